Context: an optimization exercise on an open-source flow, tuned for small area and a short achievable clock period. The choices shown serve that exercise and are no tape-out recipe. At most, simulation tests tie the RTL to the original design; equivalence was not proved. The runs stand in the order in which they began. Some may have run side by side, so a run need not build on the results above it, and the first need not be the original design. The series may have gaps, and a smaller design here may also do less where the tests do not look. The RTL of runs 8 to 17, 20 to 28, 30, 33 to 36, 41, 42, 44 to 46, 48, 49 and 54 was laid out without a check of its function. Power figures rest on the tool's default switching activity, not on a simulated workload.

==> flow/design.v <==
module ROM_shift
(
	input [4:0] addr,
	output reg [23:0] q
);
	reg [23:0] rom[31:0];
	initial 
	begin
		$readmemb("ROM_shift_init.mem", rom);
	end
	always @ (addr)
	begin
		q <= rom[addr];
	end
endmodule
module IEEE754_AdderSubtract
(
	input clock,
	input resetn,
	input [31:0] a,
	input [31:0] b,
	output reg [31:0] y
);
	wire mode, sign;
	wire [7:0]  exp_g;
	wire [23:0] mnts_g;
	wire [47:0] mnts_shift; 
	ControlLogic _ControlLogic (a, b, mode, sign, exp_g, mnts_g, mnts_shift);
	wire [30:0] adder_result;
	Adder _Adder (exp_g, mnts_g, mnts_shift[47:23], adder_result);
	wire [30:0] subtract_result;
	Subtract _Subtract (exp_g, mnts_g, mnts_shift[47:23], subtract_result);
	wire [30:0] result;
	assign result = mode ? adder_result : subtract_result;
	reg [31:0] y1;
	always @(posedge clock) 
	begin
		if (!resetn) begin
			y1 <= 32'h00000000;
			y  <= 32'h00000000;
		end else begin
			y1 <= {sign, result};
			y  <= y1;
		end
	end
endmodule
module ControlLogic
(
	input  [31:0] a,
	input  [31:0] b,
	output mode,
	output sign,
	output [7:0]  exp_g,
	output [23:0] mnts_g,
	output [47:0] mnts_shift
);
	wire sign_a, sign_b;
	wire [7:0]  exp_a, exp_b;
	wire [7:0]  exp_l;
	wire [22:0] mnts_a, mnts_b;
	wire [23:0] mnts_l;
	assign sign_a = a[31];
	assign sign_b = b[31];
	assign exp_a = a[30:23];
	assign exp_b = b[30:23];
	assign mnts_a = a[22:0];
	assign mnts_b = b[22:0];
	wire greater_exp;
	assign greater_exp  = (exp_b >= exp_a) ? 1'b1 : 1'b0;
	assign exp_g = greater_exp ? exp_b : exp_a;
	assign exp_l = greater_exp ? exp_a : exp_b;
	assign mnts_g = greater_exp ? {1'b1, mnts_b} : {1'b1, mnts_a};
	assign mnts_l = greater_exp ? {1'b1, mnts_a} : {1'b1, mnts_b};
	wire [7:0] shift;
	assign shift = exp_g - exp_l;
	wire [23:0] shift_mult_, shift_mult;
	ROM_shift ROM_shift_(shift[4:0], shift_mult_);
	assign shift_mult = shift < 32 ? shift_mult_ : 24'b000000000000000000000001;
	assign mnts_shift = mnts_l * shift_mult;
	assign mode = (sign_a == sign_b) ? 1'b1 : 1'b0;
	wire greater;
	assign greater = (a[30:0] >= b[30:0]) ? sign_a : sign_b;
	assign sign = mode ? sign_a : greater;
endmodule
module Adder
(
	input  [7:0]  exp_g,
	input  [23:0] mnts_g, 
	input  [24:0] mnts_shift,
	output [30:0] result
);
	wire signed [24:0] mnts;
	assign mnts = mnts_shift + mnts_g;
	wire nrm_bit = mnts[24];
	wire [7:0] exp;
	assign exp = exp_g + nrm_bit;
	wire [22:0] mnts_res;
	assign mnts_res = nrm_bit ? mnts[23:1] : mnts[22:0];
	assign result = {exp, mnts_res};
endmodule
module Subtract
(
	input  [7:0]  exp_g,
	input  [23:0] mnts_g, 
	input  [24:0] mnts_shift,
	output [30:0] result
);
	wire [23:0] mnts;
	assign mnts = (mnts_g >= mnts_shift) ? mnts_g - mnts_shift : mnts_shift - mnts_g;
	wire [4:0] shift_left;
	CLZ_24bits _CLZ_24bits(mnts, shift_left);
	wire [23:0] mnts_norm;
	assign mnts_norm = mnts << shift_left;
	wire [7:0] exp_norm;
	assign exp_norm = exp_g - shift_left;
	assign result = {exp_norm, mnts_norm[22:0]};
endmodule
module CLZ_24bits
(
	input [23:0] X,
	output unsigned [4:0] Y
);
	wire unsigned [11:0] p;
	wire unsigned [5:0]  v_clz4b;
	wire unsigned [2:0]  y_bne;
	wire unsigned [1:0]  y_mux;
	wire unsigned Q;
	priority_encoder_4b pe8(X[3:0],   p[11:10], v_clz4b[5]);  
	priority_encoder_4b pe7(X[7:4],   p[9:8],   v_clz4b[4]);  
	priority_encoder_4b pe6(X[11:8],  p[7:6],   v_clz4b[3]);  
	priority_encoder_4b pe5(X[15:12], p[5:4],   v_clz4b[2]);  
	priority_encoder_4b pe4(X[19:16], p[3:2],   v_clz4b[1]);  
	priority_encoder_4b pe3(X[23:20], p[1:0],   v_clz4b[0]);  
	BNE BNE_(v_clz4b, y_bne, Q);
	mux_282 mux_282_(y_bne, p, y_mux);
	assign Y = {y_bne, y_mux};
endmodule
module priority_encoder_4b
(
	input [3:0] X,
	output[1:0] Y,
	output v
);
	wire unsigned [1:0]Out_;
	wire unsigned v_;
	reg unsigned [1:0] Out;
	reg unsigned v_reg;
	assign Out_[0] = X[3] || (~X[2] && X[1]);
	assign Out_[1] = X[3] || X[2];
	assign v_ = X[3] || X[2] || X[0] || X[1];
	assign Y = ~Out_;
	assign v = ~v_;
endmodule
module BNE
(
	input unsigned [5:0] a,
	output unsigned[2:0] y,
	output unsigned Q
);
	assign Q = a[0] && a[1] && a[2] && a[3] &&
				  a[4] && a[5]; 
	assign y[0] = (a[0] && (~a[1] || (a[2] && ~a[3]))) || 
					  (a[0] && a[2] && a[4]);
	assign y[1] = a[0] && a[1] && (~a[2] || ~a[3] || (a[4] && a[5]));
	assign y[2] = a[0] && a[1] && a[2] && a[3];
endmodule
module mux_282
(
	input  unsigned [2:0]  S,
	input  unsigned [11:0] X,
	output reg unsigned [1:0]  Y	
);
	wire unsigned[1:0] Y_;
	always @(*) begin
		case(S)
			3'b000:  Y <= X[1:0];
			3'b001:  Y <= X[3:2];
			3'b010:  Y <= X[5:4];
			3'b011:  Y <= X[7:6];
			3'b100:  Y <= X[9:8];
			3'b101:  Y <= X[11:10];
			default: Y <= 2'b00;
		endcase
	end
endmodule
==> flow/ROM_shift_init.mem <==
100000000000000000000000
010000000000000000000000
001000000000000000000000
000100000000000000000000
000010000000000000000000
000001000000000000000000
000000100000000000000000
000000010000000000000000
000000001000000000000000
000000000100000000000000
000000000010000000000000
000000000001000000000000
000000000000100000000000
000000000000010000000000
000000000000001000000000
000000000000000100000000
000000000000000010000000
000000000000000001000000
000000000000000000100000
000000000000000000010000
000000000000000000001000
000000000000000000000100
000000000000000000000010
000000000000000000000001
000000000000000000000000
000000000000000000000000
000000000000000000000000
000000000000000000000000
000000000000000000000000
000000000000000000000000
000000000000000000000000
000000000000000000000000
==> flow/run.sh <==
#!/bin/bash
# synth_recipe.tcl (not shown) runs the flow's synth.tcl, then flattens the netlist and writes it again
# the make line also repeats each setting of config.mk as NAME=value (left out here)
make -C /OpenROAD-flow-scripts/flow DESIGN_CONFIG=/design/flow/config.mk WORK_HOME=/design/flow/orfs CLKGATE_MAP_FILE= SYNTH_SCRIPT=/design/flow/synth_recipe.tcl finish
==> flow/config.mk <==
export PLATFORM = sky130hd
export DESIGN_NAME = IEEE754_AdderSubtract
export DESIGN_NICKNAME = IEEE754_AdderSubtract
export VERILOG_FILES = /design/flow/design.v
export SDC_FILE = /design/flow/constraint.sdc
export NUM_CORES = 4
export LEC_CHECK = 0
export CAP_MARGIN = 20
export CORE_MARGIN = 2
export CORE_UTILIZATION = 40
export SLEW_MARGIN = 20
==> flow/constraint.sdc <==
create_clock -name core_clock -period 22.0 [get_ports {clock}]
set_input_delay 4.4000 -clock core_clock [delete_from_list [all_inputs] [get_ports {clock}]]
set_output_delay 4.4000 -clock core_clock [all_outputs]
set_load 0.01 [all_outputs]
==> impl_metrics.csv, run 1 <==
group,metric,value,unit
cells_and_area,nets,4348,
floorplan,io_pins,98,
route,vias_per_cell,5.46,
clocking,cts_tree,"built",
synthesis,syn_nets,4275,
global_route,track_usage,25.8,%
timing,period_needed,21.03,ns
floorplan,num_rows,96,
min_path,min_to,"y[13]$_SDFF_PN0_",
pwr,power.density,37.1,mW/mm2
route,wl_per_cell,20.9,um
route,postRouteAntennaNets,0,
timing,tightestPinTransition,0.967,ns
clocking,cts-root-buf,"clkbuf_16",
floorplan,fp.coreArea,0.0685,mm2
clocking,cts_buffer_depth,2,
synthesis,yosys_warnings,3,
synthesis,ys_ff_latch,64,
route,drt_iter0_drc,2137,
worst_setup_path,critPathArrivalTime,21.24,ns
clocking,numCtsBuffers,9,
pwr,pwr-share-comb,76.5,%
synthesis,ys_seq_area_share,4.63,%
job,maxCapViolations,0,
timing,post-route-period-util,95.6,%
pwr,power.switching,0.000597,W
worst_setup_path,rrSetupSlack,21.45,ns
worst_setup_path,worst_setup_path_start_kind,"primary input",
route,drc,0,
status,status,"complete, no violations",
worst_setup_path,path_max_fanout,22,
timing,final-setup-viol-count,0,
timing,max_freq,47.5,MHz
placement,dp_hpwl,76.9,mm
timing,timing.final.hold_violations,0,
placement,dp_slack,0.0970,ns
pwr,clkPwrFrac,10.4,%
placement,routabilityCongestion,0.979,
cells_and_area,area.growth.synth_to_final,10.2,%
global_route,grt_first_pass_wirelength,140,mm
clocking,cts.clk_slew.worst_paths,0.05,ns
route,vias,24000,
timing,relSlewSlack,35.5,%
synthesis,synth-edff-count,0,
cells_and_area,nFillCells,6914,
pwr,seqPwrFrac,13.1,%
clocking,clock_sinks,64,
floorplan,initial_core_util,40.4,%
pwr,peakVddDrop,0.0467,mV
cells_and_area,drive_gt1_share,6.98,%
synthesis,avgSynthCellArea,8.05,um2
synthesis,synthFlopType,"dfxtp_1",
placement,port_buffers,97,
clocking,htreeDepth,3,
worst_setup_path,path_class,"primary input to flop",
floorplan,die_w,267,um
synthesis,synthTopCellsByArea,"fa_1 (35%), ha_1 (13%), inv_1 (9.1%)",
min_path,hold_start,"y1[13]$_SDFF_PN0_",
worst_setup_path,r2r_cells,1,
synthesis,synth_cell_types,95,
worst_setup_path,critPathSlowestCell,"fa_1",
floorplan,fp.dieH,267,um
synthesis,synth_top_area_share,35.1,%
worst_setup_path,timing.rr.start,"y1[25]$_SDFF_PN0_",
synthesis,async_flop_share,0,%
global_route,globalRoute.totalOverflow,0,
floorplan,die-area,0.0713,mm2
cells_and_area,final_util,44.5,%
worst_setup_path,crit_required,22.21,ns
worst_setup_path,reg2reg_to,"y[25]$_SDFF_PN0_",
synthesis,syn_inst,3437,
global_route,antenna_found_initial,3,
pwr,p_int,0.000533,W
clocking,clk_latency,0.31,ns
pwr,p_leak,15.5,nW
route,drt_wl_total,92.1,mm
timing,worst_slack,0.969,ns
worst_setup_path,critPathCaptureType,"flop",
route,drtPass1Iterations,5,
timing,drv_slew,0,
min_path,hp-class,"flop to flop",
global_route,grt_pass1_vias,23600,
clocking,cts_hold_buf,0,
global_route,grt_max_degree,85,
synthesis,yosys.area.top_type,"fa_1",
pwr,swShare,52.9,%
timing,fin_skew,0.00220,ns
synthesis,syn_area,0.0277,mm2
min_path,worstHoldPathCells,1,
worst_setup_path,cpPeakStageDelay,0.58,ns
## metal layers
| layer | GRT usage, % | vias to the layer above | routed length (um) |
|---|---|---|---|
| met5 | 0 | - | 33 |
| met3 | 4.30 | 154 | 8250 |
| met1 | 36.5 | 11800 | 40500 |
| li1 | - | 11000 | - |
| met4 | 6.10 | 6 | 2390 |
| met2 | 41.2 | 1059 | 40900 |
## power groups by stage
stage / combinational (W) / sequential, W / clock [W]
after detailed placement: 0.000837 / 0.000151 / 0
after floorplan: 0.000546 / 0.000155 / 0
after global placement: 0.000838 / 0.000150 / 0
after CTS: 0.000842 / 0.000148 / 0.000120
after global routing: 0.000936 / 0.000150 / 0.000125
final: 0.000865 / 0.000148 / 0.000117
## layout by cell type (no fill, tap or decap), types with 24 or more instances in the layout
| cell | instances |
|---|---|
| a211oi_1 | 25 |
| a21o_1 | 64 |
| a21oi_1 | 153 |
| and2_1 | 72 |
| buf_4 | 114 |
| clkdlybuf4s50_1 | 97 |
| dfxtp_1 | 64 |
| fa_1 | 485 |
| ha_1 | 284 |
| inv_1 | 668 |
| mux2_2 | 35 |
| mux2i_1 | 36 |
| nand2_1 | 399 |
| nand2b_1 | 24 |
| nand3_1 | 41 |
| nor2_1 | 372 |
| nor2b_1 | 29 |
| nor3_1 | 35 |
| o211ai_1 | 31 |
| o21ai_0 | 78 |
| xnor2_1 | 51 |
## worst max path at each step
stage	startpoint	end	slack (ns)	cells past startpoint
floorplan	a[24]	y1[30]$_SDFF_PN0_	0.96	81
global placement	a[24]	y1[30]$_SDFF_PN0_	0.35	79
detailed placement	a[24]	y1[30]$_SDFF_PN0_	0.1	80
CTS	a[24]	y1[30]$_SDFF_PN0_	0.34	80
global route	a[24]	y1[30]$_SDFF_PN0_	-0.001	81
finish	a[24]	y1[30]$_SDFF_PN0_	0.97	81
## Yosys cell counts (18+ instances only)
| cell type | count |
|---|---|
| nor2b_1 | 29 |
| nand4_1 | 19 |
| fa_1 | 485 |
| nor2_1 | 378 |
| o21a_1 | 21 |
| o22ai_1 | 22 |
| clkbuf_1 | 118 |
| nor3_1 | 36 |
| o21ai_0 | 80 |
| buf_2 | 18 |
| dfxtp_1 | 64 |
| nand2b_1 | 24 |
| and2_1 | 73 |
| mux2_2 | 35 |
| ha_1 | 287 |
| inv_1 | 671 |
| a21oi_1 | 156 |
| o21bai_1 | 21 |
| mux2i_1 | 36 |
| nand2_1 | 403 |
| xnor2_1 | 54 |
| a21o_1 | 64 |
| a211oi_1 | 26 |
| o211ai_1 | 31 |
| nand3_1 | 41 |
## layout make-up
cell class	instances	area, um2	share of cell area [%]
repair buffers	217	1900	6.24
diodes	1	2.50	0.00821
clock inverters	4	25.0	0.0821
clock buffers	9	225	0.739
inverters	674	2540	8.34
multi-input cells	2544	23400	76.8
well taps	882	1100	3.62
flip-flops and latches	64	1280	4.20
## timing repair
item                                    4_1_cts  5_1_grt
gates resized for setup                       0       44
buffers inserted                              0        4
endpoints found under the setup margin        0       10
## worst max-delay path, delay by kind of cell
| family | cells | cell delay [ns] |
|---|---|---|
| compound gates | 33 | 5.99 |
| fa+ha+maj | 13 | 5.24 |
| simple gates | 18 | 3.05 |
| buf+inv | 14 | 1.99 |
| xor+xnor | 3 | 0.51 |
## cells by family (layout without fill, tap and decap cells)
family          count (synthesis)  after routing  share of synthesized area, %
compound gates                551            551                          13.5
xor+xnor                       68             68                          2.21
fa+ha+maj                     773            773                          48.1
buf+inv                       829            904                          11.5
flops                          64             64                          4.63
mux                            71             71                          2.73
other cells                     0              1                             0
simple gates                 1081           1081                          17.4
## metrics by stage
step / total power (W) / setup TNS (ns) / hold WS [ns] / cells / area, um2
final: 0.00113 / 0 / 0.427 / 4395 / 30500
after global routing: 0.00121 / -0.00127 / 0.434 / 4394 / 30500
after CTS: 0.00111 / 0 / 0.428 / 4390 / 30300
after detailed placement: 0.000988 / 0 / 0.417 / 4377 / 30000
after global placement: 0.000988 / 0 / 0.415 / 4377 / 30000
after floorplan: 0.000700 / 0 / 0.406 / 3437 / 27700
## state kept, by name, summed over array words and instances, names as in the netlist
name and count:
y 32, y1 32
==> run 2, diff against run 1 <==
==> flow/design.v (replaced) <==
module IEEE754_AdderSubtract
(
	input clock,
	input resetn,
	input [31:0] a,
	input [31:0] b,
	output reg [31:0] y
);
	reg [31:0] a_r, b_r;
	reg        v_r;
	wire [31:0] f;
	fp_addsub_core core (a_r, b_r, f);
	always @(posedge clock) begin
		a_r <= a;
		b_r <= b;
		v_r <= resetn;
		if (!resetn || !v_r)
			y <= 32'h00000000;
		else
			y <= f;
	end
endmodule
module fp_addsub_core
(
	input  [31:0] a,
	input  [31:0] b,
	output [31:0] y
);
	wire        agb = a[30:0] >= b[30:0];
	wire [30:0] x   = agb ? a[30:0] : b[30:0];
	wire [30:0] w   = agb ? b[30:0] : a[30:0];
	wire        s   = agb ? a[31] : b[31];
	wire        sub = a[31] ^ b[31];
	wire [7:0]  sh  = x[30:23] - w[30:23];
	wire [23:0] mw  = {1'b1, w[22:0]};
	wire [23:0] sm  = (|sh[7:5]) ? 24'd1 : (mw >> sh[4:0]);
	wire [23:0] mx  = {1'b1, x[22:0]};
	wire [24:0] r   = sub ? ({1'b0, mx} - {1'b0, sm}) : ({1'b0, mx} + {1'b0, sm});
	wire        z4  = ~|r[24:9];
	wire [24:0] n1  = z4 ? {r[8:0], 16'b0} : r;
	wire        z3  = ~|n1[24:17];
	wire [24:0] n2  = z3 ? {n1[16:0], 8'b0} : n1;
	wire        z2  = ~|n2[24:21];
	wire [24:0] n3  = z2 ? {n2[20:0], 4'b0} : n2;
	wire        z1  = ~|n3[24:23];
	wire [24:0] n4  = z1 ? {n3[22:0], 2'b0} : n3;
	wire        z0  = ~n4[24];
	wire [24:0] n5  = z0 ? {n4[23:0], 1'b0} : n4;
	wire [4:0]  lz  = {z4, z3, z2, z1 & n5[24], z0};
	wire [7:0]  e   = x[30:23] + 8'd1 - {3'b0, lz};
	assign y = {s, e, n5[23:1]};
endmodule
--- a/flow/config.mk
+++ b/flow/config.mk
@@ -6,4 +6,5 @@
 export NUM_CORES = 4
 export LEC_CHECK = 0
+export ABC_AREA = 1
 export CAP_MARGIN = 20
 export CORE_MARGIN = 2
removed: flow/ROM_shift_init.mem
==> run 2 against run 1 <==
Effect of this change:
- register-to-register slack got worse by 12 ns
- power fell by 7.8%
- wire length is 74% lower
- setup slack gained 8.4 ns
- sequential share of layout area rose by 15 points
- area after synthesis is 68% lower
- final area down 67%
- clock skew grew 0.0093 ns
- sequential power grew 41%
- worst hold slack improved by 0.063 ns
- die area is 67% lower
- combinational power fell by 23%
- critical path type is now flop to flop
- largest cell class unchanged
- highest routed layer is now met4
==> impl_metrics.csv, run 2 <==
group,metric,value,unit
clocking,clk_latency,0.36,ns
synthesis,synth_cell_types,40,
placement,placedInstanceArea,0.00980,mm2
clocking,cts-root-buf,"clkbuf_16",
synthesis,yosys_warnings,1,
cells_and_area,final_common_cell,"nand2_1",
synthesis,syn_area,0.00880,mm2
synthesis,synth_xor_area_share,4.28,%
status,status,"complete, no violations",
cells_and_area,nets,1656,
global_route,grt_pass1_vias,8117,
clocking,cts.clk_slew.worst_paths,0.07,ns
worst_setup_path,crit_start,"b_r[23]$_DFF_P_",
cells_and_area,nFillCells,2340,
timing,timing.final.hold_violations,0,
synthesis,synth_compound_area_share,8.80,%
worst_setup_path,reg2reg_to,"y[30]$_SDFF_PP0_",
global_route,track_usage,20.4,%
route,wl_per_cell,13.1,um
timing,tightestPinTransition,0.875,ns
timing,period_needed,12.58,ns
synthesis,synthMuxAreaShare,0,%
worst_setup_path,r2r_cells,74,
pwr,power,0.00104,W
route,vias,8931,
clocking,cts_resized,0,
synthesis,ys_top_cells_by_count,"nand2_1 (510), nand3_1 (159), nor2_1 (144)",
cells_and_area,final_util,46.6,%
worst_setup_path,critPathArrivalTime,12.83,ns
synthesis,synth-simple-area-share,44.5,%
min_path,worstHoldPathCells,2,
route,vias_per_cell,4.95,
worst_setup_path,path_max_fanout,86,
synthesis,synthFlopType,"dfxtp_1",
cells_and_area,drive_gt1_share,5.18,%
timing,fin_skew,0.0115,ns
synthesis,syn_inst,1465,
floorplan,initial_core_util,40.6,%
route,drc,0,
worst_setup_path,crit_family,"simple AND/OR/NAND/NOR gates",
timing,drv_slew,0,
timing,post-route-period-util,57.2,%
synthesis,ys_ff_latch,97,
timing,fin_hold_ws,0.490,ns
cells_and_area,final_cell_mix,"nand2_1 (510), nand3_1 (159), nor2_1 (144), inv_1 (140)",
cells_and_area,final_cells,1806,
synthesis,yosysMostFrequentCell,"nand2_1",
worst_setup_path,cp.depth,74,
floorplan,die-area,0.0232,mm2
floorplan,fp.coreArea,0.0217,mm2
min_path,hp-class,"flop to flop",
synthesis,synth-edff-count,0,
synthesis,synth_top_area_share,22.1,%
timing,relSlewSlack,41.7,%
worst_setup_path,crit_required,22.25,ns
timing,fin_tns_setup,0,ns
global_route,grt_max_degree,87,
global_route,antenna_found_initial,0,
clocking,htreeDepth,3,
worst_setup_path,timing.rr.start,"b_r[23]$_DFF_P_",
route,drt_wl_total,23.6,mm
worst_setup_path,cp.buffers_inverters,12,
timing,final-setup-viol-count,0,
cells_and_area,antenna_cells,0,
placement,dp_slack,9.47,ns
route,postRouteAntennaNets,0,
global_route,grt_first_pass_wirelength,39.3,mm
clocking,cts_tree,"built",
cells_and_area,area.growth.synth_to_final,14.9,%
placement,post-place-cells,1790,
job,maxCapViolations,0,
floorplan,die_w,152,um
worst_setup_path,worst_setup_path_start_kind,"flop",
synthesis,syn_nets,1600,
synthesis,ys_seq_area_share,22.1,%
floorplan,num_rows,54,
clocking,clock_sinks,97,
placement,port_buffers,97,
worst_setup_path,critPathCaptureType,"flop",
synthesis,synth_top_family_by_area,"simple AND/OR/NAND/NOR gates",
clocking,post_cts_buffers,0,
clocking,cts_buffer_depth,2,
synthesis,avgSynthCellArea,6.01,um2
worst_setup_path,critPathSlowestCell,"ha_1",
clocking,cts_hold_buf,0,
global_route,globalRoute.totalOverflow,0,
worst_setup_path,cpPeakStageDelay,0.84,ns
floorplan,io_pins,98,
timing,max_freq,79.5,MHz
pwr,peakVddDrop,0.0470,mV
cells_and_area,largestRegisters,"a_r (32), b_r (32), y (32)",
worst_setup_path,rrSetupSlack,9.42,ns
synthesis,yosys.area.top_type,"dfxtp_1",
timing,worst_slack,9.42,ns
synthesis,async_flop_share,0,%
clocking,numCtsBuffers,9,
placement,dp_hpwl,19.3,mm
placement,routabilityCongestion,0.916,
route,drt_iter0_drc,585,
synthesis,synthTopCellsByArea,"dfxtp_1 (22%), nand2_1 (22%), ha_1 (9.5%)",
cells_and_area,fin_area,0.0101,mm2
pwr,p_leak,5.30,nW
==> run 2: cell types whose count changed in the layout (fill, tap and decap cells not counted), moves of 71 or more <==
cell	before	now
nand3_1	41	159
ha_1	284	67
nor2_1	372	144
nand2_1	399	510
inv_1	668	140
fa_1	485	2
a21oi_1	153	45
buf_4	114	0
and2_1	72	1
==> run 2: worst reg2reg max path, delay by kind of cell, from the launching register on <==
kind	cells	cell delay [ns]
buffers and inverters	12	1.44
AO/OA/AOI/OAI	11	2.10
adder cells (fa/ha/maj)	7	2.76
flip-flops	1	0.35
AND/OR/NAND/NOR	42	5.51
XOR/XNOR	2	0.35
==> run 2: per-layer routing <==
metal / vias up / wire (um) / track usage [%]
met3: 29 / 844 / 2.42
met1: 3921 / 11400 / 27.0
met4: 0 / 361 / 5.47
met2: 203 / 11100 / 35.1
li1: 4778 / - / -
met5: - / 0 / 0
==> run 2: cell families after synthesis <==
kind of cell / count (synthesis)
DFF: 97
buffers and inverters: 208
and+or+nand+nor: 904
xor gates and xnor gates: 43
adders and majority gates: 69
AOI/OAI and AO/OA: 144
==> run 2: worst min path at each step <==
stage | startpoint | end | slack (ns)
floorplan | b_r[31]$_DFF_P_ | y[31]$_SDFF_PP0_ | 0.44
global placement | b_r[31]$_DFF_P_ | y[31]$_SDFF_PP0_ | 0.47
detailed placement | b_r[31]$_DFF_P_ | y[31]$_SDFF_PP0_ | 0.48
CTS | b_r[31]$_DFF_P_ | y[31]$_SDFF_PP0_ | 0.49
global route | b_r[31]$_DFF_P_ | y[31]$_SDFF_PP0_ | 0.55
finish | b_r[31]$_DFF_P_ | y[31]$_SDFF_PP0_ | 0.49
==> run 2: layout make-up <==
| type | instances | area (um2) | area share [%] |
|---|---|---|---|
| Multi-Input combinational cell | 1160 | 5950 | 58.8 |
| Sequential cell | 97 | 1940 | 19.2 |
| Timing Repair Buffer | 97 | 971 | 9.60 |
| Inverter | 156 | 588 | 5.82 |
| Tap cell | 280 | 350 | 3.46 |
| Clock buffer | 9 | 225 | 2.23 |
| Clock inverter | 7 | 87.6 | 0.866 |
==> run 2: where the power goes <==
| group | switching (W) | total, W | internal (W) |
|---|---|---|---|
| Sequential | 0.00000845 | 0.000209 | 0.000201 |
| Combinational | 0.000429 | 0.000666 | 0.000237 |
| Clock | 0.0000763 | 0.000167 | 0.0000906 |
| Total | 0.000513 | 0.00104 | 0.000528 |
==> run 3, diff against run 2 <==
==> flow/design.v (replaced) <==
module IEEE754_AdderSubtract
(
	input clock,
	input resetn,
	input [31:0] a,
	input [31:0] b,
	output reg [31:0] y
);
	wire [7:0]  ea = a[30:23];
	wire [7:0]  eb = b[30:23];
	wire [7:0]  dba, dab;
	wire        ge;                              
	bk_add #(8) u_dba (eb, ~ea, 1'b1, dba, ge);
	bk_add #(8) u_dab (ea, ~eb, 1'b1, dab, );
	wire [7:0]  sh = ge ? dba : dab;
	reg         v1, sg1, sub1, big1;
	reg  [7:0]  eg1;
	reg  [4:0]  sh1;
	reg  [22:0] mg1, mw1;
	always @(posedge clock) begin
		v1   <= resetn;
		sg1  <= ge ? b[31] : a[31];
		sub1 <= a[31] ^ b[31];
		eg1  <= ge ? eb : ea;
		big1 <= |sh[7:5];
		sh1  <= sh[4:0];
		mg1  <= ge ? b[22:0] : a[22:0];
		mw1  <= ge ? a[22:0] : b[22:0];
	end
	wire [23:0] sm = big1 ? 24'd1 : ({1'b1, mw1} >> sh1);
	wire [24:0] A = {2'b01, mg1};
	wire [24:0] B = {1'b0, sm} ^ {25{sub1}};
	wire [24:0] p = A ^ B;
	wire [24:0] gc;                              
	wire [24:0] pc;                              
	wire        co;
	bk_prefix #(25, 16) u_pre (A & B, p, gc, pc, co);
	wire        neg = sub1 & ~co;
	wire [24:0] r = p ^ (gc | (pc & {25{co}})) ^ {25{neg}};
	wire        s = sg1 ^ neg;
	wire        z4 = ~|r[24:9];
	wire [24:0] n1 = z4 ? {r[8:0], 16'b0} : r;
	wire        z3 = ~|n1[24:17];
	wire [24:0] n2 = z3 ? {n1[16:0], 8'b0} : n1;
	wire        z2 = ~|n2[24:21];
	wire [24:0] n3 = z2 ? {n2[20:0], 4'b0} : n2;
	wire        z1 = ~|n3[24:23];
	wire [24:0] n4 = z1 ? {n3[22:0], 2'b0} : n3;
	wire        z0 = ~n4[24];
	wire [24:0] n5 = z0 ? {n4[23:0], 1'b0} : n4;
	wire [4:0]  lz = {z4, z3, z2, z1 & n5[24], z0};
	wire [7:0]  egp, e;
	bk_add #(8) u_inc (eg1, 8'd0, 1'b1, egp, );
	bk_add #(8) u_exp (egp, {3'b111, ~lz}, 1'b1, e, );
	always @(posedge clock) begin
		if (!resetn || !v1)
			y <= 32'h00000000;
		else
			y <= {s, e, n5[23:1]};
	end
endmodule
module bk_prefix #(parameter N = 8, parameter TOPD = 4)
(
	input  [N-1:0] g,
	input  [N-1:0] p,
	output [N-1:0] gc,
	output [N-1:0] pc,
	output         co
);
	reg [N-1:0] G, P, Gn, Pn;
	integer i, d;
	always @(*) begin
		G = g;
		P = p;
		for (d = 1; d < N; d = d * 2) begin
			Gn = G; Pn = P;
			for (i = 2*d-1; i < N; i = i + 2*d) begin
				Gn[i] = G[i] | (P[i] & G[i-d]);
				Pn[i] = P[i] & P[i-d];
			end
			G = Gn; P = Pn;
		end
		for (d = TOPD; d >= 1; d = d / 2) begin
			Gn = G; Pn = P;
			for (i = 3*d-1; i < N; i = i + 2*d) begin
				Gn[i] = G[i] | (P[i] & G[i-d]);
				Pn[i] = P[i] & P[i-d];
			end
			G = Gn; P = Pn;
		end
	end
	assign gc = {G[N-2:0], 1'b0};
	assign pc = {P[N-2:0], 1'b1};
	assign co = G[N-1];
endmodule
module bk_add #(parameter N = 8, parameter TOPD = 4)
(
	input  [N-1:0] x,
	input  [N-1:0] y,
	input          ci,
	output [N-1:0] s,
	output         co
);
	wire [N-1:0] p = x ^ y;
	wire [N-1:0] gc, pc;
	wire         c;
	bk_prefix #(N, TOPD) u_pre (x & y, p, gc, pc, c);
	assign s  = p ^ (gc | (pc & {N{ci}}));
	assign co = c | (&p & ci);
endmodule
==> run 3 against run 2 <==
Effect of this change:
- power down 4.1%
- die area decreased by 7.8%
- worst hold slack gained 0.067 ns
- still clean on timing, DRC and antenna
- maximum frequency increased by 34%
- largest power group unchanged
- sequential power rose by 9.6%
- setup slack improved by 3.2 ns
- clock-buffer cell count up 3
- first-iteration DRC count down 16%
==> impl_metrics.csv, run 3 <==
group,metric,value,unit
status,status,"complete, no violations",
route,postRouteAntennaNets,0,
global_route,track_usage,20.6,%
global_route,grt_first_pass_wirelength,36.0,mm
pwr,power.density,106,mW/mm2
worst_setup_path,rrSetupSlack,12.64,ns
cells_and_area,drive_gt1_share,5.54,%
worst_setup_path,endpoint,"y[30]$_SDFF_PP0_",
cells_and_area,nets,1519,
cells_and_area,top_register,"y",
worst_setup_path,timing.rr.start,"sh1[0]$_DFF_P_",
worst_setup_path,worst_setup_path_start_kind,"flop",
floorplan,fp.coreArea,0.0200,mm2
worst_setup_path,critPathSlowestCell,"dfxtp_1",
synthesis,syn_nets,1465,
route,drt_iter0_drc,489,
pwr,clkPwrFrac,15.7,%
timing,rsz0062_at_grt,"false",
clocking,cts_resized,0,
timing,tightestPinTransition,1.02,ns
clocking,cts.clk_slew.worst_paths,0.07,ns
clocking,clk_latency,0.36,ns
worst_setup_path,path_max_fanout,25,
synthesis,yosys_warnings,3,
cells_and_area,final_cell_mix,"nand2_1 (474), inv_1 (139), nor2_1 (125), o21ai_0 (116), clkdlybuf4s50_1 (97)",
route,drt_wl_total,21.9,mm
global_route,globalRoute.totalOverflow,0,
synthesis,syn_area,0.00810,mm2
floorplan,io_pins,98,
worst_setup_path,path_class,"flop to flop",
job,maxCapViolations,0,
clocking,cts_buffer_depth,2,
synthesis,ys_top_cells_by_count,"nand2_1 (474), inv_1 (139), nor2_1 (126)",
timing,post-route-period-util,42.5,%
cells_and_area,largest_reg_flops,32,
cells_and_area,antenna_cells,0,
route,vias_per_cell,4.82,
global_route,grt_pass1_vias,7377,
floorplan,die-area,0.0214,mm2
worst_setup_path,crit_start,"sh1[0]$_DFF_P_",
cells_and_area,area.growth.synth_to_final,16.4,%
synthesis,synth_top_area_share,23.5,%
pwr,p_leak,4.77,nW
synthesis,syn_inst,1350,
timing,fin_tns_setup,0,ns
worst_setup_path,crit_required,22.24,ns
synthesis,yosysMostFrequentCell,"nand2_1",
floorplan,num_rows,52,
worst_setup_path,cp.buffers_inverters,8,
clocking,clock_sinks,95,
floorplan,die_w,146,um
route,drtPass1Iterations,7,
clocking,htreeDepth,3,
cells_and_area,final_common_cell,"nand2_1",
worst_setup_path,cpPeakStageDelay,0.89,ns
route,vias,8098,
worst_setup_path,critPathCaptureType,"flop",
placement,port_buffers,97,
timing,relSlewSlack,31.6,%
pwr,pwr-share-comb,61.5,%
min_path,worstHoldPathCells,2,
worst_setup_path,crit_family,"simple AND/OR/NAND/NOR gates",
cells_and_area,largestRegisters,"y (32), mg1 (23), mw1 (23)",
timing,max_freq,107,MHz
synthesis,yosys.area.top_type,"dfxtp_1",
timing,drv_slew,0,
synthesis,synth-edff-count,0,
synthesis,synthTopCellsByArea,"dfxtp_1 (23%), nand2_1 (22%), ha_1 (7.3%)",
pwr,seqPwrFrac,22.9,%
placement,routabilityCongestion,0.945,
worst_setup_path,reg2reg_to,"y[30]$_SDFF_PP0_",
timing,fin_skew,0.0165,ns
placement,dp_hpwl,17.8,mm
pwr,p_int,0.000505,W
timing,final-setup-viol-count,0,
worst_setup_path,cpMostUsedCell,"nand2_1",
route,wl_per_cell,13.0,um
synthesis,avgSynthCellArea,6.00,um2
clocking,cts-root-buf,"clkbuf_16",
global_route,grt_max_degree,70,
clocking,numCtsBuffers,9,
synthesis,synth_cell_types,47,
worst_setup_path,cp.depth,56,
placement,dp_slack,12.67,ns
clocking,post_cts_buffers,0,
timing,worst_slack,12.64,ns
synthesis,async_flop_share,0,%
pwr,swShare,49.4,%
min_path,hp-class,"flop to flop",
floorplan,fp.dieH,146,um
synthesis,synthFlopType,"dfxtp_1",
floorplan,initial_core_util,40.4,%
timing,period_needed,9.36,ns
pwr,power,0.00100,W
timing,timing.final.hold_violations,0,
global_route,antenna_found_initial,0,
worst_setup_path,r2r_cells,56,
synthesis,ys_ff_latch,95,
synthesis,ys_seq_area_share,23.5,%
clocking,cts_hold_buf,0,
worst_setup_path,critPathArrivalTime,9.60,ns
pwr,power.switching,0.000494,W
route,drc,0,
clocking,cts_tree,"built",
pwr,peakVddDrop,0.0445,mV
==> run 3: stage by stage <==
| stage | hold slack (ns) | utilization [%] | cells | cell area (um2) |
|---|---|---|---|---|
| after floorplan | 0.458 | - | 1350 | 8100 |
| after global placement | 0.541 | 45.6 | 1663 | 9130 |
| after detailed placement | 0.545 | 45.6 | 1663 | 9130 |
| after CTS | 0.564 | 47.0 | 1679 | 9420 |
| after global routing | 0.604 | 47.0 | 1679 | 9420 |
| final | 0.557 | 47.0 | 1679 | 9420 |
==> run 3: worst min path at each step <==
stage,slack [ns],start,to
floorplan,0.46,sg1$_DFF_P_,y[31]$_SDFF_PP0_
global placement,0.54,eg1[7]$_DFF_P_,y[30]$_SDFF_PP0_
detailed placement,0.54,eg1[7]$_DFF_P_,y[30]$_SDFF_PP0_
CTS,0.56,eg1[7]$_DFF_P_,y[30]$_SDFF_PP0_
global route,0.60,v1$_DFF_P_,y[29]$_SDFF_PP0_
finish,0.56,eg1[7]$_DFF_P_,y[30]$_SDFF_PP0_
==> run 3: cells by family (layout without fill, tap and decap cells) <==
group           count (synthesis)  in the layout  share of synthesized area, %
xor+xnor                       52             52                          5.72
fa+ha+maj                      49             49                          7.76
flops                          95             95                          23.5
compound gates                197            197                          13.0
simple gates                  735            735                          38.3
mux                             4              4                         0.495
buf+inv                       218            277                          11.3
==> run 3: per-layer routing <==
metal | routed length (um) | GRT usage, % | vias up | share of wire (%)
li1 | - | - | 4343 | -
met1 | 10600 | 27.2 | 3531 | 48
met2 | 9980 | 34.8 | 188 | 46
met3 | 839 | 3.19 | 36 | 3.8
met4 | 494 | 6.17 | 0 | 2.3
met5 | 0 | 0 | - | 0
==> run 3: power by group through the flow <==
stage	clock (W)	combinational (W)	sequential, W
global route	0.000166	0.000702	0.000233
finish	0.000157	0.000615	0.000229
CTS	0.000160	0.000614	0.000229
floorplan	0	0.000464	0.000228
global placement	0	0.000618	0.000233
detailed placement	0	0.000611	0.000233
==> run 3: layout make-up <==
type | count | area (um2)
Timing Repair Buffer | 100 | 993
Multi-Input combinational cell | 1037 | 5290
Inverter | 161 | 608
Clock buffer | 12 | 256
Fill cell | 2232 | 10600
Sequential cell | 95 | 1900
Clock inverter | 4 | 35.0
Tap cell | 270 | 338
==> run 3: tightest hold or removal path, stage by stage, from the launching register on <==
cell and delay (ns):
dfxtp_1 0.32, xnor2_1 0.07, a21oi_1 0.13
==> run 4, diff against run 3 <==
==> flow/flow/run.sh (new file) <==
#!/bin/bash
# The standard layout, with the smallest plain buffer (buf_1) as the port
# buffer on every input and output instead of the default choice.
set -euo pipefail
bash standard.sh finish "BUFFER_PORTS_ARGS=-buffer_cell sky130_fd_sc_hd__buf_1" > standard_flow.log 2>&1
==> flow/standard.sh (new file) <==
#!/bin/bash
# synth_recipe.tcl (not shown) runs the flow's synth.tcl, then flattens the netlist and writes it again
# the make line also repeats each setting of config.mk as NAME=value (left out here)
make -C /OpenROAD-flow-scripts/flow DESIGN_CONFIG=/design/flow/config.mk WORK_HOME=/design/flow/orfs CLKGATE_MAP_FILE= SYNTH_SCRIPT=/design/flow/synth_recipe.tcl "${@:-finish}"
--- a/flow/config.mk
+++ b/flow/config.mk
@@ -10,3 +10,4 @@
 export CORE_MARGIN = 2
 export CORE_UTILIZATION = 40
+export GPL_TIMING_DRIVEN = 0
 export SLEW_MARGIN = 20
removed: flow/run.sh
==> run 4 against run 3 <==
Effect of this change:
- still clean
- final cell count grew 3.2%
- clock skew fell by 0.0094 ns
- power rose by 0.14%
- wire length rose by 4.5%
- combinational power increased by 1%
- sequential cell count did not move
- maximum frequency increased by 13%
- area after synthesis stayed put
- clock power about the same
- largest power group unchanged
==> impl_metrics.csv, run 4 <==
group,metric,value,unit
job,maxCapViolations,0,
synthesis,yosys_warnings,3,
synthesis,synth_xor_area_share,5.72,%
global_route,grt_max_degree,20,
timing,timing.final.hold_violations,0,
route,postRouteAntennaNets,0,
cells_and_area,final_common_cell,"nand2_1",
synthesis,syn_inst,1350,
synthesis,syn_nets,1465,
cells_and_area,largestRegisters,"y (32), mg1 (23), mw1 (23)",
synthesis,syn_area,0.00810,mm2
floorplan,fp.coreArea,0.0200,mm2
clocking,cts_buffer_depth,2,
clocking,htreeDepth,3,
global_route,globalRoute.totalOverflow,0,
placement,port_buffers,97,
worst_setup_path,cpMostUsedCell,"nand2_1",
timing,rsz0062_at_grt,"false",
timing,fin_tns_setup,0,ns
pwr,peakVddDrop,0.0525,mV
synthesis,synth-edff-count,0,
global_route,antenna_found_initial,0,
route,drc,0,
floorplan,initial_core_util,40.4,%
synthesis,synth-simple-area-share,38.3,%
timing,final-setup-viol-count,0,
timing,drv_slew,0,
synthesis,synthTopCellsByArea,"dfxtp_1 (23%), nand2_1 (22%), ha_1 (7.3%)",
worst_setup_path,timing.rr.start,"sh1[0]$_DFF_P_",
worst_setup_path,crit_family,"simple AND/OR/NAND/NOR gates",
worst_setup_path,crit_start,"sh1[0]$_DFF_P_",
synthesis,synthMuxAreaShare,0.495,%
cells_and_area,area.growth.synth_to_final,12.3,%
route,drt_iter0_drc,487,
pwr,p_int,0.000493,W
synthesis,async_flop_share,0,%
clocking,cts-root-buf,"clkbuf_16",
cells_and_area,nets,1573,
route,vias_per_cell,4.79,
placement,dp_hpwl,19.0,mm
worst_setup_path,endpoint,"y[30]$_SDFF_PP0_",
clocking,cts.clk_slew.worst_paths,0.07,ns
synthesis,synth_fa_ha_area_share,7.76,%
placement,routabilityCongestion,0.959,
pwr,seqPwrFrac,21.8,%
worst_setup_path,crit_required,22.25,ns
worst_setup_path,critPathArrivalTime,8.51,ns
timing,tightestPinTransition,0.698,ns
pwr,swShare,50.8,%
cells_and_area,final_cell_mix,"nand2_1 (474), inv_1 (139), nor2_1 (126), o21ai_0 (116), buf_1 (100)",
synthesis,ys_seq_area_share,23.5,%
clocking,clock_sinks,95,
clocking,numCtsBuffers,9,
floorplan,die_w,146,um
timing,fin_hold_ws,0.525,ns
timing,period_needed,8.27,ns
clocking,clk_latency,0.36,ns
pwr,p_leak,4.65,nW
synthesis,ys_ff_latch,95,
worst_setup_path,reg2reg_to,"y[30]$_SDFF_PP0_",
route,vias,8308,
synthesis,synthFlopType,"dfxtp_1",
worst_setup_path,r2r_cells,57,
timing,fin_skew,0.00708,ns
floorplan,num_rows,52,
pwr,power.density,110,mW/mm2
clocking,post_cts_buffers,0,
floorplan,die-area,0.0214,mm2
worst_setup_path,critPathCaptureType,"flop",
worst_setup_path,cp.depth,57,
synthesis,ys_top_cells_by_count,"nand2_1 (474), inv_1 (139), nor2_1 (126)",
cells_and_area,antenna_cells,0,
pwr,clkPwrFrac,15.9,%
synthesis,synth_compound_area_share,13.0,%
route,wl_per_cell,13.2,um
clocking,cts_tree,"built",
synthesis,yosys.area.top_type,"dfxtp_1",
synthesis,avgSynthCellArea,6.00,um2
cells_and_area,top_register,"y",
worst_setup_path,rrSetupSlack,13.73,ns
synthesis,synth_top_area_share,23.5,%
route,drt_wl_total,22.8,mm
route,drtPass1Iterations,5,
global_route,grt_first_pass_wirelength,38.2,mm
global_route,track_usage,21.8,%
synthesis,synth_top_family_by_area,"simple AND/OR/NAND/NOR gates",
worst_setup_path,path_class,"flop to flop",
cells_and_area,final_util,45.4,%
pwr,pwr-share-comb,62.3,%
cells_and_area,largest_reg_flops,32,
synthesis,synth_cell_types,47,
worst_setup_path,worst_setup_path_start_kind,"flop",
floorplan,io_pins,98,
min_path,hp-class,"flop to flop",
clocking,cts_hold_buf,0,
clocking,cts_resized,0,
timing,post-route-period-util,37.6,%
worst_setup_path,critPathSlowestCell,"xor2_1",
pwr,power.switching,0.000508,W
floorplan,fp.dieH,146,um
worst_setup_path,cpPeakStageDelay,0.38,ns
timing,max_freq,121,MHz
synthesis,yosysMostFrequentCell,"nand2_1",
status,status,"complete, no violations",
worst_setup_path,path_max_fanout,10,
timing,relSlewSlack,53.4,%
worst_setup_path,cp.buffers_inverters,12,
global_route,grt_pass1_vias,7842,
cells_and_area,drive_gt1_share,6.77,%
[run 4: kinds of logic (layout without fill, tap and decap cells)]
family,count (synthesis),count (layout)
compound gates,197,197
xor+xnor,52,52
fa+ha+maj,49,49
buf+inv,218,331
flops,95,95
mux,4,4
simple gates,735,735
[run 4: worst min-delay path by stage]
stage	from	to	slack [ns]	depth (start not counted)
final	sg1$_DFF_P_	y[31]$_SDFF_PP0_	0.53	2
after global routing	v1$_DFF_P_	y[23]$_SDFF_PP0_	0.58	2
after CTS	sg1$_DFF_P_	y[31]$_SDFF_PP0_	0.53	2
after detailed placement	sg1$_DFF_P_	y[31]$_SDFF_PP0_	0.52	2
after global placement	sg1$_DFF_P_	y[31]$_SDFF_PP0_	0.50	2
after floorplan	sg1$_DFF_P_	y[31]$_SDFF_PP0_	0.46	2
[run 4: layout make-up]
cell class	count	area [um2]
buffer	57	304
clock buffer	9	225
clock inverter	7	72.6
fill	2244	10900
inverter	161	608
multi-input combinational	1037	5280
sequential	95	1900
tap	270	338
timing repair buffer	97	364
[run 4: power groups by stage]
| stage | Sequential [W] | Combinational, W | Clock [W] |
|---|---|---|---|
| after floorplan | 0.000228 | 0.000464 | 0 |
| after global placement | 0.000223 | 0.000618 | 0 |
| after detailed placement | 0.000223 | 0.000619 | 0 |
| after CTS | 0.000219 | 0.000622 | 0.000164 |
| after global routing | 0.000222 | 0.000711 | 0.000170 |
| final | 0.000219 | 0.000624 | 0.000159 |
[run 4: worst min-delay path, cell delays in order (launching register included)]
cell	delay [ns]
dfxtp_1	0.33
xor2_1	0.08
nor2_1	0.07
[run 4: layer usage]
metal,wire length [um],part of all wire [%],up-vias,GRT usage (%)
met3,786,3.4,30,2.94
met5,0,0,-,0
met1,10600,47,3643,27.7
li1,-,-,4452,-
met2,10900,48,183,38.4
met4,534,2.3,0,6.99
[run 4: through the flow]
step                      power [W]  cell area, um2  cells  setup WS (ns)
after floorplan            0.000691            8100   1350          15.18
after global placement     0.000841            8800   1717          13.79
after detailed placement   0.000842            8800   1717          13.73
after CTS                   0.00100            9090   1733          13.69
after global routing        0.00110            9090   1733          12.80
final                       0.00100            9090   1733          13.73
==> run 5, diff against run 4 <==
==> flow/run.sh (new file) <==
#!/bin/bash
# synth_recipe.tcl (not shown) runs the flow's synth.tcl, then flattens the netlist and writes it again
# the make line also repeats each setting of config.mk as NAME=value (left out here)
make -C /OpenROAD-flow-scripts/flow DESIGN_CONFIG=/design/flow/config.mk WORK_HOME=/design/flow/orfs CLKGATE_MAP_FILE= SYNTH_SCRIPT=/design/flow/synth_recipe.tcl finish
removed: flow/flow/run.sh
removed: flow/standard.sh
==> run 5 against run 4 <==
Effect of this change:
- die area stayed put
- via count is 1.3% higher
- area after synthesis stayed put
- synthesized cell count stayed put
- first-iteration DRC count is 9.0% higher
- utilization is 3.0 points higher
- sequential power hardly changed
- non-clock buffer count stayed put
- critical endpoint unchanged
- largest cell class unchanged
==> impl_metrics.csv, run 5 <==
group,metric,value,unit
floorplan,die_w,146,um
worst_setup_path,path_class,"flop to flop",
clocking,post_cts_buffers,0,
worst_setup_path,critPathCaptureType,"flop",
worst_setup_path,cpMostUsedCell,"nand2_1",
timing,post-route-period-util,37.8,%
cells_and_area,top_register,"y",
global_route,grt_pass1_vias,7937,
cells_and_area,nets,1573,
clocking,cts_hold_buf,0,
placement,dp_hpwl,19.4,mm
floorplan,fp.dieH,146,um
worst_setup_path,path_max_fanout,10,
synthesis,synthFlopType,"dfxtp_1",
cells_and_area,fin_area,0.00970,mm2
clocking,cts-root-buf,"clkbuf_16",
floorplan,initial_core_util,40.4,%
cells_and_area,antenna_cells,0,
status,status,"complete, no violations",
clocking,clk_latency,0.36,ns
route,wl_per_cell,13.5,um
synthesis,synth_xor_area_share,5.72,%
cells_and_area,largestRegisters,"y (32), mg1 (23), mw1 (23)",
pwr,p_leak,4.91,nW
global_route,track_usage,22.1,%
synthesis,ys_top_cells_by_count,"nand2_1 (474), inv_1 (139), nor2_1 (126)",
clocking,numCtsBuffers,9,
placement,port_buffers,97,
route,vias_per_cell,4.85,
synthesis,syn_area,0.00810,mm2
worst_setup_path,worst_setup_path_start_kind,"flop",
synthesis,yosys.area.top_type,"dfxtp_1",
floorplan,io_pins,98,
timing,relSlewSlack,53.7,%
synthesis,synth_compound_area_share,13.0,%
synthesis,synthTopCellsByArea,"dfxtp_1 (23%), nand2_1 (22%), ha_1 (7.3%)",
job,maxCapViolations,0,
route,drc,0,
clocking,clock_sinks,95,
timing,timing.final.hold_violations,0,
synthesis,synth-edff-count,0,
timing,tightestPinTransition,0.694,ns
worst_setup_path,crit_required,22.25,ns
synthesis,async_flop_share,0,%
global_route,antenna_found_initial,0,
synthesis,synth_fa_ha_area_share,7.76,%
worst_setup_path,cpPeakStageDelay,0.36,ns
synthesis,syn_nets,1465,
cells_and_area,seq_area,0.00190,mm2
floorplan,fp.coreArea,0.0200,mm2
placement,post-place-cells,1717,
worst_setup_path,critPathArrivalTime,8.57,ns
global_route,grt_max_degree,21,
clocking,cts_buffer_depth,2,
clocking,cts_tree,"built",
cells_and_area,final_cell_mix,"nand2_1 (474), inv_1 (139), nor2_1 (126), o21ai_0 (116), clkdlybuf4s50_1 (97)",
placement,routabilityCongestion,0.935,
timing,fin_skew,0.00712,ns
synthesis,synth_top_area_share,23.5,%
floorplan,num_rows,52,
pwr,power.density,107,mW/mm2
synthesis,yosysMostFrequentCell,"nand2_1",
pwr,peakVddDrop,0.0444,mV
synthesis,synth_top_family_by_area,"simple AND/OR/NAND/NOR gates",
clocking,htreeDepth,3,
synthesis,ys_ff_latch,95,
route,postRouteAntennaNets,0,
cells_and_area,largest_reg_flops,32,
global_route,globalRoute.totalOverflow,0,
timing,fin_tns_setup,0,ns
synthesis,synth_cell_types,47,
timing,period_needed,8.32,ns
synthesis,yosys_warnings,3,
cells_and_area,drive_gt1_share,6.77,%
clocking,cts_resized,0,
route,drt_wl_total,23.4,mm
synthesis,synth-simple-area-share,38.3,%
min_path,hp-class,"flop to flop",
worst_setup_path,critPathSlowestCell,"ha_1",
timing,rsz0062_at_grt,"false",
timing,drv_slew,0,
clocking,cts.clk_slew.worst_paths,0.08,ns
timing,max_freq,120,MHz
global_route,grt_first_pass_wirelength,38.5,mm
route,drtPass1Iterations,7,
floorplan,die-area,0.0214,mm2
cells_and_area,area.growth.synth_to_final,19.9,%
synthesis,ys_seq_area_share,23.5,%
cells_and_area,final_cells,1733,
timing,final-setup-viol-count,0,
synthesis,syn_inst,1350,
route,drt_iter0_drc,531,
cells_and_area,final_common_cell,"nand2_1",
placement,placedInstanceArea,0.00940,mm2
cells_and_area,multiInputGateArea,0.00528,mm2
synthesis,avgSynthCellArea,6.00,um2
route,vias,8413,
synthesis,synthMuxAreaShare,0.495,%
cells_and_area,nFillCells,2161,
## run 5: final timing paths
check | startpoint | endpoint | slack (ns) | cells after the start
worst max-delay path | sh1[0]$_DFF_P_ | y[30]$_SDFF_PP0_ | 13.68 | 58
worst min register to register | sg1$_DFF_P_ | y[31]$_SDFF_PP0_ | 0.53 | 2
worst max register to register | sh1[0]$_DFF_P_ | y[30]$_SDFF_PP0_ | 13.68 | 58
worst min-delay path | sg1$_DFF_P_ | y[31]$_SDFF_PP0_ | 0.53 | 2
## run 5: final cells by class
class	count	share of cell area (%)
Multi-Input combinational cell	1037	54.4
Sequential cell	95	19.6
Timing Repair Buffer	97	10.0
Inverter	161	6.27
Tap cell	270	3.48
Buffer	57	3.13
Clock buffer	9	2.32
Clock inverter	7	0.761
## run 5: power breakdown
part           internal, W  switching [W]  total [W]
combinational     0.000235       0.000419   0.000654
clock            0.0000816      0.0000793   0.000161
sequential        0.000204      0.0000147   0.000219
total             0.000521       0.000513    0.00103
## run 5: logic make-up (layout without fill, tap and decap cells)
kind of cell             count (synthesis)  count (layout)
AND/OR/NAND/NOR                        735             735
buffers and inverters                  218             331
multiplexers                             4               4
XOR/XNOR                                52              52
adder cells (fa/ha/maj)                 49              49
flip-flops                              95              95
AO/OA/AOI/OAI                          197             197
## run 5: through the flow
stage	power (W)	hold WS (ns)	worst slack (ns)	utilization, %
2_1_floorplan	0.000691	0.458	15.18	-
3_3_place_gp	0.000871	0.510	13.73	46.9
3_5_place_dp	0.000872	0.520	13.75	46.9
4_1_cts	0.00104	0.539	13.71	48.4
5_1_grt	0.00114	0.566	12.70	48.4
6_report	0.00103	0.526	13.68	48.4
## run 5: critical path, delay by kind of cell, from the launching register on
kind | cells | cell delay, ns
buf+inv | 13 | 1.48
simple gates | 33 | 4.05
xor+xnor | 1 | 0.16
flops | 1 | 0.30
compound gates | 9 | 1.53
fa+ha+maj | 2 | 0.64
## run 5: layer usage
layer	global-route usage (%)	share of wire, %	vias to the layer above
met5	0	0	-
met4	6.65	1.9	0
met3	2.75	3.4	27
met2	39.3	48	182
met1	27.9	47	3749
li1	-	-	4455
==> run 6, diff against run 5 <==
==> flow/flow/run.sh (new file) <==
#!/bin/bash
# The standard layout, with two changes to how it is made:
#  - the smallest plain buffer (buf_1) as the port buffer on every input and output;
#  - repair_timing aims for 14 ns of setup slack (the clock and constraints are unchanged).
set -euo pipefail
bash standard.sh finish "BUFFER_PORTS_ARGS=-buffer_cell sky130_fd_sc_hd__buf_1" SETUP_SLACK_MARGIN=14 > standard_flow.log 2>&1
==> flow/standard.sh (new file) <==
#!/bin/bash
# synth_recipe.tcl (not shown) runs the flow's synth.tcl, then flattens the netlist and writes it again
# the make line also repeats each setting of config.mk as NAME=value (left out here)
make -C /OpenROAD-flow-scripts/flow DESIGN_CONFIG=/design/flow/config.mk WORK_HOME=/design/flow/orfs CLKGATE_MAP_FILE= SYNTH_SCRIPT=/design/flow/synth_recipe.tcl "${@:-finish}"
removed: flow/run.sh
==> run 6 against run 5 <==
Effect of this change:
- sequential cell count did not move
- still clean
- largest cell class unchanged
- clock skew barely moved
- synthesized cell count did not move
- combinational power rose by 5.7%
- register-to-register slack improved by 0.94 ns
- first-iteration DRC count fell by 8.5%
- global-route usage fell by 0.21 points
- critical endpoint unchanged
- critical path depth rose by 2
- utilization rose by 0.062 points
- sequential share of layout area barely moved
- clock power barely moved
- critical path type unchanged
- largest power group unchanged
- clock-buffer cell count did not move
==> impl_metrics.csv, run 6 <==
group,metric,value,unit
global_route,grt_pass1_vias,7833,
pwr,swShare,50.5,%
timing,final-setup-viol-count,0,
synthesis,yosys.area.top_type,"dfxtp_1",
placement,routabilityCongestion,0.959,
cells_and_area,antenna_cells,0,
min_path,hp-class,"flop to flop",
synthesis,synth_xor_area_share,5.72,%
clocking,cts_buffer_depth,2,
worst_setup_path,crit_required,22.25,ns
route,vias_per_cell,4.82,
timing,worst_slack,14.62,ns
cells_and_area,area.growth.synth_to_final,20.0,%
floorplan,die_w,146,um
timing,fin_tns_setup,0,ns
synthesis,yosysMostFrequentCell,"nand2_1",
timing,drv_slew,0,
synthesis,syn_inst,1350,
global_route,grt_max_degree,20,
synthesis,syn_nets,1465,
synthesis,ys_top_cells_by_count,"nand2_1 (474), inv_1 (139), nor2_1 (126)",
timing,period_needed,7.38,ns
placement,dp_slack,13.73,ns
synthesis,synth_fa_ha_area_share,7.76,%
worst_setup_path,cpPeakStageDelay,0.37,ns
global_route,track_usage,21.9,%
pwr,power_leader,"combinational cells",
status,status,"complete, no violations",
pwr,seqPwrFrac,20.5,%
worst_setup_path,critPathCaptureType,"flop",
pwr,power.density,110,mW/mm2
synthesis,ys_ff_latch,95,
global_route,grt_first_pass_wirelength,38.2,mm
floorplan,initial_core_util,40.4,%
timing,tightestPinTransition,0.699,ns
placement,port_buffers,97,
cells_and_area,final_common_cell,"nand2_1",
route,postRouteAntennaNets,0,
synthesis,synth-edff-count,0,
worst_setup_path,critPathSlowestCell,"ha_1",
synthesis,synthFlopType,"dfxtp_1",
synthesis,synth_cell_types,47,
floorplan,io_pins,98,
pwr,pwr.group.clock,0.000159,W
floorplan,fp.dieH,146,um
route,wl_per_cell,13.3,um
cells_and_area,top_register,"y",
timing,fin_skew,0.00705,ns
floorplan,die-area,0.0214,mm2
route,drt_iter0_drc,486,
clocking,cts-root-buf,"clkbuf_16",
timing,rsz0062_at_grt,"false",
pwr,p_int,0.000529,W
synthesis,async_flop_share,0,%
route,vias,8509,
synthesis,syn_area,0.00810,mm2
cells_and_area,largest_reg_flops,32,
timing,post-route-period-util,33.6,%
floorplan,num_rows,52,
pwr,clkPwrFrac,14.9,%
cells_and_area,largestRegisters,"y (32), mg1 (23), mw1 (23)",
placement,placedInstanceArea,0.00880,mm2
synthesis,avgSynthCellArea,6.00,um2
clocking,htreeDepth,3,
route,drt_wl_total,23.5,mm
synthesis,synth_top_area_share,23.5,%
synthesis,yosys_warnings,3,
timing,max_freq,135,MHz
synthesis,synthMuxAreaShare,0.495,%
timing,timing.final.hold_violations,0,
worst_setup_path,cpMostUsedCell,"nand2_1",
route,drc,0,
worst_setup_path,path_class,"flop to flop",
synthesis,ys_seq_area_share,23.5,%
pwr,p_seq,0.000219,W
pwr,pg_comb,0.000691,W
global_route,antenna_found_initial,0,
floorplan,fp.coreArea,0.0200,mm2
worst_setup_path,worst_setup_path_start_kind,"flop",
worst_setup_path,critPathArrivalTime,7.63,ns
synthesis,synth_compound_area_share,13.0,%
clocking,numCtsBuffers,9,
job,maxCapViolations,0,
route,drtPass1Iterations,5,
pwr,power.switching,0.000540,W
global_route,globalRoute.totalOverflow,0,
pwr,p_leak,4.90,nW
synthesis,synthTopCellsByArea,"dfxtp_1 (23%), nand2_1 (22%), ha_1 (7.3%)",
placement,dp_hpwl,19.0,mm
cells_and_area,fin_area,0.00972,mm2
clocking,clk_latency,0.36,ns
clocking,clock_sinks,95,
worst_setup_path,path_max_fanout,10,
pwr,pwr-share-comb,64.6,%
synthesis,synth_top_family_by_area,"simple AND/OR/NAND/NOR gates",
timing,relSlewSlack,53.4,%
clocking,cts.clk_slew.worst_paths,0.07,ns
cells_and_area,drive_gt1_share,14.4,%
cells_and_area,final_cell_mix,"nand2_1 (453), inv_1 (137), nor2_1 (112), buf_1 (98), dfxtp_1 (93)",
pwr,peakVddDrop,0.0527,mV
synthesis,synth-simple-area-share,38.3,%
clocking,cts_tree,"built",
cells_and_area,nets,1606,
[run 6: cell counts after synthesis]
Identical to the previous run, type by type.
[run 6: cell type report]
cell class / instances / area, um2
Multi-Input combinational cell: 1039 / 5580
Tap cell: 270 / 338
Fill cell: 2192 / 10300
Timing Repair Buffer: 128 / 618
Inverter: 161 / 613
Sequential cell: 95 / 1900
Clock buffer: 9 / 225
Buffer: 57 / 367
Clock inverter: 7 / 72.6
[run 6: timing repair]
action                                  in CTS  in global routing
hold buffers                                 0                  0
buffers inserted                             0                 30
endpoints found under the setup margin       2                  4
cloned                                       0                  3
pin swaps                                    0                 48
gates resized for setup                     13                141
[run 6: metrics by stage]
step	total power, W	hold WS [ns]	utilization [%]	instances
after floorplan	0.000691	0.458	-	1350
after global placement	0.000841	0.503	43.9	1717
after detailed placement	0.000842	0.515	43.9	1717
after CTS	0.00101	0.534	45.5	1733
after global routing	0.00117	0.576	48.5	1766
final	0.00107	0.526	48.5	1766
[run 6: logic make-up (layout without fill, tap and decap cells)]
| group | after synthesis | count (layout) |
|---|---|---|
| DFF | 95 | 95 |
| adders and majority gates | 49 | 49 |
| xor gates and xnor gates | 52 | 52 |
| buffers and inverters | 218 | 362 |
| AOI/OAI and AO/OA | 197 | 197 |
| muxes | 4 | 4 |
| and+or+nand+nor | 735 | 737 |
[run 6: worst max-delay path, delay by kind of cell (launching register included)]
family / cells / cell delay [ns]
AND/OR/NAND/NOR: 38 / 4.19
AO/OA/AOI/OAI: 7 / 0.94
adder cells (fa/ha/maj): 2 / 0.66
XOR/XNOR: 1 / 0.10
buffers and inverters: 12 / 1.01
flip-flops: 1 / 0.33
[run 6: worst paths after layout]
kind                  startpoint                to  slack (ns)  depth (start not counted)
hold / removal       sg1$_DFF_P_  y[31]$_SDFF_PP0_        0.53                          2
hold reg to reg      sg1$_DFF_P_  y[31]$_SDFF_PP0_        0.53                          2
setup reg to reg  sh1[0]$_DFF_P_  y[30]$_SDFF_PP0_       14.62                         60
setup / recovery  sh1[0]$_DFF_P_  y[30]$_SDFF_PP0_       14.62                         60
[run 6: routing by layer]
| layer | routed length, um | global-route usage, % |
|---|---|---|
| met5 | 0 | 0 |
| met4 | 557 | 6.99 |
| met3 | 860 | 2.94 |
| met2 | 11400 | 38.4 |
| met1 | 10700 | 27.8 |
==> run 7, diff against run 6 <==
==> flow/flow/run.sh (replaced) <==
#!/bin/bash
# The standard layout, with two changes to how it is made:
#  - the smallest plain buffer (buf_1) as the port buffer on every input and output;
#  - repair_timing aims for 16 ns of setup slack (the clock and constraints are unchanged).
set -euo pipefail
bash standard.sh finish "BUFFER_PORTS_ARGS=-buffer_cell sky130_fd_sc_hd__buf_1" SETUP_SLACK_MARGIN=16 > standard_flow.log 2>&1
==> run 7 against run 6 <==
Effect of this change:
- final area rose by 30%
- worst hold slack better by 0.0061 ns
- still clean
- critical path type unchanged
- clock-buffer cell count increased by 1
- highest routed layer unchanged
- first-iteration DRC count rose by 9.5%
==> impl_metrics.csv, run 7 <==
group,metric,value,unit
status,status,"complete, no violations",
synthesis,ys_seq_area_share,23.5,%
worst_setup_path,r2r_cells,64,
worst_setup_path,crit_start,"sh1[0]$_DFF_P_",
route,postRouteAntennaNets,0,
worst_setup_path,endpoint,"y[30]$_SDFF_PP0_",
pwr,power.density,107,mW/mm2
timing,max_freq,139,MHz
route,vias,9559,
clocking,cts.clk_slew.worst_paths,0.08,ns
timing,drv_slew,0,
synthesis,synthFlopType,"dfxtp_1",
timing,post-route-period-util,32.6,%
pwr,seqPwrFrac,16.4,%
pwr,pwr-share-comb,72.1,%
placement,port_buffers,97,
pwr,clkPwrFrac,11.5,%
floorplan,die-area,0.0214,mm2
worst_setup_path,path_class,"flop to flop",
cells_and_area,drive_gt1_share,36.1,%
route,drt_wl_total,29.0,mm
route,drt_iter0_drc,532,
cells_and_area,antenna_cells,0,
worst_setup_path,timing.rr.start,"sh1[0]$_DFF_P_",
route,wl_per_cell,15.2,um
cells_and_area,largestRegisters,"y (32), mg1 (23), mw1 (23)",
worst_setup_path,reg2reg_to,"y[30]$_SDFF_PP0_",
worst_setup_path,critPathSlowestCell,"ha_1",
placement,routabilityCongestion,0.963,
synthesis,synthTopCellsByArea,"dfxtp_1 (23%), nand2_1 (22%), ha_1 (7.3%)",
worst_setup_path,critPathCaptureType,"flop",
clocking,cts_buffer_depth,2,
timing,worst_slack,14.82,ns
timing,tightestPinTransition,0.688,ns
cells_and_area,area.growth.synth_to_final,56.5,%
synthesis,yosys.area.top_type,"dfxtp_1",
clocking,htreeDepth,3,
timing,fin_hold_ws,0.532,ns
floorplan,io_pins,98,
synthesis,syn_nets,1465,
worst_setup_path,crit_required,22.25,ns
placement,dp_hpwl,19.0,mm
synthesis,synth_cell_types,47,
worst_setup_path,path_max_fanout,7,
pwr,p_leak,6.20,nW
min_path,hp-class,"flop to flop",
global_route,antenna_found_initial,0,
pwr,power.switching,0.000647,W
global_route,track_usage,25.6,%
global_route,globalRoute.totalOverflow,0,
pwr,p_int,0.000704,W
route,vias_per_cell,5.03,
cells_and_area,final_cell_mix,"nand2_1 (356), buf_4 (125), inv_1 (123), nor2_1 (93), dfxtp_1 (92)",
timing,fin_skew,0.0115,ns
synthesis,async_flop_share,0,%
floorplan,num_rows,52,
worst_setup_path,cpPeakStageDelay,0.38,ns
clocking,numCtsBuffers,9,
synthesis,syn_area,0.00810,mm2
floorplan,initial_core_util,40.4,%
worst_setup_path,critPathArrivalTime,7.42,ns
cells_and_area,nFillCells,1781,
clocking,clk_latency,0.36,ns
cells_and_area,largest_reg_flops,32,
synthesis,ys_top_cells_by_count,"nand2_1 (474), inv_1 (139), nor2_1 (126)",
worst_setup_path,worst_setup_path_start_kind,"flop",
floorplan,fp.coreArea,0.0200,mm2
clocking,cts-root-buf,"clkbuf_16",
synthesis,yosysMostFrequentCell,"nand2_1",
floorplan,die_w,146,um
route,drc,0,
min_path,hold_start,"sg1$_DFF_P_",
floorplan,fp.dieH,146,um
synthesis,avgSynthCellArea,6.00,um2
cells_and_area,top_register,"y",
min_path,worstHoldPathCells,2,
cells_and_area,nets,1743,
clocking,cts_hold_buf,0,
timing,final-setup-viol-count,0,
pwr,swShare,47.9,%
global_route,grt_first_pass_wirelength,44.2,mm
synthesis,synth_top_area_share,23.5,%
global_route,grt_pass1_vias,8982,
cells_and_area,final_common_cell,"nand2_1",
min_path,min_to,"y[31]$_SDFF_PP0_",
synthesis,yosys_warnings,3,
timing,relSlewSlack,54.1,%
route,drtPass1Iterations,5,
timing,fin_tns_setup,0,ns
synthesis,synth-edff-count,0,
clocking,cts_tree,"built",
timing,period_needed,7.18,ns
placement,dp_slack,14.06,ns
pwr,power,0.00135,W
worst_setup_path,rrSetupSlack,14.82,ns
pwr,peakVddDrop,0.0488,mV
global_route,grt_max_degree,17,
timing,timing.final.hold_violations,0,
clocking,clock_sinks,95,
synthesis,ys_ff_latch,95,
job,maxCapViolations,0,
timing,rsz0062_at_grt,"true",
synthesis,syn_inst,1350,
==> run 7: timing repair <==
item | CTS | global route
endpoints found under the setup margin | 91 | 91
resized for setup | 344 | 164
endpoints found under the hold margin | 0 | 0
pin swaps | 141 | 70
cloned | 19 | 2
setup buffers | 116 | 33
==> run 7: cell families (layout without fill, tap and decap cells) <==
logic type | count (synthesis) | after routing | synth area share, %
and+or+nand+nor | 735 | 737 | 38.3
buffers and inverters | 218 | 498 | 11.3
AOI/OAI and AO/OA | 197 | 197 | 13.0
DFF | 95 | 95 | 23.5
xor gates and xnor gates | 52 | 52 | 5.72
adders and majority gates | 49 | 49 | 7.76
muxes | 4 | 4 | 0.495
==> run 7: metal layers <==
| metal | share of wire, % | global-route usage (%) |
|---|---|---|
| met4 | 3.8 | 10.0 |
| met5 | 0 | 0 |
| met2 | 51 | 46.9 |
| met3 | 4.1 | 3.41 |
| met1 | 41 | 30.1 |
==> run 7: cell type report <==
type / count / area (um2) / share of cell area, %
clock inverters: 5 / 46.3 / 0.365
repair inverters: 1 / 30.0 / 0.237
well taps: 270 / 338 / 2.67
repair buffers: 264 / 2040 / 16.1
clock buffers: 10 / 239 / 1.89
multi-input cells: 1039 / 6770 / 53.4
inverters: 161 / 653 / 5.16
flip-flops and latches: 95 / 1910 / 15.1
plain buffers: 57 / 646 / 5.10
==> run 7: power by group through the flow <==
stage | sequential, W | combinational [W] | clock, W
final | 0.000222 | 0.000973 | 0.000155
after global routing | 0.000225 | 0.00106 | 0.000163
after CTS | 0.000220 | 0.000861 | 0.000155
after detailed placement | 0.000223 | 0.000635 | 0
after global placement | 0.000223 | 0.000634 | 0
after floorplan | 0.000228 | 0.000480 | 0
==> run 7: through the flow <==
step	cells	area, um2	util, %
global route	1902	12700	63.2
floorplan	1350	8330	-
CTS	1867	11800	58.8
global placement	1717	9030	45.1
detailed placement	1717	9030	45.1
finish	1902	12700	63.2
==> run 7: critical path: cells and delay by family, from the launching register on <==
family                     cells  cell delay [ns]
adders and majority gates      2             0.60
DFF                            1             0.34
AOI/OAI and AO/OA              8             0.85
and+or+nand+nor               39             3.87
xor gates and xnor gates       1             0.18
buffers and inverters         14             1.23
==> run 8, diff against run 7 <==
--- a/flow/design.v
+++ b/flow/design.v
@@ -5,5 +5,5 @@
 	input [31:0] a,
 	input [31:0] b,
-	output reg [31:0] y
+	output [31:0] y
 );
 	wire [7:0]  ea = a[30:23];
@@ -39,24 +39,34 @@
 	wire [24:0] r = p ^ (gc | (pc & {25{co}})) ^ {25{neg}};
 	wire        s = sg1 ^ neg;
-	wire        z4 = ~|r[24:9];
-	wire [24:0] n1 = z4 ? {r[8:0], 16'b0} : r;
-	wire        z3 = ~|n1[24:17];
-	wire [24:0] n2 = z3 ? {n1[16:0], 8'b0} : n1;
-	wire        z2 = ~|n2[24:21];
-	wire [24:0] n3 = z2 ? {n2[20:0], 4'b0} : n2;
-	wire        z1 = ~|n3[24:23];
-	wire [24:0] n4 = z1 ? {n3[22:0], 2'b0} : n3;
-	wire        z0 = ~n4[24];
-	wire [24:0] n5 = z0 ? {n4[23:0], 1'b0} : n4;
-	wire [4:0]  lz = {z4, z3, z2, z1 & n5[24], z0};
+	wire [4:0]  c;                               
+	wire        nz;                              
+	lzc32 u_lzc ({r, 7'b0}, c, nz);
+	wire [24:0] n1 = c[4] ? {r[8:0], 16'b0} : r;
+	wire [24:0] n2 = c[3] ? {n1[16:0], 8'b0} : n1;
+	wire [24:0] n3 = c[2] ? {n2[20:0], 4'b0} : n2;
+	wire [4:0]  lz = {c[4:2], c[1] & nz, c[0]};
 	wire [7:0]  egp, e;
 	bk_add #(8) u_inc (eg1, 8'd0, 1'b1, egp, );
 	bk_add #(8) u_exp (egp, {3'b111, ~lz}, 1'b1, e, );
+	reg         s2;
+	reg  [7:0]  e2;
+	reg  [1:0]  k2;
+	reg  [23:0] n32;
 	always @(posedge clock) begin
-		if (!resetn || !v1)
-			y <= 32'h00000000;
-		else
-			y <= {s, e, n5[23:1]};
+		if (!resetn || !v1) begin
+			s2  <= 1'b0;
+			e2  <= 8'd0;
+			k2  <= 2'd0;
+			n32 <= 24'd0;
+		end else begin
+			s2  <= s;
+			e2  <= e;
+			k2  <= c[1:0];
+			n32 <= n3[23:0];
+		end
 	end
+	wire [23:0] n4 = k2[1] ? {n32[21:0], 2'b0} : n32;
+	wire [23:0] n5 = k2[0] ? {n4[22:0], 1'b0} : n4;
+	assign y = {s2, e2, n5[23:1]};
 endmodule
 module bk_prefix #(parameter N = 8, parameter TOPD = 4)
@@ -109,2 +119,51 @@
 	assign co = c | (&p & ci);
 endmodule
+module lzc32
+(
+	input  [31:0] x,
+	output [4:0]  c,
+	output        v
+);
+	wire [3:0] ch, cl;
+	wire       vh, vl;
+	lzc16 u_h (x[31:16], ch, vh);
+	lzc16 u_l (x[15:0],  cl, vl);
+	assign v = vh | vl;
+	assign c = vh ? {1'b0, ch} : {1'b1, cl};
+endmodule
+module lzc16
+(
+	input  [15:0] x,
+	output [3:0]  c,
+	output        v
+);
+	wire [2:0] ch, cl;
+	wire       vh, vl;
+	lzc8 u_h (x[15:8], ch, vh);
+	lzc8 u_l (x[7:0],  cl, vl);
+	assign v = vh | vl;
+	assign c = vh ? {1'b0, ch} : {1'b1, cl};
+endmodule
+module lzc8
+(
+	input  [7:0] x,
+	output [2:0] c,
+	output       v
+);
+	wire [1:0] ch, cl;
+	wire       vh, vl;
+	lzc4 u_h (x[7:4], ch, vh);
+	lzc4 u_l (x[3:0], cl, vl);
+	assign v = vh | vl;
+	assign c = vh ? {1'b0, ch} : {1'b1, cl};
+endmodule
+module lzc4
+(
+	input  [3:0] x,
+	output [1:0] c,
+	output       v
+);
+	assign v = |x;
+	assign c[1] = ~(x[3] | x[2]);
+	assign c[0] = ~(x[3] | (~x[2] & x[1]));
+endmodule
==> flow/flow/run.sh (replaced) <==
#!/bin/bash
# The standard layout, with two changes to how it is made:
#  - the smallest plain buffer (buf_1) as the port buffer on every input and output;
#  - repair_timing aims for 15 ns of setup slack (the clock and constraints are unchanged).
set -euo pipefail
bash standard.sh finish "BUFFER_PORTS_ARGS=-buffer_cell sky130_fd_sc_hd__buf_1" SETUP_SLACK_MARGIN=15 > standard_flow.log 2>&1
==> run 8 against run 7 <==
Effect of this change:
- via count fell by 9.8%
- critical path depth fell by 59
- still clean
- sequential cell count rose by 3
- area after synthesis rose by 2.6%
==> impl_metrics.csv, run 8 <==
group,metric,value,unit
synthesis,avgSynthCellArea,6.21,um2
cells_and_area,final_common_cell,"nand2_1",
route,drt_wl_total,24.7,mm
pwr,p_seq,0.000227,W
synthesis,syn_inst,1338,
clocking,cts_buffer_depth,2,
pwr,peakVddDrop,0.0486,mV
floorplan,num_rows,52,
worst_setup_path,r2r_cells,49,
placement,routabilityCongestion,0.945,
timing,tightestPinTransition,0.679,ns
worst_setup_path,timing.rr.start,"sh1[0]$_DFF_P_",
synthesis,ys_ff_latch,98,
worst_setup_path,critPathSlowestCell,"clkbuf_1",
clocking,clk_latency,0.36,ns
route,drt_iter0_drc,490,
worst_setup_path,cp.buffers_inverters,3,
timing,relSlewSlack,54.7,%
placement,dp_slack,14.39,ns
route,vias,8625,
global_route,antenna_found_initial,0,
clocking,htreeDepth,3,
pwr,power_leader,"combinational cells",
cells_and_area,nets,1577,
global_route,globalRoute.totalOverflow,0,
floorplan,fp.dieH,148,um
pwr,power.density,97.3,mW/mm2
timing,rsz0062_at_grt,"true",
pwr,clkPwrFrac,16.9,%
timing,drv_slew,0,
min_path,hold_start,"sg1$_DFF_P_",
min_path,worstHoldPathCells,2,
cells_and_area,final_cell_mix,"nand2_1 (433), inv_1 (144), buf_1 (100), o21ai_0 (96), dfxtp_1 (96)",
timing,period_needed,6.72,ns
timing,max_freq,149,MHz
global_route,track_usage,22.3,%
route,drc,0,
cells_and_area,drive_gt1_share,12.8,%
synthesis,ys_top_cells_by_count,"nand2_1 (448), inv_1 (146), o21ai_0 (120)",
synthesis,async_flop_share,0,%
cells_and_area,largest_reg_flops,24,
synthesis,yosysMostFrequentCell,"nand2_1",
worst_setup_path,crit_required,17.60,ns
clocking,cts.clk_slew.worst_paths,0.07,ns
timing,timing.final.hold_violations,0,
placement,placedInstanceArea,0.00901,mm2
timing,fin_skew,0.0104,ns
route,drtPass1Iterations,5,
clocking,cts_hold_buf,0,
placement,dp_hpwl,20.4,mm
worst_setup_path,critPathCaptureType,"primary output",
clocking,cts-root-buf,"clkbuf_16",
worst_setup_path,critPathArrivalTime,2.32,ns
synthesis,synth_cell_types,47,
worst_setup_path,path_max_fanout,10,
pwr,power.switching,0.000463,W
synthesis,synthFlopType,"dfxtp_1",
route,vias_per_cell,4.97,
worst_setup_path,reg2reg_to,"e2[7]$_SDFF_PP0_",
clocking,cts_tree,"built",
cells_and_area,fin_area,0.00976,mm2
pwr,pwr-share-comb,59.1,%
global_route,grt_first_pass_wirelength,39.5,mm
cells_and_area,largestRegisters,"n32 (24), mg1 (23), mw1 (23)",
timing,worst_slack,15.28,ns
clocking,numCtsBuffers,9,
synthesis,syn_nets,1453,
floorplan,die-area,0.0219,mm2
pwr,pg_comb,0.000561,W
timing,fin_tns_setup,0,ns
floorplan,initial_core_util,40.9,%
route,postRouteAntennaNets,0,
cells_and_area,area.growth.synth_to_final,17.5,%
global_route,grt_pass1_vias,7875,
worst_setup_path,rrSetupSlack,15.41,ns
worst_setup_path,crit_family,"buffers and inverters",
timing,final-setup-viol-count,0,
clocking,clock_sinks,98,
status,status,"complete, no violations",
pwr,pwr.group.clock,0.000161,W
pwr,swShare,48.8,%
job,maxCapViolations,0,
synthesis,yosys.area.top_type,"dfxtp_1",
pwr,p_leak,4.76,nW
cells_and_area,antenna_cells,0,
floorplan,fp.coreArea,0.0203,mm2
synthesis,ys_seq_area_share,23.6,%
pwr,seqPwrFrac,24.0,%
cells_and_area,top_register,"n32",
worst_setup_path,path_cells,"clkbuf_1 -> clkbuf_1 -> mux2i_1 -> mux2i_1 -> buf_1",
pwr,p_int,0.000486,W
worst_setup_path,cpPeakStageDelay,0.58,ns
min_path,min_to,"s2$_SDFF_PP0_",
worst_setup_path,worst_setup_path_start_kind,"flop",
synthesis,yosys_warnings,3,
synthesis,synth_top_area_share,23.6,%
floorplan,die_w,148,um
route,wl_per_cell,14.2,um
synthesis,syn_area,0.00830,mm2
placement,port_buffers,97,
synthesis,synthTopCellsByArea,"dfxtp_1 (24%), nand2_1 (20%), o21ai_0 (7.2%)",
global_route,grt_max_degree,18,
worst_setup_path,path_class,"flop to primary output",
synthesis,synth-edff-count,0,
timing,post-route-period-util,30.6,%
min_path,hp-class,"flop to flop",
floorplan,io_pins,98,
run 8: changes by cell type after synthesis, sizes merged, moves of 4 or more:
cell,change
a21oi,+13
buf,-4
mux2i,+30
nand2,-26
nand3,-12
nand4,+5
nor2,-23
nor3,+5
o211ai,+7
o21ai,-5
o21bai,-5
run 8: timing repair:
action,in CTS,in global routing
buffers inserted,0,15
setup endpoints to repair,61,63
cloned,0,1
gates resized for setup,26,135
pin swaps,0,21
run 8: per-stage QoR:
| stage | cells | hold WS, ns | total power (W) | utilization (%) |
|---|---|---|---|---|
| finish | 1736 | 0.528 | 0.000949 | 48.1 |
| floorplan | 1338 | 0.458 | 0.000603 | - |
| CTS | 1720 | 0.541 | 0.000907 | 46.1 |
| global placement | 1705 | 0.511 | 0.000739 | 44.4 |
| detailed placement | 1705 | 0.532 | 0.000742 | 44.4 |
| global route | 1736 | 0.555 | 0.00103 | 48.1 |
run 8: cell families after synthesis:
family | share of synthesized area, %
compound gates | 13.9
xor+xnor | 5.14
fa+ha+maj | 7.56
buf+inv | 10.4
flops | 23.6
mux | 4.10
simple gates | 35.3
run 8: cell type report:
class                           instances  area, um2
Clock inverter                          6       73.8
Buffer                                 54        353
Inverter                              160        603
Clock buffer                            9        225
Sequential cell                        98       1970
Multi-Input combinational cell       1026       5710
Timing Repair Buffer                  113        482
Fill cell                            2250      10500
Tap cell                              270        338
run 8: metal layers:
metal  up-vias  routed length (um)  track usage [%]
met5         -                   0                0
met3        40                 999             3.44
met1      3845               11300             28.9
met4         0                 670             6.24
met2       216               11700             38.4
li1       4524                   -                -
run 8: how the worst max path moves through the flow:
stage	start	endpoint	slack (ns)	cells after the start
final	k2[1]$_SDFF_PP0_	y[20]	15.28	5
after detailed placement	a[24]	mg1[15]$_DFF_P_	14.39	17
after global placement	a[24]	mg1[12]$_DFF_P_	14.45	17
after CTS	sh1[0]$_DFF_P_	e2[7]$_SDFF_PP0_	15.00	47
after floorplan	a[24]	big1$_DFF_P_	15.40	19
after global routing	sh1[0]$_DFF_P_	e2[7]$_SDFF_PP0_	14.87	48
run 8: worst register-to-register path, delay by kind of cell (launching register included):
family          cells  cell delay [ns]
compound gates      8             1.19
flops               1             0.40
buf+inv             8             0.80
fa+ha+maj           2             0.71
xor+xnor            1             0.18
simple gates       30             3.24
==> run 9, diff against run 8 <==
--- a/flow/design.v
+++ b/flow/design.v
@@ -5,5 +5,5 @@
 	input [31:0] a,
 	input [31:0] b,
-	output [31:0] y
+	output reg [31:0] y
 );
 	wire [7:0]  ea = a[30:23];
@@ -49,24 +49,12 @@
 	bk_add #(8) u_inc (eg1, 8'd0, 1'b1, egp, );
 	bk_add #(8) u_exp (egp, {3'b111, ~lz}, 1'b1, e, );
-	reg         s2;
-	reg  [7:0]  e2;
-	reg  [1:0]  k2;
-	reg  [23:0] n32;
+	wire [24:0] n4 = c[1] ? {n3[22:0], 2'b0} : n3;
+	wire [24:0] n5 = c[0] ? {n4[23:0], 1'b0} : n4;
 	always @(posedge clock) begin
-		if (!resetn || !v1) begin
-			s2  <= 1'b0;
-			e2  <= 8'd0;
-			k2  <= 2'd0;
-			n32 <= 24'd0;
-		end else begin
-			s2  <= s;
-			e2  <= e;
-			k2  <= c[1:0];
-			n32 <= n3[23:0];
-		end
+		if (!resetn || !v1)
+			y <= 32'h00000000;
+		else
+			y <= {s, e, n5[23:1]};
 	end
-	wire [23:0] n4 = k2[1] ? {n32[21:0], 2'b0} : n32;
-	wire [23:0] n5 = k2[0] ? {n4[22:0], 1'b0} : n4;
-	assign y = {s2, e2, n5[23:1]};
 endmodule
 module bk_prefix #(parameter N = 8, parameter TOPD = 4)
==> run 9 against run 8 <==
Effect of this change:
- setup slack gained 0.042 ns
- area after synthesis is 3.0% higher
- worst hold slack worse by 0.019 ns
- clock skew about the same
- die area rose by 3.0%
- synthesized cell count increased by 6.6%
- power is 11% higher
- utilization is 0.42 points higher
- via count rose by 8.5%
- clock power down 3%
==> impl_metrics.csv, run 9 <==
group,metric,value,unit
route,postRouteAntennaNets,0,
floorplan,die_w,150,um
floorplan,fp.coreArea,0.0210,mm2
pwr,p_leak,5.13,nW
route,dr_wl_met3,1.08,mm
timing,fin_tns_setup,0,ns
clocking,numCtsBuffers,9,
synthesis,synth_top_area_share,22.2,%
timing,post-route-period-util,30.4,%
cells_and_area,nFillCells,2248,
cells_and_area,largestRegisters,"y (32), mg1 (23), mw1 (23)",
cells_and_area,final_common_cell,"nand2_1",
worst_setup_path,path_max_fanout,10,
synthesis,avgSynthCellArea,6.00,um2
synthesis,syn_area,0.00856,mm2
global_route,grt_max_degree,19,
clocking,cts-root-buf,"clkbuf_16",
status,status,"complete, no violations",
timing,rsz0062_at_grt,"true",
synthesis,synthFlopType,"dfxtp_1",
synthesis,yosys_warnings,3,
route,wl_per_cell,14.4,um
synthesis,synth-edff-count,0,
route,vias,9354,
cells_and_area,nets,1685,
floorplan,num_rows,53,
synthesis,yosys.area.top_type,"dfxtp_1",
timing,tightestPinTransition,0.692,ns
cells_and_area,largest_reg_flops,32,
floorplan,initial_core_util,40.7,%
job,maxCapViolations,0,
global_route,grt_pass1_vias,8514,
timing,fin_skew,0.0106,ns
cells_and_area,drive_gt1_share,15.7,%
worst_setup_path,cpMostUsedCell,"nand2_1",
clocking,clk_latency,0.36,ns
pwr,peakVddDrop,0.0420,mV
synthesis,async_flop_share,0,%
route,drc,0,
clocking,cts_buffer_depth,2,
clocking,cts.clk_slew.worst_paths,0.07,ns
placement,dp_hpwl,21.3,mm
global_route,track_usage,23.2,%
cells_and_area,antenna_cells,0,
synthesis,synthTopCellsByArea,"dfxtp_1 (22%), nand2_1 (21%), nand3_1 (10%)",
timing,period_needed,6.68,ns
timing,final-setup-viol-count,0,
route,dr_wl_met2,12.4,mm
floorplan,fp.dieH,150,um
timing,fin_hold_ws,0.509,ns
floorplan,die-area,0.0226,mm2
synthesis,ys_seq_area_share,22.2,%
synthesis,syn_nets,1541,
worst_setup_path,cpPeakStageDelay,0.36,ns
cells_and_area,final_cell_mix,"nand2_1 (452), nand3_1 (175), inv_1 (154), buf_1 (99), dfxtp_1 (94)",
global_route,grt_first_pass_wirelength,41.4,mm
cells_and_area,final_util,48.5,%
route,wirelength_met1,12.3,mm
global_route,antenna_found_initial,0,
worst_setup_path,critPathSlowestCell,"ha_1",
synthesis,yosysMostFrequentCell,"nand2_1",
clocking,cts_hold_buf,0,
min_path,hp-class,"flop to flop",
synthesis,synth_cell_types,47,
cells_and_area,area.growth.synth_to_final,19.1,%
timing,max_freq,150,MHz
floorplan,io_pins,98,
placement,routabilityCongestion,0.899,
clocking,cts_tree,"built",
worst_setup_path,worst_setup_path_start_kind,"flop",
route,highest_layer,"met4",
timing,relSlewSlack,53.9,%
global_route,globalRoute.totalOverflow,0,
synthesis,ys_top_cells_by_count,"nand2_1 (476), nand3_1 (178), inv_1 (156)",
route,drt_iter0_drc,624,
worst_setup_path,crit_required,22.25,ns
clocking,clock_sinks,95,
timing,drv_slew,0,
worst_setup_path,critPathArrivalTime,6.93,ns
placement,port_buffers,97,
synthesis,syn_inst,1426,
worst_setup_path,critPathCaptureType,"flop",
route,drtPass1Iterations,6,
placement,dp_slack,14.43,ns
route,vias_per_cell,5.06,
route,drt_wl_total,26.6,mm
timing,timing.final.hold_violations,0,
timing,worst_slack,15.32,ns
pwr,power.density,103,mW/mm2
clocking,htreeDepth,3,
synthesis,ys_ff_latch,95,
worst_setup_path,path_class,"flop to flop",
cells_and_area,top_register,"y",
[run 9: final cells by class]
type	count	area (um2)	area share (%)
plain buffers	63	452	4.43
flip-flops and latches	95	1900	18.7
inverters	172	656	6.43
clock inverters	6	63.8	0.626
well taps	275	344	3.38
clock buffers	10	229	2.25
repair buffers	133	649	6.37
multi-input cells	1096	5890	57.8
[run 9: metrics by stage]
stage	cells	area (um2)	power [W]
floorplan	1426	8560	0.000666
global placement	1798	9270	0.000820
detailed placement	1798	9270	0.000821
CTS	1815	9620	0.000986
global route	1850	10200	0.00114
finish	1850	10200	0.00105
[run 9: per-layer routing]
layer | up-vias | GRT usage [%]
met3 | 52 | 3.03
met4 | 0 | 8.96
met2 | 234 | 38.8
li1 | 4840 | -
met1 | 4228 | 30.2
met5 | - | 0
[run 9: final timing paths]
| path | start | endpoint | slack (ns) | depth (start not counted) |
|---|---|---|---|---|
| worst max-delay path | sh1[0]$_DFF_P_ | y[30]$_SDFF_PP0_ | 15.32 | 56 |
| worst min-delay path | sg1$_DFF_P_ | y[31]$_SDFF_PP0_ | 0.51 | 2 |
| worst max register to register | sh1[0]$_DFF_P_ | y[30]$_SDFF_PP0_ | 15.32 | 56 |
| worst min register to register | sg1$_DFF_P_ | y[31]$_SDFF_PP0_ | 0.51 | 2 |
[run 9: critical path: cells and delay by family, from the launching register on]
family                   cells  cell delay (ns)
AO/OA/AOI/OAI               10             1.27
XOR/XNOR                     1             0.17
adder cells (fa/ha/maj)      2             0.68
buffers and inverters       15             1.28
flip-flops                   1             0.31
AND/OR/NAND/NOR             28             2.83
[run 9: repair_timing]
item,CTS,global route
setup buffers,1,33
endpoints found under the setup margin,59,62
gates resized for setup,24,149
cloned,0,2
pin swaps,2,40
[run 9: cells by family (layout without fill, tap and decap cells)]
family                     after synthesis  count (layout)  synth area share [%]
buffers and inverters                  235             384                  11.8
and+or+nand+nor                        818             818                  42.3
muxes                                    4               4                 0.468
DFF                                     95              95                  22.2
AOI/OAI and AO/OA                      188             188                  12.0
adders and majority gates               49              49                  7.34
xor gates and xnor gates                37              37                  3.87
[run 9: where the power goes]
part	internal, W	switching, W	leakage, nW	total (W)
logic	0.000230	0.000444	4.20	0.000674
clock network	0.0000799	0.0000761	0.140	0.000156
registers	0.000206	0.0000155	0.794	0.000222
total	0.000516	0.000536	5.13	0.00105
==> run 10, diff against run 9 <==
--- a/flow/design.v
+++ b/flow/design.v
@@ -5,5 +5,5 @@
 	input [31:0] a,
 	input [31:0] b,
-	output reg [31:0] y
+	output [31:0] y
 );
 	wire [7:0]  ea = a[30:23];
@@ -49,12 +49,24 @@
 	bk_add #(8) u_inc (eg1, 8'd0, 1'b1, egp, );
 	bk_add #(8) u_exp (egp, {3'b111, ~lz}, 1'b1, e, );
-	wire [24:0] n4 = c[1] ? {n3[22:0], 2'b0} : n3;
-	wire [24:0] n5 = c[0] ? {n4[23:0], 1'b0} : n4;
+	reg         s2;
+	reg  [7:0]  e2;
+	reg  [1:0]  k2;
+	reg  [23:0] n32;
 	always @(posedge clock) begin
-		if (!resetn || !v1)
-			y <= 32'h00000000;
-		else
-			y <= {s, e, n5[23:1]};
+		if (!resetn || !v1) begin
+			s2  <= 1'b0;
+			e2  <= 8'd0;
+			k2  <= 2'd0;
+			n32 <= 24'd0;
+		end else begin
+			s2  <= s;
+			e2  <= e;
+			k2  <= c[1:0];
+			n32 <= n3[23:0];
+		end
 	end
+	wire [23:0] n4 = k2[1] ? {n32[21:0], 2'b0} : n32;
+	wire [23:0] n5 = k2[0] ? {n4[22:0], 1'b0} : n4;
+	assign y = {s2, e2, n5[23:1]};
 endmodule
 module bk_prefix #(parameter N = 8, parameter TOPD = 4)
==> flow/flow/run.sh (replaced) <==
#!/bin/bash
# The standard layout, with three changes to how it is made:
#  - synthesis maps the logic with flow/abc_area.script (registers are mapped as
#    before, the ABC step only maps the logic between them);
#  - the smallest plain buffer (buf_1) as the port buffer on every input and output;
#  - repair_timing aims for 15 ns of setup slack (the clock and constraints are unchanged).
set -euo pipefail
mkdir -p scripts
for f in "$FLOW_HOME"/scripts/*; do ln -sfn "$f" scripts/; done
rm -f scripts/abc_area.script
cp flow/abc_area.script scripts/abc_area.script
bash standard.sh finish SCRIPTS_DIR="$PWD/scripts" "BUFFER_PORTS_ARGS=-buffer_cell sky130_fd_sc_hd__buf_1" SETUP_SLACK_MARGIN=15 > standard_flow.log 2>&1
==> flow/flow/abc_area.script (new file) <==
strash
dch
amap
topo
stime -c
buffer -c
upsize -c
dnsize -c
--- a/flow/config.mk
+++ b/flow/config.mk
@@ -9,5 +9,5 @@
 export CAP_MARGIN = 20
 export CORE_MARGIN = 2
-export CORE_UTILIZATION = 40
+export CORE_UTILIZATION = 60
 export GPL_TIMING_DRIVEN = 0
 export SLEW_MARGIN = 20
==> run 10 against run 9 <==
Effect of this change:
- worst hold slack got worse by 0.076 ns
- power decreased by 17%
- die area decreased by 46%
- combinational power decreased by 25%
- non-clock buffer count increased by 42
- clock power decreased by 8%
- critical path depth decreased by 13
- final cell count decreased by 31%
- sequential cell count increased by 3
==> impl_metrics.csv, run 10 <==
group,metric,value,unit
placement,placedInstanceArea,0.00749,mm2
clocking,numCtsBuffers,9,
synthesis,ys_seq_area_share,28.6,%
global_route,grt_pass1_vias,6923,
job,maxCapViolations,0,
route,postRouteAntennaNets,0,
cells_and_area,final_common_cell,"o22ai_1",
worst_setup_path,r2r_cells,43,
floorplan,die_w,111,um
timing,period_needed,8.02,ns
worst_setup_path,critPathArrivalTime,8.31,ns
global_route,grt_first_pass_wirelength,32.2,mm
clocking,clk_latency,0.35,ns
pwr,p_leak,3.80,nW
clocking,cts-root-buf,"clkbuf_16",
synthesis,ys_ff_latch,98,
clocking,cts_buffer_depth,2,
min_path,worstHoldPathCells,1,
placement,dp_hpwl,14.6,mm
route,vias,7808,
cells_and_area,largestRegisters,"n32 (24), mg1 (23), mw1 (23)",
synthesis,yosys.area.top_type,"dfxtp_1",
placement,port_buffers,97,
pwr,power.density,97.1,mW/mm2
timing,timing.final.hold_violations,0,
clocking,clock_sinks,98,
synthesis,avgSynthCellArea,7.37,um2
clocking,cts_tree,"built",
floorplan,num_rows,39,
worst_setup_path,crit_family,"compound AO/OA/AOI/OAI gates",
timing,tightestPinTransition,0.635,ns
clocking,htreeDepth,3,
floorplan,fp.dieH,111,um
route,drc,0,
synthesis,syn_inst,929,
worst_setup_path,rrSetupSlack,13.98,ns
timing,fin_tns_setup,0,ns
floorplan,die-area,0.0123,mm2
worst_setup_path,cpMostUsedCell,"nor4_4",
synthesis,synthTopCellsByArea,"dfxtp_1 (29%), o22ai_1 (16%), ha_1 (8.6%)",
worst_setup_path,cpPeakStageDelay,0.41,ns
synthesis,async_flop_share,0,%
clocking,cts.clk_slew.worst_paths,0.07,ns
min_path,hold_start,"sg1$_DFF_P_",
cells_and_area,nets,1235,
floorplan,fp.coreArea,0.0113,mm2
route,wl_per_cell,16.9,um
cells_and_area,top_register,"n32",
synthesis,syn_nets,1044,
worst_setup_path,cp.buffers_inverters,7,
clocking,cts_hold_buf,0,
synthesis,synth_top_area_share,28.6,%
synthesis,yosys_warnings,3,
cells_and_area,drive_gt1_share,22.8,%
route,drtPass1Iterations,7,
synthesis,syn_area,0.00685,mm2
placement,routabilityCongestion,0.992,
floorplan,io_pins,98,
timing,max_freq,125,MHz
synthesis,synth_cell_types,65,
cells_and_area,final_cell_mix,"o22ai_1 (152), inv_1 (106), buf_1 (99), dfxtp_1 (97), nor2_1 (90)",
status,status,"complete, no violations",
min_path,hp-class,"flop to flop",
worst_setup_path,timing.rr.start,"sh1[0]$_DFF_P_",
floorplan,initial_core_util,60.8,%
worst_setup_path,reg2reg_to,"e2[7]$_SDFF_PP0_",
cells_and_area,largest_reg_flops,24,
synthesis,synthFlopType,"dfxtp_1",
timing,drv_slew,0,
cells_and_area,fin_area,0.00898,mm2
cells_and_area,area.growth.synth_to_final,31.2,%
synthesis,synth-edff-count,0,
worst_setup_path,path_max_fanout,6,
timing,fin_skew,0.00723,ns
min_path,min_to,"s2$_SDFF_PP0_",
global_route,grt_max_degree,16,
worst_setup_path,path_class,"flop to flop",
worst_setup_path,worst_setup_path_start_kind,"flop",
route,drt_wl_total,21.5,mm
global_route,antenna_found_initial,0,
route,drt_iter0_drc,834,
synthesis,yosysMostFrequentCell,"o22ai_1",
timing,post-route-period-util,36.5,%
worst_setup_path,critPathSlowestCell,"a2111oi_4",
global_route,track_usage,31.9,%
timing,relSlewSlack,57.2,%
timing,final-setup-viol-count,0,
route,vias_per_cell,6.16,
pwr,peakVddDrop,0.0544,mV
worst_setup_path,crit_required,22.29,ns
cells_and_area,antenna_cells,0,
global_route,globalRoute.totalOverflow,0,
worst_setup_path,critPathCaptureType,"flop",
timing,rsz0062_at_grt,"true",
synthesis,ys_top_cells_by_count,"o22ai_1 (172), inv_1 (112), dfxtp_1 (98)",
==> run 10: what timing repair did <==
item | CTS | global route
gates resized for setup | 71 | 104
pin swaps | 46 | 54
gates cloned | 2 | 1
endpoints found under the setup margin | 82 | 70
hold endpoints to repair | 0 | 0
setup buffers | 52 | 28
==> run 10: cells by family (layout without fill, tap and decap cells) <==
logic type      after synthesis  in the layout  share of synthesized area [%]
simple gates                219            219                           14.9
fa+ha+maj                    49             49                           9.17
xor+xnor                     11             11                           1.52
flops                        98             98                           28.6
buf+inv                     179            375                           10.2
compound gates              373            373                           35.6
==> run 10: where the power goes <==
group	switching, W	leakage (nW)	internal [W]
registers	0.0000163	0.818	0.000205
logic	0.000293	2.86	0.000215
clock network	0.0000669	0.127	0.0000768
==> run 10: worst max path at each step <==
| stage | from | end | slack [ns] | cells past startpoint |
|---|---|---|---|---|
| after floorplan | sh1[0]$_DFF_P_ | e2[7]$_SDFF_PP0_ | 14.74 | 45 |
| after global placement | sh1[1]$_DFF_P_ | e2[7]$_SDFF_PP0_ | 13.46 | 41 |
| after detailed placement | sh1[1]$_DFF_P_ | e2[7]$_SDFF_PP0_ | 13.39 | 41 |
| after CTS | sh1[0]$_DFF_P_ | e2[7]$_SDFF_PP0_ | 14.36 | 48 |
| after global routing | sh1[0]$_DFF_P_ | e2[7]$_SDFF_PP0_ | 13.71 | 44 |
| final | sh1[0]$_DFF_P_ | e2[7]$_SDFF_PP0_ | 13.98 | 43 |
==> run 10: through the flow <==
step	utilization, %	hold WS, ns	total power (W)	std cells	setup slack, ns
after floorplan	-	0.414	0.000502	929	14.74
after global placement	66.4	0.418	0.000587	1169	13.46
after detailed placement	66.4	0.425	0.000589	1169	13.39
after CTS	74.6	0.434	0.000793	1239	14.36
after global routing	79.7	0.453	0.000920	1268	13.71
final	79.7	0.433	0.000872	1268	13.98
==> run 10: layout make-up <==
type	instances	area [um2]
buffer	59	375
clock buffer	12	236
clock inverter	4	26.3
fill	798	2290
inverter	120	459
multi-input combinational	652	4690
sequential	98	1960
tap	143	179
timing repair buffer	179	1040
timing repair inverter	1	7.51
==> run 10: routing by layer <==
metal | up-vias | wire length (um) | GRT usage, %
met5 | - | 0 | 0
met4 | 0 | 747 | 10.8
met3 | 74 | 1730 | 5.69
met2 | 418 | 9900 | 52.3
met1 | 3517 | 9110 | 42.6
li1 | 3799 | - | -
==> run 11, diff against run 10 <==
==> flow/flow/run.sh (replaced) <==
#!/bin/bash
# The standard layout, with two changes to how it is made:
#  - the smallest plain buffer (buf_1) as the port buffer on every input and output;
#  - repair_timing aims for 15 ns of setup slack (the clock and constraints are unchanged).
set -euo pipefail
bash standard.sh finish "BUFFER_PORTS_ARGS=-buffer_cell sky130_fd_sc_hd__buf_1" SETUP_SLACK_MARGIN=15 > standard_flow.log 2>&1
--- a/flow/config.mk
+++ b/flow/config.mk
@@ -10,4 +10,5 @@
 export CORE_MARGIN = 2
 export CORE_UTILIZATION = 60
+export CTS_BUF_LIST = sky130_fd_sc_hd__clkbuf_8
 export GPL_TIMING_DRIVEN = 0
 export SLEW_MARGIN = 20
removed: flow/flow/abc_area.script
==> run 11 against run 10 <==
Effect of this change:
- final area rose by 5.9%
- sequential cell count did not move
- power rose by 4.5%
- maximum frequency rose by 19%
- critical path depth fell by 38
- via count rose by 14%
- clock power fell by 13%
- largest power group unchanged
- die area rose by 20%
- combinational power rose by about 10%
- utilization fell by 8.7 points
- clock-buffer cell count did not move
==> impl_metrics.csv, run 11 <==
group,metric,value,unit
cells_and_area,antenna_cells,0,
timing,post-route-period-util,30.6,%
route,vias,8865,
timing,drv_slew,0,
synthesis,ys_seq_area_share,23.6,%
route,dr_wl_met2,10.7,mm
clocking,cts_tree,"built",
placement,post-place-cells,1611,
global_route,globalRoute.totalOverflow,0,
pwr,power.density,95.9,mW/mm2
timing,rsz0062_at_grt,"true",
synthesis,syn_inst,1338,
cells_and_area,drive_gt1_share,12.1,%
synthesis,yosysMostFrequentCell,"nand2_1",
placement,port_buffers,97,
pwr,power,0.000912,W
timing,period_needed,6.72,ns
synthesis,synth-edff-count,0,
worst_setup_path,rrSetupSlack,15.28,ns
timing,tightestPinTransition,0.716,ns
timing,fin_skew,0.0105,ns
cells_and_area,nets,1573,
route,vias_per_cell,5.41,
cells_and_area,final_util,71.0,%
synthesis,ys_ff_latch,98,
global_route,grt_max_degree,17,
synthesis,async_flop_share,0,%
synthesis,yosys.area.top_type,"dfxtp_1",
worst_setup_path,path_class,"flop to primary output",
clocking,clock_sinks,98,
clocking,cts-root-buf,"clkbuf_8",
worst_setup_path,cp.depth,5,
cells_and_area,largestRegisters,"n32 (24), mg1 (23), mw1 (23)",
synthesis,ys_top_cells_by_count,"nand2_1 (448), inv_1 (146), o21ai_0 (120)",
pwr,peakVddDrop,0.0638,mV
floorplan,initial_core_util,62.0,%
synthesis,syn_nets,1453,
cells_and_area,nFillCells,1265,
placement,routabilityCongestion,0.976,
min_path,worstHoldPathCells,2,
cells_and_area,top_register,"n32",
route,wirelength_met1,10.5,mm
clocking,cts_hold_buf,0,
synthesis,yosys_warnings,3,
timing,final-setup-viol-count,0,
worst_setup_path,path_max_fanout,10,
route,dr_wl_met3,1.34,mm
route,wl_per_cell,14.2,um
worst_setup_path,crit_family,"buffers and inverters",
synthesis,synth_top_area_share,23.6,%
cells_and_area,largest_reg_flops,24,
synthesis,syn_area,0.00830,mm2
global_route,track_usage,31.5,%
synthesis,synthTopCellsByArea,"dfxtp_1 (24%), nand2_1 (20%), o21ai_0 (7.2%)",
timing,fin_tns_setup,0,ns
timing,relSlewSlack,52.3,%
clocking,clk_latency,0.38,ns
route,drc,0,
synthesis,synth_cell_types,47,
clocking,cts_buffer_depth,2,
floorplan,num_rows,42,
route,drt_iter0_drc,660,
status,status,"complete, no violations",
worst_setup_path,path_cells,"clkbuf_1 -> clkbuf_1 -> mux2i_1 -> mux2i_1 -> buf_1",
cells_and_area,final_common_cell,"nand2_1",
floorplan,fp.dieH,122,um
min_path,hp-class,"flop to flop",
route,postRouteAntennaNets,0,
route,highest_layer,"met4",
worst_setup_path,critPathSlowestCell,"clkbuf_1",
synthesis,synthFlopType,"dfxtp_1",
global_route,grt_pass1_vias,7741,
worst_setup_path,worst_setup_path_start_kind,"flop",
timing,max_freq,149,MHz
worst_setup_path,cpPeakStageDelay,0.58,ns
global_route,grt_first_pass_wirelength,36.9,mm
pwr,p_leak,4.70,nW
clocking,cts.clk_slew.worst_paths,0.09,ns
clocking,numCtsBuffers,9,
floorplan,io_pins,98,
worst_setup_path,crit_required,17.60,ns
timing,timing.final.hold_violations,0,
floorplan,die_w,122,um
floorplan,fp.coreArea,0.0134,mm2
worst_setup_path,r2r_cells,48,
cells_and_area,final_cell_mix,"nand2_1 (436), inv_1 (144), buf_1 (99), o21ai_0 (97), dfxtp_1 (96)",
worst_setup_path,critPathCaptureType,"primary output",
route,drt_wl_total,23.3,mm
cells_and_area,final_cells,1639,
placement,dp_hpwl,19.0,mm
floorplan,die-area,0.0148,mm2
clocking,htreeDepth,3,
cells_and_area,area.growth.synth_to_final,14.5,%
synthesis,avgSynthCellArea,6.21,um2
worst_setup_path,critPathArrivalTime,2.32,ns
worst_setup_path,cp.buffers_inverters,3,
global_route,antenna_found_initial,0,
route,drtPass1Iterations,5,
job,maxCapViolations,0,
## run 11: cell types whose count changed in the layout (fill, tap and decap cells not counted), sizes merged, moves of 10 or more
cell    before  now
nand2       63  463
o22ai      172    1
nand3        2   75
o21ai       57  124
buf        196  132
inv        120  158
mux2i        0   34
xor2         9   41
nor2        99  117
a211oi      17    0
o22a        16    0
clkbuf      54   43
o211ai       1   12
or3         10    0
## run 11: routing by layer
metal | up-vias | track usage (%)
li1 | 4518 | -
met1 | 3986 | 41.3
met2 | 300 | 52.0
met3 | 61 | 5.10
met4 | 0 | 11.9
met5 | - | 0
## run 11: cell families after synthesis
logic type                 count (synthesis)  synth area share (%)
and+or+nand+nor                          686                  35.3
xor gates and xnor gates                  47                  5.14
buffers and inverters                    214                  10.4
AOI/OAI and AO/OA                        210                  13.9
muxes                                     34                  4.10
DFF                                       98                  23.6
adders and majority gates                 49                  7.56
## run 11: area by class of cell
type                    count  area, um2  share of cell area [%]
plain buffers              54        335                    3.53
clock buffers              12        165                    1.74
clock inverters             4       56.3                   0.592
inverters                 160        607                    6.38
multi-input cells        1026       5710                    60.0
flip-flops and latches     98       1970                    20.7
well taps                 176        220                    2.32
repair buffers            109        452                    4.75
## run 11: final timing paths
kind / start / endpoint
setup / recovery: k2[1]$_SDFF_PP0_ / y[16]
hold / removal: sg1$_DFF_P_ / s2$_SDFF_PP0_
setup reg to reg: sh1[0]$_DFF_P_ / e2[7]$_SDFF_PP0_
hold reg to reg: sg1$_DFF_P_ / s2$_SDFF_PP0_
## run 11: tightest hold or removal path: cells and delay by family, from the launching register on
family                    cells  cell delay (ns)
DFF                           1             0.33
xor gates and xnor gates      1             0.06
and+or+nand+nor               1             0.07
## run 11: where the power goes
part           total (W)  internal [W]  switching [W]
logic           0.000559      0.000187       0.000372
clock network   0.000126     0.0000626      0.0000632
registers       0.000227      0.000208      0.0000194
total           0.000912      0.000457       0.000454
## run 11: per-stage QoR
stage	hold slack [ns]	area [um2]	setup slack, ns
after floorplan	0.458	8300	15.40
after global placement	0.474	8890	14.56
after detailed placement	0.480	8890	14.52
after CTS	0.502	9140	14.95
after global routing	0.579	9510	14.91
final	0.493	9510	15.28
## run 11: timing repair
item                                    4_1_cts  5_1_grt
gates cloned                                  0        1
pin swaps                                     0       16
buffers inserted                              0       11
endpoints found under the hold margin         0        0
endpoints found under the setup margin        8       63
gates resized for setup                      16      135
==> run 12, diff against run 11 <==
==> flow/flow/run.sh (replaced) <==
#!/bin/bash
# The standard layout, with three changes to how it is made:
#  - synthesis maps the logic with flow/abc_area.script (registers are mapped as
#    before, the ABC step only maps the logic between them);
#  - the smallest plain buffer (buf_1) as the port buffer on every input and output;
#  - repair_timing aims for 15 ns of setup slack (the clock and constraints are unchanged).
set -euo pipefail
mkdir -p scripts
for f in "$FLOW_HOME"/scripts/*; do ln -sfn "$f" scripts/; done
rm -f scripts/abc_area.script
cp flow/abc_area.script scripts/abc_area.script
bash standard.sh finish SCRIPTS_DIR="$PWD/scripts" "BUFFER_PORTS_ARGS=-buffer_cell sky130_fd_sc_hd__buf_1" SETUP_SLACK_MARGIN=15 > standard_flow.log 2>&1
==> flow/flow/abc_area.script (new file) <==
strash
dch
map -a
topo
stime -c
buffer -c
upsize -c
dnsize -c
==> run 12 against run 11 <==
Effect of this change:
- area after synthesis shrank 11%
- clock-buffer cell count shrank 3
- critical path depth grew 45
==> impl_metrics.csv, run 12 <==
group,metric,value,unit
status,status,"complete, no violations",
clocking,cts_buffer_depth,2,
synthesis,ys_top_cells_by_count,"nand2_1 (156), inv_1 (120), nor2_1 (116)",
route,wl_per_cell,15.9,um
worst_setup_path,crit_required,22.28,ns
global_route,grt_pass1_vias,6639,
floorplan,num_rows,40,
timing,final-setup-viol-count,0,
pwr,clkPwrFrac,13.6,%
cells_and_area,final_cells,1355,
pwr,p_int,0.000529,W
worst_setup_path,critPathSlowestCell,"xor2_1",
timing,fin_tns_setup,0,ns
cells_and_area,largestRegisters,"n32 (24), mg1 (23), mw1 (23)",
global_route,track_usage,31.2,%
placement,port_buffers,97,
timing,fin_hold_ws,0.489,ns
placement,post-place-cells,1293,
placement,dp_slack,13.75,ns
synthesis,syn_inst,1049,
floorplan,die_w,115,um
pwr,peakVddDrop,0.0467,mV
clocking,numCtsBuffers,9,
route,drtPass1Iterations,7,
placement,placedInstanceArea,0.00795,mm2
route,vias_per_cell,5.62,
cells_and_area,area.growth.synth_to_final,24.2,%
worst_setup_path,path_class,"flop to flop",
synthesis,avgSynthCellArea,7.05,um2
global_route,grt_first_pass_wirelength,32.3,mm
global_route,globalRoute.totalOverflow,0,
pwr,power.density,110,mW/mm2
timing,timing.final.hold_violations,0,
worst_setup_path,critPathCaptureType,"flop",
pwr,pwr-share-comb,63.5,%
timing,period_needed,7.10,ns
clocking,cts.clk_slew.worst_paths,0.09,ns
synthesis,synth_cell_types,51,
cells_and_area,fin_area,0.00919,mm2
cells_and_area,nFillCells,940,
clocking,htreeDepth,3,
synthesis,synthFlopType,"dfxtp_1",
floorplan,fp.dieH,115,um
synthesis,synth-edff-count,0,
floorplan,initial_core_util,61.6,%
worst_setup_path,critPathArrivalTime,7.38,ns
clocking,clock_sinks,98,
cells_and_area,drive_gt1_share,18.4,%
pwr,p_seq,0.000232,W
timing,post-route-period-util,32.3,%
pwr,power_leader,"combinational cells",
pwr,pg_comb,0.000643,W
route,drt_wl_total,21.5,mm
route,drc,0,
synthesis,yosysMostFrequentCell,"nand2_1",
cells_and_area,largest_reg_flops,24,
cells_and_area,final_cell_mix,"nand2_1 (150), inv_1 (110), nor2_1 (107), buf_1 (98), dfxtp_1 (97)",
global_route,antenna_found_initial,0,
route,vias,7609,
cells_and_area,final_util,76.5,%
timing,fin_skew,0.0126,ns
worst_setup_path,cpMostUsedCell,"nand2_1",
timing,drv_slew,0,
timing,max_freq,141,MHz
min_path,hp-class,"flop to flop",
pwr,seqPwrFrac,22.9,%
timing,tightestPinTransition,0.765,ns
synthesis,yosys.area.top_type,"dfxtp_1",
route,drt_iter0_drc,731,
cells_and_area,antenna_cells,0,
clocking,clk_latency,0.39,ns
global_route,grt_max_degree,17,
synthesis,async_flop_share,0,%
clocking,cts-root-buf,"clkbuf_8",
job,maxCapViolations,0,
synthesis,yosys_warnings,3,
timing,relSlewSlack,48.6,%
pwr,power.switching,0.000484,W
route,postRouteAntennaNets,0,
synthesis,synth_top_area_share,26.5,%
synthesis,syn_nets,1164,
placement,routabilityCongestion,0.972,
placement,dp_hpwl,15.9,mm
synthesis,synthTopCellsByArea,"dfxtp_1 (27%), xor2_1 (8.2%), ha_1 (7.9%)",
cells_and_area,nets,1318,
pwr,pwr.group.clock,0.000138,W
pwr,swShare,47.8,%
cells_and_area,final_common_cell,"nand2_1",
floorplan,io_pins,98,
worst_setup_path,cpPeakStageDelay,0.50,ns
worst_setup_path,path_max_fanout,6,
synthesis,syn_area,0.00740,mm2
pwr,power,0.00101,W
cells_and_area,top_register,"n32",
floorplan,fp.coreArea,0.0120,mm2
timing,worst_slack,14.90,ns
clocking,cts_tree,"built",
timing,rsz0062_at_grt,"true",
pwr,p_leak,4.17,nW
synthesis,ys_ff_latch,98,
synthesis,ys_seq_area_share,26.5,%
floorplan,die-area,0.0132,mm2
worst_setup_path,worst_setup_path_start_kind,"flop",
[run 12: cell count changes after synthesis, sizes merged, moves of 14 or more]
| cell | previous run | this run |
|---|---|---|
| a21oi | 57 | 82 |
| xor2 | 41 | 70 |
| o22ai | 1 | 20 |
| nand2 | 463 | 164 |
| nand3 | 75 | 24 |
| o21ai | 124 | 110 |
| inv | 157 | 136 |
[run 12: layout make-up]
type                       instances  area [um2]  area share (%)
multi-input combinational        762        5160            56.2
sequential                        98        1970            21.4
timing repair buffer             143         751            8.17
inverter                         140         539            5.87
buffer                            49         348            3.79
tap                              147         184            2.00
clock buffer                       9         124            1.35
clock inverter                     7         116            1.27
[run 12: routing by layer]
| layer | up-vias | routed length (um) | track usage, % |
|---|---|---|---|
| met1 | 3453 | 9650 | 41.6 |
| met5 | - | 0 | 0 |
| met2 | 324 | 9960 | 51.3 |
| li1 | 3789 | - | - |
| met4 | 0 | 412 | 9.32 |
| met3 | 43 | 1500 | 5.96 |
[run 12: cell families (layout without fill, tap and decap cells)]
group / after synthesis / after routing / share of synthesized area (%)
flip-flops: 98 / 98 / 26.5
AO/OA/AOI/OAI: 264 / 264 / 21.0
multiplexers: 47 / 47 / 6.36
adder cells (fa/ha/maj): 49 / 49 / 8.49
XOR/XNOR: 71 / 71 / 8.66
AND/OR/NAND/NOR: 331 / 331 / 18.6
buffers and inverters: 189 / 348 / 10.3
[run 12: final timing paths]
| path | from | end | slack, ns | depth (start not counted) |
|---|---|---|---|---|
| setup / recovery | sh1[0]$_DFF_P_ | e2[7]$_SDFF_PP0_ | 14.90 | 50 |
| hold / removal | sg1$_DFF_P_ | s2$_SDFF_PP0_ | 0.49 | 1 |
| setup reg to reg | sh1[0]$_DFF_P_ | e2[7]$_SDFF_PP0_ | 14.90 | 50 |
| hold reg to reg | sg1$_DFF_P_ | s2$_SDFF_PP0_ | 0.49 | 1 |
[run 12: critical path: cells and delay by family (launching register included)]
family / cells / cell delay, ns
muxes: 1 / 0.21
and+or+nand+nor: 19 / 2.08
xor gates and xnor gates: 4 / 0.98
DFF: 1 / 0.39
buffers and inverters: 14 / 1.13
AOI/OAI and AO/OA: 10 / 1.53
adders and majority gates: 2 / 0.66
[run 12: timing repair]
action                     CTS  global route
resized for setup           83           124
hold buffers                 0             0
buffers inserted            12            31
setup endpoints to repair   65            64
pin swaps                   19            55
cloned                       2             1
==> run 13, diff against run 12 <==
==> flow/flow/abc_area.script (replaced) <==
&get -n
&st
&dch
&nf -R 1000
&put
buffer -c
topo
stime -c
upsize -c
dnsize -c
==> run 13 against run 12 <==
Effect of this change:
- highest routed layer unchanged
- maximum frequency decreased by 4.5%
- combinational power grew 2%
- power decreased by 1.5%
- still clean on timing, DRC and antenna
==> impl_metrics.csv, run 13 <==
group,metric,value,unit
worst_setup_path,cpPeakStageDelay,0.42,ns
placement,dp_hpwl,14.8,mm
min_path,min_to,"s2$_SDFF_PP0_",
cells_and_area,final_cell_mix,"nand2_1 (214), buf_1 (100), dfxtp_1 (97), nor2_1 (68), a21oi_1 (66)",
cells_and_area,top_register,"n32",
route,drt_wl_total,20.4,mm
worst_setup_path,cp.buffers_inverters,6,
cells_and_area,nets,1214,
synthesis,synth-edff-count,0,
placement,routabilityCongestion,0.979,
clocking,cts_resized,92,
status,status,"complete, no violations",
global_route,met1_usage,44.3,%
cells_and_area,drive_gt1_share,21.6,%
cells_and_area,final_cells,1249,
route,drtPass1Iterations,6,
cells_and_area,area.growth.synth_to_final,23.6,%
timing,fin_tns_setup,0,ns
pwr,clkPwrFrac,10.7,%
global_route,antenna_found_initial,0,
global_route,grtUsageMet2,47.3,%
synthesis,yosys.area.top_type,"dfxtp_1",
synthesis,ys_seq_area_share,26.9,%
worst_setup_path,r2r_cells,42,
floorplan,fp.coreArea,0.0119,mm2
worst_setup_path,critPathSlowestCell,"or3_4",
floorplan,initial_core_util,61.1,%
timing,fin_hold_ws,0.503,ns
timing,period_needed,7.43,ns
route,dr_wl_met2,9.27,mm
clocking,cts_tree,"built",
synthesis,yosysMostFrequentCell,"nand2_1",
global_route,globalRoute.totalOverflow,0,
synthesis,synth_top_area_share,26.9,%
global_route,grt_pass1_vias,6274,
clocking,cts.clk_slew.worst_paths,0.08,ns
synthesis,synthFlopType,"dfxtp_1",
clocking,htreeDepth,3,
synthesis,synth_cell_types,65,
synthesis,ys_top_cells_by_count,"nand2_1 (217), dfxtp_1 (98), a21oi_1 (80)",
synthesis,synthTopCellsByArea,"dfxtp_1 (27%), nand2_1 (11%), ha_1 (8.1%)",
route,postRouteAntennaNets,0,
clocking,numCtsBuffers,9,
global_route,track_usage,30.3,%
clocking,clk_latency,0.39,ns
timing,relSlewSlack,45.4,%
route,vias_per_cell,5.78,
pwr,p_int,0.000545,W
cells_and_area,antenna_cells,0,
worst_setup_path,reg2reg_to,"e2[7]$_SDFF_PP0_",
cells_and_area,largest_reg_flops,24,
worst_setup_path,critPathArrivalTime,7.69,ns
pwr,power.switching,0.000452,W
job,maxCapViolations,0,
route,drt_iter0_drc,660,
timing,fin_skew,0.0163,ns
timing,timing.final.hold_violations,0,
synthesis,syn_inst,935,
placement,port_buffers,97,
floorplan,num_rows,40,
route,dr_wl_met3,1.31,mm
cells_and_area,largestRegisters,"n32 (24), mg1 (23), mw1 (23)",
min_path,hold_start,"sg1$_DFF_P_",
cells_and_area,final_common_cell,"nand2_1",
floorplan,die-area,0.0130,mm2
timing,final-setup-viol-count,0,
worst_setup_path,crit_required,22.26,ns
worst_setup_path,path_class,"flop to flop",
synthesis,yosys_warnings,3,
pwr,swShare,45.4,%
route,highest_layer,"met4",
timing,post-route-period-util,33.8,%
floorplan,fp.dieH,114,um
floorplan,die_w,114,um
min_path,hp-class,"flop to flop",
worst_setup_path,rrSetupSlack,14.57,ns
pwr,seqPwrFrac,23.5,%
global_route,met3_usage,3.92,%
min_path,worstHoldPathCells,2,
pwr,peakVddDrop,0.0561,mV
clocking,cts_buffer_depth,2,
timing,drv_slew,0,
synthesis,avgSynthCellArea,7.79,um2
global_route,grt_first_pass_wirelength,31.4,mm
clocking,post_cts_buffers,42,
placement,post-place-cells,1179,
clocking,cts_hold_buf,0,
worst_setup_path,cpMostUsedCell,"nor2_1",
route,vias,7221,
timing,tightestPinTransition,0.816,ns
worst_setup_path,path_max_fanout,7,
global_route,busiest_layer,"met2",
floorplan,io_pins,98,
timing,rsz0062_at_grt,"true",
pwr,p_leak,3.94,nW
timing,max_freq,135,MHz
synthesis,syn_nets,1050,
worst_setup_path,critPathCaptureType,"flop",
route,wl_per_cell,16.3,um
synthesis,ys_ff_latch,98,
pwr,power.density,111,mW/mm2
global_route,grt_max_degree,15,
clocking,clock_sinks,98,
synthesis,syn_area,0.00728,mm2
synthesis,async_flop_share,0,%
worst_setup_path,timing.rr.start,"sh1[0]$_DFF_P_",
route,drc,0,
worst_setup_path,crit_family,"simple AND/OR/NAND/NOR gates",
clocking,cts-root-buf,"clkbuf_8",
route,wirelength_met1,9.36,mm
pwr,pwr-share-comb,65.8,%
worst_setup_path,worst_setup_path_start_kind,"flop",
[run 13: power by group through the flow]
stage	Combinational, W	Sequential [W]	Clock [W]
finish	0.000656	0.000235	0.000106
global route	0.000703	0.000238	0.000115
global placement	0.000489	0.000236	0
detailed placement	0.000489	0.000237	0
floorplan	0.000379	0.000229	0
CTS	0.000599	0.000234	0.000108
[run 13: worst reg2reg max path, delay by kind of cell, from the launching register on]
kind | cells | cell delay [ns]
mux | 1 | 0.39
simple gates | 17 | 2.43
compound gates | 13 | 1.94
buf+inv | 6 | 0.86
fa+ha+maj | 2 | 0.72
flops | 1 | 0.38
xor+xnor | 3 | 0.61
[run 13: final cells by class]
type | instances | area (um2)
Timing Repair Buffer | 152 | 797
Tap cell | 147 | 184
Sequential cell | 98 | 1960
Clock buffer | 11 | 151
Fill cell | 947 | 2910
Clock inverter | 3 | 17.5
Inverter | 29 | 110
Buffer | 55 | 323
Multi-Input combinational cell | 754 | 5450
[run 13: worst max-delay path by stage]
stage	from	to	slack, ns	cells past startpoint
floorplan	sh1[0]$_DFF_P_	e2[7]$_SDFF_PP0_	15.03	44
global placement	sh1[0]$_DFF_P_	e2[7]$_SDFF_PP0_	13.75	42
finish	sh1[0]$_DFF_P_	e2[7]$_SDFF_PP0_	14.57	42
CTS	sh1[0]$_DFF_P_	e2[7]$_SDFF_PP0_	14.81	45
global route	sh1[0]$_DFF_P_	e2[7]$_SDFF_PP0_	14.28	43
detailed placement	sh1[0]$_DFF_P_	e2[7]$_SDFF_PP0_	13.76	43
[run 13: through the flow]
stage               area, um2  util [%]  worst slack (ns)  power (W)
finish                   9000      75.6             14.57   0.000997
global route             9000      75.6             14.28    0.00106
CTS                      8740      73.4             14.81   0.000941
detailed placement       7840      65.9             13.76   0.000726
global placement         7840      65.9             13.75   0.000726
floorplan                7300         -             15.03   0.000608
[run 13: kinds of logic after synthesis]
kind of cell | count (synthesis) | share of synthesized area (%)
adder cells (fa/ha/maj) | 49 | 8.62
XOR/XNOR | 84 | 10.3
AO/OA/AOI/OAI | 210 | 17.0
flip-flops | 98 | 26.9
AND/OR/NAND/NOR | 355 | 21.2
buffers and inverters | 84 | 4.71
multiplexers | 55 | 11.3
==> run 14, diff against run 13 <==
--- a/flow/design.v
+++ b/flow/design.v
@@ -14,5 +14,5 @@
 	bk_add #(8) u_dab (ea, ~eb, 1'b1, dab, );
 	wire [7:0]  sh = ge ? dba : dab;
-	reg         v1, sg1, sub1, big1;
+	reg         v1, sg1, sub1;
 	reg  [7:0]  eg1;
 	reg  [4:0]  sh1;
@@ -23,10 +23,9 @@
 		sub1 <= a[31] ^ b[31];
 		eg1  <= ge ? eb : ea;
-		big1 <= |sh[7:5];
-		sh1  <= sh[4:0];
+		sh1  <= (|sh[7:5]) ? 5'd23 : sh[4:0];
 		mg1  <= ge ? b[22:0] : a[22:0];
 		mw1  <= ge ? a[22:0] : b[22:0];
 	end
-	wire [23:0] sm = big1 ? 24'd1 : ({1'b1, mw1} >> sh1);
+	wire [23:0] sm = {1'b1, mw1} >> sh1;
 	wire [24:0] A = {2'b01, mg1};
 	wire [24:0] B = {1'b0, sm} ^ {25{sub1}};
@@ -53,14 +52,14 @@
 	reg  [1:0]  k2;
 	reg  [23:0] n32;
+	always @(posedge clock)
+		k2 <= c[1:0];                            
 	always @(posedge clock) begin
 		if (!resetn || !v1) begin
 			s2  <= 1'b0;
 			e2  <= 8'd0;
-			k2  <= 2'd0;
 			n32 <= 24'd0;
 		end else begin
 			s2  <= s;
 			e2  <= e;
-			k2  <= c[1:0];
 			n32 <= n3[23:0];
 		end
==> flow/flow/run.sh (replaced) <==
#!/bin/bash
# The standard layout, with two changes to how it is made:
#  - the smallest plain buffer (buf_1) as the port buffer on every input and output;
#  - repair_timing aims for 15 ns of setup slack (the clock and constraints are unchanged).
set -euo pipefail
bash standard.sh finish "BUFFER_PORTS_ARGS=-buffer_cell sky130_fd_sc_hd__buf_1" SETUP_SLACK_MARGIN=15 > standard_flow.log 2>&1
removed: flow/flow/abc_area.script
==> run 14 against run 13 <==
Effect of this change:
- still clean
- worst hold slack lost 0.010 ns
- via count grew 24%
- sequential power shrank 5%
- critical path depth shrank 37
- clock power is essentially flat
- final cell count grew 31%
- synthesized cell count grew 42%
- global-route usage grew 0.97 points
- setup slack gained 0.68 ns
- maximum frequency grew 10%
- die area grew 12%
- area after synthesis grew 13%
- critical endpoint is now y[16]
- largest cell class unchanged
- highest routed layer unchanged
==> impl_metrics.csv, run 14 <==
group,metric,value,unit
clocking,clock_sinks,97,
global_route,globalRoute.totalOverflow,0,
job,maxCapViolations,0,
timing,fin_skew,0.0149,ns
placement,routabilityCongestion,0.991,
synthesis,synth_cell_types,46,
synthesis,synthFlopType,"dfxtp_1",
timing,max_freq,148,MHz
synthesis,yosys_warnings,3,
route,vias_per_cell,5.48,
timing,worst_slack,15.25,ns
placement,post-place-cells,1597,
min_path,min_to,"s2$_SDFF_PP0_",
route,drc,0,
timing,timing.final.hold_violations,0,
timing,period_needed,6.75,ns
clocking,htreeDepth,3,
global_route,track_usage,31.3,%
clocking,clk_latency,0.39,ns
cells_and_area,fin_area,0.00943,mm2
synthesis,syn_inst,1324,
worst_setup_path,timing.rr.start,"sh1[0]$_SDFF_PP1_",
pwr,peakVddDrop,0.0596,mV
placement,dp_slack,14.30,ns
placement,dp_hpwl,18.2,mm
worst_setup_path,r2r_cells,47,
global_route,antenna_found_initial,0,
timing,drv_slew,0,
synthesis,ys_ff_latch,97,
synthesis,syn_area,0.00822,mm2
clocking,cts-root-buf,"clkbuf_8",
synthesis,async_flop_share,0,%
worst_setup_path,path_class,"flop to primary output",
timing,fin_tns_setup,0,ns
synthesis,yosysMostFrequentCell,"nand2_1",
worst_setup_path,endpoint,"y[16]",
worst_setup_path,crit_required,17.60,ns
status,status,"complete, no violations",
floorplan,die-area,0.0147,mm2
floorplan,die_w,121,um
worst_setup_path,rrSetupSlack,15.42,ns
clocking,numCtsBuffers,9,
placement,placedInstanceArea,0.00880,mm2
timing,relSlewSlack,53.9,%
worst_setup_path,worst_setup_path_start_kind,"flop",
floorplan,initial_core_util,61.8,%
floorplan,fp.dieH,121,um
cells_and_area,nFillCells,1212,
synthesis,ys_seq_area_share,23.6,%
synthesis,synth-edff-count,0,
synthesis,synthTopCellsByArea,"dfxtp_1 (24%), nand2_1 (20%), o21ai_0 (8.1%)",
floorplan,io_pins,98,
cells_and_area,antenna_cells,0,
synthesis,synth_top_area_share,23.6,%
global_route,grt_max_degree,17,
route,vias,8961,
cells_and_area,largestRegisters,"n32 (24), mg1 (23), mw1 (23)",
placement,port_buffers,97,
route,drt_wl_total,23.1,mm
synthesis,yosys.area.top_type,"dfxtp_1",
clocking,cts.clk_slew.worst_paths,0.10,ns
synthesis,avgSynthCellArea,6.21,um2
cells_and_area,nets,1569,
route,drt_iter0_drc,786,
cells_and_area,seq_area,0.00194,mm2
clocking,cts_tree,"built",
cells_and_area,drive_gt1_share,12.1,%
worst_setup_path,path_max_fanout,10,
synthesis,syn_nets,1439,
cells_and_area,final_cell_mix,"nand2_1 (433), inv_1 (149), buf_1 (101), o21ai_0 (97), dfxtp_1 (96)",
cells_and_area,top_register,"n32",
timing,rsz0062_at_grt,"true",
min_path,hp-class,"flop to flop",
cells_and_area,area.growth.synth_to_final,14.8,%
global_route,grt_pass1_vias,7795,
cells_and_area,largest_reg_flops,24,
min_path,worstHoldPathCells,2,
route,wl_per_cell,14.1,um
cells_and_area,final_cells,1635,
floorplan,num_rows,42,
cells_and_area,multiInputGateArea,0.00557,mm2
pwr,power.density,97.1,mW/mm2
worst_setup_path,crit_start,"k2[1]$_DFF_P_",
route,drtPass1Iterations,7,
floorplan,fp.coreArea,0.0133,mm2
timing,final-setup-viol-count,0,
worst_setup_path,reg2reg_to,"e2[7]$_SDFF_PP0_",
pwr,p_leak,4.87,nW
synthesis,ys_top_cells_by_count,"nand2_1 (442), inv_1 (150), o21ai_0 (133)",
timing,post-route-period-util,30.7,%
global_route,grt_first_pass_wirelength,36.8,mm
timing,tightestPinTransition,0.692,ns
clocking,cts_buffer_depth,2,
worst_setup_path,critPathCaptureType,"primary output",
min_path,hold_start,"sg1$_DFF_P_",
worst_setup_path,critPathArrivalTime,2.35,ns
cells_and_area,final_common_cell,"nand2_1",
route,postRouteAntennaNets,0,
[run 14: routing by layer]
| metal | global-route usage (%) | up-vias | wire [um] | share of wire [%] |
|---|---|---|---|---|
| li1 | - | 4513 | - | - |
| met1 | 43.4 | 4019 | 10500 | 46 |
| met2 | 49.4 | 381 | 10300 | 44 |
| met3 | 5.55 | 48 | 1710 | 7.4 |
| met4 | 9.67 | 0 | 582 | 2.5 |
| met5 | 0 | - | 0 | 0 |
[run 14: where the power goes]
| group | internal, W | switching [W] | total [W] |
|---|---|---|---|
| combinational | 0.000200 | 0.000386 | 0.000586 |
| sequential | 0.000206 | 0.0000166 | 0.000223 |
| clock | 0.0000411 | 0.0000656 | 0.000107 |
| total | 0.000447 | 0.000469 | 0.000916 |
[run 14: cell families after synthesis]
group / after synthesis / synth area share (%)
flip-flops: 97 / 23.6
buffers and inverters: 220 / 11.0
AND/OR/NAND/NOR: 671 / 35.3
AO/OA/AOI/OAI: 216 / 14.1
adder cells (fa/ha/maj): 49 / 7.64
multiplexers: 33 / 4.02
XOR/XNOR: 38 / 4.23
[run 14: worst max-delay path: stages (launching register included)]
cell,delay (ns)
dfxtp_1,0.33
clkbuf_1,0.40
clkbuf_1,0.59
mux2i_1,0.34
mux2i_1,0.14
buf_1,0.16
[run 14: repair_timing]
item	4_1_cts	5_1_grt
pin swaps	1	17
setup endpoints to repair	61	63
setup buffers	0	22
resized for setup	25	140
hold buffers	0	0
endpoints found under the hold margin	0	0
[run 14: cell type report]
type,instances,area share [%]
multi-input cells,1007,59.0
repair buffers,119,5.61
plain buffers,58,4.07
clock buffers,9,1.31
clock inverters,7,0.491
inverters,162,6.57
flip-flops and latches,97,20.6
well taps,176,2.33
[run 14: stage by stage]
step	hold slack (ns)	utilization, %	power [W]
2_1_floorplan	0.458	-	0.000623
3_3_place_gp	0.471	66.2	0.000752
3_5_place_dp	0.478	66.2	0.000759
4_1_cts	0.500	67.7	0.000867
5_1_grt	0.562	70.9	0.000993
6_report	0.492	70.9	0.000916
==> run 15, diff against run 14 <==
--- a/flow/design.v
+++ b/flow/design.v
@@ -34,5 +34,5 @@
 	wire [24:0] pc;                              
 	wire        co;
-	bk_prefix #(25, 16) u_pre (A & B, p, gc, pc, co);
+	sk_prefix #(25) u_pre (A & B, p, gc, pc, co);
 	wire        neg = sub1 & ~co;
 	wire [24:0] r = p ^ (gc | (pc & {25{co}})) ^ {25{neg}};
@@ -45,7 +45,12 @@
 	wire [24:0] n3 = c[2] ? {n2[20:0], 4'b0} : n2;
 	wire [4:0]  lz = {c[4:2], c[1] & nz, c[0]};
-	wire [7:0]  egp, e;
+	wire [7:0]  egp;
+	wire [2:0]  ehd;
+	wire [4:0]  elo;
+	wire        nb;                              
 	bk_add #(8) u_inc (eg1, 8'd0, 1'b1, egp, );
-	bk_add #(8) u_exp (egp, {3'b111, ~lz}, 1'b1, e, );
+	bk_add #(3, 2) u_dec (egp[7:5], 3'b111, 1'b0, ehd, );
+	bk_add #(5) u_exp (egp[4:0], ~lz, 1'b1, elo, nb);
+	wire [7:0]  e = {nb ? egp[7:5] : ehd, elo};
 	reg         s2;
 	reg  [7:0]  e2;
@@ -103,4 +108,33 @@
 	assign co = G[N-1];
 endmodule
+module sk_prefix #(parameter N = 8)
+(
+	input  [N-1:0] g,
+	input  [N-1:0] p,
+	output [N-1:0] gc,
+	output [N-1:0] pc,
+	output         co
+);
+	reg [N-1:0] G, P, Gn, Pn;
+	integer i, l, j;
+	always @(*) begin
+		G = g;
+		P = p;
+		for (l = 1; l < N; l = l * 2) begin
+			Gn = G; Pn = P;
+			for (i = 0; i < N; i = i + 1) begin
+				if ((i / l) % 2 == 1) begin
+					j = (i / l) * l - 1;
+					Gn[i] = G[i] | (P[i] & G[j]);
+					Pn[i] = P[i] & P[j];
+				end
+			end
+			G = Gn; P = Pn;
+		end
+	end
+	assign gc = {G[N-2:0], 1'b0};
+	assign pc = {P[N-2:0], 1'b1};
+	assign co = G[N-1];
+endmodule
 module bk_add #(parameter N = 8, parameter TOPD = 4)
 (
==> run 15 against run 14 <==
Effect of this change:
- still clean on timing, DRC and antenna
- clock-buffer cell count unchanged
- area after synthesis decreased by 0.65%
- worst hold slack improved by 0.0042 ns
- combinational power decreased by 2%
- synthesized cell count increased by 0.38%
- setup slack got worse by 0.043 ns
- critical endpoint is now mg1[18]$_DFF_P_
- largest cell class unchanged
==> impl_metrics.csv, run 15 <==
group,metric,value,unit
status,status,"complete, no violations",
pwr,p_leak,4.69,nW
pwr,p_int,0.000454,W
cells_and_area,antenna_cells,0,
timing,rsz0062_at_grt,"true",
synthesis,synthFlopType,"dfxtp_1",
timing,tightestPinTransition,0.676,ns
pwr,pwr-share-comb,62.4,%
worst_setup_path,r2r_cells,46,
route,drt_wl_total,22.0,mm
pwr,clkPwrFrac,13.4,%
timing,period_needed,6.79,ns
worst_setup_path,crit_required,22.27,ns
cells_and_area,nets,1566,
synthesis,ys_seq_area_share,23.8,%
synthesis,avgSynthCellArea,6.14,um2
clocking,numCtsBuffers,9,
floorplan,num_rows,42,
timing,fin_skew,0.00821,ns
min_path,hp-class,"flop to flop",
synthesis,ys_ff_latch,97,
cells_and_area,largest_reg_flops,24,
cells_and_area,top_register,"n32",
timing,relSlewSlack,54.9,%
clocking,cts_buffer_depth,2,
synthesis,ys_top_cells_by_count,"nand2_1 (434), inv_1 (148), o21ai_0 (134)",
route,drtPass1Iterations,5,
route,drt_iter0_drc,637,
route,vias_per_cell,5.30,
clocking,cts-root-buf,"clkbuf_8",
synthesis,yosys_warnings,5,
worst_setup_path,reg2reg_to,"e2[7]$_SDFF_PP0_",
pwr,pwr.group.clock,0.000123,W
cells_and_area,drive_gt1_share,8.87,%
placement,routabilityCongestion,0.946,
synthesis,async_flop_share,0,%
clocking,clk_latency,0.40,ns
pwr,pg_comb,0.000572,W
pwr,seqPwrFrac,24.2,%
clocking,post_cts_buffers,0,
min_path,hold_start,"sg1$_DFF_P_",
worst_setup_path,worst_setup_path_start_kind,"primary input",
floorplan,io_pins,98,
clocking,cts_tree,"built",
synthesis,yosys.area.top_type,"dfxtp_1",
timing,timing.final.hold_violations,0,
clocking,cts.clk_slew.worst_paths,0.10,ns
timing,fin_tns_setup,0,ns
placement,dp_hpwl,17.6,mm
synthesis,yosysMostFrequentCell,"nand2_1",
placement,port_buffers,97,
pwr,power.switching,0.000462,W
timing,final-setup-viol-count,0,
route,drc,0,
worst_setup_path,path_max_fanout,10,
pwr,power.density,98.9,mW/mm2
synthesis,synthTopCellsByArea,"dfxtp_1 (24%), nand2_1 (20%), o21ai_0 (8.2%)",
synthesis,syn_nets,1445,
cells_and_area,largestRegisters,"n32 (24), mg1 (23), mw1 (23)",
cells_and_area,area.growth.synth_to_final,13.4,%
cells_and_area,final_common_cell,"nand2_1",
global_route,grt_max_degree,19,
clocking,cts_resized,17,
cells_and_area,final_cell_mix,"nand2_1 (429), inv_1 (148), o21ai_0 (114), buf_1 (103), dfxtp_1 (97)",
floorplan,fp.dieH,121,um
timing,drv_slew,0,
global_route,grt_first_pass_wirelength,36.0,mm
pwr,peakVddDrop,0.0463,mV
clocking,cts_hold_buf,0,
pwr,p_seq,0.000222,W
synthesis,syn_inst,1329,
worst_setup_path,timing.rr.start,"sh1[1]$_SDFF_PP1_",
global_route,globalRoute.totalOverflow,0,
worst_setup_path,path_class,"primary input to flop",
clocking,htreeDepth,3,
global_route,grt_pass1_vias,7787,
route,postRouteAntennaNets,0,
timing,max_freq,147,MHz
min_path,min_to,"s2$_SDFF_PP0_",
synthesis,synth_cell_types,49,
pwr,power_leader,"combinational cells",
global_route,track_usage,30.6,%
timing,post-route-period-util,30.9,%
floorplan,die_w,121,um
synthesis,synth_top_area_share,23.8,%
floorplan,die-area,0.0146,mm2
route,vias,8638,
global_route,antenna_found_initial,0,
synthesis,synth-edff-count,0,
floorplan,fp.coreArea,0.0132,mm2
worst_setup_path,rrSetupSlack,15.44,ns
clocking,clock_sinks,97,
job,maxCapViolations,0,
floorplan,initial_core_util,61.7,%
pwr,power,0.000916,W
route,wl_per_cell,13.5,um
min_path,worstHoldPathCells,2,
pwr,swShare,50.4,%
worst_setup_path,critPathArrivalTime,7.06,ns
worst_setup_path,critPathCaptureType,"flop",
synthesis,syn_area,0.00817,mm2
## run 15: cell count changes after synthesis, moves of 4 or more
cell      delta
nand2_4      +4
xnor2_1      +6
o21bai_1     -4
nor2_1      +24
xor2_1       +9
buf_2        -7
inv_2        +8
nand3_2      -7
clkbuf_1     +9
nand4_1     -23
nor2_2       -4
nand2_1      -8
## run 15: metal layers
layer  up-vias  routed length, um  global-route usage (%)
met5         -                  0                       0
met4         0                470                    9.45
met2       272              10100                    50.3
met3        40               1130                    5.00
met1      3846              10300                    41.2
li1       4480                  -                       -
## run 15: critical path, cell delays in order
cell	delay, ns
buf_1	0.13
inv_1	0.06
ha_1	0.35
a21oi_1	0.15
o21ai_0	0.09
nor2_1	0.15
inv_1	0.06
a21oi_1	0.21
inv_1	0.08
a21oi_2	0.16
o21bai_1	0.12
a21oi_2	0.26
inv_2	0.16
clkbuf_1	0.27
o21ai_0	0.41
## run 15: cell families after synthesis
logic type	after synthesis	share of synthesized area, %
muxes	30	3.68
adders and majority gates	50	7.85
xor gates and xnor gates	51	5.47
and+or+nand+nor	651	33.2
buffers and inverters	225	11.0
DFF	97	23.8
AOI/OAI and AO/OA	225	15.0
## run 15: worst max-delay path by stage
| stage | startpoint | to | cells past startpoint |
|---|---|---|---|
| after global placement | a[24] | mg1[22]$_DFF_P_ | 15 |
| after floorplan | a[26] | mg1[22]$_DFF_P_ | 14 |
| after CTS | sh1[0]$_SDFF_PP1_ | e2[7]$_SDFF_PP0_ | 51 |
| after global routing | sh1[0]$_SDFF_PP1_ | e2[7]$_SDFF_PP0_ | 52 |
| after detailed placement | a[26] | mg1[22]$_DFF_P_ | 15 |
| final | a[26] | mg1[18]$_DFF_P_ | 15 |
## run 15: metrics by stage
stage,instance area (um2),utilization [%],setup WS [ns],instances,hold slack (ns)
final,9260,69.9,15.21,1631,0.497
after floorplan,8170,-,15.19,1329,0.458
after CTS,8990,67.9,14.98,1618,0.496
after detailed placement,8750,66.1,14.13,1602,0.483
after global placement,8750,66.1,14.11,1602,0.487
after global routing,9260,69.9,14.90,1631,0.518
## run 15: layout make-up
class / instances / area [um2]
Buffer: 56 / 318
Clock buffer: 9 / 124
Clock inverter: 7 / 85.1
Fill cell: 1274 / 3980
Inverter: 169 / 649
Multi-Input combinational cell: 1007 / 5460
Sequential cell: 97 / 1940
Tap cell: 176 / 220
Timing Repair Buffer: 110 / 462
==> run 16, diff against run 15 <==
--- a/flow/design.v
+++ b/flow/design.v
@@ -14,19 +14,22 @@
 	bk_add #(8) u_dab (ea, ~eb, 1'b1, dab, );
 	wire [7:0]  sh = ge ? dba : dab;
-	reg         v1, sg1, sub1;
+	reg         v1, sg1, sub1, ge1;
 	reg  [7:0]  eg1;
 	reg  [4:0]  sh1;
-	reg  [22:0] mg1, mw1;
+	reg  [22:0] ma1, mb1;
 	always @(posedge clock) begin
 		v1   <= resetn;
 		sg1  <= ge ? b[31] : a[31];
 		sub1 <= a[31] ^ b[31];
+		ge1  <= ge;
 		eg1  <= ge ? eb : ea;
 		sh1  <= (|sh[7:5]) ? 5'd23 : sh[4:0];
-		mg1  <= ge ? b[22:0] : a[22:0];
-		mw1  <= ge ? a[22:0] : b[22:0];
+		ma1  <= a[22:0];
+		mb1  <= b[22:0];
 	end
-	wire [23:0] sm = {1'b1, mw1} >> sh1;
-	wire [24:0] A = {2'b01, mg1};
+	wire [22:0] mg = ge1 ? mb1 : ma1;
+	wire [22:0] mw = ge1 ? ma1 : mb1;
+	wire [23:0] sm = {1'b1, mw} >> sh1;
+	wire [24:0] A = {2'b01, mg};
 	wire [24:0] B = {1'b0, sm} ^ {25{sub1}};
 	wire [24:0] p = A ^ B;
@@ -34,5 +37,5 @@
 	wire [24:0] pc;                              
 	wire        co;
-	sk_prefix #(25) u_pre (A & B, p, gc, pc, co);
+	bk_prefix #(25, 16) u_pre (A & B, p, gc, pc, co);
 	wire        neg = sub1 & ~co;
 	wire [24:0] r = p ^ (gc | (pc & {25{co}})) ^ {25{neg}};
@@ -108,33 +111,4 @@
 	assign co = G[N-1];
 endmodule
-module sk_prefix #(parameter N = 8)
-(
-	input  [N-1:0] g,
-	input  [N-1:0] p,
-	output [N-1:0] gc,
-	output [N-1:0] pc,
-	output         co
-);
-	reg [N-1:0] G, P, Gn, Pn;
-	integer i, l, j;
-	always @(*) begin
-		G = g;
-		P = p;
-		for (l = 1; l < N; l = l * 2) begin
-			Gn = G; Pn = P;
-			for (i = 0; i < N; i = i + 1) begin
-				if ((i / l) % 2 == 1) begin
-					j = (i / l) * l - 1;
-					Gn[i] = G[i] | (P[i] & G[j]);
-					Pn[i] = P[i] & P[j];
-				end
-			end
-			G = Gn; P = Pn;
-		end
-	end
-	assign gc = {G[N-2:0], 1'b0};
-	assign pc = {P[N-2:0], 1'b1};
-	assign co = G[N-1];
-endmodule
 module bk_add #(parameter N = 8, parameter TOPD = 4)
 (
==> run 16 against run 15 <==
Effect of this change:
- still clean
- clock skew is 0.0080 ns higher
- clock power is 7% lower
- via count is 4.4% higher
- sequential power is 4% lower
- register-to-register slack worse by 0.27 ns
- critical path depth is 35 higher
- global-route usage is 0.20 points lower
- largest cell class unchanged
- largest power group unchanged
- highest routed layer unchanged
==> impl_metrics.csv, run 16 <==
group,metric,value,unit
min_path,hp-class,"flop to flop",
route,highest_layer,"met4",
placement,post-place-cells,1645,
clocking,cts-root-buf,"clkbuf_8",
cells_and_area,final_cell_mix,"nand2_1 (485), inv_1 (143), buf_1 (100), dfxtp_1 (97), nand3_1 (92)",
cells_and_area,fin_area,0.00984,mm2
pwr,power,0.000955,W
cells_and_area,largestRegisters,"n32 (24), ma1 (23), mb1 (23)",
worst_setup_path,cpMostUsedCell,"nand2_1",
timing,fin_skew,0.0162,ns
route,drt_iter0_drc,691,
timing,period_needed,6.83,ns
timing,timing.final.hold_violations,0,
pwr,p_int,0.000470,W
cells_and_area,seq_area,0.00196,mm2
clocking,cts_hold_buf,0,
timing,post-route-period-util,31.0,%
job,maxCapViolations,0,
synthesis,yosys_warnings,5,
floorplan,num_rows,43,
floorplan,die_w,123,um
synthesis,ys_top_cells_by_count,"nand2_1 (498), inv_1 (144), o21ai_0 (103)",
timing,relSlewSlack,50.7,%
worst_setup_path,critPathArrivalTime,7.12,ns
clocking,cts_resized,29,
route,vias_per_cell,5.34,
floorplan,die-area,0.0152,mm2
global_route,busiest_layer,"met2",
placement,port_buffers,97,
worst_setup_path,crit_start,"ge1$_DFF_P_",
synthesis,yosys.area.top_type,"dfxtp_1",
clocking,numCtsBuffers,9,
worst_setup_path,path_max_fanout,10,
global_route,met1_usage,41.6,%
timing,rsz0062_at_grt,"true",
worst_setup_path,crit_required,22.29,ns
pwr,power.density,97.1,mW/mm2
cells_and_area,top_register,"n32",
pwr,seqPwrFrac,22.3,%
global_route,met3_usage,3.92,%
pwr,power.switching,0.000485,W
cells_and_area,nets,1620,
timing,final-setup-viol-count,0,
status,status,"complete, no violations",
worst_setup_path,endpoint,"e2[7]$_SDFF_PP0_",
synthesis,yosysMostFrequentCell,"nand2_1",
clocking,clock_sinks,98,
pwr,pwr-share-comb,65.8,%
pwr,swShare,50.8,%
timing,tightestPinTransition,0.740,ns
cells_and_area,final_cells,1689,
global_route,globalRoute.totalOverflow,0,
clocking,cts.clk_slew.worst_paths,0.09,ns
synthesis,syn_nets,1484,
route,vias,9017,
cells_and_area,drive_gt1_share,14.1,%
synthesis,ys_seq_area_share,23.0,%
pwr,p_leak,5.06,nW
floorplan,initial_core_util,61.5,%
placement,dp_hpwl,18.7,mm
synthesis,synthTopCellsByArea,"dfxtp_1 (23%), nand2_1 (22%), ha_1 (7.0%)",
global_route,grt_pass1_vias,7758,
route,drt_wl_total,23.5,mm
synthesis,async_flop_share,0,%
route,dr_wl_met3,1.46,mm
clocking,clk_latency,0.39,ns
synthesis,synth-edff-count,0,
worst_setup_path,worst_setup_path_start_kind,"flop",
timing,worst_slack,15.17,ns
global_route,track_usage,30.4,%
worst_setup_path,path_class,"flop to flop",
worst_setup_path,rrSetupSlack,15.17,ns
clocking,post_cts_buffers,5,
worst_setup_path,critPathCaptureType,"flop",
global_route,grt_max_degree,17,
synthesis,syn_area,0.00854,mm2
global_route,grtUsageMet2,49.3,%
timing,max_freq,146,MHz
cells_and_area,nFillCells,1291,
floorplan,fp.dieH,123,um
placement,dp_slack,14.18,ns
synthesis,synth_top_area_share,23.0,%
worst_setup_path,timing.rr.start,"ge1$_DFF_P_",
cells_and_area,multiInputGateArea,0.00588,mm2
worst_setup_path,reg2reg_to,"e2[7]$_SDFF_PP0_",
timing,fin_tns_setup,0,ns
synthesis,ys_ff_latch,98,
route,drc,0,
cells_and_area,antenna_cells,0,
synthesis,synth_cell_types,50,
synthesis,syn_inst,1368,
global_route,grt_first_pass_wirelength,36.6,mm
worst_setup_path,r2r_cells,50,
floorplan,io_pins,98,
placement,placedInstanceArea,0.00913,mm2
pwr,clkPwrFrac,11.9,%
synthesis,synthFlopType,"dfxtp_1",
route,wl_per_cell,13.9,um
route,dr_wl_met2,10.7,mm
worst_setup_path,cpPeakStageDelay,0.43,ns
route,drtPass1Iterations,5,
pwr,peakVddDrop,0.0489,mV
cells_and_area,largest_reg_flops,24,
placement,routabilityCongestion,0.954,
clocking,htreeDepth,3,
cells_and_area,area.growth.synth_to_final,15.2,%
synthesis,avgSynthCellArea,6.24,um2
clocking,cts_tree,"built",
clocking,cts_buffer_depth,2,
floorplan,fp.coreArea,0.0139,mm2
timing,drv_slew,0,
worst_setup_path,critPathSlowestCell,"o21ai_0",
cells_and_area,final_common_cell,"nand2_1",
route,wirelength_met1,10.7,mm
global_route,antenna_found_initial,0,
route,postRouteAntennaNets,0,
run 16: cell count changes after synthesis, sizes merged, moves of 5 or more:
cell    delta
inv       -11
clkbuf     -9
nand4     +11
buf       +13
xor2      -11
nor2      -15
nand2     +72
nor3       -5
o21ai     -31
nand3     +31
run 16: final cells by class:
class,instances,share of cell area [%]
plain buffers,60,4.10
clock buffers,12,1.68
clock inverters,4,0.331
inverters,157,6.04
multi-input cells,1053,59.8
flip-flops and latches,98,20.0
well taps,180,2.29
repair buffers,125,5.84
run 16: worst max-delay path: cells and delay by family (launching register included):
family,cells,cell delay [ns]
XOR/XNOR,1,0.18
adder cells (fa/ha/maj),2,0.64
AO/OA/AOI/OAI,6,1.21
AND/OR/NAND/NOR,30,3.30
flip-flops,1,0.32
buffers and inverters,11,1.03
run 16: cell families after synthesis:
| group | after synthesis | synth area share [%] |
|---|---|---|
| adder cells (fa/ha/maj) | 50 | 7.50 |
| AO/OA/AOI/OAI | 181 | 11.6 |
| buffers and inverters | 217 | 11.0 |
| AND/OR/NAND/NOR | 751 | 39.0 |
| multiplexers | 34 | 3.99 |
| flip-flops | 98 | 23.0 |
| XOR/XNOR | 37 | 3.88 |
run 16: through the flow:
stage | util (%) | hold WS (ns)
floorplan | - | 0.458
global placement | 65.8 | 0.478
detailed placement | 65.8 | 0.484
CTS | 68.0 | 0.507
global route | 70.9 | 0.527
finish | 70.9 | 0.501
run 16: worst min path at each step:
stage                      startpoint             to  slack, ns  cells past startpoint
after floorplan           sg1$_DFF_P_  s2$_SDFF_PP0_       0.46                      2
after global placement    sg1$_DFF_P_  s2$_SDFF_PP0_       0.48                      2
after detailed placement  sg1$_DFF_P_  s2$_SDFF_PP0_       0.48                      2
after CTS                 sg1$_DFF_P_  s2$_SDFF_PP0_       0.51                      2
after global routing      sg1$_DFF_P_  s2$_SDFF_PP0_       0.53                      2
final                     sg1$_DFF_P_  s2$_SDFF_PP0_       0.50                      2
run 16: power groups by stage:
stage | combinational [W] | clock, W | sequential, W
floorplan | 0.000421 | 0 | 0.000215
global placement | 0.000548 | 0 | 0.000217
detailed placement | 0.000555 | 0 | 0.000217
CTS | 0.000570 | 0.000115 | 0.000213
global route | 0.000700 | 0.000122 | 0.000216
finish | 0.000628 | 0.000114 | 0.000213
==> run 17, diff against run 16 <==
--- a/flow/design.v
+++ b/flow/design.v
@@ -14,5 +14,5 @@
 	bk_add #(8) u_dab (ea, ~eb, 1'b1, dab, );
 	wire [7:0]  sh = ge ? dba : dab;
-	reg         v1, sg1, sub1, ge1;
+	reg         v1, sg1, sub1, ge1, big1;
 	reg  [7:0]  eg1;
 	reg  [4:0]  sh1;
@@ -24,5 +24,6 @@
 		ge1  <= ge;
 		eg1  <= ge ? eb : ea;
-		sh1  <= (|sh[7:5]) ? 5'd23 : sh[4:0];
+		big1 <= |sh[7:5];
+		sh1  <= sh[4:0];
 		ma1  <= a[22:0];
 		mb1  <= b[22:0];
@@ -30,5 +31,6 @@
 	wire [22:0] mg = ge1 ? mb1 : ma1;
 	wire [22:0] mw = ge1 ? ma1 : mb1;
-	wire [23:0] sm = {1'b1, mw} >> sh1;
+	wire [4:0]  she = big1 ? 5'd23 : sh1;
+	wire [23:0] sm = {1'b1, mw} >> she;
 	wire [24:0] A = {2'b01, mg};
 	wire [24:0] B = {1'b0, sm} ^ {25{sub1}};
@@ -47,33 +49,31 @@
 	wire [24:0] n2 = c[3] ? {n1[16:0], 8'b0} : n1;
 	wire [24:0] n3 = c[2] ? {n2[20:0], 4'b0} : n2;
-	wire [4:0]  lz = {c[4:2], c[1] & nz, c[0]};
 	wire [7:0]  egp;
+	bk_add #(8) u_inc (eg1, 8'd0, 1'b1, egp, );
+	reg         s2;
+	reg  [7:0]  egp2;
+	reg  [4:0]  lz2;
+	reg  [23:0] n32;
+	always @(posedge clock) begin
+		if (!resetn || !v1) begin
+			s2   <= 1'b0;
+			egp2 <= 8'd0;
+			lz2  <= 5'd0;
+			n32  <= 24'd0;
+		end else begin
+			s2   <= s;
+			egp2 <= egp;
+			lz2  <= {c[4:2], c[1] & nz, c[0]};   
+			n32  <= n3[23:0];
+		end
+	end
+	wire [23:0] n4 = lz2[1] ? {n32[21:0], 2'b0} : n32;
+	wire [23:0] n5 = lz2[0] ? {n4[22:0], 1'b0} : n4;
 	wire [2:0]  ehd;
 	wire [4:0]  elo;
 	wire        nb;                              
-	bk_add #(8) u_inc (eg1, 8'd0, 1'b1, egp, );
-	bk_add #(3, 2) u_dec (egp[7:5], 3'b111, 1'b0, ehd, );
-	bk_add #(5) u_exp (egp[4:0], ~lz, 1'b1, elo, nb);
-	wire [7:0]  e = {nb ? egp[7:5] : ehd, elo};
-	reg         s2;
-	reg  [7:0]  e2;
-	reg  [1:0]  k2;
-	reg  [23:0] n32;
-	always @(posedge clock)
-		k2 <= c[1:0];                            
-	always @(posedge clock) begin
-		if (!resetn || !v1) begin
-			s2  <= 1'b0;
-			e2  <= 8'd0;
-			n32 <= 24'd0;
-		end else begin
-			s2  <= s;
-			e2  <= e;
-			n32 <= n3[23:0];
-		end
-	end
-	wire [23:0] n4 = k2[1] ? {n32[21:0], 2'b0} : n32;
-	wire [23:0] n5 = k2[0] ? {n4[22:0], 1'b0} : n4;
-	assign y = {s2, e2, n5[23:1]};
+	bk_add #(3, 2) u_dec (egp2[7:5], 3'b111, 1'b0, ehd, );
+	bk_add #(5) u_exp (egp2[4:0], ~lz2, 1'b1, elo, nb);
+	assign y = {s2, nb ? egp2[7:5] : ehd, elo, n5[23:1]};
 endmodule
 module bk_prefix #(parameter N = 8, parameter TOPD = 4)
==> run 17 against run 16 <==
Effect of this change:
- synthesized cell count decreased by 2.3%
- final cell count shrank 3.5%
- largest cell class unchanged
- still clean on timing, DRC and antenna
- via count shrank 4.7%
- power fell by 10%
- clock power rose by 9%
- area after synthesis shrank 2.4%
- combinational power down 18%
- critical path type is now flop to primary output
- wire length decreased by 5.0%
==> impl_metrics.csv, run 17 <==
group,metric,value,unit
status,status,"complete, no violations",
floorplan,die-area,0.0148,mm2
min_path,hp-class,"flop to flop",
floorplan,num_rows,43,
global_route,grt_max_degree,20,
worst_setup_path,cp.buffers_inverters,4,
timing,drv_slew,0,
global_route,grt_pass1_vias,7442,
route,drtPass1Iterations,5,
worst_setup_path,critPathArrivalTime,2.43,ns
pwr,p_int,0.000431,W
timing,fin_skew,0.0152,ns
synthesis,syn_area,0.00833,mm2
worst_setup_path,crit_required,17.60,ns
cells_and_area,final_common_cell,"nand2_1",
synthesis,yosysMostFrequentCell,"nand2_1",
worst_setup_path,worst_setup_path_start_kind,"flop",
pwr,power.density,93.7,mW/mm2
cells_and_area,drive_gt1_share,5.86,%
cells_and_area,largest_reg_flops,24,
route,vias,8594,
synthesis,synth-edff-count,0,
synthesis,synth_xor_area_share,5.92,%
pwr,power_leader,"combinational cells",
pwr,p_leak,4.61,nW
route,postRouteAntennaNets,0,
pwr,pwr.group.clock,0.000124,W
timing,timing.final.hold_violations,0,
clocking,cts.clk_slew.worst_paths,0.10,ns
synthesis,synth_fa_ha_area_share,7.69,%
synthesis,synthMuxAreaShare,4.44,%
synthesis,synth_compound_area_share,11.0,%
pwr,swShare,49.7,%
synthesis,ys_top_cells_by_count,"nand2_1 (507), inv_1 (137), dfxtp_1 (102)",
synthesis,synthFlopType,"dfxtp_1",
cells_and_area,nFillCells,1374,
timing,post-route-period-util,31.0,%
synthesis,yosys_warnings,5,
floorplan,initial_core_util,60.7,%
route,drt_iter0_drc,656,
synthesis,ys_seq_area_share,24.5,%
timing,period_needed,6.83,ns
worst_setup_path,crit_family,"buffers and inverters",
pwr,pg_comb,0.000513,W
clocking,numCtsBuffers,9,
cells_and_area,largestRegisters,"n32 (24), ma1 (23), mb1 (23)",
synthesis,ys_ff_latch,102,
global_route,track_usage,30.4,%
cells_and_area,nets,1561,
worst_setup_path,path_class,"flop to primary output",
cells_and_area,antenna_cells,0,
floorplan,fp.coreArea,0.0137,mm2
global_route,globalRoute.totalOverflow,0,
cells_and_area,top_register,"n32",
timing,max_freq,146,MHz
synthesis,synth_top_area_share,24.5,%
global_route,grt_first_pass_wirelength,35.5,mm
pwr,power.switching,0.000427,W
timing,rsz0062_at_grt,"true",
timing,final-setup-viol-count,0,
route,drc,0,
floorplan,io_pins,98,
floorplan,die_w,122,um
synthesis,syn_nets,1453,
route,drt_wl_total,22.4,mm
clocking,htreeDepth,3,
route,wl_per_cell,13.7,um
synthesis,synth-simple-area-share,36.7,%
pwr,clkPwrFrac,14.5,%
synthesis,yosys.area.top_type,"dfxtp_1",
synthesis,syn_inst,1337,
clocking,cts_tree,"built",
timing,relSlewSlack,54.5,%
placement,port_buffers,97,
worst_setup_path,path_cells,"buf_6 -> buf_6 -> inv_1 -> ha_1 -> a21oi_1 -> nand2_1 -> a21oi_2 -> o21bai_1 -> nand2_1 -> nand2_1 -> o21ai_0 -> buf_1",
worst_setup_path,critPathSlowestCell,"dfxtp_1",
job,maxCapViolations,0,
clocking,cts-root-buf,"clkbuf_8",
pwr,p_seq,0.000221,W
global_route,antenna_found_initial,0,
synthesis,synthTopCellsByArea,"dfxtp_1 (25%), nand2_1 (23%), ha_1 (7.2%)",
route,vias_per_cell,5.27,
timing,tightestPinTransition,0.683,ns
timing,fin_tns_setup,0,ns
placement,routabilityCongestion,0.982,
worst_setup_path,cpMostUsedCell,"nand2_1",
pwr,seqPwrFrac,25.8,%
worst_setup_path,cpPeakStageDelay,0.35,ns
worst_setup_path,path_max_fanout,10,
synthesis,synth_cell_types,44,
synthesis,avgSynthCellArea,6.23,um2
synthesis,synth_top_family_by_area,"simple AND/OR/NAND/NOR gates",
clocking,cts_buffer_depth,2,
placement,dp_hpwl,18.5,mm
clocking,clock_sinks,102,
pwr,peakVddDrop,0.0507,mV
pwr,pwr-share-comb,59.8,%
clocking,post_cts_buffers,0,
timing,fin_hold_ws,0.432,ns
synthesis,async_flop_share,0,%
clocking,clk_latency,0.38,ns
floorplan,fp.dieH,122,um
worst_setup_path,critPathCaptureType,"primary output",
cells_and_area,final_cell_mix,"nand2_1 (507), inv_1 (137), dfxtp_1 (102), o21ai_0 (101), buf_1 (99)",
cells_and_area,area.growth.synth_to_final,9.95,%
==> run 17: cell count changes after synthesis, sizes merged, moves of 5 or more <==
cell	previous run	this run
o21ai	108	102
xor2	32	40
nor3	6	11
or2	6	1
nor2	87	92
buf	31	21
nand3	111	72
xnor2	5	12
nand4	14	23
inv	152	139
==> run 17: repair_timing <==
action / CTS / global route
endpoints found under the hold margin: 0 / 0
hold buffers: 0 / 0
endpoints found under the setup margin: 6 / 12
gates resized for setup: 5 / 8
==> run 17: routing by layer <==
metal  up-vias  part of all wire, %  GRT usage, %
met4         0                  3.3          11.4
li1       4461                    -             -
met2       330                   45          49.2
met5         -                    0             0
met1      3748                   46          41.2
met3        55                  6.3          4.21
==> run 17: area by class of cell <==
type,instances,area (um2),area share [%]
Multi-Input combinational cell,1038,5490,59.9
Sequential cell,102,2040,22.3
Inverter,143,537,5.86
Timing Repair Buffer,97,365,3.99
Buffer,54,292,3.18
Tap cell,180,225,2.46
Clock buffer,9,124,1.35
Clock inverter,7,91.3,0.997
==> run 17: logic make-up (layout without fill, tap and decap cells) <==
family / count (synthesis) / after routing
AOI/OAI and AO/OA: 169 / 169
adders and majority gates: 50 / 50
muxes: 37 / 37
buffers and inverters: 197 / 310
xor gates and xnor gates: 52 / 52
DFF: 102 / 102
and+or+nand+nor: 730 / 730
==> run 17: final timing paths <==
path / startpoint / slack (ns) / endpoint / depth (start not counted)
worst min-delay path: eg1[0]$_DFF_P_ / 0.43 / egp2[0]$_SDFF_PP0_ / 1
worst max-delay path: lz2[1]$_SDFF_PP0_ / 15.17 / y[29] / 12
worst max register to register: ge1$_DFF_P_ / 16.05 / n32[11]$_SDFF_PP0_ / 36
worst min register to register: eg1[0]$_DFF_P_ / 0.43 / egp2[0]$_SDFF_PP0_ / 1
==> run 17: metrics by stage <==
step | utilization (%) | instance area [um2] | setup WS, ns | total power (W) | cells
floorplan | - | 8330 | 15.27 | 0.000598 | 1337
global placement | 65.0 | 8920 | 14.82 | 0.000722 | 1614
detailed placement | 65.0 | 8920 | 14.74 | 0.000727 | 1614
CTS | 66.7 | 9150 | 15.03 | 0.000852 | 1630
global route | 66.8 | 9160 | 14.95 | 0.000933 | 1630
finish | 66.8 | 9160 | 15.17 | 0.000858 | 1630
==> run 18, diff against run 17 <==
--- a/flow/design.v
+++ b/flow/design.v
@@ -14,5 +14,5 @@
 	bk_add #(8) u_dab (ea, ~eb, 1'b1, dab, );
 	wire [7:0]  sh = ge ? dba : dab;
-	reg         v1, sg1, sub1, ge1, big1;
+	reg         v1, sg1, sub1, ge1;
 	reg  [7:0]  eg1;
 	reg  [4:0]  sh1;
@@ -24,6 +24,5 @@
 		ge1  <= ge;
 		eg1  <= ge ? eb : ea;
-		big1 <= |sh[7:5];
-		sh1  <= sh[4:0];
+		sh1  <= (|sh[7:5]) ? 5'd23 : sh[4:0];
 		ma1  <= a[22:0];
 		mb1  <= b[22:0];
@@ -31,6 +30,5 @@
 	wire [22:0] mg = ge1 ? mb1 : ma1;
 	wire [22:0] mw = ge1 ? ma1 : mb1;
-	wire [4:0]  she = big1 ? 5'd23 : sh1;
-	wire [23:0] sm = {1'b1, mw} >> she;
+	wire [23:0] sm = {1'b1, mw} >> sh1;
 	wire [24:0] A = {2'b01, mg};
 	wire [24:0] B = {1'b0, sm} ^ {25{sub1}};
==> flow/flow/run.sh (replaced) <==
#!/bin/bash
# The standard layout, with two changes to how it is made:
#  - the smallest plain buffer (buf_1) as the port buffer on every input and output;
#  - repair_timing aims for 15.3 ns of setup slack (the clock and constraints are unchanged).
set -euo pipefail
bash standard.sh finish "BUFFER_PORTS_ARGS=-buffer_cell sky130_fd_sc_hd__buf_1" SETUP_SLACK_MARGIN=15.3 > standard_flow.log 2>&1
==> run 18 against run 17 <==
Effect of this change:
- maximum frequency is 3.5% higher
- non-clock buffer count is 13 higher
- final area is 0.89% higher
- clock skew up 0.0096 ns
- sequential power decreased by 2%
- area after synthesis shrank 0.20%
- clock power is 12% lower
- setup slack improved by 0.23 ns
- register-to-register slack worse by 0.18 ns
- first-iteration DRC count is 10% higher
- clock-buffer cell count stayed put
==> impl_metrics.csv, run 18 <==
group,metric,value,unit
status,status,"complete, no violations",
floorplan,die-area,0.0148,mm2
timing,rsz0062_at_grt,"true",
pwr,p_leak,4.67,nW
worst_setup_path,crit_start,"lz2[1]$_SDFF_PP0_",
placement,routabilityCongestion,0.954,
synthesis,synth_top_area_share,24.3,%
route,drt_wl_total,23.1,mm
placement,post-place-cells,1614,
cells_and_area,top_register,"n32",
job,maxCapViolations,0,
clocking,htreeDepth,3,
global_route,track_usage,31.2,%
route,wl_per_cell,14.1,um
clocking,clk_latency,0.39,ns
cells_and_area,final_cells,1638,
synthesis,ys_seq_area_share,24.3,%
timing,post-route-period-util,30.0,%
synthesis,syn_area,0.00832,mm2
cells_and_area,largestRegisters,"n32 (24), ma1 (23), mb1 (23)",
synthesis,synth-edff-count,0,
route,vias,8662,
synthesis,async_flop_share,0,%
floorplan,fp.coreArea,0.0137,mm2
worst_setup_path,critPathArrivalTime,2.20,ns
worst_setup_path,worst_setup_path_start_kind,"flop",
synthesis,yosys_warnings,5,
timing,fin_tns_setup,0,ns
timing,fin_skew,0.0248,ns
synthesis,ys_ff_latch,101,
clocking,cts_buffer_depth,2,
pwr,peakVddDrop,0.0785,mV
cells_and_area,final_common_cell,"nand2_1",
pwr,power.density,91.6,mW/mm2
cells_and_area,antenna_cells,0,
synthesis,synth_cell_types,50,
synthesis,syn_inst,1337,
synthesis,yosysMostFrequentCell,"nand2_1",
timing,period_needed,6.60,ns
worst_setup_path,path_class,"flop to primary output",
route,vias_per_cell,5.29,
cells_and_area,final_util,67.4,%
cells_and_area,nets,1569,
placement,placedInstanceArea,0.00891,mm2
worst_setup_path,rrSetupSlack,15.87,ns
route,drc,0,
worst_setup_path,path_max_fanout,4,
cells_and_area,fin_area,0.00925,mm2
worst_setup_path,timing.rr.start,"sh1[0]$_SDFF_PP1_",
synthesis,avgSynthCellArea,6.22,um2
clocking,cts-root-buf,"clkbuf_8",
synthesis,syn_nets,1453,
synthesis,synthTopCellsByArea,"dfxtp_1 (24%), nand2_1 (23%), ha_1 (7.2%)",
global_route,antenna_found_initial,0,
synthesis,yosys.area.top_type,"dfxtp_1",
timing,worst_slack,15.40,ns
min_path,hp-class,"flop to flop",
floorplan,die_w,122,um
global_route,grt_pass1_vias,7606,
timing,drv_slew,0,
clocking,cts_tree,"built",
placement,dp_hpwl,18.9,mm
clocking,cts_hold_buf,0,
placement,port_buffers,97,
clocking,clock_sinks,101,
worst_setup_path,reg2reg_to,"n32[22]$_SDFF_PP0_",
cells_and_area,final_cell_mix,"nand2_1 (502), inv_1 (135), buf_1 (105), dfxtp_1 (99), o21ai_0 (90)",
worst_setup_path,critPathCaptureType,"primary output",
global_route,grt_max_degree,19,
timing,tightestPinTransition,0.719,ns
timing,final-setup-viol-count,0,
clocking,cts.clk_slew.worst_paths,0.11,ns
cells_and_area,area.growth.synth_to_final,11.1,%
route,postRouteAntennaNets,0,
worst_setup_path,r2r_cells,34,
route,drt_iter0_drc,724,
global_route,grt_first_pass_wirelength,36.6,mm
timing,timing.final.hold_violations,0,
cells_and_area,nFillCells,1332,
synthesis,ys_top_cells_by_count,"nand2_1 (504), inv_1 (136), dfxtp_1 (101)",
placement,dp_slack,14.83,ns
floorplan,io_pins,98,
timing,fin_hold_ws,0.460,ns
cells_and_area,drive_gt1_share,7.27,%
floorplan,fp.dieH,122,um
clocking,numCtsBuffers,9,
floorplan,num_rows,43,
worst_setup_path,crit_required,17.60,ns
timing,relSlewSlack,52.1,%
timing,max_freq,152,MHz
synthesis,synthFlopType,"dfxtp_1",
pwr,power,0.000846,W
route,drtPass1Iterations,5,
global_route,globalRoute.totalOverflow,0,
floorplan,initial_core_util,60.6,%
cells_and_area,largest_reg_flops,24,
worst_setup_path,endpoint,"y[30]",
==> run 18: cell count changes after synthesis, sizes merged, moves of 6 or more <==
cell   previous run  this run
inv             139       145
buf              21        29
o21ai           102        96
nand2           524       517
nor2             92        84
==> run 18: cell type report <==
class | instances | area [um2] | share of cell area (%)
Multi-Input combinational cell | 1030 | 5490 | 59.4
Clock inverter | 7 | 55.1 | 0.595
Timing Repair Buffer | 105 | 428 | 4.63
Inverter | 147 | 563 | 6.09
Sequential cell | 101 | 2020 | 21.9
Tap cell | 180 | 225 | 2.44
Buffer | 59 | 333 | 3.60
Clock buffer | 9 | 124 | 1.34
==> run 18: worst min path at each step <==
stage,startpoint,endpoint,slack (ns),cells after the start
floorplan,eg1[0]$_DFF_P_,egp2[0]$_SDFF_PP0_,0.40,1
global placement,eg1[0]$_DFF_P_,egp2[0]$_SDFF_PP0_,0.43,1
detailed placement,eg1[0]$_DFF_P_,egp2[0]$_SDFF_PP0_,0.44,1
CTS,eg1[0]$_DFF_P_,egp2[0]$_SDFF_PP0_,0.45,1
global route,eg1[0]$_DFF_P_,egp2[0]$_SDFF_PP0_,0.48,1
finish,eg1[0]$_DFF_P_,egp2[0]$_SDFF_PP0_,0.46,1
==> run 18: kinds of logic after synthesis <==
logic type	after synthesis	synth area share, %
adder cells (fa/ha/maj)	50	7.70
flip-flops	101	24.3
multiplexers	40	4.81
AO/OA/AOI/OAI	175	11.8
buffers and inverters	206	10.1
AND/OR/NAND/NOR	719	36.4
XOR/XNOR	46	4.93
==> run 18: per-layer routing <==
metal,global-route usage (%),vias up,part of all wire (%)
met2,53.6,282,47
met1,39.0,3827,44
met4,12.6,0,3.3
li1,-,4496,-
met3,5.01,57,5.1
met5,0,-,0
==> run 18: power breakdown <==
part / internal [W] / switching (W)
clock: 0.0000427 / 0.0000660
combinational: 0.000173 / 0.000348
sequential: 0.000204 / 0.0000119
==> run 18: worst max-delay path, cell delays in order, from the launching register on <==
cell and delay (ns):
dfxtp_2 0.35, buf_8 0.12, clkbuf_16 0.15, inv_8 0.05, ha_4 0.20, a21oi_2 0.14, nand2_2 0.08, a21oi_2 0.14
o21bai_1 0.09, nand2_1 0.12, nand3_2 0.09, xnor2_1 0.14, buf_2 0.14
==> run 18: repair_timing <==
item / 4_1_cts / 5_1_grt
setup buffers: 3 / 5
setup endpoints to repair: 19 / 17
gates resized for setup: 17 / 17
pin swaps: 2 / 7
==> run 19, diff against run 18 <==
==> flow/flow/run.sh (replaced) <==
#!/bin/bash
# The standard layout, with two changes to how it is made:
#  - the smallest plain buffer (buf_1) as the port buffer on every input and output;
#  - repair_timing aims for 15 ns of setup slack (the clock and constraints are unchanged).
set -euo pipefail
bash standard.sh finish "BUFFER_PORTS_ARGS=-buffer_cell sky130_fd_sc_hd__buf_1" SETUP_SLACK_MARGIN=15 > standard_flow.log 2>&1
==> run 19 against run 18 <==
Effect of this change:
- non-clock buffer count fell by 8
- clock-buffer cell count rose by 1
- worst hold slack got worse by 0.031 ns
- still clean
- maximum frequency fell by 3.0%
- combinational power fell by 2%
- first-iteration DRC count fell by 2.3%
- sequential share of layout area rose by 0.25 points
==> impl_metrics.csv, run 19 <==
group,metric,value,unit
worst_setup_path,path_cells,"clkbuf_8 -> clkbuf_8 -> inv_2 -> ha_4 -> a21oi_1 -> nand2_1 -> a21oi_2 -> o21bai_1 -> nand2_1 -> nand2_2 -> xor2_1 -> clkbuf_2",
timing,final-setup-viol-count,0,
synthesis,yosys_warnings,5,
pwr,seqPwrFrac,25.7,%
clocking,clk_latency,0.41,ns
global_route,grtUsageMet2,54.0,%
cells_and_area,final_common_cell,"nand2_1",
synthesis,ys_ff_latch,101,
route,drt_wl_total,22.8,mm
floorplan,die-area,0.0148,mm2
timing,timing.final.hold_violations,0,
worst_setup_path,critPathSlowestCell,"dfxtp_2",
synthesis,synth_cell_types,50,
clocking,cts_hold_buf,0,
clocking,htreeDepth,3,
synthesis,synth_top_area_share,24.3,%
global_route,grt_pass1_vias,7799,
cells_and_area,area.growth.synth_to_final,9.84,%
synthesis,syn_nets,1453,
global_route,grt_max_degree,18,
synthesis,ys_seq_area_share,24.3,%
synthesis,synth-edff-count,0,
cells_and_area,final_cells,1630,
timing,drv_slew,0,
route,vias_per_cell,5.30,
cells_and_area,final_cell_mix,"nand2_1 (503), inv_1 (136), buf_1 (105), dfxtp_1 (100), o21ai_0 (90)",
cells_and_area,nets,1561,
worst_setup_path,cpPeakStageDelay,0.36,ns
timing,max_freq,147,MHz
timing,tightestPinTransition,0.692,ns
synthesis,syn_inst,1337,
timing,post-route-period-util,30.9,%
placement,post-place-cells,1614,
placement,port_buffers,97,
global_route,antenna_found_initial,0,
status,status,"complete, no violations",
pwr,swShare,50.3,%
timing,period_needed,6.80,ns
floorplan,fp.coreArea,0.0137,mm2
min_path,hp-class,"flop to flop",
route,postRouteAntennaNets,0,
worst_setup_path,path_max_fanout,10,
synthesis,yosys.area.top_type,"dfxtp_1",
timing,relSlewSlack,53.9,%
worst_setup_path,critPathCaptureType,"primary output",
placement,dp_slack,14.82,ns
timing,fin_skew,0.0360,ns
placement,dp_hpwl,18.8,mm
synthesis,syn_area,0.00832,mm2
worst_setup_path,critPathArrivalTime,2.40,ns
pwr,power.switching,0.000423,W
pwr,p_int,0.000417,W
cells_and_area,antenna_cells,0,
pwr,peakVddDrop,0.0908,mV
synthesis,async_flop_share,0,%
floorplan,die_w,122,um
timing,worst_slack,15.20,ns
timing,fin_hold_ws,0.429,ns
timing,rsz0062_at_grt,"false",
worst_setup_path,path_class,"flop to primary output",
job,maxCapViolations,0,
global_route,met3_usage,5.38,%
global_route,met1_usage,39.2,%
pwr,power.density,92.0,mW/mm2
global_route,busiest_layer,"met2",
clocking,numCtsBuffers,9,
clocking,cts_buffer_depth,2,
clocking,clock_sinks,101,
pwr,power,0.000840,W
synthesis,ys_top_cells_by_count,"nand2_1 (504), inv_1 (136), dfxtp_1 (101)",
route,drtPass1Iterations,5,
floorplan,initial_core_util,60.6,%
route,drt_iter0_drc,707,
global_route,globalRoute.totalOverflow,0,
synthesis,avgSynthCellArea,6.22,um2
synthesis,synthTopCellsByArea,"dfxtp_1 (24%), nand2_1 (23%), ha_1 (7.2%)",
cells_and_area,largestRegisters,"n32 (24), ma1 (23), mb1 (23)",
worst_setup_path,crit_required,17.60,ns
floorplan,fp.dieH,122,um
clocking,post_cts_buffers,0,
timing,fin_tns_setup,0,ns
route,vias,8634,
clocking,cts-root-buf,"clkbuf_8",
clocking,cts.clk_slew.worst_paths,0.12,ns
cells_and_area,largest_reg_flops,24,
global_route,grt_first_pass_wirelength,36.7,mm
cells_and_area,fin_area,0.00914,mm2
clocking,cts_resized,7,
route,drc,0,
route,wl_per_cell,14.0,um
clocking,cts_tree,"built",
synthesis,synthFlopType,"dfxtp_1",
cells_and_area,top_register,"n32",
worst_setup_path,worst_setup_path_start_kind,"flop",
cells_and_area,drive_gt1_share,6.21,%
synthesis,yosysMostFrequentCell,"nand2_1",
cells_and_area,final_util,66.6,%
pwr,p_leak,4.61,nW
placement,placedInstanceArea,0.00891,mm2
floorplan,io_pins,98,
pwr,clkPwrFrac,13.6,%
pwr,pwr-share-comb,60.7,%
placement,routabilityCongestion,0.978,
global_route,track_usage,31.4,%
floorplan,num_rows,43,
run 19: cell count changes in the layout (fill, tap and decap cells not counted), moves of 2 or more:
cell / previous run / this run
clkbuf_8: 9 / 12
buf_4: 16 / 8
clkbuf_2: 0 / 4
buf_2: 9 / 7
a21oi_1: 42 / 45
a21oi_2: 6 / 3
run 19: worst paths after layout:
| path | start | end | slack, ns | depth (start not counted) |
|---|---|---|---|---|
| setup / recovery | lz2[1]$_SDFF_PP0_ | y[28] | 15.20 | 12 |
| hold / removal | eg1[0]$_DFF_P_ | egp2[0]$_SDFF_PP0_ | 0.43 | 1 |
| setup reg to reg | sh1[0]$_SDFF_PP1_ | n32[15]$_SDFF_PP0_ | 15.93 | 33 |
| hold reg to reg | eg1[0]$_DFF_P_ | egp2[0]$_SDFF_PP0_ | 0.43 | 1 |
run 19: area by class of cell:
class	count	area, um2
Fill cell	1378	4580
Timing Repair Buffer	97	368
Clock inverter	6	45.0
Sequential cell	101	2020
Multi-Input combinational cell	1030	5470
Clock buffer	10	138
Tap cell	180	225
Inverter	147	552
Buffer	59	312
run 19: worst max-delay path, delay by kind of cell, from the launching register on:
| kind | cells | cell delay, ns |
|---|---|---|
| compound gates | 3 | 0.34 |
| xor+xnor | 1 | 0.14 |
| fa+ha+maj | 1 | 0.27 |
| buf+inv | 4 | 0.55 |
| flops | 1 | 0.36 |
| simple gates | 3 | 0.31 |
run 19: power by group through the flow:
stage | clock, W | sequential, W | combinational, W
final | 0.000114 | 0.000216 | 0.000510
after detailed placement | 0 | 0.000220 | 0.000499
after floorplan | 0 | 0.000216 | 0.000376
after global routing | 0.000124 | 0.000218 | 0.000576
after CTS | 0.000116 | 0.000216 | 0.000503
after global placement | 0 | 0.000219 | 0.000495
run 19: cells by family (layout without fill, tap and decap cells):
| kind of cell | count (synthesis) | after routing | synth area share (%) |
|---|---|---|---|
| AO/OA/AOI/OAI | 175 | 175 | 11.8 |
| XOR/XNOR | 46 | 46 | 4.93 |
| adder cells (fa/ha/maj) | 50 | 50 | 7.70 |
| buffers and inverters | 206 | 319 | 10.1 |
| flip-flops | 101 | 101 | 24.3 |
| multiplexers | 40 | 40 | 4.81 |
| AND/OR/NAND/NOR | 719 | 719 | 36.4 |
run 19: metal layers:
layer | routed length [um] | share of wire (%)
met1 | 10000 | 44
met3 | 1320 | 5.8
met2 | 10700 | 47
met4 | 763 | 3.3
met5 | 0 | 0
==> run 20, diff against run 19 <==
--- a/flow/design.v
+++ b/flow/design.v
@@ -14,5 +14,5 @@
 	bk_add #(8) u_dab (ea, ~eb, 1'b1, dab, );
 	wire [7:0]  sh = ge ? dba : dab;
-	reg         v1, sg1, sub1, ge1;
+	reg         v1, sg1, sub1, ge1, big1;
 	reg  [7:0]  eg1;
 	reg  [4:0]  sh1;
@@ -24,5 +24,6 @@
 		ge1  <= ge;
 		eg1  <= ge ? eb : ea;
-		sh1  <= (|sh[7:5]) ? 5'd23 : sh[4:0];
+		big1 <= |sh[7:5];
+		sh1  <= sh[4:0];
 		ma1  <= a[22:0];
 		mb1  <= b[22:0];
@@ -30,5 +31,6 @@
 	wire [22:0] mg = ge1 ? mb1 : ma1;
 	wire [22:0] mw = ge1 ? ma1 : mb1;
-	wire [23:0] sm = {1'b1, mw} >> sh1;
+	wire [4:0]  she = big1 ? 5'd23 : sh1;
+	wire [23:0] sm = {1'b1, mw} >> she;
 	wire [24:0] A = {2'b01, mg};
 	wire [24:0] B = {1'b0, sm} ^ {25{sub1}};
@@ -47,4 +49,5 @@
 	wire [24:0] n2 = c[3] ? {n1[16:0], 8'b0} : n1;
 	wire [24:0] n3 = c[2] ? {n2[20:0], 4'b0} : n2;
+	wire [24:0] n4 = c[0] ? {n3[23:0], 1'b0} : n3;
 	wire [7:0]  egp;
 	bk_add #(8) u_inc (eg1, 8'd0, 1'b1, egp, );
@@ -52,5 +55,5 @@
 	reg  [7:0]  egp2;
 	reg  [4:0]  lz2;
-	reg  [23:0] n32;
+	reg  [23:0] n42;
 	always @(posedge clock) begin
 		if (!resetn || !v1) begin
@@ -58,14 +61,13 @@
 			egp2 <= 8'd0;
 			lz2  <= 5'd0;
-			n32  <= 24'd0;
+			n42  <= 24'd0;
 		end else begin
 			s2   <= s;
 			egp2 <= egp;
 			lz2  <= {c[4:2], c[1] & nz, c[0]};   
-			n32  <= n3[23:0];
+			n42  <= n4[23:0];
 		end
 	end
-	wire [23:0] n4 = lz2[1] ? {n32[21:0], 2'b0} : n32;
-	wire [23:0] n5 = lz2[0] ? {n4[22:0], 1'b0} : n4;
+	wire [23:0] n5 = lz2[1] ? {n42[21:0], 2'b0} : n42;
 	wire [2:0]  ehd;
 	wire [4:0]  elo;
==> flow/flow/run.sh (replaced) <==
#!/bin/bash
# The standard layout, with two changes to how it is made:
#  - the smallest plain buffer (buf_1) as the port buffer on every input and output;
#  - repair_timing aims for 15.3 ns of setup slack (the clock and constraints are unchanged).
set -euo pipefail
bash standard.sh finish "BUFFER_PORTS_ARGS=-buffer_cell sky130_fd_sc_hd__buf_1" SETUP_SLACK_MARGIN=15.3 > standard_flow.log 2>&1
==> run 20 against run 19 <==
Effect of this change:
- via count up 4.2%
- setup slack improved by 0.22 ns
- sequential cell count increased by 1
- register-to-register slack worse by 0.07 ns
- final area up 1.1%
- wire length grew 1.4%
- critical path type unchanged
- largest power group unchanged
- utilization up 0.74 points
- synthesized cell count is 3.7% higher
- first-iteration DRC count shrank 2.3%
- still clean on timing, DRC and antenna
==> impl_metrics.csv, run 20 <==
group,metric,value,unit
synthesis,ys_seq_area_share,24.4,%
worst_setup_path,r2r_cells,33,
pwr,p_leak,4.75,nW
status,status,"complete, no violations",
placement,routabilityCongestion,0.978,
worst_setup_path,critPathCaptureType,"primary output",
route,drtPass1Iterations,5,
synthesis,ys_top_cells_by_count,"nand2_1 (545), inv_1 (138), o21ai_0 (113)",
timing,max_freq,152,MHz
cells_and_area,antenna_cells,0,
worst_setup_path,cp.depth,11,
synthesis,synthFlopType,"dfxtp_1",
floorplan,fp.coreArea,0.0137,mm2
timing,fin_hold_ws,0.449,ns
clocking,clock_sinks,102,
floorplan,die_w,122,um
timing,timing.final.hold_violations,0,
worst_setup_path,crit_required,17.60,ns
synthesis,synth-edff-count,0,
route,drt_wl_total,23.1,mm
worst_setup_path,critPathSlowestCell,"dfxtp_4",
cells_and_area,top_register,"n42",
placement,dp_hpwl,18.7,mm
global_route,grt_first_pass_wirelength,37.0,mm
pwr,power.density,96.0,mW/mm2
cells_and_area,fin_area,0.00924,mm2
floorplan,io_pins,98,
synthesis,synth_top_area_share,24.5,%
placement,placedInstanceArea,0.00895,mm2
synthesis,ys_ff_latch,102,
synthesis,synthTopCellsByArea,"nand2_1 (24%), dfxtp_1 (24%), ha_1 (7.2%)",
clocking,cts_buffer_depth,2,
route,drc,0,
worst_setup_path,path_max_fanout,6,
worst_setup_path,cpPeakStageDelay,0.39,ns
placement,port_buffers,97,
worst_setup_path,cp.buffers_inverters,3,
global_route,antenna_found_initial,0,
global_route,track_usage,31.4,%
worst_setup_path,path_cells,"inv_2 -> buf_8 -> ha_4 -> a21oi_2 -> nand2_1 -> a21oi_2 -> o21bai_2 -> nand2_2 -> nand3_1 -> xnor2_1 -> buf_2",
timing,relSlewSlack,52.7,%
timing,fin_skew,0.0214,ns
timing,tightestPinTransition,0.710,ns
job,maxCapViolations,0,
synthesis,synth_cell_types,44,
route,drt_iter0_drc,691,
synthesis,yosys.area.top_type,"nand2_1",
floorplan,die-area,0.0149,mm2
timing,drv_slew,0,
synthesis,syn_area,0.00835,mm2
pwr,peakVddDrop,0.0541,mV
worst_setup_path,critPathArrivalTime,2.18,ns
clocking,cts_tree,"built",
worst_setup_path,cpMostUsedCell,"a21oi_2",
floorplan,initial_core_util,60.9,%
min_path,worstHoldPathCells,1,
cells_and_area,final_cell_mix,"nand2_1 (543), inv_1 (136), o21ai_0 (112), nor2_1 (104), dfxtp_1 (101)",
global_route,grt_pass1_vias,7906,
cells_and_area,largest_reg_flops,24,
timing,final-setup-viol-count,0,
route,wl_per_cell,13.7,um
synthesis,async_flop_share,0,%
worst_setup_path,crit_family,"compound AO/OA/AOI/OAI gates",
clocking,cts.clk_slew.worst_paths,0.10,ns
route,vias,8997,
synthesis,syn_nets,1503,
global_route,grt_max_degree,18,
timing,post-route-period-util,29.9,%
clocking,numCtsBuffers,9,
timing,period_needed,6.58,ns
synthesis,syn_inst,1387,
clocking,htreeDepth,3,
synthesis,yosys_warnings,5,
global_route,globalRoute.totalOverflow,0,
route,postRouteAntennaNets,0,
clocking,cts-root-buf,"clkbuf_8",
cells_and_area,drive_gt1_share,6.98,%
synthesis,avgSynthCellArea,6.02,um2
cells_and_area,nets,1617,
clocking,clk_latency,0.39,ns
timing,fin_tns_setup,0,ns
route,vias_per_cell,5.34,
floorplan,fp.dieH,122,um
synthesis,yosysMostFrequentCell,"nand2_1",
timing,rsz0062_at_grt,"true",
floorplan,num_rows,43,
cells_and_area,area.growth.synth_to_final,10.6,%
min_path,hp-class,"flop to flop",
worst_setup_path,worst_setup_path_start_kind,"flop",
cells_and_area,final_common_cell,"nand2_1",
cells_and_area,largestRegisters,"n42 (24), ma1 (23), mb1 (23)",
worst_setup_path,path_class,"flop to primary output",
[run 20: what timing repair did]
action                                  4_1_cts  5_1_grt
gates resized for setup                      11       24
endpoints found under the setup margin        8       38
setup buffers                                 0        6
hold buffers                                  0        0
pin swaps                                     2        3
gates cloned                                  0        0
[run 20: routing by layer]
metal	wire, um	global-route usage [%]
met5	0	0
met2	10600	51.4
met1	10700	42.4
met3	1250	4.59
met4	610	10.3
[run 20: kinds of logic after synthesis]
logic type / after synthesis / synth area share (%)
xor+xnor: 54 / 5.84
compound gates: 191 / 12.3
fa+ha+maj: 50 / 7.67
flops: 102 / 24.4
mux: 3 / 0.359
buf+inv: 200 / 9.88
simple gates: 787 / 39.5
[run 20: worst paths after layout]
| kind | startpoint | end | slack (ns) |
|---|---|---|---|
| setup reg to reg | big1$_DFF_P_ | lz2[1]$_SDFF_PP0_ | 15.86 |
| hold / removal | eg1[0]$_DFF_P_ | egp2[0]$_SDFF_PP0_ | 0.45 |
| setup / recovery | lz2[1]$_SDFF_PP0_ | y[30] | 15.42 |
| hold reg to reg | eg1[0]$_DFF_P_ | egp2[0]$_SDFF_PP0_ | 0.45 |
[run 20: final cells by class]
| type | count | area, um2 |
|---|---|---|
| inverters | 147 | 554 |
| plain buffers | 53 | 293 |
| flip-flops and latches | 102 | 2050 |
| clock inverters | 5 | 41.3 |
| fillers | 1339 | 4480 |
| clock buffers | 10 | 138 |
| repair buffers | 103 | 414 |
| multi-input cells | 1085 | 5530 |
| well taps | 180 | 225 |
[run 20: through the flow]
stage                     worst slack, ns  util [%]  total power (W)  std cells
final                               15.42      67.3         0.000887       1685
after detailed placement            14.69      65.2         0.000760       1664
after CTS                           15.31      66.8         0.000874       1679
after global placement              14.75      65.2         0.000754       1664
after global routing                15.23      67.3         0.000970       1685
after floorplan                     15.35         -         0.000627       1387
[run 20: power by group]
group          internal (W)  switching [W]  leakage, nW
registers          0.000211      0.0000144        0.852
logic              0.000180       0.000371         3.81
clock network     0.0000450      0.0000660       0.0911
total              0.000436       0.000451         4.75
[run 20: worst register-to-register path: cells and delay by family, from the launching register on]
| family | cells | cell delay (ns) |
|---|---|---|
| AOI/OAI and AO/OA | 5 | 1.37 |
| xor gates and xnor gates | 1 | 0.17 |
| adders and majority gates | 1 | 0.34 |
| buffers and inverters | 4 | 0.73 |
| DFF | 1 | 0.42 |
| and+or+nand+nor | 22 | 2.97 |
==> run 21, diff against run 20 <==
--- a/flow/design.v
+++ b/flow/design.v
@@ -49,5 +49,4 @@
 	wire [24:0] n2 = c[3] ? {n1[16:0], 8'b0} : n1;
 	wire [24:0] n3 = c[2] ? {n2[20:0], 4'b0} : n2;
-	wire [24:0] n4 = c[0] ? {n3[23:0], 1'b0} : n3;
 	wire [7:0]  egp;
 	bk_add #(8) u_inc (eg1, 8'd0, 1'b1, egp, );
@@ -55,5 +54,5 @@
 	reg  [7:0]  egp2;
 	reg  [4:0]  lz2;
-	reg  [23:0] n42;
+	reg  [23:0] n32;
 	always @(posedge clock) begin
 		if (!resetn || !v1) begin
@@ -61,13 +60,14 @@
 			egp2 <= 8'd0;
 			lz2  <= 5'd0;
-			n42  <= 24'd0;
+			n32  <= 24'd0;
 		end else begin
 			s2   <= s;
 			egp2 <= egp;
 			lz2  <= {c[4:2], c[1] & nz, c[0]};   
-			n42  <= n4[23:0];
+			n32  <= n3[23:0];
 		end
 	end
-	wire [23:0] n5 = lz2[1] ? {n42[21:0], 2'b0} : n42;
+	wire [23:0] n4 = lz2[1] ? {n32[21:0], 2'b0} : n32;
+	wire [23:0] n5 = lz2[0] ? {n4[22:0], 1'b0} : n4;
 	wire [2:0]  ehd;
 	wire [4:0]  elo;
==> flow/flow/run.sh (replaced) <==
#!/bin/bash
# The standard layout, with two changes to how it is made:
#  - the smallest plain buffer (buf_1) as the port buffer on every input and output;
#  - repair_timing aims for 15.6 ns of setup slack (the clock and constraints are unchanged).
set -euo pipefail
bash standard.sh finish "BUFFER_PORTS_ARGS=-buffer_cell sky130_fd_sc_hd__buf_1" SETUP_SLACK_MARGIN=15.6 > standard_flow.log 2>&1
==> run 21 against run 20 <==
Effect of this change:
- still clean
- critical path depth up 1
- global-route usage down 0.56 points
- worst hold slack better by 0.012 ns
- clock skew down 0.0028 ns
- sequential power down 2%
- via count down 3.0%
- maximum frequency down 0.65%
- register-to-register slack better by 0.19 ns
- synthesized cell count down 3.6%
==> impl_metrics.csv, run 21 <==
group,metric,value,unit
status,status,"complete, no violations",
cells_and_area,final_cell_mix,"nand2_1 (496), inv_1 (131), dfxtp_1 (101), o21ai_0 (97), buf_1 (89)",
cells_and_area,final_util,69.3,%
placement,port_buffers,97,
floorplan,die_w,122,um
timing,final-setup-viol-count,0,
clocking,cts_tree,"built",
cells_and_area,fin_area,0.00950,mm2
timing,period_needed,6.62,ns
synthesis,synth-edff-count,0,
cells_and_area,top_register,"n32",
floorplan,initial_core_util,60.7,%
synthesis,yosys_warnings,5,
synthesis,syn_area,0.00833,mm2
clocking,clock_sinks,102,
worst_setup_path,path_max_fanout,3,
placement,placedInstanceArea,0.00895,mm2
worst_setup_path,path_class,"flop to primary output",
route,vias,8724,
timing,tightestPinTransition,0.699,ns
timing,fin_tns_setup,0,ns
clocking,htreeDepth,3,
worst_setup_path,critPathArrivalTime,2.22,ns
clocking,cts_buffer_depth,2,
pwr,power.switching,0.000436,W
worst_setup_path,crit_required,17.60,ns
pwr,seqPwrFrac,25.5,%
timing,timing.final.hold_violations,0,
synthesis,avgSynthCellArea,6.23,um2
clocking,clk_latency,0.39,ns
clocking,cts-root-buf,"clkbuf_8",
pwr,p_int,0.000433,W
route,wl_per_cell,14.2,um
worst_setup_path,critPathCaptureType,"primary output",
route,drtPass1Iterations,6,
global_route,grt_pass1_vias,7494,
clocking,numCtsBuffers,9,
synthesis,synthTopCellsByArea,"dfxtp_1 (25%), nand2_1 (23%), ha_1 (7.2%)",
clocking,cts.clk_slew.worst_paths,0.11,ns
synthesis,synthFlopType,"dfxtp_1",
job,maxCapViolations,0,
global_route,globalRoute.totalOverflow,0,
synthesis,syn_inst,1337,
route,postRouteAntennaNets,0,
global_route,grt_first_pass_wirelength,36.1,mm
cells_and_area,drive_gt1_share,10.1,%
worst_setup_path,worst_setup_path_start_kind,"flop",
route,drc,0,
timing,rsz0062_at_grt,"true",
cells_and_area,largestRegisters,"n32 (24), ma1 (23), mb1 (23)",
cells_and_area,largest_reg_flops,24,
synthesis,ys_seq_area_share,24.5,%
synthesis,synth_top_area_share,24.5,%
floorplan,io_pins,98,
timing,drv_slew,0,
pwr,pwr-share-comb,61.9,%
route,vias_per_cell,5.30,
floorplan,fp.coreArea,0.0137,mm2
pwr,peakVddDrop,0.0552,mV
timing,fin_hold_ws,0.462,ns
cells_and_area,area.growth.synth_to_final,14.0,%
floorplan,die-area,0.0148,mm2
synthesis,yosysMostFrequentCell,"nand2_1",
global_route,grt_max_degree,19,
synthesis,yosys.area.top_type,"dfxtp_1",
worst_setup_path,rrSetupSlack,16.05,ns
min_path,hp-class,"flop to flop",
floorplan,fp.dieH,122,um
cells_and_area,final_common_cell,"nand2_1",
placement,dp_hpwl,18.5,mm
timing,relSlewSlack,53.4,%
synthesis,synth_cell_types,44,
pwr,p_leak,4.76,nW
pwr,power,0.000869,W
synthesis,async_flop_share,0,%
global_route,track_usage,30.8,%
pwr,clkPwrFrac,12.6,%
cells_and_area,nets,1578,
synthesis,ys_top_cells_by_count,"nand2_1 (507), inv_1 (137), dfxtp_1 (102)",
pwr,power.density,91.4,mW/mm2
global_route,antenna_found_initial,0,
pwr,swShare,50.2,%
route,drt_iter0_drc,705,
placement,routabilityCongestion,0.972,
synthesis,syn_nets,1453,
floorplan,num_rows,43,
timing,fin_skew,0.0186,ns
route,drt_wl_total,23.5,mm
synthesis,ys_ff_latch,102,
timing,post-route-period-util,30.1,%
timing,max_freq,151,MHz
cells_and_area,antenna_cells,0,
==> run 21: cell type report <==
type	instances	area, um2
Buffer	54	328
Clock buffer	9	124
Clock inverter	7	53.8
Fill cell	1237	4220
Inverter	143	552
Multi-Input combinational cell	1038	5640
Sequential cell	102	2050
Tap cell	180	225
Timing Repair Buffer	114	531
==> run 21: final timing paths <==
check | start | to | cells past startpoint
max | lz2[1]$_SDFF_PP0_ | y[30] | 12
min | eg1[0]$_DFF_P_ | egp2[0]$_SDFF_PP0_ | 1
max reg2reg | ge1$_DFF_P_ | n32[11]$_SDFF_PP0_ | 37
min reg2reg | eg1[0]$_DFF_P_ | egp2[0]$_SDFF_PP0_ | 1
==> run 21: stage by stage <==
| step | instances | setup WS, ns |
|---|---|---|
| floorplan | 1337 | 15.58 |
| global placement | 1614 | 15.09 |
| detailed placement | 1614 | 15.02 |
| CTS | 1642 | 15.33 |
| global route | 1647 | 15.25 |
| finish | 1647 | 15.38 |
==> run 21: kinds of logic (layout without fill, tap and decap cells) <==
group | count (synthesis) | after routing | share of synthesized area, %
fa+ha+maj | 50 | 50 | 7.69
buf+inv | 197 | 327 | 9.74
flops | 102 | 102 | 24.5
xor+xnor | 52 | 52 | 5.92
simple gates | 730 | 730 | 36.7
compound gates | 169 | 169 | 11.0
mux | 37 | 37 | 4.44
==> run 21: repair_timing <==
item	CTS	global route
buffers inserted	12	5
gates resized for setup	24	58
endpoints found under the setup margin	31	36
pin swaps	8	23
cloned	0	0
hold buffers	0	0
==> run 21: power groups by stage <==
stage,Sequential (W),Clock (W),Combinational [W]
6_report,0.000222,0.000109,0.000538
5_1_grt,0.000224,0.000118,0.000599
4_1_cts,0.000222,0.000111,0.000517
3_5_place_dp,0.000226,0,0.000504
3_3_place_gp,0.000225,0,0.000500
2_1_floorplan,0.000221,0,0.000379
==> run 21: critical path: stages (launching register included) <==
cell and delay [ns]:
dfxtp_4 0.38, buf_8 0.12, clkbuf_16 0.14, inv_8 0.05
ha_4 0.20, a21oi_4 0.12, nand2_2 0.08, a21oi_2 0.17
o21bai_2 0.10, nand2_2 0.09, nand3_2 0.08, xnor2_2 0.13
buf_2 0.15
==> run 21: layer usage <==
layer  GRT usage [%]  share of wire, %  vias up
met5               0                 0        -
met4            10.1               2.8        0
met3            4.59               6.1       58
met2            50.6                46      335
met1            41.6                45     3849
li1                -                 -     4482
==> run 22, diff against run 21 <==
--- a/flow/design.v
+++ b/flow/design.v
@@ -9,12 +9,9 @@
 	wire [7:0]  ea = a[30:23];
 	wire [7:0]  eb = b[30:23];
-	wire [7:0]  dba, dab;
+	wire [7:0]  dba;                             
 	wire        ge;                              
 	bk_add #(8) u_dba (eb, ~ea, 1'b1, dba, ge);
-	bk_add #(8) u_dab (ea, ~eb, 1'b1, dab, );
-	wire [7:0]  sh = ge ? dba : dab;
-	reg         v1, sg1, sub1, ge1, big1;
-	reg  [7:0]  eg1;
-	reg  [4:0]  sh1;
+	reg         v1, sg1, sub1, ge1;
+	reg  [7:0]  eg1, d1;
 	reg  [22:0] ma1, mb1;
 	always @(posedge clock) begin
@@ -24,6 +21,5 @@
 		ge1  <= ge;
 		eg1  <= ge ? eb : ea;
-		big1 <= |sh[7:5];
-		sh1  <= sh[4:0];
+		d1   <= dba;
 		ma1  <= a[22:0];
 		mb1  <= b[22:0];
@@ -31,5 +27,7 @@
 	wire [22:0] mg = ge1 ? mb1 : ma1;
 	wire [22:0] mw = ge1 ? ma1 : mb1;
-	wire [4:0]  she = big1 ? 5'd23 : sh1;
+	wire [7:0]  sh;
+	bk_add #(8) u_neg (d1 ^ {8{~ge1}}, 8'd0, ~ge1, sh, );
+	wire [4:0]  she = (|sh[7:5]) ? 5'd23 : sh[4:0];
 	wire [23:0] sm = {1'b1, mw} >> she;
 	wire [24:0] A = {2'b01, mg};
@@ -49,4 +47,5 @@
 	wire [24:0] n2 = c[3] ? {n1[16:0], 8'b0} : n1;
 	wire [24:0] n3 = c[2] ? {n2[20:0], 4'b0} : n2;
+	wire [24:0] n4 = c[0] ? {n3[23:0], 1'b0} : n3;
 	wire [7:0]  egp;
 	bk_add #(8) u_inc (eg1, 8'd0, 1'b1, egp, );
@@ -54,5 +53,5 @@
 	reg  [7:0]  egp2;
 	reg  [4:0]  lz2;
-	reg  [23:0] n32;
+	reg  [23:0] n42;
 	always @(posedge clock) begin
 		if (!resetn || !v1) begin
@@ -60,14 +59,13 @@
 			egp2 <= 8'd0;
 			lz2  <= 5'd0;
-			n32  <= 24'd0;
+			n42  <= 24'd0;
 		end else begin
 			s2   <= s;
 			egp2 <= egp;
 			lz2  <= {c[4:2], c[1] & nz, c[0]};   
-			n32  <= n3[23:0];
+			n42  <= n4[23:0];
 		end
 	end
-	wire [23:0] n4 = lz2[1] ? {n32[21:0], 2'b0} : n32;
-	wire [23:0] n5 = lz2[0] ? {n4[22:0], 1'b0} : n4;
+	wire [23:0] n5 = lz2[1] ? {n42[21:0], 2'b0} : n42;
 	wire [2:0]  ehd;
 	wire [4:0]  elo;
==> flow/flow/run.sh (replaced) <==
#!/bin/bash
# The standard layout, with two changes to how it is made:
#  - the smallest plain buffer (buf_1) as the port buffer on every input and output;
#  - repair_timing aims for 15.3 ns of setup slack (the clock and constraints are unchanged).
set -euo pipefail
bash standard.sh finish "BUFFER_PORTS_ARGS=-buffer_cell sky130_fd_sc_hd__buf_1" SETUP_SLACK_MARGIN=15.3 > standard_flow.log 2>&1
==> run 22 against run 21 <==
Effect of this change:
- sequential power is essentially flat
- non-clock buffer count rose by 61
- wire length is 8.7% higher
- critical path type unchanged
- final area grew 11%
- largest power group unchanged
- synthesized cell count is 6.0% higher
- utilization grew 6.3 points
- clock skew shrank 0.00080 ns
- die area up 3.0%
- final cell count grew 8.6%
- clock-buffer cell count stayed put
- still clean
- first-iteration DRC count up 41%
- global-route usage increased by 2.2 points
==> impl_metrics.csv, run 22 <==
group,metric,value,unit
cells_and_area,antenna_cells,0,
route,drc,0,
clocking,clock_sinks,104,
route,drt_iter0_drc,995,
global_route,grt_first_pass_wirelength,39.9,mm
pwr,p_leak,5.31,nW
route,drt_wl_total,25.5,mm
route,vias_per_cell,5.43,
route,postRouteAntennaNets,0,
synthesis,yosys_warnings,5,
floorplan,fp.coreArea,0.0139,mm2
floorplan,num_rows,43,
clocking,cts_buffer_depth,2,
global_route,antenna_found_initial,0,
pwr,swShare,49.8,%
synthesis,syn_nets,1527,
worst_setup_path,critPathArrivalTime,2.22,ns
floorplan,die-area,0.0153,mm2
worst_setup_path,crit_family,"buffers and inverters",
clocking,htreeDepth,3,
clocking,cts_hold_buf,0,
timing,relSlewSlack,53.1,%
worst_setup_path,path_class,"flop to primary output",
worst_setup_path,path_cells,"inv_2 -> clkbuf_8 -> ha_4 -> a21oi_2 -> nand2_2 -> a21oi_2 -> o21bai_1 -> buf_4 -> buf_4 -> xor2_1 -> clkbuf_2",
floorplan,initial_core_util,61.6,%
timing,drv_slew,0,
min_path,hp-class,"flop to flop",
synthesis,yosys.area.top_type,"dfxtp_1",
placement,port_buffers,97,
cells_and_area,final_common_cell,"nand2_1",
floorplan,fp.dieH,124,um
worst_setup_path,critPathCaptureType,"primary output",
synthesis,synthTopCellsByArea,"dfxtp_1 (24%), nand2_1 (21%), o21ai_0 (8.7%)",
job,maxCapViolations,0,
timing,tightestPinTransition,0.704,ns
synthesis,synthFlopType,"dfxtp_1",
worst_setup_path,cp.buffers_inverters,5,
placement,dp_slack,13.61,ns
synthesis,yosysMostFrequentCell,"nand2_1",
route,vias,9707,
pwr,clkPwrFrac,12.9,%
placement,routabilityCongestion,0.962,
cells_and_area,nets,1713,
synthesis,synth_xor_area_share,4.98,%
synthesis,syn_inst,1417,
timing,post-route-period-util,30.1,%
synthesis,synth_cell_types,45,
clocking,numCtsBuffers,9,
synthesis,ys_top_cells_by_count,"nand2_1 (479), inv_1 (180), o21ai_0 (150)",
global_route,track_usage,33.0,%
worst_setup_path,worst_setup_path_start_kind,"flop",
cells_and_area,final_cell_mix,"nand2_1 (450), inv_1 (175), o21ai_0 (107), dfxtp_1 (102), buf_1 (94)",
floorplan,io_pins,98,
synthesis,syn_area,0.00859,mm2
synthesis,ys_ff_latch,104,
timing,fin_skew,0.0178,ns
clocking,cts.clk_slew.worst_paths,0.11,ns
cells_and_area,area.growth.synth_to_final,22.5,%
clocking,cts_tree,"built",
pwr,peakVddDrop,0.0711,mV
synthesis,synth_top_area_share,24.2,%
pwr,power.density,95.4,mW/mm2
synthesis,synth_fa_ha_area_share,6.41,%
synthesis,synth-simple-area-share,37.4,%
global_route,grt_max_degree,21,
cells_and_area,largestRegisters,"n42 (24), ma1 (23), mb1 (23)",
floorplan,die_w,124,um
timing,max_freq,151,MHz
synthesis,ys_seq_area_share,24.2,%
clocking,clk_latency,0.40,ns
pwr,pwr-share-comb,64.7,%
synthesis,synthMuxAreaShare,0.364,%
worst_setup_path,path_max_fanout,6,
clocking,cts-root-buf,"clkbuf_8",
cells_and_area,drive_gt1_share,17.7,%
status,status,"complete, no violations",
placement,dp_hpwl,18.8,mm
pwr,seqPwrFrac,22.4,%
route,drtPass1Iterations,6,
timing,final-setup-viol-count,0,
global_route,globalRoute.totalOverflow,0,
worst_setup_path,cpPeakStageDelay,0.38,ns
synthesis,synth_top_family_by_area,"simple AND/OR/NAND/NOR gates",
cells_and_area,largest_reg_flops,24,
cells_and_area,top_register,"n42",
timing,period_needed,6.62,ns
synthesis,synth_compound_area_share,14.1,%
worst_setup_path,crit_required,17.60,ns
synthesis,synth-edff-count,0,
synthesis,avgSynthCellArea,6.06,um2
timing,fin_tns_setup,0,ns
timing,timing.final.hold_violations,0,
timing,worst_slack,15.38,ns
synthesis,async_flop_share,0,%
global_route,grt_pass1_vias,8445,
route,wl_per_cell,14.3,um
pwr,power.switching,0.000500,W
worst_setup_path,critPathSlowestCell,"dfxtp_4",
timing,rsz0062_at_grt,"false",
pwr,p_int,0.000505,W
==> run 22: what timing repair did <==
item	4_1_cts	5_1_grt
pin swaps	23	55
gates resized for setup	99	118
setup buffers	36	37
endpoints found under the setup margin	35	44
gates cloned	1	4
==> run 22: path summary, 6_finish.rpt <==
path | start | slack (ns) | depth (start not counted) | to
max reg2reg | ge1$_DFF_P_ | 15.57 | 51 | n42[18]$_SDFF_PP0_
max | lz2[1]$_SDFF_PP0_ | 15.38 | 11 | y[27]
min | eg1[0]$_DFF_P_ | 0.46 | 1 | egp2[0]$_SDFF_PP0_
min reg2reg | eg1[0]$_DFF_P_ | 0.46 | 1 | egp2[0]$_SDFF_PP0_
==> run 22: area by class of cell <==
class                           count  area (um2)
Buffer                             56         405
Clock buffer                        9         124
Clock inverter                      7        96.3
Fill cell                        1187        3410
Inverter                          203         773
Multi-Input combinational cell   1056        5840
Sequential cell                   104        2090
Tap cell                          180         225
Timing Repair Buffer              173         975
==> run 22: cell families after synthesis <==
| logic type | after synthesis |
|---|---|
| compound gates | 222 |
| xor+xnor | 48 |
| fa+ha+maj | 44 |
| buf+inv | 259 |
| flops | 104 |
| mux | 3 |
| simple gates | 737 |
==> run 22: per-layer routing <==
layer | GRT usage (%) | wire [um] | vias up
met5 | 0 | 0 | -
met4 | 11.8 | 748 | 0
met3 | 3.85 | 1620 | 74
met2 | 54.2 | 11800 | 398
met1 | 44.8 | 11300 | 4367
li1 | - | - | 4868
==> run 22: through the flow <==
| step | utilization [%] | power [W] | std cells | area (um2) | hold slack, ns |
|---|---|---|---|---|---|
| CTS | 71.2 | 0.000926 | 1747 | 9920 | 0.459 |
| global placement | 65.9 | 0.000741 | 1694 | 9180 | 0.431 |
| global route | 75.5 | 0.00108 | 1788 | 10500 | 0.472 |
| floorplan | - | 0.000621 | 1417 | 8590 | 0.399 |
| detailed placement | 65.9 | 0.000748 | 1694 | 9180 | 0.433 |
| finish | 75.5 | 0.00100 | 1788 | 10500 | 0.458 |
==> run 22: power by group through the flow <==
stage / sequential (W) / clock (W) / combinational, W
after floorplan: 0.000226 / 0 / 0.000395
after global placement: 0.000228 / 0 / 0.000513
after detailed placement: 0.000229 / 0 / 0.000519
after CTS: 0.000225 / 0.000132 / 0.000570
after global routing: 0.000228 / 0.000138 / 0.000719
final: 0.000225 / 0.000130 / 0.000649
==> run 23, diff against run 22 <==
--- a/flow/design.v
+++ b/flow/design.v
@@ -31,6 +31,6 @@
 	wire [4:0]  she = (|sh[7:5]) ? 5'd23 : sh[4:0];
 	wire [23:0] sm = {1'b1, mw} >> she;
-	wire [24:0] A = {2'b01, mg};
-	wire [24:0] B = {1'b0, sm} ^ {25{sub1}};
+	wire [24:0] A = {2'b01, mg} ^ {25{sub1}};
+	wire [24:0] B = {1'b0, sm};
 	wire [24:0] p = A ^ B;
 	wire [24:0] gc;                              
@@ -38,7 +38,6 @@
 	wire        co;
 	bk_prefix #(25, 16) u_pre (A & B, p, gc, pc, co);
-	wire        neg = sub1 & ~co;
-	wire [24:0] r = p ^ (gc | (pc & {25{co}})) ^ {25{neg}};
-	wire        s = sg1 ^ neg;
+	wire [24:0] r = p ^ (gc | (pc & {25{co}})) ^ {25{sub1 & ~co}};
+	wire        s = sg1 ^ (sub1 & (co | (&p)));
 	wire [4:0]  c;                               
 	wire        nz;                              
==> run 23 against run 22 <==
Effect of this change:
- via count grew 1.4%
- highest routed layer unchanged
- setup slack worse by 0.079 ns
- still clean
- maximum frequency down 1.2%
==> impl_metrics.csv, run 23 <==
group,metric,value,unit
status,status,"complete, no violations",
clocking,cts_tree,"built",
placement,dp_hpwl,18.5,mm
pwr,p_int,0.000496,W
clocking,htreeDepth,3,
global_route,grt_max_degree,20,
floorplan,die_w,121,um
worst_setup_path,cp.buffers_inverters,9,
clocking,cts_buffer_depth,2,
floorplan,fp.coreArea,0.0133,mm2
worst_setup_path,crit_family,"simple AND/OR/NAND/NOR gates",
synthesis,ys_top_cells_by_count,"nand2_1 (420), inv_1 (161), o21ai_0 (145)",
worst_setup_path,path_class,"flop to flop",
global_route,globalRoute.totalOverflow,0,
synthesis,synth_top_area_share,25.4,%
cells_and_area,fin_area,0.0111,mm2
synthesis,synth_cell_types,46,
timing,period_needed,6.70,ns
worst_setup_path,critPathCaptureType,"flop",
worst_setup_path,critPathSlowestCell,"dfxtp_4",
placement,placedInstanceArea,0.00879,mm2
timing,fin_hold_ws,0.440,ns
global_route,track_usage,32.6,%
clocking,cts_resized,102,
pwr,swShare,49.3,%
global_route,antenna_found_initial,0,
clocking,clk_latency,0.40,ns
worst_setup_path,timing.rr.start,"ge1$_DFF_P_",
cells_and_area,largest_reg_flops,24,
cells_and_area,final_cell_mix,"nand2_1 (358), inv_1 (150), dfxtp_1 (102), nand3_1 (98), buf_1 (97)",
job,maxCapViolations,0,
pwr,seqPwrFrac,22.6,%
cells_and_area,final_cells,1727,
timing,fin_skew,0.0138,ns
cells_and_area,nets,1657,
worst_setup_path,path_max_fanout,8,
clocking,numCtsBuffers,9,
clocking,cts-root-buf,"clkbuf_8",
route,drc,0,
global_route,grt_pass1_vias,8219,
synthesis,ys_ff_latch,104,
synthesis,syn_inst,1329,
placement,post-place-cells,1602,
synthesis,syn_nets,1440,
synthesis,yosys.area.top_type,"dfxtp_1",
worst_setup_path,reg2reg_to,"n42[21]$_SDFF_PP0_",
cells_and_area,top_register,"n42",
clocking,clock_sinks,104,
route,vias_per_cell,5.70,
worst_setup_path,cpMostUsedCell,"nor2_4",
route,drtPass1Iterations,8,
worst_setup_path,cpPeakStageDelay,0.39,ns
timing,tightestPinTransition,0.702,ns
route,vias,9843,
cells_and_area,antenna_cells,0,
pwr,p_leak,5.43,nW
timing,post-route-period-util,30.5,%
cells_and_area,final_util,83.3,%
route,drt_iter0_drc,1022,
timing,worst_slack,15.30,ns
clocking,cts_hold_buf,0,
floorplan,fp.dieH,121,um
synthesis,yosysMostFrequentCell,"nand2_1",
route,wl_per_cell,16.3,um
placement,dp_slack,13.56,ns
pwr,clkPwrFrac,12.0,%
floorplan,die-area,0.0146,mm2
clocking,cts.clk_slew.worst_paths,0.11,ns
placement,port_buffers,97,
worst_setup_path,cp.depth,42,
route,drt_wl_total,28.1,mm
floorplan,num_rows,42,
timing,final-setup-viol-count,0,
timing,drv_slew,0,
global_route,grt_first_pass_wirelength,38.2,mm
cells_and_area,drive_gt1_share,25.1,%
worst_setup_path,endpoint,"n42[21]$_SDFF_PP0_",
min_path,hp-class,"flop to flop",
pwr,power.density,88.4,mW/mm2
cells_and_area,final_common_cell,"nand2_1",
pwr,power.switching,0.000482,W
worst_setup_path,r2r_cells,42,
worst_setup_path,critPathArrivalTime,7.04,ns
synthesis,synthFlopType,"dfxtp_1",
route,postRouteAntennaNets,0,
synthesis,async_flop_share,0,%
synthesis,yosys_warnings,5,
worst_setup_path,worst_setup_path_start_kind,"flop",
pwr,power,0.000978,W
synthesis,syn_area,0.00820,mm2
cells_and_area,area.growth.synth_to_final,34.9,%
worst_setup_path,rrSetupSlack,15.30,ns
placement,routabilityCongestion,0.970,
worst_setup_path,crit_required,22.34,ns
timing,timing.final.hold_violations,0,
synthesis,synthTopCellsByArea,"dfxtp_1 (25%), nand2_1 (19%), o21ai_0 (8.8%)",
floorplan,initial_core_util,61.7,%
timing,max_freq,149,MHz
cells_and_area,largestRegisters,"n42 (24), ma1 (23), mb1 (23)",
synthesis,avgSynthCellArea,6.17,um2
worst_setup_path,crit_start,"ge1$_DFF_P_",
pwr,peakVddDrop,0.0618,mV
clocking,post_cts_buffers,16,
floorplan,io_pins,98,
timing,relSlewSlack,53.2,%
synthesis,ys_seq_area_share,25.4,%
timing,rsz0062_at_grt,"true",
timing,fin_tns_setup,0,ns
synthesis,synth-edff-count,0,
pwr,pwr-share-comb,65.4,%
run 23: changes by cell type in the layout (fill, tap and decap cells not counted), moves of 7 or more:
| cell | delta |
|---|---|
| inv_1 | -25 |
| nor2_1 | -26 |
| ha_1 | -7 |
| o21ai_0 | -16 |
| nand2_2 | +16 |
| nand3_2 | +18 |
| nand4_1 | -10 |
| buf_4 | +20 |
| nand3_1 | +7 |
| ha_4 | +7 |
| nand2_1 | -92 |
run 23: routing by layer:
metal / vias to the layer above / GRT usage, % / share of wire, %
met5: - / 0 / 0
met4: 0 / 10.3 / 5.1
met2: 552 / 57.5 / 48
met1: 4440 / 40.5 / 39
met3: 137 / 5.22 / 8.2
li1: 4714 / - / -
run 23: power groups by stage:
stage	Combinational (W)	Clock (W)	Sequential [W]
detailed placement	0.000427	0	0.000224
global route	0.000691	0.000126	0.000223
floorplan	0.000319	0	0.000222
global placement	0.000422	0	0.000224
finish	0.000640	0.000117	0.000221
CTS	0.000466	0.000118	0.000220
run 23: cell type report:
type	count	area, um2
plain buffers	54	439
clock buffers	9	124
clock inverters	7	65.1
fillers	890	2230
inverters	175	682
multi-input cells	996	6120
flip-flops and latches	104	2090
well taps	176	220
repair buffers	205	1330
repair inverters	1	7.51
run 23: cells by family (layout without fill, tap and decap cells):
family / after synthesis / after routing / share of synthesized area, %
AO/OA/AOI/OAI: 214 / 214 / 13.9
XOR/XNOR: 50 / 50 / 5.43
adder cells (fa/ha/maj): 45 / 45 / 6.86
buffers and inverters: 229 / 451 / 11.6
flip-flops: 104 / 104 / 25.4
multiplexers: 7 / 7 / 0.869
AND/OR/NAND/NOR: 680 / 680 / 36.0
run 23: worst min-delay path by stage:
| stage | start | end | slack (ns) | cells after the start |
|---|---|---|---|---|
| 6_report | eg1[0]$_DFF_P_ | egp2[0]$_SDFF_PP0_ | 0.44 | 1 |
| 5_1_grt | eg1[0]$_DFF_P_ | egp2[0]$_SDFF_PP0_ | 0.46 | 1 |
| 4_1_cts | eg1[0]$_DFF_P_ | egp2[0]$_SDFF_PP0_ | 0.44 | 1 |
| 3_5_place_dp | eg1[0]$_DFF_P_ | egp2[0]$_SDFF_PP0_ | 0.42 | 1 |
| 3_3_place_gp | eg1[0]$_DFF_P_ | egp2[0]$_SDFF_PP0_ | 0.42 | 1 |
| 2_1_floorplan | eg1[0]$_DFF_P_ | egp2[0]$_SDFF_PP0_ | 0.40 | 1 |
==> run 24, diff against run 23 <==
--- a/flow/design.v
+++ b/flow/design.v
@@ -9,9 +9,12 @@
 	wire [7:0]  ea = a[30:23];
 	wire [7:0]  eb = b[30:23];
-	wire [7:0]  dba;                             
+	wire [7:0]  dba, dab;
 	wire        ge;                              
 	bk_add #(8) u_dba (eb, ~ea, 1'b1, dba, ge);
-	reg         v1, sg1, sub1, ge1;
-	reg  [7:0]  eg1, d1;
+	bk_add #(8) u_dab (ea, ~eb, 1'b1, dab, );
+	wire [7:0]  sh = ge ? dba : dab;
+	reg         v1, sg1, sub1, ge1, big1;
+	reg  [7:0]  eg1;
+	reg  [4:0]  sh1;
 	reg  [22:0] ma1, mb1;
 	always @(posedge clock) begin
@@ -21,5 +24,6 @@
 		ge1  <= ge;
 		eg1  <= ge ? eb : ea;
-		d1   <= dba;
+		big1 <= |sh[7:5];
+		sh1  <= sh[4:0];
 		ma1  <= a[22:0];
 		mb1  <= b[22:0];
@@ -27,7 +31,5 @@
 	wire [22:0] mg = ge1 ? mb1 : ma1;
 	wire [22:0] mw = ge1 ? ma1 : mb1;
-	wire [7:0]  sh;
-	bk_add #(8) u_neg (d1 ^ {8{~ge1}}, 8'd0, ~ge1, sh, );
-	wire [4:0]  she = (|sh[7:5]) ? 5'd23 : sh[4:0];
+	wire [4:0]  she = big1 ? 5'd23 : sh1;
 	wire [23:0] sm = {1'b1, mw} >> she;
 	wire [24:0] A = {2'b01, mg} ^ {25{sub1}};
==> run 24 against run 23 <==
Effect of this change:
- wire length shrank 17%
- combinational power shrank about 30%
- critical path depth shrank 29
- clock skew grew 0.0059 ns
- global-route usage shrank 1.2 points
==> impl_metrics.csv, run 24 <==
group,metric,value,unit
status,status,"complete, no violations",
clocking,clock_sinks,102,
worst_setup_path,cp.buffers_inverters,4,
timing,final-setup-viol-count,0,
pwr,clkPwrFrac,15.6,%
cells_and_area,final_util,68.2,%
cells_and_area,seq_area,0.00205,mm2
synthesis,synth_cell_types,48,
pwr,swShare,48.1,%
floorplan,io_pins,98,
global_route,grt_pass1_vias,7904,
global_route,antenna_found_initial,0,
clocking,cts-root-buf,"clkbuf_8",
pwr,p_seq,0.000218,W
synthesis,yosys_warnings,5,
cells_and_area,top_register,"n42",
floorplan,fp.coreArea,0.0138,mm2
cells_and_area,area.growth.synth_to_final,11.3,%
timing,post-route-period-util,30.6,%
synthesis,synth_top_area_share,24.1,%
cells_and_area,nFillCells,1291,
worst_setup_path,crit_required,17.60,ns
cells_and_area,fin_area,0.00943,mm2
worst_setup_path,critPathSlowestCell,"dfxtp_4",
synthesis,synth-edff-count,0,
route,drtPass1Iterations,7,
pwr,pwr-share-comb,56.7,%
synthesis,ys_seq_area_share,24.1,%
route,drc,0,
floorplan,die_w,123,um
route,drt_wl_total,23.3,mm
clocking,cts_hold_buf,0,
synthesis,yosysMostFrequentCell,"nand2_1",
cells_and_area,largestRegisters,"n42 (24), ma1 (23), mb1 (23)",
floorplan,num_rows,43,
floorplan,die-area,0.0151,mm2
synthesis,ys_top_cells_by_count,"nand2_1 (481), inv_1 (156), nand3_1 (120)",
pwr,peakVddDrop,0.0547,mV
placement,port_buffers,97,
timing,max_freq,148,MHz
clocking,clk_latency,0.39,ns
pwr,power.switching,0.000379,W
clocking,cts_tree,"built",
synthesis,syn_area,0.00847,mm2
cells_and_area,multiInputGateArea,0.00558,mm2
clocking,cts.clk_slew.worst_paths,0.11,ns
timing,period_needed,6.74,ns
worst_setup_path,path_max_fanout,6,
synthesis,syn_nets,1496,
timing,rsz0062_at_grt,"true",
placement,dp_hpwl,18.9,mm
clocking,numCtsBuffers,9,
timing,drv_slew,0,
global_route,grt_max_degree,18,
timing,timing.final.hold_violations,0,
floorplan,fp.dieH,123,um
cells_and_area,final_common_cell,"nand2_1",
cells_and_area,final_cell_mix,"nand2_1 (478), inv_1 (154), nand3_1 (120), o21ai_0 (117), dfxtp_1 (101)",
pwr,p_int,0.000409,W
global_route,globalRoute.totalOverflow,0,
placement,routabilityCongestion,0.999,
cells_and_area,antenna_cells,0,
pwr,power_leader,"combinational cells",
timing,relSlewSlack,49.5,%
clocking,cts_buffer_depth,2,
cells_and_area,drive_gt1_share,8.88,%
route,wl_per_cell,13.9,um
synthesis,synthTopCellsByArea,"dfxtp_1 (24%), nand2_1 (21%), ha_1 (7.2%)",
worst_setup_path,path_cells,"inv_4 -> buf_8 -> ha_4 -> a21oi_4 -> nand2_2 -> a21oi_4 -> o21bai_4 -> nand2_2 -> inv_2 -> nor2_4 -> nand2_2 -> xnor2_2 -> buf_2",
pwr,seqPwrFrac,27.6,%
clocking,htreeDepth,3,
worst_setup_path,cpPeakStageDelay,0.40,ns
synthesis,async_flop_share,0,%
synthesis,synthFlopType,"dfxtp_1",
job,maxCapViolations,0,
worst_setup_path,crit_family,"simple AND/OR/NAND/NOR gates",
pwr,pg_comb,0.000447,W
worst_setup_path,worst_setup_path_start_kind,"flop",
worst_setup_path,critPathCaptureType,"primary output",
min_path,hp-class,"flop to flop",
cells_and_area,nets,1611,
synthesis,avgSynthCellArea,6.14,um2
worst_setup_path,rrSetupSlack,16.17,ns
timing,tightestPinTransition,0.757,ns
synthesis,ys_ff_latch,102,
route,vias_per_cell,5.35,
pwr,power.density,83.5,mW/mm2
route,vias,8983,
placement,placedInstanceArea,0.00906,mm2
route,drt_iter0_drc,811,
pwr,pwr.group.clock,0.000123,W
worst_setup_path,cpMostUsedCell,"nand2_2",
synthesis,syn_inst,1379,
timing,fin_skew,0.0197,ns
worst_setup_path,critPathArrivalTime,2.34,ns
synthesis,yosys.area.top_type,"dfxtp_1",
timing,fin_tns_setup,0,ns
pwr,p_leak,4.79,nW
worst_setup_path,path_class,"flop to primary output",
global_route,track_usage,31.4,%
global_route,grt_first_pass_wirelength,37.1,mm
route,postRouteAntennaNets,0,
cells_and_area,largest_reg_flops,24,
floorplan,initial_core_util,61.2,%
run 24: changes by cell type in the layout (fill, tap and decap cells not counted), sizes merged, moves of 5 or more:
cell and delta:
buf -107, nand2 +69, o21ai -26, a21oi +13, nand3 +8, clkbuf +7, xor2 -6, nor2 +5
o211ai -5
run 24: what timing repair did:
| item | CTS | global route |
|---|---|---|
| gates resized for setup | 16 | 20 |
| setup buffers | 2 | 5 |
| setup endpoints to repair | 18 | 17 |
| pin swaps | 1 | 7 |
run 24: per-layer routing:
layer	GRT usage, %	share of wire, %
met1	39.4	43
met2	51.8	46
met3	6.97	7.4
met4	13.4	3.4
met5	0	0
run 24: area by class of cell:
class | instances | area share, %
Clock buffer | 10 | 1.46
Clock inverter | 5 | 0.703
Tap cell | 180 | 2.39
Sequential cell | 102 | 21.7
Timing Repair Buffer | 104 | 4.51
Buffer | 54 | 3.17
Multi-Input combinational cell | 1052 | 59.2
Inverter | 171 | 6.89
run 24: cells by family (layout without fill, tap and decap cells):
kind of cell / after synthesis / in the layout / synth area share, %
buffers and inverters: 225 / 344 / 11.0
and+or+nand+nor: 752 / 752 / 39.3
adders and majority gates: 51 / 51 / 7.71
DFF: 102 / 102 / 24.1
muxes: 6 / 6 / 0.709
xor gates and xnor gates: 43 / 43 / 4.45
AOI/OAI and AO/OA: 200 / 200 / 12.7
run 24: path summary, 6_finish.rpt:
path,cells past startpoint,from,end
worst min register to register,1,eg1[0]$_DFF_P_,egp2[0]$_SDFF_PP0_
worst max register to register,36,ge1$_DFF_P_,n42[1]$_SDFF_PP0_
worst min-delay path,1,eg1[0]$_DFF_P_,egp2[0]$_SDFF_PP0_
worst max-delay path,13,lz2[1]$_SDFF_PP0_,y[30]
run 24: stage by stage:
step	setup slack (ns)	power (W)	hold WS, ns	std cells
final	15.26	0.000788	0.426	1678
after global placement	14.81	0.000640	0.419	1656
after detailed placement	14.68	0.000644	0.415	1656
after CTS	15.25	0.000772	0.430	1673
after global routing	15.16	0.000853	0.455	1678
after floorplan	15.42	0.000536	0.399	1379
run 24: worst register-to-register path: cells and delay by family, from the launching register on:
kind / cells / cell delay [ns]
buffers and inverters: 7 / 1.36
adder cells (fa/ha/maj): 1 / 0.43
AO/OA/AOI/OAI: 9 / 1.56
flip-flops: 1 / 0.32
AND/OR/NAND/NOR: 19 / 2.09
==> run 25, diff against run 24 <==
--- a/flow/design.v
+++ b/flow/design.v
@@ -33,6 +33,6 @@
 	wire [4:0]  she = big1 ? 5'd23 : sh1;
 	wire [23:0] sm = {1'b1, mw} >> she;
-	wire [24:0] A = {2'b01, mg} ^ {25{sub1}};
-	wire [24:0] B = {1'b0, sm};
+	wire [24:0] A = {2'b01, mg};
+	wire [24:0] B = {1'b0, sm} ^ {25{sub1}};
 	wire [24:0] p = A ^ B;
 	wire [24:0] gc;                              
@@ -40,6 +40,7 @@
 	wire        co;
 	bk_prefix #(25, 16) u_pre (A & B, p, gc, pc, co);
-	wire [24:0] r = p ^ (gc | (pc & {25{co}})) ^ {25{sub1 & ~co}};
-	wire        s = sg1 ^ (sub1 & (co | (&p)));
+	wire        neg = sub1 & ~co;
+	wire [24:0] r = p ^ (gc | (pc & {25{co}})) ^ {25{neg}};
+	wire        s = sg1 ^ neg;
 	wire [4:0]  c;                               
 	wire        nz;                              
--- a/flow/config.mk
+++ b/flow/config.mk
@@ -9,5 +9,5 @@
 export CAP_MARGIN = 20
 export CORE_MARGIN = 2
-export CORE_UTILIZATION = 60
+export CORE_UTILIZATION = 70
 export CTS_BUF_LIST = sky130_fd_sc_hd__clkbuf_8
 export GPL_TIMING_DRIVEN = 0
==> run 25 against run 24 <==
Effect of this change:
- global-route usage rose by 8.1 points
- die area fell by 15%
- utilization rose by 12 points
- sequential power rose by 4%
- still clean
- critical endpoint is now big1$_DFF_P_
- sequential share of layout area rose by 0.48 points
- clock skew fell by 0.0014 ns
- largest cell class unchanged
- setup slack improved by 0.077 ns
- combinational power rose by 25%
- clock-buffer cell count fell by 1
- clock power barely moved
- synthesized cell count rose by 0.58%
==> impl_metrics.csv, run 25 <==
group,metric,value,unit
status,status,"complete, no violations",
worst_setup_path,path_class,"primary input to flop",
floorplan,fp.dieH,113,um
global_route,met1_usage,49.4,%
route,drt_iter0_drc,1161,
cells_and_area,nets,1616,
worst_setup_path,rrSetupSlack,15.88,ns
global_route,grt_first_pass_wirelength,40.9,mm
worst_setup_path,path_max_fanout,5,
placement,dp_slack,14.59,ns
job,maxCapViolations,0,
route,postRouteAntennaNets,0,
cells_and_area,antenna_cells,0,
placement,routabilityCongestion,0.982,
cells_and_area,top_register,"n42",
clocking,cts_buffer_depth,2,
worst_setup_path,timing.rr.start,"ge1$_DFF_P_",
synthesis,ys_ff_latch,102,
global_route,globalRoute.totalOverflow,0,
timing,timing.final.hold_violations,0,
timing,max_freq,150,MHz
cells_and_area,drive_gt1_share,6.91,%
worst_setup_path,crit_start,"a[23]",
synthesis,syn_inst,1387,
timing,drv_slew,0,
route,vias,9610,
cells_and_area,final_cell_mix,"nand2_1 (542), inv_1 (137), o21ai_0 (111), nor2_1 (103), dfxtp_1 (101)",
placement,dp_hpwl,18.6,mm
floorplan,die_w,113,um
floorplan,fp.coreArea,0.0115,mm2
global_route,grtUsageMet2,64.8,%
global_route,track_usage,39.5,%
min_path,hold_start,"eg1[0]$_DFF_P_",
synthesis,synth-edff-count,0,
cells_and_area,final_common_cell,"nand2_1",
timing,fin_tns_setup,0,ns
synthesis,synthTopCellsByArea,"nand2_1 (24%), dfxtp_1 (24%), ha_1 (7.2%)",
global_route,grt_max_degree,21,
clocking,numCtsBuffers,9,
min_path,hp-class,"flop to flop",
worst_setup_path,worst_setup_path_start_kind,"primary input",
worst_setup_path,reg2reg_to,"n42[3]$_SDFF_PP0_",
timing,fin_hold_ws,0.465,ns
synthesis,synth_top_area_share,24.5,%
synthesis,synthFlopType,"dfxtp_1",
synthesis,async_flop_share,0,%
worst_setup_path,critPathArrivalTime,6.96,ns
synthesis,yosysMostFrequentCell,"nand2_1",
floorplan,initial_core_util,72.5,%
timing,fin_skew,0.0182,ns
route,wl_per_cell,15.3,um
worst_setup_path,r2r_cells,35,
timing,relSlewSlack,54.5,%
clocking,clk_latency,0.41,ns
global_route,met3_usage,7.50,%
cells_and_area,fin_area,0.00921,mm2
pwr,power,0.000906,W
synthesis,syn_nets,1503,
global_route,grt_pass1_vias,8776,
cells_and_area,largestRegisters,"n42 (24), ma1 (23), mb1 (23)",
floorplan,num_rows,39,
placement,placedInstanceArea,0.00890,mm2
cells_and_area,final_cells,1648,
timing,period_needed,6.66,ns
cells_and_area,largest_reg_flops,24,
synthesis,ys_top_cells_by_count,"nand2_1 (545), inv_1 (138), o21ai_0 (113)",
worst_setup_path,crit_required,22.30,ns
route,vias_per_cell,5.83,
timing,rsz0062_at_grt,"true",
timing,post-route-period-util,30.3,%
clocking,cts_tree,"built",
synthesis,avgSynthCellArea,6.02,um2
synthesis,yosys_warnings,5,
floorplan,io_pins,98,
pwr,power.density,98.3,mW/mm2
route,drtPass1Iterations,17,
min_path,min_to,"egp2[0]$_SDFF_PP0_",
synthesis,synth_cell_types,44,
clocking,cts-root-buf,"clkbuf_8",
timing,worst_slack,15.34,ns
placement,port_buffers,97,
cells_and_area,area.growth.synth_to_final,10.3,%
clocking,clock_sinks,102,
clocking,cts.clk_slew.worst_paths,0.11,ns
timing,final-setup-viol-count,0,
floorplan,die-area,0.0128,mm2
cells_and_area,final_util,80.0,%
global_route,busiest_layer,"met2",
clocking,htreeDepth,3,
route,drc,0,
placement,post-place-cells,1627,
synthesis,ys_seq_area_share,24.4,%
synthesis,syn_area,0.00835,mm2
timing,tightestPinTransition,0.683,ns
min_path,worstHoldPathCells,1,
worst_setup_path,critPathCaptureType,"flop",
route,drt_wl_total,25.3,mm
global_route,antenna_found_initial,0,
pwr,peakVddDrop,0.0906,mV
pwr,p_leak,4.74,nW
synthesis,yosys.area.top_type,"nand2_1",
==> run 25: changes by cell type after synthesis, sizes merged, moves of 4 or more <==
cell,delta
o22ai,-4
clkbuf,-4
xor2,+7
nand2,+58
or2,-6
a21oi,-8
inv,-22
nor3,-6
nand3,-44
nor2,+33
xnor2,+4
o211ai,+10
==> run 25: logic make-up (layout without fill, tap and decap cells) <==
group | count (synthesis) | in the layout | share of synthesized area [%]
flops | 102 | 102 | 24.4
mux | 3 | 3 | 0.359
simple gates | 787 | 787 | 39.5
compound gates | 191 | 191 | 12.3
buf+inv | 200 | 318 | 9.88
xor+xnor | 54 | 54 | 5.84
fa+ha+maj | 50 | 50 | 7.67
==> run 25: repair_timing <==
item / CTS / global route
gates resized for setup: 11 / 19
buffers inserted: 4 / 1
pin swaps: 1 / 8
hold buffers: 0 / 0
endpoints found under the setup margin: 13 / 17
==> run 25: where the power goes <==
part	internal (W)	total, W	switching, W
Sequential	0.000211	0.000227	0.0000155
Combinational	0.000180	0.000559	0.000379
Clock	0.0000450	0.000120	0.0000752
==> run 25: per-layer routing <==
layer	vias up	part of all wire, %
met4	0	4.5
met1	4224	39
met5	-	0
li1	4612	-
met2	660	46
met3	114	9.9
==> run 25: worst max-delay path: stages <==
cell     delay, ns
buf_1         0.14
inv_1         0.07
ha_1          0.20
inv_1         0.07
fa_1          0.17
nand2_1       0.09
a21oi_2       0.16
o21ai_1       0.11
a21oi_1       0.17
inv_1         0.08
a21oi_2       0.15
inv_1         0.07
a21oi_2       0.18
nor2_2        0.09
nor2_4        0.17
buf_4         0.17
o21ai_0       0.09
xor2_1        0.15
nor2_1        0.13
nand2_1       0.10
==> run 25: worst max path at each step <==
stage	end	slack [ns]	cells past startpoint
after floorplan	big1$_DFF_P_	15.35	18
after global placement	big1$_DFF_P_	14.79	19
after detailed placement	big1$_DFF_P_	14.59	19
after CTS	y[28]	15.31	11
after global routing	big1$_DFF_P_	15.23	21
final	big1$_DFF_P_	15.34	20
==> run 25: final cells by class <==
cell class / instances / area, um2
fillers: 865 / 2300
plain buffers: 53 / 290
repair buffers: 102 / 405
flip-flops and latches: 102 / 2040
well taps: 143 / 179
clock buffers: 9 / 124
clock inverters: 7 / 75.1
inverters: 147 / 554
multi-input cells: 1085 / 5540
==> run 26, diff against run 25 <==
==> flow/flow/run.sh (replaced) <==
#!/bin/bash
# The standard layout, with two changes to how it is made:
#  - the smallest plain buffer (buf_1) as the port buffer on every input and output;
#  - repair_timing aims for 15.5 ns of setup slack (the clock and constraints are unchanged).
set -euo pipefail
bash standard.sh finish "BUFFER_PORTS_ARGS=-buffer_cell sky130_fd_sc_hd__buf_1" SETUP_SLACK_MARGIN=15.5 > standard_flow.log 2>&1
--- a/flow/config.mk
+++ b/flow/config.mk
@@ -9,5 +9,5 @@
 export CAP_MARGIN = 20
 export CORE_MARGIN = 2
-export CORE_UTILIZATION = 70
+export CORE_UTILIZATION = 60
 export CTS_BUF_LIST = sky130_fd_sc_hd__clkbuf_8
 export GPL_TIMING_DRIVEN = 0
==> run 26 against run 25 <==
Effect of this change:
- maximum frequency up 2.1%
- clock-buffer cell count unchanged
- first-iteration DRC count down 34%
- global-route usage down 7.4 points
- via count down 5.2%
- register-to-register slack better by 0.18 ns
- combinational power up 0.9%
- final cell count up 2.7%
- sequential share of layout area down 0.61 points
- sequential cell count unchanged
- final area up 2.9%
- setup slack better by 0.13 ns
==> impl_metrics.csv, run 26 <==
group,metric,value,unit
cells_and_area,fin_area,0.00948,mm2
cells_and_area,largest_reg_flops,24,
worst_setup_path,critPathSlowestCell,"dfxtp_2",
synthesis,synth_compound_area_share,12.3,%
global_route,antenna_found_initial,0,
worst_setup_path,crit_family,"compound AO/OA/AOI/OAI gates",
synthesis,synthFlopType,"dfxtp_1",
min_path,min_to,"egp2[0]$_SDFF_PP0_",
worst_setup_path,cp.buffers_inverters,3,
timing,tightestPinTransition,0.688,ns
synthesis,async_flop_share,0,%
synthesis,synth_top_area_share,24.5,%
cells_and_area,multiInputGateArea,0.00561,mm2
route,drtPass1Iterations,5,
route,vias,9110,
route,dr_wl_met2,10.9,mm
floorplan,io_pins,98,
route,highest_layer,"met4",
synthesis,syn_nets,1503,
synthesis,synth_cell_types,44,
timing,timing.final.hold_violations,0,
floorplan,num_rows,43,
synthesis,syn_area,0.00835,mm2
route,vias_per_cell,5.38,
placement,dp_slack,14.98,ns
route,drt_iter0_drc,765,
pwr,p_int,0.000478,W
synthesis,synthTopCellsByArea,"nand2_1 (24%), dfxtp_1 (24%), ha_1 (7.2%)",
placement,port_buffers,97,
min_path,worstHoldPathCells,1,
synthesis,ys_ff_latch,102,
global_route,globalRoute.totalOverflow,0,
route,drt_wl_total,23.7,mm
cells_and_area,area.growth.synth_to_final,13.5,%
synthesis,yosys_warnings,5,
timing,rsz0062_at_grt,"true",
timing,worst_slack,15.47,ns
cells_and_area,final_util,69.1,%
clocking,cts_hold_buf,0,
worst_setup_path,path_cells,"inv_2 -> buf_8 -> ha_4 -> a21oi_4 -> nand2_2 -> a21oi_4 -> o21bai_4 -> nand2_2 -> nand3_2 -> xnor2_1 -> buf_2",
job,maxCapViolations,0,
worst_setup_path,crit_required,17.60,ns
min_path,hp-class,"flop to flop",
cells_and_area,drive_gt1_share,8.99,%
timing,period_needed,6.53,ns
synthesis,synth_xor_area_share,5.84,%
worst_setup_path,path_class,"flop to primary output",
worst_setup_path,cpPeakStageDelay,0.36,ns
pwr,power.switching,0.000460,W
cells_and_area,final_common_cell,"nand2_1",
cells_and_area,largestRegisters,"n42 (24), ma1 (23), mb1 (23)",
floorplan,die_w,122,um
synthesis,synthMuxAreaShare,0.359,%
cells_and_area,nets,1623,
min_path,hold_start,"eg1[0]$_DFF_P_",
timing,relSlewSlack,54.1,%
timing,final-setup-viol-count,0,
worst_setup_path,r2r_cells,34,
synthesis,yosys.area.top_type,"nand2_1",
timing,post-route-period-util,29.7,%
worst_setup_path,worst_setup_path_start_kind,"flop",
synthesis,avgSynthCellArea,6.02,um2
status,status,"complete, no violations",
synthesis,synth_fa_ha_area_share,7.67,%
synthesis,synth-edff-count,0,
cells_and_area,final_cells,1692,
placement,dp_hpwl,18.6,mm
synthesis,yosysMostFrequentCell,"nand2_1",
route,dr_wl_met3,1.59,mm
route,wl_per_cell,14.0,um
floorplan,fp.coreArea,0.0137,mm2
worst_setup_path,reg2reg_to,"n42[1]$_SDFF_PP0_",
placement,routabilityCongestion,0.984,
clocking,cts_tree,"built",
pwr,peakVddDrop,0.0570,mV
worst_setup_path,path_max_fanout,3,
timing,max_freq,153,MHz
pwr,swShare,49.1,%
global_route,track_usage,32.1,%
cells_and_area,top_register,"n42",
placement,placedInstanceArea,0.00896,mm2
route,postRouteAntennaNets,0,
cells_and_area,seq_area,0.00204,mm2
synthesis,synth-simple-area-share,39.5,%
clocking,numCtsBuffers,9,
route,wirelength_met1,10.7,mm
timing,drv_slew,0,
cells_and_area,nFillCells,1269,
floorplan,initial_core_util,60.9,%
clocking,cts_buffer_depth,2,
pwr,pwr-share-comb,60.1,%
synthesis,synth_top_family_by_area,"simple AND/OR/NAND/NOR gates",
floorplan,die-area,0.0149,mm2
cells_and_area,antenna_cells,0,
pwr,clkPwrFrac,15.8,%
clocking,htreeDepth,3,
clocking,cts.clk_slew.worst_paths,0.10,ns
pwr,power,0.000938,W
worst_setup_path,critPathCaptureType,"primary output",
clocking,clk_latency,0.39,ns
worst_setup_path,rrSetupSlack,16.06,ns
global_route,grt_first_pass_wirelength,38.1,mm
run 26: cell types whose count changed in the layout (fill, tap and decap cells not counted), moves of 3 or more:
cell       delta
nand2_1       -3
inv_2         +3
buf_1         -5
bufinv_16     +3
buf_4         +6
clkbuf_1      -5
inv_1         -3
o21ai_2       +3
clkbuf_2      +6
run 26: power groups by stage:
| stage | clock network [W] | registers (W) | logic, W |
|---|---|---|---|
| final | 0.000148 | 0.000226 | 0.000564 |
| after floorplan | 0 | 0.000225 | 0.000402 |
| after detailed placement | 0 | 0.000230 | 0.000529 |
| after CTS | 0.000150 | 0.000226 | 0.000542 |
| after global routing | 0.000157 | 0.000229 | 0.000637 |
| after global placement | 0 | 0.000229 | 0.000525 |
run 26: cell families (layout without fill, tap and decap cells):
| group | after synthesis | after routing |
|---|---|---|
| buffers and inverters | 200 | 325 |
| AOI/OAI and AO/OA | 191 | 191 |
| and+or+nand+nor | 787 | 787 |
| DFF | 102 | 102 |
| adders and majority gates | 50 | 50 |
| xor gates and xnor gates | 54 | 54 |
| muxes | 3 | 3 |
run 26: worst reg2reg max path, delay by kind of cell (launching register included):
family	cells	cell delay, ns
xor gates and xnor gates	1	0.16
DFF	1	0.42
buffers and inverters	3	0.74
AOI/OAI and AO/OA	5	1.05
adders and majority gates	1	0.38
and+or+nand+nor	24	3.15
run 26: how the worst max path moves through the flow:
stage / from / endpoint / slack, ns / depth (start not counted)
CTS: lz2[1]$_SDFF_PP0_ / y[30] / 15.50 / 11
floorplan: a[24] / big1$_DFF_P_ / 15.52 / 18
global route: a[23] / sh1[3]$_DFF_P_ / 15.33 / 19
detailed placement: a[24] / sh1[3]$_DFF_P_ / 14.98 / 20
finish: lz2[1]$_SDFF_PP0_ / y[30] / 15.47 / 11
global placement: a[24] / big1$_DFF_P_ / 15.01 / 19
run 26: area by class of cell:
type	count	area share, %
buffer	53	3.19
clock buffer	9	1.31
clock inverter	7	1.45
inverter	147	5.85
multi-input combinational	1085	59.2
sequential	102	21.6
tap	180	2.38
timing repair buffer	109	5.05
run 26: per-layer routing:
layer  global-route usage (%)  up-vias
met4                     9.99        0
li1                         -     4620
met1                     42.6     4079
met3                     4.68       44
met5                        0        -
met2                     53.8      367
run 26: timing repair:
item / CTS / global route
pin swaps: 8 / 21
endpoints found under the setup margin: 13 / 44
resized for setup: 14 / 56
setup buffers: 11 / 1
endpoints found under the hold margin: 0 / 0
==> run 27, diff against run 26 <==
--- a/flow/design.v
+++ b/flow/design.v
@@ -50,30 +50,30 @@
 	wire [24:0] n3 = c[2] ? {n2[20:0], 4'b0} : n2;
 	wire [24:0] n4 = c[0] ? {n3[23:0], 1'b0} : n3;
+	wire [4:0]  lz = {c[4:2], c[1] & nz, c[0]};
 	wire [7:0]  egp;
-	bk_add #(8) u_inc (eg1, 8'd0, 1'b1, egp, );
-	reg         s2;
-	reg  [7:0]  egp2;
-	reg  [4:0]  lz2;
-	reg  [23:0] n42;
-	always @(posedge clock) begin
-		if (!resetn || !v1) begin
-			s2   <= 1'b0;
-			egp2 <= 8'd0;
-			lz2  <= 5'd0;
-			n42  <= 24'd0;
-		end else begin
-			s2   <= s;
-			egp2 <= egp;
-			lz2  <= {c[4:2], c[1] & nz, c[0]};   
-			n42  <= n4[23:0];
-		end
-	end
-	wire [23:0] n5 = lz2[1] ? {n42[21:0], 2'b0} : n42;
 	wire [2:0]  ehd;
 	wire [4:0]  elo;
 	wire        nb;                              
-	bk_add #(3, 2) u_dec (egp2[7:5], 3'b111, 1'b0, ehd, );
-	bk_add #(5) u_exp (egp2[4:0], ~lz2, 1'b1, elo, nb);
-	assign y = {s2, nb ? egp2[7:5] : ehd, elo, n5[23:1]};
+	bk_add #(8) u_inc (eg1, 8'd0, 1'b1, egp, );
+	bk_add #(3, 2) u_dec (egp[7:5], 3'b111, 1'b0, ehd, );
+	bk_add #(5) u_exp (egp[4:0], ~lz, 1'b1, elo, nb);
+	reg         s2, k2;
+	reg  [7:0]  e2;
+	reg  [23:0] n42;
+	always @(posedge clock)
+		k2 <= c[1];                              
+	always @(posedge clock) begin
+		if (!resetn || !v1) begin
+			s2  <= 1'b0;
+			e2  <= 8'd0;
+			n42 <= 24'd0;
+		end else begin
+			s2  <= s;
+			e2  <= {nb ? egp[7:5] : ehd, elo};
+			n42 <= n4[23:0];
+		end
+	end
+	wire [23:0] n5 = k2 ? {n42[21:0], 2'b0} : n42;
+	assign y = {s2, e2, n5[23:1]};
 endmodule
 module bk_prefix #(parameter N = 8, parameter TOPD = 4)
==> flow/flow/run.sh (replaced) <==
#!/bin/bash
# The standard layout, with two changes to how it is made:
#  - the smallest plain buffer (buf_1) as the port buffer on every input and output;
#  - repair_timing aims for 15.3 ns of setup slack (the clock and constraints are unchanged).
set -euo pipefail
bash standard.sh finish "BUFFER_PORTS_ARGS=-buffer_cell sky130_fd_sc_hd__buf_1" SETUP_SLACK_MARGIN=15.3 > standard_flow.log 2>&1
==> run 27 against run 26 <==
Effect of this change:
- sequential power down 2%
- final cell count increased by 4.4%
- highest routed layer unchanged
- area after synthesis is 0.16% higher
- critical path depth up 43
- clock skew up 0.012 ns
- still clean
- synthesized cell count is 0.65% higher
- power up 13%
==> impl_metrics.csv, run 27 <==
group,metric,value,unit
synthesis,ys_top_cells_by_count,"nand2_1 (504), inv_1 (147), o21ai_0 (122)",
worst_setup_path,critPathSlowestCell,"dfxtp_4",
worst_setup_path,worst_setup_path_start_kind,"flop",
timing,tightestPinTransition,0.666,ns
synthesis,yosysMostFrequentCell,"nand2_1",
pwr,peakVddDrop,0.0521,mV
global_route,grt_pass1_vias,8098,
clocking,cts_tree,"built",
clocking,numCtsBuffers,9,
synthesis,synth_cell_types,46,
job,maxCapViolations,0,
cells_and_area,nets,1698,
pwr,power.density,101,mW/mm2
floorplan,num_rows,43,
cells_and_area,final_util,75.8,%
placement,routabilityCongestion,0.973,
clocking,cts_buffer_depth,2,
floorplan,die-area,0.0149,mm2
clocking,htreeDepth,3,
route,drc,0,
worst_setup_path,timing.rr.start,"big1$_DFF_P_",
route,drt_iter0_drc,1007,
global_route,track_usage,31.5,%
min_path,hp-class,"flop to flop",
timing,period_needed,6.70,ns
timing,drv_slew,0,
floorplan,fp.dieH,122,um
worst_setup_path,path_class,"flop to flop",
route,drt_wl_total,25.5,mm
global_route,globalRoute.totalOverflow,0,
synthesis,synth_top_area_share,23.4,%
cells_and_area,drive_gt1_share,19.8,%
floorplan,io_pins,98,
min_path,hold_start,"sg1$_DFF_P_",
synthesis,syn_area,0.00837,mm2
placement,dp_slack,14.14,ns
synthesis,ys_seq_area_share,23.4,%
global_route,grt_max_degree,18,
cells_and_area,area.growth.synth_to_final,24.7,%
synthesis,syn_inst,1396,
timing,worst_slack,15.30,ns
cells_and_area,antenna_cells,0,
timing,relSlewSlack,55.4,%
synthesis,yosys_warnings,5,
cells_and_area,nFillCells,1145,
clocking,clock_sinks,98,
worst_setup_path,critPathArrivalTime,7.02,ns
route,vias_per_cell,5.48,
timing,fin_skew,0.0255,ns
worst_setup_path,cpMostUsedCell,"nand2_1",
pwr,p_leak,5.30,nW
worst_setup_path,crit_required,22.32,ns
synthesis,yosys.area.top_type,"dfxtp_1",
synthesis,ys_ff_latch,98,
synthesis,syn_nets,1512,
worst_setup_path,path_max_fanout,8,
clocking,cts_hold_buf,0,
timing,fin_tns_setup,0,ns
global_route,grt_first_pass_wirelength,37.5,mm
route,wl_per_cell,14.4,um
synthesis,synthTopCellsByArea,"dfxtp_1 (23%), nand2_1 (23%), o21ai_0 (7.3%)",
synthesis,avgSynthCellArea,5.99,um2
floorplan,initial_core_util,60.8,%
route,vias,9678,
timing,timing.final.hold_violations,0,
clocking,cts-root-buf,"clkbuf_8",
route,postRouteAntennaNets,0,
worst_setup_path,crit_start,"big1$_DFF_P_",
timing,post-route-period-util,30.5,%
status,status,"complete, no violations",
cells_and_area,top_register,"n42",
synthesis,synth-edff-count,0,
cells_and_area,largestRegisters,"n42 (24), ma1 (23), mb1 (23)",
floorplan,die_w,122,um
route,drtPass1Iterations,8,
cells_and_area,largest_reg_flops,24,
worst_setup_path,cpPeakStageDelay,0.39,ns
synthesis,synthFlopType,"dfxtp_1",
cells_and_area,final_common_cell,"nand2_1",
timing,max_freq,149,MHz
synthesis,async_flop_share,0,%
global_route,antenna_found_initial,0,
clocking,clk_latency,0.39,ns
placement,port_buffers,97,
timing,rsz0062_at_grt,"false",
floorplan,fp.coreArea,0.0138,mm2
worst_setup_path,critPathCaptureType,"flop",
clocking,cts.clk_slew.worst_paths,0.10,ns
timing,final-setup-viol-count,0,
placement,dp_hpwl,18.6,mm
cells_and_area,final_cell_mix,"nand2_1 (457), inv_1 (140), buf_1 (100), nor2_1 (97), dfxtp_1 (95)",
==> run 27: metal layers <==
layer	track usage, %	routed length [um]	vias to the layer above
met2	51.6	11800	442
met3	6.09	1890	97
li1	-	-	4811
met5	0	0	-
met1	41.5	10800	4328
met4	11.1	1010	0
==> run 27: critical path: cells and delay by family (launching register included) <==
| kind | cells | cell delay [ns] |
|---|---|---|
| compound gates | 5 | 0.58 |
| buf+inv | 12 | 1.26 |
| simple gates | 34 | 3.66 |
| xor+xnor | 1 | 0.16 |
| fa+ha+maj | 2 | 0.60 |
| flops | 1 | 0.39 |
==> run 27: stage by stage <==
step	hold slack (ns)	total power [W]	cells	cell area, um2
global placement	0.468	0.000780	1673	8960
CTS	0.507	0.000919	1704	9420
global route	0.562	0.00115	1766	10400
floorplan	0.458	0.000649	1396	8370
detailed placement	0.482	0.000786	1673	8960
finish	0.524	0.00106	1766	10400
==> run 27: worst paths after layout <==
check / endpoint / slack [ns] / depth (start not counted)
worst min-delay path: s2$_SDFF_PP0_ / 0.52 / 2
worst max register to register: e2[7]$_SDFF_PP0_ / 15.30 / 54
worst max-delay path: e2[7]$_SDFF_PP0_ / 15.30 / 54
worst min register to register: s2$_SDFF_PP0_ / 0.52 / 2
==> run 27: final cells by class <==
| type | instances | area (um2) | area share, % |
|---|---|---|---|
| buffer | 56 | 382 | 3.66 |
| clock buffer | 10 | 138 | 1.32 |
| clock inverter | 5 | 45.0 | 0.431 |
| inverter | 158 | 606 | 5.80 |
| multi-input combinational | 1086 | 6080 | 58.2 |
| sequential | 98 | 1970 | 18.9 |
| tap | 180 | 225 | 2.16 |
| timing repair buffer | 173 | 996 | 9.54 |
==> run 27: what timing repair did <==
item | in CTS | in global routing
endpoints found under the setup margin | 8 | 17
pin swaps | 10 | 74
gates cloned | 2 | 2
buffers inserted | 14 | 60
resized for setup | 70 | 187
==> run 27: where the power goes <==
part | switching (W) | internal (W)
combinational | 0.000458 | 0.000269
sequential | 0.0000147 | 0.000206
clock | 0.0000642 | 0.0000455
==> run 27: logic make-up after synthesis <==
logic type	count (synthesis)	synth area share (%)
buffers and inverters	214	10.5
adder cells (fa/ha/maj)	50	7.66
AND/OR/NAND/NOR	794	40.8
XOR/XNOR	41	4.61
AO/OA/AOI/OAI	192	12.1
multiplexers	7	0.867
flip-flops	98	23.4
==> run 28, diff against run 27 <==
--- a/flow/design.v
+++ b/flow/design.v
@@ -9,12 +9,11 @@
 	wire [7:0]  ea = a[30:23];
 	wire [7:0]  eb = b[30:23];
-	wire [7:0]  dba, dab;
+	wire [7:0]  d;                               
 	wire        ge;                              
-	bk_add #(8) u_dba (eb, ~ea, 1'b1, dba, ge);
-	bk_add #(8) u_dab (ea, ~eb, 1'b1, dab, );
-	wire [7:0]  sh = ge ? dba : dab;
+	bk_add #(8) u_dba (eb, ~ea, 1'b1, d, ge);
+	wire        big = ge ? (|d[7:5]) : (~&d[7:5] | (d == 8'he0));
 	reg         v1, sg1, sub1, ge1, big1;
 	reg  [7:0]  eg1;
-	reg  [4:0]  sh1;
+	reg  [4:0]  d1;
 	reg  [22:0] ma1, mb1;
 	always @(posedge clock) begin
@@ -24,13 +23,13 @@
 		ge1  <= ge;
 		eg1  <= ge ? eb : ea;
-		big1 <= |sh[7:5];
-		sh1  <= sh[4:0];
+		big1 <= big;
+		d1   <= d[4:0];
 		ma1  <= a[22:0];
 		mb1  <= b[22:0];
 	end
 	wire [22:0] mg = ge1 ? mb1 : ma1;
-	wire [22:0] mw = ge1 ? ma1 : mb1;
-	wire [4:0]  she = big1 ? 5'd23 : sh1;
-	wire [23:0] sm = {1'b1, mw} >> she;
+	wire [23:0] mw = ge1 ? {1'b1, ma1} : {2'b01, mb1[22:1]};
+	wire [4:0]  she = big1 ? {4'b1011, ge1} : (d1 ^ {5{~ge1}});
+	wire [23:0] sm = mw >> she;
 	wire [24:0] A = {2'b01, mg};
 	wire [24:0] B = {1'b0, sm} ^ {25{sub1}};
==> run 28 against run 27 <==
Effect of this change:
- still clean on timing, DRC and antenna
- non-clock buffer count rose by 11
- sequential power fell by 3%
- maximum frequency fell by 0.71%
- sequential cell count did not move
- clock power rose by about 10%
- synthesized cell count fell by 3.7%
- final area rose by 2.7%
- clock skew fell by 0.012 ns
==> impl_metrics.csv, run 28 <==
group,metric,value,unit
status,status,"complete, no violations",
timing,fin_skew,0.0139,ns
synthesis,ys_seq_area_share,24.3,%
floorplan,fp.coreArea,0.0132,mm2
floorplan,io_pins,98,
timing,tightestPinTransition,0.672,ns
timing,relSlewSlack,55.2,%
synthesis,synth_cell_types,46,
worst_setup_path,critPathCaptureType,"flop",
timing,period_needed,6.75,ns
global_route,antenna_found_initial,0,
global_route,grt_max_degree,19,
worst_setup_path,critPathSlowestCell,"dfxtp_4",
floorplan,die-area,0.0144,mm2
worst_setup_path,crit_required,22.33,ns
floorplan,fp.dieH,120,um
synthesis,synthTopCellsByArea,"dfxtp_1 (24%), nand2_1 (19%), o21ai_0 (9.1%)",
clocking,cts_hold_buf,0,
cells_and_area,top_register,"n42",
clocking,clock_sinks,98,
timing,worst_slack,15.25,ns
timing,post-route-period-util,30.7,%
cells_and_area,drive_gt1_share,23.8,%
route,drt_wl_total,28.2,mm
synthesis,syn_area,0.00809,mm2
pwr,power.switching,0.000657,W
synthesis,ys_ff_latch,98,
clocking,cts_buffer_depth,2,
synthesis,syn_inst,1345,
min_path,hp-class,"flop to flop",
pwr,pwr-share-comb,73.2,%
placement,routabilityCongestion,0.982,
worst_setup_path,r2r_cells,49,
timing,fin_tns_setup,0,ns
clocking,cts.clk_slew.worst_paths,0.10,ns
route,vias,9988,
clocking,numCtsBuffers,9,
pwr,p_leak,5.21,nW
timing,max_freq,148,MHz
cells_and_area,nFillCells,953,
clocking,cts_tree,"built",
pwr,seqPwrFrac,17.2,%
synthesis,synth_top_area_share,24.3,%
global_route,grt_pass1_vias,8430,
job,maxCapViolations,0,
timing,final-setup-viol-count,0,
route,wl_per_cell,16.4,um
synthesis,synthFlopType,"dfxtp_1",
cells_and_area,largestRegisters,"n42 (24), ma1 (23), mb1 (23)",
floorplan,initial_core_util,61.3,%
route,drc,0,
synthesis,yosys.area.top_type,"dfxtp_1",
synthesis,synth-edff-count,0,
floorplan,num_rows,42,
cells_and_area,multiInputGateArea,0.00613,mm2
floorplan,die_w,120,um
worst_setup_path,path_max_fanout,10,
placement,dp_hpwl,18.3,mm
cells_and_area,seq_area,0.00197,mm2
cells_and_area,largest_reg_flops,24,
timing,timing.final.hold_violations,0,
synthesis,yosys_warnings,5,
global_route,grt_first_pass_wirelength,39.3,mm
cells_and_area,area.growth.synth_to_final,32.6,%
synthesis,ys_top_cells_by_count,"nand2_1 (418), inv_1 (158), o21ai_0 (147)",
pwr,swShare,52.5,%
route,vias_per_cell,5.80,
worst_setup_path,cpPeakStageDelay,0.43,ns
clocking,htreeDepth,3,
route,postRouteAntennaNets,0,
timing,rsz0062_at_grt,"true",
worst_setup_path,path_class,"flop to flop",
pwr,peakVddDrop,0.0562,mV
route,drtPass1Iterations,10,
placement,dp_slack,13.51,ns
pwr,p_int,0.000595,W
pwr,clkPwrFrac,9.7,%
clocking,clk_latency,0.39,ns
cells_and_area,final_common_cell,"nand2_1",
clocking,cts-root-buf,"clkbuf_8",
synthesis,avgSynthCellArea,6.01,um2
pwr,power.density,117,mW/mm2
worst_setup_path,critPathArrivalTime,7.08,ns
synthesis,async_flop_share,0,%
worst_setup_path,worst_setup_path_start_kind,"flop",
placement,port_buffers,97,
cells_and_area,antenna_cells,0,
worst_setup_path,cpMostUsedCell,"nand2_1",
min_path,worstHoldPathCells,2,
clocking,post_cts_buffers,34,
timing,drv_slew,0,
global_route,globalRoute.totalOverflow,0,
cells_and_area,final_cell_mix,"nand2_1 (366), inv_1 (143), nor2_1 (101), buf_1 (100), dfxtp_1 (95)",
global_route,track_usage,33.8,%
route,drt_iter0_drc,1274,
clocking,cts_resized,128,
synthesis,yosysMostFrequentCell,"nand2_1",
cells_and_area,nets,1649,
synthesis,syn_nets,1454,
==> run 28: worst paths after layout <==
kind               start                to  slack (ns)
max          ge1$_DFF_P_  e2[7]$_SDFF_PP0_       15.25
min reg2reg  sg1$_DFF_P_     s2$_SDFF_PP0_        0.51
max reg2reg  ge1$_DFF_P_  e2[7]$_SDFF_PP0_       15.25
min          sg1$_DFF_P_     s2$_SDFF_PP0_        0.51
==> run 28: logic make-up (layout without fill, tap and decap cells) <==
logic type                 Yosys count  in the layout  synth area share [%]
and+or+nand+nor                    699            699                  36.7
AOI/OAI and AO/OA                  234            234                  15.5
buffers and inverters              226            426                  11.5
DFF                                 98             98                  24.3
adders and majority gates           43             43                  6.65
xor gates and xnor gates            43             43                  5.08
muxes                                2              2                 0.263
==> run 28: power by group through the flow <==
stage | Combinational (W) | Clock, W | Sequential (W)
6_report | 0.000916 | 0.000121 | 0.000215
5_1_grt | 0.000990 | 0.000131 | 0.000217
4_1_cts | 0.000707 | 0.000124 | 0.000214
3_5_place_dp | 0.000642 | 0 | 0.000218
3_3_place_gp | 0.000636 | 0 | 0.000217
2_1_floorplan | 0.000488 | 0 | 0.000216
==> run 28: critical path, delay by kind of cell, from the launching register on <==
family | cells | cell delay [ns]
buf+inv | 10 | 1.08
xor+xnor | 2 | 0.44
compound gates | 6 | 0.97
fa+ha+maj | 2 | 0.57
flops | 1 | 0.43
simple gates | 29 | 3.17
==> run 28: layout make-up <==
class	instances	share of cell area (%)
inverters	169	6.02
clock buffers	9	1.16
multi-input cells	1021	57.2
plain buffers	57	3.99
repair inverters	1	0.0584
clock inverters	7	0.794
well taps	176	2.05
flip-flops and latches	98	18.4
repair buffers	183	10.4
==> run 28: through the flow <==
stage / hold slack (ns) / util (%) / instance area (um2) / power (W) / std cells
after floorplan: 0.458 / - / 8090 / 0.000704 / 1345
after global placement: 0.493 / 65.7 / 8670 / 0.000853 / 1618
after detailed placement: 0.493 / 65.7 / 8670 / 0.000860 / 1618
after CTS: 0.521 / 72.0 / 9500 / 0.00105 / 1670
after global routing: 0.569 / 81.3 / 10700 / 0.00134 / 1721
final: 0.513 / 81.3 / 10700 / 0.00125 / 1721
==> run 28: routing by layer <==
metal	share of wire, %	up-vias	track usage (%)	wire (um)
met5	0	-	0	0
met4	5.8	0	13.8	1640
met3	8.5	193	5.09	2390
met2	46	632	56.3	12900
met1	40	4473	43.8	11200
li1	-	4690	-	-
==> run 29, diff against run 28 <==
--- a/flow/design.v
+++ b/flow/design.v
@@ -49,30 +49,30 @@
 	wire [24:0] n3 = c[2] ? {n2[20:0], 4'b0} : n2;
 	wire [24:0] n4 = c[0] ? {n3[23:0], 1'b0} : n3;
-	wire [4:0]  lz = {c[4:2], c[1] & nz, c[0]};
 	wire [7:0]  egp;
+	bk_add #(8) u_inc (eg1, 8'd0, 1'b1, egp, );
+	reg         s2;
+	reg  [7:0]  egp2;
+	reg  [4:0]  lz2;
+	reg  [23:0] n42;
+	always @(posedge clock) begin
+		if (!resetn || !v1) begin
+			s2   <= 1'b0;
+			egp2 <= 8'd0;
+			lz2  <= 5'd0;
+			n42  <= 24'd0;
+		end else begin
+			s2   <= s;
+			egp2 <= egp;
+			lz2  <= {c[4:2], c[1] & nz, c[0]};   
+			n42  <= n4[23:0];
+		end
+	end
+	wire [23:0] n5 = lz2[1] ? {n42[21:0], 2'b0} : n42;
 	wire [2:0]  ehd;
 	wire [4:0]  elo;
 	wire        nb;                              
-	bk_add #(8) u_inc (eg1, 8'd0, 1'b1, egp, );
-	bk_add #(3, 2) u_dec (egp[7:5], 3'b111, 1'b0, ehd, );
-	bk_add #(5) u_exp (egp[4:0], ~lz, 1'b1, elo, nb);
-	reg         s2, k2;
-	reg  [7:0]  e2;
-	reg  [23:0] n42;
-	always @(posedge clock)
-		k2 <= c[1];                              
-	always @(posedge clock) begin
-		if (!resetn || !v1) begin
-			s2  <= 1'b0;
-			e2  <= 8'd0;
-			n42 <= 24'd0;
-		end else begin
-			s2  <= s;
-			e2  <= {nb ? egp[7:5] : ehd, elo};
-			n42 <= n4[23:0];
-		end
-	end
-	wire [23:0] n5 = k2 ? {n42[21:0], 2'b0} : n42;
-	assign y = {s2, e2, n5[23:1]};
+	bk_add #(3, 2) u_dec (egp2[7:5], 3'b111, 1'b0, ehd, );
+	bk_add #(5) u_exp (egp2[4:0], ~lz2, 1'b1, elo, nb);
+	assign y = {s2, nb ? egp2[7:5] : ehd, elo, n5[23:1]};
 endmodule
 module bk_prefix #(parameter N = 8, parameter TOPD = 4)
==> run 29 against run 28 <==
Effect of this change:
- highest routed layer unchanged
- clock power shrank 12%
- worst hold slack got worse by 0.073 ns
- clock-buffer cell count stayed put
- via count shrank 13%
- first-iteration DRC count fell by 46%
- area after synthesis is the same
- sequential cell count rose by 4
- final cell count shrank 5.8%
- wire length decreased by 19%
- setup slack gained 0.18 ns
- critical endpoint is now y[30]
- global-route usage is 2.0 points lower
- utilization down 13 points
==> impl_metrics.csv, run 29 <==
group,metric,value,unit
worst_setup_path,worst_setup_path_start_kind,"flop",
route,drc,0,
floorplan,io_pins,98,
cells_and_area,final_util,67.9,%
pwr,p_leak,4.47,nW
route,vias,8714,
worst_setup_path,timing.rr.start,"ge1$_DFF_P_",
route,wl_per_cell,14.0,um
worst_setup_path,reg2reg_to,"n42[23]$_SDFF_PP0_",
pwr,power,0.000845,W
synthesis,async_flop_share,0,%
cells_and_area,area.growth.synth_to_final,10.8,%
floorplan,initial_core_util,61.3,%
timing,drv_slew,0,
cells_and_area,largestRegisters,"n42 (24), ma1 (23), mb1 (23)",
global_route,grt_first_pass_wirelength,36.6,mm
worst_setup_path,r2r_cells,38,
min_path,hp-class,"flop to flop",
min_path,worstHoldPathCells,1,
worst_setup_path,path_class,"flop to primary output",
synthesis,synth_cell_types,42,
global_route,antenna_found_initial,0,
clocking,cts_hold_buf,0,
cells_and_area,drive_gt1_share,7.27,%
job,maxCapViolations,0,
placement,routabilityCongestion,0.979,
timing,relSlewSlack,55.5,%
global_route,grt_max_degree,18,
status,status,"complete, no violations",
worst_setup_path,critPathArrivalTime,2.17,ns
timing,fin_tns_setup,0,ns
cells_and_area,fin_area,0.00896,mm2
worst_setup_path,crit_required,17.60,ns
timing,post-route-period-util,29.9,%
cells_and_area,top_register,"n42",
synthesis,ys_seq_area_share,25.3,%
synthesis,synthTopCellsByArea,"dfxtp_1 (25%), nand2_1 (20%), o21ai_0 (8.7%)",
cells_and_area,final_cell_mix,"nand2_1 (425), inv_1 (159), o21ai_0 (134), nand3_1 (124), dfxtp_1 (101)",
floorplan,num_rows,42,
synthesis,yosysMostFrequentCell,"nand2_1",
timing,timing.final.hold_violations,0,
pwr,peakVddDrop,0.0573,mV
timing,period_needed,6.57,ns
clocking,cts_buffer_depth,2,
clocking,cts_resized,9,
placement,dp_slack,14.72,ns
synthesis,ys_top_cells_by_count,"nand2_1 (426), inv_1 (158), o21ai_0 (140)",
clocking,cts.clk_slew.worst_paths,0.09,ns
worst_setup_path,path_max_fanout,6,
placement,placedInstanceArea,0.00867,mm2
synthesis,syn_inst,1328,
min_path,hold_start,"eg1[0]$_DFF_P_",
synthesis,syn_nets,1437,
clocking,post_cts_buffers,0,
synthesis,yosys_warnings,5,
floorplan,fp.coreArea,0.0132,mm2
cells_and_area,antenna_cells,0,
floorplan,die-area,0.0144,mm2
cells_and_area,nets,1549,
route,vias_per_cell,5.38,
timing,rsz0062_at_grt,"true",
placement,dp_hpwl,18.4,mm
route,drtPass1Iterations,5,
worst_setup_path,critPathCaptureType,"primary output",
timing,fin_hold_ws,0.440,ns
synthesis,ys_ff_latch,102,
timing,fin_skew,0.0130,ns
timing,worst_slack,15.43,ns
global_route,globalRoute.totalOverflow,0,
clocking,htreeDepth,3,
pwr,power.density,94.4,mW/mm2
cells_and_area,nFillCells,1260,
synthesis,synthFlopType,"dfxtp_1",
clocking,cts-root-buf,"clkbuf_8",
cells_and_area,largest_reg_flops,24,
placement,port_buffers,97,
timing,max_freq,152,MHz
worst_setup_path,rrSetupSlack,15.63,ns
clocking,clock_sinks,102,
timing,tightestPinTransition,0.667,ns
clocking,clk_latency,0.38,ns
route,postRouteAntennaNets,0,
synthesis,synth-edff-count,0,
global_route,grt_pass1_vias,7758,
placement,post-place-cells,1601,
synthesis,synth_top_area_share,25.3,%
synthesis,avgSynthCellArea,6.09,um2
global_route,track_usage,31.9,%
min_path,min_to,"egp2[0]$_SDFF_PP0_",
synthesis,yosys.area.top_type,"dfxtp_1",
route,drt_iter0_drc,686,
floorplan,die_w,120,um
cells_and_area,final_common_cell,"nand2_1",
floorplan,fp.dieH,120,um
clocking,cts_tree,"built",
cells_and_area,final_cells,1621,
clocking,numCtsBuffers,9,
synthesis,syn_area,0.00809,mm2
route,drt_wl_total,22.7,mm
timing,final-setup-viol-count,0,
run 29: cell count changes in the layout (fill, tap and decap cells not counted), sizes merged, moves of 5 or more:
cell,change
nor2,-44
a21oi,-12
nand3,+23
o21ai,-9
xnor2,+5
buf,-84
run 29: layer usage:
metal | global-route usage [%] | wire length, um | up-vias
met5 | 0 | 0 | -
met4 | 10.0 | 509 | 0
met3 | 4.37 | 1290 | 39
met2 | 54.5 | 10800 | 299
met1 | 41.5 | 10100 | 3913
li1 | - | - | 4463
run 29: kinds of logic after synthesis:
| family | count (synthesis) | synth area share (%) |
|---|---|---|
| AND/OR/NAND/NOR | 687 | 35.9 |
| buffers and inverters | 227 | 11.7 |
| AO/OA/AOI/OAI | 216 | 14.5 |
| flip-flops | 102 | 25.3 |
| XOR/XNOR | 51 | 5.80 |
| adder cells (fa/ha/maj) | 43 | 6.65 |
| multiplexers | 2 | 0.263 |
run 29: worst max-delay path, stage by stage, from the launching register on:
cell and delay (ns):
dfxtp_4 0.38, inv_2 0.06, buf_8 0.12, ha_4 0.21, a21oi_1 0.12, nand2_1 0.10
a21oi_2 0.18, o21bai_1 0.13, nand2_1 0.11, nand3_1 0.09, xnor2_1 0.13, buf_2 0.15
run 29: where the power goes:
group / internal [W] / total (W) / switching [W]
combinational: 0.000169 / 0.000517 / 0.000349
clock: 0.0000417 / 0.000107 / 0.0000650
sequential: 0.000210 / 0.000221 / 0.0000112
total: 0.000420 / 0.000845 / 0.000425
run 29: final cells by class:
| class | count | area (um2) | share of cell area, % |
|---|---|---|---|
| buffer | 58 | 332 | 3.70 |
| clock buffer | 9 | 124 | 1.38 |
| clock inverter | 7 | 48.8 | 0.545 |
| inverter | 169 | 636 | 7.10 |
| multi-input combinational | 999 | 5150 | 57.5 |
| sequential | 102 | 2050 | 22.8 |
| tap | 176 | 220 | 2.46 |
| timing repair buffer | 101 | 398 | 4.44 |
run 29: worst max-delay path by stage:
stage,cells after the start,slack (ns),to,from
after floorplan,12,15.45,sg1$_DFF_P_,a[24]
after global placement,34,14.77,lz2[1]$_SDFF_PP0_,ge1$_DFF_P_
after detailed placement,34,14.72,lz2[1]$_SDFF_PP0_,ge1$_DFF_P_
after CTS,11,15.30,y[28],lz2[1]$_SDFF_PP0_
after global routing,38,15.26,n42[21]$_SDFF_PP0_,ge1$_DFF_P_
final,11,15.43,y[30],lz2[1]$_SDFF_PP0_
==> run 30, diff against run 29 <==
--- a/flow/design.v
+++ b/flow/design.v
@@ -32,6 +32,6 @@
 	wire [4:0]  she = big1 ? {4'b1011, ge1} : (d1 ^ {5{~ge1}});
 	wire [23:0] sm = mw >> she;
-	wire [24:0] A = {2'b01, mg};
-	wire [24:0] B = {1'b0, sm} ^ {25{sub1}};
+	wire [24:0] A = {2'b01, mg} ^ {25{sub1}};
+	wire [24:0] B = {1'b0, sm};
 	wire [24:0] p = A ^ B;
 	wire [24:0] gc;                              
@@ -39,7 +39,6 @@
 	wire        co;
 	bk_prefix #(25, 16) u_pre (A & B, p, gc, pc, co);
-	wire        neg = sub1 & ~co;
-	wire [24:0] r = p ^ (gc | (pc & {25{co}})) ^ {25{neg}};
-	wire        s = sg1 ^ neg;
+	wire [24:0] r = p ^ (gc | (pc & {25{co}})) ^ {25{sub1 & ~co}};
+	wire        s = sg1 ^ (sub1 & (co | (&p)));
 	wire [4:0]  c;                               
 	wire        nz;                              
==> run 30 against run 29 <==
Effect of this change:
- area after synthesis rose by 3.2%
- global-route usage decreased by 1.7 points
- final area rose by 2.8%
==> impl_metrics.csv, run 30 <==
group,metric,value,unit
status,status,"complete, no violations",
timing,fin_skew,0.0215,ns
route,drt_iter0_drc,638,
timing,relSlewSlack,33.0,%
synthesis,synth_fa_ha_area_share,6.59,%
route,wl_per_cell,13.0,um
min_path,worstHoldPathCells,1,
floorplan,die_w,122,um
route,postRouteAntennaNets,0,
synthesis,syn_nets,1478,
route,drc,0,
clocking,clock_sinks,102,
clocking,clk_latency,0.40,ns
global_route,track_usage,30.1,%
job,maxCapViolations,0,
floorplan,io_pins,98,
global_route,globalRoute.totalOverflow,0,
timing,period_needed,6.56,ns
worst_setup_path,path_max_fanout,6,
synthesis,synth_xor_area_share,4.81,%
route,drt_wl_total,21.6,mm
synthesis,synth-simple-area-share,36.5,%
timing,tightestPinTransition,0.997,ns
clocking,cts_tree,"built",
timing,final-setup-viol-count,0,
worst_setup_path,path_class,"flop to primary output",
floorplan,fp.dieH,122,um
synthesis,synthFlopType,"dfxtp_1",
worst_setup_path,r2r_cells,36,
worst_setup_path,crit_required,17.60,ns
placement,post-place-cells,1645,
synthesis,yosys.area.top_type,"dfxtp_1",
timing,post-route-period-util,29.8,%
synthesis,ys_ff_latch,102,
cells_and_area,area.growth.synth_to_final,10.3,%
pwr,p_leak,4.77,nW
global_route,antenna_found_initial,0,
synthesis,synthMuxAreaShare,0.734,%
synthesis,synth_cell_types,49,
synthesis,yosysMostFrequentCell,"nand2_1",
cells_and_area,nets,1589,
min_path,hold_start,"eg1[0]$_DFF_P_",
worst_setup_path,critPathCaptureType,"primary output",
cells_and_area,largest_reg_flops,24,
cells_and_area,drive_gt1_share,7.21,%
pwr,peakVddDrop,0.0649,mV
placement,routabilityCongestion,0.973,
pwr,power.density,84.5,mW/mm2
synthesis,yosys_warnings,5,
clocking,htreeDepth,3,
clocking,cts-root-buf,"clkbuf_8",
synthesis,ys_seq_area_share,24.5,%
synthesis,syn_area,0.00835,mm2
worst_setup_path,crit_start,"lz2[1]$_SDFF_PP0_",
min_path,hp-class,"flop to flop",
worst_setup_path,critPathArrivalTime,2.16,ns
route,drtPass1Iterations,7,
clocking,numCtsBuffers,9,
cells_and_area,final_common_cell,"nand2_1",
floorplan,fp.coreArea,0.0137,mm2
placement,port_buffers,97,
synthesis,synth_top_area_share,24.5,%
timing,timing.final.hold_violations,0,
timing,rsz0062_at_grt,"false",
synthesis,ys_top_cells_by_count,"nand2_1 (489), inv_1 (180), o21ai_0 (136)",
timing,drv_slew,0,
cells_and_area,antenna_cells,0,
worst_setup_path,timing.rr.start,"ge1$_DFF_P_",
cells_and_area,multiInputGateArea,0.00530,mm2
clocking,cts_buffer_depth,2,
synthesis,avgSynthCellArea,6.10,um2
clocking,cts.clk_slew.worst_paths,0.09,ns
route,vias,8688,
placement,dp_hpwl,17.8,mm
cells_and_area,top_register,"n42",
synthesis,synth_top_family_by_area,"simple AND/OR/NAND/NOR gates",
synthesis,synth_compound_area_share,14.4,%
timing,max_freq,152,MHz
synthesis,syn_inst,1368,
clocking,cts_hold_buf,0,
cells_and_area,largestRegisters,"n42 (24), ma1 (23), mb1 (23)",
synthesis,synthTopCellsByArea,"dfxtp_1 (24%), nand2_1 (22%), o21ai_0 (8.2%)",
cells_and_area,nFillCells,1334,
synthesis,synth-edff-count,0,
pwr,power,0.000778,W
global_route,grt_max_degree,20,
worst_setup_path,worst_setup_path_start_kind,"flop",
global_route,grt_pass1_vias,7675,
timing,fin_tns_setup,0,ns
floorplan,die-area,0.0149,mm2
route,vias_per_cell,5.22,
cells_and_area,final_cells,1664,
global_route,grt_first_pass_wirelength,35.7,mm
synthesis,async_flop_share,0,%
cells_and_area,seq_area,0.00205,mm2
floorplan,num_rows,43,
cells_and_area,final_cell_mix,"nand2_1 (487), inv_1 (179), o21ai_0 (135), dfxtp_1 (101), buf_1 (97)",
floorplan,initial_core_util,60.8,%
## run 30: cell types whose count changed after synthesis, moves of 5 or more
cell and change:
nand2_1 +63, inv_1 +22, nand3_1 -30, buf_4 -5, nand3_2 +7, nor2_1 -21
## run 30: worst max-delay path: stages (launching register included)
cell	delay [ns]
dfxtp_4	0.38
inv_2	0.06
buf_8	0.12
ha_4	0.22
a21oi_2	0.13
nand2_2	0.09
a21oi_2	0.19
o21bai_1	0.11
nand2_1	0.13
nand3_2	0.08
xnor2_1	0.14
buf_2	0.14
## run 30: cell type report
class	count	share of cell area, %
Inverter	188	7.67
Tap cell	180	2.45
Timing Repair Buffer	100	4.24
Clock buffer	10	1.50
Clock inverter	6	0.625
Buffer	59	3.77
Sequential cell	102	22.2
Multi-Input combinational cell	1019	57.5
## run 30: timing repair
action                     in CTS  in global routing
setup buffers                   1                  2
pin swaps                       1                  5
gates resized for setup         8                 13
cloned                          0                  0
setup endpoints to repair       5                 10
## run 30: final timing paths
kind | slack [ns] | endpoint
worst max register to register | 16.02 | n42[17]$_SDFF_PP0_
worst min-delay path | 0.44 | egp2[0]$_SDFF_PP0_
worst max-delay path | 15.44 | y[30]
worst min register to register | 0.44 | egp2[0]$_SDFF_PP0_
## run 30: cell families (layout without fill, tap and decap cells)
kind of cell	Yosys count	count (layout)
simple gates	705	705
buf+inv	247	363
compound gates	219	219
flops	102	102
xor+xnor	45	45
fa+ha+maj	44	44
mux	6	6
## run 30: power breakdown
group | total [W] | switching (W) | internal [W]
Sequential | 0.000217 | 0.00000958 | 0.000207
Clock | 0.000116 | 0.0000692 | 0.0000472
Combinational | 0.000445 | 0.000300 | 0.000145
Total | 0.000778 | 0.000379 | 0.000399
## run 30: metrics by stage
step	setup WS (ns)	hold WS (ns)	instance area [um2]	utilization, %
2_1_floorplan	15.44	0.399	8350	-
3_3_place_gp	15.04	0.416	8940	65.1
3_5_place_dp	15.02	0.427	8940	65.1
4_1_cts	15.35	0.440	9170	66.8
5_1_grt	15.30	0.473	9210	67.1
6_report	15.44	0.436	9210	67.1
## run 30: layer usage
layer | global-route usage, % | wire, um | vias to the layer above
met2 | 48.8 | 9620 | 313
met3 | 3.89 | 1330 | 47
met4 | 10.5 | 581 | 0
li1 | - | - | 4551
met1 | 41.3 | 10100 | 3777
met5 | 0 | 0 | -
==> run 31, diff against run 30 <==
--- a/flow/design.v
+++ b/flow/design.v
@@ -32,6 +32,6 @@
 	wire [4:0]  she = big1 ? {4'b1011, ge1} : (d1 ^ {5{~ge1}});
 	wire [23:0] sm = mw >> she;
-	wire [24:0] A = {2'b01, mg} ^ {25{sub1}};
-	wire [24:0] B = {1'b0, sm};
+	wire [24:0] A = {2'b01, mg};
+	wire [24:0] B = {1'b0, sm} ^ {25{sub1}};
 	wire [24:0] p = A ^ B;
 	wire [24:0] gc;                              
@@ -39,6 +39,7 @@
 	wire        co;
 	bk_prefix #(25, 16) u_pre (A & B, p, gc, pc, co);
-	wire [24:0] r = p ^ (gc | (pc & {25{co}})) ^ {25{sub1 & ~co}};
-	wire        s = sg1 ^ (sub1 & (co | (&p)));
+	wire        neg = sub1 & ~co;
+	wire [24:0] r = p ^ (gc | (pc & {25{co}})) ^ {25{neg}};
+	wire        s = sg1 ^ neg;
 	wire [4:0]  c;                               
 	wire        nz;                              
==> flow/flow/run.sh (replaced) <==
#!/bin/bash
# The standard layout, with two changes to how it is made:
#  - the smallest plain buffer (buf_1) as the port buffer on every input and output;
#  - repair_timing aims for 15.1 ns of setup slack (the clock and constraints are unchanged).
set -euo pipefail
bash standard.sh finish "BUFFER_PORTS_ARGS=-buffer_cell sky130_fd_sc_hd__buf_1" SETUP_SLACK_MARGIN=15.1 > standard_flow.log 2>&1
==> run 31 against run 30 <==
Effect of this change:
- critical endpoint is now y[28]
- critical path type unchanged
- register-to-register slack lost 0.42 ns
- largest power group unchanged
- clock-buffer cell count shrank 1
- highest routed layer unchanged
- power grew 7.9%
- still clean
==> impl_metrics.csv, run 31 <==
group,metric,value,unit
status,status,"complete, no violations",
cells_and_area,final_common_cell,"nand2_1",
synthesis,ys_ff_latch,102,
pwr,p_leak,4.43,nW
timing,fin_skew,0.0139,ns
cells_and_area,final_cell_mix,"nand2_1 (426), inv_1 (160), o21ai_0 (137), nand3_1 (124), dfxtp_1 (101)",
placement,port_buffers,97,
floorplan,die-area,0.0144,mm2
min_path,hold_start,"eg1[0]$_DFF_P_",
timing,relSlewSlack,46.8,%
job,maxCapViolations,0,
clocking,cts_tree,"built",
synthesis,synth-edff-count,0,
synthesis,async_flop_share,0,%
worst_setup_path,timing.rr.start,"ge1$_DFF_P_",
cells_and_area,top_register,"n42",
timing,post-route-period-util,30.6,%
cells_and_area,area.growth.synth_to_final,10.0,%
synthesis,synth_top_family_by_area,"simple AND/OR/NAND/NOR gates",
timing,fin_tns_setup,0,ns
synthesis,synth_fa_ha_area_share,6.65,%
cells_and_area,final_cells,1617,
cells_and_area,nets,1545,
route,drt_iter0_drc,722,
global_route,grt_first_pass_wirelength,36.6,mm
global_route,grt_pass1_vias,7760,
clocking,htreeDepth,3,
worst_setup_path,crit_start,"lz2[1]$_SDFF_PP0_",
clocking,clk_latency,0.38,ns
worst_setup_path,critPathCaptureType,"primary output",
synthesis,synth_top_area_share,25.3,%
synthesis,syn_nets,1437,
synthesis,syn_inst,1328,
synthesis,yosys_warnings,5,
worst_setup_path,cp.buffers_inverters,3,
global_route,track_usage,31.9,%
route,vias,8709,
worst_setup_path,path_class,"flop to primary output",
floorplan,die_w,120,um
cells_and_area,largest_reg_flops,24,
worst_setup_path,critPathSlowestCell,"dfxtp_4",
clocking,numCtsBuffers,9,
floorplan,num_rows,42,
timing,drv_slew,0,
route,drt_wl_total,22.6,mm
synthesis,synthMuxAreaShare,0.263,%
cells_and_area,seq_area,0.00205,mm2
worst_setup_path,path_max_fanout,10,
timing,timing.final.hold_violations,0,
clocking,cts_buffer_depth,2,
route,wl_per_cell,14.0,um
placement,post-place-cells,1601,
synthesis,syn_area,0.00809,mm2
synthesis,synth-simple-area-share,35.9,%
min_path,hp-class,"flop to flop",
timing,tightestPinTransition,0.791,ns
pwr,power.density,94.4,mW/mm2
global_route,antenna_found_initial,0,
synthesis,synthFlopType,"dfxtp_1",
synthesis,yosys.area.top_type,"dfxtp_1",
worst_setup_path,worst_setup_path_start_kind,"flop",
clocking,cts.clk_slew.worst_paths,0.09,ns
floorplan,io_pins,98,
clocking,clock_sinks,102,
floorplan,fp.dieH,120,um
floorplan,initial_core_util,61.3,%
placement,placedInstanceArea,0.00867,mm2
pwr,peakVddDrop,0.0567,mV
worst_setup_path,crit_required,17.60,ns
timing,rsz0062_at_grt,"false",
worst_setup_path,cpMostUsedCell,"nand2_1",
placement,dp_hpwl,18.4,mm
route,postRouteAntennaNets,0,
cells_and_area,nFillCells,1268,
timing,max_freq,148,MHz
cells_and_area,antenna_cells,0,
cells_and_area,largestRegisters,"n42 (24), ma1 (23), mb1 (23)",
cells_and_area,multiInputGateArea,0.00513,mm2
global_route,grt_max_degree,18,
cells_and_area,drive_gt1_share,6.38,%
timing,period_needed,6.73,ns
global_route,globalRoute.totalOverflow,0,
worst_setup_path,path_cells,"inv_1 -> buf_6 -> ha_1 -> a21oi_1 -> nand2_1 -> a21oi_2 -> o21bai_1 -> nand2_1 -> nand2_1 -> xor2_1 -> clkbuf_2",
synthesis,ys_top_cells_by_count,"nand2_1 (426), inv_1 (158), o21ai_0 (140)",
synthesis,ys_seq_area_share,25.3,%
route,vias_per_cell,5.39,
synthesis,synthTopCellsByArea,"dfxtp_1 (25%), nand2_1 (20%), o21ai_0 (8.7%)",
route,drc,0,
synthesis,yosysMostFrequentCell,"nand2_1",
worst_setup_path,crit_family,"buffers and inverters",
synthesis,synth_xor_area_share,5.80,%
clocking,cts_hold_buf,0,
synthesis,synth_cell_types,42,
worst_setup_path,critPathArrivalTime,2.33,ns
synthesis,avgSynthCellArea,6.09,um2
floorplan,fp.coreArea,0.0132,mm2
route,drtPass1Iterations,5,
clocking,cts-root-buf,"clkbuf_8",
placement,routabilityCongestion,0.979,
cells_and_area,fin_area,0.00889,mm2
synthesis,synth_compound_area_share,14.5,%
timing,final-setup-viol-count,0,
worst_setup_path,cpPeakStageDelay,0.37,ns
run 31: cell types whose count changed after synthesis, sizes merged, moves of 4 or more:
| cell | change |
|---|---|
| nand2 | -70 |
| or2 | +5 |
| a21o | +4 |
| nand3 | +22 |
| o21ai | +6 |
| nor2 | +21 |
| inv | -19 |
| mux2i | -4 |
| a31oi | -4 |
| a21oi | -7 |
| xor2 | +4 |
run 31: logic make-up after synthesis:
family | count (synthesis)
AO/OA/AOI/OAI | 216
XOR/XNOR | 51
flip-flops | 102
adder cells (fa/ha/maj) | 43
buffers and inverters | 227
AND/OR/NAND/NOR | 687
multiplexers | 2
run 31: path summary, 6_finish.rpt:
path | cells after the start | end | slack (ns)
worst max-delay path | 11 | y[28] | 15.27
worst min-delay path | 1 | egp2[0]$_SDFF_PP0_ | 0.44
worst max register to register | 38 | n42[23]$_SDFF_PP0_ | 15.60
worst min register to register | 1 | egp2[0]$_SDFF_PP0_ | 0.44
run 31: stage by stage:
| step | hold slack [ns] | utilization, % | power (W) | setup slack, ns |
|---|---|---|---|---|
| floorplan | 0.399 | - | 0.000598 | 15.45 |
| global placement | 0.413 | 65.7 | 0.000716 | 14.77 |
| detailed placement | 0.422 | 65.7 | 0.000721 | 14.72 |
| CTS | 0.438 | 67.1 | 0.000830 | 15.14 |
| global route | 0.448 | 67.4 | 0.000917 | 15.11 |
| finish | 0.440 | 67.4 | 0.000840 | 15.27 |
run 31: area by class of cell:
type	count	area share [%]
timing repair buffer	97	4.14
buffer	58	3.63
clock inverter	7	0.549
inverter	169	7.13
tap	176	2.48
multi-input combinational	999	57.7
clock buffer	9	1.39
sequential	102	23.0
run 31: layer usage:
layer | global-route usage, % | vias up | routed length, um
li1 | - | 4452 | -
met1 | 41.5 | 3919 | 10100
met2 | 54.5 | 294 | 10700
met3 | 4.37 | 44 | 1320
met4 | 10.0 | 0 | 572
met5 | 0 | - | 0
run 31: where the power goes:
part           internal, W  total, W  switching [W]  leakage [nW]
Combinational     0.000166  0.000513       0.000347          3.49
Clock            0.0000417  0.000106      0.0000644        0.0945
Sequential        0.000210  0.000221      0.0000109         0.852
Total             0.000418  0.000840       0.000422          4.43
run 31: timing repair:
action,in CTS,in global routing
resized for setup,4,26
endpoints found under the setup margin,31,31
pin swaps,0,1
gates cloned,0,0
setup buffers,0,0
==> run 32, diff against run 31 <==
==> flow/flow/run.sh (replaced) <==
#!/bin/bash
# The standard layout, with two changes to how it is made:
#  - the smallest plain buffer (buf_1) as the port buffer on every input and output;
#  - repair_timing aims for 15.5 ns of setup slack (the clock and constraints are unchanged).
set -euo pipefail
bash standard.sh finish "BUFFER_PORTS_ARGS=-buffer_cell sky130_fd_sc_hd__buf_1" SETUP_SLACK_MARGIN=15.5 > standard_flow.log 2>&1
==> run 32 against run 31 <==
Effect of this change:
- still clean
- die area unchanged
- power grew 4.1%
- critical path depth is the same
- via count grew 1.2%
- first-iteration DRC count is 8.3% lower
- sequential share of layout area decreased by 0.56 points
- worst hold slack better by 0.032 ns
- global-route usage grew 0.16 points
- sequential power hardly changed
- final area up 2.4%
==> impl_metrics.csv, run 32 <==
group,metric,value,unit
status,status,"complete, no violations",
synthesis,syn_nets,1437,
floorplan,io_pins,98,
clocking,cts-root-buf,"clkbuf_8",
pwr,pwr-share-comb,60.2,%
global_route,antenna_found_initial,0,
clocking,clock_sinks,102,
synthesis,syn_area,0.00809,mm2
worst_setup_path,path_cells,"inv_2 -> buf_8 -> ha_4 -> a21oi_2 -> nand2_1 -> a21oi_2 -> o21bai_2 -> nand2_2 -> nand2_2 -> xor2_1 -> buf_2",
timing,post-route-period-util,29.7,%
synthesis,yosysMostFrequentCell,"nand2_1",
cells_and_area,top_register,"n42",
min_path,hp-class,"flop to flop",
global_route,grt_pass1_vias,7887,
timing,timing.final.hold_violations,0,
floorplan,die-area,0.0144,mm2
synthesis,ys_ff_latch,102,
route,postRouteAntennaNets,0,
timing,fin_tns_setup,0,ns
synthesis,syn_inst,1328,
placement,port_buffers,97,
synthesis,avgSynthCellArea,6.09,um2
synthesis,synthFlopType,"dfxtp_1",
pwr,power.switching,0.000436,W
pwr,pwr.group.clock,0.000127,W
timing,drv_slew,0,
pwr,power_leader,"combinational cells",
route,vias,8812,
clocking,cts_hold_buf,0,
cells_and_area,final_cell_mix,"nand2_1 (423), inv_1 (157), o21ai_0 (123), nand3_1 (123), dfxtp_1 (101)",
synthesis,synth-edff-count,0,
route,wl_per_cell,14.1,um
clocking,htreeDepth,3,
worst_setup_path,path_max_fanout,3,
synthesis,synthTopCellsByArea,"dfxtp_1 (25%), nand2_1 (20%), o21ai_0 (8.7%)",
cells_and_area,largest_reg_flops,24,
clocking,cts_tree,"built",
cells_and_area,nets,1557,
floorplan,num_rows,42,
cells_and_area,final_common_cell,"nand2_1",
worst_setup_path,cp.buffers_inverters,3,
floorplan,fp.dieH,120,um
clocking,cts.clk_slew.worst_paths,0.11,ns
placement,placedInstanceArea,0.00869,mm2
cells_and_area,antenna_cells,0,
global_route,grt_max_degree,20,
timing,rsz0062_at_grt,"true",
worst_setup_path,worst_setup_path_start_kind,"flop",
cells_and_area,nFillCells,1199,
timing,tightestPinTransition,0.672,ns
global_route,grt_first_pass_wirelength,37.1,mm
worst_setup_path,crit_required,17.60,ns
timing,worst_slack,15.46,ns
timing,final-setup-viol-count,0,
pwr,peakVddDrop,0.0623,mV
pwr,p_seq,0.000221,W
route,drtPass1Iterations,5,
pwr,power.density,96.0,mW/mm2
timing,max_freq,153,MHz
timing,fin_skew,0.0223,ns
synthesis,ys_top_cells_by_count,"nand2_1 (426), inv_1 (158), o21ai_0 (140)",
cells_and_area,largestRegisters,"n42 (24), ma1 (23), mb1 (23)",
timing,fin_hold_ws,0.472,ns
pwr,seqPwrFrac,25.3,%
worst_setup_path,path_class,"flop to primary output",
route,drt_wl_total,22.9,mm
timing,period_needed,6.54,ns
route,drt_iter0_drc,662,
placement,routabilityCongestion,0.966,
global_route,track_usage,32.0,%
synthesis,ys_seq_area_share,25.3,%
floorplan,fp.coreArea,0.0132,mm2
worst_setup_path,cpPeakStageDelay,0.35,ns
synthesis,async_flop_share,0,%
global_route,globalRoute.totalOverflow,0,
synthesis,synth_top_area_share,25.3,%
worst_setup_path,critPathArrivalTime,2.14,ns
route,drc,0,
worst_setup_path,crit_family,"compound AO/OA/AOI/OAI gates",
clocking,cts_buffer_depth,2,
cells_and_area,seq_area,0.00204,mm2
worst_setup_path,critPathCaptureType,"primary output",
clocking,clk_latency,0.39,ns
worst_setup_path,critPathSlowestCell,"dfxtp_2",
pwr,swShare,49.8,%
pwr,p_int,0.000438,W
cells_and_area,multiInputGateArea,0.00518,mm2
pwr,pg_comb,0.000526,W
placement,dp_hpwl,18.4,mm
floorplan,die_w,120,um
pwr,clkPwrFrac,14.5,%
synthesis,synth_cell_types,42,
cells_and_area,area.growth.synth_to_final,12.6,%
synthesis,yosys.area.top_type,"dfxtp_1",
cells_and_area,drive_gt1_share,8.33,%
synthesis,yosys_warnings,5,
timing,relSlewSlack,55.2,%
placement,dp_slack,14.83,ns
pwr,p_leak,4.53,nW
job,maxCapViolations,0,
clocking,numCtsBuffers,9,
cells_and_area,fin_area,0.00911,mm2
route,vias_per_cell,5.41,
floorplan,initial_core_util,61.3,%
==> run 32: cell count changes in the layout (fill, tap and decap cells not counted), moves of 3 or more <==
cell	change
nand2_2	+3
inv_1	-3
buf_4	+11
o21ai_1	+14
o21ai_0	-14
buf_2	+3
clkbuf_1	-4
nand2_1	-3
==> run 32: worst paths after layout <==
kind                startpoint            endpoint  slack, ns  cells past startpoint
max          lz2[1]$_SDFF_PP0_               y[28]      15.46                     11
min reg2reg        sg1$_DFF_P_       s2$_SDFF_PP0_       0.47                      2
min                sg1$_DFF_P_       s2$_SDFF_PP0_       0.47                      2
max reg2reg        ge1$_DFF_P_  n42[11]$_SDFF_PP0_      16.00                     40
==> run 32: per-layer routing <==
metal,global-route usage [%],wire length [um]
met5,0,0
met4,9.93,425
met3,4.61,1190
met2,53.3,10800
met1,42.8,10500
==> run 32: repair_timing <==
item                       in CTS  in global routing
setup endpoints to repair      35                 34
pin swaps                       2                  5
buffers inserted                5                  7
gates resized for setup        17                 43
==> run 32: worst reg2reg max path, delay by kind of cell (launching register included) <==
| family | cells | cell delay (ns) |
|---|---|---|
| XOR/XNOR | 1 | 0.17 |
| AO/OA/AOI/OAI | 4 | 0.69 |
| adder cells (fa/ha/maj) | 1 | 0.40 |
| AND/OR/NAND/NOR | 24 | 2.86 |
| buffers and inverters | 10 | 1.49 |
| flip-flops | 1 | 0.31 |
==> run 32: cells by family after synthesis <==
| kind of cell | synth area share (%) |
|---|---|
| AND/OR/NAND/NOR | 35.9 |
| flip-flops | 25.3 |
| multiplexers | 0.263 |
| adder cells (fa/ha/maj) | 6.65 |
| XOR/XNOR | 5.80 |
| AO/OA/AOI/OAI | 14.5 |
| buffers and inverters | 11.7 |
==> run 32: final cells by class <==
class,count,share of cell area [%]
clock inverters,7,0.989
repair buffers,109,5.17
plain buffers,58,3.70
well taps,176,2.42
multi-input cells,999,56.9
inverters,169,7.01
clock buffers,9,1.36
flip-flops and latches,102,22.4
==> run 32: through the flow <==
stage          total power, W  utilization, %  std cells
2_1_floorplan        0.000598               -       1328
3_3_place_gp         0.000715            65.9       1601
3_5_place_dp         0.000722            65.9       1601
4_1_cts              0.000855            68.2       1622
5_1_grt              0.000949            69.0       1629
6_report             0.000874            69.0       1629
==> run 33, diff against run 32 <==
--- a/flow/design.v
+++ b/flow/design.v
@@ -12,15 +12,18 @@
 	wire        ge;                              
 	bk_add #(8) u_dba (eb, ~ea, 1'b1, d, ge);
-	wire        big = ge ? (|d[7:5]) : (~&d[7:5] | (d == 8'he0));
-	reg         v1, sg1, sub1, ge1, big1;
-	reg  [7:0]  eg1;
+	wire [3:0]  dt  = {1'b0, ea[7:5]} - {1'b0, eb[7:5]};
+	wire        big = (dt == 4'd1)  ? (ea[4:0] >= eb[4:0]) :
+	                  (dt == 4'hf)  ? (eb[4:0] >= ea[4:0]) : (dt != 4'd0);
+	reg         v1, sa1, sb1, ge1, big1;
+	reg  [7:0]  ea1, eb1;
 	reg  [4:0]  d1;
 	reg  [22:0] ma1, mb1;
 	always @(posedge clock) begin
 		v1   <= resetn;
-		sg1  <= ge ? b[31] : a[31];
-		sub1 <= a[31] ^ b[31];
+		sa1  <= a[31];
+		sb1  <= b[31];
 		ge1  <= ge;
-		eg1  <= ge ? eb : ea;
+		ea1  <= ea;
+		eb1  <= eb;
 		big1 <= big;
 		d1   <= d[4:0];
@@ -28,4 +31,7 @@
 		mb1  <= b[22:0];
 	end
+	wire        sg1  = ge1 ? sb1 : sa1;
+	wire        sub1 = sa1 ^ sb1;
+	wire [7:0]  eg1  = ge1 ? eb1 : ea1;
 	wire [22:0] mg = ge1 ? mb1 : ma1;
 	wire [23:0] mw = ge1 ? {1'b1, ma1} : {2'b01, mb1[22:1]};
==> flow/flow/run.sh (replaced) <==
#!/bin/bash
# The standard layout, with two changes to how it is made:
#  - the smallest plain buffer (buf_1) as the port buffer on every input and output;
#  - repair_timing aims for 15.6 ns of setup slack (the clock and constraints are unchanged).
set -euo pipefail
bash standard.sh finish "BUFFER_PORTS_ARGS=-buffer_cell sky130_fd_sc_hd__buf_1" SETUP_SLACK_MARGIN=15.6 > standard_flow.log 2>&1
==> run 33 against run 32 <==
Effect of this change:
- still clean
- maximum frequency down 0.46%
- utilization up 0.080 points
- global-route usage up 0.75 points
- power up 1.9%
- synthesized cell count up 6.1%
- wire length up 6.1%
- final area up 5.4%
- combinational power up 1%
- worst hold slack better by 0.053 ns
- critical path type unchanged
- critical endpoint is now y[26]
- largest cell class unchanged
==> impl_metrics.csv, run 33 <==
group,metric,value,unit
status,status,"complete, no violations",
worst_setup_path,critPathCaptureType,"primary output",
timing,fin_tns_setup,0,ns
timing,post-route-period-util,29.9,%
cells_and_area,drive_gt1_share,8.40,%
worst_setup_path,rrSetupSlack,16.09,ns
timing,relSlewSlack,56.0,%
min_path,worstHoldPathCells,3,
worst_setup_path,timing.rr.start,"ge1$_DFF_P_",
clocking,numCtsBuffers,9,
global_route,grt_max_degree,23,
route,drtPass1Iterations,5,
global_route,track_usage,32.8,%
floorplan,num_rows,43,
pwr,p_leak,4.86,nW
clocking,cts_tree,"built",
clocking,cts_buffer_depth,2,
timing,final-setup-viol-count,0,
cells_and_area,nets,1644,
worst_setup_path,crit_required,17.60,ns
route,wirelength_met1,11.1,mm
min_path,min_to,"egp2[0]$_SDFF_PP0_",
synthesis,syn_nets,1522,
synthesis,ys_seq_area_share,25.8,%
job,maxCapViolations,0,
timing,rsz0062_at_grt,"true",
synthesis,synthFlopType,"dfxtp_1",
placement,dp_slack,15.18,ns
timing,worst_slack,15.43,ns
min_path,hold_start,"eb1[0]$_DFF_P_",
worst_setup_path,endpoint,"y[26]",
synthesis,synth_top_area_share,25.8,%
global_route,antenna_found_initial,0,
clocking,htreeDepth,3,
floorplan,die-area,0.0152,mm2
synthesis,synthTopCellsByArea,"dfxtp_1 (26%), nand2_1 (21%), nand3_1 (8.5%)",
clocking,cts_hold_buf,0,
worst_setup_path,path_class,"flop to primary output",
synthesis,async_flop_share,0,%
timing,timing.final.hold_violations,0,
route,vias,9413,
floorplan,die_w,123,um
worst_setup_path,critPathArrivalTime,2.17,ns
route,vias_per_cell,5.49,
worst_setup_path,worst_setup_path_start_kind,"flop",
route,postRouteAntennaNets,0,
synthesis,ys_top_cells_by_count,"nand2_1 (480), inv_1 (179), nand3_1 (145)",
synthesis,yosys_warnings,5,
synthesis,yosysMostFrequentCell,"nand2_1",
worst_setup_path,r2r_cells,39,
timing,period_needed,6.57,ns
cells_and_area,top_register,"n42",
cells_and_area,final_cells,1716,
timing,tightestPinTransition,0.660,ns
global_route,grt_first_pass_wirelength,39.5,mm
cells_and_area,largest_reg_flops,24,
synthesis,synth-edff-count,0,
timing,fin_hold_ws,0.525,ns
route,drt_iter0_drc,823,
cells_and_area,area.growth.synth_to_final,12.5,%
pwr,power.density,92.8,mW/mm2
global_route,globalRoute.totalOverflow,0,
cells_and_area,antenna_cells,0,
route,drc,0,
timing,max_freq,152,MHz
floorplan,io_pins,98,
pwr,peakVddDrop,0.0571,mV
global_route,grt_pass1_vias,8394,
route,drt_wl_total,24.3,mm
synthesis,synth_cell_types,43,
clocking,cts-root-buf,"clkbuf_8",
route,wl_per_cell,14.2,um
cells_and_area,largestRegisters,"n42 (24), ma1 (23), mb1 (23)",
route,dr_wl_met3,1.59,mm
synthesis,syn_inst,1409,
placement,post-place-cells,1686,
route,highest_layer,"met4",
clocking,cts.clk_slew.worst_paths,0.12,ns
placement,dp_hpwl,19.5,mm
synthesis,avgSynthCellArea,6.05,um2
floorplan,fp.dieH,123,um
worst_setup_path,reg2reg_to,"n42[2]$_SDFF_PP0_",
synthesis,ys_ff_latch,110,
floorplan,initial_core_util,61.4,%
timing,drv_slew,0,
floorplan,fp.coreArea,0.0139,mm2
clocking,clk_latency,0.40,ns
cells_and_area,final_cell_mix,"nand2_1 (476), inv_1 (176), nand3_1 (145), o21ai_0 (121), dfxtp_1 (106)",
placement,placedInstanceArea,0.00912,mm2
cells_and_area,fin_area,0.00959,mm2
synthesis,syn_area,0.00853,mm2
min_path,hp-class,"flop to flop",
placement,routabilityCongestion,1.03,
placement,port_buffers,97,
synthesis,yosys.area.top_type,"dfxtp_1",
cells_and_area,final_common_cell,"nand2_1",
clocking,clock_sinks,110,
route,dr_wl_met2,11.0,mm
timing,fin_skew,0.0185,ns
worst_setup_path,path_max_fanout,3,
worst_setup_path,crit_start,"lz2[1]$_SDFF_PP0_",
-- run 33: changes by cell type after synthesis, moves of 7 or more --
cell,change
inv_2,-8
inv_1,+21
o21ai_0,-7
nand3_1,+21
nand2_1,+54
xor2_1,-8
dfxtp_1,+8
-- run 33: cell families after synthesis --
kind of cell / synth area share, %
compound gates: 13.0
xor+xnor: 3.87
fa+ha+maj: 6.98
buf+inv: 11.7
flops: 25.8
mux: 0.587
simple gates: 38.1
-- run 33: layout make-up --
class | count | area, um2
tap | 180 | 225
multi-input combinational | 1059 | 5440
clock buffer | 9 | 124
buffer | 58 | 337
timing repair buffer | 110 | 479
clock inverter | 7 | 90.1
inverter | 183 | 692
fill | 1325 | 4290
sequential | 110 | 2210
-- run 33: through the flow --
| stage | util (%) | power [W] |
|---|---|---|
| 2_1_floorplan | - | 0.000604 |
| 3_3_place_gp | 65.7 | 0.000723 |
| 3_5_place_dp | 65.7 | 0.000730 |
| 4_1_cts | 68.1 | 0.000864 |
| 5_1_grt | 69.1 | 0.000972 |
| 6_report | 69.1 | 0.000890 |
-- run 33: routing by layer --
layer | vias to the layer above | track usage, %
met1 | 4232 | 44.6
met3 | 56 | 5.07
met4 | 0 | 11.3
met5 | - | 0
met2 | 392 | 52.9
li1 | 4733 | -
-- run 33: report_power, final --
| part | internal [W] | switching [W] | total [W] |
|---|---|---|---|
| logic | 0.000175 | 0.000357 | 0.000532 |
| registers | 0.000224 | 0.0000107 | 0.000234 |
| clock network | 0.0000460 | 0.0000778 | 0.000124 |
-- run 33: worst max-delay path, stage by stage (launching register included) --
cell	delay [ns]
dfxtp_2	0.36
inv_2	0.05
buf_8	0.12
ha_4	0.23
a21oi_4	0.13
nand2_2	0.08
a21oi_2	0.15
buf_4	0.13
buf_6	0.08
buf_6	0.08
buf_6	0.08
xor2_1	0.14
buf_2	0.15
-- run 33: timing repair --
action                                 CTS  global route
gates resized for setup                 24            52
gates cloned                             0             1
setup buffers                            9             4
setup endpoints to repair               30            34
endpoints found under the hold margin    0             0
pin swaps                                4             5
==> run 34, diff against run 33 <==
--- a/flow/design.v
+++ b/flow/design.v
@@ -55,30 +55,34 @@
 	wire [24:0] n3 = c[2] ? {n2[20:0], 4'b0} : n2;
 	wire [24:0] n4 = c[0] ? {n3[23:0], 1'b0} : n3;
+	wire [4:0]  lz = {c[4:2], c[1] & nz, c[0]};
 	wire [7:0]  egp;
+	wire [5:0]  et, etd;                         
 	bk_add #(8) u_inc (eg1, 8'd0, 1'b1, egp, );
+	bk_add #(6) u_et  (egp[7:2], {3'b111, ~lz[4:2]}, 1'b1, et, );
+	bk_add #(6) u_etd (egp[7:2], {3'b111, ~lz[4:2]}, 1'b0, etd, );
 	reg         s2;
-	reg  [7:0]  egp2;
-	reg  [4:0]  lz2;
+	reg  [5:0]  et2, etd2;
+	reg  [1:0]  el2, lz2;
 	reg  [23:0] n42;
 	always @(posedge clock) begin
 		if (!resetn || !v1) begin
 			s2   <= 1'b0;
-			egp2 <= 8'd0;
-			lz2  <= 5'd0;
+			et2  <= 6'd0;
+			etd2 <= 6'd0;
+			el2  <= 2'd0;
+			lz2  <= 2'd0;
 			n42  <= 24'd0;
 		end else begin
 			s2   <= s;
-			egp2 <= egp;
-			lz2  <= {c[4:2], c[1] & nz, c[0]};   
+			et2  <= et;
+			etd2 <= etd;
+			el2  <= egp[1:0];
+			lz2  <= lz[1:0];
 			n42  <= n4[23:0];
 		end
 	end
 	wire [23:0] n5 = lz2[1] ? {n42[21:0], 2'b0} : n42;
-	wire [2:0]  ehd;
-	wire [4:0]  elo;
-	wire        nb;                              
-	bk_add #(3, 2) u_dec (egp2[7:5], 3'b111, 1'b0, ehd, );
-	bk_add #(5) u_exp (egp2[4:0], ~lz2, 1'b1, elo, nb);
-	assign y = {s2, nb ? egp2[7:5] : ehd, elo, n5[23:1]};
+	wire [2:0]  elo = {1'b0, el2} - {1'b0, lz2};   
+	assign y = {s2, elo[2] ? etd2 : et2, elo[1:0], n5[23:1]};
 endmodule
 module bk_prefix #(parameter N = 8, parameter TOPD = 4)
==> run 34 against run 33 <==
Effect of this change:
- final cell count increased by 1.9%
- area after synthesis increased by 5.6%
- setup slack improved by 0.26 ns
- global-route usage decreased by 1.3 points
- sequential share of layout area decreased by 1.7 points
- wire length increased by 4.5%
- highest routed layer unchanged
- first-iteration DRC count decreased by 2.4%
- sequential cell count increased by 3
- critical path depth decreased by 6
- utilization increased by 3.8 points
- power increased by 18%
- synthesized cell count unchanged
==> impl_metrics.csv, run 34 <==
group,metric,value,unit
global_route,track_usage,31.4,%
global_route,globalRoute.totalOverflow,0,
synthesis,synth_compound_area_share,13.1,%
worst_setup_path,crit_required,17.60,ns
synthesis,synth_top_family_by_area,"simple AND/OR/NAND/NOR gates",
route,drc,0,
global_route,grt_pass1_vias,8578,
synthesis,yosys_warnings,4,
worst_setup_path,crit_start,"el2[0]$_SDFF_PP0_",
synthesis,synthFlopType,"dfxtp_1",
synthesis,synth_top_area_share,25.1,%
clocking,clk_latency,0.45,ns
synthesis,synth_xor_area_share,3.57,%
clocking,cts_tree,"built",
cells_and_area,nFillCells,1274,
timing,max_freq,158,MHz
synthesis,async_flop_share,0,%
floorplan,num_rows,44,
timing,rsz0062_at_grt,"false",
cells_and_area,seq_area,0.00227,mm2
synthesis,synthMuxAreaShare,1.33,%
pwr,p_leak,5.30,nW
timing,fin_skew,0.0126,ns
timing,relSlewSlack,58.1,%
cells_and_area,final_common_cell,"nand2_1",
route,drtPass1Iterations,5,
cells_and_area,area.growth.synth_to_final,18.1,%
route,wirelength_met1,11.4,mm
worst_setup_path,critPathArrivalTime,1.91,ns
worst_setup_path,timing.rr.start,"ge1$_DFF_P_",
route,dr_wl_met2,11.8,mm
clocking,cts_hold_buf,0,
synthesis,yosysMostFrequentCell,"nand2_1",
placement,dp_hpwl,20.0,mm
synthesis,synth_fa_ha_area_share,7.14,%
clocking,cts.clk_slew.worst_paths,0.07,ns
synthesis,synthTopCellsByArea,"dfxtp_1 (25%), nand2_1 (19%), inv_1 (6.7%)",
synthesis,synth_cell_types,54,
pwr,peakVddDrop,0.0677,mV
placement,port_buffers,97,
status,status,"complete, no violations",
cells_and_area,multiInputGateArea,0.00604,mm2
synthesis,yosys.area.top_type,"dfxtp_1",
min_path,hold_start,"eb1[0]$_DFF_P_",
global_route,grt_first_pass_wirelength,40.6,mm
floorplan,initial_core_util,61.7,%
route,vias_per_cell,5.47,
synthesis,syn_inst,1409,
floorplan,io_pins,98,
synthesis,ys_ff_latch,113,
cells_and_area,largest_reg_flops,24,
cells_and_area,antenna_cells,0,
global_route,grt_max_degree,17,
synthesis,synth-simple-area-share,38.3,%
synthesis,syn_area,0.00901,mm2
clocking,numCtsBuffers,17,
cells_and_area,drive_gt1_share,16.6,%
timing,tightestPinTransition,0.622,ns
floorplan,die_w,127,um
min_path,hp-class,"flop to flop",
clocking,cts_buffer_depth,2,
timing,post-route-period-util,28.7,%
route,vias,9562,
pwr,power.density,98.5,mW/mm2
synthesis,avgSynthCellArea,6.39,um2
cells_and_area,largestRegisters,"n42 (24), ma1 (23), mb1 (23)",
synthesis,synth-edff-count,0,
route,drt_iter0_drc,803,
cells_and_area,fin_area,0.0106,mm2
clocking,clock_sinks,113,
global_route,antenna_found_initial,0,
worst_setup_path,worst_setup_path_start_kind,"flop",
synthesis,syn_nets,1524,
worst_setup_path,path_max_fanout,6,
timing,period_needed,6.31,ns
clocking,htreeDepth,4,
worst_setup_path,path_class,"flop to primary output",
placement,routabilityCongestion,1.01,
route,wl_per_cell,14.6,um
route,highest_layer,"met4",
clocking,cts-root-buf,"clkbuf_8",
timing,timing.final.hold_violations,0,
timing,drv_slew,0,
synthesis,ys_top_cells_by_count,"nand2_1 (459), inv_1 (160), o21ai_0 (119)",
cells_and_area,nets,1666,
route,dr_wl_met3,1.52,mm
route,postRouteAntennaNets,0,
route,drt_wl_total,25.4,mm
timing,final-setup-viol-count,0,
floorplan,die-area,0.0160,mm2
placement,placedInstanceArea,0.00960,mm2
floorplan,fp.dieH,127,um
worst_setup_path,critPathCaptureType,"primary output",
floorplan,fp.coreArea,0.0146,mm2
cells_and_area,top_register,"n42",
cells_and_area,final_cell_mix,"nand2_1 (446), inv_1 (160), dfxtp_1 (111), nand3_1 (102), buf_1 (100)",
job,maxCapViolations,0,
synthesis,ys_seq_area_share,25.1,%
timing,fin_tns_setup,0,ns
## run 34: report_power, final
group,internal [W],total (W),switching [W]
logic,0.000209,0.000603,0.000394
clock network,0.000113,0.000204,0.0000911
registers,0.000231,0.000242,0.0000104
total,0.000553,0.00105,0.000495
## run 34: what timing repair did
action                     4_1_cts  5_1_grt
gates cloned                     0        1
setup buffers                    2       23
pin swaps                        3       44
setup endpoints to repair       14       32
resized for setup               30      132
## run 34: cells by family after synthesis
group / Yosys count
and+or+nand+nor: 749
buffers and inverters: 237
AOI/OAI and AO/OA: 215
DFF: 113
adders and majority gates: 49
xor gates and xnor gates: 35
muxes: 11
## run 34: final cells by class
cell class / count / share of cell area (%)
Buffer: 60 / 4.12
Clock buffer: 17 / 2.20
Clock inverter: 15 / 1.72
Inverter: 177 / 6.32
Multi-Input combinational cell: 1059 / 56.7
Sequential cell: 113 / 21.3
Tap cell: 184 / 2.16
Timing Repair Buffer: 123 / 5.42
## run 34: critical path, stage by stage, from the launching register on
cell and delay [ns]:
dfxtp_1 0.31, inv_1 0.03, ha_1 0.20, fa_1 0.35
buf_2 0.17, mux2_2 0.28, buf_1 0.13
## run 34: per-stage QoR
stage | hold slack (ns) | power (W) | cells | setup WS [ns] | util, %
2_1_floorplan | 0.474 | 0.000649 | 1409 | 16.17 | -
3_3_place_gp | 0.514 | 0.000767 | 1690 | 14.79 | 65.8
3_5_place_dp | 0.519 | 0.000775 | 1690 | 14.72 | 65.8
4_1_cts | 0.537 | 0.000990 | 1724 | 15.60 | 69.3
5_1_grt | 0.589 | 0.00113 | 1748 | 15.47 | 72.9
6_report | 0.534 | 0.00105 | 1748 | 15.69 | 72.9
## run 34: final timing paths
kind                       endpoint  slack (ns)  depth (start not counted)
setup / recovery              y[26]       15.69                          6
setup reg to reg  et2[3]$_SDFF_PP0_       15.81                         39
hold reg to reg   el2[0]$_SDFF_PP0_        0.53                          3
hold / removal    el2[0]$_SDFF_PP0_        0.53                          3
## run 34: routing by layer
layer	vias up	track usage (%)
met5	-	0
met4	0	11.6
met3	55	5.02
met2	347	52.1
met1	4360	41.3
li1	4800	-
==> run 35, diff against run 34 <==
==> flow/design.v (replaced) <==
module IEEE754_AdderSubtract
(
	input clock,
	input resetn,
	input [31:0] a,
	input [31:0] b,
	output [31:0] y
);
	wire [7:0]  ea = a[30:23];
	wire [7:0]  eb = b[30:23];
	wire [7:0]  d;                               
	wire        ge;                              
	bk_add #(8) u_dba (eb, ~ea, 1'b1, d, ge);
	wire        big = ge ? (|d[7:5]) : (~&d[7:5] | (d == 8'he0));
	reg         v1, sg1, sub1, ge1, big1;
	reg  [7:0]  eg1;
	reg  [4:0]  d1;
	reg  [22:0] ma1, mb1;
	always @(posedge clock) begin
		v1   <= resetn;
		sg1  <= ge ? b[31] : a[31];
		sub1 <= a[31] ^ b[31];
		ge1  <= ge;
		eg1  <= ge ? eb : ea;
		big1 <= big;
		d1   <= d[4:0];
		ma1  <= a[22:0];
		mb1  <= b[22:0];
	end
	wire [22:0] mg = ge1 ? mb1 : ma1;
	wire [23:0] mw = ge1 ? {1'b1, ma1} : {2'b01, mb1[22:1]};
	wire [4:0]  she = big1 ? {4'b1011, ge1} : (d1 ^ {5{~ge1}});
	wire [23:0] sm = mw >> she;
	wire [24:0] A = {2'b01, mg};
	wire [24:0] B = {1'b0, sm} ^ {25{sub1}};
	wire [24:0] p = A ^ B;
	wire [24:0] gc;                              
	wire [24:0] pc;                              
	wire        co;
	bk_prefix #(25, 16) u_pre (A & B, p, gc, pc, co);
	wire        neg = sub1 & ~co;
	wire [24:0] r = p ^ (gc | (pc & {25{co}})) ^ {25{neg}};
	wire        s = sg1 ^ neg;
	wire        z4 = ~|r[24:9];
	wire [24:0] n1 = z4 ? {r[8:0], 16'b0} : r;
	wire        z3 = ~|n1[24:17];
	wire [24:0] n2 = z3 ? {n1[16:0], 8'b0} : n1;
	wire        z2 = ~|n2[24:21];
	wire [24:0] n3 = z2 ? {n2[20:0], 4'b0} : n2;
	wire        z1 = ~|n3[24:23];
	wire [24:0] n4 = z1 ? {n3[22:0], 2'b0} : n3;
	wire        z0 = ~n4[24];
	wire        nz = |n3[24:21];                 
	wire [7:0]  egp;
	bk_add #(8) u_inc (eg1, 8'd0, 1'b1, egp, );
	reg         s2;
	reg  [7:0]  egp2;
	reg  [4:0]  lz2;
	reg  [23:0] n42;
	always @(posedge clock) begin
		if (!resetn || !v1) begin
			s2   <= 1'b0;
			egp2 <= 8'd0;
			lz2  <= 5'd0;
			n42  <= 24'd0;
		end else begin
			s2   <= s;
			egp2 <= egp;
			lz2  <= {z4, z3, z2, z1 & nz, z0};   
			n42  <= n4[23:0];
		end
	end
	wire [23:0] n5 = lz2[0] ? {n42[22:0], 1'b0} : n42;
	wire [2:0]  ehd;
	wire [4:0]  elo;
	wire        nb;                              
	bk_add #(3, 2) u_dec (egp2[7:5], 3'b111, 1'b0, ehd, );
	bk_add #(5) u_exp (egp2[4:0], ~lz2, 1'b1, elo, nb);
	assign y = {s2, nb ? egp2[7:5] : ehd, elo, n5[23:1]};
endmodule
module bk_prefix #(parameter N = 8, parameter TOPD = 4)
(
	input  [N-1:0] g,
	input  [N-1:0] p,
	output [N-1:0] gc,
	output [N-1:0] pc,
	output         co
);
	reg [N-1:0] G, P, Gn, Pn;
	integer i, d;
	always @(*) begin
		G = g;
		P = p;
		for (d = 1; d < N; d = d * 2) begin
			Gn = G; Pn = P;
			for (i = 2*d-1; i < N; i = i + 2*d) begin
				Gn[i] = G[i] | (P[i] & G[i-d]);
				Pn[i] = P[i] & P[i-d];
			end
			G = Gn; P = Pn;
		end
		for (d = TOPD; d >= 1; d = d / 2) begin
			Gn = G; Pn = P;
			for (i = 3*d-1; i < N; i = i + 2*d) begin
				Gn[i] = G[i] | (P[i] & G[i-d]);
				Pn[i] = P[i] & P[i-d];
			end
			G = Gn; P = Pn;
		end
	end
	assign gc = {G[N-2:0], 1'b0};
	assign pc = {P[N-2:0], 1'b1};
	assign co = G[N-1];
endmodule
module bk_add #(parameter N = 8, parameter TOPD = 4)
(
	input  [N-1:0] x,
	input  [N-1:0] y,
	input          ci,
	output [N-1:0] s,
	output         co
);
	wire [N-1:0] p = x ^ y;
	wire [N-1:0] gc, pc;
	wire         c;
	bk_prefix #(N, TOPD) u_pre (x & y, p, gc, pc, c);
	assign s  = p ^ (gc | (pc & {N{ci}}));
	assign co = c | (&p & ci);
endmodule
==> flow/flow/run.sh (replaced) <==
#!/bin/bash
# The standard layout, with two changes to how it is made:
#  - the smallest plain buffer (buf_1) as the port buffer on every input and output;
#  - repair_timing aims for 15.3 ns of setup slack (the clock and constraints are unchanged).
set -euo pipefail
bash standard.sh finish "BUFFER_PORTS_ARGS=-buffer_cell sky130_fd_sc_hd__buf_1" SETUP_SLACK_MARGIN=15.3 > standard_flow.log 2>&1
==> run 35 against run 34 <==
Effect of this change:
- register-to-register slack got worse by 0.12 ns
- global-route usage decreased by 1.3 points
- clock skew about the same
- wire length decreased by 15%
- first-iteration DRC count decreased by 21%
- utilization decreased by 3.4 points
- final cell count decreased by 8.8%
- power decreased by 6.4%
- critical path type unchanged
- largest power group unchanged
==> impl_metrics.csv, run 35 <==
group,metric,value,unit
synthesis,synthFlopType,"dfxtp_1",
timing,relSlewSlack,54.4,%
placement,port_buffers,97,
global_route,met3_usage,3.52,%
route,wl_per_cell,13.5,um
synthesis,yosysMostFrequentCell,"nand2_1",
synthesis,ys_seq_area_share,25.4,%
synthesis,synth_cell_types,44,
min_path,hp-class,"flop to flop",
cells_and_area,final_common_cell,"nand2_1",
synthesis,syn_nets,1396,
timing,fin_skew,0.0121,ns
cells_and_area,drive_gt1_share,9.87,%
job,maxCapViolations,0,
clocking,cts_tree,"built",
worst_setup_path,critPathArrivalTime,2.15,ns
cells_and_area,final_cells,1595,
global_route,grtUsageMet2,48.9,%
worst_setup_path,critPathSlowestCell,"dfxtp_4",
timing,final-setup-viol-count,0,
timing,fin_hold_ws,0.430,ns
cells_and_area,seq_area,0.00205,mm2
worst_setup_path,cpPeakStageDelay,0.36,ns
synthesis,synth_top_area_share,25.4,%
timing,post-route-period-util,29.8,%
route,postRouteAntennaNets,0,
route,vias_per_cell,5.22,
synthesis,yosys.area.top_type,"dfxtp_1",
timing,drv_slew,0,
synthesis,avgSynthCellArea,6.24,um2
timing,tightestPinTransition,0.684,ns
status,status,"complete, no violations",
placement,dp_hpwl,17.2,mm
timing,period_needed,6.55,ns
clocking,numCtsBuffers,9,
floorplan,fp.dieH,120,um
cells_and_area,nFillCells,1230,
global_route,busiest_layer,"met2",
clocking,htreeDepth,3,
pwr,peakVddDrop,0.0700,mV
timing,max_freq,153,MHz
worst_setup_path,crit_start,"lz2[0]$_SDFF_PP0_",
synthesis,syn_area,0.00803,mm2
worst_setup_path,path_class,"flop to primary output",
pwr,power.density,108,mW/mm2
route,drtPass1Iterations,5,
timing,fin_tns_setup,0,ns
route,drt_iter0_drc,636,
worst_setup_path,critPathCaptureType,"primary output",
floorplan,initial_core_util,61.1,%
route,drc,0,
floorplan,die_w,120,um
pwr,p_leak,4.59,nW
timing,rsz0062_at_grt,"false",
cells_and_area,antenna_cells,0,
clocking,cts_hold_buf,0,
route,vias,8323,
clocking,cts.clk_slew.worst_paths,0.10,ns
timing,timing.final.hold_violations,0,
min_path,worstHoldPathCells,1,
worst_setup_path,cpMostUsedCell,"nand2_1",
floorplan,io_pins,98,
synthesis,ys_top_cells_by_count,"nand2_1 (365), inv_1 (172), o21ai_0 (164)",
global_route,grt_first_pass_wirelength,34.9,mm
cells_and_area,multiInputGateArea,0.00512,mm2
global_route,met1_usage,41.7,%
cells_and_area,final_cell_mix,"nand2_1 (362), inv_1 (172), o21ai_0 (138), buf_1 (99), dfxtp_1 (99)",
placement,post-place-cells,1560,
clocking,clk_latency,0.38,ns
min_path,min_to,"egp2[0]$_SDFF_PP0_",
floorplan,num_rows,42,
cells_and_area,top_register,"n42",
worst_setup_path,reg2reg_to,"n42[6]$_SDFF_PP0_",
synthesis,syn_inst,1287,
worst_setup_path,path_cells,"buf_4 -> ha_1 -> nand2_1 -> nand2_2 -> a21oi_2 -> o21bai_1 -> nand2_1 -> inv_1 -> nor2_2 -> xor2_1 -> buf_1",
synthesis,ys_ff_latch,102,
worst_setup_path,crit_required,17.60,ns
cells_and_area,largest_reg_flops,24,
worst_setup_path,path_max_fanout,6,
clocking,cts_buffer_depth,2,
floorplan,fp.coreArea,0.0131,mm2
synthesis,synthTopCellsByArea,"dfxtp_1 (25%), nand2_1 (17%), o21ai_0 (10%)",
worst_setup_path,timing.rr.start,"d1[0]$_DFF_P_",
pwr,power,0.000981,W
worst_setup_path,r2r_cells,45,
min_path,hold_start,"eg1[0]$_DFF_P_",
global_route,antenna_found_initial,0,
synthesis,async_flop_share,0,%
worst_setup_path,rrSetupSlack,15.69,ns
global_route,track_usage,30.2,%
global_route,globalRoute.totalOverflow,0,
synthesis,synth-edff-count,0,
cells_and_area,largestRegisters,"n42 (24), ma1 (23), mb1 (23)",
cells_and_area,area.growth.synth_to_final,13.6,%
synthesis,yosys_warnings,5,
placement,routabilityCongestion,0.995,
clocking,clock_sinks,102,
cells_and_area,nets,1523,
clocking,cts-root-buf,"clkbuf_8",
global_route,grt_pass1_vias,7397,
floorplan,die-area,0.0143,mm2
global_route,grt_max_degree,18,
route,drt_wl_total,21.5,mm
worst_setup_path,worst_setup_path_start_kind,"flop",
## run 35: cell types whose count changed after synthesis, moves of 8 or more
cell / change
nand2_1: -94
o21ai_0: +45
nand3_1: -43
a21oi_1: -18
nand3_2: -16
and2_1: +14
xnor2_1: +14
inv_1: +12
dfxtp_1: -11
xor2_1: +9
clkbuf_1: +8
o21ai_1: +8
## run 35: how the worst max path moves through the flow
stage	to	slack [ns]	cells past startpoint
2_1_floorplan	sg1$_DFF_P_	15.44	12
3_3_place_gp	lz2[1]$_SDFF_PP0_	14.77	46
3_5_place_dp	lz2[1]$_SDFF_PP0_	14.70	43
4_1_cts	y[30]	15.31	13
5_1_grt	n42[21]$_SDFF_PP0_	15.29	49
6_report	y[28]	15.45	11
## run 35: report_power, final
group	total, W	internal [W]	switching, W
logic	0.000642	0.000227	0.000414
registers	0.000221	0.000209	0.0000118
clock network	0.000119	0.0000531	0.0000655
total	0.000981	0.000490	0.000492
## run 35: cell type report
cell class / count / area share [%]
clock inverter: 7 / 0.809
tap: 176 / 2.41
multi-input combinational: 947 / 56.2
sequential: 102 / 22.4
timing repair buffer: 116 / 5.58
inverter: 181 / 7.50
clock buffer: 9 / 1.36
buffer: 57 / 3.74
## run 35: layer usage
layer	routed length, um	share of wire (%)
met5	0	0
met4	479	2.2
met3	1230	5.7
met2	9650	45
met1	10200	47
## run 35: logic make-up (layout without fill, tap and decap cells)
logic type	after synthesis	count (layout)	synth area share [%]
buf+inv	238	370	12.2
flops	102	102	25.4
fa+ha+maj	43	43	6.70
simple gates	590	590	32.0
mux	6	6	0.763
xor+xnor	56	56	6.11
compound gates	252	252	16.9
## run 35: per-stage QoR
step	utilization, %	setup slack, ns	instance area, um2
final	69.5	15.45	9130
after global routing	69.5	15.29	9130
after CTS	67.8	15.31	8910
after detailed placement	65.6	14.70	8620
after global placement	65.6	14.77	8620
after floorplan	-	15.44	8030
## run 35: repair_timing
| action | 4_1_cts | 5_1_grt |
|---|---|---|
| gates resized for setup | 26 | 77 |
| setup buffers | 3 | 16 |
| endpoints found under the setup margin | 31 | 30 |
| pin swaps | 1 | 17 |
## run 35: worst max-delay path, delay by kind of cell, from the launching register on
family	cells	cell delay [ns]
AOI/OAI and AO/OA	2	0.23
xor gates and xnor gates	1	0.16
adders and majority gates	1	0.28
buffers and inverters	3	0.36
DFF	1	0.36
and+or+nand+nor	4	0.36
==> run 36, diff against run 35 <==
==> flow/flow/run.sh (replaced) <==
#!/bin/bash
# The standard layout, with two changes to how it is made:
#  - the smallest plain buffer (buf_1) as the port buffer on every input and output;
#  - repair_timing aims for 15.0 ns of setup slack (the clock and constraints are unchanged).
set -euo pipefail
bash standard.sh finish "BUFFER_PORTS_ARGS=-buffer_cell sky130_fd_sc_hd__buf_1" SETUP_SLACK_MARGIN=15.0 > standard_flow.log 2>&1
==> run 36 against run 35 <==
Effect of this change:
- still clean on timing, DRC and antenna
- final cell count fell by 0.82%
- sequential cell count did not move
- clock-buffer cell count did not move
- non-clock buffer count fell by 13
- setup slack got worse by 0.27 ns
- utilization fell by 1.3 points
- critical path depth rose by 2
- largest cell class unchanged
- highest routed layer unchanged
==> impl_metrics.csv, run 36 <==
group,metric,value,unit
global_route,antenna_found_initial,0,
worst_setup_path,rrSetupSlack,15.45,ns
cells_and_area,drive_gt1_share,7.97,%
route,postRouteAntennaNets,0,
min_path,hold_start,"eg1[0]$_DFF_P_",
global_route,globalRoute.totalOverflow,0,
synthesis,synth-edff-count,0,
placement,dp_hpwl,17.2,mm
clocking,cts-root-buf,"clkbuf_8",
synthesis,synthMuxAreaShare,0.763,%
worst_setup_path,path_class,"flop to primary output",
placement,port_buffers,97,
floorplan,io_pins,98,
route,vias,8242,
timing,rsz0062_at_grt,"false",
cells_and_area,largest_reg_flops,24,
min_path,worstHoldPathCells,1,
cells_and_area,seq_area,0.00205,mm2
floorplan,num_rows,42,
global_route,track_usage,29.9,%
cells_and_area,antenna_cells,0,
route,wl_per_cell,13.3,um
synthesis,synth_top_family_by_area,"simple AND/OR/NAND/NOR gates",
floorplan,fp.dieH,120,um
clocking,numCtsBuffers,9,
clocking,cts.clk_slew.worst_paths,0.10,ns
clocking,cts_hold_buf,0,
synthesis,synth_top_area_share,25.4,%
clocking,htreeDepth,3,
global_route,grt_first_pass_wirelength,34.6,mm
placement,placedInstanceArea,0.00862,mm2
synthesis,synth_cell_types,44,
worst_setup_path,critPathCaptureType,"primary output",
timing,max_freq,147,MHz
synthesis,async_flop_share,0,%
timing,drv_slew,0,
synthesis,ys_seq_area_share,25.4,%
timing,fin_hold_ws,0.426,ns
clocking,clock_sinks,102,
worst_setup_path,path_max_fanout,10,
worst_setup_path,crit_required,17.60,ns
worst_setup_path,r2r_cells,42,
timing,fin_tns_setup,0,ns
timing,fin_skew,0.0118,ns
route,vias_per_cell,5.21,
cells_and_area,top_register,"n42",
cells_and_area,area.growth.synth_to_final,11.5,%
synthesis,syn_area,0.00803,mm2
cells_and_area,nFillCells,1274,
route,drc,0,
synthesis,yosys_warnings,5,
synthesis,synth_xor_area_share,6.11,%
synthesis,synth_fa_ha_area_share,6.70,%
timing,tightestPinTransition,0.681,ns
job,maxCapViolations,0,
min_path,min_to,"egp2[0]$_SDFF_PP0_",
synthesis,syn_inst,1287,
floorplan,die-area,0.0143,mm2
cells_and_area,multiInputGateArea,0.00508,mm2
route,drtPass1Iterations,5,
synthesis,synth-simple-area-share,32.0,%
pwr,power,0.000959,W
synthesis,syn_nets,1396,
synthesis,avgSynthCellArea,6.24,um2
floorplan,fp.coreArea,0.0131,mm2
route,drt_iter0_drc,608,
cells_and_area,final_cells,1582,
placement,routabilityCongestion,0.995,
min_path,hp-class,"flop to flop",
clocking,clk_latency,0.38,ns
pwr,p_leak,4.52,nW
placement,post-place-cells,1560,
cells_and_area,final_util,68.2,%
timing,worst_slack,15.18,ns
cells_and_area,largestRegisters,"n42 (24), ma1 (23), mb1 (23)",
synthesis,yosysMostFrequentCell,"nand2_1",
worst_setup_path,critPathArrivalTime,2.42,ns
worst_setup_path,timing.rr.start,"ge1$_DFF_P_",
synthesis,synth_compound_area_share,16.9,%
timing,period_needed,6.82,ns
timing,post-route-period-util,31.0,%
cells_and_area,final_cell_mix,"nand2_1 (365), inv_1 (174), o21ai_0 (151), buf_1 (101), dfxtp_1 (99)",
worst_setup_path,reg2reg_to,"n42[13]$_SDFF_PP0_",
synthesis,yosys.area.top_type,"dfxtp_1",
floorplan,die_w,120,um
placement,dp_slack,14.70,ns
route,drt_wl_total,21.1,mm
timing,relSlewSlack,54.6,%
cells_and_area,final_common_cell,"nand2_1",
synthesis,ys_top_cells_by_count,"nand2_1 (365), inv_1 (172), o21ai_0 (164)",
global_route,grt_pass1_vias,7323,
worst_setup_path,worst_setup_path_start_kind,"flop",
cells_and_area,nets,1510,
clocking,cts_tree,"built",
cells_and_area,fin_area,0.00896,mm2
pwr,peakVddDrop,0.0652,mV
synthesis,synthTopCellsByArea,"dfxtp_1 (25%), nand2_1 (17%), o21ai_0 (10%)",
pwr,power.density,107,mW/mm2
synthesis,ys_ff_latch,102,
floorplan,initial_core_util,61.1,%
timing,final-setup-viol-count,0,
status,status,"complete, no violations",
clocking,cts_buffer_depth,2,
timing,timing.final.hold_violations,0,
global_route,grt_max_degree,18,
synthesis,synthFlopType,"dfxtp_1",
## run 36: cell count changes in the layout (fill, tap and decap cells not counted), sizes merged
cell	before	now
buf	145	127
clkbuf	37	42
## run 36: worst max-delay path, cell delays in order (launching register included)
cell	delay, ns
dfxtp_4	0.39
inv_1	0.09
clkbuf_4	0.20
ha_1	0.19
a21oi_1	0.14
nand2_1	0.10
a21oi_2	0.16
o21bai_1	0.10
nand2_1	0.06
inv_1	0.05
nor2_1	0.14
inv_1	0.10
o21ai_0	0.15
buf_1	0.16
## run 36: timing repair
item                                    CTS  global route
buffers inserted                          0             6
resized for setup                         6            56
pin swaps                                 0             3
endpoints found under the setup margin   29            31
## run 36: final cells by class
| class | count | area share (%) |
|---|---|---|
| multi-input cells | 947 | 56.7 |
| flip-flops and latches | 102 | 22.9 |
| inverters | 181 | 7.61 |
| repair buffers | 103 | 4.57 |
| plain buffers | 57 | 3.58 |
| well taps | 176 | 2.46 |
| clock buffers | 9 | 1.38 |
| clock inverters | 7 | 0.824 |
## run 36: cell families after synthesis
group,after synthesis
muxes,6
buffers and inverters,238
xor gates and xnor gates,56
DFF,102
AOI/OAI and AO/OA,252
and+or+nand+nor,590
adders and majority gates,43
## run 36: power by group
group / total (W) / leakage (nW) / switching, W / internal, W
clock: 0.000118 / 0.104 / 0.0000649 / 0.0000532
combinational: 0.000620 / 3.56 / 0.000406 / 0.000214
sequential: 0.000221 / 0.852 / 0.0000116 / 0.000209
## run 36: per-layer routing
metal  vias to the layer above  wire length, um  GRT usage (%)  share of wire (%)
met5                         -                0              0                  0
met3                        37             1190           3.52                5.6
li1                       4313                -              -                  -
met4                         0              429           9.93                2.0
met2                       292             9530           48.1                 45
met1                      3600             9970           41.7                 47
## run 36: how the worst max path moves through the flow
stage                       from  depth (start not counted)                end  slack, ns
6_report       lz2[0]$_SDFF_PP0_                         13              y[29]      15.18
5_1_grt              ge1$_DFF_P_                         45  n42[6]$_SDFF_PP0_      14.97
4_1_cts             big1$_DFF_P_                         46  lz2[1]$_SDFF_PP0_      15.02
3_5_place_dp        big1$_DFF_P_                         43  lz2[1]$_SDFF_PP0_      14.70
3_3_place_gp        big1$_DFF_P_                         46  lz2[1]$_SDFF_PP0_      14.77
2_1_floorplan              a[24]                         12        sg1$_DFF_P_      15.44
==> run 37, diff against run 36 <==
--- a/flow/design.v
+++ b/flow/design.v
@@ -42,14 +42,11 @@
 	wire [24:0] r = p ^ (gc | (pc & {25{co}})) ^ {25{neg}};
 	wire        s = sg1 ^ neg;
-	wire        z4 = ~|r[24:9];
-	wire [24:0] n1 = z4 ? {r[8:0], 16'b0} : r;
-	wire        z3 = ~|n1[24:17];
-	wire [24:0] n2 = z3 ? {n1[16:0], 8'b0} : n1;
-	wire        z2 = ~|n2[24:21];
-	wire [24:0] n3 = z2 ? {n2[20:0], 4'b0} : n2;
-	wire        z1 = ~|n3[24:23];
-	wire [24:0] n4 = z1 ? {n3[22:0], 2'b0} : n3;
-	wire        z0 = ~n4[24];
-	wire        nz = |n3[24:21];                 
+	wire [4:0]  c;                               
+	wire        nz;                              
+	lzc32 u_lzc ({r, 7'b0}, c, nz);
+	wire [24:0] n1 = c[4] ? {r[8:0], 16'b0} : r;
+	wire [24:0] n2 = c[3] ? {n1[16:0], 8'b0} : n1;
+	wire [24:0] n3 = c[2] ? {n2[20:0], 4'b0} : n2;
+	wire [24:0] n4 = c[0] ? {n3[23:0], 1'b0} : n3;
 	wire [7:0]  egp;
 	bk_add #(8) u_inc (eg1, 8'd0, 1'b1, egp, );
@@ -67,9 +64,9 @@
 			s2   <= s;
 			egp2 <= egp;
-			lz2  <= {z4, z3, z2, z1 & nz, z0};   
+			lz2  <= {c[4:2], c[1] & nz, c[0]};   
 			n42  <= n4[23:0];
 		end
 	end
-	wire [23:0] n5 = lz2[0] ? {n42[22:0], 1'b0} : n42;
+	wire [23:0] n5 = lz2[1] ? {n42[21:0], 2'b0} : n42;
 	wire [2:0]  ehd;
 	wire [4:0]  elo;
@@ -128,2 +125,51 @@
 	assign co = c | (&p & ci);
 endmodule
+module lzc32
+(
+	input  [31:0] x,
+	output [4:0]  c,
+	output        v
+);
+	wire [3:0] ch, cl;
+	wire       vh, vl;
+	lzc16 u_h (x[31:16], ch, vh);
+	lzc16 u_l (x[15:0],  cl, vl);
+	assign v = vh | vl;
+	assign c = vh ? {1'b0, ch} : {1'b1, cl};
+endmodule
+module lzc16
+(
+	input  [15:0] x,
+	output [3:0]  c,
+	output        v
+);
+	wire [2:0] ch, cl;
+	wire       vh, vl;
+	lzc8 u_h (x[15:8], ch, vh);
+	lzc8 u_l (x[7:0],  cl, vl);
+	assign v = vh | vl;
+	assign c = vh ? {1'b0, ch} : {1'b1, cl};
+endmodule
+module lzc8
+(
+	input  [7:0] x,
+	output [2:0] c,
+	output       v
+);
+	wire [1:0] ch, cl;
+	wire       vh, vl;
+	lzc4 u_h (x[7:4], ch, vh);
+	lzc4 u_l (x[3:0], cl, vl);
+	assign v = vh | vl;
+	assign c = vh ? {1'b0, ch} : {1'b1, cl};
+endmodule
+module lzc4
+(
+	input  [3:0] x,
+	output [1:0] c,
+	output       v
+);
+	assign v = |x;
+	assign c[1] = ~(x[3] | x[2]);
+	assign c[0] = ~(x[3] | (~x[2] & x[1]));
+endmodule
==> flow/flow/run.sh (replaced) <==
#!/bin/bash
# The standard layout, with two changes to how it is made:
#  - the smallest plain buffer (buf_1) as the port buffer on every input and output;
#  - repair_timing aims for 15.3 ns of setup slack (the clock and constraints are unchanged).
set -euo pipefail
bash standard.sh finish "BUFFER_PORTS_ARGS=-buffer_cell sky130_fd_sc_hd__buf_1" SETUP_SLACK_MARGIN=15.3 > standard_flow.log 2>&1
--- a/flow/config.mk
+++ b/flow/config.mk
@@ -11,4 +11,6 @@
 export CORE_UTILIZATION = 60
 export CTS_BUF_LIST = sky130_fd_sc_hd__clkbuf_8
+export CTS_CLUSTER_DIAMETER = 100
+export CTS_CLUSTER_SIZE = 30
 export GPL_TIMING_DRIVEN = 0
 export SLEW_MARGIN = 20
==> run 37 against run 36 <==
Effect of this change:
- worst hold slack improved by 0.014 ns
- critical path depth is 2 lower
- clock power fell by 9%
- sequential cell count unchanged
- combinational power is 17% lower
- still clean on timing, DRC and antenna
- final cell count up 2.5%
- synthesized cell count is 3.2% higher
- global-route usage rose by 2.0 points
- register-to-register slack gained 0.18 ns
- clock skew up 0.0012 ns
- highest routed layer unchanged
==> impl_metrics.csv, run 37 <==
group,metric,value,unit
clocking,cts_hold_buf,0,
route,postRouteAntennaNets,0,
cells_and_area,final_cells,1621,
synthesis,synthTopCellsByArea,"dfxtp_1 (25%), nand2_1 (20%), o21ai_0 (8.7%)",
synthesis,synth-edff-count,0,
global_route,grt_max_degree,18,
worst_setup_path,worst_setup_path_start_kind,"flop",
timing,tightestPinTransition,0.667,ns
synthesis,syn_inst,1328,
route,wl_per_cell,14.0,um
timing,drv_slew,0,
timing,rsz0062_at_grt,"true",
synthesis,ys_seq_area_share,25.3,%
clocking,cts_buffer_depth,2,
floorplan,initial_core_util,61.3,%
worst_setup_path,path_cells,"inv_2 -> buf_8 -> ha_4 -> a21oi_1 -> nand2_1 -> a21oi_2 -> o21bai_1 -> nand2_1 -> nand3_1 -> xnor2_1 -> buf_2",
placement,dp_slack,14.72,ns
clocking,numCtsBuffers,9,
synthesis,yosys.area.top_type,"dfxtp_1",
synthesis,syn_area,0.00809,mm2
route,vias_per_cell,5.38,
clocking,htreeDepth,3,
placement,post-place-cells,1601,
synthesis,synth_cell_types,42,
synthesis,avgSynthCellArea,6.09,um2
floorplan,die_w,120,um
global_route,grt_first_pass_wirelength,36.6,mm
timing,max_freq,152,MHz
cells_and_area,final_cell_mix,"nand2_1 (425), inv_1 (159), o21ai_0 (134), nand3_1 (124), dfxtp_1 (101)",
timing,timing.final.hold_violations,0,
synthesis,synthFlopType,"dfxtp_1",
route,drc,0,
pwr,power.density,94.4,mW/mm2
global_route,antenna_found_initial,0,
worst_setup_path,path_max_fanout,6,
cells_and_area,final_common_cell,"nand2_1",
floorplan,fp.coreArea,0.0132,mm2
placement,routabilityCongestion,0.979,
timing,worst_slack,15.43,ns
timing,fin_tns_setup,0,ns
worst_setup_path,path_class,"flop to primary output",
cells_and_area,largest_reg_flops,24,
pwr,power,0.000845,W
global_route,globalRoute.totalOverflow,0,
synthesis,synth_xor_area_share,5.80,%
synthesis,synth_top_area_share,25.3,%
cells_and_area,antenna_cells,0,
timing,fin_skew,0.0130,ns
route,drt_wl_total,22.7,mm
synthesis,synth_top_family_by_area,"simple AND/OR/NAND/NOR gates",
job,maxCapViolations,0,
timing,post-route-period-util,29.9,%
worst_setup_path,crit_required,17.60,ns
clocking,cts.clk_slew.worst_paths,0.09,ns
worst_setup_path,cp.buffers_inverters,3,
synthesis,ys_ff_latch,102,
worst_setup_path,cpMostUsedCell,"nand2_1",
route,vias,8714,
floorplan,fp.dieH,120,um
worst_setup_path,crit_family,"compound AO/OA/AOI/OAI gates",
pwr,p_leak,4.47,nW
cells_and_area,final_util,67.9,%
global_route,grt_pass1_vias,7758,
clocking,cts-root-buf,"clkbuf_8",
route,drtPass1Iterations,5,
worst_setup_path,critPathCaptureType,"primary output",
floorplan,num_rows,42,
cells_and_area,largestRegisters,"n42 (24), ma1 (23), mb1 (23)",
placement,port_buffers,97,
pwr,peakVddDrop,0.0573,mV
cells_and_area,drive_gt1_share,7.27,%
global_route,track_usage,31.9,%
clocking,clk_latency,0.38,ns
worst_setup_path,critPathArrivalTime,2.17,ns
floorplan,die-area,0.0144,mm2
worst_setup_path,cpPeakStageDelay,0.38,ns
synthesis,syn_nets,1437,
timing,period_needed,6.57,ns
synthesis,synth_compound_area_share,14.5,%
timing,relSlewSlack,55.5,%
clocking,clock_sinks,102,
synthesis,async_flop_share,0,%
cells_and_area,area.growth.synth_to_final,10.8,%
floorplan,io_pins,98,
cells_and_area,nets,1549,
placement,dp_hpwl,18.4,mm
worst_setup_path,critPathSlowestCell,"dfxtp_4",
clocking,cts_tree,"built",
status,status,"complete, no violations",
synthesis,synthMuxAreaShare,0.263,%
synthesis,yosys_warnings,5,
cells_and_area,top_register,"n42",
synthesis,ys_top_cells_by_count,"nand2_1 (426), inv_1 (158), o21ai_0 (140)",
min_path,hp-class,"flop to flop",
synthesis,synth-simple-area-share,35.9,%
synthesis,yosysMostFrequentCell,"nand2_1",
timing,final-setup-viol-count,0,
synthesis,synth_fa_ha_area_share,6.65,%
route,drt_iter0_drc,686,
-- run 37: layer usage --
metal	track usage, %	vias to the layer above	share of wire (%)
met3	4.37	39	5.7
li1	-	4463	-
met1	41.5	3913	45
met4	10.0	0	2.2
met5	0	-	0
met2	54.5	299	47
-- run 37: layout make-up --
cell class	instances	area, um2
Fill cell	1260	4230
Sequential cell	102	2050
Inverter	169	636
Buffer	58	332
Multi-Input combinational cell	999	5150
Clock buffer	9	124
Timing Repair Buffer	101	398
Clock inverter	7	48.8
Tap cell	176	220
-- run 37: worst paths after layout --
kind	startpoint	to	slack [ns]	cells after the start
hold / removal	eg1[0]$_DFF_P_	egp2[0]$_SDFF_PP0_	0.44	1
setup reg to reg	ge1$_DFF_P_	n42[23]$_SDFF_PP0_	15.63	38
setup / recovery	lz2[1]$_SDFF_PP0_	y[30]	15.43	11
hold reg to reg	eg1[0]$_DFF_P_	egp2[0]$_SDFF_PP0_	0.44	1
-- run 37: report_power, final --
group	total, W	switching, W	internal, W
Sequential	0.000221	0.0000112	0.000210
Combinational	0.000517	0.000349	0.000169
Clock	0.000107	0.0000650	0.0000417
-- run 37: metrics by stage --
stage | instance area [um2] | hold WS (ns)
floorplan | 8090 | 0.399
global placement | 8670 | 0.413
detailed placement | 8670 | 0.422
CTS | 8870 | 0.438
global route | 8960 | 0.448
finish | 8960 | 0.440
-- run 37: timing repair --
item,CTS,global route
gates cloned,0,0
buffers inserted,0,4
setup endpoints to repair,34,32
pin swaps,1,5
gates resized for setup,9,38
-- run 37: cells by family after synthesis --
family / count (synthesis)
and+or+nand+nor: 687
buffers and inverters: 227
AOI/OAI and AO/OA: 216
DFF: 102
xor gates and xnor gates: 51
adders and majority gates: 43
muxes: 2
-- run 37: worst register-to-register path, delay by kind of cell (launching register included) --
family | cells | cell delay [ns]
AOI/OAI and AO/OA | 5 | 1.02
adders and majority gates | 1 | 0.40
xor gates and xnor gates | 1 | 0.12
DFF | 1 | 0.33
and+or+nand+nor | 24 | 3.13
buffers and inverters | 7 | 1.29
==> run 38, diff against run 37 <==
--- a/flow/config.mk
+++ b/flow/config.mk
@@ -11,6 +11,4 @@
 export CORE_UTILIZATION = 60
 export CTS_BUF_LIST = sky130_fd_sc_hd__clkbuf_8
-export CTS_CLUSTER_DIAMETER = 100
-export CTS_CLUSTER_SIZE = 30
-export GPL_TIMING_DRIVEN = 0
+export GPL_TIMING_DRIVEN = 1
 export SLEW_MARGIN = 20
==> run 38 against run 37 <==
Effect of this change:
- still clean
- die area unchanged
- non-clock buffer count down 45
- sequential power about the same
- via count down 2.3%
- utilization about the same
- final cell count down 2.3%
- sequential cell count unchanged
- maximum frequency about the same
- area after synthesis unchanged
- clock-buffer cell count unchanged
- largest cell class unchanged
- highest routed layer unchanged
==> impl_metrics.csv, run 38 <==
group,metric,value,unit
status,status,"complete, no violations",
clocking,numCtsBuffers,9,
timing,timing.final.hold_violations,0,
global_route,grt_max_degree,62,
clocking,cts_tree,"built",
synthesis,yosysMostFrequentCell,"nand2_1",
cells_and_area,largestRegisters,"n42 (24), ma1 (23), mb1 (23)",
synthesis,synthMuxAreaShare,0.263,%
worst_setup_path,critPathArrivalTime,2.17,ns
synthesis,synth_compound_area_share,14.5,%
timing,post-route-period-util,29.8,%
placement,port_buffers,97,
synthesis,ys_top_cells_by_count,"nand2_1 (426), inv_1 (158), o21ai_0 (140)",
synthesis,synthTopCellsByArea,"dfxtp_1 (25%), nand2_1 (20%), o21ai_0 (8.7%)",
synthesis,syn_area,0.00809,mm2
global_route,globalRoute.totalOverflow,0,
floorplan,io_pins,98,
timing,relSlewSlack,40.2,%
clocking,cts_resized,11,
worst_setup_path,cpPeakStageDelay,0.38,ns
cells_and_area,final_cell_mix,"nand2_1 (425), inv_1 (156), o21ai_0 (136), nand3_1 (124), dfxtp_1 (101)",
timing,final-setup-viol-count,0,
global_route,grt_first_pass_wirelength,34.9,mm
cells_and_area,area.growth.synth_to_final,10.7,%
clocking,cts_hold_buf,0,
synthesis,synth_top_area_share,25.3,%
clocking,clk_latency,0.40,ns
route,drc,0,
synthesis,syn_inst,1328,
floorplan,fp.dieH,120,um
timing,period_needed,6.57,ns
clocking,post_cts_buffers,3,
synthesis,synth-simple-area-share,35.9,%
pwr,power.density,97.1,mW/mm2
floorplan,fp.coreArea,0.0132,mm2
clocking,cts.clk_slew.worst_paths,0.11,ns
floorplan,die-area,0.0144,mm2
timing,drv_slew,0,
worst_setup_path,crit_family,"compound AO/OA/AOI/OAI gates",
cells_and_area,final_common_cell,"nand2_1",
cells_and_area,antenna_cells,0,
worst_setup_path,cp.buffers_inverters,2,
route,drtPass1Iterations,6,
synthesis,synth-edff-count,0,
worst_setup_path,crit_required,17.60,ns
floorplan,initial_core_util,61.3,%
floorplan,num_rows,42,
worst_setup_path,rrSetupSlack,15.74,ns
timing,fin_tns_setup,0,ns
synthesis,ys_seq_area_share,25.3,%
route,vias,8510,
synthesis,yosys_warnings,5,
cells_and_area,multiInputGateArea,0.00523,mm2
synthesis,synth_xor_area_share,5.80,%
synthesis,ys_ff_latch,102,
worst_setup_path,timing.rr.start,"ge1$_DFF_P_",
clocking,cts_buffer_depth,2,
floorplan,die_w,120,um
min_path,hp-class,"flop to flop",
worst_setup_path,r2r_cells,36,
job,maxCapViolations,0,
cells_and_area,nets,1511,
clocking,htreeDepth,3,
worst_setup_path,critPathCaptureType,"primary output",
worst_setup_path,worst_setup_path_start_kind,"flop",
synthesis,synthFlopType,"dfxtp_1",
worst_setup_path,path_cells,"clkinvlp_4 -> ha_4 -> a21oi_1 -> nand2_1 -> a21oi_2 -> o21bai_2 -> nand2_1 -> nand3_1 -> xnor2_1 -> clkbuf_2",
cells_and_area,largest_reg_flops,24,
worst_setup_path,path_max_fanout,3,
global_route,track_usage,29.9,%
timing,max_freq,152,MHz
min_path,worstHoldPathCells,1,
timing,fin_skew,0.0242,ns
cells_and_area,nFillCells,1272,
synthesis,yosys.area.top_type,"dfxtp_1",
worst_setup_path,reg2reg_to,"n42[3]$_SDFF_PP0_",
pwr,peakVddDrop,0.0565,mV
worst_setup_path,path_class,"flop to primary output",
route,wl_per_cell,13.5,um
clocking,cts-root-buf,"clkbuf_8",
cells_and_area,seq_area,0.00205,mm2
route,drt_iter0_drc,766,
route,drt_wl_total,21.4,mm
worst_setup_path,cpMostUsedCell,"nand2_1",
cells_and_area,drive_gt1_share,7.04,%
cells_and_area,top_register,"n42",
global_route,grt_pass1_vias,7638,
synthesis,synth_fa_ha_area_share,6.65,%
pwr,p_leak,4.40,nW
clocking,clock_sinks,102,
synthesis,synth_top_family_by_area,"simple AND/OR/NAND/NOR gates",
timing,rsz0062_at_grt,"true",
synthesis,async_flop_share,0,%
timing,fin_hold_ws,0.448,ns
min_path,min_to,"egp2[0]$_SDFF_PP0_",
placement,routabilityCongestion,0.975,
timing,tightestPinTransition,0.895,ns
route,postRouteAntennaNets,0,
synthesis,avgSynthCellArea,6.09,um2
global_route,antenna_found_initial,0,
min_path,hold_start,"eg1[0]$_DFF_P_",
route,vias_per_cell,5.38,
worst_setup_path,critPathSlowestCell,"dfxtp_4",
synthesis,syn_nets,1437,
synthesis,synth_cell_types,42,
placement,dp_hpwl,16.3,mm
==> run 38: cell count changes in the layout (fill, tap and decap cells not counted), moves of 4 or more <==
cell / previous run / this run
buf_12: 0 / 4
clkbuf_1: 24 / 0
buf_1: 98 / 94
inv_2: 11 / 7
buf_6: 7 / 1
clkinvlp_4: 1 / 6
clkbuf_2: 10 / 3
buf_2: 6 / 0
==> run 38: logic make-up (layout without fill, tap and decap cells) <==
logic type | count (synthesis) | count (layout)
simple gates | 687 | 689
buf+inv | 227 | 303
compound gates | 216 | 217
flops | 102 | 102
xor+xnor | 51 | 51
fa+ha+maj | 43 | 43
mux | 2 | 2
==> run 38: final cells by class <==
cell class / instances / share of cell area [%]
Multi-Input combinational cell: 1002 / 58.4
Sequential cell: 102 / 22.8
Inverter: 169 / 7.34
Timing Repair Buffer: 114 / 6.13
Tap cell: 176 / 2.46
Clock buffer: 9 / 1.38
Clock inverter: 7 / 1.16
Timing Repair inverter: 4 / 0.279
==> run 38: metal layers <==
layer	track usage (%)	routed length [um]	vias up
li1	-	-	4388
met1	39.7	9660	3756
met2	48.4	9770	314
met3	4.94	1370	52
met4	12.0	635	0
met5	0	0	-
==> run 38: worst max-delay path by stage <==
| stage | startpoint | to | cells after the start |
|---|---|---|---|
| after floorplan | a[24] | sg1$_DFF_P_ | 12 |
| after global placement | ge1$_DFF_P_ | n42[21]$_SDFF_PP0_ | 34 |
| after detailed placement | ge1$_DFF_P_ | n42[5]$_SDFF_PP0_ | 34 |
| after CTS | lz2[1]$_SDFF_PP0_ | y[29] | 10 |
| after global routing | lz2[1]$_SDFF_PP0_ | y[30] | 10 |
| final | lz2[1]$_SDFF_PP0_ | y[30] | 10 |
==> run 38: stage by stage <==
step / setup WS (ns) / cells / power, W / instance area (um2) / utilization, %
2_1_floorplan: 15.45 / 1328 / 0.000598 / 8090 / -
3_3_place_gp: 14.81 / 1548 / 0.000706 / 8400 / 63.7
3_5_place_dp: 14.54 / 1548 / 0.000708 / 8400 / 63.7
4_1_cts: 15.26 / 1570 / 0.000848 / 8710 / 66.1
5_1_grt: 15.20 / 1583 / 0.000948 / 8950 / 67.9
6_report: 15.43 / 1583 / 0.000869 / 8950 / 67.9
==> run 38: report_power, final <==
group,internal [W],switching (W)
logic,0.000165,0.000349
clock network,0.0000658,0.0000679
registers,0.000210,0.0000114
total,0.000441,0.000428
==> run 39, diff against run 38 <==
--- a/flow/config.mk
+++ b/flow/config.mk
@@ -11,4 +11,5 @@
 export CORE_UTILIZATION = 60
 export CTS_BUF_LIST = sky130_fd_sc_hd__clkbuf_8
-export GPL_TIMING_DRIVEN = 1
+export GPL_TIMING_DRIVEN = 0
 export SLEW_MARGIN = 20
+export TNS_END_PERCENT = 10
==> run 39 against run 38 <==
Effect of this change:
- utilization about the same
- worst hold slack got worse by 0.0081 ns
- final cell count increased by 2.4%
- sequential power about the same
- non-clock buffer count increased by 45
- area after synthesis unchanged
- maximum frequency decreased by 0.19%
- wire length increased by 5.9%
- final area about the same
- clock skew decreased by 0.012 ns
- critical endpoint unchanged
- largest cell class unchanged
==> impl_metrics.csv, run 39 <==
group,metric,value,unit
synthesis,avgSynthCellArea,6.09,um2
worst_setup_path,critPathArrivalTime,2.18,ns
worst_setup_path,critPathCaptureType,"primary output",
route,wl_per_cell,14.0,um
worst_setup_path,crit_required,17.60,ns
pwr,peakVddDrop,0.0573,mV
clocking,cts.clk_slew.worst_paths,0.09,ns
timing,fin_hold_ws,0.440,ns
min_path,worstHoldPathCells,1,
pwr,power.density,94.4,mW/mm2
worst_setup_path,r2r_cells,38,
placement,dp_slack,14.72,ns
status,status,"complete, no violations",
timing,max_freq,152,MHz
min_path,hold_start,"eg1[0]$_DFF_P_",
floorplan,die_w,120,um
route,drtPass1Iterations,5,
cells_and_area,final_util,67.9,%
cells_and_area,final_cell_mix,"nand2_1 (425), inv_1 (159), o21ai_0 (134), nand3_1 (124), dfxtp_1 (101)",
synthesis,synthFlopType,"dfxtp_1",
min_path,min_to,"egp2[0]$_SDFF_PP0_",
worst_setup_path,timing.rr.start,"ge1$_DFF_P_",
placement,post-place-cells,1601,
floorplan,die-area,0.0144,mm2
pwr,power,0.000845,W
cells_and_area,fin_area,0.00896,mm2
worst_setup_path,reg2reg_to,"n42[23]$_SDFF_PP0_",
global_route,grt_max_degree,18,
route,postRouteAntennaNets,0,
floorplan,io_pins,98,
timing,tightestPinTransition,0.667,ns
worst_setup_path,path_max_fanout,6,
placement,port_buffers,97,
clocking,cts_hold_buf,0,
clocking,htreeDepth,3,
synthesis,ys_seq_area_share,25.3,%
synthesis,syn_area,0.00809,mm2
synthesis,synth_top_area_share,25.3,%
synthesis,syn_inst,1328,
global_route,antenna_found_initial,0,
job,maxCapViolations,0,
clocking,numCtsBuffers,9,
route,drt_wl_total,22.7,mm
clocking,cts-root-buf,"clkbuf_8",
timing,period_needed,6.58,ns
timing,post-route-period-util,29.9,%
cells_and_area,nets,1549,
synthesis,yosys.area.top_type,"dfxtp_1",
cells_and_area,final_common_cell,"nand2_1",
placement,dp_hpwl,18.4,mm
timing,worst_slack,15.42,ns
clocking,clk_latency,0.38,ns
placement,routabilityCongestion,0.979,
synthesis,synthTopCellsByArea,"dfxtp_1 (25%), nand2_1 (20%), o21ai_0 (8.7%)",
route,vias_per_cell,5.38,
floorplan,num_rows,42,
timing,fin_skew,0.0126,ns
cells_and_area,largestRegisters,"n42 (24), ma1 (23), mb1 (23)",
synthesis,yosysMostFrequentCell,"nand2_1",
global_route,grt_pass1_vias,7760,
floorplan,initial_core_util,61.3,%
synthesis,synth_cell_types,42,
clocking,clock_sinks,102,
timing,drv_slew,0,
timing,relSlewSlack,55.5,%
timing,final-setup-viol-count,0,
route,drt_iter0_drc,685,
timing,fin_tns_setup,0,ns
floorplan,fp.coreArea,0.0132,mm2
worst_setup_path,rrSetupSlack,15.63,ns
route,drc,0,
worst_setup_path,crit_start,"lz2[1]$_SDFF_PP0_",
cells_and_area,top_register,"n42",
timing,timing.final.hold_violations,0,
pwr,p_leak,4.47,nW
cells_and_area,drive_gt1_share,7.27,%
clocking,cts_tree,"built",
cells_and_area,largest_reg_flops,24,
worst_setup_path,path_class,"flop to primary output",
floorplan,fp.dieH,120,um
cells_and_area,area.growth.synth_to_final,10.8,%
global_route,grt_first_pass_wirelength,36.6,mm
cells_and_area,antenna_cells,0,
synthesis,yosys_warnings,5,
route,vias,8724,
min_path,hp-class,"flop to flop",
global_route,globalRoute.totalOverflow,0,
global_route,track_usage,31.9,%
clocking,cts_buffer_depth,2,
placement,placedInstanceArea,0.00867,mm2
worst_setup_path,worst_setup_path_start_kind,"flop",
cells_and_area,final_cells,1621,
synthesis,synth-edff-count,0,
synthesis,ys_ff_latch,102,
synthesis,syn_nets,1437,
timing,rsz0062_at_grt,"true",
synthesis,ys_top_cells_by_count,"nand2_1 (426), inv_1 (158), o21ai_0 (140)",
synthesis,async_flop_share,0,%
## run 39: cell count changes in the layout (fill, tap and decap cells not counted), sizes merged
cell,change
inv,+4
bufinv,-2
clkinvlp,-7
clkbuf,+32
nor2,-1
nand3,-1
a21oi,-1
clkinv,+1
buf,+13
## run 39: what timing repair did
action,CTS,global route
pin swaps,0,5
setup buffers,0,4
endpoints found under the setup margin,34,33
resized for setup,7,40
## run 39: final cells by class
cell class,instances,area (um2)
plain buffers,58,332
clock buffers,9,124
clock inverters,7,48.8
fillers,1259,4230
inverters,169,636
multi-input cells,999,5150
flip-flops and latches,102,2050
well taps,176,220
repair buffers,101,398
## run 39: kinds of logic after synthesis
kind of cell	share of synthesized area [%]
AOI/OAI and AO/OA	14.5
buffers and inverters	11.7
xor gates and xnor gates	5.80
muxes	0.263
and+or+nand+nor	35.9
adders and majority gates	6.65
DFF	25.3
## run 39: worst max path at each step
stage | end | slack [ns] | depth (start not counted)
after floorplan | sg1$_DFF_P_ | 15.45 | 12
after global routing | n42[21]$_SDFF_PP0_ | 15.26 | 38
after detailed placement | lz2[1]$_SDFF_PP0_ | 14.72 | 34
after CTS | y[29] | 15.24 | 11
after global placement | lz2[1]$_SDFF_PP0_ | 14.77 | 34
final | y[30] | 15.42 | 11
## run 39: power breakdown
part	internal [W]	switching, W	total [W]
logic	0.000169	0.000349	0.000517
registers	0.000210	0.0000112	0.000221
clock network	0.0000417	0.0000650	0.000107
total	0.000420	0.000425	0.000845
## run 39: critical path: stages (launching register included)
cell and delay (ns):
dfxtp_4 0.38, inv_2 0.06, buf_8 0.12, ha_4 0.21, a21oi_1 0.12, nand2_1 0.10
a21oi_2 0.20, o21bai_1 0.13, nand2_1 0.11, nand3_1 0.09, xnor2_1 0.13, buf_2 0.15
## run 39: per-layer routing
| metal | global-route usage, % | vias to the layer above | share of wire [%] |
|---|---|---|---|
| li1 | - | 4464 | - |
| met1 | 41.5 | 3922 | 45 |
| met3 | 4.37 | 39 | 5.8 |
| met2 | 54.5 | 299 | 47 |
| met4 | 10.0 | 0 | 2.2 |
| met5 | 0 | - | 0 |
==> run 40, diff against run 39 <==
==> flow/flow/run.sh (replaced) <==
#!/bin/bash
# The standard layout, with two changes to how it is made:
#  - the smallest plain buffer (buf_1) as the port buffer on every input and output;
#  - repair_timing aims for 15.6 ns of setup slack (the clock and constraints are unchanged).
set -euo pipefail
bash standard.sh finish "BUFFER_PORTS_ARGS=-buffer_cell sky130_fd_sc_hd__buf_1" SETUP_SLACK_MARGIN=15.6 > standard_flow.log 2>&1
==> run 40 against run 39 <==
Effect of this change:
- highest routed layer unchanged
- clock-buffer cell count is 2 higher
- critical endpoint is now y[28]
- maximum frequency is 0.86% higher
- still clean on timing, DRC and antenna
- sequential power hardly changed
- sequential share of layout area is 0.45 points lower
- sequential cell count stayed put
- combinational power is 3% higher
- largest power group unchanged
- clock skew is 0.0016 ns lower
- synthesized cell count stayed put
==> impl_metrics.csv, run 40 <==
group,metric,value,unit
worst_setup_path,critPathSlowestCell,"dfxtp_2",
min_path,hold_start,"eg1[0]$_DFF_P_",
min_path,worstHoldPathCells,1,
route,postRouteAntennaNets,0,
worst_setup_path,timing.rr.start,"ge1$_DFF_P_",
timing,post-route-period-util,29.6,%
synthesis,synth-edff-count,0,
cells_and_area,fin_area,0.00913,mm2
placement,routabilityCongestion,0.970,
synthesis,async_flop_share,0,%
status,status,"complete, no violations",
pwr,power.density,96.6,mW/mm2
worst_setup_path,path_cells,"inv_2 -> clkbuf_8 -> ha_4 -> nand2_1 -> nand2_2 -> a21oi_4 -> o21bai_2 -> nand2_2 -> nand2_2 -> xor2_1 -> buf_2",
cells_and_area,area.growth.synth_to_final,12.9,%
timing,timing.final.hold_violations,0,
global_route,grt_max_degree,19,
pwr,p_leak,4.53,nW
worst_setup_path,cpPeakStageDelay,0.34,ns
clocking,clk_latency,0.38,ns
worst_setup_path,crit_required,17.60,ns
floorplan,die-area,0.0144,mm2
clocking,htreeDepth,3,
worst_setup_path,critPathCaptureType,"primary output",
route,drt_iter0_drc,672,
synthesis,yosysMostFrequentCell,"nand2_1",
placement,port_buffers,97,
global_route,grt_first_pass_wirelength,37.2,mm
clocking,clock_sinks,102,
timing,period_needed,6.52,ns
worst_setup_path,r2r_cells,39,
clocking,cts_tree,"built",
clocking,cts.clk_slew.worst_paths,0.10,ns
synthesis,synth_top_area_share,25.3,%
route,wl_per_cell,14.0,um
route,drt_wl_total,22.8,mm
global_route,grt_pass1_vias,7855,
timing,max_freq,153,MHz
worst_setup_path,path_class,"flop to primary output",
timing,drv_slew,0,
worst_setup_path,worst_setup_path_start_kind,"flop",
global_route,globalRoute.totalOverflow,0,
worst_setup_path,path_max_fanout,5,
synthesis,syn_nets,1437,
synthesis,yosys.area.top_type,"dfxtp_1",
pwr,peakVddDrop,0.0635,mV
timing,fin_skew,0.0110,ns
job,maxCapViolations,0,
clocking,cts_buffer_depth,2,
cells_and_area,final_cell_mix,"nand2_1 (422), inv_1 (156), nand3_1 (122), o21ai_0 (115), dfxtp_1 (101)",
placement,dp_hpwl,18.3,mm
synthesis,synthTopCellsByArea,"dfxtp_1 (25%), nand2_1 (20%), o21ai_0 (8.7%)",
timing,tightestPinTransition,0.709,ns
placement,placedInstanceArea,0.00869,mm2
clocking,cts_hold_buf,0,
timing,final-setup-viol-count,0,
clocking,cts-root-buf,"clkbuf_8",
global_route,antenna_found_initial,0,
floorplan,initial_core_util,61.3,%
cells_and_area,top_register,"n42",
timing,fin_tns_setup,0,ns
synthesis,ys_ff_latch,102,
synthesis,yosys_warnings,5,
timing,relSlewSlack,52.7,%
global_route,track_usage,32.1,%
cells_and_area,final_common_cell,"nand2_1",
cells_and_area,drive_gt1_share,8.82,%
route,drtPass1Iterations,5,
floorplan,num_rows,42,
worst_setup_path,critPathArrivalTime,2.12,ns
synthesis,avgSynthCellArea,6.09,um2
cells_and_area,antenna_cells,0,
clocking,numCtsBuffers,9,
synthesis,ys_seq_area_share,25.3,%
min_path,hp-class,"flop to flop",
route,drc,0,
timing,rsz0062_at_grt,"true",
route,vias_per_cell,5.42,
cells_and_area,largest_reg_flops,24,
synthesis,syn_area,0.00809,mm2
worst_setup_path,cpMostUsedCell,"nand2_2",
route,vias,8812,
synthesis,ys_top_cells_by_count,"nand2_1 (426), inv_1 (158), o21ai_0 (140)",
synthesis,synthFlopType,"dfxtp_1",
floorplan,die_w,120,um
floorplan,io_pins,98,
synthesis,syn_inst,1328,
cells_and_area,largestRegisters,"n42 (24), ma1 (23), mb1 (23)",
worst_setup_path,crit_start,"lz2[1]$_SDFF_PP0_",
floorplan,fp.coreArea,0.0132,mm2
cells_and_area,nets,1555,
floorplan,fp.dieH,120,um
synthesis,synth_cell_types,42,
==> run 40: critical path: cells and delay by family, from the launching register on <==
family	cells	cell delay [ns]
simple gates	4	0.36
fa+ha+maj	1	0.28
flops	1	0.34
compound gates	2	0.27
buf+inv	3	0.35
xor+xnor	1	0.15
==> run 40: worst paths after layout <==
path / to / slack (ns)
setup / recovery: y[28] / 15.48
hold / removal: egp2[0]$_SDFF_PP0_ / 0.44
setup reg to reg: n42[0]$_SDFF_PP0_ / 15.94
hold reg to reg: egp2[0]$_SDFF_PP0_ / 0.44
==> run 40: cells by family after synthesis <==
logic type,synth area share [%]
compound gates,14.5
buf+inv,11.7
mux,0.263
fa+ha+maj,6.65
simple gates,35.9
flops,25.3
xor+xnor,5.80
==> run 40: final cells by class <==
cell class | count | area (um2)
buffer | 58 | 349
inverter | 169 | 636
fill | 1261 | 4060
clock buffer | 11 | 151
tap | 176 | 220
sequential | 102 | 2040
clock inverter | 5 | 70.1
multi-input combinational | 999 | 5220
timing repair buffer | 107 | 443
==> run 40: per-stage QoR <==
step | power (W) | cells | setup WS (ns) | utilization, % | hold slack, ns
after floorplan | 0.000599 | 1328 | 15.61 | - | 0.399
after global placement | 0.000716 | 1601 | 14.71 | 65.9 | 0.423
after detailed placement | 0.000721 | 1601 | 14.73 | 65.9 | 0.421
after CTS | 0.000858 | 1624 | 15.53 | 68.5 | 0.437
after global routing | 0.000958 | 1627 | 15.40 | 69.2 | 0.468
final | 0.000882 | 1627 | 15.48 | 69.2 | 0.443
==> run 40: routing by layer <==
layer  track usage (%)  part of all wire, %
met1              43.1                   46
met2              52.7                   45
met3              4.47                  5.9
met4              11.3                  3.1
met5                 0                    0
==> run 40: power by group <==
part	leakage [nW]	switching (W)	internal, W
clock	0.114	0.0000660	0.0000612
combinational	3.57	0.000358	0.000176
sequential	0.852	0.0000109	0.000210
==> run 40: timing repair <==
action / 4_1_cts / 5_1_grt
hold endpoints to repair: 0 / 0
setup buffers: 7 / 3
pin swaps: 5 / 4
setup endpoints to repair: 35 / 37
cloned: 0 / 0
gates resized for setup: 22 / 61
==> run 41, diff against run 40 <==
--- a/flow/design.v
+++ b/flow/design.v
@@ -12,15 +12,18 @@
 	wire        ge;                              
 	bk_add #(8) u_dba (eb, ~ea, 1'b1, d, ge);
-	wire        big = ge ? (|d[7:5]) : (~&d[7:5] | (d == 8'he0));
-	reg         v1, sg1, sub1, ge1, big1;
-	reg  [7:0]  eg1;
+	wire [3:0]  dt  = {1'b0, ea[7:5]} - {1'b0, eb[7:5]};
+	wire        big = (dt == 4'd1)  ? (ea[4:0] >= eb[4:0]) :
+	                  (dt == 4'hf)  ? (eb[4:0] >= ea[4:0]) : (dt != 4'd0);
+	reg         v1, sa1, sb1, ge1, big1;
+	reg  [7:0]  ea1, eb1;
 	reg  [4:0]  d1;
 	reg  [22:0] ma1, mb1;
 	always @(posedge clock) begin
 		v1   <= resetn;
-		sg1  <= ge ? b[31] : a[31];
-		sub1 <= a[31] ^ b[31];
+		sa1  <= a[31];
+		sb1  <= b[31];
 		ge1  <= ge;
-		eg1  <= ge ? eb : ea;
+		ea1  <= ea;
+		eb1  <= eb;
 		big1 <= big;
 		d1   <= d[4:0];
@@ -28,4 +31,7 @@
 		mb1  <= b[22:0];
 	end
+	wire        sg1  = ge1 ? sb1 : sa1;
+	wire        sub1 = sa1 ^ sb1;
+	wire [7:0]  eg1  = ge1 ? eb1 : ea1;
 	wire [22:0] mg = ge1 ? mb1 : ma1;
 	wire [23:0] mw = ge1 ? {1'b1, ma1} : {2'b01, mb1[22:1]};
@@ -51,27 +57,29 @@
 	wire [7:0]  egp;
 	bk_add #(8) u_inc (eg1, 8'd0, 1'b1, egp, );
-	reg         s2;
+	reg         s2, k2;
 	reg  [7:0]  egp2;
-	reg  [4:0]  lz2;
+	reg  [4:0]  nlz2;                            
 	reg  [23:0] n42;
+	always @(posedge clock)
+		k2 <= c[1];                              
 	always @(posedge clock) begin
 		if (!resetn || !v1) begin
 			s2   <= 1'b0;
 			egp2 <= 8'd0;
-			lz2  <= 5'd0;
+			nlz2 <= 5'h1f;                       
 			n42  <= 24'd0;
 		end else begin
 			s2   <= s;
 			egp2 <= egp;
-			lz2  <= {c[4:2], c[1] & nz, c[0]};   
+			nlz2 <= ~{c[4:2], c[1] & nz, c[0]};  
 			n42  <= n4[23:0];
 		end
 	end
-	wire [23:0] n5 = lz2[1] ? {n42[21:0], 2'b0} : n42;
+	wire [23:0] n5 = k2 ? {n42[21:0], 2'b0} : n42;
 	wire [2:0]  ehd;
 	wire [4:0]  elo;
 	wire        nb;                              
 	bk_add #(3, 2) u_dec (egp2[7:5], 3'b111, 1'b0, ehd, );
-	bk_add #(5) u_exp (egp2[4:0], ~lz2, 1'b1, elo, nb);
+	sk_add6 u_exp (egp2[4:0], nlz2, elo, nb);
 	assign y = {s2, nb ? egp2[7:5] : ehd, elo, n5[23:1]};
 endmodule
@@ -174,2 +182,23 @@
 	assign c[0] = ~(x[3] | (~x[2] & x[1]));
 endmodule
+module sk_add6
+(
+	input  [4:0] x,
+	input  [4:0] y,
+	output [4:0] s,
+	output       co
+);
+	wire [5:0] g = {x & y, 1'b1};
+	wire [5:0] p = {x ^ y, 1'b0};
+	wire g10 = g[1] | (p[1] & g[0]);
+	wire g32 = g[3] | (p[3] & g[2]);
+	wire p32 = p[3] & p[2];
+	wire g54 = g[5] | (p[5] & g[4]);
+	wire p54 = p[5] & p[4];
+	wire g20 = g[2] | (p[2] & g10);
+	wire g30 = g32 | (p32 & g10);
+	wire g40 = g[4] | (p[4] & g30);
+	wire g50 = g54 | (p54 & g30);
+	assign s  = p[5:1] ^ {g40, g30, g20, g10, g[0]};
+	assign co = g50;
+endmodule
==> flow/flow/run.sh (replaced) <==
#!/bin/bash
# The standard layout, with two changes to how it is made:
#  - the smallest plain buffer (buf_1) as the port buffer on every input and output;
#  - repair_timing aims for 15.5 ns of setup slack (the clock and constraints are unchanged).
set -euo pipefail
bash standard.sh finish "BUFFER_PORTS_ARGS=-buffer_cell sky130_fd_sc_hd__buf_1" SETUP_SLACK_MARGIN=15.5 > standard_flow.log 2>&1
--- a/flow/config.mk
+++ b/flow/config.mk
@@ -13,3 +13,2 @@
 export GPL_TIMING_DRIVEN = 0
 export SLEW_MARGIN = 20
-export TNS_END_PERCENT = 10
==> run 41 against run 40 <==
Effect of this change:
- still clean on timing, DRC and antenna
- clock-buffer cell count shrank 2
- worst hold slack better by 0.079 ns
- power increased by 1.1%
- die area grew 5.1%
- clock skew rose by 0.0050 ns
- clock power about the same
- sequential share of layout area up 1.3 points
- maximum frequency increased by 2.7%
- first-iteration DRC count up 10%
- wire length is 2.1% higher
- synthesized cell count rose by 3.2%
- critical path type unchanged
- highest routed layer unchanged
==> impl_metrics.csv, run 41 <==
group,metric,value,unit
synthesis,ys_top_cells_by_count,"nand2_1 (476), inv_1 (169), o21ai_0 (120)",
placement,dp_hpwl,19.0,mm
timing,worst_slack,15.65,ns
global_route,globalRoute.totalOverflow,0,
cells_and_area,final_common_cell,"nand2_1",
pwr,seqPwrFrac,26.5,%
min_path,worstHoldPathCells,3,
timing,timing.final.hold_violations,0,
worst_setup_path,critPathCaptureType,"primary output",
worst_setup_path,crit_start,"egp2[1]$_SDFF_PP0_",
synthesis,synthTopCellsByArea,"dfxtp_1 (26%), nand2_1 (21%), inv_1 (7.5%)",
min_path,hold_start,"ea1[0]$_DFF_P_",
synthesis,synthFlopType,"dfxtp_1",
min_path,hp-class,"flop to flop",
route,postRouteAntennaNets,0,
cells_and_area,largest_reg_flops,24,
pwr,peakVddDrop,0.0670,mV
worst_setup_path,crit_family,"adder cells",
timing,post-route-period-util,28.9,%
clocking,cts-root-buf,"clkbuf_8",
timing,fin_hold_ws,0.522,ns
route,vias_per_cell,5.38,
pwr,clkPwrFrac,14.1,%
timing,relSlewSlack,50.0,%
cells_and_area,largestRegisters,"n42 (24), ma1 (23), mb1 (23)",
route,highest_layer,"met4",
clocking,htreeDepth,3,
cells_and_area,drive_gt1_share,7.53,%
route,drtPass1Iterations,5,
cells_and_area,top_register,"n42",
status,status,"complete, no violations",
synthesis,ys_seq_area_share,26.1,%
placement,routabilityCongestion,0.990,
timing,final-setup-viol-count,0,
worst_setup_path,reg2reg_to,"n42[21]$_SDFF_PP0_",
route,dr_wl_met2,10.5,mm
worst_setup_path,path_class,"flop to primary output",
cells_and_area,final_cells,1667,
cells_and_area,area.growth.synth_to_final,10.3,%
worst_setup_path,timing.rr.start,"ge1$_DFF_P_",
worst_setup_path,path_cells,"ha_1 -> nand3_1 -> nand2_1 -> fa_1 -> xor2_1 -> buf_2",
placement,port_buffers,97,
clocking,clock_sinks,111,
cells_and_area,final_util,67.7,%
job,maxCapViolations,0,
worst_setup_path,worst_setup_path_start_kind,"flop",
synthesis,ys_ff_latch,111,
worst_setup_path,rrSetupSlack,16.02,ns
global_route,met1_usage,43.0,%
floorplan,die_w,123,um
synthesis,yosysMostFrequentCell,"nand2_1",
floorplan,initial_core_util,61.3,%
pwr,pwr-share-comb,59.4,%
pwr,swShare,50.1,%
clocking,cts_hold_buf,0,
route,wl_per_cell,14.0,um
floorplan,num_rows,43,
synthesis,synth_cell_types,51,
timing,rsz0062_at_grt,"false",
global_route,grtUsageMet2,51.2,%
route,dr_wl_met3,1.69,mm
worst_setup_path,cpPeakStageDelay,0.44,ns
synthesis,avgSynthCellArea,6.21,um2
cells_and_area,nets,1596,
global_route,track_usage,31.5,%
cells_and_area,multiInputGateArea,0.00533,mm2
worst_setup_path,r2r_cells,40,
floorplan,fp.coreArea,0.0139,mm2
global_route,busiest_layer,"met2",
floorplan,die-area,0.0152,mm2
cells_and_area,nFillCells,1395,
clocking,clk_latency,0.40,ns
worst_setup_path,crit_required,17.60,ns
clocking,cts_buffer_depth,2,
worst_setup_path,cp.depth,6,
pwr,p_int,0.000445,W
timing,tightestPinTransition,0.748,ns
worst_setup_path,path_max_fanout,2,
synthesis,syn_area,0.00851,mm2
floorplan,fp.dieH,123,um
cells_and_area,antenna_cells,0,
route,drt_wl_total,23.3,mm
pwr,power.density,94.9,mW/mm2
synthesis,async_flop_share,0,%
cells_and_area,final_cell_mix,"nand2_1 (475), inv_1 (168), o21ai_0 (114), dfxtp_1 (111), nand3_1 (107)",
placement,dp_slack,15.23,ns
synthesis,synth_top_area_share,26.1,%
timing,fin_skew,0.0160,ns
timing,period_needed,6.35,ns
timing,max_freq,158,MHz
worst_setup_path,critPathArrivalTime,1.95,ns
timing,fin_tns_setup,0,ns
worst_setup_path,endpoint,"y[27]",
worst_setup_path,critPathSlowestCell,"fa_1",
global_route,grt_pass1_vias,8011,
pwr,power.switching,0.000446,W
synthesis,yosys.area.top_type,"dfxtp_1",
global_route,grt_max_degree,23,
pwr,p_leak,4.81,nW
cells_and_area,seq_area,0.00222,mm2
synthesis,syn_inst,1371,
synthesis,synth-edff-count,0,
==> run 41: changes by cell type after synthesis, moves of 9 or more <==
cell	before	now
o21ai_0	140	120
nand2_1	426	476
inv_1	158	169
a21oi_1	36	53
nand3_1	124	107
dfxtp_1	102	111
==> run 41: stage by stage <==
stage          power, W  instance area (um2)
2_1_floorplan  0.000627                 8510
3_3_place_gp   0.000747                 9100
3_5_place_dp   0.000753                 9100
4_1_cts        0.000881                 9310
5_1_grt        0.000975                 9390
6_report       0.000892                 9390
==> run 41: how the worst min path moves through the flow <==
stage                                     to  slack, ns
after detailed placement  egp2[0]$_SDFF_PP0_       0.52
after floorplan           egp2[0]$_SDFF_PP0_       0.47
final                     egp2[0]$_SDFF_PP0_       0.52
after global placement    egp2[0]$_SDFF_PP0_       0.51
after global routing      egp2[0]$_SDFF_PP0_       0.57
after CTS                 egp2[0]$_SDFF_PP0_       0.53
==> run 41: area by class of cell <==
cell class | count | share of cell area [%]
plain buffers | 59 | 3.70
clock buffers | 9 | 1.32
clock inverters | 7 | 0.866
inverters | 179 | 7.19
multi-input cells | 1022 | 56.7
flip-flops and latches | 111 | 23.7
well taps | 180 | 2.40
repair buffers | 100 | 4.13
==> run 41: power groups by stage <==
stage / combinational [W] / clock [W] / sequential (W)
after detailed placement: 0.000513 / 0 / 0.000241
after global routing: 0.000599 / 0.000137 / 0.000239
after floorplan: 0.000389 / 0 / 0.000238
final: 0.000529 / 0.000126 / 0.000236
after CTS: 0.000516 / 0.000129 / 0.000236
after global placement: 0.000506 / 0 / 0.000240
==> run 41: kinds of logic (layout without fill, tap and decap cells) <==
family / count (synthesis) / in the layout / share of synthesized area, %
xor gates and xnor gates: 38 / 38 / 4.09
adders and majority gates: 48 / 48 / 7.32
DFF: 111 / 111 / 26.1
AOI/OAI and AO/OA: 218 / 218 / 13.9
buffers and inverters: 238 / 354 / 11.9
and+or+nand+nor: 712 / 712 / 35.9
muxes: 6 / 6 / 0.735
==> run 41: timing repair <==
item / in CTS / in global routing
buffers inserted: 0 / 3
endpoints found under the hold margin: 0 / 0
pin swaps: 0 / 4
setup endpoints to repair: 28 / 31
resized for setup: 1 / 35
==> run 41: worst min-delay path: cells and delay by family (launching register included) <==
kind             cells  cell delay [ns]
DFF                  1             0.32
and+or+nand+nor      3             0.18
==> run 42, diff against run 41 <==
==> flow/flow/run.sh (replaced) <==
#!/bin/bash
# The standard layout, with two changes to how it is made:
#  - the smallest plain buffer (buf_1) as the port buffer on every input and output;
#  - repair_timing aims for 15.8 ns of setup slack (the clock and constraints are unchanged).
set -euo pipefail
bash standard.sh finish "BUFFER_PORTS_ARGS=-buffer_cell sky130_fd_sc_hd__buf_1" SETUP_SLACK_MARGIN=15.8 > standard_flow.log 2>&1
==> run 42 against run 41 <==
Effect of this change:
- final cell count rose by 0.30%
- combinational power rose by 3%
- clock skew barely moved
- worst hold slack got worse by 0.0098 ns
- largest cell class unchanged
- synthesized cell count did not move
- first-iteration DRC count fell by 2.4%
- die area did not move
- utilization rose by 1.2 points
- power rose by 2.0%
- setup slack improved by 0.12 ns
==> impl_metrics.csv, run 42 <==
group,metric,value,unit
clocking,cts_tree,"built",
synthesis,yosys_warnings,4,
min_path,hp-class,"flop to flop",
floorplan,die_w,123,um
cells_and_area,final_common_cell,"nand2_1",
floorplan,num_rows,43,
floorplan,io_pins,98,
worst_setup_path,worst_setup_path_start_kind,"flop",
global_route,busiest_layer,"met2",
floorplan,initial_core_util,61.3,%
worst_setup_path,cpPeakStageDelay,0.35,ns
worst_setup_path,crit_family,"adder cells",
min_path,worstHoldPathCells,3,
timing,period_needed,6.23,ns
cells_and_area,drive_gt1_share,9.85,%
clocking,numCtsBuffers,9,
route,drt_wl_total,23.7,mm
route,drtPass1Iterations,6,
synthesis,synth_cell_types,51,
timing,relSlewSlack,50.2,%
global_route,grtUsageMet2,51.8,%
worst_setup_path,path_class,"flop to primary output",
synthesis,synth_top_area_share,26.1,%
cells_and_area,nets,1601,
worst_setup_path,path_cells,"ha_4 -> a21oi_4 -> nand2_2 -> fa_2 -> xor2_1 -> buf_2",
pwr,peakVddDrop,0.0693,mV
route,drt_iter0_drc,721,
route,vias_per_cell,5.43,
job,maxCapViolations,0,
worst_setup_path,timing.rr.start,"ge1$_DFF_P_",
synthesis,yosys.area.top_type,"dfxtp_1",
worst_setup_path,path_max_fanout,3,
synthesis,ys_seq_area_share,26.1,%
clocking,clk_latency,0.40,ns
cells_and_area,area.growth.synth_to_final,12.4,%
timing,final-setup-viol-count,0,
floorplan,die-area,0.0152,mm2
global_route,grt_max_degree,23,
worst_setup_path,critPathCaptureType,"primary output",
route,vias,9082,
global_route,grt_pass1_vias,8058,
timing,fin_skew,0.0163,ns
timing,tightestPinTransition,0.745,ns
cells_and_area,final_cell_mix,"nand2_1 (472), inv_1 (167), dfxtp_1 (106), nand3_1 (105), o21ai_0 (101)",
global_route,antenna_found_initial,0,
route,drc,0,
route,wl_per_cell,14.2,um
timing,max_freq,161,MHz
cells_and_area,top_register,"n42",
floorplan,fp.coreArea,0.0139,mm2
worst_setup_path,critPathSlowestCell,"dfxtp_2",
cells_and_area,largest_reg_flops,24,
min_path,min_to,"egp2[0]$_SDFF_PP0_",
placement,routabilityCongestion,0.990,
cells_and_area,largestRegisters,"n42 (24), ma1 (23), mb1 (23)",
clocking,htreeDepth,3,
synthesis,syn_area,0.00851,mm2
synthesis,syn_inst,1371,
synthesis,synthTopCellsByArea,"dfxtp_1 (26%), nand2_1 (21%), inv_1 (7.5%)",
global_route,globalRoute.totalOverflow,0,
clocking,cts_buffer_depth,2,
worst_setup_path,reg2reg_to,"n42[20]$_SDFF_PP0_",
worst_setup_path,cp.buffers_inverters,1,
worst_setup_path,crit_required,17.60,ns
route,postRouteAntennaNets,0,
synthesis,async_flop_share,0,%
synthesis,ys_top_cells_by_count,"nand2_1 (476), inv_1 (169), o21ai_0 (120)",
synthesis,syn_nets,1485,
pwr,p_leak,4.89,nW
timing,timing.final.hold_violations,0,
global_route,grt_first_pass_wirelength,37.9,mm
worst_setup_path,rrSetupSlack,16.27,ns
cells_and_area,final_cells,1672,
global_route,met3_usage,5.21,%
worst_setup_path,critPathArrivalTime,1.83,ns
clocking,cts.clk_slew.worst_paths,0.12,ns
synthesis,ys_ff_latch,111,
clocking,cts-root-buf,"clkbuf_8",
synthesis,synth-edff-count,0,
status,status,"complete, no violations",
worst_setup_path,cp.depth,6,
clocking,clock_sinks,111,
worst_setup_path,r2r_cells,39,
placement,post-place-cells,1648,
min_path,hold_start,"ea1[0]$_DFF_P_",
timing,post-route-period-util,28.3,%
pwr,power.density,95.1,mW/mm2
global_route,track_usage,31.7,%
synthesis,yosysMostFrequentCell,"nand2_1",
timing,rsz0062_at_grt,"true",
global_route,met1_usage,43.3,%
cells_and_area,antenna_cells,0,
placement,dp_hpwl,19.0,mm
synthesis,synthFlopType,"dfxtp_1",
timing,fin_tns_setup,0,ns
timing,drv_slew,0,
cells_and_area,final_util,68.9,%
floorplan,fp.dieH,123,um
synthesis,avgSynthCellArea,6.21,um2
placement,port_buffers,97,
[run 42: cell counts after synthesis]
Identical to the previous run, type by type.
[run 42: layout make-up]
type                            count  area [um2]
Multi-Input combinational cell   1022        5410
Fill cell                        1362        4320
Sequential cell                   111        2230
Inverter                          179         681
Timing Repair Buffer              105         438
Buffer                             59         375
Tap cell                          180         225
Clock buffer                        9         124
Clock inverter                      7        81.3
[run 42: how the worst max path moves through the flow]
stage	slack [ns]	start	to
2_1_floorplan	16.11	egp2[2]$_SDFF_PP0_	y[27]
4_1_cts	15.77	egp2[2]$_SDFF_PP0_	y[26]
6_report	15.77	egp2[2]$_SDFF_PP0_	y[27]
3_5_place_dp	15.23	ge1$_DFF_P_	n42[21]$_SDFF_PP0_
3_3_place_gp	15.31	ge1$_DFF_P_	nlz2[1]$_SDFF_PP1_
5_1_grt	15.68	egp2[2]$_SDFF_PP0_	y[27]
[run 42: logic make-up after synthesis]
kind of cell | synth area share [%]
and+or+nand+nor | 35.9
buffers and inverters | 11.9
AOI/OAI and AO/OA | 13.9
adders and majority gates | 7.32
xor gates and xnor gates | 4.09
muxes | 0.735
DFF | 26.1
[run 42: layer usage]
| metal | up-vias | share of wire, % |
|---|---|---|
| met2 | 316 | 45 |
| met4 | 0 | 2.0 |
| met3 | 33 | 6.7 |
| li1 | 4593 | - |
| met5 | - | 0 |
| met1 | 4140 | 46 |
[run 42: what timing repair did]
action | 4_1_cts | 5_1_grt
resized for setup | 22 | 83
pin swaps | 4 | 8
endpoints found under the setup margin | 52 | 57
buffers inserted | 2 | 6
hold buffers | 0 | 0
[run 42: per-stage QoR]
| stage | total power (W) | instance area (um2) | hold slack, ns | setup slack (ns) |
|---|---|---|---|---|
| after floorplan | 0.000627 | 8510 | 0.474 | 16.11 |
| final | 0.000909 | 9560 | 0.512 | 15.77 |
| after global routing | 0.000991 | 9560 | 0.559 | 15.68 |
| after global placement | 0.000747 | 9100 | 0.509 | 15.31 |
| after detailed placement | 0.000753 | 9100 | 0.521 | 15.23 |
| after CTS | 0.000887 | 9390 | 0.529 | 15.77 |
[run 42: power breakdown]
part           internal (W)  switching (W)  leakage, nW
registers          0.000226      0.0000108        0.928
clock network     0.0000461      0.0000800        0.104
logic              0.000183       0.000363         3.86
total              0.000455       0.000454         4.89
==> run 43, diff against run 42 <==
--- a/flow/design.v
+++ b/flow/design.v
@@ -12,18 +12,15 @@
 	wire        ge;                              
 	bk_add #(8) u_dba (eb, ~ea, 1'b1, d, ge);
-	wire [3:0]  dt  = {1'b0, ea[7:5]} - {1'b0, eb[7:5]};
-	wire        big = (dt == 4'd1)  ? (ea[4:0] >= eb[4:0]) :
-	                  (dt == 4'hf)  ? (eb[4:0] >= ea[4:0]) : (dt != 4'd0);
-	reg         v1, sa1, sb1, ge1, big1;
-	reg  [7:0]  ea1, eb1;
+	wire        big = ge ? (|d[7:5]) : (~&d[7:5] | (d == 8'he0));
+	reg         v1, sg1, sub1, ge1, big1;
+	reg  [7:0]  eg1;
 	reg  [4:0]  d1;
 	reg  [22:0] ma1, mb1;
 	always @(posedge clock) begin
 		v1   <= resetn;
-		sa1  <= a[31];
-		sb1  <= b[31];
+		sg1  <= ge ? b[31] : a[31];
+		sub1 <= a[31] ^ b[31];
 		ge1  <= ge;
-		ea1  <= ea;
-		eb1  <= eb;
+		eg1  <= ge ? eb : ea;
 		big1 <= big;
 		d1   <= d[4:0];
@@ -31,7 +28,4 @@
 		mb1  <= b[22:0];
 	end
-	wire        sg1  = ge1 ? sb1 : sa1;
-	wire        sub1 = sa1 ^ sb1;
-	wire [7:0]  eg1  = ge1 ? eb1 : ea1;
 	wire [22:0] mg = ge1 ? mb1 : ma1;
 	wire [23:0] mw = ge1 ? {1'b1, ma1} : {2'b01, mb1[22:1]};
==> flow/flow/run.sh (replaced) <==
#!/bin/bash
# The standard layout, with two changes to how it is made:
#  - the smallest plain buffer (buf_1) as the port buffer on every input and output;
#  - repair_timing aims for 15.3 ns of setup slack (the clock and constraints are unchanged).
set -euo pipefail
bash standard.sh finish "BUFFER_PORTS_ARGS=-buffer_cell sky130_fd_sc_hd__buf_1" SETUP_SLACK_MARGIN=15.3 > standard_flow.log 2>&1
==> run 43 against run 42 <==
Effect of this change:
- critical path depth rose by 7
- via count fell by 5.9%
- setup slack got worse by 0.19 ns
- clock skew rose by 0.0036 ns
- die area fell by 4.6%
- wire length fell by 8.8%
- combinational power rose by 18%
- non-clock buffer count fell by 10
- global-route usage fell by 1.0 points
- final cell count fell by 5.0%
- synthesized cell count fell by 5.3%
==> impl_metrics.csv, run 43 <==
group,metric,value,unit
worst_setup_path,crit_family,"compound AO/OA/AOI/OAI gates",
synthesis,ys_top_cells_by_count,"nand2_1 (399), inv_1 (136), o21ai_0 (127)",
global_route,globalRoute.totalOverflow,0,
floorplan,die_w,120,um
cells_and_area,area.growth.synth_to_final,10.3,%
pwr,p_int,0.000486,W
floorplan,io_pins,98,
pwr,power.density,111,mW/mm2
job,maxCapViolations,0,
floorplan,fp.coreArea,0.0132,mm2
global_route,grt_pass1_vias,7564,
timing,tightestPinTransition,0.680,ns
floorplan,initial_core_util,61.2,%
route,vias,8547,
global_route,antenna_found_initial,0,
timing,max_freq,156,MHz
timing,fin_hold_ws,0.442,ns
cells_and_area,final_cells,1588,
pwr,peakVddDrop,0.0601,mV
worst_setup_path,cp.buffers_inverters,3,
pwr,pwr-share-comb,64.5,%
clocking,cts_tree,"built",
pwr,p_leak,4.40,nW
worst_setup_path,rrSetupSlack,15.83,ns
cells_and_area,drive_gt1_share,7.15,%
placement,placedInstanceArea,0.00869,mm2
synthesis,avgSynthCellArea,6.24,um2
clocking,clk_latency,0.39,ns
floorplan,die-area,0.0145,mm2
worst_setup_path,path_cells,"buf_1 -> inv_1 -> ha_1 -> a21oi_1 -> nand2_1 -> a21o_1 -> a21o_1 -> a21o_1 -> a21o_1 -> a21o_1 -> a21o_1 -> clkbuf_1 -> mux2_2",
clocking,cts-root-buf,"clkbuf_8",
worst_setup_path,worst_setup_path_start_kind,"primary input",
placement,dp_hpwl,17.6,mm
worst_setup_path,path_max_fanout,10,
route,drtPass1Iterations,6,
route,vias_per_cell,5.38,
global_route,track_usage,30.7,%
timing,relSlewSlack,54.6,%
cells_and_area,multiInputGateArea,0.00519,mm2
pwr,clkPwrFrac,12.6,%
synthesis,synthFlopType,"dfxtp_1",
cells_and_area,fin_area,0.00894,mm2
synthesis,ys_ff_latch,103,
worst_setup_path,critPathCaptureType,"flop",
route,wl_per_cell,13.6,um
cells_and_area,antenna_cells,0,
synthesis,ys_seq_area_share,25.4,%
cells_and_area,largestRegisters,"n42 (24), ma1 (23), mb1 (23)",
clocking,numCtsBuffers,9,
worst_setup_path,critPathSlowestCell,"ha_1",
timing,period_needed,6.41,ns
global_route,grt_first_pass_wirelength,35.7,mm
timing,timing.final.hold_violations,0,
synthesis,async_flop_share,0,%
cells_and_area,largest_reg_flops,24,
min_path,hp-class,"flop to flop",
status,status,"complete, no violations",
synthesis,yosys_warnings,4,
synthesis,synth_top_area_share,25.4,%
timing,drv_slew,0,
timing,final-setup-viol-count,0,
pwr,power.switching,0.000510,W
placement,routabilityCongestion,1.01,
clocking,clock_sinks,103,
worst_setup_path,crit_required,22.28,ns
route,postRouteAntennaNets,0,
placement,port_buffers,97,
synthesis,yosys.area.top_type,"dfxtp_1",
synthesis,syn_area,0.00811,mm2
cells_and_area,top_register,"n42",
floorplan,num_rows,42,
cells_and_area,seq_area,0.00206,mm2
timing,fin_skew,0.0199,ns
worst_setup_path,cpMostUsedCell,"a21o_1",
worst_setup_path,cpPeakStageDelay,0.33,ns
cells_and_area,nFillCells,1294,
timing,rsz0062_at_grt,"true",
clocking,cts.clk_slew.worst_paths,0.09,ns
clocking,htreeDepth,3,
route,drt_iter0_drc,673,
global_route,grt_max_degree,18,
synthesis,synth-edff-count,0,
floorplan,fp.dieH,120,um
synthesis,yosysMostFrequentCell,"nand2_1",
clocking,cts_hold_buf,0,
synthesis,synth_cell_types,50,
synthesis,synthTopCellsByArea,"dfxtp_1 (25%), nand2_1 (18%), o21ai_0 (7.8%)",
synthesis,syn_inst,1299,
cells_and_area,nets,1517,
cells_and_area,final_util,67.5,%
worst_setup_path,path_class,"primary input to flop",
route,drc,0,
worst_setup_path,critPathArrivalTime,6.70,ns
timing,post-route-period-util,29.2,%
placement,post-place-cells,1572,
synthesis,syn_nets,1409,
route,drt_wl_total,21.6,mm
timing,fin_tns_setup,0,ns
clocking,cts_buffer_depth,2,
pwr,seqPwrFrac,23.0,%
pwr,swShare,51.2,%
cells_and_area,final_cell_mix,"nand2_1 (399), inv_1 (137), o21ai_0 (125), nand3_1 (124), dfxtp_1 (103)",
cells_and_area,final_common_cell,"nand2_1",
run 43: cells by family after synthesis:
logic type,after synthesis,share of synthesized area [%]
flops,103,25.4
xor+xnor,51,5.70
compound gates,219,14.7
simple gates,673,35.6
buf+inv,204,10.9
fa+ha+maj,44,6.98
mux,5,0.648
run 43: layer usage:
layer	vias to the layer above	GRT usage, %	part of all wire (%)
li1	4402	-	-
met1	3802	42.2	46
met2	303	48.4	44
met3	40	6.42	7.3
met4	0	9.96	2.7
met5	-	0	0
run 43: final timing paths:
| kind | end | start | cells past startpoint |
|---|---|---|---|
| worst min register to register | egp2[0]$_SDFF_PP0_ | eg1[0]$_DFF_P_ | 1 |
| worst max register to register | n42[15]$_SDFF_PP0_ | ge1$_DFF_P_ | 39 |
| worst min-delay path | egp2[0]$_SDFF_PP0_ | eg1[0]$_DFF_P_ | 1 |
| worst max-delay path | sg1$_DFF_P_ | a[24] | 13 |
run 43: cell type report:
| class | count | area share [%] |
|---|---|---|
| Buffer | 57 | 3.76 |
| Clock buffer | 11 | 1.69 |
| Clock inverter | 5 | 0.700 |
| Inverter | 147 | 6.21 |
| Multi-Input combinational cell | 992 | 58.0 |
| Sequential cell | 103 | 23.1 |
| Tap cell | 176 | 2.46 |
| Timing Repair Buffer | 97 | 4.07 |
run 43: repair_timing:
| item | CTS | global route |
|---|---|---|
| endpoints found under the setup margin | 22 | 29 |
| setup buffers | 0 | 0 |
| endpoints found under the hold margin | 0 | 0 |
| gates resized for setup | 1 | 15 |
run 43: power groups by stage:
stage | clock network (W) | registers [W] | logic [W]
6_report | 0.000125 | 0.000228 | 0.000642
5_1_grt | 0.000135 | 0.000231 | 0.000723
2_1_floorplan | 0 | 0.000229 | 0.000471
3_3_place_gp | 0 | 0.000232 | 0.000618
3_5_place_dp | 0 | 0.000233 | 0.000623
4_1_cts | 0.000128 | 0.000229 | 0.000626
run 43: metrics by stage:
stage | setup WS [ns] | total power, W
3_5_place_dp | 15.16 | 0.000856
4_1_cts | 15.57 | 0.000983
6_report | 15.59 | 0.000995
2_1_floorplan | 15.43 | 0.000700
3_3_place_gp | 15.18 | 0.000850
5_1_grt | 15.29 | 0.00109
==> run 44, diff against run 43 <==
--- a/flow/design.v
+++ b/flow/design.v
@@ -12,6 +12,8 @@
 	wire        ge;                              
 	bk_add #(8) u_dba (eb, ~ea, 1'b1, d, ge);
-	wire        big = ge ? (|d[7:5]) : (~&d[7:5] | (d == 8'he0));
-	reg         v1, sg1, sub1, ge1, big1;
+	wire [3:0]  dt  = {1'b0, ea[7:5]} - {1'b0, eb[7:5]};
+	wire        big = (dt == 4'd1)  ? (ea[4:0] >= eb[4:0]) :
+	                  (dt == 4'hf)  ? (eb[4:0] >= ea[4:0]) : (dt != 4'd0);
+	reg         v1, sa1, sb1, ge1, big1;
 	reg  [7:0]  eg1;
 	reg  [4:0]  d1;
@@ -19,6 +21,6 @@
 	always @(posedge clock) begin
 		v1   <= resetn;
-		sg1  <= ge ? b[31] : a[31];
-		sub1 <= a[31] ^ b[31];
+		sa1  <= a[31];
+		sb1  <= b[31];
 		ge1  <= ge;
 		eg1  <= ge ? eb : ea;
@@ -28,4 +30,6 @@
 		mb1  <= b[22:0];
 	end
+	wire        sg1  = ge1 ? sb1 : sa1;
+	wire        sub1 = sa1 ^ sb1;
 	wire [22:0] mg = ge1 ? mb1 : ma1;
 	wire [23:0] mw = ge1 ? {1'b1, ma1} : {2'b01, mb1[22:1]};
==> flow/flow/run.sh (replaced) <==
#!/bin/bash
# The standard layout, with two changes to how it is made:
#  - the smallest plain buffer (buf_1) as the port buffer on every input and output;
#  - repair_timing aims for 15.5 ns of setup slack (the clock and constraints are unchanged).
set -euo pipefail
bash standard.sh finish "BUFFER_PORTS_ARGS=-buffer_cell sky130_fd_sc_hd__buf_1" SETUP_SLACK_MARGIN=15.5 > standard_flow.log 2>&1
==> run 44 against run 43 <==
Effect of this change:
- power fell by 14%
- sequential share of layout area fell by 0.40 points
- setup slack improved by 0.043 ns
- clock skew rose by 0.0016 ns
- critical path depth fell by 7
- first-iteration DRC count rose by 28%
- register-to-register slack improved by 0.14 ns
- sequential cell count did not move
- area after synthesis rose by 1.4%
- final cell count rose by 4.5%
- synthesized cell count rose by 5.5%
- die area rose by 1.4%
==> impl_metrics.csv, run 44 <==
group,metric,value,unit
timing,fin_tns_setup,0,ns
floorplan,fp.dieH,121,um
timing,rsz0062_at_grt,"false",
floorplan,die-area,0.0147,mm2
cells_and_area,top_register,"n42",
global_route,track_usage,30.9,%
timing,worst_slack,15.63,ns
clocking,numCtsBuffers,9,
placement,post-place-cells,1643,
synthesis,yosys.area.top_type,"dfxtp_1",
clocking,clock_sinks,103,
floorplan,fp.coreArea,0.0133,mm2
worst_setup_path,cp.buffers_inverters,1,
placement,routabilityCongestion,0.981,
floorplan,num_rows,42,
synthesis,synthFlopType,"dfxtp_1",
min_path,hold_start,"eg1[0]$_DFF_P_",
worst_setup_path,reg2reg_to,"nlz2[1]$_SDFF_PP1_",
worst_setup_path,crit_required,17.60,ns
synthesis,syn_area,0.00822,mm2
clocking,htreeDepth,3,
worst_setup_path,worst_setup_path_start_kind,"flop",
route,drt_wl_total,22.2,mm
clocking,cts_tree,"built",
cells_and_area,antenna_cells,0,
cells_and_area,largest_reg_flops,24,
timing,relSlewSlack,58.7,%
placement,port_buffers,97,
job,maxCapViolations,0,
synthesis,yosysMostFrequentCell,"nand2_1",
floorplan,initial_core_util,61.8,%
synthesis,synthTopCellsByArea,"dfxtp_1 (25%), nand2_1 (21%), o21ai_0 (7.8%)",
cells_and_area,nets,1594,
placement,placedInstanceArea,0.00881,mm2
pwr,power.density,94.0,mW/mm2
cells_and_area,nFillCells,1273,
synthesis,synth-edff-count,0,
timing,post-route-period-util,29.0,%
pwr,peakVddDrop,0.0628,mV
timing,fin_hold_ws,0.443,ns
synthesis,syn_inst,1370,
worst_setup_path,critPathArrivalTime,1.97,ns
cells_and_area,final_cell_mix,"nand2_1 (461), inv_1 (164), nand3_1 (127), o21ai_0 (120), dfxtp_1 (103)",
global_route,globalRoute.totalOverflow,0,
synthesis,syn_nets,1484,
route,drtPass1Iterations,5,
cells_and_area,fin_area,0.00910,mm2
route,vias_per_cell,5.34,
synthesis,synth_top_area_share,25.1,%
pwr,power,0.000855,W
clocking,cts-root-buf,"clkbuf_8",
global_route,grt_max_degree,18,
cells_and_area,final_util,68.4,%
synthesis,yosys_warnings,4,
route,drc,0,
floorplan,die_w,121,um
worst_setup_path,critPathCaptureType,"primary output",
placement,dp_hpwl,18.3,mm
pwr,p_leak,4.64,nW
synthesis,async_flop_share,0,%
timing,fin_skew,0.0214,ns
worst_setup_path,path_max_fanout,3,
worst_setup_path,path_cells,"ha_4 -> a21oi_1 -> nand2_1 -> fa_1 -> xor2_1 -> clkbuf_2",
route,wl_per_cell,13.3,um
worst_setup_path,critPathSlowestCell,"fa_1",
worst_setup_path,crit_family,"adder cells",
timing,timing.final.hold_violations,0,
floorplan,io_pins,98,
global_route,grt_pass1_vias,7958,
clocking,cts.clk_slew.worst_paths,0.09,ns
synthesis,avgSynthCellArea,6.00,um2
route,vias,8859,
timing,final-setup-viol-count,0,
clocking,clk_latency,0.39,ns
worst_setup_path,cpPeakStageDelay,0.44,ns
cells_and_area,drive_gt1_share,6.87,%
min_path,min_to,"egp2[0]$_SDFF_PP0_",
cells_and_area,largestRegisters,"n42 (24), ma1 (23), mb1 (23)",
timing,max_freq,157,MHz
worst_setup_path,path_class,"flop to primary output",
worst_setup_path,rrSetupSlack,15.97,ns
status,status,"complete, no violations",
synthesis,ys_ff_latch,103,
global_route,antenna_found_initial,0,
synthesis,ys_seq_area_share,25.1,%
global_route,grt_first_pass_wirelength,36.4,mm
clocking,cts_buffer_depth,2,
timing,tightestPinTransition,0.605,ns
route,drt_iter0_drc,859,
timing,drv_slew,0,
min_path,hp-class,"flop to flop",
timing,period_needed,6.37,ns
worst_setup_path,r2r_cells,40,
synthesis,synth_cell_types,46,
placement,dp_slack,15.20,ns
min_path,worstHoldPathCells,1,
route,postRouteAntennaNets,0,
cells_and_area,final_common_cell,"nand2_1",
worst_setup_path,timing.rr.start,"ge1$_DFF_P_",
synthesis,ys_top_cells_by_count,"nand2_1 (465), inv_1 (164), o21ai_0 (128)",
cells_and_area,area.growth.synth_to_final,10.7,%
cells_and_area,final_cells,1660,
[run 44: cell count changes in the layout (fill, tap and decap cells not counted), sizes merged, moves of 3 or more]
cell	delta
xor2	-6
ha	+3
nand3b	-3
clkbuf	+5
xnor2	-7
nor2	-13
inv	+28
o211ai	+4
a21o	-5
o22ai	-3
nand2	+68
[run 44: how the worst max path moves through the flow]
stage                  startpoint                  to  slack, ns  cells past startpoint
3_5_place_dp          ge1$_DFF_P_  n42[13]$_SDFF_PP0_      15.20                     38
6_report       egp2[2]$_SDFF_PP0_               y[27]      15.63                      6
3_3_place_gp          ge1$_DFF_P_   n42[4]$_SDFF_PP0_      15.22                     38
5_1_grt               ge1$_DFF_P_  n42[17]$_SDFF_PP0_      15.50                     40
2_1_floorplan               a[24]      eg1[6]$_DFF_P_      15.81                     15
4_1_cts        egp2[2]$_SDFF_PP0_               y[27]      15.52                      6
[run 44: power by group]
group          internal, W  leakage [nW]  total (W)  switching (W)
registers         0.000212         0.860   0.000222      0.0000104
logic             0.000169          3.69   0.000521       0.000352
clock network    0.0000483        0.0943   0.000113      0.0000646
[run 44: final cells by class]
class	count	area (um2)	area share (%)
clock inverters	4	36.3	0.399
multi-input cells	1034	5300	58.2
flip-flops and latches	103	2060	22.7
repair buffers	99	380	4.18
clock buffers	11	151	1.66
well taps	176	220	2.42
inverters	175	663	7.29
plain buffers	58	288	3.16
[run 44: worst reg2reg max path: cells and delay by family (launching register included)]
kind / cells / cell delay [ns]
adders and majority gates: 1 / 0.31
and+or+nand+nor: 21 / 2.31
DFF: 1 / 0.33
AOI/OAI and AO/OA: 7 / 1.15
xor gates and xnor gates: 1 / 0.20
muxes: 1 / 0.18
buffers and inverters: 9 / 1.43
[run 44: logic make-up after synthesis]
kind of cell / Yosys count / share of synthesized area, %
fa+ha+maj: 48 / 7.58
buf+inv: 233 / 11.4
simple gates: 730 / 37.3
xor+xnor: 38 / 4.05
flops: 103 / 25.1
compound gates: 212 / 13.9
mux: 6 / 0.761
[run 44: what timing repair did]
action	in CTS	in global routing
gates resized for setup	4	37
pin swaps	0	3
buffers inserted	0	2
endpoints found under the setup margin	27	37
hold buffers	0	0
[run 44: metal layers]
metal  wire length [um]  global-route usage [%]
met1               9980                    40.7
met3               1530                    5.69
met5                  0                       0
met2               9970                    49.7
met4                682                    12.4
==> run 45, diff against run 44 <==
==> flow/flow/run.sh (replaced) <==
#!/bin/bash
# The standard layout, with two changes to how it is made:
#  - the smallest plain buffer (buf_1) as the port buffer on every input and output;
#  - repair_timing aims for 15.7 ns of setup slack (the clock and constraints are unchanged).
set -euo pipefail
bash standard.sh finish "BUFFER_PORTS_ARGS=-buffer_cell sky130_fd_sc_hd__buf_1" SETUP_SLACK_MARGIN=15.7 > standard_flow.log 2>&1
==> run 45 against run 44 <==
Effect of this change:
- critical endpoint is now y[26]
- clock power about the same
- wire length up 0.52%
- largest cell class unchanged
- setup slack better by 0.14 ns
- final area up 0.59%
- non-clock buffer count unchanged
- clock skew down 0.0015 ns
- combinational power up 0.8%
- highest routed layer unchanged
- worst hold slack better by 0.0027 ns
==> impl_metrics.csv, run 45 <==
group,metric,value,unit
synthesis,syn_nets,1484,
min_path,hp-class,"flop to flop",
cells_and_area,largestRegisters,"n42 (24), ma1 (23), mb1 (23)",
timing,tightestPinTransition,0.629,ns
timing,rsz0062_at_grt,"true",
placement,dp_hpwl,18.3,mm
clocking,cts_tree,"built",
synthesis,synth_cell_types,46,
global_route,met1_usage,40.7,%
global_route,busiest_layer,"met2",
worst_setup_path,critPathCaptureType,"primary output",
synthesis,synth-edff-count,0,
clocking,cts_hold_buf,0,
synthesis,syn_inst,1370,
route,vias_per_cell,5.34,
global_route,grtUsageMet2,49.8,%
cells_and_area,nets,1594,
clocking,clock_sinks,103,
route,drtPass1Iterations,5,
status,status,"complete, no violations",
timing,relSlewSlack,58.1,%
global_route,grt_first_pass_wirelength,36.5,mm
global_route,antenna_found_initial,0,
floorplan,io_pins,98,
timing,final-setup-viol-count,0,
global_route,grt_max_degree,18,
cells_and_area,largest_reg_flops,24,
pwr,peakVddDrop,0.0628,mV
route,wl_per_cell,13.4,um
timing,fin_skew,0.0199,ns
synthesis,yosysMostFrequentCell,"nand2_1",
route,drt_iter0_drc,749,
synthesis,synthTopCellsByArea,"dfxtp_1 (25%), nand2_1 (21%), o21ai_0 (7.8%)",
route,drc,0,
cells_and_area,top_register,"n42",
timing,timing.final.hold_violations,0,
placement,dp_slack,15.20,ns
placement,routabilityCongestion,0.981,
cells_and_area,final_cells,1660,
global_route,globalRoute.totalOverflow,0,
cells_and_area,final_util,68.8,%
floorplan,num_rows,42,
global_route,grt_pass1_vias,7963,
placement,placedInstanceArea,0.00881,mm2
clocking,htreeDepth,3,
timing,worst_slack,15.77,ns
synthesis,synth_top_area_share,25.1,%
clocking,clk_latency,0.39,ns
floorplan,initial_core_util,61.8,%
synthesis,ys_seq_area_share,25.1,%
worst_setup_path,path_class,"flop to primary output",
cells_and_area,antenna_cells,0,
pwr,p_leak,4.70,nW
synthesis,syn_area,0.00822,mm2
cells_and_area,fin_area,0.00915,mm2
timing,fin_tns_setup,0,ns
clocking,cts-root-buf,"clkbuf_8",
route,vias,8870,
global_route,met3_usage,5.69,%
synthesis,async_flop_share,0,%
floorplan,fp.coreArea,0.0133,mm2
timing,period_needed,6.23,ns
timing,max_freq,160,MHz
cells_and_area,area.growth.synth_to_final,11.3,%
route,postRouteAntennaNets,0,
clocking,numCtsBuffers,9,
worst_setup_path,critPathArrivalTime,1.83,ns
worst_setup_path,worst_setup_path_start_kind,"flop",
global_route,track_usage,30.9,%
synthesis,yosys_warnings,4,
clocking,cts_buffer_depth,2,
timing,post-route-period-util,28.3,%
floorplan,fp.dieH,121,um
route,drt_wl_total,22.3,mm
placement,port_buffers,97,
timing,drv_slew,0,
synthesis,ys_ff_latch,103,
floorplan,die_w,121,um
job,maxCapViolations,0,
pwr,power.density,94.0,mW/mm2
synthesis,ys_top_cells_by_count,"nand2_1 (465), inv_1 (164), o21ai_0 (128)",
synthesis,avgSynthCellArea,6.00,um2
worst_setup_path,path_max_fanout,2,
cells_and_area,final_common_cell,"nand2_1",
cells_and_area,drive_gt1_share,8.36,%
synthesis,yosys.area.top_type,"dfxtp_1",
floorplan,die-area,0.0147,mm2
cells_and_area,final_cell_mix,"nand2_1 (459), inv_1 (164), nand3_1 (125), o21ai_0 (118), dfxtp_1 (100)",
clocking,cts.clk_slew.worst_paths,0.09,ns
worst_setup_path,crit_required,17.60,ns
placement,post-place-cells,1643,
synthesis,synthFlopType,"dfxtp_1",
run 45: cell counts after synthesis:
No cell type changed its count.
run 45: worst max-delay path, stage by stage (launching register included):
cell     delay [ns]
dfxtp_2        0.34
ha_1           0.31
nand3_2        0.09
nand2_2        0.07
fa_2           0.51
buf_2          0.13
run 45: path summary, 6_finish.rpt:
kind / start / endpoint / slack, ns / cells after the start
setup / recovery: egp2[1]$_SDFF_PP0_ / y[26] / 15.77 / 5
hold / removal: eg1[0]$_DFF_P_ / egp2[0]$_SDFF_PP0_ / 0.45 / 1
setup reg to reg: ge1$_DFF_P_ / nlz2[1]$_SDFF_PP1_ / 16.11 / 40
hold reg to reg: eg1[0]$_DFF_P_ / egp2[0]$_SDFF_PP0_ / 0.45 / 1
run 45: repair_timing:
item,in CTS,in global routing
gates cloned,0,0
gates resized for setup,12,65
setup endpoints to repair,32,62
pin swaps,3,5
buffers inserted,0,2
endpoints found under the hold margin,0,0
run 45: final cells by class:
type                    instances  area (um2)
clock inverters                 4        36.3
plain buffers                  58         299
flip-flops and latches        103        2070
inverters                     175         661
fillers                      1264        4140
well taps                     176         220
clock buffers                  11         151
repair buffers                 99         383
multi-input cells            1034        5340
run 45: per-layer routing:
metal | vias up | wire [um]
met2 | 301 | 10100
met1 | 3925 | 10200
met5 | - | 0
met4 | 0 | 720
li1 | 4579 | -
met3 | 65 | 1280
run 45: per-stage QoR:
stage / hold WS (ns) / total power, W
2_1_floorplan: 0.399 / 0.000601
3_3_place_gp: 0.416 / 0.000720
3_5_place_dp: 0.423 / 0.000726
4_1_cts: 0.441 / 0.000842
5_1_grt: 0.464 / 0.000940
6_report: 0.446 / 0.000860
run 45: logic make-up (layout without fill, tap and decap cells):
family	count (synthesis)	count (layout)	share of synthesized area [%]
xor gates and xnor gates	38	38	4.05
AOI/OAI and AO/OA	212	212	13.9
and+or+nand+nor	730	730	37.3
adders and majority gates	48	48	7.58
buffers and inverters	233	347	11.4
muxes	6	6	0.761
DFF	103	103	25.1
run 45: power by group:
group	switching, W	internal, W	total, W	leakage [nW]
combinational	0.000354	0.000171	0.000525	3.75
sequential	0.0000104	0.000212	0.000222	0.860
clock	0.0000648	0.0000482	0.000113	0.0943
==> run 46, diff against run 45 <==
==> flow/flow/run.sh (replaced) <==
#!/bin/bash
# The standard layout, with two changes to how it is made:
#  - the smallest plain buffer (buf_1) as the port buffer on every input and output;
#  - repair_timing aims for 15.9 ns of setup slack (the clock and constraints are unchanged).
set -euo pipefail
bash standard.sh finish "BUFFER_PORTS_ARGS=-buffer_cell sky130_fd_sc_hd__buf_1" SETUP_SLACK_MARGIN=15.9 > standard_flow.log 2>&1
==> run 46 against run 45 <==
Effect of this change:
- power increased by 2.3%
- die area unchanged
- utilization increased by 1.4 points
- global-route usage increased by 0.39 points
- maximum frequency increased by 0.13%
- sequential share of layout area decreased by 0.44 points
- wire length increased by 2.6%
- clock skew about the same
- critical path type unchanged
- largest cell class unchanged
==> impl_metrics.csv, run 46 <==
group,metric,value,unit
floorplan,io_pins,98,
worst_setup_path,path_class,"flop to primary output",
synthesis,synth-edff-count,0,
timing,timing.final.hold_violations,0,
global_route,grt_pass1_vias,8026,
timing,drv_slew,0,
pwr,p_leak,4.79,nW
cells_and_area,final_common_cell,"nand2_1",
global_route,grt_max_degree,18,
route,drt_wl_total,22.9,mm
route,postRouteAntennaNets,0,
pwr,power,0.000880,W
floorplan,fp.coreArea,0.0133,mm2
cells_and_area,antenna_cells,0,
placement,post-place-cells,1643,
cells_and_area,final_cell_mix,"nand2_1 (460), inv_1 (163), nand3_1 (124), o21ai_0 (103), dfxtp_1 (99)",
placement,dp_hpwl,18.3,mm
floorplan,fp.dieH,121,um
timing,relSlewSlack,55.1,%
floorplan,die_w,121,um
clocking,cts-root-buf,"clkbuf_8",
route,drc,0,
synthesis,avgSynthCellArea,6.00,um2
synthesis,ys_ff_latch,103,
global_route,antenna_found_initial,0,
clocking,cts_buffer_depth,2,
synthesis,synth_top_area_share,25.1,%
clocking,cts.clk_slew.worst_paths,0.11,ns
synthesis,yosys_warnings,4,
synthesis,synth_cell_types,46,
route,vias,8925,
timing,fin_skew,0.0198,ns
worst_setup_path,critPathArrivalTime,1.82,ns
global_route,track_usage,31.3,%
synthesis,synthFlopType,"dfxtp_1",
synthesis,ys_top_cells_by_count,"nand2_1 (465), inv_1 (164), o21ai_0 (128)",
cells_and_area,area.growth.synth_to_final,13.6,%
route,drtPass1Iterations,6,
synthesis,ys_seq_area_share,25.1,%
pwr,peakVddDrop,0.0572,mV
synthesis,syn_inst,1370,
min_path,hp-class,"flop to flop",
timing,post-route-period-util,28.3,%
cells_and_area,final_cells,1671,
timing,fin_tns_setup,0,ns
synthesis,async_flop_share,0,%
floorplan,initial_core_util,61.8,%
pwr,power.density,94.3,mW/mm2
status,status,"complete, no violations",
timing,max_freq,161,MHz
timing,final-setup-viol-count,0,
cells_and_area,largest_reg_flops,24,
global_route,grt_first_pass_wirelength,37.0,mm
route,drt_iter0_drc,677,
cells_and_area,drive_gt1_share,10.6,%
cells_and_area,largestRegisters,"n42 (24), ma1 (23), mb1 (23)",
timing,fin_hold_ws,0.434,ns
route,wl_per_cell,13.7,um
timing,tightestPinTransition,0.673,ns
cells_and_area,top_register,"n42",
clocking,htreeDepth,3,
clocking,cts_hold_buf,0,
clocking,clk_latency,0.39,ns
cells_and_area,final_util,70.2,%
worst_setup_path,worst_setup_path_start_kind,"flop",
placement,routabilityCongestion,1.02,
synthesis,yosys.area.top_type,"dfxtp_1",
cells_and_area,nFillCells,1241,
timing,period_needed,6.22,ns
synthesis,syn_area,0.00822,mm2
clocking,clock_sinks,103,
floorplan,num_rows,42,
worst_setup_path,critPathCaptureType,"primary output",
timing,rsz0062_at_grt,"true",
clocking,numCtsBuffers,9,
clocking,cts_tree,"built",
synthesis,synthTopCellsByArea,"dfxtp_1 (25%), nand2_1 (21%), o21ai_0 (7.8%)",
route,vias_per_cell,5.34,
worst_setup_path,path_max_fanout,2,
floorplan,die-area,0.0147,mm2
job,maxCapViolations,0,
cells_and_area,nets,1605,
synthesis,yosysMostFrequentCell,"nand2_1",
placement,port_buffers,97,
global_route,globalRoute.totalOverflow,0,
synthesis,syn_nets,1484,
worst_setup_path,crit_required,17.60,ns
==> run 46: cell counts after synthesis <==
No cell type changed its count.
==> run 46: where the power goes <==
group / internal [W] / switching, W / total [W]
clock: 0.0000450 / 0.0000668 / 0.000112
sequential: 0.000212 / 0.0000108 / 0.000223
combinational: 0.000184 / 0.000362 / 0.000546
total: 0.000440 / 0.000440 / 0.000880
==> run 46: layer usage <==
| metal | global-route usage [%] | up-vias | wire (um) |
|---|---|---|---|
| li1 | - | 4606 | - |
| met4 | 9.88 | 0 | 494 |
| met1 | 41.9 | 3945 | 10500 |
| met3 | 5.08 | 48 | 1340 |
| met2 | 51.4 | 326 | 10500 |
| met5 | 0 | - | 0 |
==> run 46: cells by family (layout without fill, tap and decap cells) <==
kind of cell / count (synthesis) / count (layout) / synth area share (%)
xor gates and xnor gates: 38 / 38 / 4.05
AOI/OAI and AO/OA: 212 / 212 / 13.9
muxes: 6 / 6 / 0.761
DFF: 103 / 103 / 25.1
buffers and inverters: 233 / 358 / 11.4
adders and majority gates: 48 / 48 / 7.58
and+or+nand+nor: 730 / 730 / 37.3
==> run 46: cell type report <==
class	instances	area, um2	share of cell area (%)
repair buffers	110	475	5.09
clock buffers	10	138	1.47
multi-input cells	1034	5420	58.0
clock inverters	5	41.3	0.442
well taps	176	220	2.36
inverters	175	661	7.07
flip-flops and latches	103	2070	22.1
plain buffers	58	320	3.43
==> run 46: what timing repair did <==
item                                    CTS  global route
pin swaps                                 5            15
setup buffers                             2            11
endpoints found under the setup margin   57            59
resized for setup                        31            96
==> run 46: final timing paths <==
kind	slack [ns]	cells after the start	to	start
worst min-delay path	0.43	1	egp2[0]$_SDFF_PP0_	eg1[0]$_DFF_P_
worst max-delay path	15.78	5	y[26]	nlz2[1]$_SDFF_PP1_
worst max register to register	16.32	39	n42[4]$_SDFF_PP0_	ge1$_DFF_P_
worst min register to register	0.43	1	egp2[0]$_SDFF_PP0_	eg1[0]$_DFF_P_
==> run 46: through the flow <==
stage                     setup WS (ns)  cell area (um2)
final                             15.78             9340
after global routing              15.71             9340
after CTS                         15.76             9080
after detailed placement          15.28             8820
after global placement            15.22             8820
after floorplan                   15.92             8230
==> run 46: critical path, cell delays in order (launching register included) <==
cell	delay (ns)
dfxtp_2	0.34
ha_1	0.28
nand3_1	0.10
nand2_2	0.08
fa_2	0.54
buf_6	0.10
==> run 47, diff against run 46 <==
--- a/flow/design.v
+++ b/flow/design.v
@@ -12,8 +12,6 @@
 	wire        ge;                              
 	bk_add #(8) u_dba (eb, ~ea, 1'b1, d, ge);
-	wire [3:0]  dt  = {1'b0, ea[7:5]} - {1'b0, eb[7:5]};
-	wire        big = (dt == 4'd1)  ? (ea[4:0] >= eb[4:0]) :
-	                  (dt == 4'hf)  ? (eb[4:0] >= ea[4:0]) : (dt != 4'd0);
-	reg         v1, sa1, sb1, ge1, big1;
+	wire        big = ge ? (|d[7:5]) : (~&d[7:5] | (d == 8'he0));
+	reg         v1, sg1, sub1, ge1, big1;
 	reg  [7:0]  eg1;
 	reg  [4:0]  d1;
@@ -21,6 +19,6 @@
 	always @(posedge clock) begin
 		v1   <= resetn;
-		sa1  <= a[31];
-		sb1  <= b[31];
+		sg1  <= ge ? b[31] : a[31];
+		sub1 <= a[31] ^ b[31];
 		ge1  <= ge;
 		eg1  <= ge ? eb : ea;
@@ -30,6 +28,4 @@
 		mb1  <= b[22:0];
 	end
-	wire        sg1  = ge1 ? sb1 : sa1;
-	wire        sub1 = sa1 ^ sb1;
 	wire [22:0] mg = ge1 ? mb1 : ma1;
 	wire [23:0] mw = ge1 ? {1'b1, ma1} : {2'b01, mb1[22:1]};
==> flow/flow/run.sh (replaced) <==
#!/bin/bash
# The standard layout, with two changes to how it is made:
#  - the smallest plain buffer (buf_1) as the port buffer on every input and output;
#  - repair_timing aims for 15.7 ns of setup slack (the clock and constraints are unchanged).
set -euo pipefail
bash standard.sh finish "BUFFER_PORTS_ARGS=-buffer_cell sky130_fd_sc_hd__buf_1" SETUP_SLACK_MARGIN=15.7 > standard_flow.log 2>&1
==> run 47 against run 46 <==
Effect of this change:
- sequential power increased by 3%
- wire length down 5.2%
- critical path depth increased by 8
- clock power barely moved
- non-clock buffer count down 12
- final area shrank 3.0%
- combinational power increased by 19%
- power increased by 12%
- worst hold slack got worse by 0.0013 ns
- clock-buffer cell count unchanged
- largest cell class unchanged
- highest routed layer unchanged
==> impl_metrics.csv, run 47 <==
group,metric,value,unit
timing,worst_slack,15.70,ns
timing,fin_hold_ws,0.432,ns
job,maxCapViolations,0,
global_route,grt_first_pass_wirelength,34.7,mm
worst_setup_path,cpMostUsedCell,"a21o_1",
synthesis,syn_nets,1409,
placement,post-place-cells,1572,
route,wl_per_cell,13.6,um
floorplan,num_rows,42,
synthesis,ys_ff_latch,103,
synthesis,synth-edff-count,0,
timing,tightestPinTransition,0.714,ns
synthesis,syn_area,0.00811,mm2
placement,placedInstanceArea,0.00873,mm2
pwr,power,0.000989,W
cells_and_area,antenna_cells,0,
global_route,track_usage,29.9,%
placement,routabilityCongestion,0.995,
cells_and_area,area.growth.synth_to_final,11.7,%
timing,fin_tns_setup,0,ns
floorplan,initial_core_util,61.2,%
timing,fin_skew,0.0133,ns
synthesis,synthFlopType,"dfxtp_1",
clocking,htreeDepth,3,
clocking,numCtsBuffers,9,
synthesis,async_flop_share,0,%
global_route,antenna_found_initial,0,
route,drc,0,
route,drtPass1Iterations,6,
worst_setup_path,path_cells,"clkbuf_4 -> inv_12 -> ha_4 -> a21oi_2 -> nand2_2 -> a21o_1 -> a21o_1 -> a21o_1 -> a21o_1 -> a21o_1 -> a21o_1 -> clkbuf_8 -> mux2_2",
min_path,hp-class,"flop to flop",
timing,timing.final.hold_violations,0,
synthesis,avgSynthCellArea,6.24,um2
synthesis,ys_seq_area_share,25.4,%
placement,port_buffers,97,
placement,dp_hpwl,17.6,mm
route,drt_iter0_drc,723,
cells_and_area,final_common_cell,"nand2_1",
global_route,grt_max_degree,19,
timing,relSlewSlack,52.4,%
cells_and_area,fin_area,0.00906,mm2
worst_setup_path,critPathArrivalTime,6.58,ns
status,status,"complete, no violations",
route,drt_wl_total,21.7,mm
pwr,power.density,109,mW/mm2
clocking,cts_buffer_depth,2,
placement,dp_slack,15.16,ns
worst_setup_path,cpPeakStageDelay,0.27,ns
pwr,peakVddDrop,0.0670,mV
timing,period_needed,6.30,ns
route,postRouteAntennaNets,0,
cells_and_area,final_util,68.4,%
global_route,globalRoute.totalOverflow,0,
floorplan,die_w,120,um
timing,final-setup-viol-count,0,
floorplan,die-area,0.0145,mm2
clocking,cts-root-buf,"clkbuf_8",
timing,post-route-period-util,28.6,%
route,vias_per_cell,5.35,
synthesis,ys_top_cells_by_count,"nand2_1 (399), inv_1 (136), o21ai_0 (127)",
clocking,cts_tree,"built",
timing,drv_slew,0,
timing,max_freq,159,MHz
synthesis,yosys_warnings,4,
worst_setup_path,critPathSlowestCell,"mux2_2",
clocking,clk_latency,0.38,ns
cells_and_area,drive_gt1_share,9.41,%
synthesis,yosys.area.top_type,"dfxtp_1",
worst_setup_path,path_class,"primary input to flop",
cells_and_area,largest_reg_flops,24,
pwr,p_leak,4.45,nW
cells_and_area,nFillCells,1257,
floorplan,fp.coreArea,0.0132,mm2
cells_and_area,nets,1519,
global_route,grt_pass1_vias,7415,
worst_setup_path,path_max_fanout,10,
synthesis,synth_top_area_share,25.4,%
floorplan,io_pins,98,
cells_and_area,top_register,"n42",
synthesis,yosysMostFrequentCell,"nand2_1",
route,vias,8509,
synthesis,syn_inst,1299,
clocking,cts.clk_slew.worst_paths,0.10,ns
worst_setup_path,critPathCaptureType,"flop",
cells_and_area,final_cell_mix,"nand2_1 (396), inv_1 (134), nand3_1 (124), o21ai_0 (112), dfxtp_1 (99)",
cells_and_area,final_cells,1590,
clocking,clock_sinks,103,
floorplan,fp.dieH,120,um
worst_setup_path,crit_required,22.28,ns
cells_and_area,largestRegisters,"n42 (24), ma1 (23), mb1 (23)",
synthesis,synthTopCellsByArea,"dfxtp_1 (25%), nand2_1 (18%), o21ai_0 (7.8%)",
timing,rsz0062_at_grt,"true",
synthesis,synth_cell_types,50,
worst_setup_path,worst_setup_path_start_kind,"primary input",
run 47: changes by cell type in the layout (fill, tap and decap cells not counted), sizes merged, moves of 4 or more:
cell	delta
a21o	+5
buf	-9
inv	-29
nand2	-68
nor2	+13
o211ai	-4
xnor2	+7
xor2	+6
run 47: repair_timing:
item | CTS | global route
setup endpoints to repair | 42 | 61
hold buffers | 0 | 0
setup buffers | 0 | 2
pin swaps | 2 | 8
gates resized for setup | 6 | 62
run 47: final timing paths:
| kind | startpoint | endpoint | slack, ns | cells after the start |
|---|---|---|---|---|
| max | a[24] | sg1$_DFF_P_ | 15.70 | 13 |
| max reg2reg | ge1$_DFF_P_ | n42[13]$_SDFF_PP0_ | 16.20 | 40 |
| min reg2reg | eg1[0]$_DFF_P_ | egp2[0]$_SDFF_PP0_ | 0.43 | 1 |
| min | eg1[0]$_DFF_P_ | egp2[0]$_SDFF_PP0_ | 0.43 | 1 |
run 47: final cells by class:
| type | count | area [um2] | area share [%] |
|---|---|---|---|
| buffer | 57 | 358 | 3.95 |
| clock buffer | 10 | 138 | 1.52 |
| clock inverter | 6 | 52.6 | 0.580 |
| inverter | 147 | 564 | 6.23 |
| multi-input combinational | 992 | 5270 | 58.2 |
| sequential | 103 | 2070 | 22.8 |
| tap | 176 | 220 | 2.43 |
| timing repair buffer | 99 | 385 | 4.25 |
run 47: cell families (layout without fill, tap and decap cells):
logic type | count (synthesis) | in the layout | synth area share (%)
fa+ha+maj | 44 | 44 | 6.98
compound gates | 219 | 219 | 14.7
simple gates | 673 | 673 | 35.6
buf+inv | 204 | 319 | 10.9
mux | 5 | 5 | 0.648
flops | 103 | 103 | 25.4
xor+xnor | 51 | 51 | 5.70
run 47: metal layers:
metal	share of wire [%]	global-route usage (%)	routed length, um	vias up
met4	2.3	9.16	490	0
met1	46	40.4	9880	3770
li1	-	-	-	4392
met3	7.5	5.94	1620	34
met2	45	48.4	9650	313
met5	0	0	0	-
run 47: critical path, delay by kind of cell:
family	cells	cell delay, ns
AO/OA/AOI/OAI	7	1.23
adder cells (fa/ha/maj)	1	0.24
buffers and inverters	3	0.35
multiplexers	1	0.27
AND/OR/NAND/NOR	1	0.07
run 47: power by group:
group	internal, W	switching (W)
Clock	0.0000457	0.0000645
Sequential	0.000216	0.0000126
Combinational	0.000216	0.000435
==> run 48, diff against run 47 <==
--- a/flow/design.v
+++ b/flow/design.v
@@ -12,6 +12,8 @@
 	wire        ge;                              
 	bk_add #(8) u_dba (eb, ~ea, 1'b1, d, ge);
-	wire        big = ge ? (|d[7:5]) : (~&d[7:5] | (d == 8'he0));
-	reg         v1, sg1, sub1, ge1, big1;
+	wire [3:0]  dt  = {1'b0, ea[7:5]} - {1'b0, eb[7:5]};
+	wire        big = (dt == 4'd1)  ? (ea[4:0] >= eb[4:0]) :
+	                  (dt == 4'hf)  ? (eb[4:0] >= ea[4:0]) : (dt != 4'd0);
+	reg         v1, sa1, sb1, ge1, big1;
 	reg  [7:0]  eg1;
 	reg  [4:0]  d1;
@@ -19,6 +21,6 @@
 	always @(posedge clock) begin
 		v1   <= resetn;
-		sg1  <= ge ? b[31] : a[31];
-		sub1 <= a[31] ^ b[31];
+		sa1  <= a[31];
+		sb1  <= b[31];
 		ge1  <= ge;
 		eg1  <= ge ? eb : ea;
@@ -28,4 +30,6 @@
 		mb1  <= b[22:0];
 	end
+	wire        sg1  = ge1 ? sb1 : sa1;
+	wire        sub1 = sa1 ^ sb1;
 	wire [22:0] mg = ge1 ? mb1 : ma1;
 	wire [23:0] mw = ge1 ? {1'b1, ma1} : {2'b01, mb1[22:1]};
@@ -49,9 +53,13 @@
 	wire [24:0] n3 = c[2] ? {n2[20:0], 4'b0} : n2;
 	wire [24:0] n4 = c[0] ? {n3[23:0], 1'b0} : n3;
+	wire [4:0]  lz = {c[4:2], c[1] & nz, c[0]};
 	wire [7:0]  egp;
+	wire [5:0]  et, etd;                         
 	bk_add #(8) u_inc (eg1, 8'd0, 1'b1, egp, );
+	bk_add #(6) u_et  (egp[7:2], {3'b111, ~lz[4:2]}, 1'b1, et, );
+	bk_add #(6) u_etd (egp[7:2], {3'b111, ~lz[4:2]}, 1'b0, etd, );
 	reg         s2, k2;
-	reg  [7:0]  egp2;
-	reg  [4:0]  nlz2;                            
+	reg  [5:0]  et2, etd2;
+	reg  [1:0]  el2, lz2;
 	reg  [23:0] n42;
 	always @(posedge clock)
@@ -60,21 +68,21 @@
 		if (!resetn || !v1) begin
 			s2   <= 1'b0;
-			egp2 <= 8'd0;
-			nlz2 <= 5'h1f;                       
+			et2  <= 6'd0;
+			etd2 <= 6'd0;
+			el2  <= 2'd0;
+			lz2  <= 2'd0;
 			n42  <= 24'd0;
 		end else begin
 			s2   <= s;
-			egp2 <= egp;
-			nlz2 <= ~{c[4:2], c[1] & nz, c[0]};  
+			et2  <= et;
+			etd2 <= etd;
+			el2  <= egp[1:0];
+			lz2  <= lz[1:0];
 			n42  <= n4[23:0];
 		end
 	end
 	wire [23:0] n5 = k2 ? {n42[21:0], 2'b0} : n42;
-	wire [2:0]  ehd;
-	wire [4:0]  elo;
-	wire        nb;                              
-	bk_add #(3, 2) u_dec (egp2[7:5], 3'b111, 1'b0, ehd, );
-	sk_add6 u_exp (egp2[4:0], nlz2, elo, nb);
-	assign y = {s2, nb ? egp2[7:5] : ehd, elo, n5[23:1]};
+	wire [2:0]  elo = {1'b0, el2} - {1'b0, lz2};   
+	assign y = {s2, elo[2] ? etd2 : et2, elo[1:0], n5[23:1]};
 endmodule
 module bk_prefix #(parameter N = 8, parameter TOPD = 4)
@@ -176,23 +184,2 @@
 	assign c[0] = ~(x[3] | (~x[2] & x[1]));
 endmodule
-module sk_add6
-(
-	input  [4:0] x,
-	input  [4:0] y,
-	output [4:0] s,
-	output       co
-);
-	wire [5:0] g = {x & y, 1'b1};
-	wire [5:0] p = {x ^ y, 1'b0};
-	wire g10 = g[1] | (p[1] & g[0]);
-	wire g32 = g[3] | (p[3] & g[2]);
-	wire p32 = p[3] & p[2];
-	wire g54 = g[5] | (p[5] & g[4]);
-	wire p54 = p[5] & p[4];
-	wire g20 = g[2] | (p[2] & g10);
-	wire g30 = g32 | (p32 & g10);
-	wire g40 = g[4] | (p[4] & g30);
-	wire g50 = g54 | (p54 & g30);
-	assign s  = p[5:1] ^ {g40, g30, g20, g10, g[0]};
-	assign co = g50;
-endmodule
==> run 48 against run 47 <==
Effect of this change:
- sequential share of layout area shrank 2.5 points
- die area grew 4.5%
- first-iteration DRC count grew 20%
- global-route usage grew 2.3 points
- area after synthesis grew 4.7%
- clock power grew 5%
- sequential power is essentially flat
- critical endpoint is now y[27]
==> impl_metrics.csv, run 48 <==
group,metric,value,unit
global_route,grt_pass1_vias,7934,
timing,rsz0062_at_grt,"false",
placement,post-place-cells,1663,
clocking,cts.clk_slew.worst_paths,0.10,ns
min_path,hp-class,"flop to flop",
cells_and_area,antenna_cells,0,
synthesis,syn_nets,1501,
global_route,grt_first_pass_wirelength,38.0,mm
route,drt_iter0_drc,871,
placement,routabilityCongestion,1.02,
clocking,clk_latency,0.40,ns
floorplan,fp.coreArea,0.0138,mm2
cells_and_area,final_cell_mix,"nand2_1 (430), inv_1 (170), dfxtp_1 (104), buf_1 (98), nand3_1 (85)",
synthesis,synth-edff-count,0,
cells_and_area,final_util,76.0,%
placement,port_buffers,97,
global_route,met3_usage,6.60,%
clocking,cts_hold_buf,0,
cells_and_area,final_common_cell,"nand2_1",
global_route,met1_usage,43.5,%
route,drtPass1Iterations,7,
synthesis,synth_top_area_share,25.0,%
clocking,cts-root-buf,"clkbuf_8",
cells_and_area,nets,1676,
synthesis,yosys_warnings,4,
cells_and_area,top_register,"n42",
placement,dp_slack,14.34,ns
timing,worst_slack,15.77,ns
synthesis,syn_area,0.00849,mm2
synthesis,syn_inst,1386,
floorplan,io_pins,98,
pwr,p_leak,5.29,nW
global_route,grt_max_degree,19,
floorplan,fp.dieH,123,um
synthesis,synthTopCellsByArea,"dfxtp_1 (25%), nand2_1 (21%), o21ai_0 (8.1%)",
worst_setup_path,critPathCaptureType,"primary output",
clocking,numCtsBuffers,9,
cells_and_area,multiInputGateArea,0.00587,mm2
route,drt_wl_total,25.7,mm
synthesis,ys_ff_latch,106,
pwr,power.density,97.7,mW/mm2
timing,drv_slew,0,
clocking,cts_tree,"built",
synthesis,synth_cell_types,52,
worst_setup_path,crit_required,17.60,ns
global_route,grtUsageMet2,51.8,%
clocking,htreeDepth,3,
synthesis,ys_seq_area_share,25.0,%
cells_and_area,largestRegisters,"n42 (24), ma1 (23), mb1 (23)",
pwr,power,0.00103,W
route,dr_wl_met3,1.95,mm
global_route,busiest_layer,"met2",
floorplan,initial_core_util,61.4,%
route,highest_layer,"met4",
clocking,clock_sinks,106,
timing,period_needed,6.23,ns
status,status,"complete, no violations",
route,wirelength_met1,11.4,mm
route,postRouteAntennaNets,0,
floorplan,num_rows,43,
route,dr_wl_met2,11.5,mm
cells_and_area,final_cells,1746,
pwr,peakVddDrop,0.0636,mV
timing,fin_skew,0.0164,ns
timing,fin_tns_setup,0,ns
clocking,cts_buffer_depth,2,
floorplan,die-area,0.0151,mm2
route,wl_per_cell,14.7,um
global_route,globalRoute.totalOverflow,0,
synthesis,yosysMostFrequentCell,"nand2_1",
floorplan,die_w,123,um
timing,timing.final.hold_violations,0,
cells_and_area,seq_area,0.00213,mm2
synthesis,yosys.area.top_type,"dfxtp_1",
route,vias_per_cell,5.45,
job,maxCapViolations,0,
global_route,track_usage,32.2,%
timing,relSlewSlack,58.1,%
cells_and_area,area.growth.synth_to_final,23.8,%
global_route,antenna_found_initial,0,
timing,max_freq,160,MHz
worst_setup_path,worst_setup_path_start_kind,"flop",
timing,post-route-period-util,28.3,%
timing,tightestPinTransition,0.613,ns
cells_and_area,nFillCells,1137,
cells_and_area,largest_reg_flops,24,
worst_setup_path,critPathArrivalTime,1.83,ns
worst_setup_path,path_max_fanout,6,
synthesis,ys_top_cells_by_count,"nand2_1 (468), inv_1 (175), o21ai_0 (138)",
synthesis,synthFlopType,"dfxtp_1",
synthesis,avgSynthCellArea,6.12,um2
route,drc,0,
placement,dp_hpwl,19.0,mm
synthesis,async_flop_share,0,%
route,vias,9523,
cells_and_area,drive_gt1_share,19.0,%
worst_setup_path,path_class,"flop to primary output",
timing,final-setup-viol-count,0,
==> run 48: changes by cell type in the layout (fill, tap and decap cells not counted), moves of 11 or more <==
cell,delta
o21ai_0,-28
nand2_1,+34
buf_4,+50
inv_1,+36
nor2_1,-13
buf_8,+11
nand2_2,+31
o21ai_2,+25
nand3_1,-39
==> run 48: layout make-up <==
type                    count  share of cell area, %
multi-input cells        1040                   55.9
flip-flops and latches    106                   20.3
well taps                 180                   2.14
plain buffers              59                   4.47
clock buffers              10                   1.31
repair buffers            164                   9.00
inverters                 181                   6.49
clock inverters             6                  0.429
==> run 48: power breakdown <==
part | switching, W | internal [W]
sequential | 0.0000115 | 0.000220
clock | 0.0000698 | 0.0000455
combinational | 0.000428 | 0.000252
total | 0.000509 | 0.000517
==> run 48: path summary, 6_finish.rpt <==
kind                     startpoint                 to  slack (ns)  cells after the start
hold / removal       eg1[0]$_DFF_P_  el2[0]$_SDFF_PP0_        0.48                      1
setup reg to reg        ge1$_DFF_P_  et2[3]$_SDFF_PP0_       15.84                     41
setup / recovery  el2[0]$_SDFF_PP0_              y[27]       15.77                      6
hold reg to reg      eg1[0]$_DFF_P_  el2[0]$_SDFF_PP0_        0.48                      1
==> run 48: metrics by stage <==
stage / hold slack (ns) / instance area, um2
2_1_floorplan: 0.399 / 8490
3_3_place_gp: 0.410 / 9080
3_5_place_dp: 0.410 / 9080
4_1_cts: 0.472 / 9620
5_1_grt: 0.484 / 10500
6_report: 0.483 / 10500
==> run 48: critical path, cell delays in order, from the launching register on <==
cell and delay [ns]:
dfxtp_1 0.32, inv_1 0.04, ha_2 0.17, fa_2 0.34
buf_8 0.14, mux2_4 0.30, buf_6 0.12
==> run 48: logic make-up (layout without fill, tap and decap cells) <==
logic type | after synthesis | in the layout | synth area share, %
multiplexers | 12 | 12 | 1.53
buffers and inverters | 240 | 420 | 11.7
flip-flops | 106 | 106 | 25.0
adder cells (fa/ha/maj) | 49 | 49 | 7.58
XOR/XNOR | 39 | 39 | 4.11
AND/OR/NAND/NOR | 705 | 705 | 34.9
AO/OA/AOI/OAI | 235 | 235 | 15.1
==> run 48: timing repair <==
action	in CTS	in global routing
setup endpoints to repair	45	40
pin swaps	21	64
gates cloned	2	3
resized for setup	83	200
buffers inserted	19	43
==> run 49, diff against run 48 <==
==> flow/flow/run.sh (replaced) <==
#!/bin/bash
# The standard layout, with two changes to how it is made:
#  - the smallest plain buffer (buf_1) as the port buffer on every input and output;
#  - repair_timing aims for 15.9 ns of setup slack (the clock and constraints are unchanged).
set -euo pipefail
bash standard.sh finish "BUFFER_PORTS_ARGS=-buffer_cell sky130_fd_sc_hd__buf_1" SETUP_SLACK_MARGIN=15.9 > standard_flow.log 2>&1
==> run 49 against run 48 <==
Effect of this change:
- worst hold slack lost 0.023 ns
- die area is the same
- clock-buffer cell count is 2 higher
- synthesized cell count is the same
- critical path type unchanged
- largest power group unchanged
- clock power is 3% higher
- sequential cell count stayed put
- sequential share of layout area fell by 0.46 points
==> impl_metrics.csv, run 49 <==
group,metric,value,unit
placement,port_buffers,97,
synthesis,synth_cell_types,52,
synthesis,ys_seq_area_share,25.0,%
synthesis,synthFlopType,"dfxtp_1",
floorplan,fp.dieH,123,um
synthesis,ys_top_cells_by_count,"nand2_1 (468), inv_1 (175), o21ai_0 (138)",
worst_setup_path,critPathArrivalTime,1.83,ns
worst_setup_path,cpPeakStageDelay,0.34,ns
global_route,grt_pass1_vias,8368,
timing,period_needed,6.23,ns
timing,timing.final.hold_violations,0,
cells_and_area,antenna_cells,0,
synthesis,synth-edff-count,0,
route,drt_wl_total,26.6,mm
synthesis,yosysMostFrequentCell,"nand2_1",
worst_setup_path,crit_required,17.60,ns
pwr,p_int,0.000534,W
status,status,"complete, no violations",
timing,fin_hold_ws,0.460,ns
worst_setup_path,path_max_fanout,6,
global_route,met1_usage,44.0,%
worst_setup_path,cp.buffers_inverters,3,
worst_setup_path,critPathSlowestCell,"dfxtp_2",
route,wl_per_cell,15.2,um
global_route,antenna_found_initial,0,
pwr,power.density,98.0,mW/mm2
synthesis,avgSynthCellArea,6.12,um2
floorplan,die-area,0.0151,mm2
cells_and_area,area.growth.synth_to_final,26.7,%
cells_and_area,largestRegisters,"n42 (24), ma1 (23), mb1 (23)",
synthesis,synth_top_area_share,25.0,%
pwr,peakVddDrop,0.0649,mV
route,dr_wl_met2,12.2,mm
timing,relSlewSlack,58.9,%
synthesis,synthTopCellsByArea,"dfxtp_1 (25%), nand2_1 (21%), o21ai_0 (8.1%)",
synthesis,async_flop_share,0,%
clocking,cts-root-buf,"clkbuf_8",
route,drtPass1Iterations,6,
timing,fin_tns_setup,0,ns
pwr,pwr-share-comb,66.7,%
cells_and_area,largest_reg_flops,24,
floorplan,fp.coreArea,0.0138,mm2
route,vias,9755,
synthesis,syn_inst,1386,
placement,dp_hpwl,18.9,mm
timing,drv_slew,0,
pwr,swShare,49.4,%
timing,tightestPinTransition,0.616,ns
pwr,seqPwrFrac,22.0,%
clocking,htreeDepth,3,
worst_setup_path,critPathCaptureType,"primary output",
cells_and_area,drive_gt1_share,20.7,%
worst_setup_path,path_class,"flop to primary output",
timing,max_freq,160,MHz
synthesis,syn_nets,1501,
global_route,globalRoute.totalOverflow,0,
timing,fin_skew,0.0144,ns
global_route,track_usage,33.1,%
clocking,clk_latency,0.39,ns
clocking,clock_sinks,106,
clocking,cts_tree,"built",
synthesis,yosys.area.top_type,"dfxtp_1",
timing,rsz0062_at_grt,"true",
pwr,clkPwrFrac,11.3,%
global_route,grt_first_pass_wirelength,39.4,mm
synthesis,yosys_warnings,4,
synthesis,ys_ff_latch,106,
route,drt_iter0_drc,1064,
cells_and_area,final_common_cell,"nand2_1",
floorplan,die_w,123,um
cells_and_area,nets,1679,
placement,routabilityCongestion,1.05,
pwr,p_leak,5.41,nW
global_route,busiest_layer,"met2",
route,vias_per_cell,5.58,
cells_and_area,final_cell_mix,"nand2_1 (427), inv_1 (168), dfxtp_1 (103), buf_1 (94), o21ai_0 (82)",
timing,post-route-period-util,28.3,%
worst_setup_path,crit_family,"adder cells",
global_route,grtUsageMet2,54.4,%
route,drc,0,
min_path,hp-class,"flop to flop",
pwr,power.switching,0.000520,W
route,highest_layer,"met4",
worst_setup_path,path_cells,"inv_2 -> ha_4 -> fa_2 -> buf_8 -> mux2_4 -> buf_6",
global_route,met3_usage,5.63,%
route,wirelength_met1,11.4,mm
clocking,numCtsBuffers,9,
worst_setup_path,worst_setup_path_start_kind,"flop",
timing,final-setup-viol-count,0,
cells_and_area,top_register,"n42",
job,maxCapViolations,0,
floorplan,io_pins,98,
global_route,grt_max_degree,18,
floorplan,initial_core_util,61.4,%
route,dr_wl_met3,2.07,mm
clocking,cts.clk_slew.worst_paths,0.10,ns
clocking,cts_buffer_depth,2,
synthesis,syn_area,0.00849,mm2
floorplan,num_rows,43,
route,postRouteAntennaNets,0,
-- run 49: kinds of logic (layout without fill, tap and decap cells) --
family / after synthesis / in the layout / synth area share (%)
adders and majority gates: 49 / 49 / 7.58
muxes: 12 / 12 / 1.53
and+or+nand+nor: 705 / 705 / 34.9
DFF: 106 / 106 / 25.0
buffers and inverters: 240 / 423 / 11.7
AOI/OAI and AO/OA: 235 / 235 / 15.1
xor gates and xnor gates: 39 / 39 / 4.11
-- run 49: final cells by class --
class / instances / area (um2)
multi-input combinational: 1040 / 6040
fill: 1118 / 3070
sequential: 106 / 2130
timing repair buffer: 167 / 1010
inverter: 181 / 682
buffer: 59 / 472
tap: 180 / 225
clock buffer: 12 / 165
clock inverter: 4 / 33.8
-- run 49: per-stage QoR --
stage,util [%],total power [W],instances,setup slack (ns),instance area [um2]
final,77.8,0.00105,1749,15.77,10800
after CTS,71.0,0.000933,1706,15.75,9820
after global placement,65.7,0.000756,1663,14.36,9090
after floorplan,-,0.000632,1386,15.91,8500
after global routing,77.8,0.00113,1749,15.46,10800
after detailed placement,65.7,0.000763,1663,14.26,9090
-- run 49: what timing repair did --
item	CTS	global route
pin swaps	28	71
hold buffers	0	0
resized for setup	112	212
setup buffers	25	41
setup endpoints to repair	63	68
gates cloned	2	2
-- run 49: path summary, 6_finish.rpt --
kind	slack (ns)	end	from	cells past startpoint
max reg2reg	15.84	et2[3]$_SDFF_PP0_	ge1$_DFF_P_	40
min	0.46	el2[0]$_SDFF_PP0_	eg1[0]$_DFF_P_	1
min reg2reg	0.46	el2[0]$_SDFF_PP0_	eg1[0]$_DFF_P_	1
max	15.77	y[29]	el2[0]$_SDFF_PP0_	6
-- run 49: power by group through the flow --
| stage | logic, W | clock network [W] | registers [W] |
|---|---|---|---|
| floorplan | 0.000400 | 0 | 0.000232 |
| global placement | 0.000522 | 0 | 0.000234 |
| detailed placement | 0.000528 | 0 | 0.000235 |
| CTS | 0.000581 | 0.000121 | 0.000231 |
| global route | 0.000771 | 0.000127 | 0.000234 |
| finish | 0.000703 | 0.000119 | 0.000232 |
-- run 49: worst register-to-register path: cells and delay by family, from the launching register on --
family | cells | cell delay [ns]
simple gates | 20 | 2.20
buf+inv | 9 | 1.11
flops | 1 | 0.38
fa+ha+maj | 4 | 1.25
compound gates | 5 | 0.82
xor+xnor | 2 | 0.32
==> run 50, diff against run 49 <==
==> flow/design.v: back to that of run 43 <==
==> flow/flow/run.sh (replaced) <==
#!/bin/bash
# The standard layout, with two changes to how it is made:
#  - the smallest plain buffer (buf_1) as the port buffer on every input and output;
#  - repair_timing aims for 15.5 ns of setup slack (the clock and constraints are unchanged).
set -euo pipefail
bash standard.sh finish "BUFFER_PORTS_ARGS=-buffer_cell sky130_fd_sc_hd__buf_1" SETUP_SLACK_MARGIN=15.5 > standard_flow.log 2>&1
==> run 50 against run 49 <==
Effect of this change:
- final area shrank 16%
- setup slack worse by 0.062 ns
- wire length shrank 19%
- sequential cell count shrank 3
- sequential power hardly changed
- worst hold slack got worse by 0.033 ns
- non-clock buffer count is 71 lower
- largest power group unchanged
- clock power grew 13%
- first-iteration DRC count down 43%
- critical path type unchanged
- power shrank 4.3%
- largest cell class unchanged
- utilization down 9.6 points
==> impl_metrics.csv, run 50 <==
group,metric,value,unit
status,status,"complete, no violations",
floorplan,fp.dieH,120,um
placement,post-place-cells,1572,
clocking,post_cts_buffers,0,
timing,max_freq,159,MHz
route,drt_iter0_drc,608,
global_route,antenna_found_initial,0,
clocking,cts.clk_slew.worst_paths,0.10,ns
floorplan,initial_core_util,61.2,%
timing,fin_tns_setup,0,ns
synthesis,yosys.area.top_type,"dfxtp_1",
cells_and_area,top_register,"n42",
synthesis,syn_nets,1409,
cells_and_area,area.growth.synth_to_final,11.3,%
synthesis,synthMuxAreaShare,0.648,%
pwr,clkPwrFrac,13.3,%
worst_setup_path,rrSetupSlack,16.10,ns
min_path,hold_start,"eg1[0]$_DFF_P_",
worst_setup_path,crit_start,"egp2[2]$_SDFF_PP0_",
synthesis,synth_top_area_share,25.4,%
cells_and_area,final_cells,1589,
job,maxCapViolations,0,
synthesis,syn_area,0.00811,mm2
pwr,seqPwrFrac,22.7,%
synthesis,syn_inst,1299,
clocking,cts_buffer_depth,2,
worst_setup_path,cpPeakStageDelay,0.38,ns
synthesis,synth_xor_area_share,5.70,%
cells_and_area,largest_reg_flops,24,
timing,final-setup-viol-count,0,
worst_setup_path,critPathCaptureType,"primary output",
clocking,htreeDepth,3,
worst_setup_path,path_cells,"ha_4 -> a21oi_2 -> nand2_1 -> fa_1 -> xor2_1 -> clkbuf_2",
synthesis,avgSynthCellArea,6.24,um2
clocking,cts_hold_buf,0,
pwr,p_leak,4.43,nW
route,drtPass1Iterations,6,
timing,rsz0062_at_grt,"false",
cells_and_area,antenna_cells,0,
cells_and_area,final_common_cell,"nand2_1",
worst_setup_path,worst_setup_path_start_kind,"flop",
pwr,swShare,51.0,%
route,postRouteAntennaNets,0,
clocking,cts-root-buf,"clkbuf_8",
worst_setup_path,crit_required,17.60,ns
synthesis,synth-edff-count,0,
global_route,globalRoute.totalOverflow,0,
route,vias,8497,
route,vias_per_cell,5.35,
clocking,numCtsBuffers,9,
global_route,grt_pass1_vias,7550,
global_route,grt_max_degree,20,
synthesis,synth_compound_area_share,14.7,%
clocking,clk_latency,0.37,ns
cells_and_area,drive_gt1_share,8.07,%
floorplan,fp.coreArea,0.0132,mm2
worst_setup_path,critPathArrivalTime,1.89,ns
route,wl_per_cell,13.6,um
synthesis,synth-simple-area-share,35.6,%
synthesis,synth_top_family_by_area,"simple AND/OR/NAND/NOR gates",
route,drc,0,
synthesis,synth_cell_types,50,
min_path,worstHoldPathCells,1,
synthesis,ys_ff_latch,103,
cells_and_area,nets,1518,
placement,routabilityCongestion,1.01,
pwr,p_int,0.000494,W
worst_setup_path,timing.rr.start,"ge1$_DFF_P_",
timing,post-route-period-util,28.6,%
global_route,track_usage,30.4,%
worst_setup_path,critPathSlowestCell,"fa_1",
global_route,grt_first_pass_wirelength,35.6,mm
synthesis,async_flop_share,0,%
pwr,pwr-share-comb,64.0,%
min_path,min_to,"egp2[0]$_SDFF_PP0_",
clocking,cts_resized,1,
cells_and_area,final_cell_mix,"nand2_1 (397), inv_1 (136), o21ai_0 (125), nand3_1 (124), dfxtp_1 (103)",
pwr,peakVddDrop,0.0635,mV
clocking,cts_tree,"built",
cells_and_area,nFillCells,1304,
synthesis,synthFlopType,"dfxtp_1",
synthesis,ys_seq_area_share,25.4,%
pwr,power.density,112,mW/mm2
timing,tightestPinTransition,0.679,ns
clocking,clock_sinks,103,
timing,relSlewSlack,54.7,%
pwr,power.switching,0.000514,W
timing,drv_slew,0,
synthesis,yosys_warnings,4,
floorplan,io_pins,98,
timing,period_needed,6.29,ns
placement,port_buffers,97,
placement,dp_hpwl,17.6,mm
synthesis,yosysMostFrequentCell,"nand2_1",
timing,fin_skew,0.0126,ns
synthesis,synthTopCellsByArea,"dfxtp_1 (25%), nand2_1 (18%), o21ai_0 (7.8%)",
floorplan,die_w,120,um
worst_setup_path,path_class,"flop to primary output",
cells_and_area,largestRegisters,"n42 (24), ma1 (23), mb1 (23)",
timing,timing.final.hold_violations,0,
worst_setup_path,r2r_cells,39,
floorplan,die-area,0.0145,mm2
run 50: cell count changes in the layout (fill, tap and decap cells not counted), sizes merged, moves of 5 or more:
cell / delta
nand2: -70
inv: -35
mux2: -6
xnor2: +9
a21o: +5
nand3: +33
buf: -70
o21ai: -6
run 50: power by group through the flow:
stage	clock [W]	sequential, W	combinational [W]
after global routing	0.000143	0.000232	0.000730
final	0.000134	0.000229	0.000646
after CTS	0.000137	0.000229	0.000626
after floorplan	0	0.000229	0.000471
after detailed placement	0	0.000233	0.000622
after global placement	0	0.000232	0.000617
run 50: worst max path at each step:
stage                         endpoint  depth (start not counted)
floorplan                  sg1$_DFF_P_                         12
global placement    n42[19]$_SDFF_PP0_                         38
detailed placement  n42[15]$_SDFF_PP0_                         38
CTS                              y[27]                          6
global route              big1$_DFF_P_                         13
finish                           y[27]                          6
run 50: cells by family (layout without fill, tap and decap cells):
logic type                 count (synthesis)  count (layout)
adders and majority gates                 44              44
muxes                                      5               5
buffers and inverters                    204             318
DFF                                      103             103
and+or+nand+nor                          673             673
AOI/OAI and AO/OA                        219             219
xor gates and xnor gates                  51              51
run 50: area by class of cell:
class                      count  area (um2)  share of cell area (%)
multi-input combinational    992        5240                    58.0
sequential                   103        2060                    22.8
inverter                     147         556                    6.15
timing repair buffer          98         373                    4.13
buffer                        57         343                    3.80
tap                          176         220                    2.44
clock buffer                   9         124                    1.37
clock inverter                 7         113                    1.25
run 50: per-layer routing:
layer,routed length (um),global-route usage [%],part of all wire [%]
met4,615,9.88,2.8
met2,9580,49.0,44
met1,10200,42.1,47
met5,0,0,0
met3,1260,4.34,5.8
run 50: worst max-delay path: cells and delay by family (launching register included):
family / cells / cell delay [ns]
adder cells (fa/ha/maj): 2 / 0.61
flip-flops: 1 / 0.37
XOR/XNOR: 1 / 0.17
buffers and inverters: 1 / 0.16
AO/OA/AOI/OAI: 1 / 0.13
AND/OR/NAND/NOR: 1 / 0.09
run 50: per-stage QoR:
stage / power (W) / setup WS [ns] / hold slack, ns / util, % / instance area, um2
global route: 0.00110 / 15.51 / 0.459 / 68.2 / 9030
detailed placement: 0.000855 / 15.32 / 0.419 / 65.8 / 8710
floorplan: 0.000701 / 15.53 / 0.399 / - / 8120
finish: 0.00101 / 15.71 / 0.427 / 68.2 / 9030
global placement: 0.000849 / 15.24 / 0.415 / 65.8 / 8710
CTS: 0.000992 / 15.58 / 0.431 / 67.6 / 8950
==> run 51, diff against run 50 <==
--- a/flow/config.mk
+++ b/flow/config.mk
@@ -9,5 +9,5 @@
 export CAP_MARGIN = 20
 export CORE_MARGIN = 2
-export CORE_UTILIZATION = 60
+export CORE_UTILIZATION = 50
 export CTS_BUF_LIST = sky130_fd_sc_hd__clkbuf_8
 export GPL_TIMING_DRIVEN = 0
==> run 51 against run 50 <==
Effect of this change:
- combinational power increased by 0.8%
- maximum frequency fell by 1.1%
- critical endpoint unchanged
- synthesized cell count did not move
- worst hold slack better by 0.0086 ns
- largest power group unchanged
- still clean on timing, DRC and antenna
- clock power is 13% lower
==> impl_metrics.csv, run 51 <==
group,metric,value,unit
global_route,globalRoute.totalOverflow,0,
pwr,clkPwrFrac,11.6,%
synthesis,async_flop_share,0,%
cells_and_area,top_register,"n42",
global_route,met3_usage,3.28,%
global_route,grt_pass1_vias,7422,
pwr,power.switching,0.000516,W
worst_setup_path,crit_family,"adder cells",
synthesis,yosys_warnings,4,
worst_setup_path,reg2reg_to,"n42[18]$_SDFF_PP0_",
route,vias_per_cell,5.15,
clocking,clock_sinks,103,
cells_and_area,nFillCells,1696,
timing,fin_hold_ws,0.435,ns
global_route,track_usage,26.0,%
floorplan,die-area,0.0172,mm2
worst_setup_path,crit_required,17.60,ns
synthesis,synth_top_area_share,25.4,%
min_path,hold_start,"eg1[0]$_DFF_P_",
placement,routabilityCongestion,0.945,
cells_and_area,largestRegisters,"n42 (24), ma1 (23), mb1 (23)",
timing,relSlewSlack,53.4,%
timing,period_needed,6.36,ns
min_path,worstHoldPathCells,1,
min_path,hp-class,"flop to flop",
clocking,numCtsBuffers,9,
job,maxCapViolations,0,
pwr,seqPwrFrac,22.9,%
cells_and_area,nets,1522,
synthesis,avgSynthCellArea,6.24,um2
route,drtPass1Iterations,5,
pwr,pwr-share-comb,65.4,%
clocking,cts_tree,"built",
route,dr_wl_met3,1.06,mm
synthesis,ys_top_cells_by_count,"nand2_1 (399), inv_1 (136), o21ai_0 (127)",
clocking,clk_latency,0.38,ns
pwr,p_int,0.000479,W
synthesis,syn_nets,1409,
pwr,peakVddDrop,0.0463,mV
clocking,cts_buffer_depth,2,
worst_setup_path,path_max_fanout,3,
placement,port_buffers,97,
route,dr_wl_met2,9.78,mm
timing,fin_skew,0.0123,ns
global_route,grtUsageMet2,40.6,%
cells_and_area,area.growth.synth_to_final,11.7,%
synthesis,synth-edff-count,0,
global_route,grt_first_pass_wirelength,36.6,mm
floorplan,fp.dieH,131,um
worst_setup_path,cp.buffers_inverters,1,
cells_and_area,drive_gt1_share,8.05,%
synthesis,yosys.area.top_type,"dfxtp_1",
route,wirelength_met1,11.0,mm
route,wl_per_cell,13.8,um
placement,dp_hpwl,18.7,mm
timing,timing.final.hold_violations,0,
synthesis,yosysMostFrequentCell,"nand2_1",
worst_setup_path,r2r_cells,41,
clocking,cts.clk_slew.worst_paths,0.10,ns
synthesis,syn_area,0.00811,mm2
synthesis,syn_inst,1299,
placement,placedInstanceArea,0.00876,mm2
global_route,met1_usage,37.0,%
synthesis,ys_ff_latch,103,
synthesis,synth_cell_types,50,
floorplan,fp.coreArea,0.0159,mm2
worst_setup_path,worst_setup_path_start_kind,"flop",
global_route,grt_max_degree,19,
timing,post-route-period-util,28.9,%
cells_and_area,largest_reg_flops,24,
global_route,antenna_found_initial,0,
global_route,busiest_layer,"met2",
status,status,"complete, no violations",
pwr,swShare,51.9,%
worst_setup_path,path_class,"flop to primary output",
route,drc,0,
worst_setup_path,critPathCaptureType,"primary output",
floorplan,num_rows,46,
floorplan,initial_core_util,51.0,%
timing,tightestPinTransition,0.699,ns
timing,max_freq,157,MHz
cells_and_area,antenna_cells,0,
worst_setup_path,cpPeakStageDelay,0.38,ns
cells_and_area,final_common_cell,"nand2_1",
route,drt_wl_total,22.5,mm
timing,rsz0062_at_grt,"true",
route,drt_iter0_drc,736,
worst_setup_path,rrSetupSlack,16.02,ns
timing,fin_tns_setup,0,ns
worst_setup_path,timing.rr.start,"ge1$_DFF_P_",
floorplan,io_pins,98,
cells_and_area,final_util,57.0,%
cells_and_area,fin_area,0.00906,mm2
clocking,cts-root-buf,"clkbuf_8",
worst_setup_path,critPathSlowestCell,"fa_1",
clocking,htreeDepth,3,
synthesis,synthFlopType,"dfxtp_1",
pwr,p_leak,4.44,nW
synthesis,synthTopCellsByArea,"dfxtp_1 (25%), nand2_1 (18%), o21ai_0 (7.8%)",
timing,drv_slew,0,
timing,final-setup-viol-count,0,
floorplan,die_w,131,um
worst_setup_path,path_cells,"ha_1 -> a21oi_1 -> nand2_1 -> fa_1 -> xor2_1 -> clkbuf_2",
route,vias,8415,
worst_setup_path,critPathArrivalTime,1.96,ns
pwr,power.density,110,mW/mm2
route,highest_layer,"met4",
cells_and_area,final_cell_mix,"nand2_1 (398), inv_1 (136), nand3_1 (124), o21ai_0 (120), dfxtp_1 (103)",
min_path,min_to,"egp2[0]$_SDFF_PP0_",
route,postRouteAntennaNets,0,
synthesis,ys_seq_area_share,25.4,%
[run 51: power by group through the flow]
stage	logic (W)	registers, W	clock network (W)
2_1_floorplan	0.000471	0.000229	0
3_3_place_gp	0.000628	0.000232	0
3_5_place_dp	0.000631	0.000232	0
4_1_cts	0.000634	0.000228	0.000120
5_1_grt	0.000729	0.000232	0.000128
6_report	0.000651	0.000228	0.000116
[run 51: layout make-up]
| class | count | area [um2] | share of cell area [%] |
|---|---|---|---|
| repair inverters | 1 | 5.00 | 0.0552 |
| repair buffers | 101 | 395 | 4.36 |
| plain buffers | 57 | 347 | 3.83 |
| clock inverters | 5 | 50.0 | 0.552 |
| multi-input cells | 992 | 5220 | 57.7 |
| well taps | 216 | 270 | 2.98 |
| flip-flops and latches | 103 | 2060 | 22.8 |
| inverters | 147 | 556 | 6.13 |
| clock buffers | 11 | 151 | 1.67 |
[run 51: what timing repair did]
action / 4_1_cts / 5_1_grt
hold buffers: 0 / 0
gates cloned: 0 / 1
setup buffers: 0 / 4
gates resized for setup: 2 / 33
setup endpoints to repair: 28 / 31
pin swaps: 0 / 2
[run 51: worst max path at each step]
stage                       startpoint                 end  slack [ns]  cells past startpoint
global route               ge1$_DFF_P_  n42[18]$_SDFF_PP0_       15.51                     43
finish              egp2[2]$_SDFF_PP0_               y[27]       15.64                      6
global placement           ge1$_DFF_P_  n42[23]$_SDFF_PP0_       15.14                     38
CTS                        ge1$_DFF_P_  n42[23]$_SDFF_PP0_       15.54                     39
floorplan                        a[24]         sg1$_DFF_P_       15.53                     12
detailed placement         ge1$_DFF_P_  n42[23]$_SDFF_PP0_       15.15                     38
[run 51: cell families after synthesis]
logic type / share of synthesized area [%]
buf+inv: 10.9
compound gates: 14.7
xor+xnor: 5.70
fa+ha+maj: 6.98
mux: 0.648
simple gates: 35.6
flops: 25.4
[run 51: per-stage QoR]
| stage | power [W] | worst slack, ns | std cells |
|---|---|---|---|
| final | 0.000995 | 15.64 | 1633 |
| after global routing | 0.00109 | 15.51 | 1633 |
| after CTS | 0.000983 | 15.54 | 1628 |
| after detailed placement | 0.000863 | 15.15 | 1612 |
| after global placement | 0.000860 | 15.14 | 1612 |
| after floorplan | 0.000701 | 15.53 | 1299 |
==> run 52, diff against run 51 <==
--- a/flow/config.mk
+++ b/flow/config.mk
@@ -9,6 +9,7 @@
 export CAP_MARGIN = 20
 export CORE_MARGIN = 2
-export CORE_UTILIZATION = 50
+export CORE_UTILIZATION = 60
 export CTS_BUF_LIST = sky130_fd_sc_hd__clkbuf_8
 export GPL_TIMING_DRIVEN = 0
+export PLACE_DENSITY = 0.75
 export SLEW_MARGIN = 20
==> run 52 against run 51 <==
Effect of this change:
- power down 1.0%
- global-route usage rose by 5.5 points
- non-clock buffer count is 1 lower
- utilization rose by 11 points
- clock-buffer cell count decreased by 1
- clock skew fell by 0.0019 ns
- final cell count fell by 2.5%
- largest power group unchanged
==> impl_metrics.csv, run 52 <==
group,metric,value,unit
placement,dp_hpwl,18.1,mm
worst_setup_path,endpoint,"y[27]",
clocking,cts-root-buf,"clkbuf_8",
timing,final-setup-viol-count,0,
route,postRouteAntennaNets,0,
cells_and_area,final_cells,1592,
timing,rsz0062_at_grt,"false",
route,dr_wl_met2,10.1,mm
synthesis,ys_top_cells_by_count,"nand2_1 (399), inv_1 (136), o21ai_0 (127)",
route,wl_per_cell,14.1,um
cells_and_area,largestRegisters,"n42 (24), ma1 (23), mb1 (23)",
route,vias_per_cell,5.44,
route,drt_wl_total,22.4,mm
pwr,power.density,110,mW/mm2
route,drc,0,
route,drtPass1Iterations,5,
clocking,numCtsBuffers,9,
route,drt_iter0_drc,725,
synthesis,async_flop_share,0,%
timing,fin_hold_ws,0.443,ns
global_route,grt_pass1_vias,7834,
pwr,p_leak,4.42,nW
global_route,track_usage,31.5,%
timing,tightestPinTransition,0.667,ns
synthesis,syn_inst,1299,
global_route,met1_usage,42.7,%
global_route,antenna_found_initial,0,
worst_setup_path,timing.rr.start,"ge1$_DFF_P_",
synthesis,yosysMostFrequentCell,"nand2_1",
timing,max_freq,156,MHz
clocking,clk_latency,0.39,ns
placement,placedInstanceArea,0.00871,mm2
global_route,grtUsageMet2,52.1,%
cells_and_area,top_register,"n42",
worst_setup_path,worst_setup_path_start_kind,"flop",
worst_setup_path,reg2reg_to,"nlz2[1]$_SDFF_PP1_",
timing,fin_skew,0.0104,ns
synthesis,synth-edff-count,0,
timing,timing.final.hold_violations,0,
global_route,busiest_layer,"met2",
floorplan,fp.coreArea,0.0132,mm2
worst_setup_path,path_max_fanout,3,
pwr,peakVddDrop,0.0606,mV
pwr,power.switching,0.000512,W
placement,port_buffers,97,
cells_and_area,drive_gt1_share,7.84,%
timing,drv_slew,0,
synthesis,ys_seq_area_share,25.4,%
cells_and_area,final_util,67.7,%
placement,routabilityCongestion,0.976,
floorplan,num_rows,42,
global_route,grt_max_degree,18,
timing,relSlewSlack,55.6,%
global_route,globalRoute.totalOverflow,0,
worst_setup_path,r2r_cells,35,
global_route,met3_usage,4.39,%
synthesis,ys_ff_latch,103,
pwr,power,0.000985,W
worst_setup_path,critPathCaptureType,"primary output",
synthesis,syn_area,0.00811,mm2
timing,worst_slack,15.60,ns
synthesis,synth_top_area_share,25.4,%
floorplan,fp.dieH,120,um
cells_and_area,largest_reg_flops,24,
route,wirelength_met1,10.3,mm
clocking,htreeDepth,3,
pwr,swShare,52.0,%
timing,period_needed,6.40,ns
cells_and_area,area.growth.synth_to_final,10.6,%
worst_setup_path,crit_required,17.60,ns
worst_setup_path,crit_start,"egp2[2]$_SDFF_PP0_",
timing,post-route-period-util,29.1,%
global_route,grt_first_pass_wirelength,36.8,mm
cells_and_area,final_common_cell,"nand2_1",
route,dr_wl_met3,1.39,mm
cells_and_area,nFillCells,1206,
pwr,seqPwrFrac,23.2,%
synthesis,synthFlopType,"dfxtp_1",
status,status,"complete, no violations",
placement,dp_slack,15.10,ns
worst_setup_path,path_class,"flop to primary output",
clocking,cts.clk_slew.worst_paths,0.10,ns
min_path,hp-class,"flop to flop",
worst_setup_path,rrSetupSlack,15.94,ns
clocking,clock_sinks,103,
floorplan,initial_core_util,61.2,%
worst_setup_path,critPathArrivalTime,2.00,ns
cells_and_area,nets,1521,
route,vias,8658,
floorplan,io_pins,98,
synthesis,avgSynthCellArea,6.24,um2
placement,post-place-cells,1572,
pwr,p_int,0.000473,W
synthesis,syn_nets,1409,
cells_and_area,fin_area,0.00897,mm2
route,highest_layer,"met4",
floorplan,die-area,0.0145,mm2
cells_and_area,final_cell_mix,"nand2_1 (398), inv_1 (138), nand3_1 (124), o21ai_0 (120), dfxtp_1 (103)",
synthesis,synth_cell_types,50,
synthesis,yosys.area.top_type,"dfxtp_1",
floorplan,die_w,120,um
job,maxCapViolations,0,
pwr,clkPwrFrac,11.2,%
clocking,cts_tree,"built",
clocking,cts_buffer_depth,2,
synthesis,synthTopCellsByArea,"dfxtp_1 (25%), nand2_1 (18%), o21ai_0 (7.8%)",
cells_and_area,antenna_cells,0,
synthesis,yosys_warnings,4,
timing,fin_tns_setup,0,ns
pwr,pwr-share-comb,65.5,%
run 52: power by group through the flow:
stage	combinational, W	clock [W]	sequential, W
after floorplan	0.000471	0	0.000229
after global placement	0.000617	0	0.000232
after detailed placement	0.000622	0	0.000233
after CTS	0.000627	0.000113	0.000229
after global routing	0.000726	0.000121	0.000232
final	0.000646	0.000111	0.000229
run 52: worst min-delay path by stage:
stage / startpoint / end / slack [ns] / depth (start not counted)
final: eg1[0]$_DFF_P_ / egp2[0]$_SDFF_PP0_ / 0.44 / 1
after global routing: eg1[0]$_DFF_P_ / egp2[0]$_SDFF_PP0_ / 0.47 / 1
after CTS: eg1[0]$_DFF_P_ / egp2[0]$_SDFF_PP0_ / 0.43 / 1
after detailed placement: eg1[0]$_DFF_P_ / egp2[0]$_SDFF_PP0_ / 0.41 / 1
after global placement: eg1[0]$_DFF_P_ / egp2[0]$_SDFF_PP0_ / 0.41 / 1
after floorplan: eg1[0]$_DFF_P_ / egp2[0]$_SDFF_PP0_ / 0.40 / 1
run 52: worst max-delay path, stage by stage, from the launching register on:
cell,delay (ns)
dfxtp_1,0.32
ha_1,0.33
a21oi_1,0.16
nand2_1,0.11
fa_1,0.38
xor2_1,0.16
clkbuf_2,0.15
run 52: cells by family (layout without fill, tap and decap cells):
logic type | after synthesis | in the layout | share of synthesized area (%)
AO/OA/AOI/OAI | 219 | 219 | 14.7
buffers and inverters | 204 | 321 | 10.9
multiplexers | 5 | 5 | 0.648
AND/OR/NAND/NOR | 673 | 673 | 35.6
flip-flops | 103 | 103 | 25.4
adder cells (fa/ha/maj) | 44 | 44 | 6.98
XOR/XNOR | 51 | 51 | 5.70
run 52: cell type report:
type / instances / area [um2] / share of cell area [%]
flip-flops and latches: 103 / 2060 / 23.0
well taps: 176 / 220 / 2.46
repair inverters: 1 / 5.00 / 0.0558
plain buffers: 57 / 345 / 3.85
inverters: 147 / 556 / 6.20
repair buffers: 100 / 388 / 4.33
clock buffers: 10 / 138 / 1.54
multi-input cells: 992 / 5210 / 58.1
clock inverters: 6 / 43.8 / 0.488
run 52: timing repair:
action                                  CTS  global route
pin swaps                                 0             1
hold buffers                              0             0
setup buffers                             0             3
gates resized for setup                   2            28
cloned                                    0             1
endpoints found under the setup margin   30            30
hold endpoints to repair                  0             0
==> run 53, diff against run 52 <==
==> flow/flow/run.sh (replaced) <==
#!/bin/bash
# The standard layout, with two changes to how it is made:
#  - the smallest plain buffer (buf_1) as the port buffer on every input and output;
#  - repair_timing aims for 15.6 ns of setup slack (the clock and constraints are unchanged).
set -euo pipefail
bash standard.sh finish "BUFFER_PORTS_ARGS=-buffer_cell sky130_fd_sc_hd__buf_1" SETUP_SLACK_MARGIN=15.6 > standard_flow.log 2>&1
--- a/flow/config.mk
+++ b/flow/config.mk
@@ -12,4 +12,3 @@
 export CTS_BUF_LIST = sky130_fd_sc_hd__clkbuf_8
 export GPL_TIMING_DRIVEN = 0
-export PLACE_DENSITY = 0.75
 export SLEW_MARGIN = 20
==> run 53 against run 52 <==
Effect of this change:
- area after synthesis unchanged
- wire length shrank 1.8%
- critical endpoint unchanged
- clock skew down 0.0013 ns
- synthesized cell count is the same
- global-route usage down 0.70 points
- die area unchanged
- still clean on timing, DRC and antenna
- maximum frequency rose by 1.4%
==> impl_metrics.csv, run 53 <==
group,metric,value,unit
worst_setup_path,worst_setup_path_start_kind,"flop",
timing,final-setup-viol-count,0,
synthesis,synth_xor_area_share,5.70,%
timing,max_freq,158,MHz
worst_setup_path,cp.buffers_inverters,1,
worst_setup_path,path_class,"flop to primary output",
synthesis,ys_top_cells_by_count,"nand2_1 (399), inv_1 (136), o21ai_0 (127)",
synthesis,yosysMostFrequentCell,"nand2_1",
job,maxCapViolations,0,
timing,period_needed,6.31,ns
clocking,cts_tree,"built",
synthesis,synthTopCellsByArea,"dfxtp_1 (25%), nand2_1 (18%), o21ai_0 (7.8%)",
synthesis,ys_seq_area_share,25.4,%
global_route,grt_pass1_vias,7558,
route,drt_wl_total,22.0,mm
synthesis,synth_fa_ha_area_share,6.98,%
worst_setup_path,critPathSlowestCell,"fa_1",
pwr,power.switching,0.000512,W
clocking,cts_buffer_depth,2,
pwr,pwr-share-comb,65.7,%
cells_and_area,fin_area,0.00901,mm2
status,status,"complete, no violations",
floorplan,io_pins,98,
floorplan,die-area,0.0145,mm2
synthesis,yosys.area.top_type,"dfxtp_1",
pwr,p_leak,4.43,nW
floorplan,num_rows,42,
floorplan,die_w,120,um
global_route,grt_max_degree,19,
global_route,grt_first_pass_wirelength,35.8,mm
cells_and_area,final_common_cell,"nand2_1",
floorplan,fp.dieH,120,um
floorplan,fp.coreArea,0.0132,mm2
clocking,cts_hold_buf,0,
worst_setup_path,path_cells,"ha_4 -> a21oi_1 -> nand2_1 -> fa_1 -> xor2_1 -> buf_2",
synthesis,synth_top_area_share,25.4,%
pwr,peakVddDrop,0.0654,mV
min_path,hp-class,"flop to flop",
placement,placedInstanceArea,0.00871,mm2
cells_and_area,final_cells,1591,
route,wl_per_cell,13.8,um
placement,dp_hpwl,17.7,mm
placement,port_buffers,97,
pwr,clkPwrFrac,11.2,%
synthesis,async_flop_share,0,%
timing,fin_tns_setup,0,ns
timing,drv_slew,0,
clocking,numCtsBuffers,9,
worst_setup_path,critPathArrivalTime,1.91,ns
cells_and_area,antenna_cells,0,
global_route,track_usage,30.8,%
global_route,antenna_found_initial,0,
synthesis,synthFlopType,"dfxtp_1",
placement,post-place-cells,1572,
pwr,power,0.000987,W
route,vias_per_cell,5.42,
timing,fin_hold_ws,0.429,ns
floorplan,initial_core_util,61.2,%
worst_setup_path,cpPeakStageDelay,0.39,ns
synthesis,synth_compound_area_share,14.7,%
cells_and_area,area.growth.synth_to_final,11.2,%
worst_setup_path,path_max_fanout,3,
clocking,clk_latency,0.38,ns
timing,relSlewSlack,55.2,%
synthesis,ys_ff_latch,103,
pwr,p_int,0.000474,W
cells_and_area,largest_reg_flops,24,
cells_and_area,final_util,68.0,%
global_route,globalRoute.totalOverflow,0,
clocking,cts-root-buf,"clkbuf_8",
cells_and_area,nFillCells,1267,
timing,rsz0062_at_grt,"false",
worst_setup_path,crit_required,17.60,ns
synthesis,yosys_warnings,4,
pwr,seqPwrFrac,23.2,%
route,postRouteAntennaNets,0,
timing,timing.final.hold_violations,0,
cells_and_area,top_register,"n42",
synthesis,synthMuxAreaShare,0.648,%
timing,post-route-period-util,28.7,%
clocking,clock_sinks,103,
worst_setup_path,critPathCaptureType,"primary output",
worst_setup_path,crit_family,"adder cells",
route,drt_iter0_drc,800,
cells_and_area,largestRegisters,"n42 (24), ma1 (23), mb1 (23)",
synthesis,synth-edff-count,0,
clocking,cts.clk_slew.worst_paths,0.10,ns
route,vias,8616,
timing,fin_skew,0.00910,ns
synthesis,syn_area,0.00811,mm2
timing,worst_slack,15.69,ns
pwr,swShare,51.9,%
cells_and_area,final_cell_mix,"nand2_1 (398), inv_1 (135), nand3_1 (124), o21ai_0 (123), dfxtp_1 (103)",
timing,tightestPinTransition,0.673,ns
route,drc,0,
synthesis,syn_nets,1409,
placement,dp_slack,15.28,ns
placement,routabilityCongestion,1.02,
cells_and_area,nets,1520,
pwr,power.density,109,mW/mm2
synthesis,avgSynthCellArea,6.24,um2
synthesis,synth-simple-area-share,35.6,%
clocking,htreeDepth,3,
synthesis,synth_top_family_by_area,"simple AND/OR/NAND/NOR gates",
synthesis,synth_cell_types,50,
cells_and_area,drive_gt1_share,8.41,%
route,drtPass1Iterations,6,
synthesis,syn_inst,1299,
run 53: kinds of logic (layout without fill, tap and decap cells):
logic type,after synthesis,count (layout)
mux,5,5
fa+ha+maj,44,44
xor+xnor,51,51
simple gates,673,673
flops,103,103
compound gates,219,219
buf+inv,204,320
run 53: layout make-up:
cell class / instances / area (um2) / share of cell area [%]
Multi-Input combinational cell: 992 / 5240 / 58.2
Sequential cell: 103 / 2060 / 22.9
Inverter: 147 / 556 / 6.16
Timing Repair Buffer: 99 / 380 / 4.22
Buffer: 57 / 354 / 3.93
Tap cell: 176 / 220 / 2.44
Clock buffer: 10 / 138 / 1.53
Clock inverter: 6 / 52.6 / 0.583
Timing Repair inverter: 1 / 5.00 / 0.0555
run 53: per-layer routing:
metal  track usage (%)  vias up  wire length, um
li1                  -     4403                -
met1              42.6     3851            10200
met2              49.5      317             9790
met3              4.06       45             1310
met4              10.8        0              649
met5                 0        -                0
run 53: power by group through the flow:
stage / Clock (W) / Combinational [W] / Sequential, W
after detailed placement: 0 / 0.000623 / 0.000233
after floorplan: 0 / 0.000472 / 0.000229
after global routing: 0.000120 / 0.000724 / 0.000232
after global placement: 0 / 0.000617 / 0.000232
after CTS: 0.000113 / 0.000627 / 0.000228
final: 0.000110 / 0.000648 / 0.000229
run 53: repair_timing:
action | CTS | global route
gates cloned | 0 | 1
buffers inserted | 0 | 2
endpoints found under the setup margin | 30 | 45
gates resized for setup | 2 | 34
pin swaps | 0 | 2
run 53: path summary, 6_finish.rpt:
path | from | end | slack [ns] | cells after the start
min | eg1[0]$_DFF_P_ | egp2[0]$_SDFF_PP0_ | 0.43 | 1
max | nlz2[2]$_SDFF_PP1_ | y[27] | 15.69 | 6
min reg2reg | eg1[0]$_DFF_P_ | egp2[0]$_SDFF_PP0_ | 0.43 | 1
max reg2reg | ge1$_DFF_P_ | n42[14]$_SDFF_PP0_ | 16.10 | 39
run 53: worst register-to-register path, delay by kind of cell (launching register included):
family	cells	cell delay, ns
simple gates	22	2.52
compound gates	6	1.14
buf+inv	8	1.08
fa+ha+maj	1	0.38
flops	1	0.33
mux	1	0.18
xor+xnor	1	0.17
==> run 54, diff against run 53 <==
--- a/flow/design.v
+++ b/flow/design.v
@@ -12,6 +12,8 @@
 	wire        ge;                              
 	bk_add #(8) u_dba (eb, ~ea, 1'b1, d, ge);
-	wire        big = ge ? (|d[7:5]) : (~&d[7:5] | (d == 8'he0));
-	reg         v1, sg1, sub1, ge1, big1;
+	wire [3:0]  dt  = {1'b0, ea[7:5]} - {1'b0, eb[7:5]};
+	wire        big = (dt == 4'd1)  ? (ea[4:0] >= eb[4:0]) :
+	                  (dt == 4'hf)  ? (eb[4:0] >= ea[4:0]) : (dt != 4'd0);
+	reg         v1, sa1, sb1, ge1, big1;
 	reg  [7:0]  eg1;
 	reg  [4:0]  d1;
@@ -19,6 +21,6 @@
 	always @(posedge clock) begin
 		v1   <= resetn;
-		sg1  <= ge ? b[31] : a[31];
-		sub1 <= a[31] ^ b[31];
+		sa1  <= a[31];
+		sb1  <= b[31];
 		ge1  <= ge;
 		eg1  <= ge ? eb : ea;
@@ -28,4 +30,6 @@
 		mb1  <= b[22:0];
 	end
+	wire        sg1  = ge1 ? sb1 : sa1;
+	wire        sub1 = sa1 ^ sb1;
 	wire [22:0] mg = ge1 ? mb1 : ma1;
 	wire [23:0] mw = ge1 ? {1'b1, ma1} : {2'b01, mb1[22:1]};
==> run 54 against run 53 <==
Effect of this change:
- maximum frequency grew 0.23%
- largest power group unchanged
- final area grew 1.1%
- utilization is 0.46 points higher
- still clean
- critical path depth stayed put
- combinational power fell by 19%
==> impl_metrics.csv, run 54 <==
group,metric,value,unit
cells_and_area,antenna_cells,0,
synthesis,yosysMostFrequentCell,"nand2_1",
clocking,cts_buffer_depth,2,
cells_and_area,final_cells,1659,
cells_and_area,final_util,68.5,%
min_path,hp-class,"flop to flop",
synthesis,syn_area,0.00822,mm2
cells_and_area,largest_reg_flops,24,
timing,max_freq,159,MHz
pwr,power.density,94.2,mW/mm2
synthesis,async_flop_share,0,%
timing,timing.final.hold_violations,0,
worst_setup_path,cpPeakStageDelay,0.43,ns
timing,rsz0062_at_grt,"false",
worst_setup_path,cp.buffers_inverters,1,
route,vias_per_cell,5.39,
timing,drv_slew,0,
synthesis,avgSynthCellArea,6.00,um2
timing,fin_skew,0.0189,ns
timing,post-route-period-util,28.6,%
synthesis,synth_top_family_by_area,"simple AND/OR/NAND/NOR gates",
timing,period_needed,6.30,ns
floorplan,die_w,121,um
timing,final-setup-viol-count,0,
synthesis,synthMuxAreaShare,0.761,%
clocking,clock_sinks,103,
cells_and_area,drive_gt1_share,7.48,%
floorplan,fp.coreArea,0.0133,mm2
clocking,cts_tree,"built",
clocking,numCtsBuffers,9,
placement,port_buffers,97,
cells_and_area,final_common_cell,"nand2_1",
synthesis,synth_cell_types,46,
route,drt_iter0_drc,830,
route,wl_per_cell,13.4,um
floorplan,io_pins,98,
synthesis,synthFlopType,"dfxtp_1",
floorplan,fp.dieH,121,um
route,drtPass1Iterations,6,
synthesis,ys_ff_latch,103,
global_route,grt_pass1_vias,7963,
cells_and_area,largestRegisters,"n42 (24), ma1 (23), mb1 (23)",
synthesis,syn_nets,1484,
cells_and_area,area.growth.synth_to_final,10.8,%
global_route,grt_first_pass_wirelength,36.5,mm
worst_setup_path,worst_setup_path_start_kind,"flop",
synthesis,synth_fa_ha_area_share,7.58,%
synthesis,synth-edff-count,0,
worst_setup_path,path_class,"flop to primary output",
clocking,clk_latency,0.39,ns
synthesis,syn_inst,1370,
cells_and_area,final_cell_mix,"nand2_1 (460), inv_1 (164), nand3_1 (126), o21ai_0 (120), dfxtp_1 (100)",
worst_setup_path,critPathArrivalTime,1.90,ns
status,status,"complete, no violations",
placement,dp_hpwl,18.3,mm
floorplan,num_rows,42,
placement,dp_slack,15.20,ns
timing,worst_slack,15.70,ns
worst_setup_path,crit_required,17.60,ns
global_route,track_usage,30.9,%
global_route,grt_max_degree,18,
clocking,cts_hold_buf,0,
route,drt_wl_total,22.2,mm
route,drc,0,
worst_setup_path,path_cells,"ha_4 -> a21oi_2 -> nand2_2 -> fa_1 -> xor2_1 -> buf_2",
cells_and_area,nets,1593,
job,maxCapViolations,0,
placement,post-place-cells,1643,
cells_and_area,top_register,"n42",
pwr,power,0.000858,W
pwr,peakVddDrop,0.0628,mV
synthesis,synth_compound_area_share,13.9,%
synthesis,ys_seq_area_share,25.1,%
route,vias,8937,
synthesis,synthTopCellsByArea,"dfxtp_1 (25%), nand2_1 (21%), o21ai_0 (7.8%)",
synthesis,synth-simple-area-share,37.3,%
clocking,cts-root-buf,"clkbuf_8",
global_route,globalRoute.totalOverflow,0,
floorplan,initial_core_util,61.8,%
floorplan,die-area,0.0147,mm2
worst_setup_path,rrSetupSlack,16.05,ns
synthesis,synth_top_area_share,25.1,%
worst_setup_path,crit_family,"adder cells",
timing,fin_tns_setup,0,ns
timing,tightestPinTransition,0.606,ns
synthesis,yosys.area.top_type,"dfxtp_1",
clocking,cts.clk_slew.worst_paths,0.09,ns
synthesis,ys_top_cells_by_count,"nand2_1 (465), inv_1 (164), o21ai_0 (128)",
global_route,antenna_found_initial,0,
synthesis,synth_xor_area_share,4.05,%
worst_setup_path,critPathCaptureType,"primary output",
pwr,p_leak,4.66,nW
placement,routabilityCongestion,0.981,
worst_setup_path,critPathSlowestCell,"fa_1",
clocking,htreeDepth,3,
route,postRouteAntennaNets,0,
timing,relSlewSlack,58.5,%
worst_setup_path,path_max_fanout,3,
synthesis,yosys_warnings,4,
-- run 54: cell count changes after synthesis, moves of 6 or more --
cell,delta
xor2_1,-6
nor2_1,-6
buf_6,-6
nor2_2,-6
inv_1,+28
nand2_1,+66
-- run 54: cell type report --
cell class | count | area [um2]
buffer | 58 | 293
clock buffer | 11 | 151
multi-input combinational | 1034 | 5310
clock inverter | 4 | 36.3
tap | 176 | 220
inverter | 175 | 661
timing repair buffer | 98 | 373
sequential | 103 | 2070
fill | 1272 | 4190
-- run 54: power breakdown --
part	switching, W	total (W)	internal [W]
registers	0.0000104	0.000222	0.000212
clock network	0.0000647	0.000113	0.0000483
logic	0.000354	0.000522	0.000169
total	0.000429	0.000858	0.000429
-- run 54: per-stage QoR --
stage	area [um2]	hold slack [ns]
final	9110	0.443
after global routing	9110	0.464
after CTS	9010	0.441
after detailed placement	8810	0.423
after global placement	8810	0.416
after floorplan	8220	0.399
-- run 54: what timing repair did --
item / in CTS / in global routing
pin swaps: 0 / 5
setup buffers: 0 / 1
resized for setup: 7 / 48
endpoints found under the setup margin: 32 / 45
-- run 54: logic make-up after synthesis --
logic type	after synthesis
buf+inv	233
flops	103
fa+ha+maj	48
simple gates	730
xor+xnor	38
compound gates	212
mux	6
-- run 54: final timing paths --
path / startpoint / to / depth (start not counted)
worst max register to register: ge1$_DFF_P_ / nlz2[1]$_SDFF_PP1_ / 40
worst min register to register: eg1[0]$_DFF_P_ / egp2[0]$_SDFF_PP0_ / 1
worst min-delay path: eg1[0]$_DFF_P_ / egp2[0]$_SDFF_PP0_ / 1
worst max-delay path: egp2[2]$_SDFF_PP0_ / y[27] / 6
-- run 54: routing by layer --
layer / part of all wire (%) / GRT usage, % / up-vias
met5: 0 / 0 / -
met2: 45 / 49.8 / 372
met4: 3.0 / 12.4 / 0
met3: 6.8 / 5.69 / 59
li1: - / - / 4577
met1: 45 / 40.7 / 3929
-- run 54: worst register-to-register path, delay by kind of cell, from the launching register on --
family                     cells  cell delay [ns]
adders and majority gates      1             0.31
xor gates and xnor gates       1             0.20
AOI/OAI and AO/OA              7             1.15
DFF                            1             0.33
muxes                          1             0.18
and+or+nand+nor               21             2.21
buffers and inverters          9             1.40

static timing again, ports no longer ideal:
No port has a modelled driver above. Below, the same layouts with a new extraction and two added sets of constraints. Step 1 assumes that a clkbuf_16 drives the clock port and a buf_2 every other input. Step 2 adds t to the input delays and takes it off the output delays; t is the mean of the earliest and latest rising clock arrival at the registers after step 1. Input paths then give back, and output paths get back, about the clock's delay inside the block. Three values: ideal ports, drivers, drivers and shift; two values: the first two.
run | t, ns | setup slack, ns | slew at the worst register clock pin (ns)
run 1 | 0.343 | 0.969 / 0.976 / 0.633 | 0.05 / 0.05
run 2 | 0.401 | 9.415 / 9.415 / 9.415 | 0.08 / 0.08
run 3 | 0.399 | 12.639 / 12.639 / 12.639 | 0.08 / 0.08
run 4 | 0.403 | 13.733 / 13.733 / 13.733 | 0.08 / 0.08
run 5 | 0.400 | 13.683 / 13.683 / 13.683 | 0.08 / 0.08
run 6 | 0.400 | 14.619 / 14.619 / 14.312 | 0.08 / 0.08
run 7 | 0.397 | 14.822 / 14.822 / 14.822 | 0.08 / 0.08
run 8 | 0.401 | 15.278 / 15.234 / 14.894 | 0.07 / 0.07
run 9 | 0.408 | 15.320 / 15.320 / 14.941 | 0.07 / 0.07
run 10 | 0.392 | 13.975 / 13.975 / 13.975 | 0.07 / 0.07
run 11 | 0.417 | 15.279 / 15.239 / 14.924 | 0.09 / 0.09
run 12 | 0.421 | 14.900 / 14.900 / 14.796 | 0.09 / 0.09
run 13 | 0.417 | 14.565 / 14.565 / 14.565 | 0.10 / 0.10
run 14 | 0.418 | 15.249 / 15.211 / 14.961 | 0.11 / 0.11
run 15 | 0.434 | 15.206 / 15.223 / 14.788 | 0.10 / 0.10
run 16 | 0.422 | 15.170 / 15.170 / 14.931 | 0.10 / 0.10
run 17 | 0.410 | 15.172 / 15.135 / 14.912 | 0.10 / 0.10
run 18 | 0.424 | 15.403 / 15.360 / 15.060 | 0.11 / 0.11
run 19 | 0.426 | 15.202 / 15.164 / 14.815 | 0.12 / 0.12
run 20 | 0.414 | 15.418 / 15.380 / 15.035 | 0.10 / 0.10
run 21 | 0.418 | 15.375 / 15.338 / 15.176 | 0.11 / 0.11
run 22 | 0.431 | 15.379 / 15.339 / 15.197 | 0.11 / 0.11
run 23 | 0.430 | 15.300 / 15.300 / 15.139 | 0.11 / 0.11
run 24 | 0.424 | 15.261 / 15.221 / 15.119 | 0.11 / 0.11
run 25 | 0.446 | 15.338 / 15.303 / 14.911 | 0.12 / 0.12
run 26 | 0.421 | 15.472 / 15.430 / 15.074 | 0.10 / 0.10
run 27 | 0.417 | 15.296 / 15.296 / 15.116 | 0.11 / 0.11
run 28 | 0.423 | 15.248 / 15.248 / 15.111 | 0.10 / 0.10
run 29 | 0.417 | 15.432 / 15.393 / 15.148 | 0.10 / 0.10
run 30 | 0.422 | 15.441 / 15.403 / 15.101 | 0.11 / 0.11
run 31 | 0.416 | 15.265 / 15.227 / 15.142 | 0.10 / 0.10
run 32 | 0.421 | 15.457 / 15.418 / 15.268 | 0.11 / 0.11
run 33 | 0.432 | 15.426 / 15.387 / 15.819 | 0.12 / 0.12
run 34 | 0.486 | 15.685 / 15.647 / 15.704 | 0.08 / 0.08
run 35 | 0.418 | 15.451 / 15.412 / 15.128 | 0.10 / 0.10
run 36 | 0.412 | 15.181 / 15.142 / 15.100 | 0.10 / 0.10
run 37 | 0.417 | 15.432 / 15.393 / 15.148 | 0.10 / 0.10
run 38 | 0.425 | 15.435 / 15.399 / 15.116 | 0.11 / 0.11
run 39 | 0.418 | 15.422 / 15.383 / 15.149 | 0.10 / 0.10
run 40 | 0.412 | 15.478 / 15.437 / 15.295 | 0.10 / 0.10
run 41 | 0.433 | 15.652 / 15.613 / 15.918 | 0.12 / 0.12
run 42 | 0.432 | 15.772 / 15.733 / 15.879 | 0.12 / 0.12
run 43 | 0.418 | 15.586 / 15.551 / 15.185 | 0.10 / 0.10
run 44 | 0.421 | 15.629 / 15.588 / 15.415 | 0.10 / 0.10
run 45 | 0.425 | 15.768 / 15.727 / 15.526 | 0.10 / 0.10
run 46 | 0.423 | 15.776 / 15.731 / 15.637 | 0.11 / 0.11
run 47 | 0.411 | 15.700 / 15.711 / 15.300 | 0.10 / 0.10
run 48 | 0.433 | 15.766 / 15.724 / 15.533 | 0.10 / 0.10
run 49 | 0.420 | 15.767 / 15.730 / 15.607 | 0.11 / 0.11
run 50 | 0.407 | 15.705 / 15.668 / 15.342 | 0.10 / 0.10
run 51 | 0.416 | 15.638 / 15.598 / 15.311 | 0.10 / 0.10
run 52 | 0.420 | 15.597 / 15.557 / 15.293 | 0.10 / 0.10
run 53 | 0.411 | 15.687 / 15.648 / 15.316 | 0.10 / 0.10
run 54 | 0.422 | 15.702 / 15.661 / 15.477 | 0.10 / 0.10
After both steps every run listed still meets setup and hold. The setup slack of run 25, which loses most, moves by -0.035 ns with the drivers and by -0.427 ns with both steps.
